Context: an optimization exercise on an open-source flow, tuned for small area, a short achievable clock period and few clock cycles per item. The choices shown serve that exercise and are no tape-out recipe. Where RTL was checked, it was by simulation tests only, not by an equivalence proof against the original. Runs are listed by start time; runs that overlapped did not see each other's results, and the first one shown may already differ from the original design. Not every run is shown, and edits may drop behaviour that the tests do not exercise. For runs 3 to 6, 13 to 18, 31, 32, 39, 47, 59 and 60, only the layout was checked, not whether the RTL still works. Power is estimated from default activity; no workload was simulated.

$ cat design/flow/run.sh
#!/bin/bash
# synth_recipe.tcl (not shown) runs the flow's synth.tcl, then flattens the netlist and writes it again
# the make line also repeats each setting of config.mk as NAME=value (left out here)
make -C /OpenROAD-flow-scripts/flow DESIGN_CONFIG=/design/flow/config.mk WORK_HOME=/design/flow/orfs CLKGATE_MAP_FILE= SYNTH_SCRIPT=/design/flow/synth_recipe.tcl finish
$ cat design/flow/constraint.sdc
create_clock -name core_clock -period 12.0 [get_ports {clk}]
set_input_delay 2.4000 -clock core_clock [delete_from_list [all_inputs] [get_ports {clk}]]
set_output_delay 2.4000 -clock core_clock [all_outputs]
set_load 0.01 [all_outputs]
$ cat design/flow/design.v
module md5_kmsel (
  input  wire [5:0]  step,      
  output reg  [31:0] k_next,    
  output reg  [2:0]  msel,      
  output reg  [4:0]  shamt      
);
  always @(*) begin
    case (step)
      6'd0: begin k_next = 32'he8c7b756; msel = 3'd2; shamt = 5'd7; end
      6'd1: begin k_next = 32'h242070db; msel = 3'd4; shamt = 5'd12; end
      6'd2: begin k_next = 32'hc1bdceee; msel = 3'd1; shamt = 5'd17; end
      6'd3: begin k_next = 32'hf57c0faf; msel = 3'd0; shamt = 5'd22; end
      6'd4: begin k_next = 32'h4787c62a; msel = 3'd7; shamt = 5'd7; end
      6'd5: begin k_next = 32'ha8304613; msel = 3'd4; shamt = 5'd12; end
      6'd6: begin k_next = 32'hfd469501; msel = 3'd6; shamt = 5'd17; end
      6'd7: begin k_next = 32'h698098d8; msel = 3'd0; shamt = 5'd22; end
      6'd8: begin k_next = 32'h8b44f7af; msel = 3'd2; shamt = 5'd7; end
      6'd9: begin k_next = 32'hffff5bb1; msel = 3'd4; shamt = 5'd12; end
      6'd10: begin k_next = 32'h895cd7be; msel = 3'd1; shamt = 5'd17; end
      6'd11: begin k_next = 32'h6b901122; msel = 3'd0; shamt = 5'd22; end
      6'd12: begin k_next = 32'hfd987193; msel = 3'd7; shamt = 5'd7; end
      6'd13: begin k_next = 32'ha679438e; msel = 3'd4; shamt = 5'd12; end
      6'd14: begin k_next = 32'h49b40821; msel = 3'd6; shamt = 5'd17; end
      6'd15: begin k_next = 32'hf61e2562; msel = 3'd1; shamt = 5'd22; end
      6'd16: begin k_next = 32'hc040b340; msel = 3'd0; shamt = 5'd5; end
      6'd17: begin k_next = 32'h265e5a51; msel = 3'd5; shamt = 5'd9; end
      6'd18: begin k_next = 32'he9b6c7aa; msel = 3'd3; shamt = 5'd14; end
      6'd19: begin k_next = 32'hd62f105d; msel = 3'd6; shamt = 5'd20; end
      6'd20: begin k_next = 32'h02441453; msel = 3'd0; shamt = 5'd5; end
      6'd21: begin k_next = 32'hd8a1e681; msel = 3'd0; shamt = 5'd9; end
      6'd22: begin k_next = 32'he7d3fbc8; msel = 3'd3; shamt = 5'd14; end
      6'd23: begin k_next = 32'h21e1cde6; msel = 3'd1; shamt = 5'd20; end
      6'd24: begin k_next = 32'hc33707d6; msel = 3'd0; shamt = 5'd5; end
      6'd25: begin k_next = 32'hf4d50d87; msel = 3'd5; shamt = 5'd9; end
      6'd26: begin k_next = 32'h455a14ed; msel = 3'd3; shamt = 5'd14; end
      6'd27: begin k_next = 32'ha9e3e905; msel = 3'd6; shamt = 5'd20; end
      6'd28: begin k_next = 32'hfcefa3f8; msel = 3'd0; shamt = 5'd5; end
      6'd29: begin k_next = 32'h676f02d9; msel = 3'd0; shamt = 5'd9; end
      6'd30: begin k_next = 32'h8d2a4c8a; msel = 3'd3; shamt = 5'd14; end
      6'd31: begin k_next = 32'hfffa3942; msel = 3'd4; shamt = 5'd20; end
      6'd32: begin k_next = 32'h8771f681; msel = 3'd6; shamt = 5'd4; end
      6'd33: begin k_next = 32'h6d9d6122; msel = 3'd5; shamt = 5'd11; end
      6'd34: begin k_next = 32'hfde5380c; msel = 3'd7; shamt = 5'd16; end
      6'd35: begin k_next = 32'ha4beea44; msel = 3'd4; shamt = 5'd23; end
      6'd36: begin k_next = 32'h4bdecfa9; msel = 3'd1; shamt = 5'd4; end
      6'd37: begin k_next = 32'hf6bb4b60; msel = 3'd5; shamt = 5'd11; end
      6'd38: begin k_next = 32'hbebfbc70; msel = 3'd2; shamt = 5'd16; end
      6'd39: begin k_next = 32'h289b7ec6; msel = 3'd4; shamt = 5'd23; end
      6'd40: begin k_next = 32'heaa127fa; msel = 3'd6; shamt = 5'd4; end
      6'd41: begin k_next = 32'hd4ef3085; msel = 3'd5; shamt = 5'd11; end
      6'd42: begin k_next = 32'h04881d05; msel = 3'd7; shamt = 5'd16; end
      6'd43: begin k_next = 32'hd9d4d039; msel = 3'd4; shamt = 5'd23; end
      6'd44: begin k_next = 32'he6db99e5; msel = 3'd1; shamt = 5'd4; end
      6'd45: begin k_next = 32'h1fa27cf8; msel = 3'd5; shamt = 5'd11; end
      6'd46: begin k_next = 32'hc4ac5665; msel = 3'd2; shamt = 5'd16; end
      6'd47: begin k_next = 32'hf4292244; msel = 3'd0; shamt = 5'd23; end
      6'd48: begin k_next = 32'h432aff97; msel = 3'd3; shamt = 5'd6; end
      6'd49: begin k_next = 32'hab9423a7; msel = 3'd6; shamt = 5'd10; end
      6'd50: begin k_next = 32'hfc93a039; msel = 3'd5; shamt = 5'd15; end
      6'd51: begin k_next = 32'h655b59c3; msel = 3'd5; shamt = 5'd21; end
      6'd52: begin k_next = 32'h8f0ccc92; msel = 3'd3; shamt = 5'd6; end
      6'd53: begin k_next = 32'hffeff47d; msel = 3'd1; shamt = 5'd10; end
      6'd54: begin k_next = 32'h85845dd1; msel = 3'd5; shamt = 5'd15; end
      6'd55: begin k_next = 32'h6fa87e4f; msel = 3'd0; shamt = 5'd21; end
      6'd56: begin k_next = 32'hfe2ce6e0; msel = 3'd3; shamt = 5'd6; end
      6'd57: begin k_next = 32'ha3014314; msel = 3'd6; shamt = 5'd10; end
      6'd58: begin k_next = 32'h4e0811a1; msel = 3'd5; shamt = 5'd15; end
      6'd59: begin k_next = 32'hf7537e82; msel = 3'd5; shamt = 5'd21; end
      6'd60: begin k_next = 32'hbd3af235; msel = 3'd3; shamt = 5'd6; end
      6'd61: begin k_next = 32'h2ad7d2bb; msel = 3'd1; shamt = 5'd10; end
      6'd62: begin k_next = 32'heb86d391; msel = 3'd5; shamt = 5'd15; end
      6'd63: begin k_next = 32'hd76aa478; msel = 3'd0; shamt = 5'd21; end
      default: begin k_next = 32'h0; msel = 3'd0; shamt = 5'd0; end
    endcase
  end
endmodule
module MD5_custom_SIMD_instruction (clk, reset,
	in_v, rd, vrd1, vrd2,
		in_data, in_vdata1, in_vdata2,
	out_v, out_rd, out_vrd1, out_vrd2,
		out_data, out_vdata1, out_vdata2);
	input clk, reset;
	input in_v;
	input [4:0] rd;
	input [2:0] vrd1, vrd2;
	input [32-1:0] in_data;
	input [256-1:0] in_vdata1, in_vdata2;
	output out_v;
	output [4:0] out_rd;
	output [2:0] out_vrd1, out_vrd2;
	output [32-1:0] out_data;
	output [256-1:0] out_vdata1, out_vdata2;
	wire [511:0] min = {in_vdata2, in_vdata1};
	reg        busy, first, outv;
	reg [5:0]  cnt;
	reg [4:0]  t_rd;
	reg [2:0]  t_vrd1, t_vrd2;
	reg [31:0] a, b, c, d, t;
	reg [31:0] ring [0:15];
	wire [31:0] k_next;
	wire [2:0]  msel;
	wire [4:0]  shamt;
	md5_kmsel rom (.step(cnt), .k_next(k_next), .msel(msel), .shamt(shamt));
	reg [31:0] mword;
	always @(*) begin
		case (msel)
			3'd0: mword = ring[0];
			3'd1: mword = ring[1];
			3'd2: mword = ring[2];
			3'd3: mword = ring[3];
			3'd4: mword = ring[5];
			3'd5: mword = ring[8];
			3'd6: mword = ring[9];
			3'd7: mword = ring[10];
			default: mword = ring[0];
		endcase
	end
	reg [31:0] f;
	always @(*) begin
		if (first) f = 32'hd76aa477;
		else case (cnt[5:4])
			2'd0: f = (b & c) | (~b & d);
			2'd1: f = (d & b) | (~d & c);
			2'd2: f = b ^ c ^ d;
			default: f = c ^ (b | ~d);
		endcase
	end
	wire [31:0] x = f + t;
	wire [63:0] xx = {x, x} << shamt;
	wire [31:0] y = xx[63:32];
	wire [31:0] bn = b + y;
	integer j;
	always @(posedge clk) begin
		if (reset) begin
			busy <= 1'b0;
			outv <= 1'b0;
		end else begin
			busy <= busy ? (cnt != 6'd63) : in_v;
			outv <= busy & (cnt == 6'd63);
		end
		first <= ~busy;
		cnt <= busy ? cnt + 6'd1 : 6'd0;
		if (busy) begin
			a <= d; d <= c; c <= b; b <= bn;
			t <= d + k_next + mword;
			for (j = 0; j < 16; j = j + 1) ring[(j+1)%16] <= ring[j];
		end else begin
			a <= 32'h67452301; b <= 32'hefcdab89; c <= 32'h98badcfe; d <= 32'h10325476;
			t <= min[31:0];
			t_rd <= rd; t_vrd1 <= vrd1; t_vrd2 <= vrd2;
			ring[1] <= min[31:0];
			ring[2] <= min[63:32];
			ring[4] <= min[95:64];
			ring[15] <= min[127:96];
			ring[13] <= min[159:128];
			ring[6] <= min[191:160];
			ring[0] <= min[223:192];
			ring[3] <= min[255:224];
			ring[9] <= min[287:256];
			ring[10] <= min[319:288];
			ring[12] <= min[351:320];
			ring[7] <= min[383:352];
			ring[5] <= min[415:384];
			ring[14] <= min[447:416];
			ring[8] <= min[479:448];
			ring[11] <= min[511:480];
		end
	end
	assign out_v = outv;
	assign out_rd = t_rd;
	assign out_vrd1 = t_vrd1;
	assign out_vrd2 = t_vrd2;
	assign out_data = 32'd0;
	assign out_vdata2 = {256{1'b0}};
	assign out_vdata1 = {128'd0, d + 32'h10325476, c + 32'h98badcfe, b + 32'hefcdab89, a + 32'h67452301};
endmodule
$ cat design/flow/config.mk
export PLATFORM = sky130hd
export DESIGN_NAME = MD5_custom_SIMD_instruction
export DESIGN_NICKNAME = MD5_custom_SIMD_instruction
export VERILOG_FILES = /design/flow/design.v
export SDC_FILE = /design/flow/constraint.sdc
export NUM_CORES = 8
export LEC_CHECK = 0
export CAP_MARGIN = 20
export CORE_MARGIN = 2
export CORE_UTILIZATION = 30
export SLEW_MARGIN = 20
==> impl_metrics.yaml, run 1 <==
cells_and_area:
  multiInputGateArea_um2: 24600
  final_util_pct: 37.3
  final_nets: 5841
  area_delta_synth_final_pct: 23.3
  seq_area_um2: 14800
  drive_above_1_share_pct: 15.5
  design_area_um2: 52200
  fillCellCount: 14100
setup_path:
  critPathLaunchType: "register"
  end_kind: "register"
  r2r-end: "b[31]"
  critical_path_class: "register to register"
  crit_slowest_cell: "dfxtp_4"
  reg2reg_from: "cnt[4]"
  critPathMaxStageDelay_ps: 690
  r2r_cells: 29
  crit_arrival_ps: 9930
  worstPathRequired_ps: 12600
  r2r_setup_slack_ps: 2680
  cp_max_fo: 59
route:
  routed_wl_um: 184000
  wl_met3_um: 17900
  vias: 36300
  drc: 0
  dr.pass1.iters: 5
  wl_per_cell_um: 25.9
  first_iter_violations: 3546
  wl_met2_um: 83800
  topRoutingLayerUsed: "met5"
  vias_per_cell: 5.11
  wl_met1_um: 74800
  ant_nets: 0
yosys:
  ys_seq_elements: 732
  syn_area_per_cell_um2: 9.15
  async_reset_ff_share_pct: 0
  synth_cells: 4629
  synth_edf_count: 11
  ys_seq_area_share_pct: 34.9
  synth_flop_cell: "dfxtp_1"
  yosys_warnings: 3
  netlist_area_um2: 42400
  synth_cell_types: 89
min_path:
  min-delay-start: "ring[7][4]"
  whs_path_depth: 1
  min_path_type: "register to register"
  whs_endpoint: "ring[8][4]"
timing:
  worst_slew_pin_slew_ps: 1270
  whs_ps: 407
  fmax_ghz: 0.107
  maxSlewHeadroom_pct: 15.7
  fin_crit_ps: 9320
  hold_violations: 0
  fin_crit_sh_pct: 77.7
  maxSlewViolCount: 0
  setup_tns_ps: 0
  clock_skew_ps: 64.0
  finalSetupViolations: 0
  rsz0062_at_grt: "false"
placement:
  dp_hpwl_um: 147000
  placed_area_um2: 49100
  gp_congestion: 0.982
  io_buffer_count: 665
pwr:
  power-per-cell-area_nw_per_um2: 204
  ir_drop_mv: 0.114
  p_leak_uw: 0.0209
  finalPower_uw: 10600
grt:
  grt_usage_pct: 24.3
  grt_pass1_wl_um: 253000
  grt.overflow.total: 0
  grt_max_degree: 189
  antenna_found_initial: 83
  grt_pass1_vias: 33600
clock_network:
  numCtsBuffers: 86
  clk_pin_slew_worst_paths_ps: 70
  cts_tree: "built"
  cts_buffer_depth: 3
  clock-root-buffer: "clkbuf_16"
  cts-resized-gates: 0
  h-tree-depth: 3
  clkSinkCount: 732
  clk_latency_ps: 740
  cts_hold_buf: 0
  post_cts_buffers: 0
floorplan:
  rows: 137
  core_um2: 140000
  dieArea_um2: 144000
  pin_count: 1114
  floorplan.initialDensity_pct: 30.3
  die_x_um: 380
  die_y_um: 380
flow_run:
  cap_viol_max_count: 0
run_status:
  status: "complete, no violations"
registers in the layout, summed over array words and instances, names as in the netlist:
signal / flops
t: 32
b: 32
busy: 1
t_vrd1: 3
t_vrd2: 3
msel: 3
first: 1
a: 32
t_rd: 5
ring: 512
outv: 1
cnt: 6
k_next: 32
c: 32
shamt: 5
d: 32
per-stage QoR:
step	setup slack (ps)	std cells
6_report	2680	7105
5_1_grt	2100	7092
4_1_cts	2850	7076
3_5_place_dp	2920	6917
3_3_place_gp	3040	6917
2_1_floorplan	4570	5044
cell usage after synthesis (all sizes together) (17+ instances only):
master / count / area, um2
dfxtp: 721 / 14400
o22ai: 47 / 294
fa: 34 / 681
xnor2: 143 / 1250
a21oi: 259 / 1300
a221oi: 34 / 304
o21ai: 192 / 961
a21o: 46 / 345
a211oi: 31 / 243
clkbuf: 252 / 950
nand3: 82 / 410
a22o: 20 / 175
inv: 73 / 274
and2: 64 / 400
nor3: 76 / 380
nor2b: 17 / 106
mux2i: 68 / 681
o21a: 30 / 225
nor2: 298 / 1120
nand2: 387 / 1450
a31oi: 82 / 513
o211ai: 34 / 265
mux4: 28 / 631
buf: 473 / 3350
xor2: 106 / 928
and3: 24 / 155
o21bai: 33 / 248
nand2b: 71 / 444
mux2: 544 / 6130
o311ai: 19 / 166
ha: 120 / 1500
critical path: cells and delay by family, from the launching register on:
family                     cells  cell delay [ps]
and+or+nand+nor                8             1810
muxes                          3             1120
buffers and inverters          1              660
xor gates and xnor gates       1              160
AOI/OAI and AO/OA             13             3690
adders and majority gates      3             1030
DFF                            1              690
layout by cell type, fill, tap and decap left out, types with 18 or more instances in the layout:
| master | instances |
|---|---|
| nand2b_1 | 71 |
| and2_1 | 62 |
| xor2_1 | 106 |
| inv_1 | 67 |
| clkdlybuf4s50_1 | 665 |
| mux2_2 | 543 |
| fa_1 | 34 |
| o21a_1 | 30 |
| xnor2_1 | 143 |
| a22o_1 | 20 |
| nor3_1 | 76 |
| buf_4 | 56 |
| mux2i_1 | 68 |
| nor2_1 | 296 |
| o211ai_1 | 32 |
| nand3_1 | 82 |
| o21ai_0 | 180 |
| clkbuf_16 | 88 |
| and3_1 | 23 |
| a21oi_1 | 257 |
| o21bai_1 | 33 |
| a31oi_1 | 82 |
| conb_1 | 416 |
| clkbuf_8 | 20 |
| dfxtp_1 | 715 |
| o22ai_1 | 47 |
| a211oi_1 | 29 |
| ha_1 | 120 |
| diode_2 | 29 |
| mux4_2 | 28 |
| clkbuf_1 | 18 |
| a221oi_1 | 33 |
| nand2_1 | 386 |
| a21o_1 | 46 |
layout make-up:
cell class	instances	share of cell area (%)
flip-flops and latches	732	28.3
repair buffers	722	13.6
clock inverters	33	0.959
inverters	78	0.563
multi-input cells	3509	47.1
clock buffers	126	4.88
well taps	1876	4.50
diodes	29	0.139
kinds of logic (layout without fill, tap and decap cells):
| kind of cell | Yosys count | after routing | synth area share, % |
|---|---|---|---|
| simple gates | 1078 | 1078 | 11.5 |
| compound gates | 972 | 972 | 14.9 |
| buf+inv | 803 | 959 | 10.8 |
| flops | 732 | 732 | 34.9 |
| mux | 640 | 640 | 17.6 |
| xor+xnor | 249 | 249 | 5.15 |
| fa+ha+maj | 154 | 154 | 5.15 |
| other cells | 1 | 445 | 0.00885 |
report_power, final:
group | internal, uW | total, uW | switching [uW] | leakage (uW)
Combinational | 2090 | 4710 | 2610 | 0.0132
Sequential | 2760 | 3130 | 375 | 0.00617
Clock | 1620 | 2800 | 1180 | 0.00148
layer usage:
layer  up-vias  global-route usage, %
met4        42                   8.83
li1      16500                      -
met2      1801                   39.3
met1     17600                   30.5
met3       313                   7.22
met5         -                      0
worst max path at each step:
stage | startpoint | end | slack, ps
CTS | cnt[4] | b[31] | 2850
floorplan | cnt[4] | b[31] | 4570
finish | cnt[4] | b[31] | 2680
detailed placement | cnt[4] | b[31] | 2920
global route | cnt[4] | b[31] | 2100
global placement | cnt[4] | b[31] | 3040
Testbench counts, summed over its fixed seeds: cycles 104,000, hashes 1,600.
==> run 2, diff against run 1 <==
--- a/design/flow/config.mk
+++ b/design/flow/config.mk
@@ -6,6 +6,8 @@
 export NUM_CORES = 8
 export LEC_CHECK = 0
+export ABC_CLOCK_PERIOD_IN_PS = 2500
 export CAP_MARGIN = 20
 export CORE_MARGIN = 2
-export CORE_UTILIZATION = 30
+export CORE_UTILIZATION = 50
+export SETUP_SLACK_MARGIN = 5
 export SLEW_MARGIN = 20
==> impl_metrics.yaml, run 2 <==
run_status:
  status: "did not finish"
  haltStage: "I/O pin placement (3_2_place_iop)"
  firstError: "[ERROR PPL-0024] Number of IO pins (1114) exceeds maximum number of available positions (1064). Increase the die perimeter from 1180.18um to 1515.04um."
yosys:
  synth_edf_count: 11
  synth_flop_cell: "dfxtp_1"
  ys_seq_elements: 732
  synth_top_area_cell: "dfxtp_1"
  synth_common_cells: "dfxtp_1, mux2_2, buf_4, nand2_1, nor2_1"
  synth_cells: 4629
  yosys_warnings: 3
  yosysMostFrequentCell: "dfxtp_1"
  synthTopCellsByArea: "dfxtp_1, mux2_2, buf_4, ha_1, nand2_1"
  synth_top_area_share_pct: 34.1
  netlist_area_um2: 42400
  ys_seq_area_share_pct: 34.9
  synth_cell_types: 89
  syn_area_per_cell_um2: 9.15
  async_reset_ff_share_pct: 0
floorplan:
  die_x_um: 295
  rows: 106
  die_y_um: 295
  floorplan.initialDensity_pct: 50.5
run 2: cell counts after synthesis:
No cell type changed its count.
run 2: cells by family after synthesis:
group / share of synthesized area, %
compound gates: 14.9
mux: 17.6
other cells: 0.00885
xor+xnor: 5.15
simple gates: 11.5
buf+inv: 10.8
flops: 34.9
fa+ha+maj: 5.15
--- run 3: outline of the changes from run 2 ---
design/flow/design.v: 176 -> 197 lines; modules unchanged: 0
  md5_tables: new, 76 lines, shown in part
  MD5_custom_SIMD_instruction: edited, 100 -> 121 lines, not shown
  removed: md5_kmsel
==> module md5_tables as of run 3, first 10 of 76 lines <==
module md5_tables (
  input  wire [5:0]  step,
  output reg  [31:0] kadd,
  output reg  [7:0]  msel,
  output reg  [15:0] rsel
);
  always @(*) begin
    case (step)
      6'd0: begin kadd = 32'he8c7b756; msel = 8'b00000100; rsel = 16'b0000000000000001; end
      6'd1: begin kadd = 32'h242070db; msel = 8'b00010000; rsel = 16'b0000000000000010; end
--- a/design/flow/config.mk
+++ b/design/flow/config.mk
@@ -6,8 +6,8 @@
 export NUM_CORES = 8
 export LEC_CHECK = 0
-export ABC_CLOCK_PERIOD_IN_PS = 2500
+export ABC_CLOCK_PERIOD_IN_PS = 1000
 export CAP_MARGIN = 20
-export CORE_MARGIN = 2
-export CORE_UTILIZATION = 50
+export CORE_AREA = 5 5 385 385
+export DIE_AREA = 0 0 390 390
 export SETUP_SLACK_MARGIN = 5
 export SLEW_MARGIN = 20
==> impl_metrics.yaml, run 3 <==
grt:
  grt_max_degree: 195
  grt.overflow.total: 0
  grt_pass1_wl_um: 290000
  grt_usage_pct: 25.9
  antenna_found_initial: 56
  grt_pass1_vias: 39600
yosys:
  yosysMostFrequentCell: "nand2_1"
  ys_seq_elements: 749
  synth_top_area_cell: "dfxtp_1"
  synth_top_area_share_pct: 35.0
  synth_cell_types: 91
  netlist_area_um2: 42200
  syn_area_per_cell_um2: 7.51
  ys_seq_area_share_pct: 35.8
  async_reset_ff_share_pct: 0
  synth_cells: 5627
  synthTopCellsByArea: "dfxtp_1, nand2_1, buf_4, ha_1, a22oi_1"
  synth_flop_cell: "dfxtp_1"
  synth_edf_count: 11
  yosys_warnings: 3
  synth_common_cells: "nand2_1, dfxtp_1, buf_4, clkbuf_1, a21oi_1"
floorplan:
  core_um2: 143000
  pin_count: 1114
  floorplan.initialDensity_pct: 29.4
  dieArea_um2: 152000
  die_x_um: 390
  rows: 139
  die_y_um: 390
setup_path:
  worstPathRequired_ps: 12580
  crit_family: "compound AO/OA/AOI/OAI gates"
  worst-path-buf-inv: 4
  critPathLaunchType: "register"
  crit_arrival_ps: 7430
  cp_max_fo: 7
  critical_path_class: "register to register"
  critPathMaxStageDelay_ps: 450
  crit_slowest_cell: "ha_1"
  end_kind: "register"
route:
  vias: 42600
  ant_nets: 0
  drc: 0
  vias_per_cell: 5.21
  first_iter_violations: 4763
  dr.pass1.iters: 9
  routed_wl_um: 211000
  wl_per_cell_um: 25.8
timing:
  rsz0062_at_grt: "true"
  whs_ps: 367
  finalSetupViolations: 0
  maxSlewViolCount: 0
  worst_slew_pin_slew_ps: 1120
  fin_crit_sh_pct: 57.0
  setup_ws_ps: 5160
  fmax_ghz: 0.146
  setup_tns_ps: 0
  maxSlewHeadroom_pct: 24.9
  hold_violations: 0
  fin_crit_ps: 6840
  clock_skew_ps: 91.7
cells_and_area:
  largest_reg_flops: 512
  regMostFlops: "ring"
  drive_above_1_share_pct: 8.38
  multiInputGateArea_um2: 24800
  design_area_um2: 54200
  final_nets: 6900
  fillCellCount: 14900
  stdcell_count: 8187
  final_cell_mix: "nand2_1, dfxtp_1, clkdlybuf4s50_1"
  final_common_cell: "nand2_1"
  area_delta_synth_final_pct: 28.4
  seq_area_um2: 15100
  final_util_pct: 37.8
clock_network:
  clk_pin_slew_worst_paths_ps: 60
  clk_latency_ps: 750
  cts_tree: "built"
  cts_buffer_depth: 3
  h-tree-depth: 3
  clkSinkCount: 749
  numCtsBuffers: 85
  clock-root-buffer: "clkbuf_16"
placement:
  io_buffer_count: 665
  placed_cells: 7899
  placed_area_um2: 49200
  pre_cts_slack_ps: 3090
  dp_hpwl_um: 158000
  gp_congestion: 0.949
pwr:
  comb_cell_power_uw: 4910
  pg_seq_uw: 3210
  power-per-cell-area_nw_per_um2: 201
  switching_share_pct: 41.6
  combPwrFrac_pct: 45.0
  ir_drop_mv: 0.138
  finalPower_uw: 10900
  internal_power_uw: 6370
  power_clock_uw: 2790
  top_power_group: "combinational cells"
  p_leak_uw: 0.0241
  switching_power_uw: 4530
  pwr-share-clk_pct: 25.6
  pwr-share-seq_pct: 29.5
flow_run:
  cap_viol_max_count: 0
run_status:
  status: "complete, no violations"
min_path:
  min_path_type: "register to register"
-- run 3: cell count changes after synthesis, sizes merged, moves of 47 or more --
cell	previous run	this run
nor2	298	219
clkbuf	252	334
a221o	1	48
nand2	387	1844
xnor2	143	85
a22oi	16	187
mux2	544	2
mux2i	68	7
-- run 3: final cells by class --
| type | count | share of cell area, % |
|---|---|---|
| Tap cell | 1903 | 4.39 |
| Multi-Input combinational cell | 4385 | 45.7 |
| Sequential cell | 749 | 27.9 |
| Clock buffer | 123 | 4.67 |
| Timing Repair Buffer | 836 | 15.4 |
| Inverter | 118 | 0.847 |
| Clock inverter | 33 | 0.893 |
| Antenna cell | 40 | 0.185 |
-- run 3: cell families (layout without fill, tap and decap cells) --
kind of cell | Yosys count | count (layout) | share of synthesized area [%]
other | 1 | 456 | 0.00888
AO/OA/AOI/OAI | 1153 | 1153 | 19.0
XOR/XNOR | 148 | 148 | 3.07
AND/OR/NAND/NOR | 2482 | 2482 | 24.3
multiplexers | 9 | 9 | 0.219
flip-flops | 749 | 749 | 35.8
adder cells (fa/ha/maj) | 177 | 177 | 5.81
buffers and inverters | 908 | 1110 | 11.8
-- run 3: final timing paths --
check | start | end | slack, ps | cells after the start
hold / removal | ring[14][7] | ring[15][7] | 370 | 2
hold reg to reg | ring[14][7] | ring[15][7] | 370 | 2
setup reg to reg | cnt[4] | b[29] | 5160 | 31
setup / recovery | cnt[4] | b[29] | 5160 | 31
-- run 3: layer usage --
layer | global-route usage (%) | up-vias | wire length, um
li1 | - | 19500 | -
met1 | 34.3 | 20400 | 86700
met2 | 39.5 | 2317 | 92000
met3 | 7.40 | 424 | 22200
met4 | 10.4 | 44 | 9720
met5 | 0 | - | 293
-- run 3: timing repair --
item / 4_1_cts / 5_1_grt
setup endpoints to repair: 28 / 19
buffers inserted: 29 / 55
hold buffers: 0 / 0
cloned: 5 / 3
resized for setup: 102 / 104
pin swaps: 27 / 63
==> run 4, diff against run 3 <==
--- a/design/flow/config.mk
+++ b/design/flow/config.mk
@@ -6,5 +6,5 @@
 export NUM_CORES = 8
 export LEC_CHECK = 0
-export ABC_CLOCK_PERIOD_IN_PS = 1000
+export ABC_CLOCK_PERIOD_IN_PS = 2500
 export CAP_MARGIN = 20
 export CORE_AREA = 5 5 385 385
==> impl_metrics.yaml, run 4 <==
run_status:
  status: "complete, no violations"
grt:
  grt_pass1_wl_um: 290000
  grt_max_degree: 195
  antenna_found_initial: 56
  grt_pass1_vias: 39600
  grt.overflow.total: 0
  grt_usage_pct: 25.9
cells_and_area:
  design_area_um2: 54200
  area_delta_synth_final_pct: 28.4
  regMostFlops: "ring"
  final_nets: 6900
  fillCellCount: 14900
  drive_above_1_share_pct: 8.38
  final_cell_mix: "nand2_1, dfxtp_1, clkdlybuf4s50_1"
  final_common_cell: "nand2_1"
  largest_reg_flops: 512
timing:
  setup_tns_ps: 0
  fin_crit_sh_pct: 57.0
  finalSetupViolations: 0
  maxSlewHeadroom_pct: 24.9
  fmax_ghz: 0.146
  worst_slew_pin_slew_ps: 1120
  setup_ws_ps: 5160
  fin_crit_ps: 6840
  hold_violations: 0
  clock_skew_ps: 91.7
  maxSlewViolCount: 0
  rsz0062_at_grt: "true"
route:
  first_iter_violations: 4763
  ant_nets: 0
  routed_wl_um: 211000
  drc: 0
  wl_per_cell_um: 25.8
  vias_per_cell: 5.21
  vias: 42600
  dr.pass1.iters: 9
flow_run:
  cap_viol_max_count: 0
yosys:
  yosys_warnings: 3
  synth_cell_types: 91
  ys_seq_area_share_pct: 35.8
  synth_common_cells: "nand2_1, dfxtp_1, buf_4, clkbuf_1, a21oi_1"
  synth_top_area_cell: "dfxtp_1"
  synth_top_family_by_area: "simple AND/OR/NAND/NOR gates"
  synth_compound_area_share_pct: 19.0
  synth_top_area_share_pct: 35.0
  ys_seq_elements: 749
  synth_cells: 5627
  yosys.area_share.adder_pct: 5.81
  async_reset_ff_share_pct: 0
  netlist_area_um2: 42200
  synth_xor_area_share_pct: 3.07
  syn_area_per_cell_um2: 7.51
  synth.area.mux_share_pct: 0.219
  synthTopCellsByArea: "dfxtp_1, nand2_1, buf_4, ha_1, a22oi_1"
  synth_flop_cell: "dfxtp_1"
  synth_edf_count: 11
  yosys.area_share.simple_pct: 24.3
  yosysMostFrequentCell: "nand2_1"
floorplan:
  pin_count: 1114
  rows: 139
  floorplan.initialDensity_pct: 29.4
  core_um2: 143000
  die_y_um: 390
  die_x_um: 390
  dieArea_um2: 152000
clock_network:
  cts_hold_buf: 0
  numCtsBuffers: 85
  cts_tree: "built"
  clock-root-buffer: "clkbuf_16"
  clk_pin_slew_worst_paths_ps: 60
  clkSinkCount: 749
  clk_latency_ps: 750
  h-tree-depth: 3
  cts_buffer_depth: 3
placement:
  dp_hpwl_um: 158000
  gp_congestion: 0.949
  pre_cts_slack_ps: 3090
  io_buffer_count: 665
  placed_area_um2: 49200
pwr:
  p_leak_uw: 0.0241
  finalPower_uw: 10900
  power-per-cell-area_nw_per_um2: 201
  ir_drop_mv: 0.138
setup_path:
  critPathLaunchType: "register"
  crit_family: "compound AO/OA/AOI/OAI gates"
  crit_slowest_cell: "ha_1"
  crit_arrival_ps: 7430
  end_kind: "register"
  worst-path-buf-inv: 4
  critical_path_class: "register to register"
  cp_max_fo: 7
  critPathMaxStageDelay_ps: 450
  worstPathRequired_ps: 12580
min_path:
  min_path_type: "register to register"
-- run 4: where the power goes --
part / internal, uW / switching (uW) / total, uW
sequential: 2820 / 392 / 3210
combinational: 1950 / 2950 / 4910
clock: 1600 / 1190 / 2790
-- run 4: cells by family after synthesis --
family / Yosys count
and+or+nand+nor: 2482
adders and majority gates: 177
other: 1
xor gates and xnor gates: 148
buffers and inverters: 908
muxes: 9
AOI/OAI and AO/OA: 1153
DFF: 749
-- run 4: through the flow --
step                      util (%)  cells  hold WS [ps]
after CTS                     37.0   8089           366
after global routing          37.8   8170           407
after floorplan                  -   6042           397
after detailed placement      34.3   7899           406
final                         37.8   8187           367
after global placement        34.3   7899           404
-- run 4: final timing paths --
check | from | to | slack (ps) | depth (start not counted)
setup / recovery | cnt[4] | b[29] | 5160 | 31
hold / removal | ring[14][7] | ring[15][7] | 370 | 2
setup reg to reg | cnt[4] | b[29] | 5160 | 31
hold reg to reg | ring[14][7] | ring[15][7] | 370 | 2
-- run 4: layout make-up --
class / count / area [um2] / share of cell area [%]
Sequential cell: 749 / 15100 / 27.9
Antenna cell: 40 / 100 / 0.185
Inverter: 118 / 459 / 0.847
Multi-Input combinational cell: 4385 / 24800 / 45.7
Clock buffer: 123 / 2530 / 4.67
Timing Repair Buffer: 836 / 8360 / 15.4
Clock inverter: 33 / 484 / 0.893
Tap cell: 1903 / 2380 / 4.39
-- run 4: routing by layer --
layer | up-vias | global-route usage [%] | share of wire [%] | wire [um]
li1 | 19500 | - | - | -
met1 | 20400 | 34.3 | 41 | 86700
met2 | 2317 | 39.5 | 44 | 92000
met3 | 424 | 7.40 | 11 | 22200
met4 | 44 | 10.4 | 4.6 | 9720
met5 | - | 0 | 0.14 | 293
-- run 4: timing repair --
action	CTS	global route
gates cloned	5	3
endpoints found under the hold margin	0	0
buffers inserted	29	55
setup endpoints to repair	28	19
pin swaps	27	63
resized for setup	102	104
==> run 5: too many edits to list; what changed since run 4 <==
design/flow/design.v: 197 -> 266 lines; modules unchanged: 0
  md5_tables: edited, 76 -> 146 lines, not shown
  MD5_custom_SIMD_instruction: edited, 121 -> 120 lines, not shown
removed: design/flow/run.sh
==> design/flow/flow/run.sh (new file) <==
#!/bin/bash
# Standard ORFS layout with a tighter setup-repair target and minimum-size port buffers.
set -euo pipefail
bash standard.sh SETUP_SLACK_MARGIN=7.5 "BUFFER_PORTS_ARGS=-buffer_cell sky130_fd_sc_hd__buf_1" finish > standard.log 2>&1
==> design/flow/standard.sh (new file) <==
#!/bin/bash
# synth_recipe.tcl (not shown) runs the flow's synth.tcl, then flattens the netlist and writes it again
# the make line also repeats each setting of config.mk as NAME=value (left out here)
make -C /OpenROAD-flow-scripts/flow DESIGN_CONFIG=/design/flow/config.mk WORK_HOME=/design/flow/orfs CLKGATE_MAP_FILE= SYNTH_SCRIPT=/design/flow/synth_recipe.tcl "${@:-finish}"
--- a/design/flow/config.mk
+++ b/design/flow/config.mk
@@ -6,8 +6,6 @@
 export NUM_CORES = 8
 export LEC_CHECK = 0
-export ABC_CLOCK_PERIOD_IN_PS = 2500
 export CAP_MARGIN = 20
 export CORE_AREA = 5 5 385 385
 export DIE_AREA = 0 0 390 390
-export SETUP_SLACK_MARGIN = 5
 export SLEW_MARGIN = 20
==> impl_metrics.yaml, run 5 <==
grt:
  grt_max_degree: 220
  use_met1_pct: 33.6
  grt.overflow.total: 0
  grt.busiest_layer: "met2"
  gr-usage-met2_pct: 42.9
  grt_usage_pct: 26.6
  grt_pass1_vias: 40700
  met3_usage_pct: 7.57
  antenna_found_initial: 38
  grt_pass1_wl_um: 296000
timing:
  fin_crit_sh_pct: 57.2
  hold_violations: 0
  rsz0062_at_grt: "true"
  worst_slew_pin_slew_ps: 1120
  clock_skew_ps: 66.4
  fin_crit_ps: 6860
  finalSetupViolations: 0
  whs_ps: 415
  maxSlewHeadroom_pct: 25.0
  maxSlewViolCount: 0
  setup_tns_ps: 0
  fmax_ghz: 0.146
route:
  drc: 0
  wl_met2_um: 99300
  topRoutingLayerUsed: "met5"
  wl_met1_um: 85100
  vias: 43700
  wl_per_cell_um: 26.0
  wl_met3_um: 21900
  first_iter_violations: 4964
  routed_wl_um: 217000
  vias_per_cell: 5.24
  ant_nets: 0
  dr.pass1.iters: 9
placement:
  gp_congestion: 0.962
  dp_hpwl_um: 156000
  placed_cells: 7884
  io_buffer_count: 665
clock_network:
  clk_pin_slew_worst_paths_ps: 60
  cts_hold_buf: 0
  clock-root-buffer: "clkbuf_16"
  clkSinkCount: 775
  cts_buffer_depth: 3
  numCtsBuffers: 89
  cts_tree: "built"
  h-tree-depth: 3
  clk_latency_ps: 740
yosys:
  ys_seq_area_share_pct: 36.5
  yosys.area_share.adder_pct: 5.52
  synth_top_family_by_area: "simple AND/OR/NAND/NOR gates"
  yosys_warnings: 3
  syn_area_per_cell_um2: 7.62
  synth_cells: 5621
  yosysMostFrequentCell: "nand2_1"
  synth.area.mux_share_pct: 0.348
  synth_top_area_cell: "dfxtp_1"
  synth_common_cells: "nand2_1, dfxtp_1, buf_4, clkbuf_1, a22oi_1"
  synth_cell_types: 88
  synth_top_area_share_pct: 35.7
  synth_xor_area_share_pct: 3.25
  ys_seq_elements: 775
  async_reset_ff_share_pct: 0
  synth_compound_area_share_pct: 18.1
  synthTopCellsByArea: "dfxtp_1, nand2_1, buf_4, ha_1, a22oi_1"
  yosys.area_share.simple_pct: 24.5
  synth_edf_count: 11
  synth_flop_cell: "dfxtp_1"
  netlist_area_um2: 42800
floorplan:
  floorplan.initialDensity_pct: 29.9
  rows: 139
  die_x_um: 390
  dieArea_um2: 152000
  die_y_um: 390
  pin_count: 1114
  core_um2: 143000
cells_and_area:
  drive_above_1_share_pct: 12.9
  final_common_cell: "nand2_1"
  final_nets: 7060
  fillCellCount: 15000
  largest_reg_flops: 512
  stdcell_count: 8327
  area_delta_synth_final_pct: 24.3
  final_cell_mix: "nand2_1, dfxtp_1, buf_1"
  regMostFlops: "ring"
pwr:
  p_leak_uw: 0.0236
  finalPower_uw: 12000
  ir_drop_mv: 0.251
  power-per-cell-area_nw_per_um2: 226
min_path:
  min_path_type: "register to register"
setup_path:
  crit_arrival_ps: 7440
  critical_path_class: "register to register"
  critPathLaunchType: "register"
  crit_path_frequent_cell: "buf_4"
  crit_slowest_cell: "dfxtp_4"
  worstPathRequired_ps: 12580
  end_kind: "register"
  critPathMaxStageDelay_ps: 390
  cp_max_fo: 7
run_status:
  status: "complete, no violations"
flow_run:
  cap_viol_max_count: 0
-- run 5: power by group --
part           leakage [uW]  switching (uW)  internal [uW]
Clock               0.00150            1220           1660
Sequential          0.00652             458           2920
Combinational        0.0156            3340           2430
-- run 5: metrics by stage --
step,util [%],worst slack [ps],instance area (um2)
2_1_floorplan,-,5740,44700
5_1_grt,37.1,4980,53200
6_report,37.1,5140,53300
4_1_cts,36.4,5330,52300
3_3_place_gp,31.8,3690,45600
3_5_place_dp,31.8,3530,45600
-- run 5: worst paths after layout --
| check | startpoint | endpoint | slack, ps | cells after the start |
|---|---|---|---|---|
| worst max-delay path | fs[0] | b[31] | 5140 | 42 |
| worst min-delay path | ring[12][15] | ring[13][15] | 420 | 2 |
| worst max register to register | fs[0] | b[31] | 5140 | 42 |
| worst min register to register | ring[12][15] | ring[13][15] | 420 | 2 |
-- run 5: logic make-up after synthesis --
| logic type | after synthesis |
|---|---|
| xor gates and xnor gates | 159 |
| AOI/OAI and AO/OA | 1093 |
| muxes | 13 |
| other | 1 |
| and+or+nand+nor | 2497 |
| buffers and inverters | 915 |
| adders and majority gates | 168 |
| DFF | 775 |
-- run 5: critical path: cells and delay by family (launching register included) --
family | cells | cell delay (ps)
simple gates | 9 | 1670
flops | 1 | 390
compound gates | 5 | 1020
buf+inv | 27 | 3300
fa+ha+maj | 1 | 340
-- run 5: timing repair --
| item | 4_1_cts | 5_1_grt |
|---|---|---|
| hold endpoints to repair | 0 | 0 |
| gates cloned | 17 | 2 |
| setup endpoints to repair | 180 | 55 |
| pin swaps | 162 | 119 |
| gates resized for setup | 332 | 113 |
| setup buffers | 194 | 49 |
-- run 5: final cells by class --
type	instances	area (um2)	share of cell area, %
multi-input cells	4346	25600	48.0
flip-flops and latches	775	15700	29.5
repair buffers	1006	5960	11.2
clock buffers	127	2570	4.83
well taps	1903	2380	4.47
clock inverters	37	523	0.982
inverters	114	500	0.940
diodes	17	42.5	0.0799
repair inverters	2	32.5	0.0611
==> run 6, diff against run 5 <==
==> design/flow/flow/run.sh (replaced) <==
#!/bin/bash
# Standard ORFS layout with a tighter setup-repair target and minimum-size port buffers.
set -euo pipefail
bash standard.sh SETUP_SLACK_MARGIN=8.5 "BUFFER_PORTS_ARGS=-buffer_cell sky130_fd_sc_hd__buf_1" finish > standard.log 2>&1
==> impl_metrics.yaml, run 6 <==
run_status:
  status: "complete, no violations"
clock_network:
  numCtsBuffers: 91
  clock-root-buffer: "clkbuf_16"
  h-tree-depth: 3
  clk_latency_ps: 730
  cts_buffer_depth: 3
  cts_tree: "built"
  clk_pin_slew_worst_paths_ps: 80
  clkSinkCount: 775
  cts_hold_buf: 0
flow_run:
  cap_viol_max_count: 0
floorplan:
  dieArea_um2: 152000
  core_um2: 143000
  floorplan.initialDensity_pct: 29.9
  rows: 139
  die_x_um: 390
  die_y_um: 390
  pin_count: 1114
setup_path:
  cp_max_fo: 7
  critical_path_class: "register to register"
  crit_slowest_cell: "dfxtp_4"
  reg2reg_from: "fs[3]"
  worstPathRequired_ps: 12600
  end_kind: "register"
  critPathMaxStageDelay_ps: 380
  crit_start: "fs[3]"
  critPathLaunchType: "register"
  crit_arrival_ps: 7270
  worst-path-buf-inv: 4
  crit_family: "compound AO/OA/AOI/OAI gates"
timing:
  fmax_ghz: 0.150
  maxSlewViolCount: 0
  maxSlewHeadroom_pct: 41.4
  worst_slew_pin_slew_ps: 876
  fin_crit_sh_pct: 55.6
  setup_tns_ps: 0
  clock_skew_ps: 69.6
  finalSetupViolations: 0
  hold_violations: 0
  fin_crit_ps: 6670
  rsz0062_at_grt: "true"
yosys:
  synth_flop_cell: "dfxtp_1"
  yosys.area_share.simple_pct: 24.5
  synth_cell_types: 88
  synth_cells: 5621
  synth_top_family_by_area: "simple AND/OR/NAND/NOR gates"
  synth_common_cells: "nand2_1, dfxtp_1, buf_4, clkbuf_1, a22oi_1"
  yosys.area_share.adder_pct: 5.52
  synth_compound_area_share_pct: 18.1
  yosys_warnings: 3
  async_reset_ff_share_pct: 0
  synth.area.mux_share_pct: 0.348
  syn_area_per_cell_um2: 7.62
  synth_edf_count: 11
  synthTopCellsByArea: "dfxtp_1, nand2_1, buf_4, ha_1, a22oi_1"
  ys_seq_elements: 775
  netlist_area_um2: 42800
  ys_seq_area_share_pct: 36.5
  synth_top_area_share_pct: 35.7
  synth_top_area_cell: "dfxtp_1"
  synth_xor_area_share_pct: 3.25
  yosysMostFrequentCell: "nand2_1"
pwr:
  internal_power_uw: 7170
  switching_power_uw: 5040
  pwr-share-clk_pct: 23.8
  p_leak_uw: 0.0245
  finalPower_uw: 12200
  pwr-share-seq_pct: 27.7
  combPwrFrac_pct: 48.5
  ir_drop_mv: 0.244
  power-per-cell-area_nw_per_um2: 222
  switching_share_pct: 41.3
route:
  ant_nets: 0
  drc: 0
  first_iter_violations: 5192
  vias_per_cell: 5.23
  routed_wl_um: 217000
  vias: 43700
  dr.pass1.iters: 9
  wl_per_cell_um: 26.0
grt:
  grt_max_degree: 203
  antenna_found_initial: 31
  grt_pass1_wl_um: 297000
  grt_usage_pct: 26.7
  grt_pass1_vias: 40600
  grt.overflow.total: 0
cells_and_area:
  fillCellCount: 14700
  seq_area_um2: 16000
  final_cell_mix: "nand2_1, dfxtp_1, buf_1"
  area_delta_synth_final_pct: 28.5
  drive_above_1_share_pct: 17.3
  final_common_cell: "nand2_1"
  regMostFlops: "ring"
  largest_reg_flops: 512
  final_nets: 7088
  multiInputGateArea_um2: 25800
placement:
  dp_hpwl_um: 157000
  io_buffer_count: 665
  gp_congestion: 0.963
min_path:
  min-delay-start: "ring[4][12]"
  min_path_type: "register to register"
==> run 6: cell counts after synthesis <==
No cell type changed its count.
==> run 6: worst paths after layout <==
check	endpoint	depth (start not counted)	slack (ps)
worst max-delay path	b[31]	30	5330
worst min-delay path	ring[5][12]	2	380
worst max register to register	b[31]	30	5330
worst min register to register	ring[5][12]	2	380
==> run 6: timing repair <==
item	in CTS	in global routing
resized for setup	711	246
pin swaps	149	101
gates cloned	17	2
endpoints found under the setup margin	340	259
setup buffers	167	96
==> run 6: stage by stage <==
stage	util [%]	instances	instance area, um2	worst slack (ps)	hold WS [ps]
after floorplan	-	6036	45000	5740	386
after global placement	31.9	7890	45800	3700	404
after detailed placement	31.9	7890	45800	3620	408
after CTS	37.1	8242	53300	5450	386
after global routing	38.4	8345	55000	5080	417
final	38.4	8352	55100	5330	378
==> run 6: power groups by stage <==
stage                     clock network, uW  logic [uW]  registers, uW
after global placement                    0        4270           3400
after global routing                   3070        6320           3400
after CTS                              2960        5270           3390
final                                  2910        5920           3380
after detailed placement                  0        4300           3400
after floorplan                           0        3140           3180
==> run 6: layout make-up <==
class | count | area share, %
Multi-Input combinational cell | 4346 | 46.9
Sequential cell | 775 | 29.1
Timing Repair Buffer | 1033 | 12.9
Clock buffer | 125 | 4.68
Tap cell | 1903 | 4.33
Clock inverter | 43 | 1.05
Inverter | 114 | 0.932
Antenna cell | 12 | 0.0545
Timing Repair inverter | 1 | 0.0295
==> run 6: cells by family (layout without fill, tap and decap cells) <==
kind of cell	after synthesis	count (layout)
AOI/OAI and AO/OA	1093	1093
xor gates and xnor gates	159	159
adders and majority gates	168	168
buffers and inverters	915	1316
DFF	775	775
muxes	13	13
other	1	428
and+or+nand+nor	2497	2497
==> run 6: metal layers <==
metal / wire, um / vias up / global-route usage, %
li1: - / 19800 / -
met1: 86300 / 21100 / 34.9
met2: 99000 / 2369 / 42.9
met3: 22000 / 416 / 6.32
met4: 9470 / 22 / 9.63
met5: 154 / - / 0
--- run 7: outline of the changes from run 6 ---
design/flow/design.v: 266 -> 191 lines; modules unchanged: 0
  md5_tables: edited, 146 -> 70 lines, shown in part
  MD5_custom_SIMD_instruction: edited, 120 -> 121 lines, not shown
==> module md5_tables, changes in run 7, first 18 of 213 lines <==
@@ -1,146 +1,70 @@
 module md5_tables (
   input  wire [5:0]  step,
-  output reg  [31:0] kadd,
-  output reg  [7:0]  msel,
-  output reg  [3:0]  fnext,    
-  output reg  [16:0] rnext     
+  output wire [31:0] kadd,
+  output wire [7:0]  msel,
+  output wire [3:0]  fnext,
+  output wire [16:0] rnext
 );
-  always @(*) begin
-    case (step)
-      6'd0: kadd = 32'he8c7b756;
-      6'd1: kadd = 32'h242070db;
-      6'd2: kadd = 32'hc1bdceee;
-      6'd3: kadd = 32'hf57c0faf;
--- a/design/flow/config.mk
+++ b/design/flow/config.mk
@@ -6,6 +6,8 @@
 export NUM_CORES = 8
 export LEC_CHECK = 0
+export ABC_AREA = 1
 export CAP_MARGIN = 20
 export CORE_AREA = 5 5 385 385
+export CTS_BUF_LIST = sky130_fd_sc_hd__clkbuf_4 sky130_fd_sc_hd__clkbuf_8
 export DIE_AREA = 0 0 390 390
 export SLEW_MARGIN = 20
==> impl_metrics.yaml, run 7 <==
run_status:
  status: "complete, no violations"
clock_network:
  cts_tree: "built"
  numCtsBuffers: 131
  clock-root-buffer: "clkbuf_8"
  clkSinkCount: 714
  clk_pin_slew_worst_paths_ps: 60
  cts_buffer_depth: 3
  clk_latency_ps: 900
  h-tree-depth: 4
  cts_hold_buf: 0
setup_path:
  crit_path_frequent_cell: "nand2_4"
  crit_slowest_cell: "fa_2"
  crit_arrival_ps: 5760
  critPathLaunchType: "register"
  r2r_setup_slack_ps: 6950
  critPathMaxStageDelay_ps: 400
  worstPathRequired_ps: 12720
  r2r-end: "b[16]"
  cp_max_fo: 5
  r2r_cells: 34
  end_kind: "register"
  critical_path_class: "register to register"
  reg2reg_from: "fs[0]"
yosys:
  ys_seq_area_share_pct: 33.8
  syn_area_per_cell_um2: 7.42
  synth_xor_area_share_pct: 1.09
  synth.area.mux_share_pct: 9.97
  synthTopCellsByArea: "dfxtp_1, mux2i_1, nand2_1, buf_4, inv_1"
  synth_cell_types: 58
  netlist_area_um2: 42700
  yosys_warnings: 2
  synth_edf_count: 11
  ys_seq_elements: 714
  yosys.area_share.simple_pct: 23.0
  synth_compound_area_share_pct: 12.0
  synth_top_family_by_area: "simple AND/OR/NAND/NOR gates"
  yosys.area_share.adder_pct: 5.16
  async_reset_ff_share_pct: 0
  synth_cells: 5751
  synth_flop_cell: "dfxtp_1"
  synth_top_area_share_pct: 33.0
  synth_common_cells: "nand2_1, dfxtp_1, inv_1, nor2_1, mux2i_1"
  synth_top_area_cell: "dfxtp_1"
  yosysMostFrequentCell: "nand2_1"
grt:
  grt.overflow.total: 0
  antenna_found_initial: 54
  grt_max_degree: 133
  grt_pass1_vias: 44300
  grt_pass1_wl_um: 336000
  grt_usage_pct: 31.0
route:
  vias: 46700
  dr.pass1.iters: 9
  drc: 0
  routed_wl_um: 251000
  first_iter_violations: 4837
  vias_per_cell: 5.22
  wl_per_cell_um: 28.1
  ant_nets: 0
pwr:
  comb_cell_power_uw: 7160
  internal_power_uw: 7100
  pg_seq_uw: 3250
  power-per-cell-area_nw_per_um2: 215
  combPwrFrac_pct: 55.1
  p_leak_uw: 0.0287
  top_power_group: "combinational cells"
  pwr-share-seq_pct: 25.0
  power_clock_uw: 2580
  switching_share_pct: 45.3
  ir_drop_mv: 0.179
  pwr-share-clk_pct: 19.8
  switching_power_uw: 5880
timing:
  worst_slew_pin_slew_ps: 1150
  fmax_ghz: 0.198
  maxSlewHeadroom_pct: 21.3
  clock_skew_ps: 75.8
  rsz0062_at_grt: "true"
  setup_ws_ps: 6950
  finalSetupViolations: 0
  hold_violations: 0
  fin_crit_ps: 5050
  setup_tns_ps: 0
  fin_crit_sh_pct: 42.1
  maxSlewViolCount: 0
placement:
  io_buffer_count: 665
  gp_congestion: 1.01
  placed_cells: 8170
  dp_hpwl_um: 189000
  pre_cts_slack_ps: 4920
cells_and_area:
  fillCellCount: 14400
  final_common_cell: "nand2_1"
  final_cell_mix: "nand2_1, dfxtp_1, buf_1"
  area_delta_synth_final_pct: 41.6
  stdcell_count: 8936
  regMostFlops: "ring"
  largest_reg_flops: 512
  drive_above_1_share_pct: 29.1
  final_nets: 7620
min_path:
  min-delay-start: "ring[4][16]"
  whs_endpoint: "ring[5][16]"
  min_path_type: "register to register"
  whs_path_depth: 1
floorplan:
  die_x_um: 390
  dieArea_um2: 152000
  die_y_um: 390
  floorplan.initialDensity_pct: 29.7
  rows: 139
  pin_count: 1114
  core_um2: 143000
flow_run:
  cap_viol_max_count: 0
-- run 7: metal layers --
layer | wire length [um] | up-vias | share of wire, % | GRT usage, %
met4 | 18800 | 40 | 7.5 | 18.8
met3 | 24200 | 745 | 9.6 | 8.19
met5 | 275 | - | 0.11 | 0
met1 | 94500 | 22300 | 38 | 36.8
li1 | - | 20700 | - | -
met2 | 114000 | 2877 | 45 | 50.0
-- run 7: area by class of cell --
class / count / area [um2] / share of cell area (%)
multi-input combinational: 4194 / 29200 / 48.3
sequential: 714 / 14800 / 24.5
timing repair buffer: 1218 / 8330 / 13.8
inverter: 643 / 2780 / 4.60
clock buffer: 193 / 2420 / 4.01
tap: 1903 / 2380 / 3.94
clock inverter: 31 / 402 / 0.665
antenna: 35 / 87.6 / 0.145
timing repair inverter: 5 / 46.3 / 0.0766
-- run 7: timing repair --
item                                     CTS  global route
gates cloned                              14             0
resized for setup                       1305           510
pin swaps                                319           303
buffers inserted                         370           123
endpoints found under the setup margin   237           220
-- run 7: worst max path at each step --
| stage | start | cells after the start | end |
|---|---|---|---|
| floorplan | d[18] | 31 | b[23] |
| global placement | cnt[5] | 29 | t[27] |
| detailed placement | cnt[5] | 29 | t[27] |
| CTS | fs[0] | 32 | b[22] |
| global route | fs[0] | 33 | b[26] |
| finish | fs[0] | 34 | b[16] |
-- run 7: per-stage QoR --
step                      total power (uW)  utilization, %  hold WS, ps  instance area (um2)
after detailed placement              7570            32.3          392                46300
final                                13000            42.1          360                60400
after global routing                 13500            42.1          375                60400
after CTS                            11800            40.0          353                57400
after global placement                7550            32.3          388                46300
after floorplan                       5920               -          387                45000
-- run 7: worst max-delay path: cells and delay by family, from the launching register on --
family / cells / cell delay (ps)
AND/OR/NAND/NOR: 19 / 2290
adder cells (fa/ha/maj): 3 / 1010
buffers and inverters: 9 / 970
AO/OA/AOI/OAI: 3 / 280
flip-flops: 1 / 320
Testbench counts for the RTL of run 7, summed over its fixed seeds: cycles 105,600, hashes 1,600.
==> run 8, diff against run 7 <==
--- a/design/flow/config.mk
+++ b/design/flow/config.mk
@@ -9,5 +9,4 @@
 export CAP_MARGIN = 20
 export CORE_AREA = 5 5 385 385
-export CTS_BUF_LIST = sky130_fd_sc_hd__clkbuf_4 sky130_fd_sc_hd__clkbuf_8
 export DIE_AREA = 0 0 390 390
 export SLEW_MARGIN = 20
==> impl_metrics.yaml, run 8 <==
pwr:
  p_leak_uw: 0.0290
  power-per-cell-area_nw_per_um2: 218
  ir_drop_mv: 0.210
timing:
  hold_violations: 0
  worst_slew_pin_slew_ps: 1210
  maxSlewViolCount: 0
  finalSetupViolations: 0
  fin_crit_sh_pct: 42.1
  maxSlewHeadroom_pct: 19.2
  clock_skew_ps: 75.1
  fin_crit_ps: 5050
  fmax_ghz: 0.198
  setup_tns_ps: 0
  rsz0062_at_grt: "true"
yosys:
  synth_top_area_cell: "dfxtp_1"
  synth_common_cells: "nand2_1, dfxtp_1, inv_1, nor2_1, mux2i_1"
  synth_top_area_share_pct: 33.0
  yosysMostFrequentCell: "nand2_1"
  ys_seq_area_share_pct: 33.8
  synth_cells: 5751
  yosys_warnings: 2
  syn_area_per_cell_um2: 7.42
  synth_flop_cell: "dfxtp_1"
  synth_edf_count: 11
  netlist_area_um2: 42700
  synth_cell_types: 58
  ys_seq_elements: 714
  async_reset_ff_share_pct: 0
  synthTopCellsByArea: "dfxtp_1, mux2i_1, nand2_1, buf_4, inv_1"
grt:
  gr-usage-met2_pct: 50.2
  grt_usage_pct: 31.0
  grt_pass1_wl_um: 337000
  antenna_found_initial: 48
  grt.overflow.total: 0
  grt.busiest_layer: "met2"
  met3_usage_pct: 8.22
  grt_pass1_vias: 44200
  grt_max_degree: 133
  use_met1_pct: 36.5
route:
  wl_per_cell_um: 28.4
  routed_wl_um: 253000
  first_iter_violations: 4417
  vias_per_cell: 5.25
  vias: 46700
  ant_nets: 0
  dr.pass1.iters: 6
  drc: 0
cells_and_area:
  final_nets: 7604
  drive_above_1_share_pct: 29.4
  area_delta_synth_final_pct: 43.3
  final_cell_mix: "nand2_1, dfxtp_1, buf_1"
  final_common_cell: "nand2_1"
  largest_reg_flops: 512
  final_util_pct: 42.6
  regMostFlops: "ring"
min_path:
  whs_endpoint: "ring[5][19]"
  min_path_type: "register to register"
  whs_path_depth: 1
  min-delay-start: "ring[4][19]"
clock_network:
  cts_buffer_depth: 3
  h-tree-depth: 3
  cts_tree: "built"
  post_cts_buffers: 385
  cts-resized-gates: 1317
  cts_hold_buf: 0
  clk_pin_slew_worst_paths_ps: 60
  clock-root-buffer: "clkbuf_16"
  clkSinkCount: 714
  numCtsBuffers: 84
  clk_latency_ps: 760
setup_path:
  worst-path-buf-inv: 7
  worstPathRequired_ps: 12590
  critPathMaxStageDelay_ps: 370
  r2r_cells: 33
  critical_path_class: "register to register"
  r2r_setup_slack_ps: 6950
  cp_max_fo: 4
  crit_slowest_cell: "dfxtp_4"
  end_kind: "register"
  critPathLaunchType: "register"
  reg2reg_from: "d[8]"
  crit_family: "simple AND/OR/NAND/NOR gates"
  crit_arrival_ps: 5640
  r2r-end: "b[29]"
  crit_path_frequent_cell: "nand2_1"
floorplan:
  floorplan.initialDensity_pct: 29.7
  rows: 139
  dieArea_um2: 152000
  die_x_um: 390
  core_um2: 143000
  pin_count: 1114
  die_y_um: 390
run_status:
  status: "complete, no violations"
flow_run:
  cap_viol_max_count: 0
placement:
  dp_hpwl_um: 189000
  gp_congestion: 1.01
  io_buffer_count: 665
## run 8: cell counts after synthesis
Identical to the previous run, type by type.
## run 8: layer usage
metal / up-vias / routed length [um]
met5: - / 198
met3: 749 / 24700
li1: 20700 / -
met2: 2823 / 114000
met1: 22300 / 93900
met4: 32 / 20100
## run 8: cell type report
cell class / instances / area [um2]
clock buffer: 111 / 2320
timing repair inverter: 5 / 40.0
antenna: 31 / 77.6
multi-input combinational: 4194 / 29500
tap: 1903 / 2380
inverter: 643 / 2760
fill: 14300 / 82300
sequential: 714 / 14800
timing repair buffer: 1249 / 8710
clock inverter: 44 / 613
## run 8: how the worst max path moves through the flow
stage / depth (start not counted) / from / slack [ps] / to
2_1_floorplan: 31 / d[18] / 7760 / b[23]
3_3_place_gp: 29 / cnt[5] / 4850 / t[27]
3_5_place_dp: 29 / cnt[5] / 4920 / t[27]
4_1_cts: 27 / fs[1] / 7100 / b[26]
5_1_grt: 33 / d[9] / 6690 / b[29]
6_report: 33 / d[8] / 6950 / b[29]
## run 8: per-stage QoR
| stage | std cells | cell area (um2) | hold WS [ps] | total power [uW] | setup WS, ps |
|---|---|---|---|---|---|
| after global routing | 8881 | 61100 | 408 | 13900 | 6690 |
| after detailed placement | 8170 | 46300 | 392 | 7570 | 4920 |
| after floorplan | 6166 | 45000 | 387 | 5920 | 7760 |
| final | 8894 | 61200 | 391 | 13400 | 6950 |
| after global placement | 8170 | 46300 | 388 | 7550 | 4850 |
| after CTS | 8727 | 57800 | 394 | 12100 | 7100 |
## run 8: power breakdown
group	internal (uW)	leakage, uW	switching [uW]
Clock	1550	0.00142	1170
Combinational	3070	0.0215	4300
Sequential	2760	0.00605	498
## run 8: logic make-up after synthesis
family,synth area share [%]
other,0.00879
AO/OA/AOI/OAI,12.0
buffers and inverters,15.0
adder cells (fa/ha/maj),5.16
multiplexers,9.97
XOR/XNOR,1.09
flip-flops,33.8
AND/OR/NAND/NOR,23.0
==> run 9, diff against run 8 <==
==> design/flow/flow/run.sh (replaced) <==
#!/bin/bash
# Standard ORFS layout with a tighter setup-repair target, free resizing and minimum-size port buffers.
set -euo pipefail
bash standard.sh SETUP_SLACK_MARGIN=8.5 MATCH_CELL_FOOTPRINT=0 "BUFFER_PORTS_ARGS=-buffer_cell sky130_fd_sc_hd__buf_1" finish > standard.log 2>&1
--- a/design/flow/config.mk
+++ b/design/flow/config.mk
@@ -11,2 +11,3 @@
 export DIE_AREA = 0 0 390 390
 export SLEW_MARGIN = 20
+export TNS_END_PERCENT = 0
==> impl_metrics.yaml, run 9 <==
grt:
  grt.overflow.total: 0
  grt_pass1_wl_um: 321000
  grt_max_degree: 145
  antenna_found_initial: 62
  grt_usage_pct: 29.5
  grt_pass1_vias: 42600
yosys:
  syn_area_per_cell_um2: 7.42
  yosys_warnings: 2
  synth_flop_cell: "dfxtp_1"
  synth_top_area_cell: "dfxtp_1"
  yosys.area_share.adder_pct: 5.16
  synth_cell_types: 58
  synth_top_area_share_pct: 33.0
  synth_compound_area_share_pct: 12.0
  synth_cells: 5751
  synth_top_family_by_area: "simple AND/OR/NAND/NOR gates"
  synthTopCellsByArea: "dfxtp_1, mux2i_1, nand2_1, buf_4, inv_1"
  ys_seq_area_share_pct: 33.8
  yosys.area_share.simple_pct: 23.0
  ys_seq_elements: 714
  netlist_area_um2: 42700
  synth.area.mux_share_pct: 9.97
  yosysMostFrequentCell: "nand2_1"
  synth_xor_area_share_pct: 1.09
  async_reset_ff_share_pct: 0
  synth_edf_count: 11
  synth_common_cells: "nand2_1, dfxtp_1, inv_1, nor2_1, mux2i_1"
floorplan:
  pin_count: 1114
  rows: 139
  dieArea_um2: 152000
  core_um2: 143000
  die_x_um: 390
  floorplan.initialDensity_pct: 29.7
  die_y_um: 390
flow_run:
  cap_viol_max_count: 0
cells_and_area:
  final_nets: 7357
  design_area_um2: 55200
  drive_above_1_share_pct: 18.7
  final_util_pct: 38.5
  area_delta_synth_final_pct: 29.5
  largest_reg_flops: 512
  final_common_cell: "nand2_1"
  final_cell_mix: "nand2_1, buf_1, dfxtp_1"
  regMostFlops: "ring"
timing:
  finalSetupViolations: 0
  clock_skew_ps: 53.6
  fin_crit_ps: 5140
  maxSlewViolCount: 0
  fmax_ghz: 0.194
  rsz0062_at_grt: "true"
  setup_ws_ps: 6860
  whs_ps: 387
  hold_violations: 0
  worst_slew_pin_slew_ps: 1120
  setup_tns_ps: 0
  maxSlewHeadroom_pct: 25.5
  fin_crit_sh_pct: 42.9
pwr:
  power-per-cell-area_nw_per_um2: 211
  p_leak_uw: 0.0267
  ir_drop_mv: 0.187
setup_path:
  crit_arrival_ps: 5760
  worstPathRequired_ps: 12620
  critPathMaxStageDelay_ps: 440
  critical_path_class: "register to register"
  crit_path_frequent_cell: "nand2_1"
  cp_max_fo: 5
  critPathLaunchType: "register"
  crit_slowest_cell: "dfxtp_4"
  end_kind: "register"
  r2r_setup_slack_ps: 6860
placement:
  io_buffer_count: 665
  placed_area_um2: 45800
  gp_congestion: 1.05
  pre_cts_slack_ps: 5120
  dp_hpwl_um: 187000
run_status:
  status: "complete, no violations"
clock_network:
  clock-root-buffer: "clkbuf_16"
  clkSinkCount: 714
  clk_latency_ps: 730
  cts_tree: "built"
  clk_pin_slew_worst_paths_ps: 60
  h-tree-depth: 3
  numCtsBuffers: 82
  cts_hold_buf: 0
  cts_buffer_depth: 3
route:
  drc: 0
  vias_per_cell: 5.25
  dr.pass1.iters: 6
  first_iter_violations: 5021
  ant_nets: 0
  vias: 45300
  routed_wl_um: 240000
  wl_per_cell_um: 27.8
min_path:
  min_path_type: "register to register"
[run 9: final cells by class]
type                    count  area (um2)
multi-input cells        4193       27200
well taps                1903        2380
flip-flops and latches    714       14600
fillers                 15000       88200
repair inverters            2        17.5
clock buffers             108        2240
repair buffers           1008        5590
inverters                 643        2670
clock inverters            38         518
diodes                     27        67.6
[run 9: cells by family (layout without fill, tap and decap cells)]
logic type,Yosys count,in the layout
compound gates,854,854
flops,714,714
simple gates,2290,2290
mux,425,425
other cells,1,443
xor+xnor,53,53
fa+ha+maj,155,155
buf+inv,1259,1799
[run 9: path summary, 6_finish.rpt]
path | start | endpoint | cells past startpoint
max reg2reg | b[1] | b[29] | 30
max | b[1] | b[29] | 30
min | ring[4][11] | ring[5][11] | 1
min reg2reg | ring[4][11] | ring[5][11] | 1
[run 9: through the flow]
stage                     instances  total power [uW]
after CTS                      8520             10800
after floorplan                6166              5780
final                          8636             11600
after global routing           8622             12200
after detailed placement       8168              7350
after global placement         8168              7330
[run 9: power breakdown]
part | leakage, uW | switching [uW] | internal [uW]
combinational | 0.0193 | 3690 | 2150
clock | 0.00134 | 1150 | 1450
sequential | 0.00603 | 482 | 2730
[run 9: what timing repair did]
item | in CTS | in global routing
pin swaps | 138 | 225
setup endpoints to repair | 231 | 405
setup buffers | 203 | 84
gates cloned | 3 | 5
resized for setup | 589 | 424
[run 9: metal layers]
layer	track usage, %	routed length, um
met1	35.3	89400
met2	48.0	108000
met3	7.69	24500
met4	16.9	18200
met5	0	237
[run 9: critical path: cells and delay by family (launching register included)]
| kind | cells | cell delay [ps] |
|---|---|---|
| AOI/OAI and AO/OA | 6 | 700 |
| DFF | 1 | 440 |
| adders and majority gates | 2 | 790 |
| and+or+nand+nor | 18 | 2610 |
| buffers and inverters | 4 | 510 |
==> run 10, diff against run 9 <==
==> design/flow/flow/run.sh (replaced) <==
#!/bin/bash
# Standard ORFS layout with a tighter setup-repair target, free resizing and minimum-size port buffers.
set -euo pipefail
bash standard.sh SETUP_SLACK_MARGIN=7.5 MATCH_CELL_FOOTPRINT=0 "BUFFER_PORTS_ARGS=-buffer_cell sky130_fd_sc_hd__buf_1" finish > standard.log 2>&1
==> impl_metrics.yaml, run 10 <==
clock_network:
  clk_pin_slew_worst_paths_ps: 60
  cts_buffer_depth: 3
  clk_latency_ps: 760
  cts_tree: "built"
  numCtsBuffers: 86
  clock-root-buffer: "clkbuf_16"
  h-tree-depth: 3
  cts_hold_buf: 0
  clkSinkCount: 714
  cts-resized-gates: 674
  post_cts_buffers: 216
yosys:
  yosysMostFrequentCell: "nand2_1"
  synth_cell_types: 58
  syn_area_per_cell_um2: 7.42
  synth_top_area_share_pct: 33.0
  yosys_warnings: 2
  netlist_area_um2: 42700
  ys_seq_elements: 714
  synth_edf_count: 11
  synth_flop_cell: "dfxtp_1"
  ys_seq_area_share_pct: 33.8
  synth_top_area_cell: "dfxtp_1"
  async_reset_ff_share_pct: 0
  synth_cells: 5751
  synth_common_cells: "nand2_1, dfxtp_1, inv_1, nor2_1, mux2i_1"
  synthTopCellsByArea: "dfxtp_1, mux2i_1, nand2_1, buf_4, inv_1"
cells_and_area:
  inv_count: 645
  final_cell_mix: "nand2_1, buf_1, dfxtp_1"
  final_common_cell: "nand2_1"
  fillCellCount: 15000
  final-clk-cell-share_pct: 5.65
  final_nets: 7336
  seq_share_pct: 26.5
  seq_cells: 714
  multiInputGateArea_um2: 26800
  seq_area_um2: 14500
  stdcell_count: 8612
  n_antenna_cell: 16
  clkbuf_count: 117
  design_area_um2: 54800
  area_delta_synth_final_pct: 28.5
  final_util_pct: 38.2
  regMostFlops: "ring"
  drive_above_1_share_pct: 17.5
  nMultiInputCombCells: 4193
  largest_reg_flops: 512
  buf_share_pct: 9.69
  multi_input_area_share_pct: 48.8
  num-nonclk-buffers: 983
  largestClassByArea: "multi-input gates"
timing:
  maxSlewHeadroom_pct: 23.0
  fin_crit_ps: 5180
  setup_ws_ps: 6820
  hold_violations: 0
  clock_skew_ps: 78.7
  maxSlewViolCount: 0
  finalSetupViolations: 0
  whs_ps: 329
  rsz0062_at_grt: "true"
  fin_crit_sh_pct: 43.2
  worst_slew_pin_slew_ps: 1150
  setup_tns_ps: 0
  fmax_ghz: 0.193
placement:
  io_buffer_count: 665
  pre_cts_slack_ps: 4060
  placed_cells: 8165
  placed_area_um2: 45600
  dp_hpwl_um: 191000
  gp_congestion: 1.01
grt:
  grt_usage_pct: 30.1
  grt_max_degree: 124
  use_met1_pct: 35.7
  grt.overflow.total: 0
  grt_pass1_wl_um: 326000
  gr-usage-met2_pct: 48.7
  grt.busiest_layer: "met2"
  met3_usage_pct: 7.80
  antenna_found_initial: 48
  grt_pass1_vias: 42600
floorplan:
  dieArea_um2: 152000
  die_y_um: 390
  num_tap_cells: 1903
  pin_count: 1114
  die_x_um: 390
  core_um2: 143000
  rows: 139
  floorplan.initialDensity_pct: 29.7
route:
  first_iter_violations: 4714
  dr.pass1.iters: 7
  vias: 44700
  drc: 0
  vias_per_cell: 5.19
  routed_wl_um: 243000
  wl_per_cell_um: 28.2
  ant_nets: 0
pwr:
  p_leak_uw: 0.0265
  internal_power_uw: 6460
  ir_drop_mv: 0.175
  power-per-cell-area_nw_per_um2: 213
  combPwrFrac_pct: 48.4
  switching_share_pct: 44.8
  pwr-share-clk_pct: 24.2
  pwr-share-seq_pct: 27.4
  finalPower_uw: 11700
  switching_power_uw: 5240
setup_path:
  crit_arrival_ps: 5840
  end_kind: "register"
  critPathLaunchType: "register"
  cp_max_fo: 7
  critical_path_class: "register to register"
  worstPathRequired_ps: 12660
run_status:
  status: "complete, no violations"
flow_run:
  cap_viol_max_count: 0
min_path:
  min_path_type: "register to register"
==> run 10: changes by cell type in the layout (fill, tap and decap cells not counted), moves of 13 or more <==
cell,previous run,this run
dfxtp_1,633,646
inv_1,541,555
nand2_1,911,940
nand2_2,105,89
nor2_4,46,30
==> run 10: power by group through the flow <==
| stage | registers, uW | logic (uW) | clock network [uW] |
|---|---|---|---|
| global placement | 3210 | 4070 | 0 |
| floorplan | 2970 | 2750 | 0 |
| global route | 3240 | 6040 | 2970 |
| finish | 3210 | 5660 | 2840 |
| detailed placement | 3210 | 4090 | 0 |
| CTS | 3190 | 5120 | 2890 |
==> run 10: final timing paths <==
check | start | endpoint | slack (ps) | cells after the start
setup / recovery | cnt[0] | t[24] | 6820 | 24
hold / removal | ring[7][11] | ring[8][11] | 330 | 1
setup reg to reg | cnt[0] | t[24] | 6820 | 24
hold reg to reg | ring[7][11] | ring[8][11] | 330 | 1
==> run 10: worst max-delay path, stage by stage (launching register included) <==
cell and delay [ps]:
dfxtp_4 370, ha_4 180, ha_4 190, nand2_2 100
nor2_2 80, nand2_4 100, buf_4 190, nand2_1 180
nor3_1 770, nand4_1 230, o21ai_0 410, fa_1 490
inv_1 70, ha_2 300, a21oi_2 170, inv_1 70
a31oi_1 160, o21ai_0 150, a21oi_4 200, nor2_1 70
nand2_1 60, nand2_1 90, xor2_1 220, nor2_1 70
nor2_1 150
==> run 10: kinds of logic after synthesis <==
family | count (synthesis) | share of synthesized area (%)
flops | 714 | 33.8
simple gates | 2290 | 23.0
xor+xnor | 53 | 1.09
other cells | 1 | 0.00879
mux | 425 | 9.97
fa+ha+maj | 155 | 5.16
compound gates | 854 | 12.0
buf+inv | 1259 | 15.0
==> run 10: metal layers <==
layer  vias up  part of all wire, %
li1      20100                    -
met4        38                  7.7
met5         -                 0.10
met2      2624                   45
met3       646                  9.5
met1     21300                   38
--- run 11: outline of the changes from run 10 ---
design/flow/design.v: 191 -> 361 lines; modules unchanged: 0
  md5_tables: edited, 70 -> 63 lines, not shown
  md5_add: new, 169 lines, shown in part
  MD5_custom_SIMD_instruction: edited, 121 -> 129 lines, not shown
==> module md5_add as of run 11, first 26 of 169 lines <==
module md5_add (
  input  wire [31:0] a,
  input  wire [31:0] b,
  output wire [31:0] s
);
  wire [31:0] p = a ^ b;
  wire [31:0] gg = a & b;
  wire g1 = gg[1] | (p[1] & gg[0]);
  wire p1 = p[1] & p[0];
  wire g2 = gg[3] | (p[3] & gg[2]);
  wire p2 = p[3] & p[2];
  wire g3 = gg[5] | (p[5] & gg[4]);
  wire p3 = p[5] & p[4];
  wire g4 = gg[7] | (p[7] & gg[6]);
  wire p4 = p[7] & p[6];
  wire g5 = gg[9] | (p[9] & gg[8]);
  wire p5 = p[9] & p[8];
  wire g6 = gg[11] | (p[11] & gg[10]);
  wire p6 = p[11] & p[10];
  wire g7 = gg[13] | (p[13] & gg[12]);
  wire p7 = p[13] & p[12];
  wire g8 = gg[15] | (p[15] & gg[14]);
  wire p8 = p[15] & p[14];
  wire g9 = gg[17] | (p[17] & gg[16]);
  wire p9 = p[17] & p[16];
  wire g10 = gg[19] | (p[19] & gg[18]);
changed, not shown: design/flow/flow/run.sh
==> impl_metrics.yaml, run 11 <==
yosys:
  ys_seq_elements: 747
  yosysMostFrequentCell: "nand2_1"
  synth_flop_cell: "dfxtp_1"
  synth_cells: 5389
  synth_top_area_share_pct: 36.6
  ys_seq_area_share_pct: 37.4
  synth_cell_types: 58
  netlist_area_um2: 40300
  yosys_warnings: 2
  syn_area_per_cell_um2: 7.47
  synth_common_cells: "nand2_1, dfxtp_1, nor2_1, mux2i_1, inv_1"
  synth_edf_count: 11
  synth_top_area_cell: "dfxtp_1"
  async_reset_ff_share_pct: 0
  synthTopCellsByArea: "dfxtp_1, mux2i_1, nand2_1, buf_4, nand3_1"
min_path:
  min_path_type: "register to register"
  min-delay-start: "ring[4][12]"
timing:
  fin_crit_sh_pct: 35.8
  rsz0062_at_grt: "true"
  hold_violations: 0
  maxSlewViolCount: 0
  setup_tns_ps: 0
  worst_slew_pin_slew_ps: 1110
  maxSlewHeadroom_pct: 26.0
  clock_skew_ps: 78.0
  finalSetupViolations: 0
  fmax_ghz: 0.232
  fin_crit_ps: 4300
clock_network:
  cts_buffer_depth: 3
  numCtsBuffers: 86
  clkSinkCount: 747
  clock-root-buffer: "clkbuf_16"
  clk_pin_slew_worst_paths_ps: 60
  h-tree-depth: 3
  cts_tree: "built"
  clk_latency_ps: 730
floorplan:
  pin_count: 1114
  rows: 139
  die_y_um: 390
  dieArea_um2: 152000
  core_um2: 143000
  floorplan.initialDensity_pct: 28.1
  die_x_um: 390
setup_path:
  end_kind: "register"
  critPathLaunchType: "register"
  reg2reg_from: "fs[1]"
  worstPathRequired_ps: 12530
  critical_path_class: "register to register"
  critPathMaxStageDelay_ps: 430
  crit_path_frequent_cell: "nand2_1"
  worst-path-buf-inv: 2
  crit_start: "fs[1]"
  crit_arrival_ps: 4830
  cp_max_fo: 16
  crit_family: "simple AND/OR/NAND/NOR gates"
  crit_slowest_cell: "dfxtp_4"
grt:
  antenna_found_initial: 26
  grt_usage_pct: 24.3
  grt_pass1_wl_um: 268000
  grt_pass1_vias: 37300
  grt_max_degree: 131
  grt.overflow.total: 0
placement:
  placed_cells: 7854
  io_buffer_count: 665
  gp_congestion: 1.05
  dp_hpwl_um: 155000
cells_and_area:
  seq_area_um2: 15200
  fillCellCount: 15200
  stdcell_count: 8143
  final_nets: 6708
  regMostFlops: "ring"
  largest_reg_flops: 512
  drive_above_1_share_pct: 13.3
  area_delta_synth_final_pct: 22.1
  final_common_cell: "nand2_1"
  final_util_pct: 34.3
  final_cell_mix: "nand2_1, dfxtp_1, buf_1"
  multiInputGateArea_um2: 22700
route:
  wl_met3_um: 14400
  wl_met2_um: 91500
  routed_wl_um: 196000
  ant_nets: 0
  vias: 39500
  wl_per_cell_um: 24.1
  wl_met1_um: 81400
  topRoutingLayerUsed: "met5"
  first_iter_violations: 2975
  dr.pass1.iters: 6
  drc: 0
  vias_per_cell: 4.86
flow_run:
  cap_viol_max_count: 0
pwr:
  p_leak_uw: 0.0246
  ir_drop_mv: 0.135
  power-per-cell-area_nw_per_um2: 201
  finalPower_uw: 9900
run_status:
  status: "complete, no violations"
run 11: final timing paths:
check        slack [ps]  cells past startpoint     endpoint
min                 380                      1  ring[5][12]
max reg2reg        7700                     33        b[22]
max                7700                     33        b[22]
min reg2reg         380                      1  ring[5][12]
run 11: report_power, final:
group	switching, uW	internal, uW
sequential	392	2840
clock	1210	1630
combinational	2490	1340
run 11: layer usage:
layer / vias up / GRT usage (%)
met5: - / 0
met4: 10 / 10.0
met3: 371 / 5.29
met2: 1774 / 40.3
met1: 18900 / 30.6
li1: 18500 / -
run 11: cell families (layout without fill, tap and decap cells):
logic type	after synthesis	count (layout)	synth area share [%]
buffers and inverters	1067	1483	14.1
other	1	434	0.00931
flip-flops	747	747	37.4
AND/OR/NAND/NOR	2507	2509	27.1
AO/OA/AOI/OAI	483	483	7.17
XOR/XNOR	104	104	2.26
multiplexers	480	480	11.9
run 11: through the flow:
stage | hold WS (ps) | cell area [um2] | setup WS (ps)
6_report | 382 | 49200 | 7700
5_1_grt | 373 | 49200 | 7400
4_1_cts | 356 | 48700 | 7840
3_5_place_dp | 392 | 43400 | 6440
3_3_place_gp | 389 | 43400 | 6460
2_1_floorplan | 387 | 41900 | 8530
run 11: layout make-up:
cell class / count / area share (%)
Clock inverter: 47 / 1.26
Inverter: 489 / 3.80
Timing Repair inverter: 1 / 0.0102
Multi-Input combinational cell: 3992 / 46.1
Timing Repair Buffer: 833 / 8.04
Clock buffer: 113 / 4.97
Tap cell: 1903 / 4.84
Antenna cell: 18 / 0.0916
Sequential cell: 747 / 30.9
run 11: repair_timing:
item | CTS | global route
hold buffers | 0 | 0
buffers inserted | 92 | 16
gates cloned | 3 | 0
resized for setup | 337 | 105
endpoints found under the setup margin | 679 | 676
pin swaps | 107 | 56
Testbench counts for the RTL of run 11, summed over its fixed seeds: cycles 105,600, hashes 1,600.
==> run 12, diff against run 11 <==
==> design/flow/flow/run.sh (replaced) <==
#!/bin/bash
# ORFS layout (standard.sh) with: the full-adder and half-adder cells kept out of
# synthesis and layout (the platform's don't-use list plus fa/ha), a tighter setup-repair
# target, free resizing, and minimum-size port buffers.
set -euo pipefail
DU="sky130_fd_sc_hd__probe_p_8 sky130_fd_sc_hd__probec_p_8 sky130_fd_sc_hd__lpflow_bleeder_1 sky130_fd_sc_hd__lpflow_clkbufkapwr_1 sky130_fd_sc_hd__lpflow_clkbufkapwr_16 sky130_fd_sc_hd__lpflow_clkbufkapwr_2 sky130_fd_sc_hd__lpflow_clkbufkapwr_4 sky130_fd_sc_hd__lpflow_clkbufkapwr_8 sky130_fd_sc_hd__lpflow_clkinvkapwr_1 sky130_fd_sc_hd__lpflow_clkinvkapwr_16 sky130_fd_sc_hd__lpflow_clkinvkapwr_2 sky130_fd_sc_hd__lpflow_clkinvkapwr_4 sky130_fd_sc_hd__lpflow_clkinvkapwr_8 sky130_fd_sc_hd__lpflow_decapkapwr_12 sky130_fd_sc_hd__lpflow_decapkapwr_3 sky130_fd_sc_hd__lpflow_decapkapwr_4 sky130_fd_sc_hd__lpflow_decapkapwr_6 sky130_fd_sc_hd__lpflow_decapkapwr_8 sky130_fd_sc_hd__lpflow_inputiso0n_1 sky130_fd_sc_hd__lpflow_inputiso0p_1 sky130_fd_sc_hd__lpflow_inputiso1n_1 sky130_fd_sc_hd__lpflow_inputiso1p_1 sky130_fd_sc_hd__lpflow_inputisolatch_1 sky130_fd_sc_hd__lpflow_isobufsrc_1 sky130_fd_sc_hd__lpflow_isobufsrc_16 sky130_fd_sc_hd__lpflow_isobufsrc_2 sky130_fd_sc_hd__lpflow_isobufsrc_4 sky130_fd_sc_hd__lpflow_isobufsrc_8 sky130_fd_sc_hd__lpflow_isobufsrckapwr_16 sky130_fd_sc_hd__lpflow_lsbuf_lh_hl_isowell_tap_1 sky130_fd_sc_hd__lpflow_lsbuf_lh_hl_isowell_tap_2 sky130_fd_sc_hd__lpflow_lsbuf_lh_hl_isowell_tap_4 sky130_fd_sc_hd__lpflow_lsbuf_lh_isowell_4 sky130_fd_sc_hd__lpflow_lsbuf_lh_isowell_tap_1 sky130_fd_sc_hd__lpflow_lsbuf_lh_isowell_tap_2 sky130_fd_sc_hd__lpflow_lsbuf_lh_isowell_tap_4 sky130_fd_sc_hd__fa_1 sky130_fd_sc_hd__fa_2 sky130_fd_sc_hd__fa_4 sky130_fd_sc_hd__ha_1 sky130_fd_sc_hd__ha_2 sky130_fd_sc_hd__ha_4"
bash standard.sh "DONT_USE_CELLS=$DU" SETUP_SLACK_MARGIN=8.5 MATCH_CELL_FOOTPRINT=0 "BUFFER_PORTS_ARGS=-buffer_cell sky130_fd_sc_hd__buf_1" finish > standard.log 2>&1
==> impl_metrics.yaml, run 12 <==
run_status:
  status: "complete, no violations"
setup_path:
  r2r_setup_slack_ps: 7790
  crit_family: "simple AND/OR/NAND/NOR gates"
  crit_arrival_ps: 4760
  reg2reg_from: "cnt[2]"
  r2r-end: "rv[0]"
  crit_slowest_cell: "nor4_1"
  worst-path-buf-inv: 8
  critPathLaunchType: "register"
  critical_path_class: "register to register"
  end_kind: "register"
  crit_path_frequent_cell: "inv_1"
  cp_max_fo: 36
  r2r_cells: 19
  cp_cell_sequence: "inv_1 -> nor2_1 -> inv_1 -> nor2_1 -> nand2_1 -> inv_1 -> nand2_1 -> inv_1 -> nor2_4 -> o21ai_2 -> buf_6 -> inv_1 -> buf_4 -> nand2_1 -> inv_1 -> nor2_2 -> nand2_1 -> nor4_1 -> nand3_1"
  worstPathRequired_ps: 12550
  critPathMaxStageDelay_ps: 500
cells_and_area:
  final_common_cell: "nand2_1"
  drive_above_1_share_pct: 14.9
  final_cell_mix: "nand2_1, buf_1, dfxtp_1"
  final_util_pct: 34.5
  regMostFlops: "ring"
  largest_reg_flops: 512
  area_delta_synth_final_pct: 23.0
  final_nets: 6717
timing:
  maxSlewHeadroom_pct: 24.0
  worst_slew_pin_slew_ps: 1140
  fmax_ghz: 0.238
  maxSlewViolCount: 0
  clock_skew_ps: 81.2
  hold_violations: 0
  finalSetupViolations: 0
  whs_ps: 389
  rsz0062_at_grt: "true"
  setup_tns_ps: 0
  fin_crit_sh_pct: 35.0
  fin_crit_ps: 4210
floorplan:
  pin_count: 1114
  floorplan.initialDensity_pct: 28.1
  rows: 139
  dieArea_um2: 152000
  core_um2: 143000
  die_y_um: 390
  die_x_um: 390
min_path:
  min-delay-start: "ring[15][23]"
  min_path_type: "register to register"
  whs_endpoint: "ring[0][23]"
  whs_path_depth: 1
clock_network:
  cts_buffer_depth: 3
  clkSinkCount: 747
  clk_latency_ps: 740
  cts_tree: "built"
  numCtsBuffers: 85
  h-tree-depth: 3
  cts_hold_buf: 0
  clk_pin_slew_worst_paths_ps: 60
  clock-root-buffer: "clkbuf_16"
route:
  dr.pass1.iters: 5
  first_iter_violations: 3140
  ant_nets: 0
  vias: 39500
  vias_per_cell: 4.85
  wl_per_cell_um: 23.7
  routed_wl_um: 193000
  drc: 0
grt:
  grt_pass1_vias: 37000
  grt_max_degree: 134
  grt_usage_pct: 23.7
  grt.overflow.total: 0
  antenna_found_initial: 33
  grt_pass1_wl_um: 262000
flow_run:
  cap_viol_max_count: 0
yosys:
  syn_area_per_cell_um2: 7.47
  synth_edf_count: 11
  ys_seq_area_share_pct: 37.4
  yosys_warnings: 2
  synth_top_area_share_pct: 36.6
  synthTopCellsByArea: "dfxtp_1, mux2i_1, nand2_1, buf_4, nand3_1"
  synth_top_area_cell: "dfxtp_1"
  netlist_area_um2: 40300
  synth_flop_cell: "dfxtp_1"
  ys_seq_elements: 747
  synth_common_cells: "nand2_1, dfxtp_1, nor2_1, mux2i_1, inv_1"
  synth_cell_types: 58
  yosysMostFrequentCell: "nand2_1"
  synth_cells: 5389
  async_reset_ff_share_pct: 0
pwr:
  power-per-cell-area_nw_per_um2: 198
  ir_drop_mv: 0.128
  p_leak_uw: 0.0246
placement:
  io_buffer_count: 665
  dp_hpwl_um: 151000
  gp_congestion: 1.01
-- run 12: cell families after synthesis --
logic type	count (synthesis)	share of synthesized area, %
XOR/XNOR	104	2.26
multiplexers	480	11.9
flip-flops	747	37.4
AO/OA/AOI/OAI	483	7.17
AND/OR/NAND/NOR	2507	27.1
buffers and inverters	1067	14.1
other	1	0.00931
-- run 12: final cells by class --
cell class | instances | area (um2)
tap | 1903 | 2380
timing repair buffer | 844 | 4130
antenna | 17 | 42.5
clock inverter | 35 | 445
sequential | 747 | 15200
inverter | 489 | 1890
multi-input combinational | 3992 | 23000
fill | 15200 | 93900
clock buffer | 121 | 2420
-- run 12: worst max-delay path by stage --
| stage | startpoint | end | slack (ps) | depth (start not counted) |
|---|---|---|---|---|
| 4_1_cts | fs[1] | b[28] | 7900 | 35 |
| 5_1_grt | b[1] | b[20] | 7590 | 34 |
| 2_1_floorplan | b[2] | b[30] | 8500 | 36 |
| 3_5_place_dp | fin | t[24] | 6370 | 25 |
| 6_report | cnt[2] | rv[0] | 7790 | 19 |
| 3_3_place_gp | fin | t[24] | 6490 | 25 |
-- run 12: where the power goes --
part	switching (uW)	leakage, uW	internal, uW
clock network	1180	0.00137	1500
logic	2540	0.0169	1380
registers	389	0.00631	2850
-- run 12: routing by layer --
layer | global-route usage, % | share of wire, % | up-vias
li1 | - | - | 18500
met1 | 30.1 | 41 | 18700
met2 | 38.5 | 45 | 1877
met3 | 5.03 | 8.3 | 426
met4 | 11.0 | 5.3 | 10
met5 | 0 | 0.036 | -
-- run 12: stage by stage --
stage                     std cells  power [uW]  area (um2)  worst slack, ps
after floorplan                5804        5380       41900             8500
after global placement         7844        6300       43300             6490
after detailed placement       7844        6360       43300             6370
after CTS                      8087        9460       48100             7900
after global routing           8140       10400       49500             7590
final                          8148        9830       49600             7790
-- run 12: repair_timing --
item	4_1_cts	5_1_grt
setup buffers	82	44
cloned	5	0
gates resized for setup	291	340
pin swaps	72	120
endpoints found under the setup margin	514	502
==> run 13, diff against run 12 <==
--- a/design/flow/design.v
+++ b/design/flow/design.v
@@ -5,60 +5,62 @@
   output wire [3:0]  fsel,
   output wire [3:0]  rv,
-  output wire [4:0]  ru
+  output wire [4:0]  ru,
+  output wire        cl
 );
   wire [63:0] dec = 64'd1 << step;
-  assign kadd[0] = |(dec & 64'hf4ef5e112e3a536a);
-  assign kadd[1] = |(dec & 64'h289b0182c394bd3f);
-  assign kadd[2] = |(dec & 64'h12a3d68c0f88250d);
-  assign kadd[3] = |(dec & 64'h20a42914744c259e);
-  assign kadd[4] = |(dec & 64'h72752940311a16a3);
-  assign kadd[5] = |(dec & 64'h352679721484cf1c);
-  assign kadd[6] = |(dec & 64'h01e8f1e8b5db8087);
-  assign kadd[7] = |(dec & 64'h6d5b339177e4378e);
-  assign kadd[8] = |(dec & 64'hc64b15329bc5bf49);
-  assign kadd[9] = |(dec & 64'hfb83c1b93167273d);
-  assign kadd[10] = |(dec & 64'h09f165d147b4857d);
-  assign kadd[11] = |(dec & 64'h08d934fccac2428c);
-  assign kadd[12] = |(dec & 64'h7ce97ec5845b1fc3);
-  assign kadd[13] = |(dec & 64'h99a7a3cf98619103);
-  assign kadd[14] = |(dec & 64'h7bf968bb48e63736);
-  assign kadd[15] = |(dec & 64'h7135185918e505d5);
-  assign kadd[16] = |(dec & 64'haa2c93e73be82215);
-  assign kadd[17] = |(dec & 64'h782d32f8fd4e8251);
-  assign kadd[18] = |(dec & 64'he1724a5e331ec75d);
-  assign kadd[19] = |(dec & 64'h15b9d6faf40ab60c);
-  assign kadd[20] = |(dec & 64'h380e18fb8746fe2c);
-  assign kadd[21] = |(dec & 64'h11a1e36df9ac622e);
-  assign kadd[22] = |(dec & 64'ha8281a15bed32749);
-  assign kadd[23] = |(dec & 64'h60e67ffe9ae45a95);
-  assign kadd[24] = |(dec & 64'hdafb2817edc45fdc);
-  assign kadd[25] = |(dec & 64'hefb33171a15aab10);
-  assign kadd[26] = |(dec & 64'h9dfcf66ff64ab25a);
-  assign kadd[27] = |(dec & 64'h75b629d6d8245fe1);
-  assign kadd[28] = |(dec & 64'h1924aa6492289248);
-  assign kadd[29] = |(dec & 64'hfbae91eebac6baeb);
-  assign kadd[30] = |(dec & 64'hcdaddb36b76ddadd);
-  assign kadd[31] = |(dec & 64'h5b76db6ddb6db76d);
-  assign msel[0] = |(dec & 64'h0080800031310888);
-  assign msel[1] = |(dec & 64'h2020101000808404);
-  assign msel[2] = |(dec & 64'h0000404000000101);
-  assign msel[3] = |(dec & 64'h1111000044440000);
-  assign msel[4] = |(dec & 64'h0000088880002222);
-  assign msel[5] = |(dec & 64'h4c4c222202020000);
-  assign msel[6] = |(dec & 64'h0202010108084040);
-  assign msel[7] = |(dec & 64'h0000040400001010);
-  assign fsel[0] = |(dec & 64'h000000000000fffe);
-  assign fsel[1] = |(dec & 64'h00000000ffff0000);
-  assign fsel[2] = |(dec & 64'h0000ffff00000000);
-  assign fsel[3] = |(dec & 64'hffff000000000000);
-  assign rv[0] = |(dec & 64'h0000555588882222);
-  assign rv[1] = |(dec & 64'h8888000033334444);
-  assign rv[2] = |(dec & 64'h3333000044448888);
-  assign rv[3] = |(dec & 64'h4444aaaa00001111);
-  assign ru[0] = |(dec & 64'h1111111111111111);
-  assign ru[1] = |(dec & 64'h2222222222220000);
-  assign ru[2] = |(dec & 64'h4444000044442222);
-  assign ru[3] = |(dec & 64'h0000444400004444);
-  assign ru[4] = |(dec & 64'h8888888888888888);
+  assign kadd[0] = |(dec & 64'h7a77af08971d29b5);
+  assign kadd[1] = |(dec & 64'h944d80c161ca5e9f);
+  assign kadd[2] = |(dec & 64'h8951eb4607c41286);
+  assign kadd[3] = |(dec & 64'h1052148a3a2612cf);
+  assign kadd[4] = |(dec & 64'hb93a94a0188d0b51);
+  assign kadd[5] = |(dec & 64'h9a933cb90a42678e);
+  assign kadd[6] = |(dec & 64'h80f478f45aedc043);
+  assign kadd[7] = |(dec & 64'h36ad99c8bbf21bc7);
+  assign kadd[8] = |(dec & 64'h63258a994de2dfa4);
+  assign kadd[9] = |(dec & 64'h7dc1e0dc98b3939e);
+  assign kadd[10] = |(dec & 64'h84f8b2e8a3da42be);
+  assign kadd[11] = |(dec & 64'h046c9a7e65612146);
+  assign kadd[12] = |(dec & 64'hbe74bf62c22d8fe1);
+  assign kadd[13] = |(dec & 64'h4cd3d1e7cc30c881);
+  assign kadd[14] = |(dec & 64'hbdfcb45da4731b9b);
+  assign kadd[15] = |(dec & 64'h389a8c2c8c7282ea);
+  assign kadd[16] = |(dec & 64'h551649f39df4110a);
+  assign kadd[17] = |(dec & 64'hbc16997c7ea74128);
+  assign kadd[18] = |(dec & 64'h70b9252f198f63ae);
+  assign kadd[19] = |(dec & 64'h0adceb7d7a055b06);
+  assign kadd[20] = |(dec & 64'h9c070c7dc3a37f16);
+  assign kadd[21] = |(dec & 64'h88d0f1b6fcd63117);
+  assign kadd[22] = |(dec & 64'h54140d0adf6993a4);
+  assign kadd[23] = |(dec & 64'h30733fff4d722d4a);
+  assign kadd[24] = |(dec & 64'h6d7d940bf6e22fee);
+  assign kadd[25] = |(dec & 64'h77d998b8d0ad5588);
+  assign kadd[26] = |(dec & 64'h4efe7b37fb25592d);
+  assign kadd[27] = |(dec & 64'h3adb14eb6c122ff0);
+  assign kadd[28] = |(dec & 64'h8c92553249144924);
+  assign kadd[29] = |(dec & 64'h7dd748f75d635d75);
+  assign kadd[30] = |(dec & 64'h66d6ed9b5bb6ed6e);
+  assign kadd[31] = |(dec & 64'h2dbb6db6edb6dbb6);
+  assign msel[0] = |(dec & 64'h0040400018988444);
+  assign msel[1] = |(dec & 64'h1010080800404202);
+  assign msel[2] = |(dec & 64'h0000202000000080);
+  assign msel[3] = |(dec & 64'h0888800022220000);
+  assign msel[4] = |(dec & 64'h0000044440001111);
+  assign msel[5] = |(dec & 64'h2626111101010000);
+  assign msel[6] = |(dec & 64'h0101008084042020);
+  assign msel[7] = |(dec & 64'h0000020200000808);
+  assign fsel[0] = |(dec & 64'h0000000000007fff);
+  assign fsel[1] = |(dec & 64'h000000007fff8000);
+  assign fsel[2] = |(dec & 64'h00007fff80000000);
+  assign fsel[3] = |(dec & 64'h7fff800000000000);
+  assign rv[0] = |(dec & 64'h00002aaac4441111);
+  assign rv[1] = |(dec & 64'h444400001999a222);
+  assign rv[2] = |(dec & 64'h1999800022224444);
+  assign rv[3] = |(dec & 64'h2222555500000888);
+  assign ru[0] = |(dec & 64'h0888888888888888);
+  assign ru[1] = |(dec & 64'h1111111111110000);
+  assign ru[2] = |(dec & 64'h2222000022221111);
+  assign ru[3] = |(dec & 64'h0000222200002222);
+  assign ru[4] = |(dec & 64'h4444444444444444);
+  assign cl = |(dec & 64'h8000000000000000);
 endmodule
 module md5_add (
@@ -261,10 +263,10 @@
 	wire       run = busy | fin;
 	wire       last = busy & (cnt == 6'd63);
-	wire [5:0] cnt_n = busy ? cnt + 6'd1 : 6'd0;
 	wire [31:0] kadd;
 	wire [7:0]  msel;
 	wire [3:0]  fsel, rvn;
 	wire [4:0]  run_;
-	md5_tables tab (.step(cnt_n), .kadd(kadd), .msel(msel), .fsel(fsel), .rv(rvn), .ru(run_));
+	wire        cln;
+	md5_tables tab (.step(cnt), .kadd(kadd), .msel(msel), .fsel(fsel), .rv(rvn), .ru(run_), .cl(cln));
 	wire        pol = ~cnt[0] & ~fin;
 	wire [31:0] mword = {32{pol}} ^ (
@@ -316,11 +318,11 @@
 		end
 		first <= ~run;
-		cnt <= cnt_n;
-		kr <= last ? 32'h10325476 : kadd;
-		mr <= last ? 8'd0 : msel;
-		fs <= fsel;
-		rv <= last ? 4'd0 : rvn;
-		ru <= last ? 5'd0 : run_;
-		cl <= last;
+		cnt <= busy ? cnt + 6'd1 : 6'd0;
+		kr <= busy ? kadd : 32'he8c7b756;
+		mr <= busy ? msel : 8'd4;
+		fs <= busy ? fsel : 4'd0;
+		rv <= busy ? rvn : 4'd8;
+		ru <= busy ? run_ : 5'd1;
+		cl <= busy & cln;
 		a <= t;
 		if (run) begin
--- a/design/flow/config.mk
+++ b/design/flow/config.mk
@@ -11,3 +11,3 @@
 export DIE_AREA = 0 0 390 390
 export SLEW_MARGIN = 20
-export TNS_END_PERCENT = 0
+export TNS_END_PERCENT = 30
==> impl_metrics.yaml, run 13 <==
setup_path:
  cp_max_fo: 8
  crit_arrival_ps: 4790
  end_kind: "register"
  reg2reg_from: "fs[1]"
  r2r_cells: 31
  critical_path_class: "register to register"
  critPathMaxStageDelay_ps: 410
  crit_slowest_cell: "dfxtp_4"
  r2r-end: "b[30]"
  worstPathRequired_ps: 12530
  r2r_setup_slack_ps: 7740
  critPathLaunchType: "register"
min_path:
  min-delay-start: "ring[7][13]"
  min_path_type: "register to register"
  whs_path_depth: 1
  whs_endpoint: "ring[8][13]"
timing:
  worst_slew_pin_slew_ps: 1150
  fmax_ghz: 0.235
  rsz0062_at_grt: "true"
  whs_ps: 363
  setup_tns_ps: 0
  hold_violations: 0
  fin_crit_sh_pct: 35.5
  clock_skew_ps: 64.0
  fin_crit_ps: 4260
  finalSetupViolations: 0
  setup_ws_ps: 7740
  maxSlewHeadroom_pct: 23.5
  maxSlewViolCount: 0
cells_and_area:
  final_util_pct: 36.5
  final_cell_mix: "nand2_1, buf_1, dfxtp_1"
  regMostFlops: "ring"
  fillCellCount: 15000
  largest_reg_flops: 512
  area_delta_synth_final_pct: 29.6
  stdcell_count: 8249
  design_area_um2: 52400
  final_common_cell: "nand2_1"
  final_nets: 6826
  drive_above_1_share_pct: 19.8
pwr:
  p_leak_uw: 0.0256
  ir_drop_mv: 0.135
  finalPower_uw: 10400
  power-per-cell-area_nw_per_um2: 199
floorplan:
  die_x_um: 390
  rows: 139
  dieArea_um2: 152000
  floorplan.initialDensity_pct: 28.2
  core_um2: 143000
  die_y_um: 390
  pin_count: 1114
yosys:
  async_reset_ff_share_pct: 0
  synth_cell_types: 65
  synth_common_cells: "nand2_1, dfxtp_1, nor2_1, mux2i_1, inv_1"
  yosysMostFrequentCell: "nand2_1"
  yosys_warnings: 2
  synth_top_area_share_pct: 36.4
  netlist_area_um2: 40400
  synth_edf_count: 11
  ys_seq_elements: 747
  syn_area_per_cell_um2: 7.46
  ys_seq_area_share_pct: 37.3
  synth_flop_cell: "dfxtp_1"
  synth_top_area_cell: "dfxtp_1"
  synth_cells: 5419
  synthTopCellsByArea: "dfxtp_1, mux2i_1, nand2_1, buf_4, nand3_1"
placement:
  io_buffer_count: 665
  gp_congestion: 1.04
  dp_hpwl_um: 150000
  placed_cells: 7871
  pre_cts_slack_ps: 6680
  placed_area_um2: 43500
route:
  vias_per_cell: 4.87
  wl_per_cell_um: 24.0
  ant_nets: 0
  routed_wl_um: 198000
  dr.pass1.iters: 6
  drc: 0
  vias: 40200
  first_iter_violations: 3322
grt:
  grt_pass1_vias: 38100
  antenna_found_initial: 28
  grt_pass1_wl_um: 268000
  grt_usage_pct: 24.1
  grt_max_degree: 79
  grt.overflow.total: 0
clock_network:
  h-tree-depth: 3
  clock-root-buffer: "clkbuf_16"
  cts_hold_buf: 0
  numCtsBuffers: 88
  cts_tree: "built"
  clk_pin_slew_worst_paths_ps: 60
  cts_buffer_depth: 3
  clkSinkCount: 747
  clk_latency_ps: 740
flow_run:
  cap_viol_max_count: 0
run_status:
  status: "complete, no violations"
[run 13: layout make-up]
class / count / area (um2) / area share (%)
sequential: 747 / 15300 / 29.2
inverter: 501 / 1940 / 3.69
tap: 1903 / 2380 / 4.54
multi-input combinational: 4003 / 24400 / 46.6
timing repair buffer: 927 / 5290 / 10.1
clock buffer: 116 / 2470 / 4.71
antenna: 10 / 25.0 / 0.0477
clock inverter: 42 / 599 / 1.14
[run 13: where the power goes]
group	switching (uW)	leakage, uW	total [uW]	internal (uW)
logic	2740	0.0178	4370	1620
registers	388	0.00631	3230	2840
clock network	1200	0.00147	2830	1620
total	4340	0.0256	10400	6090
[run 13: repair_timing]
action | in CTS | in global routing
hold endpoints to repair | 0 | 0
gates cloned | 11 | 2
pin swaps | 120 | 234
setup endpoints to repair | 524 | 233
resized for setup | 483 | 616
buffers inserted | 120 | 77
[run 13: critical path: cells and delay by family (launching register included)]
kind | cells | cell delay, ps
and+or+nand+nor | 28 | 3160
buffers and inverters | 3 | 490
DFF | 1 | 410
[run 13: worst max-delay path by stage]
stage	from	end	cells past startpoint
after global routing	fs[1]	b[30]	30
after floorplan	d[15]	b[31]	35
final	fs[1]	b[30]	31
after global placement	mr[3]	t[25]	24
after detailed placement	mr[3]	t[16]	22
after CTS	fs[1]	b[28]	30
[run 13: metal layers]
layer	global-route usage, %	wire length, um
met1	29.8	79000
met2	40.3	92900
met3	5.29	16000
met4	10.6	10300
met5	0	106
[run 13: kinds of logic (layout without fill, tap and decap cells)]
logic type,count (synthesis),in the layout,share of synthesized area (%)
AOI/OAI and AO/OA,473,474,7.06
muxes,487,487,12.1
DFF,747,747,37.3
other,1,426,0.00927
xor gates and xnor gates,100,100,2.17
and+or+nand+nor,2522,2525,27.2
adders and majority gates,1,1,0.0248
buffers and inverters,1088,1586,14.2
==> run 14, diff against run 13 <==
--- a/design/flow/config.mk
+++ b/design/flow/config.mk
@@ -11,3 +11,3 @@
 export DIE_AREA = 0 0 390 390
 export SLEW_MARGIN = 20
-export TNS_END_PERCENT = 30
+export TNS_END_PERCENT = 10
==> impl_metrics.yaml, run 14 <==
grt:
  grt.overflow.total: 0
  antenna_found_initial: 26
  grt_pass1_wl_um: 267000
  grt_max_degree: 157
  grt_pass1_vias: 38000
  grt_usage_pct: 24.0
timing:
  fin_crit_sh_pct: 35.3
  maxSlewHeadroom_pct: 17.7
  whs_ps: 363
  hold_violations: 0
  rsz0062_at_grt: "true"
  fmax_ghz: 0.236
  finalSetupViolations: 0
  maxSlewViolCount: 0
  clock_skew_ps: 63.3
  worst_slew_pin_slew_ps: 1230
  setup_tns_ps: 0
  fin_crit_ps: 4240
pwr:
  pwr-share-seq_pct: 31.6
  switching_share_pct: 41.4
  switching_power_uw: 4240
  internal_power_uw: 6000
  pwr-share-clk_pct: 27.6
  top_power_group: "combinational cells"
  ir_drop_mv: 0.136
  pg_seq_uw: 3240
  combPwrFrac_pct: 40.8
  finalPower_uw: 10200
  p_leak_uw: 0.0253
  power_clock_uw: 2820
  comb_cell_power_uw: 4180
  power-per-cell-area_nw_per_um2: 198
floorplan:
  die_x_um: 390
  pin_count: 1114
  core_um2: 143000
  dieArea_um2: 152000
  floorplan.initialDensity_pct: 28.2
  die_y_um: 390
  rows: 139
route:
  routed_wl_um: 198000
  ant_nets: 0
  first_iter_violations: 3379
  wl_per_cell_um: 24.0
  dr.pass1.iters: 6
  vias: 40100
  drc: 0
  vias_per_cell: 4.87
clock_network:
  clkSinkCount: 747
  cts_hold_buf: 0
  h-tree-depth: 3
  numCtsBuffers: 88
  cts_tree: "built"
  clk_latency_ps: 740
  clock-root-buffer: "clkbuf_16"
  clk_pin_slew_worst_paths_ps: 60
  cts_buffer_depth: 3
yosys:
  yosys_warnings: 2
  syn_area_per_cell_um2: 7.46
  ys_seq_elements: 747
  synth_top_area_share_pct: 36.4
  synth_edf_count: 11
  async_reset_ff_share_pct: 0
  ys_seq_area_share_pct: 37.3
  synth_cells: 5419
  synth_top_area_cell: "dfxtp_1"
  synth_cell_types: 65
  synthTopCellsByArea: "dfxtp_1, mux2i_1, nand2_1, buf_4, nand3_1"
  netlist_area_um2: 40400
  synth_flop_cell: "dfxtp_1"
  synth_common_cells: "nand2_1, dfxtp_1, nor2_1, mux2i_1, inv_1"
  yosysMostFrequentCell: "nand2_1"
cells_and_area:
  final_nets: 6809
  multiInputGateArea_um2: 24200
  stdcell_count: 8234
  final_util_pct: 36.1
  final_common_cell: "nand2_1"
  area_delta_synth_final_pct: 28.2
  drive_above_1_share_pct: 18.7
  fillCellCount: 15100
  final_cell_mix: "nand2_1, buf_1, dfxtp_1"
  seq_area_um2: 15200
  largest_reg_flops: 512
  regMostFlops: "ring"
setup_path:
  end_kind: "register"
  crit_slowest_cell: "dfxtp_4"
  critPathLaunchType: "register"
  critPathMaxStageDelay_ps: 410
  critical_path_class: "register to register"
  crit_path_frequent_cell: "nand2_2"
  worstPathRequired_ps: 12570
  worst-path-buf-inv: 4
  crit_family: "simple AND/OR/NAND/NOR gates"
  crit_arrival_ps: 4810
  cp_max_fo: 8
placement:
  dp_hpwl_um: 150000
  gp_congestion: 1.04
  io_buffer_count: 665
  placed_cells: 7871
run_status:
  status: "complete, no violations"
min_path:
  min_path_type: "register to register"
flow_run:
  cap_viol_max_count: 0
-- run 14: metrics by stage --
stage / setup slack (ps) / instance area [um2]
2_1_floorplan: 8500 / 42000
3_3_place_gp: 6740 / 43500
3_5_place_dp: 6680 / 43500
4_1_cts: 7930 / 49300
5_1_grt: 7550 / 51800
6_report: 7760 / 51800
-- run 14: final timing paths --
check / startpoint / slack (ps) / depth (start not counted) / endpoint
worst max-delay path: fs[1] / 7760 / 31 / b[28]
worst min-delay path: ring[7][13] / 360 / 1 / ring[8][13]
worst max register to register: fs[1] / 7760 / 31 / b[28]
worst min register to register: ring[7][13] / 360 / 1 / ring[8][13]
-- run 14: layout make-up --
class / count / share of cell area [%]
Antenna cell: 12 / 0.0579
Clock buffer: 116 / 4.76
Clock inverter: 42 / 1.16
Inverter: 501 / 3.72
Multi-Input combinational cell: 4003 / 46.7
Sequential cell: 747 / 29.4
Tap cell: 1903 / 4.59
Timing Repair Buffer: 910 / 9.61
-- run 14: layer usage --
metal,vias up,part of all wire [%],wire length [um],global-route usage (%)
li1,18700,-,-,-
met1,19100,40,79100,29.7
met2,1894,47,92600,40.1
met3,453,7.8,15300,5.22
met4,14,5.3,10400,10.5
met5,-,0.044,86,0
-- run 14: cell families after synthesis --
logic type	count (synthesis)	synth area share (%)
simple gates	2522	27.2
buf+inv	1088	14.2
flops	747	37.3
mux	487	12.1
compound gates	473	7.06
xor+xnor	100	2.17
fa+ha+maj	1	0.0248
other cells	1	0.00927
-- run 14: worst reg2reg max path: cells and delay by family (launching register included) --
family | cells | cell delay (ps)
buffers and inverters | 4 | 510
AO/OA/AOI/OAI | 3 | 410
AND/OR/NAND/NOR | 23 | 2580
XOR/XNOR | 1 | 210
flip-flops | 1 | 410
-- run 14: what timing repair did --
action	CTS	global route
resized for setup	441	485
buffers inserted	112	68
pin swaps	120	177
cloned	10	3
setup endpoints to repair	524	517
==> run 15, diff against run 14 <==
--- a/design/flow/config.mk
+++ b/design/flow/config.mk
@@ -11,3 +11,3 @@
 export DIE_AREA = 0 0 390 390
 export SLEW_MARGIN = 20
-export TNS_END_PERCENT = 10
+export TNS_END_PERCENT = 0
==> impl_metrics.yaml, run 15 <==
run_status:
  status: "complete, no violations"
floorplan:
  dieArea_um2: 152000
  die_x_um: 390
  floorplan.initialDensity_pct: 28.2
  num_tap_cells: 1903
  core_um2: 143000
  rows: 139
  pin_count: 1114
  die_y_um: 390
yosys:
  synth_top_family_by_area: "simple AND/OR/NAND/NOR gates"
  synth_cell_types: 65
  yosysMostFrequentCell: "nand2_1"
  synth_flop_cell: "dfxtp_1"
  synth_common_cells: "nand2_1, dfxtp_1, nor2_1, mux2i_1, inv_1"
  yosys_warnings: 2
  ys_seq_area_share_pct: 37.3
  synth_top_area_share_pct: 36.4
  syn_area_per_cell_um2: 7.46
  async_reset_ff_share_pct: 0
  netlist_area_um2: 40400
  yosys.area_share.simple_pct: 27.2
  synth_edf_count: 11
  synth_compound_area_share_pct: 7.06
  yosys.area_share.adder_pct: 0.0248
  synth.area.mux_share_pct: 12.1
  synth_cells: 5419
  ys_seq_elements: 747
  synth_xor_area_share_pct: 2.17
  synth_top_area_cell: "dfxtp_1"
  synthTopCellsByArea: "dfxtp_1, mux2i_1, nand2_1, buf_4, nand3_1"
pwr:
  p_leak_uw: 0.0244
  switching_share_pct: 40.9
  pwr-share-seq_pct: 33.4
  ir_drop_mv: 0.134
  switching_power_uw: 3950
  pwr-share-clk_pct: 29.2
  finalPower_uw: 9660
  power-per-cell-area_nw_per_um2: 195
  internal_power_uw: 5710
  combPwrFrac_pct: 37.5
cells_and_area:
  final_nets: 6728
  area_delta_synth_final_pct: 22.2
  multi_input_area_share_pct: 46.1
  final_common_cell: "nand2_1"
  largest_reg_flops: 512
  seq_share_pct: 30.8
  fillCellCount: 15300
  num-nonclk-buffers: 829
  buf_share_pct: 8.19
  final_cell_mix: "nand2_1, buf_1, dfxtp_1"
  nMultiInputCombCells: 4003
  clkbuf_count: 116
  largestClassByArea: "multi-input gates"
  inv_count: 501
  drive_above_1_share_pct: 13.5
  design_area_um2: 49400
  multiInputGateArea_um2: 22800
  seq_cells: 747
  final-clk-cell-share_pct: 6.21
  seq_area_um2: 15200
  n_antenna_cell: 12
  regMostFlops: "ring"
grt:
  grt_pass1_vias: 37700
  grt_pass1_wl_um: 265000
  grt_usage_pct: 23.8
  grt.overflow.total: 0
  antenna_found_initial: 29
  grt_max_degree: 157
route:
  dr.pass1.iters: 6
  routed_wl_um: 192000
  vias: 39600
  first_iter_violations: 3233
  wl_per_cell_um: 23.6
  ant_nets: 0
  vias_per_cell: 4.86
  drc: 0
timing:
  finalSetupViolations: 0
  hold_violations: 0
  setup_tns_ps: 0
  fin_crit_sh_pct: 35.8
  worst_slew_pin_slew_ps: 1190
  maxSlewHeadroom_pct: 20.3
  fin_crit_ps: 4300
  fmax_ghz: 0.233
  clock_skew_ps: 61.2
  maxSlewViolCount: 0
  rsz0062_at_grt: "true"
placement:
  io_buffer_count: 665
  dp_hpwl_um: 150000
  gp_congestion: 1.04
  placed_area_um2: 43500
setup_path:
  cp_max_fo: 16
  r2r_setup_slack_ps: 7700
  r2r_cells: 31
  crit_slowest_cell: "dfxtp_4"
  critPathMaxStageDelay_ps: 380
  crit_start: "fs[1]"
  crit_path_frequent_cell: "nand2_2"
  critPathLaunchType: "register"
  crit_arrival_ps: 4860
  worstPathRequired_ps: 12560
  reg2reg_from: "fs[1]"
  critical_path_class: "register to register"
  r2r-end: "b[28]"
  end_kind: "register"
  critPathCapture: "b[28]"
clock_network:
  h-tree-depth: 3
  cts_hold_buf: 0
  numCtsBuffers: 88
  clkSinkCount: 747
  cts_tree: "built"
  cts_buffer_depth: 3
  clock-root-buffer: "clkbuf_16"
  clk_latency_ps: 730
  clk_pin_slew_worst_paths_ps: 60
flow_run:
  cap_viol_max_count: 0
min_path:
  min_path_type: "register to register"
## run 15: cell counts after synthesis
No cell type changed its count.
## run 15: layer usage
layer  vias up  GRT usage [%]  wire length, um  share of wire (%)
met5         -              0              118              0.061
met4        20           10.5             9660                5.0
met3       422           5.06            15100                7.9
met2      1839           39.7            89700                 47
met1     18800           29.6            77900                 40
li1      18600              -                -                  -
## run 15: worst max-delay path: cells and delay by family (launching register included)
kind | cells | cell delay, ps
compound gates | 1 | 140
flops | 1 | 380
simple gates | 27 | 3090
buf+inv | 3 | 460
## run 15: through the flow
step / setup slack, ps / cells / utilization [%] / hold WS [ps]
4_1_cts: 7930 / 8130 / 34.0 / 364
3_5_place_dp: 6680 / 7871 / 30.3 / 393
2_1_floorplan: 8500 / 5834 / - / 387
3_3_place_gp: 6740 / 7871 / 30.3 / 389
6_report: 7700 / 8153 / 34.5 / 363
5_1_grt: 7490 / 8143 / 34.4 / 373
## run 15: timing repair
action	CTS	global route
buffers inserted	93	11
pin swaps	104	66
gates cloned	8	0
resized for setup	376	137
endpoints found under the setup margin	524	517
## run 15: power by group through the flow
stage / logic (uW) / registers, uW / clock network [uW]
2_1_floorplan: 2140 / 3100 / 0
3_3_place_gp: 2870 / 3260 / 0
3_5_place_dp: 2920 / 3260 / 0
6_report: 3620 / 3220 / 2820
4_1_cts: 3400 / 3220 / 2910
5_1_grt: 3960 / 3260 / 3010
## run 15: how the worst min path moves through the flow
stage,startpoint,to,slack [ps],cells after the start
2_1_floorplan,ring[15][0],ring[0][0],390,1
3_3_place_gp,ring[11][31],ring[12][31],390,1
3_5_place_dp,ring[14][26],ring[15][26],390,1
4_1_cts,ring[7][13],ring[8][13],360,1
5_1_grt,ring[7][13],ring[8][13],370,1
6_report,ring[7][13],ring[8][13],360,1
==> run 16, diff against run 15 <==
--- a/design/flow/config.mk
+++ b/design/flow/config.mk
@@ -10,4 +10,5 @@
 export CORE_AREA = 5 5 385 385
 export DIE_AREA = 0 0 390 390
+export PLACE_DENSITY = 0.8
 export SLEW_MARGIN = 20
 export TNS_END_PERCENT = 0
==> impl_metrics.yaml, run 16 <==
floorplan:
  rows: 139
  floorplan.initialDensity_pct: 28.2
  pin_count: 1114
  dieArea_um2: 152000
  core_um2: 143000
  die_x_um: 390
  die_y_um: 390
placement:
  dp_hpwl_um: 150000
  placed_cells: 7863
  placed_area_um2: 43500
  gp_congestion: 1.07
  io_buffer_count: 665
timing:
  clock_skew_ps: 68.1
  fin_crit_ps: 4500
  fmax_ghz: 0.222
  hold_violations: 0
  maxSlewHeadroom_pct: 14.5
  worst_slew_pin_slew_ps: 1280
  fin_crit_sh_pct: 37.5
  maxSlewViolCount: 0
  setup_tns_ps: 0
  rsz0062_at_grt: "true"
  finalSetupViolations: 0
grt:
  grt_pass1_wl_um: 266000
  antenna_found_initial: 32
  grt_pass1_vias: 38900
  grt.overflow.total: 0
  grt_max_degree: 162
  grt_usage_pct: 23.9
clock_network:
  post_cts_buffers: 81
  cts_hold_buf: 0
  cts-resized-gates: 336
  cts_tree: "built"
  clkSinkCount: 747
  clock-root-buffer: "clkbuf_16"
  h-tree-depth: 3
  clk_latency_ps: 740
  cts_buffer_depth: 3
  numCtsBuffers: 88
  clk_pin_slew_worst_paths_ps: 60
yosys:
  synth_cells: 5419
  ys_seq_elements: 747
  synth_cell_types: 65
  netlist_area_um2: 40400
  yosys_warnings: 2
  synth_top_area_cell: "dfxtp_1"
  ys_seq_area_share_pct: 37.3
  synth_common_cells: "nand2_1, dfxtp_1, nor2_1, mux2i_1, inv_1"
  async_reset_ff_share_pct: 0
  synth_edf_count: 11
  synthTopCellsByArea: "dfxtp_1, mux2i_1, nand2_1, buf_4, nand3_1"
  yosysMostFrequentCell: "nand2_1"
  synth_top_area_share_pct: 36.4
  syn_area_per_cell_um2: 7.46
  synth_flop_cell: "dfxtp_1"
cells_and_area:
  stdcell_count: 8165
  regMostFlops: "ring"
  final_nets: 6737
  largest_reg_flops: 512
  final_util_pct: 34.8
  area_delta_synth_final_pct: 23.4
  fillCellCount: 14700
  design_area_um2: 49900
  final_cell_mix: "nand2_1, buf_1, dfxtp_1"
  final_common_cell: "nand2_1"
  drive_above_1_share_pct: 14.6
route:
  wl_per_cell_um: 24.0
  first_iter_violations: 3883
  dr.pass1.iters: 8
  vias_per_cell: 5.03
  routed_wl_um: 196000
  vias: 41100
  ant_nets: 0
  drc: 0
min_path:
  whs_endpoint: "ring[7][19]"
  min_path_type: "register to register"
  min-delay-start: "ring[6][19]"
  whs_path_depth: 1
setup_path:
  crit_slowest_cell: "a21boi_0"
  r2r-end: "b[22]"
  r2r_cells: 29
  worstPathRequired_ps: 12560
  reg2reg_from: "fs[1]"
  cp_max_fo: 8
  crit_path_frequent_cell: "nand2_1"
  end_kind: "register"
  critPathLaunchType: "register"
  critical_path_class: "register to register"
  r2r_setup_slack_ps: 7500
  crit_arrival_ps: 5070
  critPathMaxStageDelay_ps: 630
pwr:
  power-per-cell-area_nw_per_um2: 198
  ir_drop_mv: 0.132
  finalPower_uw: 9860
  p_leak_uw: 0.0245
run_status:
  status: "complete, no violations"
flow_run:
  cap_viol_max_count: 0
run 16: cell counts after synthesis:
Identical to the previous run, type by type.
run 16: layout make-up:
cell class / count / area [um2] / area share [%]
multi-input combinational: 4003 / 23000 / 46.2
sequential: 747 / 15200 / 30.5
timing repair buffer: 838 / 4140 / 8.30
clock buffer: 117 / 2450 / 4.91
tap: 1903 / 2380 / 4.77
inverter: 501 / 1940 / 3.88
clock inverter: 45 / 674 / 1.35
antenna: 11 / 27.5 / 0.0552
run 16: how the worst max path moves through the flow:
stage               startpoint    end
detailed placement       mr[2]  t[17]
finish                   fs[1]  b[22]
floorplan                d[15]  b[31]
global route             fs[1]  b[28]
CTS                      fs[1]  b[25]
global placement         mr[2]  t[30]
run 16: critical path: cells and delay by family, from the launching register on:
family | cells | cell delay [ps]
AND/OR/NAND/NOR | 22 | 2480
AO/OA/AOI/OAI | 2 | 770
buffers and inverters | 5 | 640
flip-flops | 1 | 430
run 16: logic make-up (layout without fill, tap and decap cells):
group	Yosys count	in the layout	synth area share (%)
AND/OR/NAND/NOR	2522	2525	27.2
AO/OA/AOI/OAI	473	474	7.06
buffers and inverters	1088	1501	14.2
adder cells (fa/ha/maj)	1	1	0.0248
flip-flops	747	747	37.3
multiplexers	487	487	12.1
XOR/XNOR	100	100	2.17
other	1	427	0.00927
run 16: report_power, final:
group | switching, uW | internal (uW)
clock network | 1210 | 1660
logic | 2450 | 1310
registers | 389 | 2840
total | 4050 | 5810
run 16: stage by stage:
| stage | worst slack [ps] | hold WS (ps) |
|---|---|---|
| global placement | 6920 | 390 |
| global route | 7320 | 405 |
| finish | 7500 | 380 |
| floorplan | 8500 | 387 |
| CTS | 7960 | 380 |
| detailed placement | 6850 | 392 |
run 16: layer usage:
layer  vias to the layer above  track usage (%)  routed length (um)
met5                         -                0                 172
met4                        24             14.0               13700
met3                       671             5.90               19200
met2                      2456             39.4               90200
met1                     19300             28.1               72800
li1                      18600                -                   -
## Run 17: large edit since run 16, in outline
design/flow/design.v: 363 -> 492 lines; modules unchanged: 1
  md5_tables: edited, 65 -> 32 lines, not shown
  md5_addbk: new, 123 lines, not shown
  md5_ktab: new, 38 lines, not shown
  MD5_custom_SIMD_instruction: edited, 129 -> 130 lines, not shown
changed, not shown: design/flow/flow/run.sh
--- a/design/flow/config.mk
+++ b/design/flow/config.mk
@@ -10,5 +10,4 @@
 export CORE_AREA = 5 5 385 385
 export DIE_AREA = 0 0 390 390
-export PLACE_DENSITY = 0.8
 export SLEW_MARGIN = 20
 export TNS_END_PERCENT = 0
==> impl_metrics.yaml, run 17 <==
route:
  drc: 0
  ant_nets: 0
  routed_wl_um: 186000
  first_iter_violations: 3032
  vias: 39100
  vias_per_cell: 4.88
  dr.pass1.iters: 6
  wl_per_cell_um: 23.3
yosys:
  synth_top_area_share_pct: 35.6
  synth_edf_count: 11
  synth_flop_cell: "dfxtp_1"
  synthTopCellsByArea: "dfxtp_1, mux2i_1, nand2_1, buf_4, nand3_1"
  syn_area_per_cell_um2: 7.44
  yosysMostFrequentCell: "nand2_1"
  synth_top_area_cell: "dfxtp_1"
  ys_seq_area_share_pct: 36.5
  async_reset_ff_share_pct: 0
  synth_common_cells: "nand2_1, dfxtp_1, mux2i_1, nand3_1, buf_4"
  netlist_area_um2: 39600
  synth_cell_types: 59
  yosys_warnings: 2
  synth_cells: 5316
  ys_seq_elements: 715
clock_network:
  post_cts_buffers: 60
  clkSinkCount: 715
  clk_pin_slew_worst_paths_ps: 70
  numCtsBuffers: 85
  h-tree-depth: 3
  cts_tree: "built"
  cts_buffer_depth: 3
  cts_hold_buf: 0
  cts-resized-gates: 249
  clk_latency_ps: 710
  clock-root-buffer: "clkbuf_16"
timing:
  worst_slew_pin_slew_ps: 1190
  clock_skew_ps: 55.3
  fmax_ghz: 0.223
  maxSlewHeadroom_pct: 20.8
  whs_ps: 387
  fin_crit_sh_pct: 37.4
  rsz0062_at_grt: "true"
  maxSlewViolCount: 0
  hold_violations: 0
  fin_crit_ps: 4480
  finalSetupViolations: 0
  setup_tns_ps: 0
placement:
  dp_hpwl_um: 146000
  placed_cells: 7753
  placed_area_um2: 42500
  io_buffer_count: 665
  gp_congestion: 1.10
cells_and_area:
  stdcell_count: 8000
  regMostFlops: "ring"
  multiInputGateArea_um2: 22200
  final_nets: 6581
  largest_reg_flops: 512
  drive_above_1_share_pct: 11.0
  area_delta_synth_final_pct: 19.8
  final_common_cell: "nand2_1"
  fillCellCount: 15200
  seq_area_um2: 14500
  design_area_um2: 47400
  final_cell_mix: "nand2_1, buf_1, dfxtp_1"
setup_path:
  crit_family: "simple AND/OR/NAND/NOR gates"
  critPathLaunchType: "register"
  r2r-end: "t[31]"
  critical_path_class: "register to register"
  end_kind: "register"
  crit_arrival_ps: 5050
  crit_slowest_cell: "or4_1"
  critPathMaxStageDelay_ps: 490
  cp_cell_sequence: "nand2_2 -> nor2_4 -> nand2_1 -> nor2_1 -> nand2_1 -> inv_1 -> nor2_2 -> nand3_1 -> or4_1 -> nor4_1 -> nand4_1 -> nor2_1 -> inv_1 -> nand2_1 -> xnor2_1 -> or2_2 -> nand2_1 -> nor2_1 -> nand2_1 -> nand2_1 -> nand2_1 -> nand3b_1 -> nand3_1 -> nand2_1"
  worst-path-buf-inv: 2
  worstPathRequired_ps: 12570
  crit_path_frequent_cell: "nand2_1"
  r2r_cells: 24
  r2r_setup_slack_ps: 7520
  reg2reg_from: "cnt[1]"
  cp_max_fo: 6
floorplan:
  core_um2: 143000
  die_y_um: 390
  dieArea_um2: 152000
  pin_count: 1114
  floorplan.initialDensity_pct: 27.6
  rows: 139
  die_x_um: 390
grt:
  antenna_found_initial: 24
  grt_max_degree: 134
  grt_pass1_vias: 36800
  grt.overflow.total: 0
  grt_pass1_wl_um: 256000
  grt_usage_pct: 23.0
pwr:
  p_leak_uw: 0.0239
  finalPower_uw: 9040
  power-per-cell-area_nw_per_um2: 191
  ir_drop_mv: 0.115
run_status:
  status: "complete, no violations"
min_path:
  whs_endpoint: "a[31]"
  min-delay-start: "t[31]"
  whs_path_depth: 0
  min_path_type: "register to register"
flow_run:
  cap_viol_max_count: 0
-- run 17: changes by cell type after synthesis, sizes merged, moves of 9 or more --
cell / before / now
a21boi: 23 / 36
nand2: 1270 / 1335
nand3: 397 / 445
buf: 503 / 493
nor2: 530 / 429
dfxtp: 736 / 704
xnor2: 26 / 15
o21ai: 154 / 144
nand4: 128 / 145
clkbuf: 84 / 94
inv: 497 / 434
o21bai: 16 / 25
-- run 17: where the power goes --
group	switching [uW]	total [uW]	internal [uW]
Clock	1150	2730	1580
Sequential	386	3110	2730
Combinational	2160	3200	1040
-- run 17: layout make-up --
cell class	count	share of cell area (%)
sequential	715	30.7
clock inverter	45	1.33
inverter	436	3.57
antenna	11	0.0581
timing repair inverter	2	0.0317
clock buffer	105	4.86
timing repair buffer	788	7.67
multi-input combinational	3995	46.8
tap	1903	5.02
-- run 17: routing by layer --
layer  vias up  track usage (%)  part of all wire, %
met3       469             4.81                  8.6
met2      2077             38.7                   47
li1      18300                -                    -
met1     18300             27.6                   39
met4         0             12.0                  5.9
met5         -                0                    0
-- run 17: kinds of logic after synthesis --
group,count (synthesis),synth area share (%)
and+or+nand+nor,2533,28.1
buffers and inverters,1023,13.9
DFF,715,36.5
muxes,482,12.2
AOI/OAI and AO/OA,469,7.27
xor gates and xnor gates,93,2.06
other,1,0.00948
-- run 17: how the worst max path moves through the flow --
| stage | cells past startpoint | startpoint | to |
|---|---|---|---|
| after floorplan | 37 | b[4] | b[22] |
| after global placement | 22 | cnt[3] | t[14] |
| after detailed placement | 29 | cnt[3] | t[31] |
| after CTS | 36 | b[10] | b[17] |
| after global routing | 31 | fs[0] | b[30] |
| final | 24 | cnt[1] | t[31] |
-- run 17: metrics by stage --
step / utilization [%] / setup WS, ps
2_1_floorplan: - / 8470
3_3_place_gp: 29.6 / 5940
3_5_place_dp: 29.6 / 6090
4_1_cts: 32.7 / 7650
5_1_grt: 33.0 / 7270
6_report: 33.0 / 7520
==> run 18, diff against run 17 <==
==> design/flow/flow/run.sh (replaced) <==
#!/bin/bash
# ORFS layout (standard.sh) with: the full-adder and half-adder cells kept out of
# synthesis and layout (the platform's don't-use list plus fa/ha), a tighter setup-repair
# target, free resizing, and minimum-size port buffers.
set -euo pipefail
DU="sky130_fd_sc_hd__probe_p_8 sky130_fd_sc_hd__probec_p_8 sky130_fd_sc_hd__lpflow_bleeder_1 sky130_fd_sc_hd__lpflow_clkbufkapwr_1 sky130_fd_sc_hd__lpflow_clkbufkapwr_16 sky130_fd_sc_hd__lpflow_clkbufkapwr_2 sky130_fd_sc_hd__lpflow_clkbufkapwr_4 sky130_fd_sc_hd__lpflow_clkbufkapwr_8 sky130_fd_sc_hd__lpflow_clkinvkapwr_1 sky130_fd_sc_hd__lpflow_clkinvkapwr_16 sky130_fd_sc_hd__lpflow_clkinvkapwr_2 sky130_fd_sc_hd__lpflow_clkinvkapwr_4 sky130_fd_sc_hd__lpflow_clkinvkapwr_8 sky130_fd_sc_hd__lpflow_decapkapwr_12 sky130_fd_sc_hd__lpflow_decapkapwr_3 sky130_fd_sc_hd__lpflow_decapkapwr_4 sky130_fd_sc_hd__lpflow_decapkapwr_6 sky130_fd_sc_hd__lpflow_decapkapwr_8 sky130_fd_sc_hd__lpflow_inputiso0n_1 sky130_fd_sc_hd__lpflow_inputiso0p_1 sky130_fd_sc_hd__lpflow_inputiso1n_1 sky130_fd_sc_hd__lpflow_inputiso1p_1 sky130_fd_sc_hd__lpflow_inputisolatch_1 sky130_fd_sc_hd__lpflow_isobufsrc_1 sky130_fd_sc_hd__lpflow_isobufsrc_16 sky130_fd_sc_hd__lpflow_isobufsrc_2 sky130_fd_sc_hd__lpflow_isobufsrc_4 sky130_fd_sc_hd__lpflow_isobufsrc_8 sky130_fd_sc_hd__lpflow_isobufsrckapwr_16 sky130_fd_sc_hd__lpflow_lsbuf_lh_hl_isowell_tap_1 sky130_fd_sc_hd__lpflow_lsbuf_lh_hl_isowell_tap_2 sky130_fd_sc_hd__lpflow_lsbuf_lh_hl_isowell_tap_4 sky130_fd_sc_hd__lpflow_lsbuf_lh_isowell_4 sky130_fd_sc_hd__lpflow_lsbuf_lh_isowell_tap_1 sky130_fd_sc_hd__lpflow_lsbuf_lh_isowell_tap_2 sky130_fd_sc_hd__lpflow_lsbuf_lh_isowell_tap_4 sky130_fd_sc_hd__fa_1 sky130_fd_sc_hd__fa_2 sky130_fd_sc_hd__fa_4 sky130_fd_sc_hd__ha_1 sky130_fd_sc_hd__ha_2 sky130_fd_sc_hd__ha_4"
bash standard.sh "DONT_USE_CELLS=$DU" SETUP_SLACK_MARGIN=8.5 MATCH_CELL_FOOTPRINT=0 "BUFFER_PORTS_ARGS=-buffer_cell sky130_fd_sc_hd__buf_1" finish > standard.log 2>&1
==> impl_metrics.yaml, run 18 <==
route:
  vias_per_cell: 4.89
  drc: 0
  wl_per_cell_um: 23.6
  first_iter_violations: 3041
  dr.pass1.iters: 6
  ant_nets: 0
  routed_wl_um: 193000
  vias: 39900
pwr:
  combPwrFrac_pct: 38.5
  comb_cell_power_uw: 3700
  power-per-cell-area_nw_per_um2: 189
  p_leak_uw: 0.0252
  pg_seq_uw: 3140
  pwr-share-seq_pct: 32.8
  power_clock_uw: 2750
  switching_power_uw: 3950
  internal_power_uw: 5640
  top_power_group: "combinational cells"
  pwr-share-clk_pct: 28.7
  ir_drop_mv: 0.144
  switching_share_pct: 41.2
timing:
  fmax_ghz: 0.237
  fin_crit_sh_pct: 35.2
  rsz0062_at_grt: "true"
  whs_ps: 387
  maxSlewHeadroom_pct: 22.6
  setup_ws_ps: 7770
  fin_crit_ps: 4230
  finalSetupViolations: 0
  setup_tns_ps: 0
  maxSlewViolCount: 0
  clock_skew_ps: 71.9
  hold_violations: 0
  worst_slew_pin_slew_ps: 1160
floorplan:
  pin_count: 1114
  rows: 139
  floorplan.initialDensity_pct: 27.6
  core_um2: 143000
  die_y_um: 390
  die_x_um: 390
  dieArea_um2: 152000
yosys:
  synthTopCellsByArea: "dfxtp_1, mux2i_1, nand2_1, buf_4, nand3_1"
  synth_top_area_share_pct: 35.6
  syn_area_per_cell_um2: 7.44
  yosysMostFrequentCell: "nand2_1"
  async_reset_ff_share_pct: 0
  synth_top_area_cell: "dfxtp_1"
  synth_common_cells: "nand2_1, dfxtp_1, mux2i_1, nand3_1, buf_4"
  synth_cells: 5316
  ys_seq_elements: 715
  synth_flop_cell: "dfxtp_1"
  synth_edf_count: 11
  yosys_warnings: 2
  synth_cell_types: 59
  ys_seq_area_share_pct: 36.5
  netlist_area_um2: 39600
setup_path:
  critPathLaunchType: "register"
  r2r_cells: 31
  cp_max_fo: 7
  crit_arrival_ps: 4820
  critPathMaxStageDelay_ps: 420
  worstPathRequired_ps: 12590
  crit_path_frequent_cell: "nand2_1"
  crit_slowest_cell: "dfxtp_4"
  end_kind: "register"
  critical_path_class: "register to register"
clock_network:
  numCtsBuffers: 83
  clock-root-buffer: "clkbuf_16"
  cts_buffer_depth: 3
  cts_tree: "built"
  h-tree-depth: 3
  clk_pin_slew_worst_paths_ps: 60
  clkSinkCount: 715
  clk_latency_ps: 720
cells_and_area:
  final_nets: 6739
  final_cell_mix: "nand2_1, buf_1, dfxtp_1"
  drive_above_1_share_pct: 19.8
  area_delta_synth_final_pct: 28.4
  final_util_pct: 35.4
  largest_reg_flops: 512
  fillCellCount: 15000
  final_common_cell: "nand2_1"
  regMostFlops: "ring"
grt:
  antenna_found_initial: 24
  grt_pass1_vias: 36800
  grt_usage_pct: 23.3
  grt.overflow.total: 0
  grt_max_degree: 148
  grt_pass1_wl_um: 259000
placement:
  io_buffer_count: 665
  pre_cts_slack_ps: 6150
  gp_congestion: 1.04
  dp_hpwl_um: 148000
run_status:
  status: "complete, no violations"
min_path:
  whs_path_depth: 0
  min_path_type: "register to register"
flow_run:
  cap_viol_max_count: 0
run 18: cell counts after synthesis:
Identical to the previous run, type by type.
run 18: cell families (layout without fill, tap and decap cells):
logic type / Yosys count / count (layout) / synth area share (%)
AO/OA/AOI/OAI: 469 / 469 / 7.27
other: 1 / 432 / 0.00948
multiplexers: 482 / 482 / 12.2
AND/OR/NAND/NOR: 2533 / 2536 / 28.1
XOR/XNOR: 93 / 93 / 2.06
buffers and inverters: 1023 / 1536 / 13.9
flip-flops: 715 / 715 / 36.5
run 18: what timing repair did:
item,CTS,global route
hold buffers,0,0
gates cloned,4,4
pin swaps,44,201
resized for setup,325,605
endpoints found under the setup margin,273,318
buffers inserted,87,146
run 18: area by class of cell:
type | count | area, um2 | area share, %
tap | 1903 | 2380 | 4.69
sequential | 715 | 14600 | 28.8
antenna | 16 | 40.0 | 0.0788
timing repair inverter | 4 | 35.0 | 0.0690
clock buffer | 113 | 2340 | 4.61
clock inverter | 38 | 618 | 1.22
timing repair buffer | 945 | 4980 | 9.81
multi-input combinational | 3996 | 24000 | 47.3
inverter | 436 | 1760 | 3.47
run 18: layer usage:
metal	wire length, um	track usage (%)	share of wire, %
met5	33	0	0.017
met4	12700	13.0	6.6
met3	16300	5.28	8.5
met2	89600	38.8	46
met1	74200	27.7	38
run 18: stage by stage:
step | instances | total power [uW] | cell area (um2)
floorplan | 5731 | 5170 | 41100
global placement | 7758 | 6110 | 42500
detailed placement | 7758 | 6160 | 42500
CTS | 8000 | 9080 | 47500
global route | 8157 | 10100 | 50800
finish | 8166 | 9590 | 50800
run 18: worst max-delay path: cells and delay by family (launching register included):
kind            cells  cell delay, ps
compound gates      1             180
xor+xnor            1             180
buf+inv             3             440
flops               1             420
simple gates       26            2870
run 18: worst paths after layout:
check | from | endpoint | slack (ps)
max | cnt[0] | t[23] | 7770
min | t[31] | a[31] | 390
max reg2reg | cnt[0] | t[23] | 7770
min reg2reg | t[31] | a[31] | 390
## Run 19: large edit since run 18, in outline
design/flow/design.v: 492 -> 563 lines; modules unchanged: 2
  md5_tables: edited, 32 -> 53 lines, not shown
  md5_ktab: edited, 38 -> 69 lines, shown in part
  MD5_custom_SIMD_instruction: edited, 130 -> 149 lines, not shown
==> module md5_ktab, changes in run 19, first 18 of 101 lines <==
@@ -3,36 +3,67 @@
   output wire [31:0] k
 );
-  wire [63:0] dec = 64'd1 << step;
-  assign k[0] = |(dec & 64'hf4ef5e112e3a536a);
-  assign k[1] = |(dec & 64'h289b0182c394bd3f);
-  assign k[2] = |(dec & 64'h12a3d68c0f88250d);
-  assign k[3] = |(dec & 64'h20a42914744c259e);
-  assign k[4] = |(dec & 64'h72752940311a16a3);
-  assign k[5] = |(dec & 64'h352679721484cf1c);
-  assign k[6] = |(dec & 64'h01e8f1e8b5db8087);
-  assign k[7] = |(dec & 64'h6d5b339177e4378e);
-  assign k[8] = |(dec & 64'hc64b15329bc5bf49);
-  assign k[9] = |(dec & 64'hfb83c1b93167273d);
-  assign k[10] = |(dec & 64'h09f165d147b4857d);
-  assign k[11] = |(dec & 64'h08d934fccac2428c);
-  assign k[12] = |(dec & 64'h7ce97ec5845b1fc3);
-  assign k[13] = |(dec & 64'h99a7a3cf98619103);
changed, not shown: design/flow/flow/run.sh
==> impl_metrics.yaml, run 19 <==
route:
  first_iter_violations: 2652
  wl_per_cell_um: 21.6
  ant_nets: 0
  drc: 0
  dr.pass1.iters: 6
  vias: 37500
  routed_wl_um: 170000
  vias_per_cell: 4.77
cells_and_area:
  final_cell_mix: "nand2_1, buf_1, dfxtp_1"
  fillCellCount: 15300
  largest_reg_flops: 512
  final_common_cell: "nand2_1"
  design_area_um2: 47300
  area_delta_synth_final_pct: 22.0
  seq_area_um2: 14400
  final_nets: 6430
  regMostFlops: "ring"
  drive_above_1_share_pct: 13.7
  final_util_pct: 33.0
  multiInputGateArea_um2: 22000
  stdcell_count: 7860
clock_network:
  cts_tree: "built"
  h-tree-depth: 3
  cts_buffer_depth: 3
  numCtsBuffers: 82
  clk_latency_ps: 700
  post_cts_buffers: 90
  cts_hold_buf: 0
  clkSinkCount: 705
  clock-root-buffer: "clkbuf_16"
  clk_pin_slew_worst_paths_ps: 70
  cts-resized-gates: 324
timing:
  whs_ps: 389
  fmax_ghz: 0.231
  worst_slew_pin_slew_ps: 1050
  maxSlewHeadroom_pct: 30.0
  finalSetupViolations: 0
  maxSlewViolCount: 0
  fin_crit_ps: 4330
  hold_violations: 0
  clock_skew_ps: 63.3
  rsz0062_at_grt: "true"
  fin_crit_sh_pct: 36.1
  setup_tns_ps: 0
  setup_ws_ps: 7670
placement:
  placed_area_um2: 41600
  dp_hpwl_um: 129000
  io_buffer_count: 665
  pre_cts_slack_ps: 5990
  gp_congestion: 0.965
  placed_cells: 7565
yosys:
  ys_seq_elements: 705
  yosys_warnings: 2
  yosysMostFrequentCell: "nand2_1"
  synth_edf_count: 11
  synth_cell_types: 68
  syn_area_per_cell_um2: 7.54
  synth_top_area_share_pct: 35.8
  ys_seq_area_share_pct: 36.7
  synth_flop_cell: "dfxtp_1"
  synth_common_cells: "nand2_1, dfxtp_1, mux2i_1, buf_4, nand3_1"
  synth_cells: 5139
  netlist_area_um2: 38800
  async_reset_ff_share_pct: 0
  synth_top_area_cell: "dfxtp_1"
  synthTopCellsByArea: "dfxtp_1, mux2i_1, nand2_1, buf_4, nand3_1"
min_path:
  min-delay-start: "ring[7][28]"
  min_path_type: "register to register"
floorplan:
  die_x_um: 390
  floorplan.initialDensity_pct: 27.0
  core_um2: 143000
  rows: 139
  dieArea_um2: 152000
  die_y_um: 390
  pin_count: 1114
setup_path:
  critical_path_class: "register to register"
  crit_slowest_cell: "nor2_1"
  crit_path_frequent_cell: "nand2_1"
  cp_max_fo: 5
  critPathLaunchType: "register"
  crit_start: "cnt[1]"
  end_kind: "register"
  reg2reg_from: "cnt[1]"
  worstPathRequired_ps: 12510
  critPathMaxStageDelay_ps: 410
  crit_arrival_ps: 4850
grt:
  antenna_found_initial: 35
  grt_pass1_vias: 35400
  grt.overflow.total: 0
  grt_max_degree: 144
  grt_usage_pct: 20.8
  grt_pass1_wl_um: 235000
pwr:
  power-per-cell-area_nw_per_um2: 197
  ir_drop_mv: 0.134
  finalPower_uw: 9320
  p_leak_uw: 0.0230
flow_run:
  cap_viol_max_count: 0
run_status:
  status: "complete, no violations"
-- run 19: cell count changes after synthesis, moves of 34 or more --
cell / delta
nor4_1: -48
a21oi_1: +60
nand3_1: -65
nor3_1: -34
o21ai_0: +41
inv_1: -48
nand2_1: -46
nand4_1: -71
-- run 19: power breakdown --
group | internal (uW) | switching (uW)
Combinational | 1250 | 2410
Clock | 1500 | 1100
Sequential | 2700 | 362
Total | 5450 | 3870
-- run 19: worst paths after layout --
check	depth (start not counted)	to	slack, ps
setup / recovery	27	t[13]	7670
setup reg to reg	27	t[13]	7670
hold reg to reg	1	ring[8][28]	390
hold / removal	1	ring[8][28]	390
-- run 19: cell type report --
type / instances / area share, %
well taps: 1903 / 5.04
repair inverters: 2 / 0.0291
inverters: 391 / 3.29
clock buffers: 113 / 4.82
clock inverters: 36 / 1.05
multi-input cells: 3863 / 46.6
repair buffers: 827 / 8.64
flip-flops and latches: 705 / 30.4
diodes: 20 / 0.106
-- run 19: critical path: cells and delay by family, from the launching register on --
| family | cells | cell delay [ps] |
|---|---|---|
| simple gates | 16 | 2270 |
| buf+inv | 6 | 780 |
| compound gates | 4 | 540 |
| flops | 1 | 370 |
| xor+xnor | 1 | 160 |
-- run 19: metal layers --
metal | vias to the layer above | global-route usage, % | wire (um)
li1 | 17700 | - | -
met1 | 17400 | 23.6 | 63600
met2 | 1923 | 34.8 | 80000
met3 | 429 | 5.51 | 15100
met4 | 20 | 13.0 | 11000
met5 | - | 0 | 137
-- run 19: cells by family (layout without fill, tap and decap cells) --
kind of cell / after synthesis / count (layout) / synth area share (%)
buf+inv: 988 / 1369 / 14.1
xor+xnor: 102 / 102 / 2.32
other cells: 1 / 436 / 0.00968
mux: 481 / 481 / 12.4
flops: 705 / 705 / 36.7
simple gates: 2244 / 2246 / 24.8
compound gates: 618 / 618 / 9.64
Testbench counts for the RTL of run 19, summed over its fixed seeds: cycles 105,600, hashes 1,600.
==> run 20, diff against run 19 <==
==> design/flow/flow/run.sh (replaced) <==
#!/bin/bash
# ORFS layout (standard.sh) with: the full-adder and half-adder cells kept out of
# synthesis and layout (the platform's don't-use list plus fa/ha), a tighter setup-repair
# target, free resizing, and minimum-size port buffers.
set -euo pipefail
DU="sky130_fd_sc_hd__probe_p_8 sky130_fd_sc_hd__probec_p_8 sky130_fd_sc_hd__lpflow_bleeder_1 sky130_fd_sc_hd__lpflow_clkbufkapwr_1 sky130_fd_sc_hd__lpflow_clkbufkapwr_16 sky130_fd_sc_hd__lpflow_clkbufkapwr_2 sky130_fd_sc_hd__lpflow_clkbufkapwr_4 sky130_fd_sc_hd__lpflow_clkbufkapwr_8 sky130_fd_sc_hd__lpflow_clkinvkapwr_1 sky130_fd_sc_hd__lpflow_clkinvkapwr_16 sky130_fd_sc_hd__lpflow_clkinvkapwr_2 sky130_fd_sc_hd__lpflow_clkinvkapwr_4 sky130_fd_sc_hd__lpflow_clkinvkapwr_8 sky130_fd_sc_hd__lpflow_decapkapwr_12 sky130_fd_sc_hd__lpflow_decapkapwr_3 sky130_fd_sc_hd__lpflow_decapkapwr_4 sky130_fd_sc_hd__lpflow_decapkapwr_6 sky130_fd_sc_hd__lpflow_decapkapwr_8 sky130_fd_sc_hd__lpflow_inputiso0n_1 sky130_fd_sc_hd__lpflow_inputiso0p_1 sky130_fd_sc_hd__lpflow_inputiso1n_1 sky130_fd_sc_hd__lpflow_inputiso1p_1 sky130_fd_sc_hd__lpflow_inputisolatch_1 sky130_fd_sc_hd__lpflow_isobufsrc_1 sky130_fd_sc_hd__lpflow_isobufsrc_16 sky130_fd_sc_hd__lpflow_isobufsrc_2 sky130_fd_sc_hd__lpflow_isobufsrc_4 sky130_fd_sc_hd__lpflow_isobufsrc_8 sky130_fd_sc_hd__lpflow_isobufsrckapwr_16 sky130_fd_sc_hd__lpflow_lsbuf_lh_hl_isowell_tap_1 sky130_fd_sc_hd__lpflow_lsbuf_lh_hl_isowell_tap_2 sky130_fd_sc_hd__lpflow_lsbuf_lh_hl_isowell_tap_4 sky130_fd_sc_hd__lpflow_lsbuf_lh_isowell_4 sky130_fd_sc_hd__lpflow_lsbuf_lh_isowell_tap_1 sky130_fd_sc_hd__lpflow_lsbuf_lh_isowell_tap_2 sky130_fd_sc_hd__lpflow_lsbuf_lh_isowell_tap_4 sky130_fd_sc_hd__fa_1 sky130_fd_sc_hd__fa_2 sky130_fd_sc_hd__fa_4 sky130_fd_sc_hd__ha_1 sky130_fd_sc_hd__ha_2 sky130_fd_sc_hd__ha_4"
bash standard.sh "DONT_USE_CELLS=$DU" SETUP_SLACK_MARGIN=8.5 MATCH_CELL_FOOTPRINT=0 "BUFFER_PORTS_ARGS=-buffer_cell sky130_fd_sc_hd__buf_1" finish > standard.log 2>&1
==> impl_metrics.yaml, run 20 <==
route:
  ant_nets: 0
  wl_per_cell_um: 21.8
  dr.pass1.iters: 9
  vias_per_cell: 4.80
  drc: 0
  routed_wl_um: 172000
  first_iter_violations: 2924
  vias: 38000
timing:
  clock_skew_ps: 41.6
  finalSetupViolations: 0
  worst_slew_pin_slew_ps: 1160
  fin_crit_ps: 4200
  maxSlewViolCount: 0
  fmax_ghz: 0.238
  setup_tns_ps: 0
  hold_violations: 0
  rsz0062_at_grt: "true"
  whs_ps: 386
  maxSlewHeadroom_pct: 22.8
  fin_crit_sh_pct: 35.0
placement:
  dp_hpwl_um: 129000
  placed_cells: 7564
  gp_congestion: 1.01
  io_buffer_count: 665
  placed_area_um2: 41600
setup_path:
  end_kind: "register"
  critPathLaunchType: "register"
  worstPathRequired_ps: 12530
  critPathMaxStageDelay_ps: 350
  crit_path_frequent_cell: "nand2_2"
  r2r_setup_slack_ps: 7800
  crit_arrival_ps: 4730
  critical_path_class: "register to register"
  r2r_cells: 35
  r2r-end: "b[22]"
  reg2reg_from: "fs[0]"
  cp_max_fo: 9
  crit_slowest_cell: "dfxtp_2"
clock_network:
  clkSinkCount: 705
  clk_latency_ps: 690
  clock-root-buffer: "clkbuf_16"
  numCtsBuffers: 79
  cts_tree: "built"
  h-tree-depth: 3
  clk_pin_slew_worst_paths_ps: 70
  cts-resized-gates: 470
  post_cts_buffers: 136
  cts_hold_buf: 0
  cts_buffer_depth: 3
cells_and_area:
  fillCellCount: 15100
  multiInputGateArea_um2: 22600
  largest_reg_flops: 512
  final_common_cell: "nand2_1"
  final_nets: 6501
  design_area_um2: 48600
  seq_area_um2: 14400
  final_cell_mix: "nand2_1, buf_1, dfxtp_1"
  area_delta_synth_final_pct: 25.3
  regMostFlops: "ring"
  stdcell_count: 7925
  drive_above_1_share_pct: 16.8
yosys:
  synth_flop_cell: "dfxtp_1"
  syn_area_per_cell_um2: 7.54
  yosys_warnings: 2
  synth_top_area_cell: "dfxtp_1"
  synth_top_area_share_pct: 35.8
  synth_cell_types: 68
  synthTopCellsByArea: "dfxtp_1, mux2i_1, nand2_1, buf_4, nand3_1"
  synth_edf_count: 11
  yosysMostFrequentCell: "nand2_1"
  synth_cells: 5139
  synth_common_cells: "nand2_1, dfxtp_1, mux2i_1, buf_4, nand3_1"
  ys_seq_area_share_pct: 36.7
  netlist_area_um2: 38800
  async_reset_ff_share_pct: 0
  ys_seq_elements: 705
floorplan:
  rows: 139
  floorplan.initialDensity_pct: 27.0
  dieArea_um2: 152000
  pin_count: 1114
  die_y_um: 390
  core_um2: 143000
  die_x_um: 390
grt:
  grt_pass1_wl_um: 238000
  grt_usage_pct: 21.1
  grt_pass1_vias: 35600
  grt_max_degree: 124
  grt.overflow.total: 0
  antenna_found_initial: 29
min_path:
  whs_path_depth: 1
  whs_endpoint: "ring[13][16]"
  min_path_type: "register to register"
  min-delay-start: "ring[12][16]"
run_status:
  status: "complete, no violations"
flow_run:
  cap_viol_max_count: 0
pwr:
  power-per-cell-area_nw_per_um2: 197
  p_leak_uw: 0.0235
  finalPower_uw: 9560
  ir_drop_mv: 0.129
==> run 20: cell counts after synthesis <==
Identical to the previous run, type by type.
==> run 20: worst max-delay path by stage <==
stage,cells past startpoint,slack [ps],endpoint,start
finish,35,7800,b[22],fs[0]
global route,37,7580,b[31],fs[0]
CTS,35,7890,b[22],fs[1]
detailed placement,29,5490,t[31],cnt[0]
global placement,30,5460,t[31],cnt[0]
floorplan,35,8500,b[22],b[0]
==> run 20: cells by family (layout without fill, tap and decap cells) <==
logic type	after synthesis	in the layout	share of synthesized area, %
flip-flops	705	705	36.7
other	1	433	0.00968
XOR/XNOR	102	102	2.32
buffers and inverters	988	1436	14.1
multiplexers	481	481	12.4
AO/OA/AOI/OAI	618	618	9.64
AND/OR/NAND/NOR	2244	2247	24.8
==> run 20: per-stage QoR <==
stage	setup WS, ps	utilization [%]
after floorplan	8500	-
after global placement	5460	29.0
after CTS	7890	33.0
after detailed placement	5490	29.0
final	7800	33.9
after global routing	7580	33.8
==> run 20: worst max-delay path, delay by kind of cell (launching register included) <==
family / cells / cell delay (ps)
compound gates: 3 / 350
simple gates: 29 / 2850
flops: 1 / 350
buf+inv: 3 / 420
==> run 20: metal layers <==
layer / vias to the layer above / routed length, um / track usage, %
li1: 17800 / - / -
met1: 17700 / 64400 / 24.0
met2: 1948 / 80900 / 35.8
met3: 494 / 15000 / 5.04
met4: 14 / 12100 / 12.6
met5: - / 103 / 0
==> run 20: report_power, final <==
| group | internal (uW) | switching (uW) |
|---|---|---|
| sequential | 2710 | 373 |
| combinational | 1350 | 2520 |
| clock | 1530 | 1080 |
| total | 5590 | 3970 |
==> run 20: final cells by class <==
cell class | count | share of cell area (%)
Clock buffer | 113 | 4.81
Clock inverter | 30 | 1.00
Antenna cell | 17 | 0.0876
Timing Repair Buffer | 899 | 9.64
Timing Repair inverter | 3 | 0.0567
Inverter | 391 | 3.31
Multi-Input combinational cell | 3864 | 46.5
Sequential cell | 705 | 29.7
Tap cell | 1903 | 4.90
==> run 21, diff against run 20 <==
--- a/design/flow/config.mk
+++ b/design/flow/config.mk
@@ -9,4 +9,6 @@
 export CAP_MARGIN = 20
 export CORE_AREA = 5 5 385 385
+export CTS_BUF_LIST = sky130_fd_sc_hd__clkbuf_2 sky130_fd_sc_hd__clkbuf_4 sky130_fd_sc_hd__clkbuf_8
+export CTS_CLUSTER_SIZE = 20
 export DIE_AREA = 0 0 390 390
 export SLEW_MARGIN = 20
==> impl_metrics.yaml, run 21 <==
clock_network:
  cts_hold_buf: 0
  numCtsBuffers: 120
  h-tree-depth: 3
  clock-root-buffer: "clkbuf_8"
  clkSinkCount: 705
  clk_pin_slew_worst_paths_ps: 60
  cts_buffer_depth: 3
  clk_latency_ps: 870
  cts_tree: "built"
setup_path:
  crit_arrival_ps: 4860
  cp_num_cells: 32
  critPathCapture: "b[22]"
  r2r_setup_slack_ps: 7790
  critical_path_class: "register to register"
  crit_start: "b[10]"
  r2r-end: "b[22]"
  worst-path-buf-inv: 5
  crit_family: "simple AND/OR/NAND/NOR gates"
  critPathMaxStageDelay_ps: 350
  critPathLaunchType: "register"
  reg2reg_from: "b[10]"
  crit_slowest_cell: "dfxtp_4"
  end_kind: "register"
  worstPathRequired_ps: 12650
  cp_max_fo: 8
  r2r_cells: 32
yosys:
  synth_common_cells: "nand2_1, dfxtp_1, mux2i_1, buf_4, nand3_1"
  synth_cells: 5139
  yosysMostFrequentCell: "nand2_1"
  async_reset_ff_share_pct: 0
  synth_top_area_share_pct: 35.8
  synth_flop_cell: "dfxtp_1"
  synth_cell_types: 68
  ys_seq_area_share_pct: 36.7
  yosys_warnings: 2
  synth_top_area_cell: "dfxtp_1"
  ys_seq_elements: 705
  netlist_area_um2: 38800
  synth_edf_count: 11
  synthTopCellsByArea: "dfxtp_1, mux2i_1, nand2_1, buf_4, nand3_1"
  syn_area_per_cell_um2: 7.54
flow_run:
  cap_viol_max_count: 0
grt:
  grt_max_degree: 124
  grt_usage_pct: 21.0
  grt.overflow.total: 0
  grt_pass1_vias: 35900
  grt_pass1_wl_um: 238000
  antenna_found_initial: 33
route:
  first_iter_violations: 2800
  vias: 38200
  vias_per_cell: 4.78
  routed_wl_um: 172000
  drc: 0
  wl_per_cell_um: 21.4
  dr.pass1.iters: 6
  ant_nets: 0
floorplan:
  die_y_um: 390
  die_x_um: 390
  dieArea_um2: 152000
  pin_count: 1114
  floorplan.initialDensity_pct: 27.0
  core_um2: 143000
  rows: 139
cells_and_area:
  multiInputGateArea_um2: 22500
  seq_area_um2: 14400
  largest_reg_flops: 512
  regMostFlops: "ring"
  final_util_pct: 33.8
  drive_above_1_share_pct: 17.9
  area_delta_synth_final_pct: 25.1
  fillCellCount: 15100
  final_nets: 6538
  final_common_cell: "nand2_1"
  final_cell_mix: "nand2_1, buf_1, dfxtp_1"
timing:
  maxSlewHeadroom_pct: 21.7
  maxSlewViolCount: 0
  setup_tns_ps: 0
  worst_slew_pin_slew_ps: 1170
  rsz0062_at_grt: "true"
  fin_crit_ps: 4210
  hold_violations: 0
  fin_crit_sh_pct: 35.1
  clock_skew_ps: 82.1
  finalSetupViolations: 0
  fmax_ghz: 0.238
placement:
  gp_congestion: 1.01
  dp_hpwl_um: 129000
  io_buffer_count: 665
pwr:
  ir_drop_mv: 0.111
  finalPower_uw: 9400
  p_leak_uw: 0.0236
  power-per-cell-area_nw_per_um2: 194
run_status:
  status: "complete, no violations"
min_path:
  min_path_type: "register to register"
run 21: cell counts after synthesis:
Identical to the previous run, type by type.
run 21: worst min-delay path by stage:
stage,from,end,cells past startpoint
final,ring[12][8],ring[13][8],1
after global placement,ring[6][1],ring[7][1],1
after CTS,ring[4][28],ring[5][28],1
after detailed placement,ring[13][24],ring[14][24],1
after global routing,ring[7][7],ring[8][7],1
after floorplan,ring[15][0],ring[0][0],1
run 21: what timing repair did:
action,4_1_cts,5_1_grt
cloned,7,1
endpoints found under the setup margin,334,329
pin swaps,73,121
gates resized for setup,400,294
setup buffers,124,65
run 21: kinds of logic after synthesis:
logic type	count (synthesis)	share of synthesized area, %
flip-flops	705	36.7
AO/OA/AOI/OAI	618	9.64
other	1	0.00968
XOR/XNOR	102	2.32
AND/OR/NAND/NOR	2244	24.8
buffers and inverters	988	14.1
multiplexers	481	12.4
run 21: cell type report:
class / instances / area share (%)
diodes: 20 / 0.103
clock buffers: 177 / 4.65
repair inverters: 3 / 0.0516
well taps: 1903 / 4.91
repair buffers: 896 / 9.72
clock inverters: 40 / 1.11
multi-input cells: 3863 / 46.4
inverters: 391 / 3.33
flip-flops and latches: 705 / 29.8
run 21: layer usage:
metal	share of wire [%]	up-vias	global-route usage, %
met5	0.054	-	0
met4	7.0	14	12.5
met3	8.7	489	5.17
met2	47	1994	35.6
met1	37	17800	23.7
li1	-	17900	-
run 21: stage by stage:
step	cells	area (um2)	hold slack, ps	worst slack (ps)
after global routing	7990	48500	371	7550
after detailed placement	7564	41600	392	5490
after floorplan	5554	40300	387	8500
after global placement	7564	41600	389	5460
final	7998	48500	349	7790
after CTS	7912	46900	352	7860
run 21: worst register-to-register path, delay by kind of cell, from the launching register on:
kind	cells	cell delay, ps
compound gates	3	320
buf+inv	5	760
flops	1	350
simple gates	24	2640
run 21: power breakdown:
part,leakage [uW],switching (uW),internal [uW]
clock network,0.00146,1100,1400
registers,0.00596,375,2710
logic,0.0162,2480,1340
==> run 22, diff against run 21 <==
==> design/flow/flow/run.sh (replaced) <==
#!/bin/bash
# ORFS layout (standard.sh) with: the full-adder and half-adder cells kept out of
# synthesis and layout (the platform's don't-use list plus fa/ha), a tighter setup-repair
# target, free resizing, and minimum-size port buffers.
set -euo pipefail
DU="sky130_fd_sc_hd__probe_p_8 sky130_fd_sc_hd__probec_p_8 sky130_fd_sc_hd__lpflow_bleeder_1 sky130_fd_sc_hd__lpflow_clkbufkapwr_1 sky130_fd_sc_hd__lpflow_clkbufkapwr_16 sky130_fd_sc_hd__lpflow_clkbufkapwr_2 sky130_fd_sc_hd__lpflow_clkbufkapwr_4 sky130_fd_sc_hd__lpflow_clkbufkapwr_8 sky130_fd_sc_hd__lpflow_clkinvkapwr_1 sky130_fd_sc_hd__lpflow_clkinvkapwr_16 sky130_fd_sc_hd__lpflow_clkinvkapwr_2 sky130_fd_sc_hd__lpflow_clkinvkapwr_4 sky130_fd_sc_hd__lpflow_clkinvkapwr_8 sky130_fd_sc_hd__lpflow_decapkapwr_12 sky130_fd_sc_hd__lpflow_decapkapwr_3 sky130_fd_sc_hd__lpflow_decapkapwr_4 sky130_fd_sc_hd__lpflow_decapkapwr_6 sky130_fd_sc_hd__lpflow_decapkapwr_8 sky130_fd_sc_hd__lpflow_inputiso0n_1 sky130_fd_sc_hd__lpflow_inputiso0p_1 sky130_fd_sc_hd__lpflow_inputiso1n_1 sky130_fd_sc_hd__lpflow_inputiso1p_1 sky130_fd_sc_hd__lpflow_inputisolatch_1 sky130_fd_sc_hd__lpflow_isobufsrc_1 sky130_fd_sc_hd__lpflow_isobufsrc_16 sky130_fd_sc_hd__lpflow_isobufsrc_2 sky130_fd_sc_hd__lpflow_isobufsrc_4 sky130_fd_sc_hd__lpflow_isobufsrc_8 sky130_fd_sc_hd__lpflow_isobufsrckapwr_16 sky130_fd_sc_hd__lpflow_lsbuf_lh_hl_isowell_tap_1 sky130_fd_sc_hd__lpflow_lsbuf_lh_hl_isowell_tap_2 sky130_fd_sc_hd__lpflow_lsbuf_lh_hl_isowell_tap_4 sky130_fd_sc_hd__lpflow_lsbuf_lh_isowell_4 sky130_fd_sc_hd__lpflow_lsbuf_lh_isowell_tap_1 sky130_fd_sc_hd__lpflow_lsbuf_lh_isowell_tap_2 sky130_fd_sc_hd__lpflow_lsbuf_lh_isowell_tap_4 sky130_fd_sc_hd__fa_1 sky130_fd_sc_hd__fa_2 sky130_fd_sc_hd__fa_4 sky130_fd_sc_hd__ha_1 sky130_fd_sc_hd__ha_2 sky130_fd_sc_hd__ha_4"
bash standard.sh "DONT_USE_CELLS=$DU" SETUP_SLACK_MARGIN=8.5 MATCH_CELL_FOOTPRINT=0 SKIP_REPAIR_TIE_FANOUT=1 "BUFFER_PORTS_ARGS=-buffer_cell sky130_fd_sc_hd__buf_1" finish > standard.log 2>&1
--- a/design/flow/config.mk
+++ b/design/flow/config.mk
@@ -9,6 +9,4 @@
 export CAP_MARGIN = 20
 export CORE_AREA = 5 5 385 385
-export CTS_BUF_LIST = sky130_fd_sc_hd__clkbuf_2 sky130_fd_sc_hd__clkbuf_4 sky130_fd_sc_hd__clkbuf_8
-export CTS_CLUSTER_SIZE = 20
 export DIE_AREA = 0 0 390 390
 export SLEW_MARGIN = 20
==> impl_metrics.yaml, run 22 <==
run_status:
  status: "complete, no violations"
timing:
  finalSetupViolations: 0
  fmax_ghz: 0.231
  setup_tns_ps: 0
  clock_skew_ps: 64.0
  rsz0062_at_grt: "true"
  maxSlewViolCount: 0
  maxSlewHeadroom_pct: 23.3
  hold_violations: 0
  worst_slew_pin_slew_ps: 1150
  fin_crit_sh_pct: 36.0
  fin_crit_ps: 4330
  setup_ws_ps: 7670
floorplan:
  die_y_um: 390
  dieArea_um2: 152000
  floorplan.initialDensity_pct: 27.0
  pin_count: 1114
  die_x_um: 390
  rows: 139
  core_um2: 143000
yosys:
  synthTopCellsByArea: "dfxtp_1, mux2i_1, nand2_1, buf_4, nand3_1"
  netlist_area_um2: 38800
  synth_top_area_share_pct: 35.8
  synth_cells: 5139
  async_reset_ff_share_pct: 0
  synth_flop_cell: "dfxtp_1"
  synth_top_area_cell: "dfxtp_1"
  yosys_warnings: 2
  ys_seq_area_share_pct: 36.7
  ys_seq_elements: 705
  synth_cell_types: 68
  synth_edf_count: 11
  syn_area_per_cell_um2: 7.54
  yosysMostFrequentCell: "nand2_1"
  synth_common_cells: "nand2_1, dfxtp_1, mux2i_1, buf_4, nand3_1"
pwr:
  internal_power_uw: 5630
  switching_share_pct: 41.6
  top_power_group: "combinational cells"
  switching_power_uw: 4010
  power_clock_uw: 2660
  power-per-cell-area_nw_per_um2: 204
  p_leak_uw: 0.0222
  comb_cell_power_uw: 3910
  pg_seq_uw: 3070
  combPwrFrac_pct: 40.6
  ir_drop_mv: 0.143
  pwr-share-seq_pct: 31.8
  pwr-share-clk_pct: 27.6
placement:
  io_buffer_count: 665
  dp_hpwl_um: 126000
  pre_cts_slack_ps: 5670
  gp_congestion: 0.987
  placed_cells: 7148
clock_network:
  numCtsBuffers: 80
  cts_tree: "built"
  clock-root-buffer: "clkbuf_16"
  cts_hold_buf: 0
  clkSinkCount: 705
  h-tree-depth: 3
  clk_pin_slew_worst_paths_ps: 90
  clk_latency_ps: 720
  cts_buffer_depth: 3
setup_path:
  end_kind: "register"
  crit_slowest_cell: "dfxtp_2"
  critPathMaxStageDelay_ps: 340
  crit_path_frequent_cell: "nand2_1"
  cp_max_fo: 14
  crit_arrival_ps: 4850
  worstPathRequired_ps: 12520
  worst-path-buf-inv: 7
  crit_family: "simple AND/OR/NAND/NOR gates"
  critical_path_class: "register to register"
  critPathLaunchType: "register"
grt:
  gr-usage-met2_pct: 35.5
  met3_usage_pct: 4.78
  antenna_found_initial: 28
  grt_usage_pct: 20.7
  grt_pass1_vias: 34700
  use_met1_pct: 23.7
  grt_max_degree: 417
  grt.busiest_layer: "met2"
  grt_pass1_wl_um: 234000
  grt.overflow.total: 0
cells_and_area:
  final_cell_mix: "nand2_1, buf_1, dfxtp_1"
  stdcell_count: 7499
  largest_reg_flops: 512
  drive_above_1_share_pct: 19.1
  fillCellCount: 15300
  final_common_cell: "nand2_1"
  area_delta_synth_final_pct: 21.9
  regMostFlops: "ring"
  final_nets: 6080
route:
  ant_nets: 0
  vias_per_cell: 4.89
  wl_met3_um: 13300
  drc: 0
  routed_wl_um: 169000
  first_iter_violations: 2627
  vias: 36700
  dr.pass1.iters: 6
  wl_met1_um: 63400
  topRoutingLayerUsed: "met5"
  wl_met2_um: 80400
  wl_per_cell_um: 22.6
flow_run:
  cap_viol_max_count: 0
min_path:
  min_path_type: "register to register"
-- run 22: repair_timing --
action / 4_1_cts / 5_1_grt
endpoints found under the setup margin: 454 / 247
pin swaps: 43 / 167
setup buffers: 76 / 110
resized for setup: 252 / 551
cloned: 5 / 4
-- run 22: cells by family after synthesis --
kind of cell | after synthesis | share of synthesized area (%)
simple gates | 2244 | 24.8
buf+inv | 988 | 14.1
flops | 705 | 36.7
compound gates | 618 | 9.64
mux | 481 | 12.4
xor+xnor | 102 | 2.32
other cells | 1 | 0.00968
-- run 22: through the flow --
stage / hold slack (ps) / power (uW) / utilization, % / instance area, um2
6_report: 397 / 9640 / 32.9 / 47200
4_1_cts: 377 / 9130 / 31.0 / 44500
5_1_grt: 403 / 10200 / 32.9 / 47200
3_5_place_dp: 392 / 6190 / 27.9 / 40000
3_3_place_gp: 389 / 6140 / 27.9 / 40000
2_1_floorplan: 387 / 5230 / - / 38800
-- run 22: area by class of cell --
| type | instances | area [um2] | share of cell area (%) |
|---|---|---|---|
| Antenna cell | 10 | 25.0 | 0.0530 |
| Clock buffer | 113 | 2320 | 4.91 |
| Clock inverter | 33 | 552 | 1.17 |
| Inverter | 391 | 1610 | 3.41 |
| Multi-Input combinational cell | 3449 | 21300 | 45.0 |
| Sequential cell | 705 | 14400 | 30.5 |
| Tap cell | 1903 | 2380 | 5.04 |
| Timing Repair Buffer | 892 | 4620 | 9.79 |
| Timing Repair inverter | 3 | 23.8 | 0.0503 |
-- run 22: final timing paths --
| path | from | depth (start not counted) | slack (ps) | end |
|---|---|---|---|---|
| worst min-delay path | ring[9][18] | 1 | 400 | ring[10][18] |
| worst max register to register | cnt[1] | 28 | 7670 | b[23] |
| worst min register to register | ring[9][18] | 1 | 400 | ring[10][18] |
| worst max-delay path | cnt[1] | 28 | 7670 | b[23] |
==> run 23, diff against run 22 <==
==> design/flow/flow/run.sh (replaced) <==
#!/bin/bash
# ORFS layout (standard.sh) with: the full-adder and half-adder cells kept out of
# synthesis and layout (the platform's don't-use list plus fa/ha), a tighter setup-repair
# target, free resizing, and minimum-size port buffers.
set -euo pipefail
DU="sky130_fd_sc_hd__probe_p_8 sky130_fd_sc_hd__probec_p_8 sky130_fd_sc_hd__lpflow_bleeder_1 sky130_fd_sc_hd__lpflow_clkbufkapwr_1 sky130_fd_sc_hd__lpflow_clkbufkapwr_16 sky130_fd_sc_hd__lpflow_clkbufkapwr_2 sky130_fd_sc_hd__lpflow_clkbufkapwr_4 sky130_fd_sc_hd__lpflow_clkbufkapwr_8 sky130_fd_sc_hd__lpflow_clkinvkapwr_1 sky130_fd_sc_hd__lpflow_clkinvkapwr_16 sky130_fd_sc_hd__lpflow_clkinvkapwr_2 sky130_fd_sc_hd__lpflow_clkinvkapwr_4 sky130_fd_sc_hd__lpflow_clkinvkapwr_8 sky130_fd_sc_hd__lpflow_decapkapwr_12 sky130_fd_sc_hd__lpflow_decapkapwr_3 sky130_fd_sc_hd__lpflow_decapkapwr_4 sky130_fd_sc_hd__lpflow_decapkapwr_6 sky130_fd_sc_hd__lpflow_decapkapwr_8 sky130_fd_sc_hd__lpflow_inputiso0n_1 sky130_fd_sc_hd__lpflow_inputiso0p_1 sky130_fd_sc_hd__lpflow_inputiso1n_1 sky130_fd_sc_hd__lpflow_inputiso1p_1 sky130_fd_sc_hd__lpflow_inputisolatch_1 sky130_fd_sc_hd__lpflow_isobufsrc_1 sky130_fd_sc_hd__lpflow_isobufsrc_16 sky130_fd_sc_hd__lpflow_isobufsrc_2 sky130_fd_sc_hd__lpflow_isobufsrc_4 sky130_fd_sc_hd__lpflow_isobufsrc_8 sky130_fd_sc_hd__lpflow_isobufsrckapwr_16 sky130_fd_sc_hd__lpflow_lsbuf_lh_hl_isowell_tap_1 sky130_fd_sc_hd__lpflow_lsbuf_lh_hl_isowell_tap_2 sky130_fd_sc_hd__lpflow_lsbuf_lh_hl_isowell_tap_4 sky130_fd_sc_hd__lpflow_lsbuf_lh_isowell_4 sky130_fd_sc_hd__lpflow_lsbuf_lh_isowell_tap_1 sky130_fd_sc_hd__lpflow_lsbuf_lh_isowell_tap_2 sky130_fd_sc_hd__lpflow_lsbuf_lh_isowell_tap_4 sky130_fd_sc_hd__fa_1 sky130_fd_sc_hd__fa_2 sky130_fd_sc_hd__fa_4 sky130_fd_sc_hd__ha_1 sky130_fd_sc_hd__ha_2 sky130_fd_sc_hd__ha_4"
bash standard.sh "DONT_USE_CELLS=$DU" SETUP_SLACK_MARGIN=7.5 MATCH_CELL_FOOTPRINT=0 SKIP_REPAIR_TIE_FANOUT=1 "BUFFER_PORTS_ARGS=-buffer_cell sky130_fd_sc_hd__buf_1" finish > standard.log 2>&1
==> impl_metrics.yaml, run 23 <==
run_status:
  status: "complete, no violations"
clock_network:
  h-tree-depth: 3
  cts_hold_buf: 0
  cts_tree: "built"
  cts_buffer_depth: 3
  clk_pin_slew_worst_paths_ps: 80
  clkSinkCount: 705
  clk_latency_ps: 710
  numCtsBuffers: 80
  clock-root-buffer: "clkbuf_16"
yosys:
  yosys_warnings: 2
  synth_cell_types: 68
  synth_top_area_cell: "dfxtp_1"
  netlist_area_um2: 38800
  yosysMostFrequentCell: "nand2_1"
  async_reset_ff_share_pct: 0
  synth_cells: 5139
  synthTopCellsByArea: "dfxtp_1, mux2i_1, nand2_1, buf_4, nand3_1"
  synth_common_cells: "nand2_1, dfxtp_1, mux2i_1, buf_4, nand3_1"
  ys_seq_elements: 705
  syn_area_per_cell_um2: 7.54
  ys_seq_area_share_pct: 36.7
  synth_flop_cell: "dfxtp_1"
  synth_top_area_share_pct: 35.8
  synth_edf_count: 11
cells_and_area:
  drive_above_1_share_pct: 14.9
  regMostFlops: "ring"
  final_nets: 6040
  area_delta_synth_final_pct: 18.8
  final_cell_mix: "nand2_1, buf_1, dfxtp_1"
  largest_reg_flops: 512
  fillCellCount: 15400
  final_common_cell: "nand2_1"
route:
  wl_per_cell_um: 22.5
  first_iter_violations: 2744
  wl_met1_um: 64200
  vias: 36500
  vias_per_cell: 4.89
  ant_nets: 0
  wl_met3_um: 12900
  wl_met2_um: 79400
  drc: 0
  dr.pass1.iters: 6
  routed_wl_um: 168000
  topRoutingLayerUsed: "met5"
setup_path:
  end_kind: "register"
  critPathLaunchType: "register"
  cp_max_fo: 8
  worstPathRequired_ps: 12550
  r2r_cells: 34
  critical_path_class: "register to register"
  crit_slowest_cell: "dfxtp_4"
  crit_path_frequent_cell: "nand2_1"
  r2r-end: "b[26]"
  reg2reg_from: "fs[1]"
  r2r_setup_slack_ps: 7610
  crit_arrival_ps: 4940
  critPathMaxStageDelay_ps: 470
pwr:
  switching_share_pct: 41.2
  combPwrFrac_pct: 38.9
  ir_drop_mv: 0.113
  p_leak_uw: 0.0218
  pwr-share-seq_pct: 32.5
  top_power_group: "combinational cells"
  comb_cell_power_uw: 3650
  internal_power_uw: 5520
  pg_seq_uw: 3050
  pwr-share-clk_pct: 28.6
  power_clock_uw: 2690
  power-per-cell-area_nw_per_um2: 204
  finalPower_uw: 9390
  switching_power_uw: 3870
grt:
  use_met1_pct: 24.0
  grt_pass1_vias: 34600
  grt.overflow.total: 0
  grt_max_degree: 417
  gr-usage-met2_pct: 35.0
  met3_usage_pct: 4.53
  grt_usage_pct: 20.5
  grt.busiest_layer: "met2"
  antenna_found_initial: 24
  grt_pass1_wl_um: 232000
timing:
  clock_skew_ps: 44.0
  hold_violations: 0
  rsz0062_at_grt: "true"
  setup_tns_ps: 0
  fin_crit_sh_pct: 36.6
  maxSlewViolCount: 0
  worst_slew_pin_slew_ps: 1210
  fmax_ghz: 0.228
  maxSlewHeadroom_pct: 19.3
  finalSetupViolations: 0
  fin_crit_ps: 4390
  whs_ps: 376
min_path:
  min-delay-start: "ring[13][29]"
  whs_endpoint: "ring[14][29]"
  whs_path_depth: 1
  min_path_type: "register to register"
placement:
  dp_hpwl_um: 126000
  io_buffer_count: 665
  gp_congestion: 0.964
floorplan:
  die_x_um: 390
  core_um2: 143000
  dieArea_um2: 152000
  rows: 139
  pin_count: 1114
  die_y_um: 390
  floorplan.initialDensity_pct: 27.0
flow_run:
  cap_viol_max_count: 0
run 23: cell counts after synthesis:
Identical to the previous run, type by type.
run 23: critical path: cells and delay by family, from the launching register on:
kind	cells	cell delay, ps
DFF	1	470
buffers and inverters	3	440
and+or+nand+nor	30	3240
AOI/OAI and AO/OA	1	80
run 23: logic make-up (layout without fill, tap and decap cells):
group | count (synthesis) | in the layout | share of synthesized area, %
compound gates | 618 | 618 | 9.64
buf+inv | 988 | 1391 | 14.1
other cells | 1 | 13 | 0.00968
flops | 705 | 705 | 36.7
mux | 481 | 481 | 12.4
xor+xnor | 102 | 102 | 2.32
simple gates | 2244 | 2246 | 24.8
run 23: worst max-delay path by stage:
stage / start / endpoint / slack [ps] / cells past startpoint
after floorplan: b[11] / b[22] / 8460 / 33
after detailed placement: cnt[0] / t[31] / 6050 / 30
after global placement: cnt[0] / t[31] / 6010 / 30
after CTS: cnt[1] / t[31] / 7430 / 33
final: fs[1] / b[26] / 7610 / 34
after global routing: fs[0] / b[17] / 7410 / 34
run 23: stage by stage:
| stage | utilization, % | setup slack (ps) | instance area [um2] | instances |
|---|---|---|---|---|
| floorplan | - | 8460 | 38800 | 5139 |
| global route | 32.1 | 7410 | 46000 | 7454 |
| CTS | 30.5 | 7430 | 43700 | 7333 |
| detailed placement | 27.9 | 6050 | 40000 | 7152 |
| finish | 32.1 | 7610 | 46100 | 7459 |
| global placement | 27.9 | 6010 | 40000 | 7152 |
run 23: final cells by class:
class,instances,area (um2),area share [%]
well taps,1903,2380,5.17
flip-flops and latches,705,14300,31.2
clock buffers,105,2210,4.79
diodes,12,30.0,0.0652
repair buffers,855,4380,9.52
repair inverters,1,7.51,0.0163
clock inverters,39,664,1.44
inverters,391,1570,3.40
multi-input cells,3448,20500,44.4
run 23: repair_timing:
item                       CTS  global route
gates resized for setup    133           372
pin swaps                    9            79
setup endpoints to repair   65            51
setup buffers               36           110
cloned                       1             3
==> run 24, diff against run 23 <==
==> design/flow/flow/run.sh (replaced) <==
#!/bin/bash
# ORFS layout (standard.sh) with: the full-adder and half-adder cells kept out of
# synthesis and layout (the platform's don't-use list plus fa/ha), a tighter setup-repair
# target, free resizing, and minimum-size port buffers.
set -euo pipefail
DU="sky130_fd_sc_hd__probe_p_8 sky130_fd_sc_hd__probec_p_8 sky130_fd_sc_hd__lpflow_bleeder_1 sky130_fd_sc_hd__lpflow_clkbufkapwr_1 sky130_fd_sc_hd__lpflow_clkbufkapwr_16 sky130_fd_sc_hd__lpflow_clkbufkapwr_2 sky130_fd_sc_hd__lpflow_clkbufkapwr_4 sky130_fd_sc_hd__lpflow_clkbufkapwr_8 sky130_fd_sc_hd__lpflow_clkinvkapwr_1 sky130_fd_sc_hd__lpflow_clkinvkapwr_16 sky130_fd_sc_hd__lpflow_clkinvkapwr_2 sky130_fd_sc_hd__lpflow_clkinvkapwr_4 sky130_fd_sc_hd__lpflow_clkinvkapwr_8 sky130_fd_sc_hd__lpflow_decapkapwr_12 sky130_fd_sc_hd__lpflow_decapkapwr_3 sky130_fd_sc_hd__lpflow_decapkapwr_4 sky130_fd_sc_hd__lpflow_decapkapwr_6 sky130_fd_sc_hd__lpflow_decapkapwr_8 sky130_fd_sc_hd__lpflow_inputiso0n_1 sky130_fd_sc_hd__lpflow_inputiso0p_1 sky130_fd_sc_hd__lpflow_inputiso1n_1 sky130_fd_sc_hd__lpflow_inputiso1p_1 sky130_fd_sc_hd__lpflow_inputisolatch_1 sky130_fd_sc_hd__lpflow_isobufsrc_1 sky130_fd_sc_hd__lpflow_isobufsrc_16 sky130_fd_sc_hd__lpflow_isobufsrc_2 sky130_fd_sc_hd__lpflow_isobufsrc_4 sky130_fd_sc_hd__lpflow_isobufsrc_8 sky130_fd_sc_hd__lpflow_isobufsrckapwr_16 sky130_fd_sc_hd__lpflow_lsbuf_lh_hl_isowell_tap_1 sky130_fd_sc_hd__lpflow_lsbuf_lh_hl_isowell_tap_2 sky130_fd_sc_hd__lpflow_lsbuf_lh_hl_isowell_tap_4 sky130_fd_sc_hd__lpflow_lsbuf_lh_isowell_4 sky130_fd_sc_hd__lpflow_lsbuf_lh_isowell_tap_1 sky130_fd_sc_hd__lpflow_lsbuf_lh_isowell_tap_2 sky130_fd_sc_hd__lpflow_lsbuf_lh_isowell_tap_4 sky130_fd_sc_hd__fa_1 sky130_fd_sc_hd__fa_2 sky130_fd_sc_hd__fa_4 sky130_fd_sc_hd__ha_1 sky130_fd_sc_hd__ha_2 sky130_fd_sc_hd__ha_4"
bash standard.sh "DONT_USE_CELLS=$DU" SETUP_SLACK_MARGIN=7 MATCH_CELL_FOOTPRINT=0 SKIP_REPAIR_TIE_FANOUT=1 "BUFFER_PORTS_ARGS=-buffer_cell sky130_fd_sc_hd__buf_1" finish > standard.log 2>&1
==> impl_metrics.yaml, run 24 <==
yosys:
  async_reset_ff_share_pct: 0
  synth_cell_types: 68
  synth_flop_cell: "dfxtp_1"
  synth_common_cells: "nand2_1, dfxtp_1, mux2i_1, buf_4, nand3_1"
  synth_compound_area_share_pct: 9.64
  yosys.area_share.simple_pct: 24.8
  synth_top_family_by_area: "simple AND/OR/NAND/NOR gates"
  synth_edf_count: 11
  synth_top_area_cell: "dfxtp_1"
  synth_top_area_share_pct: 35.8
  synth_xor_area_share_pct: 2.32
  yosys.area_share.adder_pct: 0
  syn_area_per_cell_um2: 7.54
  ys_seq_elements: 705
  synth.area.mux_share_pct: 12.4
  netlist_area_um2: 38800
  synth_cells: 5139
  yosys_warnings: 2
  synthTopCellsByArea: "dfxtp_1, mux2i_1, nand2_1, buf_4, nand3_1"
  ys_seq_area_share_pct: 36.7
  yosysMostFrequentCell: "nand2_1"
route:
  wl_met2_um: 78400
  vias: 35700
  dr.pass1.iters: 6
  drc: 0
  routed_wl_um: 165000
  wl_met3_um: 12800
  wl_met1_um: 63600
  vias_per_cell: 4.85
  topRoutingLayerUsed: "met5"
  wl_per_cell_um: 22.4
  ant_nets: 0
  first_iter_violations: 2717
placement:
  gp_congestion: 0.964
  placed_area_um2: 40000
  dp_hpwl_um: 126000
  io_buffer_count: 665
  placed_cells: 7152
  pre_cts_slack_ps: 6050
cells_and_area:
  regMostFlops: "ring"
  largest_reg_flops: 512
  final_nets: 5935
  final_cell_mix: "nand2_1, buf_1, dfxtp_1"
  area_delta_synth_final_pct: 13.0
  drive_above_1_share_pct: 8.81
  stdcell_count: 7354
  final_util_pct: 30.5
  design_area_um2: 43800
  final_common_cell: "nand2_1"
  fillCellCount: 15500
grt:
  grt_max_degree: 417
  grt_usage_pct: 20.4
  grt_pass1_vias: 34300
  grt.overflow.total: 0
  antenna_found_initial: 23
  grt_pass1_wl_um: 231000
clock_network:
  cts_hold_buf: 0
  clock-root-buffer: "clkbuf_16"
  h-tree-depth: 3
  clkSinkCount: 705
  cts_buffer_depth: 3
  numCtsBuffers: 80
  clk_pin_slew_worst_paths_ps: 70
  cts_tree: "built"
  clk_latency_ps: 710
timing:
  worst_slew_pin_slew_ps: 1150
  whs_ps: 373
  clock_skew_ps: 44.1
  fin_crit_ps: 4760
  setup_ws_ps: 7240
  maxSlewHeadroom_pct: 23.3
  setup_tns_ps: 0
  fmax_ghz: 0.210
  hold_violations: 0
  finalSetupViolations: 0
  maxSlewViolCount: 0
  rsz0062_at_grt: "true"
  fin_crit_sh_pct: 39.7
setup_path:
  crit_slowest_cell: "dfxtp_2"
  r2r_cells: 30
  cp_max_fo: 23
  r2r_setup_slack_ps: 7240
  critPathLaunchType: "register"
  reg2reg_from: "cnt[5]"
  end_kind: "register"
  critical_path_class: "register to register"
  critPathMaxStageDelay_ps: 520
  worstPathRequired_ps: 12550
  critPathCapture: "b[26]"
  crit_path_frequent_cell: "nand2_1"
  r2r-end: "b[26]"
  crit_arrival_ps: 5320
  crit_start: "cnt[5]"
floorplan:
  core_um2: 143000
  dieArea_um2: 152000
  floorplan.initialDensity_pct: 27.0
  pin_count: 1114
  die_x_um: 390
  rows: 139
  die_y_um: 390
pwr:
  power-per-cell-area_nw_per_um2: 204
  p_leak_uw: 0.0211
  finalPower_uw: 8940
  ir_drop_mv: 0.113
run_status:
  status: "complete, no violations"
min_path:
  min_path_type: "register to register"
flow_run:
  cap_viol_max_count: 0
[run 24: what timing repair did]
action / in CTS / in global routing
setup buffers: 7 / 35
cloned: 1 / 2
setup endpoints to repair: 56 / 49
pin swaps: 1 / 10
gates resized for setup: 29 / 103
[run 24: report_power, final]
group	leakage [uW]	switching [uW]	internal (uW)
clock network	0.00138	1100	1580
logic	0.0137	2200	1020
registers	0.00595	343	2690
[run 24: area by class of cell]
type	count	area, um2	area share [%]
clock inverters	39	664	1.52
repair buffers	750	3330	7.59
inverters	391	1510	3.45
diodes	12	30.0	0.0685
multi-input cells	3446	19400	44.3
flip-flops and latches	705	14300	32.6
repair inverters	3	20.0	0.0457
well taps	1903	2380	5.43
clock buffers	105	2210	5.03
[run 24: how the worst min path moves through the flow]
stage	startpoint	end	slack [ps]	cells past startpoint
2_1_floorplan	ring[15][0]	ring[0][0]	390	1
4_1_cts	ring[13][23]	ring[14][23]	360	1
3_3_place_gp	ring[13][27]	ring[14][27]	390	1
5_1_grt	ring[13][23]	ring[14][23]	370	1
6_report	ring[13][29]	ring[14][29]	370	1
3_5_place_dp	ring[14][21]	ring[15][21]	390	1
[run 24: critical path, delay by kind of cell, from the launching register on]
family / cells / cell delay [ps]
buffers and inverters: 10 / 1430
AOI/OAI and AO/OA: 4 / 700
and+or+nand+nor: 15 / 1750
DFF: 1 / 520
xor gates and xnor gates: 1 / 200
[run 24: logic make-up (layout without fill, tap and decap cells)]
kind of cell    after synthesis  after routing
compound gates              618            618
buf+inv                     988           1288
flops                       705            705
other cells                   1             13
simple gates               2244           2244
mux                         481            481
xor+xnor                    102            102
[run 24: per-layer routing]
layer	GRT usage [%]	up-vias
met5	0	-
li1	-	17100
met4	10.5	8
met3	4.50	378
met1	24.0	16600
met2	34.8	1537
==> run 25, diff against run 24 <==
==> design/flow/flow/run.sh (replaced) <==
#!/bin/bash
# ORFS layout (standard.sh) with: the full-adder and half-adder cells kept out of
# synthesis and layout (the platform's don't-use list plus fa/ha), a tighter setup-repair
# target, free resizing, and minimum-size port buffers.
set -euo pipefail
DU="sky130_fd_sc_hd__probe_p_8 sky130_fd_sc_hd__probec_p_8 sky130_fd_sc_hd__lpflow_bleeder_1 sky130_fd_sc_hd__lpflow_clkbufkapwr_1 sky130_fd_sc_hd__lpflow_clkbufkapwr_16 sky130_fd_sc_hd__lpflow_clkbufkapwr_2 sky130_fd_sc_hd__lpflow_clkbufkapwr_4 sky130_fd_sc_hd__lpflow_clkbufkapwr_8 sky130_fd_sc_hd__lpflow_clkinvkapwr_1 sky130_fd_sc_hd__lpflow_clkinvkapwr_16 sky130_fd_sc_hd__lpflow_clkinvkapwr_2 sky130_fd_sc_hd__lpflow_clkinvkapwr_4 sky130_fd_sc_hd__lpflow_clkinvkapwr_8 sky130_fd_sc_hd__lpflow_decapkapwr_12 sky130_fd_sc_hd__lpflow_decapkapwr_3 sky130_fd_sc_hd__lpflow_decapkapwr_4 sky130_fd_sc_hd__lpflow_decapkapwr_6 sky130_fd_sc_hd__lpflow_decapkapwr_8 sky130_fd_sc_hd__lpflow_inputiso0n_1 sky130_fd_sc_hd__lpflow_inputiso0p_1 sky130_fd_sc_hd__lpflow_inputiso1n_1 sky130_fd_sc_hd__lpflow_inputiso1p_1 sky130_fd_sc_hd__lpflow_inputisolatch_1 sky130_fd_sc_hd__lpflow_isobufsrc_1 sky130_fd_sc_hd__lpflow_isobufsrc_16 sky130_fd_sc_hd__lpflow_isobufsrc_2 sky130_fd_sc_hd__lpflow_isobufsrc_4 sky130_fd_sc_hd__lpflow_isobufsrc_8 sky130_fd_sc_hd__lpflow_isobufsrckapwr_16 sky130_fd_sc_hd__lpflow_lsbuf_lh_hl_isowell_tap_1 sky130_fd_sc_hd__lpflow_lsbuf_lh_hl_isowell_tap_2 sky130_fd_sc_hd__lpflow_lsbuf_lh_hl_isowell_tap_4 sky130_fd_sc_hd__lpflow_lsbuf_lh_isowell_4 sky130_fd_sc_hd__lpflow_lsbuf_lh_isowell_tap_1 sky130_fd_sc_hd__lpflow_lsbuf_lh_isowell_tap_2 sky130_fd_sc_hd__lpflow_lsbuf_lh_isowell_tap_4 sky130_fd_sc_hd__fa_1 sky130_fd_sc_hd__fa_2 sky130_fd_sc_hd__fa_4 sky130_fd_sc_hd__ha_1 sky130_fd_sc_hd__ha_2 sky130_fd_sc_hd__ha_4"
bash standard.sh "DONT_USE_CELLS=$DU" SETUP_SLACK_MARGIN=6.5 MATCH_CELL_FOOTPRINT=0 SKIP_REPAIR_TIE_FANOUT=1 "BUFFER_PORTS_ARGS=-buffer_cell sky130_fd_sc_hd__buf_1" finish > standard.log 2>&1
==> impl_metrics.yaml, run 25 <==
floorplan:
  dieArea_um2: 152000
  die_x_um: 390
  die_y_um: 390
  rows: 139
  floorplan.initialDensity_pct: 27.0
  core_um2: 143000
  pin_count: 1114
cells_and_area:
  area_delta_synth_final_pct: 11.4
  largest_reg_flops: 512
  final_common_cell: "nand2_1"
  multiInputGateArea_um2: 19200
  final_cell_mix: "nand2_1, dfxtp_1, buf_1"
  seq_area_um2: 14300
  final_nets: 5902
  final_util_pct: 30.1
  fillCellCount: 15600
  regMostFlops: "ring"
  drive_above_1_share_pct: 7.10
yosys:
  syn_area_per_cell_um2: 7.54
  synthTopCellsByArea: "dfxtp_1, mux2i_1, nand2_1, buf_4, nand3_1"
  synth_compound_area_share_pct: 9.64
  yosysMostFrequentCell: "nand2_1"
  netlist_area_um2: 38800
  synth_cell_types: 68
  async_reset_ff_share_pct: 0
  synth_cells: 5139
  ys_seq_elements: 705
  synth_top_family_by_area: "simple AND/OR/NAND/NOR gates"
  synth_edf_count: 11
  ys_seq_area_share_pct: 36.7
  synth.area.mux_share_pct: 12.4
  synth_xor_area_share_pct: 2.32
  synth_top_area_share_pct: 35.8
  synth_top_area_cell: "dfxtp_1"
  yosys.area_share.adder_pct: 0
  yosys_warnings: 2
  synth_common_cells: "nand2_1, dfxtp_1, mux2i_1, buf_4, nand3_1"
  synth_flop_cell: "dfxtp_1"
  yosys.area_share.simple_pct: 24.8
pwr:
  pwr-share-seq_pct: 34.1
  switching_share_pct: 40.8
  pwr-share-clk_pct: 30.3
  top_power_group: "combinational cells"
  switching_power_uw: 3620
  power-per-cell-area_nw_per_um2: 205
  pg_seq_uw: 3030
  comb_cell_power_uw: 3160
  internal_power_uw: 5250
  ir_drop_mv: 0.113
  power_clock_uw: 2680
  p_leak_uw: 0.0208
  combPwrFrac_pct: 35.6
clock_network:
  clk_latency_ps: 690
  cts_tree: "built"
  clock-root-buffer: "clkbuf_16"
  h-tree-depth: 3
  clk_pin_slew_worst_paths_ps: 70
  cts_hold_buf: 0
  numCtsBuffers: 80
  clkSinkCount: 705
  cts_buffer_depth: 3
placement:
  gp_congestion: 0.964
  dp_hpwl_um: 126000
  io_buffer_count: 665
grt:
  grt_usage_pct: 20.3
  grt.overflow.total: 0
  grt_pass1_wl_um: 230000
  grt_max_degree: 417
  antenna_found_initial: 24
  grt_pass1_vias: 34300
route:
  routed_wl_um: 163000
  vias: 35500
  ant_nets: 0
  drc: 0
  first_iter_violations: 2793
  vias_per_cell: 4.84
  wl_per_cell_um: 22.3
  dr.pass1.iters: 7
setup_path:
  worstPathRequired_ps: 12630
  crit_arrival_ps: 5780
  critPathMaxStageDelay_ps: 570
  crit_slowest_cell: "dfxtp_4"
  crit_path_frequent_cell: "nand2_1"
  critPathLaunchType: "register"
  worst-path-buf-inv: 3
  end_kind: "register"
  cp_max_fo: 28
  critical_path_class: "register to register"
  crit_family: "simple AND/OR/NAND/NOR gates"
timing:
  worst_slew_pin_slew_ps: 1210
  rsz0062_at_grt: "true"
  maxSlewHeadroom_pct: 19.2
  clock_skew_ps: 42.0
  fin_crit_sh_pct: 43.0
  maxSlewViolCount: 0
  setup_tns_ps: 0
  finalSetupViolations: 0
  hold_violations: 0
  fin_crit_ps: 5160
  fmax_ghz: 0.194
run_status:
  status: "complete, no violations"
flow_run:
  cap_viol_max_count: 0
min_path:
  min_path_type: "register to register"
-- run 25: cell count changes in the layout (fill, tap and decap cells not counted), sizes merged --
cell,delta
buf,-31
clkinvlp,-7
inv,+5
-- run 25: repair_timing --
item | CTS | global route
setup buffers | 0 | 11
gates resized for setup | 5 | 28
gates cloned | 0 | 1
endpoints found under the setup margin | 32 | 38
pin swaps | 0 | 2
-- run 25: kinds of logic after synthesis --
logic type	count (synthesis)
muxes	481
AOI/OAI and AO/OA	618
and+or+nand+nor	2244
other	1
buffers and inverters	988
DFF	705
xor gates and xnor gates	102
-- run 25: worst paths after layout --
check	start	end	slack, ps	cells past startpoint
hold / removal	ring[13][29]	ring[14][29]	380	1
hold reg to reg	ring[13][29]	ring[14][29]	380	1
setup reg to reg	cnt[3]	t[31]	6840	28
setup / recovery	cnt[3]	t[31]	6840	28
-- run 25: area by class of cell --
cell class / count / area share, %
antenna: 12 / 0.0695
clock buffer: 105 / 5.11
clock inverter: 39 / 1.54
inverter: 391 / 3.43
multi-input combinational: 3446 / 44.4
sequential: 705 / 33.0
tap: 1903 / 5.51
timing repair buffer: 719 / 6.91
timing repair inverter: 1 / 0.0174
-- run 25: metrics by stage --
stage | area (um2) | std cells | setup WS [ps] | power, uW | hold WS (ps)
5_1_grt | 43200 | 7316 | 6490 | 9420 | 371
4_1_cts | 42900 | 7296 | 6450 | 8900 | 358
2_1_floorplan | 38800 | 5139 | 8460 | 5220 | 387
6_report | 43200 | 7321 | 6840 | 8870 | 377
3_3_place_gp | 40000 | 7152 | 6010 | 6150 | 388
3_5_place_dp | 40000 | 7152 | 6050 | 6200 | 392
-- run 25: routing by layer --
| layer | GRT usage (%) | up-vias | wire, um |
|---|---|---|---|
| met5 | 0 | - | 61 |
| met4 | 10.4 | 10 | 9260 |
| met3 | 4.53 | 348 | 12700 |
| met2 | 34.7 | 1504 | 77500 |
| met1 | 23.8 | 16600 | 63300 |
| li1 | - | 17000 | - |
==> run 26, diff against run 25 <==
==> design/flow/flow/run.sh (replaced) <==
#!/bin/bash
# ORFS layout (standard.sh) with: the full-adder and half-adder cells kept out of
# synthesis and layout (the platform's don't-use list plus fa/ha), a tighter setup-repair
# target, free resizing, and minimum-size port buffers.
set -euo pipefail
DU="sky130_fd_sc_hd__probe_p_8 sky130_fd_sc_hd__probec_p_8 sky130_fd_sc_hd__lpflow_bleeder_1 sky130_fd_sc_hd__lpflow_clkbufkapwr_1 sky130_fd_sc_hd__lpflow_clkbufkapwr_16 sky130_fd_sc_hd__lpflow_clkbufkapwr_2 sky130_fd_sc_hd__lpflow_clkbufkapwr_4 sky130_fd_sc_hd__lpflow_clkbufkapwr_8 sky130_fd_sc_hd__lpflow_clkinvkapwr_1 sky130_fd_sc_hd__lpflow_clkinvkapwr_16 sky130_fd_sc_hd__lpflow_clkinvkapwr_2 sky130_fd_sc_hd__lpflow_clkinvkapwr_4 sky130_fd_sc_hd__lpflow_clkinvkapwr_8 sky130_fd_sc_hd__lpflow_decapkapwr_12 sky130_fd_sc_hd__lpflow_decapkapwr_3 sky130_fd_sc_hd__lpflow_decapkapwr_4 sky130_fd_sc_hd__lpflow_decapkapwr_6 sky130_fd_sc_hd__lpflow_decapkapwr_8 sky130_fd_sc_hd__lpflow_inputiso0n_1 sky130_fd_sc_hd__lpflow_inputiso0p_1 sky130_fd_sc_hd__lpflow_inputiso1n_1 sky130_fd_sc_hd__lpflow_inputiso1p_1 sky130_fd_sc_hd__lpflow_inputisolatch_1 sky130_fd_sc_hd__lpflow_isobufsrc_1 sky130_fd_sc_hd__lpflow_isobufsrc_16 sky130_fd_sc_hd__lpflow_isobufsrc_2 sky130_fd_sc_hd__lpflow_isobufsrc_4 sky130_fd_sc_hd__lpflow_isobufsrc_8 sky130_fd_sc_hd__lpflow_isobufsrckapwr_16 sky130_fd_sc_hd__lpflow_lsbuf_lh_hl_isowell_tap_1 sky130_fd_sc_hd__lpflow_lsbuf_lh_hl_isowell_tap_2 sky130_fd_sc_hd__lpflow_lsbuf_lh_hl_isowell_tap_4 sky130_fd_sc_hd__lpflow_lsbuf_lh_isowell_4 sky130_fd_sc_hd__lpflow_lsbuf_lh_isowell_tap_1 sky130_fd_sc_hd__lpflow_lsbuf_lh_isowell_tap_2 sky130_fd_sc_hd__lpflow_lsbuf_lh_isowell_tap_4 sky130_fd_sc_hd__fa_1 sky130_fd_sc_hd__fa_2 sky130_fd_sc_hd__fa_4 sky130_fd_sc_hd__ha_1 sky130_fd_sc_hd__ha_2 sky130_fd_sc_hd__ha_4"
bash standard.sh "DONT_USE_CELLS=$DU" SETUP_SLACK_MARGIN=9.5 MATCH_CELL_FOOTPRINT=0 SKIP_REPAIR_TIE_FANOUT=1 "BUFFER_PORTS_ARGS=-buffer_cell sky130_fd_sc_hd__buf_1" finish > standard.log 2>&1
==> impl_metrics.yaml, run 26 <==
floorplan:
  core_um2: 143000
  floorplan.initialDensity_pct: 27.0
  die_x_um: 390
  pin_count: 1114
  rows: 139
  die_y_um: 390
  dieArea_um2: 152000
timing:
  fin_crit_sh_pct: 35.1
  fin_crit_ps: 4210
  finalSetupViolations: 0
  fmax_ghz: 0.238
  maxSlewHeadroom_pct: 22.8
  whs_ps: 379
  rsz0062_at_grt: "true"
  setup_tns_ps: 0
  maxSlewViolCount: 0
  hold_violations: 0
  worst_slew_pin_slew_ps: 1160
  clock_skew_ps: 37.9
  setup_ws_ps: 7790
yosys:
  synthTopCellsByArea: "dfxtp_1, mux2i_1, nand2_1, buf_4, nand3_1"
  async_reset_ff_share_pct: 0
  synth_edf_count: 11
  synth_flop_cell: "dfxtp_1"
  syn_area_per_cell_um2: 7.54
  synth_cell_types: 68
  synth_top_area_cell: "dfxtp_1"
  ys_seq_area_share_pct: 36.7
  netlist_area_um2: 38800
  synth_top_area_share_pct: 35.8
  ys_seq_elements: 705
  yosys_warnings: 2
  synth_common_cells: "nand2_1, dfxtp_1, mux2i_1, buf_4, nand3_1"
  yosysMostFrequentCell: "nand2_1"
  synth_cells: 5139
pwr:
  power-per-cell-area_nw_per_um2: 204
  p_leak_uw: 0.0222
  ir_drop_mv: 0.146
grt:
  grt.overflow.total: 0
  grt_max_degree: 417
  grt_usage_pct: 20.8
  use_met1_pct: 23.9
  grt_pass1_vias: 35500
  gr-usage-met2_pct: 35.2
  grt.busiest_layer: "met2"
  antenna_found_initial: 18
  grt_pass1_wl_um: 235000
  met3_usage_pct: 4.60
cells_and_area:
  final_common_cell: "nand2_1"
  fillCellCount: 15200
  final_nets: 6075
  largest_reg_flops: 512
  area_delta_synth_final_pct: 21.3
  design_area_um2: 47000
  regMostFlops: "ring"
  drive_above_1_share_pct: 18.7
  stdcell_count: 7492
  final_cell_mix: "nand2_1, buf_1, dfxtp_1"
clock_network:
  clkSinkCount: 705
  numCtsBuffers: 78
  cts_tree: "built"
  clk_pin_slew_worst_paths_ps: 60
  h-tree-depth: 3
  cts_buffer_depth: 3
  cts_hold_buf: 0
  clock-root-buffer: "clkbuf_16"
  clk_latency_ps: 680
placement:
  io_buffer_count: 665
  pre_cts_slack_ps: 5960
  gp_congestion: 0.957
  placed_cells: 7152
  placed_area_um2: 40100
  dp_hpwl_um: 124000
route:
  routed_wl_um: 168000
  drc: 0
  wl_per_cell_um: 22.4
  vias: 36700
  first_iter_violations: 2640
  ant_nets: 0
  dr.pass1.iters: 6
  vias_per_cell: 4.89
setup_path:
  crit_family: "simple AND/OR/NAND/NOR gates"
  worst-path-buf-inv: 4
  end_kind: "register"
  critPathMaxStageDelay_ps: 420
  cp_max_fo: 8
  worstPathRequired_ps: 12590
  crit_path_frequent_cell: "nand2_2"
  critPathLaunchType: "register"
  crit_arrival_ps: 4800
  crit_slowest_cell: "dfxtp_4"
  critical_path_class: "register to register"
run_status:
  status: "complete, no violations"
min_path:
  min_path_type: "register to register"
flow_run:
  cap_viol_max_count: 0
-- run 26: cell families (layout without fill, tap and decap cells) --
kind of cell	after synthesis	in the layout	share of synthesized area [%]
XOR/XNOR	102	102	2.32
AND/OR/NAND/NOR	2244	2246	24.8
buffers and inverters	988	1424	14.1
other	1	13	0.00968
multiplexers	481	481	12.4
flip-flops	705	705	36.7
AO/OA/AOI/OAI	618	618	9.64
-- run 26: area by class of cell --
class                           instances  area, um2  area share (%)
Inverter                              391       1580            3.36
Timing Repair inverter                  4       25.0          0.0532
Timing Repair Buffer                  889       4640            9.87
Clock buffer                          106       2200            4.67
Tap cell                             1903       2380            5.06
Antenna cell                           12       30.0          0.0639
Clock inverter                         34        579            1.23
Sequential cell                       705      14400            30.6
Multi-Input combinational cell       3448      21200            45.1
-- run 26: per-layer routing --
metal,up-vias,part of all wire [%]
met5,-,0.0078
met2,1607,47
li1,17400,-
met1,17200,38
met3,466,7.7
met4,2,7.1
-- run 26: stage by stage --
step	util, %	power (uW)
floorplan	-	5250
global placement	28.0	6180
detailed placement	28.0	6220
CTS	31.9	9350
global route	32.8	10200
finish	32.8	9610
-- run 26: timing repair --
action | 4_1_cts | 5_1_grt
pin swaps | 137 | 117
resized for setup | 467 | 242
gates cloned | 8 | 1
buffers inserted | 140 | 39
endpoints found under the setup margin | 753 | 750
-- run 26: worst paths after layout --
path                    start           to  slack [ps]  cells past startpoint
setup / recovery        fs[1]        b[17]        7790                     37
hold / removal    ring[4][25]  ring[5][25]         380                      1
setup reg to reg        fs[1]        b[17]        7790                     37
hold reg to reg   ring[4][25]  ring[5][25]         380                      1
-- run 26: power by group --
group,internal (uW),switching (uW),leakage [uW]
Combinational,1380,2560,0.0149
Clock,1540,1070,0.00135
Sequential,2700,352,0.00596
-- run 26: worst reg2reg max path, delay by kind of cell (launching register included) --
kind	cells	cell delay, ps
AND/OR/NAND/NOR	31	3070
flip-flops	1	420
AO/OA/AOI/OAI	2	160
buffers and inverters	4	460
==> run 27, diff against run 26 <==
==> design/flow/flow/run.sh (replaced) <==
#!/bin/bash
# ORFS layout (standard.sh) with: the full-adder and half-adder cells kept out of
# synthesis and layout (the platform's don't-use list plus fa/ha), a tighter setup-repair
# target, free resizing, and minimum-size port buffers.
set -euo pipefail
DU="sky130_fd_sc_hd__probe_p_8 sky130_fd_sc_hd__probec_p_8 sky130_fd_sc_hd__lpflow_bleeder_1 sky130_fd_sc_hd__lpflow_clkbufkapwr_1 sky130_fd_sc_hd__lpflow_clkbufkapwr_16 sky130_fd_sc_hd__lpflow_clkbufkapwr_2 sky130_fd_sc_hd__lpflow_clkbufkapwr_4 sky130_fd_sc_hd__lpflow_clkbufkapwr_8 sky130_fd_sc_hd__lpflow_clkinvkapwr_1 sky130_fd_sc_hd__lpflow_clkinvkapwr_16 sky130_fd_sc_hd__lpflow_clkinvkapwr_2 sky130_fd_sc_hd__lpflow_clkinvkapwr_4 sky130_fd_sc_hd__lpflow_clkinvkapwr_8 sky130_fd_sc_hd__lpflow_decapkapwr_12 sky130_fd_sc_hd__lpflow_decapkapwr_3 sky130_fd_sc_hd__lpflow_decapkapwr_4 sky130_fd_sc_hd__lpflow_decapkapwr_6 sky130_fd_sc_hd__lpflow_decapkapwr_8 sky130_fd_sc_hd__lpflow_inputiso0n_1 sky130_fd_sc_hd__lpflow_inputiso0p_1 sky130_fd_sc_hd__lpflow_inputiso1n_1 sky130_fd_sc_hd__lpflow_inputiso1p_1 sky130_fd_sc_hd__lpflow_inputisolatch_1 sky130_fd_sc_hd__lpflow_isobufsrc_1 sky130_fd_sc_hd__lpflow_isobufsrc_16 sky130_fd_sc_hd__lpflow_isobufsrc_2 sky130_fd_sc_hd__lpflow_isobufsrc_4 sky130_fd_sc_hd__lpflow_isobufsrc_8 sky130_fd_sc_hd__lpflow_isobufsrckapwr_16 sky130_fd_sc_hd__lpflow_lsbuf_lh_hl_isowell_tap_1 sky130_fd_sc_hd__lpflow_lsbuf_lh_hl_isowell_tap_2 sky130_fd_sc_hd__lpflow_lsbuf_lh_hl_isowell_tap_4 sky130_fd_sc_hd__lpflow_lsbuf_lh_isowell_4 sky130_fd_sc_hd__lpflow_lsbuf_lh_isowell_tap_1 sky130_fd_sc_hd__lpflow_lsbuf_lh_isowell_tap_2 sky130_fd_sc_hd__lpflow_lsbuf_lh_isowell_tap_4 sky130_fd_sc_hd__fa_1 sky130_fd_sc_hd__fa_2 sky130_fd_sc_hd__fa_4 sky130_fd_sc_hd__ha_1 sky130_fd_sc_hd__ha_2 sky130_fd_sc_hd__ha_4"
bash standard.sh "DONT_USE_CELLS=$DU" SETUP_SLACK_MARGIN=10 MATCH_CELL_FOOTPRINT=0 SKIP_REPAIR_TIE_FANOUT=1 "BUFFER_PORTS_ARGS=-buffer_cell sky130_fd_sc_hd__buf_1" finish > standard.log 2>&1
==> impl_metrics.yaml, run 27 <==
route:
  vias_per_cell: 4.89
  first_iter_violations: 2640
  ant_nets: 0
  vias: 36700
  drc: 0
  wl_per_cell_um: 22.4
  routed_wl_um: 168000
  dr.pass1.iters: 6
pwr:
  pg_seq_uw: 3060
  ir_drop_mv: 0.146
  pwr-share-seq_pct: 31.8
  power-per-cell-area_nw_per_um2: 204
  p_leak_uw: 0.0222
  comb_cell_power_uw: 3940
  switching_power_uw: 3990
  power_clock_uw: 2610
  switching_share_pct: 41.5
  pwr-share-clk_pct: 27.1
  top_power_group: "combinational cells"
  combPwrFrac_pct: 41.1
  internal_power_uw: 5620
timing:
  maxSlewHeadroom_pct: 22.8
  clock_skew_ps: 37.9
  fin_crit_ps: 4210
  finalSetupViolations: 0
  hold_violations: 0
  fin_crit_sh_pct: 35.1
  maxSlewViolCount: 0
  setup_ws_ps: 7790
  rsz0062_at_grt: "true"
  fmax_ghz: 0.238
  setup_tns_ps: 0
  worst_slew_pin_slew_ps: 1160
setup_path:
  critPathLaunchType: "register"
  crit_arrival_ps: 4800
  crit_start: "fs[1]"
  crit_path_frequent_cell: "nand2_2"
  r2r_cells: 37
  end_kind: "register"
  r2r-end: "b[17]"
  crit_slowest_cell: "dfxtp_4"
  critPathMaxStageDelay_ps: 420
  worstPathRequired_ps: 12590
  critical_path_class: "register to register"
  crit_family: "simple AND/OR/NAND/NOR gates"
  reg2reg_from: "fs[1]"
  worst-path-buf-inv: 4
  cp_max_fo: 8
  r2r_setup_slack_ps: 7790
min_path:
  whs_path_depth: 1
  whs_endpoint: "ring[5][25]"
  min-delay-start: "ring[4][25]"
  min_path_type: "register to register"
cells_and_area:
  largest_reg_flops: 512
  drive_above_1_share_pct: 18.7
  final_common_cell: "nand2_1"
  final_cell_mix: "nand2_1, buf_1, dfxtp_1"
  final_nets: 6075
  fillCellCount: 15200
  regMostFlops: "ring"
  area_delta_synth_final_pct: 21.3
  design_area_um2: 47000
floorplan:
  die_x_um: 390
  floorplan.initialDensity_pct: 27.0
  dieArea_um2: 152000
  core_um2: 143000
  die_y_um: 390
  rows: 139
  pin_count: 1114
yosys:
  synth_top_family_by_area: "simple AND/OR/NAND/NOR gates"
  synth_compound_area_share_pct: 9.64
  yosys.area_share.adder_pct: 0
  synth_top_area_cell: "dfxtp_1"
  synth_flop_cell: "dfxtp_1"
  netlist_area_um2: 38800
  ys_seq_area_share_pct: 36.7
  synth.area.mux_share_pct: 12.4
  yosys.area_share.simple_pct: 24.8
  synth_edf_count: 11
  synth_cell_types: 68
  synth_top_area_share_pct: 35.8
  yosys_warnings: 2
  synth_cells: 5139
  synth_common_cells: "nand2_1, dfxtp_1, mux2i_1, buf_4, nand3_1"
  async_reset_ff_share_pct: 0
  ys_seq_elements: 705
  yosysMostFrequentCell: "nand2_1"
  syn_area_per_cell_um2: 7.54
  synth_xor_area_share_pct: 2.32
  synthTopCellsByArea: "dfxtp_1, mux2i_1, nand2_1, buf_4, nand3_1"
clock_network:
  h-tree-depth: 3
  cts_hold_buf: 0
  clk_latency_ps: 680
  clock-root-buffer: "clkbuf_16"
  cts_buffer_depth: 3
  clkSinkCount: 705
  cts_tree: "built"
  numCtsBuffers: 78
  clk_pin_slew_worst_paths_ps: 60
grt:
  grt_usage_pct: 20.8
  grt_pass1_vias: 35500
  grt.overflow.total: 0
  grt_pass1_wl_um: 235000
  antenna_found_initial: 18
  grt_max_degree: 417
placement:
  gp_congestion: 0.957
  io_buffer_count: 665
  pre_cts_slack_ps: 5960
  placed_area_um2: 40100
  dp_hpwl_um: 124000
run_status:
  status: "complete, no violations"
flow_run:
  cap_viol_max_count: 0
-- run 27: cell counts after synthesis --
No cell type changed its count.
-- run 27: per-stage QoR --
step | total power, uW | util (%) | hold slack (ps) | cells
6_report | 9610 | 32.8 | 379 | 7492
4_1_cts | 9350 | 31.9 | 378 | 7440
2_1_floorplan | 5250 | - | 387 | 5139
5_1_grt | 10200 | 32.8 | 403 | 7485
3_5_place_dp | 6220 | 28.0 | 392 | 7152
3_3_place_gp | 6180 | 28.0 | 389 | 7152
-- run 27: cells by family after synthesis --
family / after synthesis
AND/OR/NAND/NOR: 2244
other: 1
multiplexers: 481
buffers and inverters: 988
XOR/XNOR: 102
AO/OA/AOI/OAI: 618
flip-flops: 705
-- run 27: routing by layer --
layer	part of all wire [%]	vias to the layer above	global-route usage [%]
met3	7.7	466	4.60
li1	-	17400	-
met2	47	1607	35.2
met1	38	17200	23.9
met4	7.1	2	12.3
met5	0.0078	-	0
-- run 27: worst max-delay path by stage --
stage / to / slack (ps) / depth (start not counted)
floorplan: b[25] / 8550 / 38
global placement: t[31] / 5820 / 30
detailed placement: t[31] / 5960 / 30
CTS: b[27] / 7930 / 35
global route: b[28] / 7520 / 32
finish: b[17] / 7790 / 37
-- run 27: final cells by class --
type                    instances  area [um2]  area share [%]
diodes                         12        30.0          0.0639
clock buffers                 106        2200            4.67
clock inverters                34         579            1.23
inverters                     391        1580            3.36
multi-input cells            3448       21200            45.1
flip-flops and latches        705       14400            30.6
well taps                    1903        2380            5.06
repair buffers                889        4640            9.87
repair inverters                4        25.0          0.0532
-- run 27: timing repair --
action / 4_1_cts / 5_1_grt
gates resized for setup: 467 / 242
pin swaps: 137 / 117
gates cloned: 8 / 1
endpoints found under the setup margin: 798 / 767
buffers inserted: 140 / 39
==> run 28, diff against run 27 <==
==> design/flow/flow/run.sh (replaced) <==
#!/bin/bash
# ORFS layout (standard.sh) with: the full-adder and half-adder cells kept out of
# synthesis and layout (the platform's don't-use list plus fa/ha), a tighter setup-repair
# target, free resizing, and minimum-size port buffers.
set -euo pipefail
DU="sky130_fd_sc_hd__probe_p_8 sky130_fd_sc_hd__probec_p_8 sky130_fd_sc_hd__lpflow_bleeder_1 sky130_fd_sc_hd__lpflow_clkbufkapwr_1 sky130_fd_sc_hd__lpflow_clkbufkapwr_16 sky130_fd_sc_hd__lpflow_clkbufkapwr_2 sky130_fd_sc_hd__lpflow_clkbufkapwr_4 sky130_fd_sc_hd__lpflow_clkbufkapwr_8 sky130_fd_sc_hd__lpflow_clkinvkapwr_1 sky130_fd_sc_hd__lpflow_clkinvkapwr_16 sky130_fd_sc_hd__lpflow_clkinvkapwr_2 sky130_fd_sc_hd__lpflow_clkinvkapwr_4 sky130_fd_sc_hd__lpflow_clkinvkapwr_8 sky130_fd_sc_hd__lpflow_decapkapwr_12 sky130_fd_sc_hd__lpflow_decapkapwr_3 sky130_fd_sc_hd__lpflow_decapkapwr_4 sky130_fd_sc_hd__lpflow_decapkapwr_6 sky130_fd_sc_hd__lpflow_decapkapwr_8 sky130_fd_sc_hd__lpflow_inputiso0n_1 sky130_fd_sc_hd__lpflow_inputiso0p_1 sky130_fd_sc_hd__lpflow_inputiso1n_1 sky130_fd_sc_hd__lpflow_inputiso1p_1 sky130_fd_sc_hd__lpflow_inputisolatch_1 sky130_fd_sc_hd__lpflow_isobufsrc_1 sky130_fd_sc_hd__lpflow_isobufsrc_16 sky130_fd_sc_hd__lpflow_isobufsrc_2 sky130_fd_sc_hd__lpflow_isobufsrc_4 sky130_fd_sc_hd__lpflow_isobufsrc_8 sky130_fd_sc_hd__lpflow_isobufsrckapwr_16 sky130_fd_sc_hd__lpflow_lsbuf_lh_hl_isowell_tap_1 sky130_fd_sc_hd__lpflow_lsbuf_lh_hl_isowell_tap_2 sky130_fd_sc_hd__lpflow_lsbuf_lh_hl_isowell_tap_4 sky130_fd_sc_hd__lpflow_lsbuf_lh_isowell_4 sky130_fd_sc_hd__lpflow_lsbuf_lh_isowell_tap_1 sky130_fd_sc_hd__lpflow_lsbuf_lh_isowell_tap_2 sky130_fd_sc_hd__lpflow_lsbuf_lh_isowell_tap_4 sky130_fd_sc_hd__fa_1 sky130_fd_sc_hd__fa_2 sky130_fd_sc_hd__fa_4 sky130_fd_sc_hd__ha_1 sky130_fd_sc_hd__ha_2 sky130_fd_sc_hd__ha_4"
bash standard.sh "DONT_USE_CELLS=$DU" SETUP_SLACK_MARGIN=9 MATCH_CELL_FOOTPRINT=0 SKIP_REPAIR_TIE_FANOUT=1 "BUFFER_PORTS_ARGS=-buffer_cell sky130_fd_sc_hd__buf_1" finish > standard.log 2>&1
==> impl_metrics.yaml, run 28 <==
timing:
  maxSlewHeadroom_pct: 22.8
  maxSlewViolCount: 0
  finalSetupViolations: 0
  rsz0062_at_grt: "true"
  whs_ps: 379
  fin_crit_ps: 4210
  clock_skew_ps: 37.9
  worst_slew_pin_slew_ps: 1160
  fin_crit_sh_pct: 35.1
  hold_violations: 0
  fmax_ghz: 0.238
  setup_tns_ps: 0
cells_and_area:
  area_delta_synth_final_pct: 21.3
  final_nets: 6075
  final_cell_mix: "nand2_1, buf_1, dfxtp_1"
  regMostFlops: "ring"
  final_util_pct: 32.8
  drive_above_1_share_pct: 18.7
  final_common_cell: "nand2_1"
  largest_reg_flops: 512
setup_path:
  crit_family: "simple AND/OR/NAND/NOR gates"
  r2r-end: "b[17]"
  r2r_cells: 37
  worst-path-buf-inv: 4
  critPathLaunchType: "register"
  crit_arrival_ps: 4800
  end_kind: "register"
  crit_path_frequent_cell: "nand2_2"
  worstPathRequired_ps: 12590
  cp_max_fo: 8
  crit_slowest_cell: "dfxtp_4"
  critPathMaxStageDelay_ps: 420
  r2r_setup_slack_ps: 7790
  critical_path_class: "register to register"
  reg2reg_from: "fs[1]"
clock_network:
  clk_latency_ps: 680
  h-tree-depth: 3
  cts_buffer_depth: 3
  cts_tree: "built"
  clk_pin_slew_worst_paths_ps: 60
  clock-root-buffer: "clkbuf_16"
  numCtsBuffers: 78
  clkSinkCount: 705
pwr:
  power-per-cell-area_nw_per_um2: 204
  internal_power_uw: 5620
  pwr-share-seq_pct: 31.8
  ir_drop_mv: 0.146
  top_power_group: "combinational cells"
  combPwrFrac_pct: 41.1
  switching_share_pct: 41.5
  comb_cell_power_uw: 3940
  p_leak_uw: 0.0222
  power_clock_uw: 2610
  switching_power_uw: 3990
  pwr-share-clk_pct: 27.1
  pg_seq_uw: 3060
min_path:
  min-delay-start: "ring[4][25]"
  whs_path_depth: 1
  min_path_type: "register to register"
  whs_endpoint: "ring[5][25]"
placement:
  dp_hpwl_um: 124000
  io_buffer_count: 665
  gp_congestion: 0.957
route:
  wl_per_cell_um: 22.4
  routed_wl_um: 168000
  ant_nets: 0
  drc: 0
  vias_per_cell: 4.89
  vias: 36700
  dr.pass1.iters: 6
  first_iter_violations: 2640
yosys:
  synthTopCellsByArea: "dfxtp_1, mux2i_1, nand2_1, buf_4, nand3_1"
  netlist_area_um2: 38800
  synth_cells: 5139
  yosysMostFrequentCell: "nand2_1"
  synth_cell_types: 68
  synth_edf_count: 11
  ys_seq_elements: 705
  yosys_warnings: 2
  ys_seq_area_share_pct: 36.7
  syn_area_per_cell_um2: 7.54
  synth_flop_cell: "dfxtp_1"
  async_reset_ff_share_pct: 0
  synth_top_area_cell: "dfxtp_1"
  synth_top_area_share_pct: 35.8
  synth_common_cells: "nand2_1, dfxtp_1, mux2i_1, buf_4, nand3_1"
floorplan:
  pin_count: 1114
  floorplan.initialDensity_pct: 27.0
  dieArea_um2: 152000
  core_um2: 143000
  rows: 139
  die_y_um: 390
  die_x_um: 390
grt:
  grt_pass1_vias: 35500
  grt_max_degree: 417
  grt_usage_pct: 20.8
  grt_pass1_wl_um: 235000
  grt.overflow.total: 0
  antenna_found_initial: 18
flow_run:
  cap_viol_max_count: 0
run_status:
  status: "complete, no violations"
-- run 28: cell counts after synthesis --
No cell type changed its count.
-- run 28: kinds of logic after synthesis --
logic type	count (synthesis)	share of synthesized area, %
AND/OR/NAND/NOR	2244	24.8
buffers and inverters	988	14.1
flip-flops	705	36.7
AO/OA/AOI/OAI	618	9.64
multiplexers	481	12.4
XOR/XNOR	102	2.32
other	1	0.00968
-- run 28: metrics by stage --
stage | instance area [um2] | setup WS [ps] | power, uW | cells
after detailed placement | 40100 | 5960 | 6220 | 7152
after CTS | 45800 | 7930 | 9350 | 7440
final | 47000 | 7790 | 9610 | 7492
after floorplan | 38900 | 8550 | 5250 | 5139
after global placement | 40100 | 5820 | 6180 | 7152
after global routing | 47000 | 7520 | 10200 | 7485
-- run 28: worst max-delay path by stage --
stage / slack [ps] / startpoint / to / cells past startpoint
finish: 7790 / fs[1] / b[17] / 37
global route: 7520 / fs[1] / b[28] / 32
CTS: 7930 / fs[1] / b[27] / 35
detailed placement: 5960 / cnt[0] / t[31] / 30
global placement: 5820 / cnt[0] / t[31] / 30
floorplan: 8550 / b[3] / b[25] / 38
-- run 28: timing repair --
action                     4_1_cts  5_1_grt
setup endpoints to repair      639      578
cloned                           8        1
gates resized for setup        467      242
setup buffers                  140       39
pin swaps                      137      117
hold buffers                     0        0
-- run 28: metal layers --
metal,wire (um),track usage (%),vias to the layer above
met5,13,0,-
li1,-,-,17400
met2,78800,35.2,1607
met3,12900,4.60,466
met4,11900,12.3,2
met1,64200,23.9,17200
-- run 28: cell type report --
class / instances / area, um2
Antenna cell: 12 / 30.0
Clock buffer: 106 / 2200
Clock inverter: 34 / 579
Fill cell: 15200 / 96500
Inverter: 391 / 1580
Multi-Input combinational cell: 3448 / 21200
Sequential cell: 705 / 14400
Tap cell: 1903 / 2380
Timing Repair Buffer: 889 / 4640
Timing Repair inverter: 4 / 25.0
==> run 29, diff against run 28 <==
--- a/design/flow/config.mk
+++ b/design/flow/config.mk
@@ -8,6 +8,6 @@
 export ABC_AREA = 1
 export CAP_MARGIN = 20
-export CORE_AREA = 5 5 385 385
-export DIE_AREA = 0 0 390 390
+export CORE_AREA = 5 5 375 375
+export DIE_AREA = 0 0 380 380
 export SLEW_MARGIN = 20
 export TNS_END_PERCENT = 0
==> impl_metrics.yaml, run 29 <==
clock_network:
  clock-root-buffer: "clkbuf_16"
  cts_buffer_depth: 3
  h-tree-depth: 3
  clkSinkCount: 705
  numCtsBuffers: 80
  clk_latency_ps: 690
  cts_hold_buf: 0
  clk_pin_slew_worst_paths_ps: 60
  cts_tree: "built"
timing:
  maxSlewViolCount: 0
  setup_tns_ps: 0
  fmax_ghz: 0.239
  rsz0062_at_grt: "true"
  fin_crit_sh_pct: 34.9
  setup_ws_ps: 7820
  clock_skew_ps: 27.4
  hold_violations: 0
  finalSetupViolations: 0
  maxSlewHeadroom_pct: 21.2
  worst_slew_pin_slew_ps: 1180
  fin_crit_ps: 4180
cells_and_area:
  largest_reg_flops: 512
  final_common_cell: "nand2_1"
  fillCellCount: 14500
  final_cell_mix: "nand2_1, buf_1, dfxtp_1"
  buf_share_pct: 9.77
  inv_count: 394
  seq_area_um2: 14400
  largestClassByArea: "multi-input gates"
  nMultiInputCombCells: 3448
  final_nets: 6070
  final-clk-cell-share_pct: 5.77
  num-nonclk-buffers: 883
  seq_share_pct: 30.9
  drive_above_1_share_pct: 18.7
  seq_cells: 705
  regMostFlops: "ring"
  n_antenna_cell: 12
  clkbuf_count: 108
  multi_input_area_share_pct: 45.3
  multiInputGateArea_um2: 21200
  area_delta_synth_final_pct: 20.6
yosys:
  netlist_area_um2: 38800
  ys_seq_elements: 705
  yosysMostFrequentCell: "nand2_1"
  ys_seq_area_share_pct: 36.7
  synthTopCellsByArea: "dfxtp_1, mux2i_1, nand2_1, buf_4, nand3_1"
  syn_area_per_cell_um2: 7.54
  synth_cell_types: 68
  synth_edf_count: 11
  async_reset_ff_share_pct: 0
  synth_common_cells: "nand2_1, dfxtp_1, mux2i_1, buf_4, nand3_1"
  synth_top_area_share_pct: 35.8
  yosys_warnings: 2
  synth_flop_cell: "dfxtp_1"
  synth_cells: 5139
  synth_top_area_cell: "dfxtp_1"
placement:
  pre_cts_slack_ps: 5910
  dp_hpwl_um: 123000
  gp_congestion: 0.982
  io_buffer_count: 665
pwr:
  power-per-cell-area_nw_per_um2: 203
  p_leak_uw: 0.0221
  ir_drop_mv: 0.144
grt:
  grt_pass1_wl_um: 235000
  grt_max_degree: 417
  met3_usage_pct: 4.81
  antenna_found_initial: 21
  grt.overflow.total: 0
  grt_pass1_vias: 35700
  grt.busiest_layer: "met2"
  grt_usage_pct: 21.6
  gr-usage-met2_pct: 37.2
  use_met1_pct: 24.5
route:
  drc: 0
  vias_per_cell: 5.00
  vias: 36800
  dr.pass1.iters: 6
  routed_wl_um: 165000
  ant_nets: 0
  first_iter_violations: 3117
  wl_per_cell_um: 22.4
setup_path:
  critPathLaunchType: "register"
  crit_arrival_ps: 4740
  cp_max_fo: 5
  crit_path_frequent_cell: "nand2_1"
  critical_path_class: "register to register"
  end_kind: "register"
  worstPathRequired_ps: 12550
  crit_slowest_cell: "dfxtp_4"
  critPathMaxStageDelay_ps: 420
floorplan:
  pin_count: 1114
  core_um2: 136000
  floorplan.initialDensity_pct: 28.5
  rows: 135
  dieArea_um2: 144000
  die_y_um: 380
  num_tap_cells: 1781
  die_x_um: 380
min_path:
  min_path_type: "register to register"
run_status:
  status: "complete, no violations"
flow_run:
  cap_viol_max_count: 0
[run 29: report_power, final]
group / switching (uW) / total (uW) / internal (uW)
Combinational: 2520 / 3910 / 1390
Sequential: 363 / 3070 / 2710
Clock: 1090 / 2510 / 1420
Total: 3970 / 9480 / 5510
[run 29: logic make-up after synthesis]
| group | count (synthesis) | synth area share [%] |
|---|---|---|
| AO/OA/AOI/OAI | 618 | 9.64 |
| multiplexers | 481 | 12.4 |
| AND/OR/NAND/NOR | 2244 | 24.8 |
| flip-flops | 705 | 36.7 |
| buffers and inverters | 988 | 14.1 |
| other | 1 | 0.00968 |
| XOR/XNOR | 102 | 2.32 |
[run 29: per-layer routing]
metal	part of all wire [%]	vias to the layer above
met4	6.9	18
met1	37	17300
met2	48	1685
met3	8.1	461
li1	-	17400
met5	0.065	-
[run 29: stage by stage]
stage                     utilization, %  power (uW)  hold WS, ps  cell area [um2]  instances
after CTS                           33.3        9150          395            45200       7298
final                               34.4        9480          399            46700       7369
after floorplan                        -        5250          387            38900       5139
after global placement              29.4        6150          389            40000       7026
after global routing                34.4       10000          408            46700       7365
after detailed placement            29.4        6190          392            40000       7027
[run 29: final timing paths]
| check | start | to | slack (ps) | cells past startpoint |
|---|---|---|---|---|
| setup reg to reg | b[24] | b[15] | 7820 | 29 |
| hold reg to reg | ring[7][5] | ring[8][5] | 400 | 1 |
| hold / removal | ring[7][5] | ring[8][5] | 400 | 1 |
| setup / recovery | b[24] | b[15] | 7820 | 29 |
[run 29: critical path: cells and delay by family, from the launching register on]
family | cells | cell delay [ps]
compound gates | 6 | 630
buf+inv | 5 | 630
flops | 1 | 420
simple gates | 18 | 2330
[run 29: repair_timing]
action / in CTS / in global routing
cloned: 6 / 2
resized for setup: 402 / 314
pin swaps: 94 / 137
setup buffers: 119 / 57
setup endpoints to repair: 520 / 642
==> run 30, diff against run 29 <==
--- a/design/flow/config.mk
+++ b/design/flow/config.mk
@@ -10,4 +10,5 @@
 export CORE_AREA = 5 5 375 375
 export DIE_AREA = 0 0 380 380
+export PLACE_DENSITY = 0.5
 export SLEW_MARGIN = 20
 export TNS_END_PERCENT = 0
==> impl_metrics.yaml, run 30 <==
run_status:
  status: "complete, no violations"
cells_and_area:
  final_cell_mix: "nand2_1, buf_1, dfxtp_1"
  final_common_cell: "nand2_1"
  multiInputGateArea_um2: 21200
  fillCellCount: 14500
  area_delta_synth_final_pct: 21.0
  largest_reg_flops: 512
  final_nets: 6070
  seq_area_um2: 14400
  regMostFlops: "ring"
  drive_above_1_share_pct: 18.3
setup_path:
  crit_path_frequent_cell: "nand2_1"
  critical_path_class: "register to register"
  cp_max_fo: 8
  cp_num_cells: 35
  r2r-end: "b[19]"
  r2r_cells: 35
  crit_arrival_ps: 4800
  reg2reg_from: "d[15]"
  critPathLaunchType: "register"
  critPathCapture: "b[19]"
  end_kind: "register"
  crit_slowest_cell: "dfxtp_4"
  crit_family: "simple AND/OR/NAND/NOR gates"
  crit_start: "d[15]"
  r2r_setup_slack_ps: 7730
  worstPathRequired_ps: 12520
  worst-path-buf-inv: 4
  critPathMaxStageDelay_ps: 450
route:
  routed_wl_um: 171000
  ant_nets: 0
  wl_per_cell_um: 23.1
  dr.pass1.iters: 6
  first_iter_violations: 2793
  vias: 36200
  vias_per_cell: 4.91
  drc: 0
clock_network:
  cts_tree: "built"
  clk_pin_slew_worst_paths_ps: 60
  clkSinkCount: 705
  h-tree-depth: 3
  cts_buffer_depth: 3
  clock-root-buffer: "clkbuf_16"
  numCtsBuffers: 84
  cts_hold_buf: 0
  clk_latency_ps: 750
yosys:
  synth_edf_count: 11
  synth_common_cells: "nand2_1, dfxtp_1, mux2i_1, buf_4, nand3_1"
  synth_cell_types: 68
  yosys_warnings: 2
  synth_flop_cell: "dfxtp_1"
  ys_seq_area_share_pct: 36.7
  netlist_area_um2: 38800
  synth_cells: 5139
  ys_seq_elements: 705
  synthTopCellsByArea: "dfxtp_1, mux2i_1, nand2_1, buf_4, nand3_1"
  yosysMostFrequentCell: "nand2_1"
  synth_top_area_cell: "dfxtp_1"
  synth_top_area_share_pct: 35.8
  async_reset_ff_share_pct: 0
  syn_area_per_cell_um2: 7.54
pwr:
  p_leak_uw: 0.0222
  pwr-share-seq_pct: 31.8
  power-per-cell-area_nw_per_um2: 205
  switching_power_uw: 4040
  combPwrFrac_pct: 40.6
  ir_drop_mv: 0.128
  switching_share_pct: 42.1
  internal_power_uw: 5560
  pwr-share-clk_pct: 27.6
grt:
  antenna_found_initial: 42
  grt_max_degree: 417
  grt_usage_pct: 22.2
  grt_pass1_wl_um: 240000
  grt.overflow.total: 0
  grt_pass1_vias: 35000
timing:
  setup_tns_ps: 0
  clock_skew_ps: 79.9
  maxSlewHeadroom_pct: 19.8
  fin_crit_sh_pct: 35.6
  finalSetupViolations: 0
  worst_slew_pin_slew_ps: 1200
  fin_crit_ps: 4270
  maxSlewViolCount: 0
  hold_violations: 0
  rsz0062_at_grt: "true"
  fmax_ghz: 0.234
  whs_ps: 356
floorplan:
  rows: 135
  core_um2: 136000
  pin_count: 1114
  floorplan.initialDensity_pct: 28.5
  dieArea_um2: 144000
  die_y_um: 380
  die_x_um: 380
placement:
  io_buffer_count: 665
  dp_hpwl_um: 126000
  gp_congestion: 0.950
flow_run:
  cap_viol_max_count: 0
min_path:
  min_path_type: "register to register"
==> run 30: what timing repair did <==
action	4_1_cts	5_1_grt
setup buffers	102	66
gates resized for setup	373	311
setup endpoints to repair	662	645
pin swaps	99	144
cloned	8	3
==> run 30: layout make-up <==
class                   count  share of cell area (%)
diodes                     19                   0.101
clock buffers             120                    5.18
clock inverters            32                   0.984
inverters                 391                    3.38
multi-input cells        3448                    45.2
flip-flops and latches    705                    30.7
well taps                1781                    4.75
repair buffers            878                    9.66
repair inverters            4                  0.0907
==> run 30: cells by family after synthesis <==
family | Yosys count | synth area share (%)
simple gates | 2244 | 24.8
compound gates | 618 | 9.64
buf+inv | 988 | 14.1
xor+xnor | 102 | 2.32
other cells | 1 | 0.00968
flops | 705 | 36.7
mux | 481 | 12.4
==> run 30: per-stage QoR <==
step	instance area (um2)	setup slack [ps]	util [%]	total power (uW)	std cells
6_report	46900	7730	34.5	9600	7378
5_1_grt	46900	7520	34.5	10200	7371
4_1_cts	45200	7800	33.3	9300	7290
3_5_place_dp	40000	5620	29.4	6200	7028
3_3_place_gp	40000	5420	29.4	6180	7028
2_1_floorplan	38900	8550	-	5250	5139
==> run 30: per-layer routing <==
metal	GRT usage [%]	part of all wire, %	vias up
met5	0	0.10	-
met4	11.1	5.7	26
met3	5.25	7.4	404
met2	38.0	47	1439
met1	26.1	39	17000
li1	-	-	17400
==> run 30: worst min path at each step <==
stage,start,to,slack (ps),depth (start not counted)
detailed placement,ring[13][14],ring[14][14],390,1
finish,ring[11][14],ring[12][14],360,1
global route,ring[11][14],ring[12][14],360,1
CTS,ring[7][16],ring[8][16],350,1
global placement,ring[14][19],ring[15][19],390,1
floorplan,ring[15][0],ring[0][0],390,1
==> run 30: power by group through the flow <==
stage | combinational (uW) | sequential (uW) | clock, uW
floorplan | 2290 | 2960 | 0
global placement | 3100 | 3080 | 0
detailed placement | 3120 | 3080 | 0
CTS | 3540 | 3040 | 2720
global route | 4250 | 3080 | 2820
finish | 3900 | 3050 | 2650
==> run 31: too many edits to list; what changed since run 30 <==
design/flow/design.v: 563 -> 661 lines; modules unchanged: 4
  md5_add: edited, 169 -> 267 lines, not shown
--- a/design/flow/config.mk
+++ b/design/flow/config.mk
@@ -10,5 +10,4 @@
 export CORE_AREA = 5 5 375 375
 export DIE_AREA = 0 0 380 380
-export PLACE_DENSITY = 0.5
 export SLEW_MARGIN = 20
 export TNS_END_PERCENT = 0
==> impl_metrics.yaml, run 31 <==
pwr:
  power_clock_uw: 2590
  combPwrFrac_pct: 46.5
  pwr-share-seq_pct: 29.3
  p_leak_uw: 0.0237
  top_power_group: "combinational cells"
  power-per-cell-area_nw_per_um2: 212
  pg_seq_uw: 3140
  internal_power_uw: 5850
  comb_cell_power_uw: 4970
  switching_share_pct: 45.3
  pwr-share-clk_pct: 24.2
  finalPower_uw: 10700
  ir_drop_mv: 0.201
  switching_power_uw: 4850
yosys:
  netlist_area_um2: 41100
  ys_seq_elements: 705
  synth_top_area_share_pct: 33.8
  synthTopCellsByArea: "dfxtp_1, nand2_1, mux2i_1, buf_4, nand3_1"
  synth_top_family_by_area: "simple AND/OR/NAND/NOR gates"
  yosys.area_share.simple_pct: 29.5
  synth_cells: 5651
  yosys_warnings: 2
  synth.area.mux_share_pct: 11.7
  synth_top_area_cell: "dfxtp_1"
  synth_cell_types: 68
  yosys.area_share.adder_pct: 0
  synth_compound_area_share_pct: 8.11
  synth_flop_cell: "dfxtp_1"
  synth_common_cells: "nand2_1, dfxtp_1, mux2i_1, nand3_1, buf_4"
  async_reset_ff_share_pct: 0
  synth_xor_area_share_pct: 2.20
  yosysMostFrequentCell: "nand2_1"
  syn_area_per_cell_um2: 7.27
  synth_edf_count: 11
  ys_seq_area_share_pct: 34.6
clock_network:
  cts_buffer_depth: 3
  numCtsBuffers: 80
  clock-root-buffer: "clkbuf_16"
  h-tree-depth: 3
  clkSinkCount: 705
  clk_latency_ps: 710
  clk_pin_slew_worst_paths_ps: 60
  cts_tree: "built"
route:
  routed_wl_um: 188000
  ant_nets: 0
  vias_per_cell: 5.09
  vias: 40300
  dr.pass1.iters: 6
  first_iter_violations: 3341
  drc: 0
  wl_per_cell_um: 23.7
setup_path:
  cp_max_fo: 5
  end_kind: "register"
  crit_slowest_cell: "dfxtp_4"
  critPathMaxStageDelay_ps: 450
  critical_path_class: "register to register"
  crit_path_frequent_cell: "nand2_4"
  worstPathRequired_ps: 12540
  crit_arrival_ps: 4680
  critPathLaunchType: "register"
cells_and_area:
  fillCellCount: 14200
  multiInputGateArea_um2: 24100
  design_area_um2: 50400
  stdcell_count: 7923
  seq_area_um2: 14400
  final_cell_mix: "nand2_1, buf_1, dfxtp_1"
  regMostFlops: "ring"
  final_nets: 6608
  drive_above_1_share_pct: 22.4
  largest_reg_flops: 512
  area_delta_synth_final_pct: 22.7
  final_common_cell: "nand2_1"
  final_util_pct: 37.1
placement:
  gp_congestion: 1.00
  placed_cells: 7537
  placed_area_um2: 42300
  io_buffer_count: 665
  dp_hpwl_um: 143000
  pre_cts_slack_ps: 6450
grt:
  antenna_found_initial: 34
  grt_usage_pct: 24.4
  grt_pass1_vias: 38700
  grt.overflow.total: 0
  grt_pass1_wl_um: 262000
  grt_max_degree: 417
floorplan:
  rows: 135
  die_y_um: 380
  dieArea_um2: 144000
  die_x_um: 380
  core_um2: 136000
  pin_count: 1114
  floorplan.initialDensity_pct: 30.2
timing:
  finalSetupViolations: 0
  fin_crit_ps: 4140
  maxSlewViolCount: 0
  hold_violations: 0
  whs_ps: 380
  clock_skew_ps: 68.5
  fin_crit_sh_pct: 34.5
  worst_slew_pin_slew_ps: 1070
  fmax_ghz: 0.241
  setup_ws_ps: 7860
  maxSlewHeadroom_pct: 29.0
  rsz0062_at_grt: "true"
  setup_tns_ps: 0
min_path:
  min_path_type: "register to register"
flow_run:
  cap_viol_max_count: 0
run_status:
  status: "complete, no violations"
run 31: changes by cell type in the layout (fill, tap and decap cells not counted), sizes merged, moves of 9 or more:
cell	before	now
clkinv	18	28
o21ai	192	182
a21boi	29	17
nor2	404	453
o211ai	25	10
nand4	75	114
inv	387	444
nand3b	23	10
nand2	1285	1630
buf	870	889
a21oi	214	205
nand3	386	477
xor2	81	90
run 31: logic make-up (layout without fill, tap and decap cells):
group | Yosys count | count (layout)
AND/OR/NAND/NOR | 2758 | 2759
buffers and inverters | 1049 | 1514
flip-flops | 705 | 705
AO/OA/AOI/OAI | 554 | 554
multiplexers | 481 | 481
XOR/XNOR | 103 | 103
other | 1 | 26
run 31: worst max-delay path: cells and delay by family (launching register included):
family	cells	cell delay (ps)
AO/OA/AOI/OAI	2	250
buffers and inverters	5	880
flip-flops	1	450
AND/OR/NAND/NOR	25	2410
run 31: metal layers:
layer | GRT usage, % | wire length (um)
met5 | 0 | 74
met4 | 15.1 | 13300
met3 | 6.26 | 16400
met2 | 40.9 | 87200
met1 | 27.7 | 70700
run 31: path summary, 6_finish.rpt:
path | startpoint | to | slack [ps] | cells after the start
max | d[13] | b[25] | 7860 | 32
max reg2reg | d[13] | b[25] | 7860 | 32
min reg2reg | ring[7][10] | ring[8][10] | 380 | 1
min | ring[7][10] | ring[8][10] | 380 | 1
run 31: area by class of cell:
type | count | share of cell area, %
antenna | 25 | 0.124
clock buffer | 104 | 4.43
clock inverter | 45 | 1.08
inverter | 456 | 3.85
multi-input combinational | 3898 | 47.9
sequential | 705 | 28.7
tap | 1781 | 4.42
timing repair buffer | 905 | 9.50
timing repair inverter | 4 | 0.0596
run 31: what timing repair did:
item                                    4_1_cts  5_1_grt
endpoints found under the setup margin      591      397
buffers inserted                            110       94
resized for setup                           480      484
hold buffers                                  0        0
gates cloned                                  7        1
pin swaps                                    98      238
==> run 32, diff against run 31 <==
--- a/design/flow/design.v
+++ b/design/flow/design.v
@@ -584,5 +584,5 @@
 	wire [31:0] tc = (d & kr) | (d & mword) | (kr & mword);
 	wire [31:0] tsum;
-	md5_addbk addt (.a(ts), .b({tc[30:0], 1'b0}), .s(tsum));
+	md5_add addt (.a(ts), .b({tc[30:0], 1'b0}), .s(tsum));
 	wire [31:0] f = ({32{first}} & 32'hd76aa477) |
 		({32{fs[0]}} & ((b & c) | (~b & d))) |
==> impl_metrics.yaml, run 32 <==
run_status:
  status: "complete, no violations"
cells_and_area:
  final_nets: 6841
  seq_area_um2: 14400
  stdcell_count: 8145
  fillCellCount: 14300
  drive_above_1_share_pct: 25.0
  multiInputGateArea_um2: 25300
  final_util_pct: 38.6
  final_common_cell: "nand2_1"
  largest_reg_flops: 512
  design_area_um2: 52400
  regMostFlops: "ring"
  area_delta_synth_final_pct: 25.5
  final_cell_mix: "nand2_1, buf_1, dfxtp_1"
clock_network:
  cts_buffer_depth: 3
  clk_latency_ps: 710
  cts_tree: "built"
  clock-root-buffer: "clkbuf_16"
  clk_pin_slew_worst_paths_ps: 60
  clkSinkCount: 705
  cts_hold_buf: 0
  numCtsBuffers: 81
  h-tree-depth: 3
placement:
  placed_area_um2: 43000
  pre_cts_slack_ps: 6220
  io_buffer_count: 665
  dp_hpwl_um: 150000
  gp_congestion: 0.994
  placed_cells: 7695
yosys:
  async_reset_ff_share_pct: 0
  yosysMostFrequentCell: "nand2_1"
  ys_seq_elements: 705
  ys_seq_area_share_pct: 34.0
  synth_flop_cell: "dfxtp_1"
  synth_edf_count: 11
  synth_compound_area_share_pct: 8.44
  synth_top_area_cell: "dfxtp_1"
  netlist_area_um2: 41800
  synth.area.mux_share_pct: 11.6
  synth_cell_types: 68
  yosys.area_share.simple_pct: 30.1
  synth_top_area_share_pct: 33.3
  yosys.area_share.adder_pct: 0
  synthTopCellsByArea: "dfxtp_1, nand2_1, mux2i_1, buf_4, nand3_1"
  syn_area_per_cell_um2: 7.19
  synth_top_family_by_area: "simple AND/OR/NAND/NOR gates"
  synth_cells: 5809
  synth_common_cells: "nand2_1, dfxtp_1, mux2i_1, nand3_1, buf_4"
  synth_xor_area_share_pct: 1.94
  yosys_warnings: 2
grt:
  antenna_found_initial: 42
  grt_pass1_wl_um: 279000
  grt_usage_pct: 26.1
  grt.overflow.total: 0
  grt_pass1_vias: 40400
  grt_max_degree: 417
timing:
  fmax_ghz: 0.246
  whs_ps: 379
  rsz0062_at_grt: "true"
  setup_tns_ps: 0
  maxSlewHeadroom_pct: 33.5
  setup_ws_ps: 7940
  fin_crit_sh_pct: 33.8
  worst_slew_pin_slew_ps: 998
  clock_skew_ps: 47.9
  hold_violations: 0
  fin_crit_ps: 4060
  finalSetupViolations: 0
  maxSlewViolCount: 0
floorplan:
  die_x_um: 380
  die_y_um: 380
  rows: 135
  floorplan.initialDensity_pct: 30.8
  core_um2: 136000
  dieArea_um2: 144000
  pin_count: 1114
pwr:
  ir_drop_mv: 0.189
  p_leak_uw: 0.0247
  power-per-cell-area_nw_per_um2: 214
  pwr-share-seq_pct: 28.3
  finalPower_uw: 11200
  switching_share_pct: 45.9
  internal_power_uw: 6070
  switching_power_uw: 5140
  combPwrFrac_pct: 48.7
  pwr-share-clk_pct: 23.0
setup_path:
  critPathLaunchType: "register"
  critical_path_class: "register to register"
  critPathMaxStageDelay_ps: 320
  crit_family: "simple AND/OR/NAND/NOR gates"
  worstPathRequired_ps: 12620
  crit_arrival_ps: 4680
  worst-path-buf-inv: 4
  r2r_setup_slack_ps: 7940
  crit_slowest_cell: "dfxtp_2"
  end_kind: "register"
  cp_max_fo: 7
  crit_path_frequent_cell: "nand2_1"
route:
  wl_per_cell_um: 24.5
  first_iter_violations: 3447
  dr.pass1.iters: 8
  vias: 42200
  ant_nets: 0
  routed_wl_um: 199000
  vias_per_cell: 5.18
  drc: 0
min_path:
  min_path_type: "register to register"
flow_run:
  cap_viol_max_count: 0
run 32: cell types whose count changed in the layout (fill, tap and decap cells not counted), sizes merged, moves of 9 or more:
cell and change:
a21oi +34, buf +67, clkbuf +12, inv +28, nand2 +20, nand3 -10, nor2 +55, nor3 +9
o21ai +11, xor2 -20
run 32: kinds of logic (layout without fill, tap and decap cells):
group                  after synthesis  in the layout
AO/OA/AOI/OAI                      599            599
XOR/XNOR                            91             91
buffers and inverters             1091           1624
flip-flops                         705            705
multiplexers                       483            483
other                                1             21
AND/OR/NAND/NOR                   2839           2841
run 32: final timing paths:
| path | start | end | cells after the start |
|---|---|---|---|
| max reg2reg | cnt[0] | t[26] | 25 |
| max | cnt[0] | t[26] | 25 |
| min reg2reg | ring[6][22] | ring[7][22] | 1 |
| min | ring[6][22] | ring[7][22] | 1 |
run 32: timing repair:
| action | in CTS | in global routing |
|---|---|---|
| resized for setup | 778 | 451 |
| endpoints found under the setup margin | 739 | 562 |
| gates cloned | 11 | 2 |
| setup buffers | 205 | 68 |
| pin swaps | 224 | 254 |
run 32: layout make-up:
type / count / share of cell area [%]
Timing Repair Buffer: 980 / 10.4
Clock buffer: 108 / 4.31
Tap cell: 1781 / 4.25
Clock inverter: 36 / 0.902
Inverter: 496 / 4.08
Antenna cell: 20 / 0.0955
Multi-Input combinational cell: 4015 / 48.3
Timing Repair inverter: 4 / 0.0692
Sequential cell: 705 / 27.6
run 32: power groups by stage:
stage	clock network [uW]	registers [uW]	logic [uW]
final	2580	3180	5460
after global routing	2720	3210	5920
after CTS	2640	3170	4790
after detailed placement	0	3180	4050
after global placement	0	3170	4030
after floorplan	0	2980	2880
run 32: layer usage:
metal | up-vias | share of wire, % | track usage (%)
met5 | - | 0.061 | 0
met4 | 18 | 7.3 | 16.0
met3 | 545 | 8.8 | 7.08
met2 | 2054 | 46 | 42.9
met1 | 19900 | 38 | 30.3
li1 | 19700 | - | -
==> run 33, diff against run 32 <==
==> design/flow/design.v: back to that of run 19 <==
--- a/design/flow/config.mk
+++ b/design/flow/config.mk
@@ -10,4 +10,5 @@
 export CORE_AREA = 5 5 375 375
 export DIE_AREA = 0 0 380 380
+export PLACE_DENSITY = 0.7
 export SLEW_MARGIN = 20
 export TNS_END_PERCENT = 0
==> impl_metrics.yaml, run 33 <==
setup_path:
  reg2reg_from: "fs[1]"
  crit_start: "fs[1]"
  critical_path_class: "register to register"
  crit_path_frequent_cell: "nand2_1"
  worst-path-buf-inv: 4
  crit_slowest_cell: "dfxtp_4"
  r2r-end: "b[15]"
  critPathLaunchType: "register"
  cp_max_fo: 8
  crit_arrival_ps: 4920
  worstPathRequired_ps: 12550
  r2r_cells: 31
  crit_family: "simple AND/OR/NAND/NOR gates"
  cp_num_cells: 31
  critPathMaxStageDelay_ps: 420
  end_kind: "register"
  r2r_setup_slack_ps: 7630
yosys:
  synth_flop_cell: "dfxtp_1"
  syn_area_per_cell_um2: 7.54
  synth_top_area_share_pct: 35.8
  synth_common_cells: "nand2_1, dfxtp_1, mux2i_1, buf_4, nand3_1"
  synth_cell_types: 68
  synth_top_area_cell: "dfxtp_1"
  synthTopCellsByArea: "dfxtp_1, mux2i_1, nand2_1, buf_4, nand3_1"
  yosys_warnings: 2
  synth_edf_count: 11
  yosysMostFrequentCell: "nand2_1"
  synth_cells: 5139
  ys_seq_area_share_pct: 36.7
  ys_seq_elements: 705
  netlist_area_um2: 38800
  async_reset_ff_share_pct: 0
pwr:
  ir_drop_mv: 0.144
  power-per-cell-area_nw_per_um2: 203
  finalPower_uw: 9390
  p_leak_uw: 0.0218
grt:
  grt_max_degree: 417
  grt.overflow.total: 0
  grt_usage_pct: 21.7
  antenna_found_initial: 22
  grt_pass1_wl_um: 235000
  grt_pass1_vias: 35800
timing:
  maxSlewHeadroom_pct: 21.5
  rsz0062_at_grt: "true"
  hold_violations: 0
  setup_tns_ps: 0
  maxSlewViolCount: 0
  whs_ps: 383
  fin_crit_ps: 4370
  worst_slew_pin_slew_ps: 1180
  clock_skew_ps: 35.9
  fmax_ghz: 0.229
  finalSetupViolations: 0
  fin_crit_sh_pct: 36.4
  setup_ws_ps: 7630
placement:
  placed_area_um2: 40000
  placed_cells: 7025
  io_buffer_count: 665
  pre_cts_slack_ps: 5960
  gp_congestion: 0.993
  dp_hpwl_um: 126000
cells_and_area:
  final_nets: 6038
  final_common_cell: "nand2_1"
  stdcell_count: 7334
  final_util_pct: 34.0
  fillCellCount: 14300
  design_area_um2: 46200
  drive_above_1_share_pct: 16.9
  largest_reg_flops: 512
  area_delta_synth_final_pct: 19.1
  regMostFlops: "ring"
  final_cell_mix: "nand2_1, buf_1, dfxtp_1"
clock_network:
  clock-root-buffer: "clkbuf_16"
  numCtsBuffers: 78
  clk_pin_slew_worst_paths_ps: 60
  clk_latency_ps: 690
  h-tree-depth: 3
  cts_tree: "built"
  clkSinkCount: 705
  cts_buffer_depth: 3
floorplan:
  floorplan.initialDensity_pct: 28.5
  pin_count: 1114
  die_y_um: 380
  dieArea_um2: 144000
  core_um2: 136000
  rows: 135
  die_x_um: 380
min_path:
  min_path_type: "register to register"
  whs_path_depth: 1
  min-delay-start: "ring[4][25]"
  whs_endpoint: "ring[5][25]"
flow_run:
  cap_viol_max_count: 0
route:
  first_iter_violations: 3066
  vias_per_cell: 5.06
  dr.pass1.iters: 6
  ant_nets: 0
  drc: 0
  vias: 37100
  wl_per_cell_um: 22.9
  routed_wl_um: 168000
run_status:
  status: "complete, no violations"
[run 33: cell types whose count changed after synthesis, sizes merged, moves of 45 or more]
cell and delta:
nand2 -367, nor2 -102, inv -100, nand3 -81, clkbuf +47, buf -45
nand4 -45
[run 33: routing by layer]
layer | track usage (%) | routed length, um | part of all wire [%]
met1 | 24.5 | 62800 | 37
met2 | 37.3 | 79200 | 47
met4 | 12.4 | 11600 | 6.9
met3 | 5.17 | 14100 | 8.4
met5 | 0 | 94 | 0.056
[run 33: repair_timing]
item | in CTS | in global routing
cloned | 4 | 3
setup buffers | 87 | 62
gates resized for setup | 323 | 290
hold buffers | 0 | 0
pin swaps | 71 | 124
endpoints found under the setup margin | 592 | 590
hold endpoints to repair | 0 | 0
[run 33: final cells by class]
class | count | area, um2 | area share (%)
Clock inverter | 29 | 377 | 0.816
Multi-Input combinational cell | 3448 | 21000 | 45.4
Sequential cell | 705 | 14400 | 31.1
Tap cell | 1781 | 2230 | 4.83
Clock buffer | 111 | 2260 | 4.89
Timing Repair Buffer | 854 | 4350 | 9.43
Inverter | 391 | 1580 | 3.41
Timing Repair inverter | 2 | 12.5 | 0.0271
Antenna cell | 13 | 32.5 | 0.0705
[run 33: power by group]
group | internal [uW] | total [uW] | switching (uW)
clock | 1410 | 2470 | 1060
sequential | 2700 | 3070 | 363
combinational | 1330 | 3860 | 2530
[run 33: kinds of logic after synthesis]
logic type      Yosys count  share of synthesized area, %
xor+xnor                102                          2.32
simple gates           2244                          24.8
compound gates          618                          9.64
buf+inv                 988                          14.1
mux                     481                          12.4
other cells               1                       0.00968
flops                   705                          36.7
[run 33: how the worst max path moves through the flow]
| stage | endpoint | slack, ps |
|---|---|---|
| 6_report | b[15] | 7630 |
| 3_5_place_dp | b[31] | 5960 |
| 5_1_grt | b[15] | 7510 |
| 4_1_cts | b[15] | 7860 |
| 2_1_floorplan | b[25] | 8550 |
| 3_3_place_gp | t[31] | 5800 |
Testbench counts for the RTL of run 33, summed over its fixed seeds: cycles 105,600, hashes 1,600.
==> run 34, diff against run 33 <==
--- a/design/flow/design.v
+++ b/design/flow/design.v
@@ -462,5 +462,5 @@
 		endcase
 	end
-	wire       run = busy | fin;
+	reg        run;    
 	wire       last = busy & (cnt == 6'd63);
 	wire [31:0] kadd;
@@ -513,8 +513,10 @@
 	always @(posedge clk) begin
 		if (reset) begin
+			run <= 1'b0;
 			busy <= 1'b0;
 			fin <= 1'b0;
 			outv <= 1'b0;
 		end else begin
+			run <= busy | in_v;
 			busy <= busy ? ~last : in_v;
 			fin <= last;
--- a/design/flow/config.mk
+++ b/design/flow/config.mk
@@ -10,5 +10,4 @@
 export CORE_AREA = 5 5 375 375
 export DIE_AREA = 0 0 380 380
-export PLACE_DENSITY = 0.7
 export SLEW_MARGIN = 20
 export TNS_END_PERCENT = 0
==> impl_metrics.yaml, run 34 <==
pwr:
  ir_drop_mv: 0.138
  power-per-cell-area_nw_per_um2: 207
  p_leak_uw: 0.0205
setup_path:
  crit_start: "fs[1]"
  cp_num_cells: 28
  reg2reg_from: "fs[1]"
  r2r_setup_slack_ps: 7810
  end_kind: "register"
  worstPathRequired_ps: 12590
  critical_path_class: "register to register"
  crit_slowest_cell: "xnor2_1"
  crit_path_frequent_cell: "nand2_1"
  r2r-end: "b[28]"
  critPathMaxStageDelay_ps: 460
  crit_arrival_ps: 4780
  r2r_cells: 28
  critPathLaunchType: "register"
  critPathCapture: "b[28]"
  cp_max_fo: 8
  worst-path-buf-inv: 2
  crit_family: "simple AND/OR/NAND/NOR gates"
clock_network:
  numCtsBuffers: 82
  post_cts_buffers: 133
  cts_buffer_depth: 3
  clkSinkCount: 706
  cts_hold_buf: 0
  cts_tree: "built"
  h-tree-depth: 3
  clock-root-buffer: "clkbuf_16"
  clk_latency_ps: 700
  clk_pin_slew_worst_paths_ps: 60
  cts-resized-gates: 415
cells_and_area:
  final_util_pct: 34.0
  largest_reg_flops: 512
  regMostFlops: "ring"
  stdcell_count: 7445
  final_common_cell: "nand2_1"
  area_delta_synth_final_pct: 18.7
  final_cell_mix: "nand2_1, buf_1, dfxtp_1"
  final_nets: 6139
  drive_above_1_share_pct: 15.5
timing:
  worst_slew_pin_slew_ps: 1120
  setup_ws_ps: 7810
  rsz0062_at_grt: "true"
  finalSetupViolations: 0
  setup_tns_ps: 0
  whs_ps: 385
  fin_crit_sh_pct: 34.9
  hold_violations: 0
  fmax_ghz: 0.239
  maxSlewViolCount: 0
  maxSlewHeadroom_pct: 25.1
  fin_crit_ps: 4190
  clock_skew_ps: 49.0
route:
  vias_per_cell: 4.96
  dr.pass1.iters: 6
  routed_wl_um: 171000
  first_iter_violations: 2698
  ant_nets: 0
  drc: 0
  vias: 36900
  wl_per_cell_um: 23.0
grt:
  grt_pass1_wl_um: 242000
  grt_usage_pct: 22.4
  grt_pass1_vias: 35900
  antenna_found_initial: 33
  grt.overflow.total: 0
  grt_max_degree: 417
yosys:
  netlist_area_um2: 38900
  ys_seq_area_share_pct: 36.6
  synthTopCellsByArea: "dfxtp_1, nand2_1, mux2i_1, buf_4, nand3_1"
  yosysMostFrequentCell: "nand2_1"
  synth_common_cells: "nand2_1, dfxtp_1, inv_1, buf_4, mux2i_1"
  synth_flop_cell: "dfxtp_1"
  async_reset_ff_share_pct: 0
  synth_top_area_share_pct: 35.8
  synth_top_area_cell: "dfxtp_1"
  synth_cells: 5243
  synth_edf_count: 11
  synth_cell_types: 67
  ys_seq_elements: 706
  yosys_warnings: 2
  syn_area_per_cell_um2: 7.42
floorplan:
  die_y_um: 380
  pin_count: 1114
  floorplan.initialDensity_pct: 28.7
  rows: 135
  die_x_um: 380
  core_um2: 136000
  dieArea_um2: 144000
placement:
  placed_cells: 7124
  dp_hpwl_um: 130000
  io_buffer_count: 665
  gp_congestion: 0.969
  pre_cts_slack_ps: 6320
min_path:
  min_path_type: "register to register"
  whs_path_depth: 1
  whs_endpoint: "ring[7][28]"
  min-delay-start: "ring[6][28]"
run_status:
  status: "complete, no violations"
flow_run:
  cap_viol_max_count: 0
==> run 34: cell count changes after synthesis, moves of 11 or more <==
cell / previous run / this run
o21ai_0: 150 / 238
inv_1: 349 / 430
mux2i_1: 481 / 401
nor2_1: 374 / 326
nand2_1: 1233 / 1276
nand3_1: 379 / 355
o2111ai_1: 6 / 30
o22ai_1: 12 / 29
nand4_1: 70 / 54
a21oi_1: 208 / 196
o21ai_1: 41 / 29
nand2_2: 45 / 56
==> run 34: logic make-up (layout without fill, tap and decap cells) <==
group           after synthesis  count (layout)  share of synthesized area [%]
compound gates              732             732                           11.4
flops                       706             706                           36.6
buf+inv                    1072            1473                           14.7
other cells                   1              19                        0.00964
simple gates               2217            2219                           24.4
xor+xnor                    113             113                           2.54
mux                         401             401                           10.3
fa+ha+maj                     1               1                         0.0257
==> run 34: through the flow <==
stage | area [um2] | total power [uW]
floorplan | 38900 | 5320
global placement | 40100 | 6310
detailed placement | 40100 | 6360
CTS | 45800 | 9490
global route | 46200 | 10100
finish | 46200 | 9560
==> run 34: final cells by class <==
| cell class | count | area (um2) |
|---|---|---|
| clock buffers | 106 | 2280 |
| well taps | 1781 | 2230 |
| multi-input cells | 3467 | 20500 |
| repair inverters | 2 | 15.0 |
| inverters | 467 | 1850 |
| repair buffers | 855 | 4330 |
| clock inverters | 43 | 609 |
| flip-flops and latches | 706 | 14400 |
| fillers | 14600 | 89600 |
| diodes | 18 | 45.0 |
==> run 34: metal layers <==
metal	track usage [%]	routed length, um	up-vias
li1	-	-	17600
met5	0	122	-
met3	4.70	12600	424
met4	12.1	10200	18
met2	38.5	81600	1620
met1	26.3	66700	17200
==> run 34: power breakdown <==
| part | internal (uW) | switching, uW | total, uW |
|---|---|---|---|
| clock | 1560 | 1110 | 2680 |
| combinational | 1290 | 2510 | 3800 |
| sequential | 2710 | 374 | 3090 |
| total | 5560 | 4000 | 9560 |
Testbench counts for the RTL of run 34, summed over its fixed seeds: cycles 105,600, hashes 1,600.
==> run 35, diff against run 34 <==
--- a/design/flow/config.mk
+++ b/design/flow/config.mk
@@ -11,3 +11,3 @@
 export DIE_AREA = 0 0 380 380
 export SLEW_MARGIN = 20
-export TNS_END_PERCENT = 0
+export TNS_END_PERCENT = 2
==> impl_metrics.yaml, run 35 <==
route:
  drc: 0
  wl_met1_um: 67200
  wl_per_cell_um: 23.1
  first_iter_violations: 2778
  ant_nets: 0
  vias: 37400
  topRoutingLayerUsed: "met5"
  vias_per_cell: 4.98
  routed_wl_um: 173000
  dr.pass1.iters: 8
  wl_met2_um: 82400
  wl_met3_um: 12900
yosys:
  synth_top_area_cell: "dfxtp_1"
  netlist_area_um2: 38900
  synth_top_area_share_pct: 35.8
  syn_area_per_cell_um2: 7.42
  async_reset_ff_share_pct: 0
  yosysMostFrequentCell: "nand2_1"
  synth_cells: 5243
  ys_seq_elements: 706
  synth_flop_cell: "dfxtp_1"
  synth_edf_count: 11
  synth_common_cells: "nand2_1, dfxtp_1, inv_1, buf_4, mux2i_1"
  ys_seq_area_share_pct: 36.6
  synth_cell_types: 67
  yosys_warnings: 2
  synthTopCellsByArea: "dfxtp_1, nand2_1, mux2i_1, buf_4, nand3_1"
pwr:
  internal_power_uw: 5710
  ir_drop_mv: 0.138
  p_leak_uw: 0.0210
  switching_share_pct: 42.0
  power_clock_uw: 2680
  switching_power_uw: 4140
  top_power_group: "combinational cells"
  pwr-share-seq_pct: 31.4
  combPwrFrac_pct: 41.4
  power-per-cell-area_nw_per_um2: 207
  pg_seq_uw: 3100
  pwr-share-clk_pct: 27.2
  comb_cell_power_uw: 4080
placement:
  gp_congestion: 0.969
  dp_hpwl_um: 130000
  pre_cts_slack_ps: 6320
  io_buffer_count: 665
setup_path:
  r2r_setup_slack_ps: 7800
  crit_arrival_ps: 4740
  worstPathRequired_ps: 12530
  end_kind: "register"
  worst-path-buf-inv: 1
  critical_path_class: "register to register"
  r2r_cells: 34
  crit_path_frequent_cell: "nand2_2"
  cp_max_fo: 8
  crit_start: "fs[1]"
  critPathLaunchType: "register"
  crit_family: "simple AND/OR/NAND/NOR gates"
  critPathCapture: "b[29]"
  cp_num_cells: 34
  reg2reg_from: "fs[1]"
  crit_slowest_cell: "dfxtp_4"
  critPathMaxStageDelay_ps: 410
  r2r-end: "b[29]"
clock_network:
  cts_tree: "built"
  numCtsBuffers: 82
  clkSinkCount: 706
  clk_latency_ps: 700
  clock-root-buffer: "clkbuf_16"
  h-tree-depth: 3
  clk_pin_slew_worst_paths_ps: 60
  cts_buffer_depth: 3
min_path:
  min_path_type: "register to register"
  min-delay-start: "ring[6][28]"
timing:
  finalSetupViolations: 0
  fin_crit_ps: 4200
  worst_slew_pin_slew_ps: 1200
  clock_skew_ps: 46.5
  maxSlewHeadroom_pct: 20.1
  rsz0062_at_grt: "true"
  fin_crit_sh_pct: 35.0
  hold_violations: 0
  maxSlewViolCount: 0
  setup_tns_ps: 0
  fmax_ghz: 0.238
  setup_ws_ps: 7800
grt:
  grt.busiest_layer: "met2"
  grt_usage_pct: 22.6
  grt_max_degree: 417
  use_met1_pct: 26.3
  grt_pass1_vias: 36200
  gr-usage-met2_pct: 38.7
  met3_usage_pct: 4.77
  antenna_found_initial: 33
  grt.overflow.total: 0
  grt_pass1_wl_um: 243000
cells_and_area:
  regMostFlops: "ring"
  final_nets: 6198
  area_delta_synth_final_pct: 22.2
  final_common_cell: "nand2_1"
  drive_above_1_share_pct: 19.0
  final_cell_mix: "nand2_1, buf_1, dfxtp_1"
  largest_reg_flops: 512
run_status:
  status: "complete, no violations"
floorplan:
  die_y_um: 380
  pin_count: 1114
  rows: 135
  dieArea_um2: 144000
  core_um2: 136000
  floorplan.initialDensity_pct: 28.7
  die_x_um: 380
flow_run:
  cap_viol_max_count: 0
run 35: changes by cell type in the layout (fill, tap and decap cells not counted), sizes merged:
cell and change:
clkinvlp +1, buf +57, inv -1, clkbuf +2
run 35: cell type report:
class                           count  area, um2
Antenna cell                       18       45.0
Clock buffer                      106       2280
Clock inverter                     43        609
Fill cell                       14400      88200
Inverter                          467       1880
Multi-Input combinational cell   3467      21200
Sequential cell                   706      14400
Tap cell                         1781       2230
Timing Repair Buffer              914       4890
Timing Repair inverter              2       15.0
run 35: logic make-up (layout without fill, tap and decap cells):
kind of cell / count (synthesis) / after routing / synth area share (%)
AO/OA/AOI/OAI: 732 / 732 / 11.4
other: 1 / 19 / 0.00964
XOR/XNOR: 113 / 113 / 2.54
AND/OR/NAND/NOR: 2217 / 2219 / 24.4
flip-flops: 706 / 706 / 36.6
adder cells (fa/ha/maj): 1 / 1 / 0.0257
buffers and inverters: 1072 / 1532 / 14.7
multiplexers: 401 / 401 / 10.3
run 35: worst min path at each step:
stage | endpoint | slack, ps | depth (start not counted)
2_1_floorplan | ring[0][0] | 390 | 1
6_report | ring[7][28] | 390 | 1
4_1_cts | ring[7][28] | 390 | 1
5_1_grt | ring[7][28] | 400 | 1
3_3_place_gp | ring[7][31] | 390 | 1
3_5_place_dp | ring[8][2] | 400 | 1
run 35: metrics by stage:
stage	utilization, %	hold slack, ps	power [uW]	std cells	cell area (um2)
2_1_floorplan	-	391	5320	5243	38900
3_3_place_gp	29.5	392	6310	7124	40100
3_5_place_dp	29.5	398	6360	7124	40100
4_1_cts	34.1	385	9550	7448	46300
5_1_grt	35.0	401	10400	7496	47500
6_report	35.0	389	9850	7504	47600
run 35: repair_timing:
| action | CTS | global route |
|---|---|---|
| setup endpoints to repair | 358 | 419 |
| pin swaps | 113 | 69 |
| hold buffers | 0 | 0 |
| setup buffers | 168 | 37 |
| cloned | 7 | 1 |
| gates resized for setup | 493 | 243 |
==> run 36, diff against run 35 <==
--- a/design/flow/config.mk
+++ b/design/flow/config.mk
@@ -9,5 +9,7 @@
 export CAP_MARGIN = 20
 export CORE_AREA = 5 5 375 375
+export CTS_CLUSTER_DIAMETER = 80
+export CTS_CLUSTER_SIZE = 22
 export DIE_AREA = 0 0 380 380
 export SLEW_MARGIN = 20
-export TNS_END_PERCENT = 2
+export TNS_END_PERCENT = 0
==> impl_metrics.yaml, run 36 <==
run_status:
  status: "complete, no violations"
cells_and_area:
  final_nets: 6153
  regMostFlops: "ring"
  clkbuf_count: 61
  drive_above_1_share_pct: 17.8
  num-nonclk-buffers: 893
  largest_reg_flops: 512
  n_antenna_cell: 16
  final-clk-cell-share_pct: 4.17
  nMultiInputCombCells: 3467
  multi_input_area_share_pct: 45.6
  buf_share_pct: 9.93
  seq_area_um2: 14400
  multiInputGateArea_um2: 21100
  design_area_um2: 46200
  area_delta_synth_final_pct: 18.7
  fillCellCount: 14500
  seq_cells: 706
  final_common_cell: "nand2_1"
  final_cell_mix: "nand2_1, buf_1, dfxtp_1"
  seq_share_pct: 31.2
  inv_count: 471
  largestClassByArea: "multi-input gates"
clock_network:
  clk_pin_slew_worst_paths_ps: 90
  cts_buffer_depth: 3
  clock-root-buffer: "clkbuf_16"
  clkSinkCount: 706
  numCtsBuffers: 56
  cts_tree: "built"
  clk_latency_ps: 730
  h-tree-depth: 2
yosys:
  synth.area.mux_share_pct: 10.3
  yosys_warnings: 2
  synth_common_cells: "nand2_1, dfxtp_1, inv_1, buf_4, mux2i_1"
  synth_top_area_share_pct: 35.8
  synth_edf_count: 11
  synthTopCellsByArea: "dfxtp_1, nand2_1, mux2i_1, buf_4, nand3_1"
  synth_top_family_by_area: "simple AND/OR/NAND/NOR gates"
  netlist_area_um2: 38900
  yosys.area_share.adder_pct: 0.0257
  ys_seq_elements: 706
  yosysMostFrequentCell: "nand2_1"
  ys_seq_area_share_pct: 36.6
  synth_cells: 5243
  yosys.area_share.simple_pct: 24.4
  async_reset_ff_share_pct: 0
  syn_area_per_cell_um2: 7.42
  synth_xor_area_share_pct: 2.54
  synth_flop_cell: "dfxtp_1"
  synth_compound_area_share_pct: 11.4
  synth_top_area_cell: "dfxtp_1"
  synth_cell_types: 67
setup_path:
  critPathMaxStageDelay_ps: 380
  r2r_cells: 32
  r2r_setup_slack_ps: 7740
  crit_path_frequent_cell: "buf_4"
  cp_max_fo: 8
  r2r-end: "b[7]"
  end_kind: "register"
  worstPathRequired_ps: 12620
  critical_path_class: "register to register"
  reg2reg_from: "first"
  crit_arrival_ps: 4880
  crit_slowest_cell: "dfxtp_4"
  critPathLaunchType: "register"
floorplan:
  floorplan.initialDensity_pct: 28.7
  rows: 135
  pin_count: 1114
  dieArea_um2: 144000
  die_y_um: 380
  core_um2: 136000
  num_tap_cells: 1781
  die_x_um: 380
timing:
  fin_crit_sh_pct: 35.5
  fmax_ghz: 0.235
  maxSlewViolCount: 0
  finalSetupViolations: 0
  maxSlewHeadroom_pct: 20.5
  rsz0062_at_grt: "true"
  clock_skew_ps: 115
  setup_tns_ps: 0
  setup_ws_ps: 7740
  fin_crit_ps: 4260
  hold_violations: 0
  worst_slew_pin_slew_ps: 1190
placement:
  pre_cts_slack_ps: 6320
  dp_hpwl_um: 130000
  gp_congestion: 0.969
  io_buffer_count: 665
  placed_area_um2: 40100
grt:
  grt_usage_pct: 22.3
  grt_max_degree: 417
  antenna_found_initial: 35
  grt_pass1_wl_um: 240000
  grt.overflow.total: 0
  grt_pass1_vias: 35600
pwr:
  p_leak_uw: 0.0203
  finalPower_uw: 9200
  ir_drop_mv: 0.138
  power-per-cell-area_nw_per_um2: 199
route:
  ant_nets: 0
  wl_per_cell_um: 23.1
  vias: 37000
  dr.pass1.iters: 6
  first_iter_violations: 2813
  vias_per_cell: 4.98
  drc: 0
  routed_wl_um: 172000
flow_run:
  cap_viol_max_count: 0
min_path:
  whs_path_depth: 1
  min_path_type: "register to register"
  min-delay-start: "ring[12][18]"
  whs_endpoint: "ring[13][18]"
-- run 36: cell counts after synthesis --
Identical to the previous run, type by type.
-- run 36: cell families after synthesis --
family,Yosys count
compound gates,732
xor+xnor,113
fa+ha+maj,1
buf+inv,1072
flops,706
mux,401
other cells,1
simple gates,2217
-- run 36: worst max path at each step --
stage               slack [ps]   start  endpoint  cells past startpoint
floorplan                 8530    b[9]     b[29]                     35
global placement          6130  cnt[0]     t[31]                     28
detailed placement        6320  cnt[0]     t[31]                     29
CTS                       7820   fs[0]     b[29]                     35
global route              7500   c[14]     b[28]                     35
finish                    7740   first      b[7]                     32
-- run 36: stage by stage --
stage / util (%) / cells / hold slack (ps)
finish: 34.0 / 7425 / 408
global route: 34.0 / 7417 / 417
CTS: 33.0 / 7368 / 410
detailed placement: 29.5 / 7124 / 398
global placement: 29.5 / 7124 / 392
floorplan: - / 5243 / 391
-- run 36: where the power goes --
group	total (uW)	internal, uW	switching (uW)
logic	4080	1430	2650
clock network	2030	1010	1020
registers	3090	2710	383
-- run 36: critical path, delay by kind of cell (launching register included) --
kind	cells	cell delay [ps]
buffers and inverters	10	1260
DFF	1	380
and+or+nand+nor	20	2250
AOI/OAI and AO/OA	2	250
-- run 36: repair_timing --
action / in CTS / in global routing
hold endpoints to repair: 0 / 0
resized for setup: 416 / 292
gates cloned: 7 / 1
setup endpoints to repair: 354 / 417
buffers inserted: 146 / 40
pin swaps: 91 / 121
hold buffers: 0 / 0
-- run 36: layer usage --
| layer | global-route usage, % | vias up | routed length [um] |
|---|---|---|---|
| met5 | 0 | - | 143 |
| met4 | 12.1 | 20 | 11000 |
| met3 | 4.40 | 431 | 12200 |
| met2 | 38.6 | 1611 | 81800 |
| met1 | 25.9 | 17300 | 66600 |
| li1 | - | 17600 | - |
==> run 37, diff against run 36 <==
--- a/design/flow/config.mk
+++ b/design/flow/config.mk
@@ -10,5 +10,5 @@
 export CORE_AREA = 5 5 375 375
 export CTS_CLUSTER_DIAMETER = 80
-export CTS_CLUSTER_SIZE = 22
+export CTS_CLUSTER_SIZE = 28
 export DIE_AREA = 0 0 380 380
 export SLEW_MARGIN = 20
==> impl_metrics.yaml, run 37 <==
timing:
  maxSlewViolCount: 0
  hold_violations: 0
  fin_crit_sh_pct: 35.7
  fmax_ghz: 0.233
  rsz0062_at_grt: "true"
  setup_tns_ps: 0
  worst_slew_pin_slew_ps: 1110
  whs_ps: 409
  setup_ws_ps: 7710
  maxSlewHeadroom_pct: 25.9
  finalSetupViolations: 0
  clock_skew_ps: 84.4
  fin_crit_ps: 4290
route:
  wl_met1_um: 66600
  vias_per_cell: 4.96
  topRoutingLayerUsed: "met5"
  first_iter_violations: 2661
  dr.pass1.iters: 7
  vias: 36700
  wl_per_cell_um: 23.1
  wl_met3_um: 11700
  drc: 0
  ant_nets: 0
  routed_wl_um: 170000
  wl_met2_um: 81300
grt:
  grt_pass1_wl_um: 240000
  grt.overflow.total: 0
  antenna_found_initial: 33
  gr-usage-met2_pct: 38.5
  grt_pass1_vias: 35500
  grt.busiest_layer: "met2"
  use_met1_pct: 26.0
  met3_usage_pct: 4.19
  grt_max_degree: 417
  grt_usage_pct: 22.2
cells_and_area:
  final_util_pct: 33.4
  area_delta_synth_final_pct: 16.5
  final_nets: 6115
  design_area_um2: 45300
  stdcell_count: 7389
  drive_above_1_share_pct: 15.6
  largest_reg_flops: 512
  final_common_cell: "nand2_1"
  final_cell_mix: "nand2_1, buf_1, dfxtp_1"
  regMostFlops: "ring"
setup_path:
  critPathLaunchType: "register"
  crit_slowest_cell: "dfxtp_2"
  critical_path_class: "register to register"
  worstPathRequired_ps: 12610
  end_kind: "register"
  crit_path_frequent_cell: "buf_4"
  cp_max_fo: 8
  reg2reg_from: "fs[0]"
  crit_start: "fs[0]"
  critPathMaxStageDelay_ps: 340
  r2r_setup_slack_ps: 7710
  crit_arrival_ps: 4890
yosys:
  synth_edf_count: 11
  synth_common_cells: "nand2_1, dfxtp_1, inv_1, buf_4, mux2i_1"
  ys_seq_elements: 706
  synth_flop_cell: "dfxtp_1"
  synth_top_area_share_pct: 35.8
  async_reset_ff_share_pct: 0
  synthTopCellsByArea: "dfxtp_1, nand2_1, mux2i_1, buf_4, nand3_1"
  synth_top_area_cell: "dfxtp_1"
  synth_cells: 5243
  yosysMostFrequentCell: "nand2_1"
  synth_cell_types: 67
  yosys_warnings: 2
  netlist_area_um2: 38900
  ys_seq_area_share_pct: 36.6
  syn_area_per_cell_um2: 7.42
clock_network:
  clkSinkCount: 706
  numCtsBuffers: 53
  clk_latency_ps: 700
  clk_pin_slew_worst_paths_ps: 100
  cts_hold_buf: 0
  h-tree-depth: 2
  cts_buffer_depth: 3
  cts_tree: "built"
  clock-root-buffer: "clkbuf_16"
floorplan:
  dieArea_um2: 144000
  rows: 135
  core_um2: 136000
  die_y_um: 380
  pin_count: 1114
  floorplan.initialDensity_pct: 28.7
  die_x_um: 380
placement:
  io_buffer_count: 665
  pre_cts_slack_ps: 6320
  dp_hpwl_um: 130000
  placed_area_um2: 40100
  placed_cells: 7124
  gp_congestion: 0.969
min_path:
  min_path_type: "register to register"
  min-delay-start: "ring[13][14]"
run_status:
  status: "complete, no violations"
pwr:
  finalPower_uw: 8940
  switching_share_pct: 44.4
  ir_drop_mv: 0.138
  pwr-share-seq_pct: 34.6
  pwr-share-clk_pct: 22.2
  p_leak_uw: 0.0200
  combPwrFrac_pct: 43.3
  internal_power_uw: 4970
  switching_power_uw: 3970
  power-per-cell-area_nw_per_um2: 197
flow_run:
  cap_viol_max_count: 0
run 37: changes by cell type in the layout (fill, tap and decap cells not counted), moves of 7 or more:
cell,before,now
buf_4,192,160
dfxtp_1,615,625
inv_4,16,8
nand2_1,1130,1176
nand2_2,159,132
nand2_4,43,24
nand3_1,282,292
nand3_2,65,57
nor2_1,256,267
nor2_4,38,25
o21ai_2,16,9
run 37: cell families after synthesis:
group                    synth area share (%)
multiplexers                             10.3
XOR/XNOR                                 2.54
flip-flops                               36.6
buffers and inverters                    14.7
other                                 0.00964
AND/OR/NAND/NOR                          24.4
AO/OA/AOI/OAI                            11.4
adder cells (fa/ha/maj)                0.0257
run 37: layout make-up:
| cell class | instances | area [um2] |
|---|---|---|
| well taps | 1781 | 2230 |
| flip-flops and latches | 706 | 14400 |
| diodes | 16 | 40.0 |
| clock buffers | 56 | 1370 |
| repair buffers | 858 | 4320 |
| repair inverters | 4 | 47.5 |
| clock inverters | 34 | 542 |
| multi-input cells | 3467 | 20600 |
| fillers | 14600 | 90500 |
| inverters | 467 | 1860 |
run 37: timing repair:
item / in CTS / in global routing
buffers inserted: 139 / 13
pin swaps: 90 / 47
cloned: 7 / 0
endpoints found under the hold margin: 0 / 0
setup endpoints to repair: 353 / 416
resized for setup: 418 / 127
run 37: worst max-delay path: cells and delay by family (launching register included):
family | cells | cell delay (ps)
AND/OR/NAND/NOR | 18 | 2140
buffers and inverters | 10 | 1310
AO/OA/AOI/OAI | 3 | 420
flip-flops | 1 | 340
run 37: power groups by stage:
stage / clock network [uW] / logic [uW] / registers [uW]
after floorplan: 0 / 2340 / 2980
after global placement: 0 / 3190 / 3120
after detailed placement: 0 / 3230 / 3130
after CTS: 2030 / 3700 / 3090
after global routing: 2120 / 4230 / 3130
final: 1980 / 3870 / 3090
run 37: worst paths after layout:
path | depth (start not counted) | end
hold / removal | 1 | ring[14][14]
setup reg to reg | 31 | b[7]
setup / recovery | 31 | b[7]
hold reg to reg | 1 | ring[14][14]
==> run 38, diff against run 37 <==
--- a/design/flow/config.mk
+++ b/design/flow/config.mk
@@ -7,9 +7,9 @@
 export LEC_CHECK = 0
 export ABC_AREA = 1
-export CAP_MARGIN = 20
+export CAP_MARGIN = 5
 export CORE_AREA = 5 5 375 375
 export CTS_CLUSTER_DIAMETER = 80
 export CTS_CLUSTER_SIZE = 28
 export DIE_AREA = 0 0 380 380
-export SLEW_MARGIN = 20
+export SLEW_MARGIN = 5
 export TNS_END_PERCENT = 0
==> impl_metrics.yaml, run 38 <==
run_status:
  status: "complete, no violations"
clock_network:
  clock-root-buffer: "clkbuf_16"
  cts_tree: "built"
  clk_latency_ps: 700
  numCtsBuffers: 53
  cts_buffer_depth: 3
  clk_pin_slew_worst_paths_ps: 100
  h-tree-depth: 2
  clkSinkCount: 706
  cts_hold_buf: 0
cells_and_area:
  fillCellCount: 14600
  design_area_um2: 45300
  regMostFlops: "ring"
  final_util_pct: 33.4
  stdcell_count: 7389
  largest_reg_flops: 512
  final_nets: 6115
  drive_above_1_share_pct: 15.6
  area_delta_synth_final_pct: 16.5
  final_common_cell: "nand2_1"
  final_cell_mix: "nand2_1, buf_1, dfxtp_1"
setup_path:
  critical_path_class: "register to register"
  critPathMaxStageDelay_ps: 340
  worstPathRequired_ps: 12610
  cp_max_fo: 8
  crit_path_frequent_cell: "buf_4"
  crit_arrival_ps: 4890
  end_kind: "register"
  crit_slowest_cell: "dfxtp_2"
  critPathLaunchType: "register"
flow_run:
  cap_viol_max_count: 0
timing:
  fin_crit_ps: 4290
  setup_ws_ps: 7710
  hold_violations: 0
  setup_tns_ps: 0
  maxSlewHeadroom_pct: 25.9
  clock_skew_ps: 84.4
  worst_slew_pin_slew_ps: 1110
  fin_crit_sh_pct: 35.7
  finalSetupViolations: 0
  maxSlewViolCount: 0
  rsz0062_at_grt: "true"
  fmax_ghz: 0.233
  whs_ps: 409
pwr:
  finalPower_uw: 8940
  ir_drop_mv: 0.138
  p_leak_uw: 0.0200
  power-per-cell-area_nw_per_um2: 197
floorplan:
  pin_count: 1114
  die_y_um: 380
  die_x_um: 380
  dieArea_um2: 144000
  core_um2: 136000
  rows: 135
  floorplan.initialDensity_pct: 28.7
yosys:
  netlist_area_um2: 38900
  synth_edf_count: 11
  ys_seq_area_share_pct: 36.6
  synth_top_area_share_pct: 35.8
  synthTopCellsByArea: "dfxtp_1, nand2_1, mux2i_1, buf_4, nand3_1"
  async_reset_ff_share_pct: 0
  ys_seq_elements: 706
  synth_cells: 5243
  synth_common_cells: "nand2_1, dfxtp_1, inv_1, buf_4, mux2i_1"
  yosys_warnings: 2
  synth_flop_cell: "dfxtp_1"
  yosysMostFrequentCell: "nand2_1"
  synth_cell_types: 67
  synth_top_area_cell: "dfxtp_1"
  syn_area_per_cell_um2: 7.42
grt:
  grt.overflow.total: 0
  grt_pass1_wl_um: 240000
  grt_pass1_vias: 35500
  grt_usage_pct: 22.2
  grt_max_degree: 417
  antenna_found_initial: 33
placement:
  placed_area_um2: 40100
  pre_cts_slack_ps: 6320
  dp_hpwl_um: 130000
  placed_cells: 7124
  io_buffer_count: 665
  gp_congestion: 0.969
route:
  vias_per_cell: 4.96
  drc: 0
  wl_per_cell_um: 23.1
  ant_nets: 0
  routed_wl_um: 170000
  vias: 36700
  first_iter_violations: 2661
  dr.pass1.iters: 7
min_path:
  min_path_type: "register to register"
==> run 38: final cells by class <==
| cell class | count | area (um2) | area share [%] |
|---|---|---|---|
| multi-input combinational | 3467 | 20600 | 45.3 |
| sequential | 706 | 14400 | 31.7 |
| timing repair buffer | 858 | 4320 | 9.52 |
| tap | 1781 | 2230 | 4.91 |
| inverter | 467 | 1860 | 4.10 |
| clock buffer | 56 | 1370 | 3.02 |
| clock inverter | 34 | 542 | 1.19 |
| timing repair inverter | 4 | 47.5 | 0.105 |
| antenna | 16 | 40.0 | 0.0883 |
==> run 38: worst paths after layout <==
kind                            slack (ps)      endpoint          from  cells after the start
worst min-delay path                   410  ring[14][14]  ring[13][14]                      1
worst max-delay path                  7710          b[7]         fs[0]                     31
worst min register to register         410  ring[14][14]  ring[13][14]                      1
worst max register to register        7710          b[7]         fs[0]                     31
==> run 38: cells by family after synthesis <==
kind of cell / share of synthesized area [%]
simple gates: 24.4
buf+inv: 14.7
compound gates: 11.4
flops: 36.6
mux: 10.3
xor+xnor: 2.54
fa+ha+maj: 0.0257
other cells: 0.00964
==> run 38: per-layer routing <==
layer	global-route usage [%]	part of all wire (%)	vias up
met5	0	0.079	-
met3	4.19	6.9	424
met2	38.5	48	1537
met1	26.0	39	17200
li1	-	-	17500
met4	11.9	6.2	18
==> run 38: repair_timing <==
item / 4_1_cts / 5_1_grt
pin swaps: 90 / 47
setup endpoints to repair: 353 / 416
gates resized for setup: 418 / 127
endpoints found under the hold margin: 0 / 0
setup buffers: 139 / 13
cloned: 7 / 0
==> run 38: where the power goes <==
part	internal [uW]	leakage, uW	total, uW	switching (uW)
combinational	1320	0.0131	3870	2550
sequential	2710	0.00597	3090	380
clock	938	0.000919	1980	1040
total	4970	0.0200	8940	3970
==> run 38: worst max-delay path, delay by kind of cell (launching register included) <==
family,cells,cell delay (ps)
flops,1,340
buf+inv,10,1310
compound gates,3,420
simple gates,18,2140
==> run 39, diff against run 38 <==
--- a/design/flow/design.v
+++ b/design/flow/design.v
@@ -348,67 +348,67 @@
   output wire [31:0] k
 );
-  wire [63:0] t0 = 64'hf4ef5e112e3a536a;
+  wire [63:0] t0 = 64'h7a77af08971d29b5;
   assign k[0] = t0[step];
-  wire [63:0] t1 = 64'h289b0182c394bd3f;
+  wire [63:0] t1 = 64'h944d80c161ca5e9f;
   assign k[1] = t1[step];
-  wire [63:0] t2 = 64'h12a3d68c0f88250d;
+  wire [63:0] t2 = 64'h8951eb4607c41286;
   assign k[2] = t2[step];
-  wire [63:0] t3 = 64'h20a42914744c259e;
+  wire [63:0] t3 = 64'h1052148a3a2612cf;
   assign k[3] = t3[step];
-  wire [63:0] t4 = 64'h72752940311a16a3;
+  wire [63:0] t4 = 64'hb93a94a0188d0b51;
   assign k[4] = t4[step];
-  wire [63:0] t5 = 64'h352679721484cf1c;
+  wire [63:0] t5 = 64'h9a933cb90a42678e;
   assign k[5] = t5[step];
-  wire [63:0] t6 = 64'h01e8f1e8b5db8087;
+  wire [63:0] t6 = 64'h80f478f45aedc043;
   assign k[6] = t6[step];
-  wire [63:0] t7 = 64'h6d5b339177e4378e;
+  wire [63:0] t7 = 64'h36ad99c8bbf21bc7;
   assign k[7] = t7[step];
-  wire [63:0] t8 = 64'hc64b15329bc5bf49;
+  wire [63:0] t8 = 64'h63258a994de2dfa4;
   assign k[8] = t8[step];
-  wire [63:0] t9 = 64'hfb83c1b93167273d;
+  wire [63:0] t9 = 64'h7dc1e0dc98b3939e;
   assign k[9] = t9[step];
-  wire [63:0] t10 = 64'h09f165d147b4857d;
+  wire [63:0] t10 = 64'h84f8b2e8a3da42be;
   assign k[10] = t10[step];
-  wire [63:0] t11 = 64'h08d934fccac2428c;
+  wire [63:0] t11 = 64'h046c9a7e65612146;
   assign k[11] = t11[step];
-  wire [63:0] t12 = 64'h7ce97ec5845b1fc3;
+  wire [63:0] t12 = 64'hbe74bf62c22d8fe1;
   assign k[12] = t12[step];
-  wire [63:0] t13 = 64'h99a7a3cf98619103;
+  wire [63:0] t13 = 64'h4cd3d1e7cc30c881;
   assign k[13] = t13[step];
-  wire [63:0] t14 = 64'h7bf968bb48e63736;
+  wire [63:0] t14 = 64'hbdfcb45da4731b9b;
   assign k[14] = t14[step];
-  wire [63:0] t15 = 64'h7135185918e505d5;
+  wire [63:0] t15 = 64'h389a8c2c8c7282ea;
   assign k[15] = t15[step];
-  wire [63:0] t16 = 64'haa2c93e73be82215;
+  wire [63:0] t16 = 64'h551649f39df4110a;
   assign k[16] = t16[step];
-  wire [63:0] t17 = 64'h782d32f8fd4e8251;
+  wire [63:0] t17 = 64'hbc16997c7ea74128;
   assign k[17] = t17[step];
-  wire [63:0] t18 = 64'he1724a5e331ec75d;
+  wire [63:0] t18 = 64'h70b9252f198f63ae;
   assign k[18] = t18[step];
-  wire [63:0] t19 = 64'h15b9d6faf40ab60c;
+  wire [63:0] t19 = 64'h0adceb7d7a055b06;
   assign k[19] = t19[step];
-  wire [63:0] t20 = 64'h380e18fb8746fe2c;
+  wire [63:0] t20 = 64'h9c070c7dc3a37f16;
   assign k[20] = t20[step];
-  wire [63:0] t21 = 64'h11a1e36df9ac622e;
+  wire [63:0] t21 = 64'h88d0f1b6fcd63117;
   assign k[21] = t21[step];
-  wire [63:0] t22 = 64'ha8281a15bed32749;
+  wire [63:0] t22 = 64'h54140d0adf6993a4;
   assign k[22] = t22[step];
-  wire [63:0] t23 = 64'h60e67ffe9ae45a95;
+  wire [63:0] t23 = 64'h30733fff4d722d4a;
   assign k[23] = t23[step];
-  wire [63:0] t24 = 64'hdafb2817edc45fdc;
+  wire [63:0] t24 = 64'h6d7d940bf6e22fee;
   assign k[24] = t24[step];
-  wire [63:0] t25 = 64'hefb33171a15aab10;
+  wire [63:0] t25 = 64'h77d998b8d0ad5588;
   assign k[25] = t25[step];
-  wire [63:0] t26 = 64'h9dfcf66ff64ab25a;
+  wire [63:0] t26 = 64'h4efe7b37fb25592d;
   assign k[26] = t26[step];
-  wire [63:0] t27 = 64'h75b629d6d8245fe1;
+  wire [63:0] t27 = 64'h3adb14eb6c122ff0;
   assign k[27] = t27[step];
-  wire [63:0] t28 = 64'h1924aa6492289248;
+  wire [63:0] t28 = 64'h8c92553249144924;
   assign k[28] = t28[step];
-  wire [63:0] t29 = 64'hfbae91eebac6baeb;
+  wire [63:0] t29 = 64'h7dd748f75d635d75;
   assign k[29] = t29[step];
-  wire [63:0] t30 = 64'hcdaddb36b76ddadd;
+  wire [63:0] t30 = 64'h66d6ed9b5bb6ed6e;
   assign k[30] = t30[step];
-  wire [63:0] t31 = 64'h5b76db6ddb6db76d;
+  wire [63:0] t31 = 64'h2dbb6db6edb6dbb6;
   assign k[31] = t31[step];
 endmodule
@@ -437,5 +437,7 @@
 	reg [31:0] ring [0:15];
 	reg [7:0]  mr;
-	reg [3:0]  fs;
+	reg [3:0]  fs;     
+	reg [3:0]  fs2;    
+	reg [31:0] kr;     
 	wire       cl = fin;
 	reg [3:0]  rv;
@@ -480,7 +482,8 @@
 		({32{mr[6]}} & ring[9]) |
 		({32{mr[7]}} & ring[10]));
+	wire [5:0]  nstep = cnt + 6'd1;
+	wire [1:0]  nround = nstep[5:4];
 	wire [31:0] kt;
 	md5_ktab ktab (.step(cnt), .k(kt));
-	wire [31:0] kr = fin ? 32'h10325476 : kt;
 	wire [31:0] ts = d ^ kr ^ mword;
 	wire [31:0] tc = (d & kr) | (d & mword) | (kr & mword);
@@ -488,8 +491,8 @@
 	md5_addbk addt (.a(ts), .b({tc[30:0], 1'b0}), .s(tsum));
 	wire [31:0] f = ({32{first}} & 32'hd76aa477) |
-		({32{fs[0]}} & ((b & c) | (~b & d))) |
-		({32{fs[1]}} & ((d & b) | (~d & c))) |
-		({32{fs[2]}} & (b ^ c ^ d)) |
-		({32{fs[3]}} & (c ^ (b | ~d)));
+		({fs2[0], fs2[0], fs2[0], fs2[0], fs2[0], fs2[0], fs2[0], fs2[0], fs2[0], fs2[0], fs2[0], fs2[0], fs2[0], fs2[0], fs2[0], fs2[0], {16{fs[0]}}} & ((b & c) | (~b & d))) |
+		({fs2[1], fs2[1], fs2[1], fs2[1], fs2[1], fs2[1], fs2[1], fs2[1], fs2[1], fs2[1], fs2[1], fs2[1], fs2[1], fs2[1], fs2[1], fs2[1], {16{fs[1]}}} & ((d & b) | (~d & c))) |
+		({fs2[2], fs2[2], fs2[2], fs2[2], fs2[2], fs2[2], fs2[2], fs2[2], fs2[2], fs2[2], fs2[2], fs2[2], fs2[2], fs2[2], fs2[2], fs2[2], {16{fs[2]}}} & (b ^ c ^ d)) |
+		({fs2[3], fs2[3], fs2[3], fs2[3], fs2[3], fs2[3], fs2[3], fs2[3], fs2[3], fs2[3], fs2[3], fs2[3], fs2[3], fs2[3], fs2[3], fs2[3], {16{fs[3]}}} & (c ^ (b | ~d)));
 	wire [31:0] x;
 	md5_add addx (.a(f), .b(t), .s(x));
@@ -527,4 +530,6 @@
 		mr <= busy ? msel : 8'd4;
 		fs <= busy ? fsel : 4'd0;
+		fs2 <= (busy & (cnt != 6'd63)) ? (4'd1 << nround) : 4'd0;
+		kr <= busy ? kt : 32'he8c7b756;
 		a <= t;
 		if (run) begin
--- a/design/flow/config.mk
+++ b/design/flow/config.mk
@@ -7,9 +7,9 @@
 export LEC_CHECK = 0
 export ABC_AREA = 1
-export CAP_MARGIN = 5
+export CAP_MARGIN = 20
 export CORE_AREA = 5 5 375 375
 export CTS_CLUSTER_DIAMETER = 80
 export CTS_CLUSTER_SIZE = 28
 export DIE_AREA = 0 0 380 380
-export SLEW_MARGIN = 5
+export SLEW_MARGIN = 20
 export TNS_END_PERCENT = 0
==> impl_metrics.yaml, run 39 <==
run_status:
  status: "complete, no violations"
cells_and_area:
  seq_cells: 742
  buf_share_pct: 9.04
  design_area_um2: 46900
  num-nonclk-buffers: 861
  largest_reg_flops: 512
  final_nets: 6181
  clkbuf_count: 61
  n_antenna_cell: 42
  seq_share_pct: 32.5
  inv_count: 492
  nMultiInputCombCells: 3469
  fillCellCount: 14400
  area_delta_synth_final_pct: 18.1
  final_cell_mix: "nand2_1, buf_1, dfxtp_1"
  largestClassByArea: "multi-input gates"
  stdcell_count: 7487
  regMostFlops: "ring"
  final-clk-cell-share_pct: 4.40
  multi_input_area_share_pct: 44.9
  multiInputGateArea_um2: 21100
  final_common_cell: "nand2_1"
  seq_area_um2: 15200
  drive_above_1_share_pct: 17.4
yosys:
  yosysMostFrequentCell: "nand2_1"
  synth_flop_cell: "dfxtp_1"
  async_reset_ff_share_pct: 0
  synth_edf_count: 11
  netlist_area_um2: 39700
  synth_top_area_cell: "dfxtp_1"
  synth_cells: 5299
  synth_common_cells: "nand2_1, dfxtp_1, inv_1, buf_4, mux2i_1"
  synth_top_area_share_pct: 36.9
  ys_seq_elements: 742
  ys_seq_area_share_pct: 37.7
  synth_cell_types: 70
  yosys_warnings: 2
  syn_area_per_cell_um2: 7.49
  synthTopCellsByArea: "dfxtp_1, nand2_1, mux2i_1, buf_4, nand3_1"
timing:
  fin_crit_ps: 4130
  maxSlewViolCount: 0
  hold_violations: 0
  worst_slew_pin_slew_ps: 1060
  maxSlewHeadroom_pct: 29.6
  clock_skew_ps: 88.3
  rsz0062_at_grt: "true"
  setup_tns_ps: 0
  fin_crit_sh_pct: 34.4
  setup_ws_ps: 7870
  finalSetupViolations: 0
  fmax_ghz: 0.242
grt:
  gr-usage-met2_pct: 40.1
  grt_pass1_wl_um: 252000
  grt_usage_pct: 23.8
  grt_pass1_vias: 35300
  grt.busiest_layer: "met2"
  met3_usage_pct: 5.23
  grt.overflow.total: 0
  antenna_found_initial: 63
  use_met1_pct: 28.1
  grt_max_degree: 417
min_path:
  min_path_type: "register to register"
route:
  wl_met3_um: 15800
  wl_met2_um: 86200
  dr.pass1.iters: 8
  topRoutingLayerUsed: "met5"
  vias_per_cell: 5.05
  wl_met1_um: 69500
  routed_wl_um: 184000
  drc: 0
  ant_nets: 0
  vias: 37800
  first_iter_violations: 3657
  wl_per_cell_um: 24.5
floorplan:
  num_tap_cells: 1781
  floorplan.initialDensity_pct: 29.2
  dieArea_um2: 144000
  pin_count: 1114
  rows: 135
  die_x_um: 380
  die_y_um: 380
  core_um2: 136000
pwr:
  p_leak_uw: 0.0205
  ir_drop_mv: 0.138
  power-per-cell-area_nw_per_um2: 195
placement:
  pre_cts_slack_ps: 6460
  placed_area_um2: 41000
  gp_congestion: 0.976
  io_buffer_count: 665
  placed_cells: 7183
  dp_hpwl_um: 141000
clock_network:
  cts_hold_buf: 0
  clk_latency_ps: 730
  h-tree-depth: 2
  clk_pin_slew_worst_paths_ps: 100
  cts_tree: "built"
  cts_buffer_depth: 3
  clock-root-buffer: "clkbuf_16"
  clkSinkCount: 742
  numCtsBuffers: 57
setup_path:
  critPathLaunchType: "register"
  worst-path-buf-inv: 7
  crit_arrival_ps: 4680
  cp_max_fo: 20
  worstPathRequired_ps: 12540
  critPathMaxStageDelay_ps: 340
  crit_family: "simple AND/OR/NAND/NOR gates"
  crit_slowest_cell: "dfxtp_1"
  end_kind: "register"
  critical_path_class: "register to register"
flow_run:
  cap_viol_max_count: 0
[run 39: cell count changes after synthesis, moves of 9 or more]
| cell | before | now |
|---|---|---|
| nor3_1 | 39 | 30 |
| a21oi_1 | 196 | 217 |
| o21ai_1 | 29 | 40 |
| o21ai_0 | 238 | 254 |
| inv_1 | 430 | 446 |
| nand2_1 | 1276 | 1230 |
| dfxtp_1 | 695 | 731 |
| xor2_1 | 86 | 77 |
| a211oi_1 | 16 | 4 |
| nor2_1 | 326 | 352 |
| o2111ai_1 | 30 | 21 |
[run 39: report_power, final]
group	switching, uW	leakage [uW]	total (uW)	internal, uW
registers	376	0.00627	3200	2820
clock network	1140	0.000989	2150	1010
logic	2430	0.0132	3790	1350
[run 39: through the flow]
stage | util (%) | hold WS, ps | total power, uW
floorplan | - | 391 | 5240
global placement | 30.2 | 393 | 6090
detailed placement | 30.2 | 398 | 6140
CTS | 33.3 | 388 | 8740
global route | 34.5 | 416 | 9620
finish | 34.5 | 387 | 9130
[run 39: repair_timing]
action / 4_1_cts / 5_1_grt
buffers inserted: 112 / 40
gates cloned: 8 / 2
pin swaps: 89 / 141
gates resized for setup: 385 / 329
setup endpoints to repair: 310 / 298
[run 39: logic make-up (layout without fill, tap and decap cells)]
kind of cell,after synthesis,in the layout,synth area share [%]
AND/OR/NAND/NOR,2195,2197,23.9
buffers and inverters,1090,1453,14.5
AO/OA/AOI/OAI,759,759,11.3
flip-flops,742,742,37.7
multiplexers,405,405,10.2
XOR/XNOR,106,106,2.36
adder cells (fa/ha/maj),1,1,0.0252
other,1,43,0.00945
[run 39: worst paths after layout]
path / start / to / slack (ps) / cells after the start
worst max-delay path: cnt[4] / b[17] / 7870 / 26
worst max register to register: cnt[4] / b[17] / 7870 / 26
worst min register to register: ring[12][2] / ring[13][2] / 390 / 1
worst min-delay path: ring[12][2] / ring[13][2] / 390 / 1
==> run 40, diff against run 39 <==
--- a/design/flow/design.v
+++ b/design/flow/design.v
@@ -440,28 +440,7 @@
 	reg [3:0]  fs2;    
 	reg [31:0] kr;     
-	wire       cl = fin;
 	reg [3:0]  rv;
 	reg [4:0]  ru;
-	always @(*) begin
-		case ({cnt[5:4], cnt[1:0]})
-			4'd0: begin rv = fin ? 4'd0 : 4'd8; ru = fin ? 5'd0 : 5'd1; end
-			4'd1: begin rv = fin ? 4'd0 : 4'd1; ru = fin ? 5'd0 : 5'd4; end
-			4'd2: begin rv = fin ? 4'd0 : 4'd2; ru = fin ? 5'd0 : 5'd8; end
-			4'd3: begin rv = fin ? 4'd0 : 4'd4; ru = fin ? 5'd0 : 5'd16; end
-			4'd4: begin rv = fin ? 4'd0 : 4'd2; ru = fin ? 5'd0 : 5'd1; end
-			4'd5: begin rv = fin ? 4'd0 : 4'd2; ru = fin ? 5'd0 : 5'd2; end
-			4'd6: begin rv = fin ? 4'd0 : 4'd4; ru = fin ? 5'd0 : 5'd4; end
-			4'd7: begin rv = fin ? 4'd0 : 4'd1; ru = fin ? 5'd0 : 5'd16; end
-			4'd8: begin rv = fin ? 4'd0 : 4'd1; ru = fin ? 5'd0 : 5'd1; end
-			4'd9: begin rv = fin ? 4'd0 : 4'd8; ru = fin ? 5'd0 : 5'd2; end
-			4'd10: begin rv = fin ? 4'd0 : 4'd1; ru = fin ? 5'd0 : 5'd8; end
-			4'd11: begin rv = fin ? 4'd0 : 4'd8; ru = fin ? 5'd0 : 5'd16; end
-			4'd12: begin rv = fin ? 4'd0 : 4'd4; ru = fin ? 5'd0 : 5'd1; end
-			4'd13: begin rv = fin ? 4'd0 : 4'd4; ru = fin ? 5'd0 : 5'd2; end
-			4'd14: begin rv = fin ? 4'd0 : 4'd8; ru = fin ? 5'd0 : 5'd4; end
-			4'd15: begin rv = fin ? 4'd0 : 4'd2; ru = fin ? 5'd0 : 5'd16; end
-			default: begin rv = 4'd0; ru = 5'd0; end
-		endcase
-	end
+	reg        cl;
 	reg        run;    
 	wire       last = busy & (cnt == 6'd63);
@@ -530,4 +509,7 @@
 		mr <= busy ? msel : 8'd4;
 		fs <= busy ? fsel : 4'd0;
+		rv <= busy ? rvn : 4'd8;
+		ru <= busy ? run_ : 5'd1;
+		cl <= busy & cln;
 		fs2 <= (busy & (cnt != 6'd63)) ? (4'd1 << nround) : 4'd0;
 		kr <= busy ? kt : 32'he8c7b756;
==> impl_metrics.yaml, run 40 <==
yosys:
  synth_top_area_cell: "dfxtp_1"
  yosysMostFrequentCell: "nand2_1"
  synth_flop_cell: "dfxtp_1"
  ys_seq_area_share_pct: 38.0
  synth_cell_types: 66
  netlist_area_um2: 39900
  yosys_warnings: 2
  ys_seq_elements: 752
  synth_top_area_share_pct: 37.1
  synth_edf_count: 11
  synth_common_cells: "nand2_1, dfxtp_1, inv_1, buf_4, mux2i_1"
  synth_cells: 5351
  syn_area_per_cell_um2: 7.47
  async_reset_ff_share_pct: 0
  synthTopCellsByArea: "dfxtp_1, nand2_1, mux2i_1, buf_4, inv_1"
grt:
  grt_max_degree: 417
  grt.busiest_layer: "met2"
  gr-usage-met2_pct: 39.8
  met3_usage_pct: 4.35
  grt_pass1_vias: 35100
  antenna_found_initial: 47
  use_met1_pct: 28.5
  grt.overflow.total: 0
  grt_pass1_wl_um: 249000
  grt_usage_pct: 23.4
timing:
  fmax_ghz: 0.239
  fin_crit_sh_pct: 34.8
  rsz0062_at_grt: "true"
  fin_crit_ps: 4180
  clock_skew_ps: 75.7
  maxSlewViolCount: 0
  maxSlewHeadroom_pct: 21.7
  setup_tns_ps: 0
  setup_ws_ps: 7820
  worst_slew_pin_slew_ps: 1170
  finalSetupViolations: 0
  hold_violations: 0
placement:
  io_buffer_count: 665
  pre_cts_slack_ps: 6820
  dp_hpwl_um: 141000
  gp_congestion: 0.970
clock_network:
  clkSinkCount: 752
  h-tree-depth: 2
  clk_pin_slew_worst_paths_ps: 110
  cts_buffer_depth: 3
  numCtsBuffers: 54
  clk_latency_ps: 720
  cts_tree: "built"
  clock-root-buffer: "clkbuf_16"
cells_and_area:
  final_nets: 6155
  drive_above_1_share_pct: 14.5
  final_cell_mix: "nand2_1, buf_1, dfxtp_1"
  largest_reg_flops: 512
  regMostFlops: "ring"
  final_common_cell: "nand2_1"
  area_delta_synth_final_pct: 14.9
floorplan:
  rows: 135
  core_um2: 136000
  die_x_um: 380
  die_y_um: 380
  floorplan.initialDensity_pct: 29.4
  dieArea_um2: 144000
  pin_count: 1114
route:
  topRoutingLayerUsed: "met5"
  wl_met3_um: 13700
  ant_nets: 0
  dr.pass1.iters: 5
  wl_met2_um: 84600
  drc: 0
  wl_per_cell_um: 24.2
  first_iter_violations: 3605
  wl_met1_um: 70900
  routed_wl_um: 180000
  vias: 37500
  vias_per_cell: 5.04
setup_path:
  cp_num_cells: 35
  worst-path-buf-inv: 1
  end_kind: "register"
  crit_family: "simple AND/OR/NAND/NOR gates"
  cp_max_fo: 8
  crit_slowest_cell: "dfxtp_4"
  critPathLaunchType: "register"
  crit_path_frequent_cell: "nand2_2"
  worstPathRequired_ps: 12590
  critical_path_class: "register to register"
  r2r_cells: 35
  crit_arrival_ps: 4770
  critPathMaxStageDelay_ps: 390
min_path:
  whs_path_depth: 1
  min_path_type: "register to register"
pwr:
  power-per-cell-area_nw_per_um2: 194
  ir_drop_mv: 0.127
  p_leak_uw: 0.0200
run_status:
  status: "complete, no violations"
flow_run:
  cap_viol_max_count: 0
==> run 40: cell types whose count changed after synthesis, moves of 8 or more <==
cell and change:
nand3_1 -12, xnor2_1 +10, nand2_1 -27, mux2i_1 -15, inv_1 +24, dfxtp_1 +10
nor2_1 +36, buf_2 -10, nor3_1 +8, a221oi_1 -9, clkbuf_1 +26, o21ai_0 +16
==> run 40: through the flow <==
stage	hold WS [ps]	total power [uW]	cells	utilization [%]	cell area [um2]
final	383	8930	7443	33.8	45900
after global routing	392	9420	7434	33.8	45900
after CTS	378	8660	7374	32.9	44600
after detailed placement	397	6210	7224	30.3	41200
after global placement	392	6170	7224	30.3	41200
after floorplan	391	5270	5351	-	40000
==> run 40: cells by family (layout without fill, tap and decap cells) <==
group	Yosys count	after routing	share of synthesized area (%)
XOR/XNOR	116	116	2.54
flip-flops	752	752	38.0
multiplexers	390	390	9.77
AND/OR/NAND/NOR	2181	2183	23.4
AO/OA/AOI/OAI	786	786	11.7
buffers and inverters	1125	1408	14.7
other	1	27	0.00939
==> run 40: where the power goes <==
part	total (uW)	internal (uW)	switching (uW)	leakage, uW
Clock	2130	990	1140	0.000974
Sequential	3240	2860	389	0.00635
Combinational	3550	1210	2340	0.0127
==> run 40: layout make-up <==
class | instances | area [um2]
Timing Repair Buffer | 800 | 3700
Multi-Input combinational cell | 3476 | 20500
Sequential cell | 752 | 15400
Clock buffer | 57 | 1380
Antenna cell | 26 | 65.1
Clock inverter | 38 | 651
Fill cell | 14500 | 89900
Tap cell | 1781 | 2230
Inverter | 513 | 1980
==> run 40: final timing paths <==
check,from,endpoint,slack [ps]
hold / removal,ring[4][23],ring[5][23],380
setup / recovery,b[2],b[17],7820
setup reg to reg,b[2],b[17],7820
hold reg to reg,ring[4][23],ring[5][23],380
==> run 40: repair_timing <==
item / CTS / global route
gates resized for setup: 282 / 260
setup endpoints to repair: 293 / 303
hold buffers: 0 / 0
setup buffers: 52 / 43
cloned: 3 / 0
pin swaps: 45 / 99
Testbench counts for the RTL of run 40, summed over its fixed seeds: cycles 105,600, hashes 1,600.
==> run 41, diff against run 40 <==
--- a/design/flow/design.v
+++ b/design/flow/design.v
@@ -489,5 +489,5 @@
 		({32{cl}} & 32'hefcdab89);
 	wire [31:0] bn;
-	md5_add addb (.a(b), .b(y), .s(bn));
+	md5_add addb (.a(b & {32{run}}), .b(y), .s(bn));
 	wire [31:0] dn;
 	md5_addbk addd (.a(c), .b({32{fin}} & 32'h98badcfe), .s(dn));
@@ -509,12 +509,12 @@
 		mr <= busy ? msel : 8'd4;
 		fs <= busy ? fsel : 4'd0;
-		rv <= busy ? rvn : 4'd8;
-		ru <= busy ? run_ : 5'd1;
-		cl <= busy & cln;
+		rv <= reset ? 4'd0 : busy ? rvn : in_v ? 4'd8 : 4'd0;
+		ru <= reset ? 5'd0 : busy ? run_ : in_v ? 5'd1 : 5'd0;
+		cl <= reset | (busy ? cln : ~in_v);
 		fs2 <= (busy & (cnt != 6'd63)) ? (4'd1 << nround) : 4'd0;
 		kr <= busy ? kt : 32'he8c7b756;
 		a <= t;
+		b <= bn;
 		if (run) begin
-			b <= bn;
 			c <= b;
 			d <= dn;
@@ -522,5 +522,5 @@
 			for (j = 0; j < 16; j = j + 1) ring[(j+1)%16] <= ~ring[j];
 		end else begin
-			b <= 32'hefcdab89; c <= 32'h98badcfe; d <= 32'h10325476;
+			c <= 32'h98badcfe; d <= 32'h10325476;
 			t <= min[31:0];
 			t_rd <= rd; t_vrd1 <= vrd1; t_vrd2 <= vrd2;
==> impl_metrics.yaml, run 41 <==
setup_path:
  crit_path_frequent_cell: "nand2_1"
  worstPathRequired_ps: 12600
  end_kind: "register"
  crit_slowest_cell: "dfxtp_2"
  crit_arrival_ps: 4710
  cp_max_fo: 8
  critical_path_class: "register to register"
  critPathLaunchType: "register"
  critPathMaxStageDelay_ps: 360
yosys:
  synth_cells: 5333
  synth_cell_types: 68
  yosys.area_share.simple_pct: 23.2
  synth_common_cells: "nand2_1, dfxtp_1, inv_1, buf_4, nor2_1"
  synth_top_area_cell: "dfxtp_1"
  synth_top_area_share_pct: 37.1
  synth.area.mux_share_pct: 9.95
  ys_seq_elements: 752
  syn_area_per_cell_um2: 7.51
  async_reset_ff_share_pct: 0
  ys_seq_area_share_pct: 37.9
  yosys_warnings: 2
  synthTopCellsByArea: "dfxtp_1, nand2_1, mux2i_1, buf_4, inv_1"
  synth_flop_cell: "dfxtp_1"
  synth_edf_count: 11
  yosys.area_share.adder_pct: 0.0750
  yosysMostFrequentCell: "nand2_1"
  synth_xor_area_share_pct: 2.97
  netlist_area_um2: 40000
  synth_top_family_by_area: "simple AND/OR/NAND/NOR gates"
  synth_compound_area_share_pct: 11.3
route:
  ant_nets: 0
  drc: 0
  vias: 37400
  first_iter_violations: 3701
  routed_wl_um: 178000
  wl_per_cell_um: 23.9
  vias_per_cell: 5.02
  dr.pass1.iters: 6
timing:
  clock_skew_ps: 55.4
  setup_tns_ps: 0
  maxSlewHeadroom_pct: 20.3
  fmax_ghz: 0.243
  whs_ps: 401
  fin_crit_ps: 4110
  setup_ws_ps: 7890
  hold_violations: 0
  maxSlewViolCount: 0
  fin_crit_sh_pct: 34.3
  rsz0062_at_grt: "true"
  worst_slew_pin_slew_ps: 1190
  finalSetupViolations: 0
floorplan:
  core_um2: 136000
  die_x_um: 380
  die_y_um: 380
  floorplan.initialDensity_pct: 29.5
  dieArea_um2: 144000
  rows: 135
  pin_count: 1114
grt:
  gr-usage-met2_pct: 37.4
  grt_pass1_vias: 34700
  grt_pass1_wl_um: 247000
  grt.overflow.total: 0
  use_met1_pct: 30.6
  grt_usage_pct: 23.2
  antenna_found_initial: 42
  met3_usage_pct: 5.29
  grt.busiest_layer: "met2"
  grt_max_degree: 417
run_status:
  status: "complete, no violations"
cells_and_area:
  final_cell_mix: "nand2_1, buf_1, dfxtp_1"
  drive_above_1_share_pct: 14.4
  area_delta_synth_final_pct: 14.5
  stdcell_count: 7447
  final_common_cell: "nand2_1"
  design_area_um2: 45800
  largest_reg_flops: 512
  fillCellCount: 14600
  regMostFlops: "ring"
  final_nets: 6162
pwr:
  p_leak_uw: 0.0202
  internal_power_uw: 4660
  pwr-share-clk_pct: 26.2
  ir_drop_mv: 0.187
  pwr-share-seq_pct: 41.2
  switching_power_uw: 3150
  power-per-cell-area_nw_per_um2: 170
  switching_share_pct: 40.3
  combPwrFrac_pct: 32.6
clock_network:
  clk_latency_ps: 690
  cts_buffer_depth: 3
  h-tree-depth: 2
  cts_tree: "built"
  clk_pin_slew_worst_paths_ps: 110
  clkSinkCount: 752
  numCtsBuffers: 53
  clock-root-buffer: "clkbuf_16"
placement:
  pre_cts_slack_ps: 6990
  gp_congestion: 0.966
  dp_hpwl_um: 139000
  io_buffer_count: 665
  placed_cells: 7222
  placed_area_um2: 41200
flow_run:
  cap_viol_max_count: 0
min_path:
  min_path_type: "register to register"
-- run 41: per-layer routing --
metal	share of wire, %	wire (um)
met3	9.0	16000
met1	42	74700
met2	45	80000
met4	4.0	7130
met5	0.039	69
-- run 41: metrics by stage --
step	power, uW	utilization, %
3_5_place_dp	5450	30.3
5_1_grt	8230	33.7
6_report	7810	33.8
3_3_place_gp	5410	30.3
4_1_cts	7680	32.8
2_1_floorplan	4680	-
-- run 41: worst paths after layout --
path | startpoint | endpoint | slack [ps] | depth (start not counted)
worst max register to register | first | b[28] | 7890 | 31
worst min register to register | ring[4][28] | ring[5][28] | 400 | 1
worst max-delay path | first | b[28] | 7890 | 31
worst min-delay path | ring[4][28] | ring[5][28] | 400 | 1
-- run 41: cells by family (layout without fill, tap and decap cells) --
logic type	after synthesis	in the layout
buf+inv	1116	1421
mux	398	398
fa+ha+maj	3	3
compound gates	757	757
simple gates	2171	2173
flops	752	752
xor+xnor	135	135
other cells	1	27
-- run 41: area by class of cell --
cell class	count	area, um2	area share [%]
multi-input cells	3467	20300	44.4
diodes	26	65.1	0.142
well taps	1781	2230	4.86
repair buffers	817	3890	8.50
clock inverters	35	546	1.19
inverters	513	1980	4.31
flip-flops and latches	752	15400	33.6
clock buffers	56	1370	2.98
-- run 41: critical path, delay by kind of cell (launching register included) --
family                 cells  cell delay [ps]
and+or+nand+nor           21             2470
buffers and inverters      7              830
DFF                        1              360
AOI/OAI and AO/OA          3              390
-- run 41: power by group through the flow --
stage | registers (uW) | clock network, uW | logic (uW)
global placement | 3260 | 0 | 2150
detailed placement | 3260 | 0 | 2180
CTS | 3220 | 2100 | 2360
finish | 3220 | 2050 | 2550
global route | 3250 | 2180 | 2800
floorplan | 3090 | 0 | 1590
-- run 41: repair_timing --
action	CTS	global route
gates resized for setup	313	262
cloned	3	0
buffers inserted	66	39
hold buffers	0	0
endpoints found under the setup margin	295	307
pin swaps	57	107
Testbench counts for the RTL of run 41, summed over its fixed seeds: cycles 105,600, hashes 1,600.
==> run 42, diff against run 41 <==
--- a/design/flow/design.v
+++ b/design/flow/design.v
@@ -469,9 +469,12 @@
 	wire [31:0] tsum;
 	md5_addbk addt (.a(ts), .b({tc[30:0], 1'b0}), .s(tsum));
-	wire [31:0] f = ({32{first}} & 32'hd76aa477) |
-		({fs2[0], fs2[0], fs2[0], fs2[0], fs2[0], fs2[0], fs2[0], fs2[0], fs2[0], fs2[0], fs2[0], fs2[0], fs2[0], fs2[0], fs2[0], fs2[0], {16{fs[0]}}} & ((b & c) | (~b & d))) |
-		({fs2[1], fs2[1], fs2[1], fs2[1], fs2[1], fs2[1], fs2[1], fs2[1], fs2[1], fs2[1], fs2[1], fs2[1], fs2[1], fs2[1], fs2[1], fs2[1], {16{fs[1]}}} & ((d & b) | (~d & c))) |
-		({fs2[2], fs2[2], fs2[2], fs2[2], fs2[2], fs2[2], fs2[2], fs2[2], fs2[2], fs2[2], fs2[2], fs2[2], fs2[2], fs2[2], fs2[2], fs2[2], {16{fs[2]}}} & (b ^ c ^ d)) |
-		({fs2[3], fs2[3], fs2[3], fs2[3], fs2[3], fs2[3], fs2[3], fs2[3], fs2[3], fs2[3], fs2[3], fs2[3], fs2[3], fs2[3], fs2[3], fs2[3], {16{fs[3]}}} & (c ^ (b | ~d)));
+	wire [31:0] cxd = c ^ d;
+	wire [31:0] fs32a = {{16{fs2[0]}}, {16{fs[0]}}};
+	wire [31:0] fs32b = {{16{fs2[1]}}, {16{fs[1]}}};
+	wire [31:0] fs32c = {{16{fs2[2]}}, {16{fs[2]}}};
+	wire [31:0] fs32d = {{16{fs2[3]}}, {16{fs[3]}}};
+	wire [31:0] f1 = ({32{first}} & 32'hd76aa477) | (fs32a & c) | (fs32b & (c | d)) | (fs32c & ~cxd) | (fs32d & ~c);
+	wire [31:0] f0 = ({32{first}} & 32'hd76aa477) | (fs32a & d) | (fs32b & (c & ~d)) | (fs32c & cxd) | (fs32d & ~cxd);
+	wire [31:0] f = (b & f1) | (~b & f0);
 	wire [31:0] x;
 	md5_add addx (.a(f), .b(t), .s(x));
==> impl_metrics.yaml, run 42 <==
min_path:
  min_path_type: "register to register"
route:
  vias_per_cell: 4.97
  wl_met1_um: 73400
  topRoutingLayerUsed: "met5"
  drc: 0
  dr.pass1.iters: 6
  vias: 36600
  routed_wl_um: 172000
  wl_met3_um: 15800
  wl_per_cell_um: 23.3
  ant_nets: 0
  wl_met2_um: 78100
  first_iter_violations: 3747
clock_network:
  clk_latency_ps: 720
  numCtsBuffers: 55
  h-tree-depth: 2
  clock-root-buffer: "clkbuf_16"
  clkSinkCount: 752
  cts_tree: "built"
  clk_pin_slew_worst_paths_ps: 110
  cts_buffer_depth: 3
grt:
  grt_pass1_vias: 34000
  grt_pass1_wl_um: 240000
  met3_usage_pct: 5.57
  gr-usage-met2_pct: 36.3
  grt.overflow.total: 0
  grt_max_degree: 417
  grt_usage_pct: 22.4
  antenna_found_initial: 24
  grt.busiest_layer: "met2"
  use_met1_pct: 29.8
pwr:
  ir_drop_mv: 0.288
  power-per-cell-area_nw_per_um2: 177
  p_leak_uw: 0.0194
run_status:
  status: "complete, no violations"
yosys:
  ys_seq_elements: 752
  synth_common_cells: "nand2_1, dfxtp_1, inv_1, buf_4, mux2i_1"
  synth_top_area_cell: "dfxtp_1"
  synth_cell_types: 67
  synthTopCellsByArea: "dfxtp_1, nand2_1, mux2i_1, buf_4, inv_1"
  synth_cells: 5354
  synth_flop_cell: "dfxtp_1"
  ys_seq_area_share_pct: 37.8
  yosysMostFrequentCell: "nand2_1"
  synth_top_area_share_pct: 37.0
  yosys_warnings: 2
  netlist_area_um2: 40100
  syn_area_per_cell_um2: 7.49
  async_reset_ff_share_pct: 0
  synth_edf_count: 11
timing:
  worst_slew_pin_slew_ps: 1130
  maxSlewHeadroom_pct: 24.3
  maxSlewViolCount: 0
  fin_crit_ps: 4170
  fin_crit_sh_pct: 34.8
  hold_violations: 0
  clock_skew_ps: 77.4
  setup_tns_ps: 0
  rsz0062_at_grt: "true"
  finalSetupViolations: 0
  fmax_ghz: 0.240
setup_path:
  crit_path_frequent_cell: "nand2_1"
  crit_arrival_ps: 4720
  end_kind: "register"
  critPathLaunchType: "register"
  critical_path_class: "register to register"
  crit_slowest_cell: "dfxtp_2"
  cp_max_fo: 8
  critPathMaxStageDelay_ps: 330
  worstPathRequired_ps: 12550
flow_run:
  cap_viol_max_count: 0
placement:
  io_buffer_count: 665
  dp_hpwl_um: 134000
  gp_congestion: 0.946
floorplan:
  die_x_um: 380
  die_y_um: 380
  core_um2: 136000
  floorplan.initialDensity_pct: 29.5
  pin_count: 1114
  rows: 135
  dieArea_um2: 144000
cells_and_area:
  final_common_cell: "nand2_1"
  largest_reg_flops: 512
  fillCellCount: 14600
  final_util_pct: 32.8
  area_delta_synth_final_pct: 11.1
  regMostFlops: "ring"
  final_cell_mix: "nand2_1, dfxtp_1, buf_1"
  final_nets: 6107
  drive_above_1_share_pct: 9.38
==> run 42: cell families after synthesis <==
family / after synthesis / share of synthesized area, %
AOI/OAI and AO/OA: 775 / 11.5
xor gates and xnor gates: 135 / 2.99
adders and majority gates: 1 / 0.0250
buffers and inverters: 1139 / 14.9
DFF: 752 / 37.8
muxes: 396 / 9.89
other: 1 / 0.00935
and+or+nand+nor: 2155 / 22.9
==> run 42: repair_timing <==
item	4_1_cts	5_1_grt
setup endpoints to repair	383	398
setup buffers	28	17
hold buffers	0	0
hold endpoints to repair	0	0
cloned	1	3
gates resized for setup	116	125
pin swaps	16	29
==> run 42: cell type report <==
class	count	area, um2	area share (%)
clock inverters	31	505	1.13
multi-input cells	3465	19700	44.1
repair buffers	759	3450	7.73
flip-flops and latches	752	15200	34.2
diodes	15	37.5	0.0843
clock buffers	61	1460	3.28
well taps	1781	2230	5.00
inverters	516	1990	4.47
==> run 42: path summary, 6_finish.rpt <==
kind,depth (start not counted),end,startpoint,slack [ps]
setup / recovery,34,b[31],first,7830
hold / removal,1,ring[13][0],ring[12][0],400
setup reg to reg,34,b[31],first,7830
hold reg to reg,1,ring[13][0],ring[12][0],400
==> run 42: critical path, delay by kind of cell (launching register included) <==
family | cells | cell delay, ps
compound gates | 3 | 260
simple gates | 28 | 3070
flops | 1 | 330
buf+inv | 3 | 370
==> run 42: power breakdown <==
| part | leakage, uW | switching, uW | internal (uW) |
|---|---|---|---|
| Clock | 0.000946 | 1110 | 965 |
| Sequential | 0.00634 | 400 | 2830 |
| Combinational | 0.0122 | 1720 | 848 |
==> run 42: stage by stage <==
step	total power (uW)	hold slack, ps	setup slack, ps	area (um2)	cells
2_1_floorplan	4840	391	8500	40100	5354
3_3_place_gp	5630	392	6930	41200	7224
3_5_place_dp	5660	398	6840	41200	7224
4_1_cts	7820	406	7830	43900	7345
5_1_grt	8320	416	7500	44500	7376
6_report	7880	402	7830	44600	7380
Testbench counts for the RTL of run 42, summed over its fixed seeds: cycles 105,600, hashes 1,600.
==> run 43, diff against run 42 <==
--- a/design/flow/config.mk
+++ b/design/flow/config.mk
@@ -9,6 +9,6 @@
 export CAP_MARGIN = 20
 export CORE_AREA = 5 5 375 375
-export CTS_CLUSTER_DIAMETER = 80
-export CTS_CLUSTER_SIZE = 28
+export CTS_CLUSTER_DIAMETER = 60
+export CTS_CLUSTER_SIZE = 24
 export DIE_AREA = 0 0 380 380
 export SLEW_MARGIN = 20
==> impl_metrics.yaml, run 43 <==
yosys:
  netlist_area_um2: 40100
  synth_common_cells: "nand2_1, dfxtp_1, inv_1, buf_4, mux2i_1"
  synth.area.mux_share_pct: 9.89
  synth_edf_count: 11
  async_reset_ff_share_pct: 0
  synthTopCellsByArea: "dfxtp_1, nand2_1, mux2i_1, buf_4, inv_1"
  syn_area_per_cell_um2: 7.49
  synth_top_area_cell: "dfxtp_1"
  synth_top_area_share_pct: 37.0
  synth_compound_area_share_pct: 11.5
  ys_seq_area_share_pct: 37.8
  yosys.area_share.simple_pct: 22.9
  synth_top_family_by_area: "simple AND/OR/NAND/NOR gates"
  yosys.area_share.adder_pct: 0.0250
  yosysMostFrequentCell: "nand2_1"
  synth_cells: 5354
  synth_cell_types: 67
  ys_seq_elements: 752
  synth_xor_area_share_pct: 2.99
  synth_flop_cell: "dfxtp_1"
  yosys_warnings: 2
cells_and_area:
  fillCellCount: 14500
  final_nets: 6134
  stdcell_count: 7432
  largest_reg_flops: 512
  regMostFlops: "ring"
  final_common_cell: "nand2_1"
  design_area_um2: 45400
  final_util_pct: 33.4
  area_delta_synth_final_pct: 13.1
  final_cell_mix: "nand2_1, dfxtp_1, buf_1"
  drive_above_1_share_pct: 10.1
route:
  routed_wl_um: 172000
  dr.pass1.iters: 6
  wl_per_cell_um: 23.2
  vias: 36700
  drc: 0
  first_iter_violations: 3824
  ant_nets: 0
  vias_per_cell: 4.94
placement:
  placed_area_um2: 41200
  placed_cells: 7224
  gp_congestion: 0.946
  io_buffer_count: 665
  dp_hpwl_um: 134000
pwr:
  top_power_group: "registers"
  internal_power_uw: 5090
  pwr-share-clk_pct: 31.2
  switching_power_uw: 3330
  comb_cell_power_uw: 2560
  ir_drop_mv: 0.291
  combPwrFrac_pct: 30.4
  p_leak_uw: 0.0198
  switching_share_pct: 39.6
  power-per-cell-area_nw_per_um2: 186
  pwr-share-seq_pct: 38.4
  pg_seq_uw: 3240
  power_clock_uw: 2630
timing:
  finalSetupViolations: 0
  maxSlewHeadroom_pct: 21.9
  fmax_ghz: 0.239
  clock_skew_ps: 84.4
  setup_tns_ps: 0
  whs_ps: 391
  fin_crit_sh_pct: 34.8
  maxSlewViolCount: 0
  hold_violations: 0
  rsz0062_at_grt: "true"
  worst_slew_pin_slew_ps: 1170
  fin_crit_ps: 4180
setup_path:
  crit_path_frequent_cell: "nand2_1"
  critPathMaxStageDelay_ps: 330
  crit_arrival_ps: 4720
  critical_path_class: "register to register"
  end_kind: "register"
  r2r_setup_slack_ps: 7820
  crit_slowest_cell: "dfxtp_2"
  critPathLaunchType: "register"
  worstPathRequired_ps: 12540
  cp_max_fo: 11
floorplan:
  rows: 135
  core_um2: 136000
  die_y_um: 380
  floorplan.initialDensity_pct: 29.5
  die_x_um: 380
  pin_count: 1114
  dieArea_um2: 144000
run_status:
  status: "complete, no violations"
grt:
  grt_pass1_wl_um: 241000
  grt_max_degree: 417
  grt.overflow.total: 0
  grt_pass1_vias: 34400
  grt_usage_pct: 22.6
  antenna_found_initial: 28
min_path:
  min_path_type: "register to register"
clock_network:
  clkSinkCount: 752
  h-tree-depth: 3
  cts_hold_buf: 0
  cts_tree: "built"
  clk_pin_slew_worst_paths_ps: 80
  clk_latency_ps: 740
  clock-root-buffer: "clkbuf_16"
  numCtsBuffers: 77
  cts_buffer_depth: 3
flow_run:
  cap_viol_max_count: 0
## run 43: cell count changes in the layout (fill, tap and decap cells not counted), moves of 4 or more
cell       delta
buf_4         +5
clkbuf_1      +6
clkbuf_16    +21
inv_16        -4
nor2_1        +5
clkinv_2      +6
a21oi_2       -6
bufinv_16     +6
dfxtp_2       +5
inv_12        +4
a21oi_1       +6
dfxtp_1       -8
## run 43: per-layer routing
layer | wire, um | vias to the layer above | global-route usage (%)
met3 | 16600 | 240 | 6.27
met4 | 5370 | 12 | 7.34
met2 | 77300 | 1616 | 35.9
li1 | - | 17600 | -
met5 | 74 | - | 0
met1 | 73100 | 17300 | 29.6
## run 43: timing repair
| item | in CTS | in global routing |
|---|---|---|
| setup endpoints to repair | 349 | 396 |
| setup buffers | 33 | 16 |
| gates cloned | 2 | 3 |
| resized for setup | 147 | 92 |
| pin swaps | 19 | 27 |
## run 43: final cells by class
type | instances | area (um2) | area share, %
clock buffers | 85 | 1970 | 4.34
multi-input cells | 3465 | 19600 | 43.2
repair inverters | 1 | 11.3 | 0.0248
clock inverters | 53 | 813 | 1.79
flip-flops and latches | 752 | 15200 | 33.6
well taps | 1781 | 2230 | 4.91
repair buffers | 763 | 3470 | 7.65
diodes | 16 | 40.0 | 0.0883
inverters | 516 | 1990 | 4.39
## run 43: worst paths after layout
| kind | cells after the start | from | to |
|---|---|---|---|
| max reg2reg | 31 | first | b[31] |
| max | 31 | first | b[31] |
| min reg2reg | 1 | ring[13][1] | ring[14][1] |
| min | 1 | ring[13][1] | ring[14][1] |
## run 43: metrics by stage
step | setup WS (ps) | total power [uW]
finish | 7820 | 8430
global route | 7500 | 8890
global placement | 6930 | 5630
CTS | 7870 | 8390
floorplan | 8500 | 4840
detailed placement | 6840 | 5660
## run 43: critical path: cells and delay by family, from the launching register on
kind | cells | cell delay (ps)
compound gates | 3 | 610
flops | 1 | 330
buf+inv | 2 | 300
simple gates | 26 | 2770
==> run 44, diff against run 43 <==
--- a/design/flow/config.mk
+++ b/design/flow/config.mk
@@ -9,7 +9,8 @@
 export CAP_MARGIN = 20
 export CORE_AREA = 5 5 375 375
-export CTS_CLUSTER_DIAMETER = 60
-export CTS_CLUSTER_SIZE = 24
+export CTS_CLUSTER_DIAMETER = 80
+export CTS_CLUSTER_SIZE = 28
 export DIE_AREA = 0 0 380 380
+export PLACE_DENSITY = 0.55
 export SLEW_MARGIN = 20
 export TNS_END_PERCENT = 0
==> impl_metrics.yaml, run 44 <==
run_status:
  status: "complete, no violations"
route:
  wl_per_cell_um: 23.3
  first_iter_violations: 3662
  vias: 36800
  ant_nets: 0
  vias_per_cell: 4.97
  dr.pass1.iters: 5
  drc: 0
  routed_wl_um: 172000
yosys:
  synth_edf_count: 11
  ys_seq_elements: 752
  yosys.area_share.adder_pct: 0.0250
  ys_seq_area_share_pct: 37.8
  yosys.area_share.simple_pct: 22.9
  synthTopCellsByArea: "dfxtp_1, nand2_1, mux2i_1, buf_4, inv_1"
  synth_cell_types: 67
  synth_cells: 5354
  syn_area_per_cell_um2: 7.49
  yosys_warnings: 2
  synth_top_area_cell: "dfxtp_1"
  synth_xor_area_share_pct: 2.99
  netlist_area_um2: 40100
  synth_top_area_share_pct: 37.0
  synth_common_cells: "nand2_1, dfxtp_1, inv_1, buf_4, mux2i_1"
  synth_top_family_by_area: "simple AND/OR/NAND/NOR gates"
  synth_flop_cell: "dfxtp_1"
  synth_compound_area_share_pct: 11.5
  async_reset_ff_share_pct: 0
  yosysMostFrequentCell: "nand2_1"
  synth.area.mux_share_pct: 9.89
grt:
  grt_pass1_vias: 34100
  gr-usage-met2_pct: 36.6
  met3_usage_pct: 5.29
  grt_pass1_wl_um: 239000
  grt_usage_pct: 22.3
  use_met1_pct: 29.4
  grt.overflow.total: 0
  grt.busiest_layer: "met2"
  antenna_found_initial: 22
  grt_max_degree: 417
clock_network:
  numCtsBuffers: 55
  clkSinkCount: 752
  h-tree-depth: 2
  cts_hold_buf: 0
  clock-root-buffer: "clkbuf_16"
  cts_tree: "built"
  clk_pin_slew_worst_paths_ps: 110
  post_cts_buffers: 33
  clk_latency_ps: 730
  cts_buffer_depth: 3
  cts-resized-gates: 171
setup_path:
  crit_path_frequent_cell: "nand2_2"
  critical_path_class: "register to register"
  critPathMaxStageDelay_ps: 390
  crit_slowest_cell: "dfxtp_4"
  r2r_cells: 33
  critPathLaunchType: "register"
  crit_arrival_ps: 4680
  end_kind: "register"
  worstPathRequired_ps: 12550
  cp_max_fo: 8
  crit_start: "fs[3]"
  critPathCapture: "b[29]"
  r2r_setup_slack_ps: 7870
  reg2reg_from: "fs[3]"
  r2r-end: "b[29]"
floorplan:
  pin_count: 1114
  dieArea_um2: 144000
  die_y_um: 380
  core_um2: 136000
  rows: 135
  die_x_um: 380
  floorplan.initialDensity_pct: 29.5
flow_run:
  cap_viol_max_count: 0
cells_and_area:
  drive_above_1_share_pct: 12.4
  area_delta_synth_final_pct: 14.0
  regMostFlops: "ring"
  fillCellCount: 14500
  final_common_cell: "nand2_1"
  largest_reg_flops: 512
  multiInputGateArea_um2: 20300
  final_cell_mix: "nand2_1, dfxtp_1, buf_1"
  final_util_pct: 33.7
  design_area_um2: 45700
  final_nets: 6144
  stdcell_count: 7411
  seq_area_um2: 15300
timing:
  hold_violations: 0
  whs_ps: 392
  fin_crit_sh_pct: 34.4
  rsz0062_at_grt: "true"
  setup_tns_ps: 0
  maxSlewHeadroom_pct: 15.4
  setup_ws_ps: 7870
  worst_slew_pin_slew_ps: 1270
  clock_skew_ps: 83.6
  fmax_ghz: 0.242
  fin_crit_ps: 4130
  finalSetupViolations: 0
  maxSlewViolCount: 0
pwr:
  power_clock_uw: 2110
  switching_share_pct: 41.7
  ir_drop_mv: 0.149
  power-per-cell-area_nw_per_um2: 177
  combPwrFrac_pct: 34.0
  internal_power_uw: 4720
  comb_cell_power_uw: 2750
  pwr-share-clk_pct: 26.1
  switching_power_uw: 3370
  p_leak_uw: 0.0199
  pwr-share-seq_pct: 39.8
  finalPower_uw: 8090
  pg_seq_uw: 3220
  top_power_group: "registers"
placement:
  io_buffer_count: 665
  pre_cts_slack_ps: 7030
  dp_hpwl_um: 132000
  placed_cells: 7227
  placed_area_um2: 41200
  gp_congestion: 0.936
min_path:
  min_path_type: "register to register"
-- run 44: cell types whose count changed in the layout (fill, tap and decap cells not counted), moves of 9 or more --
| cell | delta |
|---|---|
| nand2_1 | -54 |
| a21oi_1 | -11 |
| nand3_2 | +22 |
| nand2_2 | +40 |
| nand2_4 | +12 |
| nor2_1 | -17 |
| buf_4 | +26 |
| nor2_4 | +11 |
| o21ai_0 | -9 |
| nand3_1 | -27 |
| clkbuf_16 | -16 |
-- run 44: how the worst min path moves through the flow --
stage | startpoint | end | slack [ps] | cells after the start
6_report | ring[11][15] | ring[12][15] | 390 | 1
5_1_grt | ring[7][30] | ring[8][30] | 420 | 1
4_1_cts | ring[7][30] | ring[8][30] | 390 | 1
3_5_place_dp | ring[6][14] | ring[7][14] | 400 | 1
3_3_place_gp | ring[4][11] | ring[5][11] | 390 | 1
2_1_floorplan | ring[15][0] | ring[0][0] | 390 | 1
-- run 44: final cells by class --
| cell class | count | area share [%] |
|---|---|---|
| inverters | 516 | 4.42 |
| multi-input cells | 3466 | 44.3 |
| repair buffers | 795 | 8.47 |
| clock buffers | 55 | 3.01 |
| clock inverters | 38 | 1.42 |
| flip-flops and latches | 752 | 33.4 |
| diodes | 8 | 0.0438 |
| well taps | 1781 | 4.87 |
-- run 44: critical path, delay by kind of cell, from the launching register on --
| kind | cells | cell delay (ps) |
|---|---|---|
| AOI/OAI and AO/OA | 2 | 380 |
| buffers and inverters | 4 | 480 |
| DFF | 1 | 390 |
| and+or+nand+nor | 27 | 2710 |
-- run 44: metal layers --
layer | vias to the layer above | share of wire (%) | wire length [um]
met5 | - | 0.053 | 91
met4 | 16 | 2.8 | 4900
met3 | 242 | 9.0 | 15500
met2 | 1542 | 46 | 79100
met1 | 17500 | 42 | 72800
li1 | 17500 | - | -
==> run 45, diff against run 44 <==
==> design/flow/flow/run.sh (replaced) <==
#!/bin/bash
# ORFS layout (standard.sh) with: the full-adder and half-adder cells kept out of
# synthesis and layout (the platform's don't-use list plus fa/ha), a tighter setup-repair
# target, free resizing, and minimum-size port buffers.
set -euo pipefail
DU="sky130_fd_sc_hd__probe_p_8 sky130_fd_sc_hd__probec_p_8 sky130_fd_sc_hd__lpflow_bleeder_1 sky130_fd_sc_hd__lpflow_clkbufkapwr_1 sky130_fd_sc_hd__lpflow_clkbufkapwr_16 sky130_fd_sc_hd__lpflow_clkbufkapwr_2 sky130_fd_sc_hd__lpflow_clkbufkapwr_4 sky130_fd_sc_hd__lpflow_clkbufkapwr_8 sky130_fd_sc_hd__lpflow_clkinvkapwr_1 sky130_fd_sc_hd__lpflow_clkinvkapwr_16 sky130_fd_sc_hd__lpflow_clkinvkapwr_2 sky130_fd_sc_hd__lpflow_clkinvkapwr_4 sky130_fd_sc_hd__lpflow_clkinvkapwr_8 sky130_fd_sc_hd__lpflow_decapkapwr_12 sky130_fd_sc_hd__lpflow_decapkapwr_3 sky130_fd_sc_hd__lpflow_decapkapwr_4 sky130_fd_sc_hd__lpflow_decapkapwr_6 sky130_fd_sc_hd__lpflow_decapkapwr_8 sky130_fd_sc_hd__lpflow_inputiso0n_1 sky130_fd_sc_hd__lpflow_inputiso0p_1 sky130_fd_sc_hd__lpflow_inputiso1n_1 sky130_fd_sc_hd__lpflow_inputiso1p_1 sky130_fd_sc_hd__lpflow_inputisolatch_1 sky130_fd_sc_hd__lpflow_isobufsrc_1 sky130_fd_sc_hd__lpflow_isobufsrc_16 sky130_fd_sc_hd__lpflow_isobufsrc_2 sky130_fd_sc_hd__lpflow_isobufsrc_4 sky130_fd_sc_hd__lpflow_isobufsrc_8 sky130_fd_sc_hd__lpflow_isobufsrckapwr_16 sky130_fd_sc_hd__lpflow_lsbuf_lh_hl_isowell_tap_1 sky130_fd_sc_hd__lpflow_lsbuf_lh_hl_isowell_tap_2 sky130_fd_sc_hd__lpflow_lsbuf_lh_hl_isowell_tap_4 sky130_fd_sc_hd__lpflow_lsbuf_lh_isowell_4 sky130_fd_sc_hd__lpflow_lsbuf_lh_isowell_tap_1 sky130_fd_sc_hd__lpflow_lsbuf_lh_isowell_tap_2 sky130_fd_sc_hd__lpflow_lsbuf_lh_isowell_tap_4 sky130_fd_sc_hd__fa_1 sky130_fd_sc_hd__fa_2 sky130_fd_sc_hd__fa_4 sky130_fd_sc_hd__ha_1 sky130_fd_sc_hd__ha_2 sky130_fd_sc_hd__ha_4"
bash standard.sh "DONT_USE_CELLS=$DU" SETUP_SLACK_MARGIN=8.3 MATCH_CELL_FOOTPRINT=0 SKIP_REPAIR_TIE_FANOUT=1 "BUFFER_PORTS_ARGS=-buffer_cell sky130_fd_sc_hd__buf_1" finish > standard.log 2>&1
--- a/design/flow/config.mk
+++ b/design/flow/config.mk
@@ -12,5 +12,4 @@
 export CTS_CLUSTER_SIZE = 28
 export DIE_AREA = 0 0 380 380
-export PLACE_DENSITY = 0.55
 export SLEW_MARGIN = 20
 export TNS_END_PERCENT = 0
==> impl_metrics.yaml, run 45 <==
run_status:
  status: "complete, no violations"
floorplan:
  rows: 135
  core_um2: 136000
  die_y_um: 380
  dieArea_um2: 144000
  floorplan.initialDensity_pct: 29.5
  die_x_um: 380
  pin_count: 1114
timing:
  clock_skew_ps: 56.0
  setup_ws_ps: 7850
  hold_violations: 0
  finalSetupViolations: 0
  maxSlewHeadroom_pct: 30.8
  rsz0062_at_grt: "true"
  setup_tns_ps: 0
  fin_crit_sh_pct: 34.6
  fmax_ghz: 0.241
  maxSlewViolCount: 0
  worst_slew_pin_slew_ps: 1040
  fin_crit_ps: 4150
grt:
  gr-usage-met2_pct: 36.9
  antenna_found_initial: 28
  grt_max_degree: 417
  use_met1_pct: 30.0
  grt.busiest_layer: "met2"
  grt_pass1_wl_um: 243000
  grt_pass1_vias: 34100
  met3_usage_pct: 5.90
  grt_usage_pct: 22.7
  grt.overflow.total: 0
setup_path:
  crit_slowest_cell: "dfxtp_2"
  reg2reg_from: "first"
  r2r-end: "b[30]"
  critPathLaunchType: "register"
  crit_start: "first"
  crit_arrival_ps: 4690
  end_kind: "register"
  critical_path_class: "register to register"
  r2r_setup_slack_ps: 7850
  critPathCapture: "b[30]"
  cp_max_fo: 8
  r2r_cells: 34
  worstPathRequired_ps: 12530
  critPathMaxStageDelay_ps: 340
yosys:
  ys_seq_elements: 752
  synth_flop_cell: "dfxtp_1"
  synth_common_cells: "nand2_1, dfxtp_1, inv_1, buf_4, mux2i_1"
  synth_cells: 5354
  synth_top_area_cell: "dfxtp_1"
  yosys.area_share.adder_pct: 0.0250
  yosys_warnings: 2
  synth_cell_types: 67
  syn_area_per_cell_um2: 7.49
  synth.area.mux_share_pct: 9.89
  synth_top_family_by_area: "simple AND/OR/NAND/NOR gates"
  synth_top_area_share_pct: 37.0
  ys_seq_area_share_pct: 37.8
  synth_xor_area_share_pct: 2.99
  yosysMostFrequentCell: "nand2_1"
  async_reset_ff_share_pct: 0
  netlist_area_um2: 40100
  yosys.area_share.simple_pct: 22.9
  synth_compound_area_share_pct: 11.5
  synthTopCellsByArea: "dfxtp_1, nand2_1, mux2i_1, buf_4, inv_1"
  synth_edf_count: 11
cells_and_area:
  final_common_cell: "nand2_1"
  final_cell_mix: "nand2_1, dfxtp_1, buf_1"
  final_nets: 6161
  area_delta_synth_final_pct: 14.0
  drive_above_1_share_pct: 12.4
  fillCellCount: 14500
  largest_reg_flops: 512
  regMostFlops: "ring"
min_path:
  min-delay-start: "ring[15][6]"
  whs_path_depth: 1
  whs_endpoint: "ring[0][6]"
  min_path_type: "register to register"
clock_network:
  numCtsBuffers: 55
  clk_latency_ps: 700
  cts_buffer_depth: 3
  cts_tree: "built"
  clkSinkCount: 752
  clock-root-buffer: "clkbuf_16"
  clk_pin_slew_worst_paths_ps: 100
  h-tree-depth: 2
  cts_hold_buf: 0
placement:
  pre_cts_slack_ps: 7000
  gp_congestion: 0.960
  dp_hpwl_um: 134000
  io_buffer_count: 665
pwr:
  switching_share_pct: 41.5
  pg_seq_uw: 3230
  comb_cell_power_uw: 2790
  p_leak_uw: 0.0199
  combPwrFrac_pct: 34.5
  internal_power_uw: 4730
  ir_drop_mv: 0.281
  switching_power_uw: 3350
  pwr-share-seq_pct: 39.9
  power-per-cell-area_nw_per_um2: 177
  pwr-share-clk_pct: 25.6
  power_clock_uw: 2070
  top_power_group: "registers"
route:
  dr.pass1.iters: 6
  first_iter_violations: 3801
  wl_per_cell_um: 23.6
  routed_wl_um: 175000
  drc: 0
  vias: 37000
  vias_per_cell: 4.98
  ant_nets: 0
flow_run:
  cap_viol_max_count: 0
-- run 45: cell counts after synthesis --
Identical to the previous run, type by type.
-- run 45: per-stage QoR --
| stage | util [%] | power (uW) | hold WS (ps) | cell area [um2] | cells |
|---|---|---|---|---|---|
| after floorplan | - | 4830 | 391 | 40100 | 5354 |
| after global placement | 30.4 | 5610 | 393 | 41200 | 7229 |
| after detailed placement | 30.4 | 5640 | 397 | 41200 | 7229 |
| after CTS | 32.8 | 7900 | 403 | 44600 | 7390 |
| after global routing | 33.7 | 8540 | 419 | 45700 | 7427 |
| final | 33.7 | 8090 | 399 | 45700 | 7431 |
-- run 45: repair_timing --
item / 4_1_cts / 5_1_grt
pin swaps: 57 / 89
resized for setup: 244 / 192
endpoints found under the setup margin: 298 / 241
setup buffers: 62 / 26
gates cloned: 4 / 6
-- run 45: final cells by class --
cell class                 count  area [um2]  area share, %
clock buffer                  57        1400           3.07
clock inverter                38         524           1.15
sequential                   752       15300           33.4
inverter                     516        2000           4.37
timing repair buffer         810        3960           8.67
multi-input combinational   3466       20300           44.4
antenna                        9        22.5         0.0493
tap                         1781        2230           4.88
timing repair inverter         2        22.5         0.0493
-- run 45: worst max-delay path: cells and delay by family, from the launching register on --
| family | cells | cell delay, ps |
|---|---|---|
| buffers and inverters | 6 | 770 |
| and+or+nand+nor | 25 | 2490 |
| DFF | 1 | 340 |
| AOI/OAI and AO/OA | 3 | 380 |
-- run 45: logic make-up (layout without fill, tap and decap cells) --
kind of cell               count (synthesis)  in the layout
muxes                                    396            396
adders and majority gates                  1              1
DFF                                      752            752
buffers and inverters                   1139           1423
and+or+nand+nor                         2155           2158
other                                      1             10
AOI/OAI and AO/OA                        775            775
xor gates and xnor gates                 135            135
-- run 45: routing by layer --
metal	up-vias	share of wire [%]
met5	-	0.080
met4	20	3.0
met3	276	9.6
met2	1537	45
met1	17600	42
li1	17600	-
==> run 46, diff against run 45 <==
==> design/flow/flow/run.sh (replaced) <==
#!/bin/bash
# ORFS layout (standard.sh) with: the full-adder and half-adder cells kept out of
# synthesis and layout (the platform's don't-use list plus fa/ha), a tighter setup-repair
# target, free resizing, and minimum-size port buffers.
set -euo pipefail
DU="sky130_fd_sc_hd__probe_p_8 sky130_fd_sc_hd__probec_p_8 sky130_fd_sc_hd__lpflow_bleeder_1 sky130_fd_sc_hd__lpflow_clkbufkapwr_1 sky130_fd_sc_hd__lpflow_clkbufkapwr_16 sky130_fd_sc_hd__lpflow_clkbufkapwr_2 sky130_fd_sc_hd__lpflow_clkbufkapwr_4 sky130_fd_sc_hd__lpflow_clkbufkapwr_8 sky130_fd_sc_hd__lpflow_clkinvkapwr_1 sky130_fd_sc_hd__lpflow_clkinvkapwr_16 sky130_fd_sc_hd__lpflow_clkinvkapwr_2 sky130_fd_sc_hd__lpflow_clkinvkapwr_4 sky130_fd_sc_hd__lpflow_clkinvkapwr_8 sky130_fd_sc_hd__lpflow_decapkapwr_12 sky130_fd_sc_hd__lpflow_decapkapwr_3 sky130_fd_sc_hd__lpflow_decapkapwr_4 sky130_fd_sc_hd__lpflow_decapkapwr_6 sky130_fd_sc_hd__lpflow_decapkapwr_8 sky130_fd_sc_hd__lpflow_inputiso0n_1 sky130_fd_sc_hd__lpflow_inputiso0p_1 sky130_fd_sc_hd__lpflow_inputiso1n_1 sky130_fd_sc_hd__lpflow_inputiso1p_1 sky130_fd_sc_hd__lpflow_inputisolatch_1 sky130_fd_sc_hd__lpflow_isobufsrc_1 sky130_fd_sc_hd__lpflow_isobufsrc_16 sky130_fd_sc_hd__lpflow_isobufsrc_2 sky130_fd_sc_hd__lpflow_isobufsrc_4 sky130_fd_sc_hd__lpflow_isobufsrc_8 sky130_fd_sc_hd__lpflow_isobufsrckapwr_16 sky130_fd_sc_hd__lpflow_lsbuf_lh_hl_isowell_tap_1 sky130_fd_sc_hd__lpflow_lsbuf_lh_hl_isowell_tap_2 sky130_fd_sc_hd__lpflow_lsbuf_lh_hl_isowell_tap_4 sky130_fd_sc_hd__lpflow_lsbuf_lh_isowell_4 sky130_fd_sc_hd__lpflow_lsbuf_lh_isowell_tap_1 sky130_fd_sc_hd__lpflow_lsbuf_lh_isowell_tap_2 sky130_fd_sc_hd__lpflow_lsbuf_lh_isowell_tap_4 sky130_fd_sc_hd__fa_1 sky130_fd_sc_hd__fa_2 sky130_fd_sc_hd__fa_4 sky130_fd_sc_hd__ha_1 sky130_fd_sc_hd__ha_2 sky130_fd_sc_hd__ha_4"
bash standard.sh "DONT_USE_CELLS=$DU" SETUP_SLACK_MARGIN=8.7 MATCH_CELL_FOOTPRINT=0 SKIP_REPAIR_TIE_FANOUT=1 "BUFFER_PORTS_ARGS=-buffer_cell sky130_fd_sc_hd__buf_1" finish > standard.log 2>&1
==> impl_metrics.yaml, run 46 <==
route:
  drc: 0
  ant_nets: 0
  wl_per_cell_um: 23.3
  vias: 36600
  dr.pass1.iters: 6
  vias_per_cell: 4.97
  first_iter_violations: 3747
  routed_wl_um: 172000
pwr:
  power-per-cell-area_nw_per_um2: 177
  ir_drop_mv: 0.288
  p_leak_uw: 0.0194
floorplan:
  die_y_um: 380
  floorplan.initialDensity_pct: 29.5
  core_um2: 136000
  pin_count: 1114
  die_x_um: 380
  dieArea_um2: 144000
  rows: 135
yosys:
  yosys_warnings: 2
  ys_seq_elements: 752
  synth.area.mux_share_pct: 9.89
  synth_cell_types: 67
  synth_cells: 5354
  synth_edf_count: 11
  syn_area_per_cell_um2: 7.49
  synth_xor_area_share_pct: 2.99
  async_reset_ff_share_pct: 0
  synth_top_area_share_pct: 37.0
  synthTopCellsByArea: "dfxtp_1, nand2_1, mux2i_1, buf_4, inv_1"
  synth_top_area_cell: "dfxtp_1"
  yosysMostFrequentCell: "nand2_1"
  netlist_area_um2: 40100
  yosys.area_share.simple_pct: 22.9
  ys_seq_area_share_pct: 37.8
  synth_flop_cell: "dfxtp_1"
  synth_top_family_by_area: "simple AND/OR/NAND/NOR gates"
  synth_compound_area_share_pct: 11.5
  yosys.area_share.adder_pct: 0.0250
  synth_common_cells: "nand2_1, dfxtp_1, inv_1, buf_4, mux2i_1"
timing:
  maxSlewViolCount: 0
  hold_violations: 0
  rsz0062_at_grt: "true"
  fmax_ghz: 0.240
  fin_crit_ps: 4170
  clock_skew_ps: 77.4
  maxSlewHeadroom_pct: 24.3
  fin_crit_sh_pct: 34.8
  setup_ws_ps: 7830
  setup_tns_ps: 0
  worst_slew_pin_slew_ps: 1130
  finalSetupViolations: 0
grt:
  grt_pass1_vias: 34000
  grt_usage_pct: 22.4
  grt_pass1_wl_um: 240000
  use_met1_pct: 29.8
  antenna_found_initial: 24
  grt_max_degree: 417
  grt.overflow.total: 0
  met3_usage_pct: 5.57
  grt.busiest_layer: "met2"
  gr-usage-met2_pct: 36.3
min_path:
  min_path_type: "register to register"
setup_path:
  critPathMaxStageDelay_ps: 330
  end_kind: "register"
  crit_arrival_ps: 4720
  critPathLaunchType: "register"
  worst-path-buf-inv: 3
  worstPathRequired_ps: 12550
  critical_path_class: "register to register"
  crit_slowest_cell: "dfxtp_2"
  cp_max_fo: 8
  crit_family: "simple AND/OR/NAND/NOR gates"
  crit_path_frequent_cell: "nand2_1"
cells_and_area:
  final_nets: 6107
  largest_reg_flops: 512
  final_cell_mix: "nand2_1, dfxtp_1, buf_1"
  regMostFlops: "ring"
  drive_above_1_share_pct: 9.38
  final_common_cell: "nand2_1"
  area_delta_synth_final_pct: 11.1
clock_network:
  clk_latency_ps: 720
  numCtsBuffers: 55
  cts_buffer_depth: 3
  clock-root-buffer: "clkbuf_16"
  clkSinkCount: 752
  clk_pin_slew_worst_paths_ps: 110
  h-tree-depth: 2
  cts_tree: "built"
placement:
  gp_congestion: 0.946
  pre_cts_slack_ps: 6840
  dp_hpwl_um: 134000
  io_buffer_count: 665
run_status:
  status: "complete, no violations"
flow_run:
  cap_viol_max_count: 0
run 46: cell types whose count changed in the layout (fill, tap and decap cells not counted), moves of 6 or more:
cell | before | now
a21oi_4 | 9 | 2
buf_12 | 18 | 11
buf_4 | 109 | 65
dfxtp_1 | 684 | 703
dfxtp_2 | 49 | 31
diode_2 | 9 | 15
nand2_1 | 1156 | 1199
nand2_2 | 91 | 62
nand2_4 | 20 | 8
nand3_1 | 264 | 290
nand3_2 | 46 | 30
nand3_4 | 10 | 0
nor2_1 | 353 | 359
nor2_4 | 24 | 17
run 46: worst paths after layout:
check         startpoint          end  slack (ps)  depth (start not counted)
min          ring[12][0]  ring[13][0]         400                          1
max                first        b[31]        7830                         34
max reg2reg        first        b[31]        7830                         34
min reg2reg  ring[12][0]  ring[13][0]         400                          1
run 46: repair_timing:
item                                    4_1_cts  5_1_grt
pin swaps                                    16       29
buffers inserted                             28       17
gates cloned                                  1        3
endpoints found under the setup margin      319      320
resized for setup                           116      125
hold buffers                                  0        0
run 46: layout make-up:
type	instances	area [um2]
fillers	14600	91300
multi-input cells	3465	19700
flip-flops and latches	752	15200
repair buffers	759	3450
well taps	1781	2230
inverters	516	1990
clock buffers	61	1460
clock inverters	31	505
diodes	15	37.5
run 46: routing by layer:
layer | share of wire [%] | up-vias | wire, um
met1 | 43 | 17400 | 73400
met4 | 2.7 | 10 | 4670
li1 | - | 17500 | -
met5 | 0.037 | - | 64
met3 | 9.2 | 224 | 15800
met2 | 45 | 1579 | 78100
run 46: per-stage QoR:
stage               cell area [um2]  util [%]  instances  power (uW)  hold slack [ps]
floorplan                     40100         -       5354        4840              391
global placement              41200      30.3       7224        5630              392
detailed placement            41200      30.3       7224        5660              398
CTS                           43900      32.3       7345        7820              406
global route                  44500      32.8       7376        8320              416
finish                        44600      32.8       7380        7880              402
run 46: report_power, final:
group	internal, uW	switching [uW]
clock	965	1110
combinational	848	1720
sequential	2830	400
==> run 47, diff against run 46 <==
--- a/design/flow/design.v
+++ b/design/flow/design.v
@@ -434,5 +434,5 @@
 	reg [4:0]  t_rd;
 	reg [2:0]  t_vrd1, t_vrd2;
-	reg [31:0] a, b, c, d, t;
+	reg [31:0] b, c, d, t;
 	reg [31:0] ring [0:15];
 	reg [7:0]  mr;
@@ -517,8 +517,7 @@
 		fs2 <= (busy & (cnt != 6'd63)) ? (4'd1 << nround) : 4'd0;
 		kr <= busy ? kt : 32'he8c7b756;
-		a <= t;
 		b <= bn;
 		if (run) begin
-			c <= b;
+			c <= fin ? t : b;    
 			d <= dn;
 			t <= tsum;
@@ -552,4 +551,4 @@
 	assign out_data = 32'd0;
 	assign out_vdata2 = {256{1'b0}};
-	assign out_vdata1 = {128'd0, t, d, b, a};
+	assign out_vdata1 = {128'd0, t, d, b, c};
 endmodule
==> design/flow/flow/run.sh (replaced) <==
#!/bin/bash
# ORFS layout (standard.sh) with: the full-adder and half-adder cells kept out of
# synthesis and layout (the platform's don't-use list plus fa/ha), a tighter setup-repair
# target, free resizing, and minimum-size port buffers.
set -euo pipefail
DU="sky130_fd_sc_hd__probe_p_8 sky130_fd_sc_hd__probec_p_8 sky130_fd_sc_hd__lpflow_bleeder_1 sky130_fd_sc_hd__lpflow_clkbufkapwr_1 sky130_fd_sc_hd__lpflow_clkbufkapwr_16 sky130_fd_sc_hd__lpflow_clkbufkapwr_2 sky130_fd_sc_hd__lpflow_clkbufkapwr_4 sky130_fd_sc_hd__lpflow_clkbufkapwr_8 sky130_fd_sc_hd__lpflow_clkinvkapwr_1 sky130_fd_sc_hd__lpflow_clkinvkapwr_16 sky130_fd_sc_hd__lpflow_clkinvkapwr_2 sky130_fd_sc_hd__lpflow_clkinvkapwr_4 sky130_fd_sc_hd__lpflow_clkinvkapwr_8 sky130_fd_sc_hd__lpflow_decapkapwr_12 sky130_fd_sc_hd__lpflow_decapkapwr_3 sky130_fd_sc_hd__lpflow_decapkapwr_4 sky130_fd_sc_hd__lpflow_decapkapwr_6 sky130_fd_sc_hd__lpflow_decapkapwr_8 sky130_fd_sc_hd__lpflow_inputiso0n_1 sky130_fd_sc_hd__lpflow_inputiso0p_1 sky130_fd_sc_hd__lpflow_inputiso1n_1 sky130_fd_sc_hd__lpflow_inputiso1p_1 sky130_fd_sc_hd__lpflow_inputisolatch_1 sky130_fd_sc_hd__lpflow_isobufsrc_1 sky130_fd_sc_hd__lpflow_isobufsrc_16 sky130_fd_sc_hd__lpflow_isobufsrc_2 sky130_fd_sc_hd__lpflow_isobufsrc_4 sky130_fd_sc_hd__lpflow_isobufsrc_8 sky130_fd_sc_hd__lpflow_isobufsrckapwr_16 sky130_fd_sc_hd__lpflow_lsbuf_lh_hl_isowell_tap_1 sky130_fd_sc_hd__lpflow_lsbuf_lh_hl_isowell_tap_2 sky130_fd_sc_hd__lpflow_lsbuf_lh_hl_isowell_tap_4 sky130_fd_sc_hd__lpflow_lsbuf_lh_isowell_4 sky130_fd_sc_hd__lpflow_lsbuf_lh_isowell_tap_1 sky130_fd_sc_hd__lpflow_lsbuf_lh_isowell_tap_2 sky130_fd_sc_hd__lpflow_lsbuf_lh_isowell_tap_4 sky130_fd_sc_hd__fa_1 sky130_fd_sc_hd__fa_2 sky130_fd_sc_hd__fa_4 sky130_fd_sc_hd__ha_1 sky130_fd_sc_hd__ha_2 sky130_fd_sc_hd__ha_4"
bash standard.sh "DONT_USE_CELLS=$DU" SETUP_SLACK_MARGIN=9 MATCH_CELL_FOOTPRINT=0 SKIP_REPAIR_TIE_FANOUT=1 "BUFFER_PORTS_ARGS=-buffer_cell sky130_fd_sc_hd__buf_1" finish > standard.log 2>&1
==> impl_metrics.yaml, run 47 <==
run_status:
  status: "complete, no violations"
pwr:
  power-per-cell-area_nw_per_um2: 175
  power_clock_uw: 2030
  internal_power_uw: 4550
  switching_share_pct: 42.9
  top_power_group: "registers"
  switching_power_uw: 3420
  combPwrFrac_pct: 35.7
  comb_cell_power_uw: 2840
  pwr-share-clk_pct: 25.5
  pwr-share-seq_pct: 38.9
  finalPower_uw: 7960
  p_leak_uw: 0.0198
  ir_drop_mv: 0.167
  pg_seq_uw: 3090
yosys:
  synth_cells: 5400
  synth_top_area_cell: "dfxtp_1"
  async_reset_ff_share_pct: 0
  netlist_area_um2: 39800
  synth_flop_cell: "dfxtp_1"
  ys_seq_area_share_pct: 36.5
  yosys_warnings: 2
  ys_seq_elements: 720
  yosysMostFrequentCell: "nand2_1"
  synth_common_cells: "nand2_1, dfxtp_1, inv_1, buf_4, nor2_1"
  synth_edf_count: 11
  synth_top_area_share_pct: 35.6
  synthTopCellsByArea: "dfxtp_1, nand2_1, mux2i_1, buf_4, inv_1"
  synth_cell_types: 74
  syn_area_per_cell_um2: 7.37
setup_path:
  worstPathRequired_ps: 12590
  r2r_cells: 32
  crit_slowest_cell: "dfxtp_4"
  critPathMaxStageDelay_ps: 410
  critical_path_class: "register to register"
  r2r_setup_slack_ps: 7740
  cp_max_fo: 8
  reg2reg_from: "fs[0]"
  end_kind: "register"
  critPathLaunchType: "register"
  crit_path_frequent_cell: "nand2_1"
  r2r-end: "b[26]"
  crit_arrival_ps: 4850
flow_run:
  cap_viol_max_count: 0
timing:
  fmax_ghz: 0.235
  hold_violations: 0
  clock_skew_ps: 70.3
  worst_slew_pin_slew_ps: 1210
  fin_crit_sh_pct: 35.5
  rsz0062_at_grt: "true"
  setup_tns_ps: 0
  finalSetupViolations: 0
  fin_crit_ps: 4260
  maxSlewHeadroom_pct: 18.9
  maxSlewViolCount: 0
route:
  wl_per_cell_um: 26.2
  vias: 38500
  first_iter_violations: 4093
  wl_met1_um: 74100
  wl_met3_um: 18700
  drc: 0
  wl_met2_um: 87800
  ant_nets: 0
  routed_wl_um: 195000
  vias_per_cell: 5.16
  topRoutingLayerUsed: "met5"
  dr.pass1.iters: 8
floorplan:
  floorplan.initialDensity_pct: 29.3
  pin_count: 1114
  rows: 135
  die_y_um: 380
  core_um2: 136000
  dieArea_um2: 144000
  die_x_um: 380
clock_network:
  cts-resized-gates: 288
  numCtsBuffers: 50
  clock-root-buffer: "clkbuf_16"
  h-tree-depth: 2
  cts_hold_buf: 0
  clk_latency_ps: 740
  clkSinkCount: 720
  cts_buffer_depth: 3
  cts_tree: "built"
  post_cts_buffers: 58
  clk_pin_slew_worst_paths_ps: 110
cells_and_area:
  design_area_um2: 45500
  final_nets: 6175
  fillCellCount: 14600
  regMostFlops: "ring"
  final_util_pct: 33.5
  final_cell_mix: "nand2_1, buf_1, dfxtp_1"
  drive_above_1_share_pct: 12.8
  area_delta_synth_final_pct: 14.3
  final_common_cell: "nand2_1"
  largest_reg_flops: 512
placement:
  placed_area_um2: 40800
  dp_hpwl_um: 154000
  io_buffer_count: 665
  gp_congestion: 0.984
min_path:
  whs_path_depth: 1
  whs_endpoint: "ring[2][2]"
  min_path_type: "register to register"
  min-delay-start: "ring[1][2]"
grt:
  grt.busiest_layer: "met2"
  grt_usage_pct: 25.3
  gr-usage-met2_pct: 41.1
  use_met1_pct: 29.9
  grt_pass1_wl_um: 265000
  grt.overflow.total: 0
  antenna_found_initial: 52
  met3_usage_pct: 6.88
  grt_pass1_vias: 36200
  grt_max_degree: 417
## run 47: changes by cell type after synthesis, moves of 9 or more
cell	delta
a21oi_2	-10
nor2_1	+31
o21ai_0	+21
nand2_2	-10
o22ai_1	-9
buf_4	+9
dfxtp_1	-32
nand3_1	+16
buf_1	-11
nand2_1	+22
o211ai_1	+11
clkbuf_1	+19
## run 47: cell type report
| type | count | area (um2) | area share, % |
|---|---|---|---|
| Antenna cell | 24 | 60.1 | 0.132 |
| Clock buffer | 51 | 1260 | 2.78 |
| Clock inverter | 38 | 663 | 1.46 |
| Inverter | 505 | 1950 | 4.29 |
| Multi-Input combinational cell | 3538 | 20700 | 45.5 |
| Sequential cell | 720 | 14700 | 32.3 |
| Tap cell | 1781 | 2230 | 4.90 |
| Timing Repair Buffer | 802 | 3930 | 8.64 |
## run 47: worst max-delay path by stage
stage / startpoint / end / slack [ps] / cells past startpoint
global route: fs[0] / b[26] / 7530 / 32
detailed placement: fin / t[31] / 6410 / 28
global placement: fin / t[31] / 6440 / 28
floorplan: first / b[30] / 8520 / 35
finish: fs[0] / b[26] / 7740 / 32
CTS: first / b[18] / 7920 / 31
## run 47: worst max-delay path: cells and delay by family, from the launching register on
family / cells / cell delay (ps)
AOI/OAI and AO/OA: 1 / 180
and+or+nand+nor: 27 / 3040
buffers and inverters: 4 / 500
DFF: 1 / 410
## run 47: stage by stage
| stage | cells | hold slack, ps | setup WS (ps) |
|---|---|---|---|
| CTS | 7401 | 387 | 7920 |
| finish | 7459 | 382 | 7740 |
| detailed placement | 7248 | 398 | 6410 |
| global placement | 7248 | 393 | 6440 |
| global route | 7452 | 396 | 7530 |
| floorplan | 5400 | 391 | 8520 |
## run 47: kinds of logic after synthesis
family	count (synthesis)	synth area share [%]
AND/OR/NAND/NOR	2193	23.2
XOR/XNOR	131	2.94
multiplexers	402	10.1
other	1	0.00942
adder cells (fa/ha/maj)	1	0.0251
buffers and inverters	1144	15.2
AO/OA/AOI/OAI	808	12.1
flip-flops	720	36.5
==> run 48, diff against run 47 <==
--- a/design/flow/design.v
+++ b/design/flow/design.v
@@ -4,5 +4,5 @@
   output wire [3:0]  fsel,
   output wire [3:0]  rv,
-  output wire [4:0]  ru,
+  output wire [3:0]  ru,
   output wire        cl
 );
@@ -31,22 +31,20 @@
   wire [63:0] fsel_t3 = 64'h7fff800000000000;
   assign fsel[3] = fsel_t3[step];
-  wire [63:0] rv_t0 = 64'h00002aaac4441111;
+  wire [63:0] rv_t0 = 64'h00000888f7770000;
   assign rv[0] = rv_t0[step];
-  wire [63:0] rv_t1 = 64'h444400001999a222;
+  wire [63:0] rv_t1 = 64'h7777000008888000;
   assign rv[1] = rv_t1[step];
-  wire [63:0] rv_t2 = 64'h1999800022224444;
+  wire [63:0] rv_t2 = 64'h0888b33300004444;
   assign rv[2] = rv_t2[step];
-  wire [63:0] rv_t3 = 64'h2222555500000888;
+  wire [63:0] rv_t3 = 64'h0000444400003bbb;
   assign rv[3] = rv_t3[step];
   wire [63:0] ru_t0 = 64'h0888888888888888;
   assign ru[0] = ru_t0[step];
-  wire [63:0] ru_t1 = 64'h1111111111110000;
+  wire [63:0] ru_t1 = 64'h1111111111111111;
   assign ru[1] = ru_t1[step];
-  wire [63:0] ru_t2 = 64'h2222000022221111;
+  wire [63:0] ru_t2 = 64'h2222222222222222;
   assign ru[2] = ru_t2[step];
-  wire [63:0] ru_t3 = 64'h0000222200002222;
+  wire [63:0] ru_t3 = 64'h4444444444444444;
   assign ru[3] = ru_t3[step];
-  wire [63:0] ru_t4 = 64'h4444444444444444;
-  assign ru[4] = ru_t4[step];
   wire [63:0] cl_t0 = 64'h8000000000000000;
   assign cl = cl_t0[step];
@@ -441,5 +439,5 @@
 	reg [31:0] kr;     
 	reg [3:0]  rv;
-	reg [4:0]  ru;
+	reg [3:0]  ru;
 	reg        cl;
 	reg        run;    
@@ -448,5 +446,5 @@
 	wire [7:0]  msel;
 	wire [3:0]  fsel, rvn;
-	wire [4:0]  run_;
+	wire [3:0]  run_;
 	wire        cln;
 	md5_tables tab (.step(cnt), .msel(msel), .fsel(fsel), .rv(rvn), .ru(run_), .cl(cln));
@@ -486,8 +484,7 @@
 	wire [31:0] y =
 		({32{ru[0]}} & {z[27:0], z[31:28]}) |
-		({32{ru[1]}} & {z[23:0], z[31:24]}) |
-		({32{ru[2]}} & {z[19:0], z[31:20]}) |
-		({32{ru[3]}} & {z[15:0], z[31:16]}) |
-		({32{ru[4]}} & {z[11:0], z[31:12]}) |
+		({32{ru[1]}} & {z[22:0], z[31:23]}) |
+		({32{ru[2]}} & {z[17:0], z[31:18]}) |
+		({32{ru[3]}} & {z[11:0], z[31:12]}) |
 		({32{cl}} & 32'hefcdab89);
 	wire [31:0] bn;
@@ -513,5 +510,5 @@
 		fs <= busy ? fsel : 4'd0;
 		rv <= reset ? 4'd0 : busy ? rvn : in_v ? 4'd8 : 4'd0;
-		ru <= reset ? 5'd0 : busy ? run_ : in_v ? 5'd1 : 5'd0;
+		ru <= reset ? 4'd0 : busy ? run_ : in_v ? 4'd1 : 4'd0;
 		cl <= reset | (busy ? cln : ~in_v);
 		fs2 <= (busy & (cnt != 6'd63)) ? (4'd1 << nround) : 4'd0;
==> impl_metrics.yaml, run 48 <==
run_status:
  status: "complete, no violations"
cells_and_area:
  final_common_cell: "nand2_1"
  final_nets: 6069
  final_cell_mix: "nand2_1, buf_1, dfxtp_1"
  stdcell_count: 7338
  regMostFlops: "ring"
  largest_reg_flops: 512
  area_delta_synth_final_pct: 13.2
  drive_above_1_share_pct: 12.1
  design_area_um2: 44600
  final_util_pct: 32.8
  fillCellCount: 14600
clock_network:
  cts_buffer_depth: 3
  h-tree-depth: 2
  clk_pin_slew_worst_paths_ps: 100
  clk_latency_ps: 680
  cts_tree: "built"
  clock-root-buffer: "clkbuf_16"
  clkSinkCount: 719
  numCtsBuffers: 46
timing:
  worst_slew_pin_slew_ps: 1040
  fmax_ghz: 0.243
  finalSetupViolations: 0
  clock_skew_ps: 54.6
  setup_tns_ps: 0
  maxSlewViolCount: 0
  rsz0062_at_grt: "true"
  fin_crit_sh_pct: 34.3
  maxSlewHeadroom_pct: 30.5
  fin_crit_ps: 4120
  hold_violations: 0
  whs_ps: 385
  setup_ws_ps: 7880
floorplan:
  die_x_um: 380
  rows: 135
  floorplan.initialDensity_pct: 29.0
  dieArea_um2: 144000
  die_y_um: 380
  pin_count: 1114
  core_um2: 136000
route:
  first_iter_violations: 3270
  vias: 36600
  routed_wl_um: 177000
  wl_per_cell_um: 24.1
  dr.pass1.iters: 6
  ant_nets: 0
  topRoutingLayerUsed: "met5"
  wl_met2_um: 82300
  drc: 0
  wl_met3_um: 13200
  wl_met1_um: 75400
  vias_per_cell: 4.98
setup_path:
  critPathLaunchType: "register"
  end_kind: "register"
  crit_path_frequent_cell: "nand2_2"
  crit_arrival_ps: 4720
  cp_max_fo: 11
  critical_path_class: "register to register"
  worstPathRequired_ps: 12610
  critPathMaxStageDelay_ps: 410
  r2r_setup_slack_ps: 7880
  crit_slowest_cell: "dfxtp_4"
yosys:
  synth_edf_count: 11
  synth_top_area_share_pct: 36.0
  syn_area_per_cell_um2: 7.45
  synth_common_cells: "nand2_1, dfxtp_1, inv_1, buf_4, mux2i_1"
  synthTopCellsByArea: "dfxtp_1, nand2_1, mux2i_1, buf_4, nand3_1"
  async_reset_ff_share_pct: 0
  yosysMostFrequentCell: "nand2_1"
  ys_seq_elements: 719
  synth_cell_types: 69
  yosys_warnings: 2
  netlist_area_um2: 39400
  synth_top_area_cell: "dfxtp_1"
  synth_flop_cell: "dfxtp_1"
  ys_seq_area_share_pct: 36.8
  synth_cells: 5290
grt:
  grt.overflow.total: 0
  grt_pass1_wl_um: 247000
  grt_pass1_vias: 34700
  antenna_found_initial: 26
  grt_usage_pct: 23.1
  grt_max_degree: 417
placement:
  placed_cells: 7149
  dp_hpwl_um: 138000
  gp_congestion: 0.957
  placed_area_um2: 40400
  io_buffer_count: 665
  pre_cts_slack_ps: 6650
pwr:
  ir_drop_mv: 0.112
  power-per-cell-area_nw_per_um2: 171
  finalPower_uw: 7620
  p_leak_uw: 0.0195
flow_run:
  cap_viol_max_count: 0
min_path:
  min_path_type: "register to register"
==> run 48: cell count changes after synthesis, moves of 8 or more <==
cell	delta
nand3_1	+23
nor2_1	-29
o21ai_0	-10
o22ai_1	-10
clkbuf_1	-11
o21ai_1	-14
inv_2	-10
nand2_1	-55
nand4_1	+8
a21oi_1	-11
mux2i_1	+18
==> run 48: critical path: cells and delay by family (launching register included) <==
family	cells	cell delay, ps
simple gates	27	2580
buf+inv	5	790
flops	1	410
compound gates	3	240
==> run 48: final cells by class <==
cell class              instances  area [um2]  area share [%]
inverters                     493        1900            4.26
well taps                    1781        2230            5.00
multi-input cells            3445       20200            45.2
diodes                         14        35.0          0.0785
flip-flops and latches        719       14700            32.9
clock inverters                28         523            1.17
repair buffers                806        3900            8.75
clock buffers                  52        1190            2.68
==> run 48: path summary, 6_finish.rpt <==
path | startpoint | endpoint | depth (start not counted)
setup reg to reg | first | b[20] | 35
hold / removal | ring[14][5] | ring[15][5] | 1
setup / recovery | first | b[20] | 35
hold reg to reg | ring[14][5] | ring[15][5] | 1
==> run 48: metal layers <==
layer  GRT usage [%]  up-vias
met4            7.90        8
li1                -    17400
met1            29.9    17400
met3            4.54      242
met5               0        -
met2            38.6     1493
==> run 48: cells by family after synthesis <==
kind of cell | synth area share (%)
compound gates | 11.5
xor+xnor | 2.97
buf+inv | 15.1
flops | 36.8
mux | 10.7
other cells | 0.00951
simple gates | 22.9
==> run 48: power by group <==
group / internal (uW) / leakage, uW / switching (uW)
Clock: 838 / 0.000811 / 1050
Combinational: 900 / 0.0126 / 1750
Sequential: 2690 / 0.00607 / 381
Total: 4430 / 0.0195 / 3190
==> run 48: what timing repair did <==
| item | in CTS | in global routing |
|---|---|---|
| gates resized for setup | 351 | 104 |
| setup buffers | 76 | 12 |
| hold buffers | 0 | 0 |
| endpoints found under the setup margin | 257 | 274 |
| endpoints found under the hold margin | 0 | 0 |
| cloned | 7 | 0 |
| pin swaps | 102 | 49 |
Testbench counts for the RTL of run 48, summed over its fixed seeds: cycles 105,600, hashes 1,600.
==> run 49, diff against run 48 <==
--- a/design/flow/config.mk
+++ b/design/flow/config.mk
@@ -9,6 +9,7 @@
 export CAP_MARGIN = 20
 export CORE_AREA = 5 5 375 375
-export CTS_CLUSTER_DIAMETER = 80
-export CTS_CLUSTER_SIZE = 28
+export CTS_BUF_LIST = sky130_fd_sc_hd__clkbuf_4 sky130_fd_sc_hd__clkbuf_8
+export CTS_CLUSTER_DIAMETER = 60
+export CTS_CLUSTER_SIZE = 14
 export DIE_AREA = 0 0 380 380
 export SLEW_MARGIN = 20
==> impl_metrics.yaml, run 49 <==
placement:
  placed_area_um2: 40400
  dp_hpwl_um: 138000
  gp_congestion: 0.957
  io_buffer_count: 665
yosys:
  syn_area_per_cell_um2: 7.45
  synth_edf_count: 11
  ys_seq_elements: 719
  synth_flop_cell: "dfxtp_1"
  synthTopCellsByArea: "dfxtp_1, nand2_1, mux2i_1, buf_4, nand3_1"
  netlist_area_um2: 39400
  synth_cell_types: 69
  synth_cells: 5290
  yosys_warnings: 2
  async_reset_ff_share_pct: 0
  yosysMostFrequentCell: "nand2_1"
  synth_common_cells: "nand2_1, dfxtp_1, inv_1, buf_4, mux2i_1"
  synth_top_area_cell: "dfxtp_1"
  synth_top_area_share_pct: 36.0
  ys_seq_area_share_pct: 36.8
clock_network:
  cts_hold_buf: 0
  clock-root-buffer: "clkbuf_8"
  clk_latency_ps: 780
  h-tree-depth: 3
  clkSinkCount: 719
  cts_tree: "built"
  cts_buffer_depth: 3
  numCtsBuffers: 79
  clk_pin_slew_worst_paths_ps: 100
floorplan:
  floorplan.initialDensity_pct: 29.0
  pin_count: 1114
  die_x_um: 380
  dieArea_um2: 144000
  rows: 135
  die_y_um: 380
  core_um2: 136000
  num_tap_cells: 1781
cells_and_area:
  drive_above_1_share_pct: 14.1
  buf_share_pct: 9.00
  nMultiInputCombCells: 3446
  inv_count: 494
  num-nonclk-buffers: 815
  largest_reg_flops: 512
  seq_area_um2: 14700
  area_delta_synth_final_pct: 14.1
  multiInputGateArea_um2: 20300
  clkbuf_count: 89
  fillCellCount: 14600
  final_cell_mix: "nand2_1, buf_1, dfxtp_1"
  n_antenna_cell: 20
  seq_cells: 719
  seq_share_pct: 32.7
  largestClassByArea: "multi-input gates"
  multi_input_area_share_pct: 45.2
  final-clk-cell-share_pct: 3.82
  final_common_cell: "nand2_1"
  design_area_um2: 45000
  regMostFlops: "ring"
  final_nets: 6113
timing:
  fin_crit_ps: 4110
  rsz0062_at_grt: "true"
  maxSlewHeadroom_pct: 24.6
  fin_crit_sh_pct: 34.3
  clock_skew_ps: 65.9
  finalSetupViolations: 0
  worst_slew_pin_slew_ps: 1130
  fmax_ghz: 0.243
  whs_ps: 383
  setup_tns_ps: 0
  hold_violations: 0
  maxSlewViolCount: 0
setup_path:
  cp_num_cells: 33
  worstPathRequired_ps: 12620
  crit_path_frequent_cell: "nand2_2"
  critical_path_class: "register to register"
  end_kind: "register"
  crit_family: "simple AND/OR/NAND/NOR gates"
  r2r_cells: 33
  critPathMaxStageDelay_ps: 550
  worst-path-buf-inv: 6
  critPathLaunchType: "register"
  r2r-end: "b[20]"
  reg2reg_from: "first"
  critPathCapture: "b[20]"
  cp_max_fo: 8
  crit_start: "first"
  r2r_setup_slack_ps: 7890
  crit_arrival_ps: 4740
  crit_slowest_cell: "dfxtp_4"
min_path:
  min_path_type: "register to register"
route:
  routed_wl_um: 179000
  first_iter_violations: 3263
  vias: 37000
  vias_per_cell: 5.00
  dr.pass1.iters: 5
  wl_per_cell_um: 24.2
  drc: 0
  ant_nets: 0
grt:
  grt_pass1_vias: 34800
  antenna_found_initial: 24
  grt_pass1_wl_um: 247000
  grt_usage_pct: 23.2
  grt.overflow.total: 0
  grt_max_degree: 417
run_status:
  status: "complete, no violations"
pwr:
  p_leak_uw: 0.0197
  ir_drop_mv: 0.125
  power-per-cell-area_nw_per_um2: 170
flow_run:
  cap_viol_max_count: 0
run 49: per-stage QoR:
stage	utilization [%]	instances	total power [uW]	worst slack, ps
2_1_floorplan	-	5290	4620	8590
3_3_place_gp	29.8	7149	5380	6670
3_5_place_dp	29.8	7149	5410	6650
4_1_cts	32.1	7335	7450	7970
5_1_grt	33.1	7391	8080	7610
6_report	33.1	7400	7670	7890
run 49: cell families (layout without fill, tap and decap cells):
kind of cell | Yosys count | in the layout | synth area share [%]
AND/OR/NAND/NOR | 2133 | 2135 | 22.9
buffers and inverters | 1127 | 1434 | 15.1
AO/OA/AOI/OAI | 758 | 758 | 11.5
flip-flops | 719 | 719 | 36.8
multiplexers | 420 | 420 | 10.7
XOR/XNOR | 132 | 132 | 2.97
other | 1 | 21 | 0.00951
run 49: repair_timing:
action | in CTS | in global routing
gates cloned | 8 | 4
setup endpoints to repair | 258 | 274
pin swaps | 58 | 112
resized for setup | 281 | 254
setup buffers | 53 | 41
run 49: power breakdown:
part	internal [uW]	leakage [uW]	total [uW]	switching, uW
Sequential	2690	0.00607	3080	383
Combinational	928	0.0128	2710	1780
Clock	863	0.000880	1880	1020
Total	4480	0.0197	7670	3180
run 49: how the worst min path moves through the flow:
| stage | from | endpoint | cells past startpoint |
|---|---|---|---|
| finish | ring[4][27] | ring[5][27] | 1 |
| global route | ring[4][14] | ring[5][14] | 1 |
| CTS | ring[4][14] | ring[5][14] | 1 |
| detailed placement | ring[4][27] | ring[5][27] | 1 |
| global placement | ring[4][19] | ring[5][19] | 1 |
| floorplan | ring[15][0] | ring[0][0] | 1 |
run 49: worst register-to-register path, delay by kind of cell (launching register included):
kind,cells,cell delay (ps)
flops,1,550
buf+inv,6,910
compound gates,3,300
simple gates,24,2260
run 49: per-layer routing:
metal / share of wire [%] / track usage [%] / vias to the layer above
met4: 3.4 / 7.41 / 8
met2: 47 / 38.9 / 1583
met3: 7.9 / 4.70 / 253
met1: 42 / 29.9 / 17700
li1: - / - / 17500
met5: 0.030 / 0 / -
==> run 50, diff against run 49 <==
--- a/design/flow/config.mk
+++ b/design/flow/config.mk
@@ -9,7 +9,7 @@
 export CAP_MARGIN = 20
 export CORE_AREA = 5 5 375 375
-export CTS_BUF_LIST = sky130_fd_sc_hd__clkbuf_4 sky130_fd_sc_hd__clkbuf_8
+export CTS_BUF_LIST = sky130_fd_sc_hd__clkbuf_8
 export CTS_CLUSTER_DIAMETER = 60
-export CTS_CLUSTER_SIZE = 14
+export CTS_CLUSTER_SIZE = 16
 export DIE_AREA = 0 0 380 380
 export SLEW_MARGIN = 20
==> impl_metrics.yaml, run 50 <==
route:
  routed_wl_um: 178000
  drc: 0
  first_iter_violations: 3263
  wl_per_cell_um: 24.1
  ant_nets: 0
  vias_per_cell: 5.01
  vias: 37100
  wl_met2_um: 82900
  dr.pass1.iters: 6
  topRoutingLayerUsed: "met5"
  wl_met3_um: 13900
  wl_met1_um: 75000
cells_and_area:
  regMostFlops: "ring"
  final_nets: 6102
  fillCellCount: 14700
  final_common_cell: "nand2_1"
  final_cell_mix: "nand2_1, buf_1, dfxtp_1"
  drive_above_1_share_pct: 12.8
  largest_reg_flops: 512
  final_util_pct: 32.8
  seq_area_um2: 14700
  area_delta_synth_final_pct: 13.1
  multiInputGateArea_um2: 20100
yosys:
  synth_top_area_share_pct: 36.0
  synth_cells: 5290
  synth_edf_count: 11
  synth_common_cells: "nand2_1, dfxtp_1, inv_1, buf_4, mux2i_1"
  synth_flop_cell: "dfxtp_1"
  syn_area_per_cell_um2: 7.45
  netlist_area_um2: 39400
  ys_seq_area_share_pct: 36.8
  synth_cell_types: 69
  synth_top_area_cell: "dfxtp_1"
  yosysMostFrequentCell: "nand2_1"
  async_reset_ff_share_pct: 0
  ys_seq_elements: 719
  yosys_warnings: 2
  synthTopCellsByArea: "dfxtp_1, nand2_1, mux2i_1, buf_4, nand3_1"
min_path:
  min_path_type: "register to register"
placement:
  gp_congestion: 0.957
  io_buffer_count: 665
  dp_hpwl_um: 138000
clock_network:
  numCtsBuffers: 75
  cts_tree: "built"
  h-tree-depth: 3
  clock-root-buffer: "clkbuf_8"
  cts_hold_buf: 0
  cts_buffer_depth: 3
  clk_pin_slew_worst_paths_ps: 100
  clk_latency_ps: 770
  clkSinkCount: 719
pwr:
  pwr-share-clk_pct: 24.2
  pwr-share-seq_pct: 40.7
  combPwrFrac_pct: 35.1
  switching_power_uw: 3150
  ir_drop_mv: 0.109
  internal_power_uw: 4400
  p_leak_uw: 0.0196
  power-per-cell-area_nw_per_um2: 169
  switching_share_pct: 41.7
grt:
  grt.overflow.total: 0
  grt_pass1_wl_um: 247000
  grt_max_degree: 417
  grt_usage_pct: 23.2
  grt_pass1_vias: 34900
  grt.busiest_layer: "met2"
  use_met1_pct: 29.9
  antenna_found_initial: 26
  met3_usage_pct: 4.80
  gr-usage-met2_pct: 38.7
setup_path:
  crit_slowest_cell: "dfxtp_4"
  critPathLaunchType: "register"
  cp_max_fo: 8
  critical_path_class: "register to register"
  critPathMaxStageDelay_ps: 390
  end_kind: "register"
  crit_arrival_ps: 4790
  worstPathRequired_ps: 12610
floorplan:
  die_x_um: 380
  floorplan.initialDensity_pct: 29.0
  pin_count: 1114
  dieArea_um2: 144000
  die_y_um: 380
  core_um2: 136000
  rows: 135
timing:
  fmax_ghz: 0.239
  rsz0062_at_grt: "true"
  setup_tns_ps: 0
  maxSlewHeadroom_pct: 27.0
  worst_slew_pin_slew_ps: 1090
  clock_skew_ps: 58.6
  maxSlewViolCount: 0
  hold_violations: 0
  fin_crit_sh_pct: 34.8
  finalSetupViolations: 0
  fin_crit_ps: 4180
flow_run:
  cap_viol_max_count: 0
run_status:
  status: "complete, no violations"
[run 50: power by group through the flow]
stage	Sequential, uW	Combinational (uW)	Clock (uW)
3_3_place_gp	3110	2270	0
5_1_grt	3100	2910	1960
3_5_place_dp	3110	2300	0
2_1_floorplan	2930	1690	0
4_1_cts	3060	2470	1870
6_report	3070	2650	1830
[run 50: cells by family (layout without fill, tap and decap cells)]
group	after synthesis	after routing	share of synthesized area [%]
multiplexers	420	420	10.7
flip-flops	719	719	36.8
AO/OA/AOI/OAI	758	758	11.5
other	1	24	0.00951
buffers and inverters	1127	1430	15.1
AND/OR/NAND/NOR	2133	2135	22.9
XOR/XNOR	132	132	2.97
[run 50: cell type report]
class	instances	share of cell area, %
repair buffers	809	8.86
diodes	23	0.129
flip-flops and latches	719	33.0
multi-input cells	3446	45.0
clock inverters	46	1.26
clock buffers	82	2.53
inverters	493	4.27
well taps	1781	5.00
[run 50: path summary, 6_finish.rpt]
path,start,end,slack [ps],depth (start not counted)
hold / removal,ring[13][10],ring[14][10],400,1
setup reg to reg,fs[3],b[20],7820,32
setup / recovery,fs[3],b[20],7820,32
hold reg to reg,ring[13][10],ring[14][10],400,1
[run 50: metrics by stage]
step	power [uW]	area, um2	hold slack [ps]	worst slack, ps	instances
final	7550	44600	399	7820	7399
after global placement	5380	40400	393	6670	7149
after CTS	7400	43500	398	7910	7340
after floorplan	4620	39400	391	8590	5290
after global routing	7970	44600	410	7550	7390
after detailed placement	5410	40400	398	6650	7149
[run 50: critical path: cells and delay by family, from the launching register on]
| kind | cells | cell delay (ps) |
|---|---|---|
| buffers and inverters | 8 | 1180 |
| AND/OR/NAND/NOR | 20 | 1940 |
| AO/OA/AOI/OAI | 4 | 500 |
| flip-flops | 1 | 390 |
[run 50: timing repair]
item                       CTS  global route
buffers inserted            56            34
cloned                       7             2
gates resized for setup    242           209
pin swaps                   53            93
setup endpoints to repair  258           270
==> run 51, diff against run 50 <==
==> design/flow/flow/run.sh (replaced) <==
#!/bin/bash
# ORFS layout (standard.sh) with: the full-adder and half-adder cells kept out of
# synthesis and layout (the platform's don't-use list plus fa/ha), a tighter setup-repair
# target, free resizing, and minimum-size port buffers.
set -euo pipefail
DU="sky130_fd_sc_hd__probe_p_8 sky130_fd_sc_hd__probec_p_8 sky130_fd_sc_hd__lpflow_bleeder_1 sky130_fd_sc_hd__lpflow_clkbufkapwr_1 sky130_fd_sc_hd__lpflow_clkbufkapwr_16 sky130_fd_sc_hd__lpflow_clkbufkapwr_2 sky130_fd_sc_hd__lpflow_clkbufkapwr_4 sky130_fd_sc_hd__lpflow_clkbufkapwr_8 sky130_fd_sc_hd__lpflow_clkinvkapwr_1 sky130_fd_sc_hd__lpflow_clkinvkapwr_16 sky130_fd_sc_hd__lpflow_clkinvkapwr_2 sky130_fd_sc_hd__lpflow_clkinvkapwr_4 sky130_fd_sc_hd__lpflow_clkinvkapwr_8 sky130_fd_sc_hd__lpflow_decapkapwr_12 sky130_fd_sc_hd__lpflow_decapkapwr_3 sky130_fd_sc_hd__lpflow_decapkapwr_4 sky130_fd_sc_hd__lpflow_decapkapwr_6 sky130_fd_sc_hd__lpflow_decapkapwr_8 sky130_fd_sc_hd__lpflow_inputiso0n_1 sky130_fd_sc_hd__lpflow_inputiso0p_1 sky130_fd_sc_hd__lpflow_inputiso1n_1 sky130_fd_sc_hd__lpflow_inputiso1p_1 sky130_fd_sc_hd__lpflow_inputisolatch_1 sky130_fd_sc_hd__lpflow_isobufsrc_1 sky130_fd_sc_hd__lpflow_isobufsrc_16 sky130_fd_sc_hd__lpflow_isobufsrc_2 sky130_fd_sc_hd__lpflow_isobufsrc_4 sky130_fd_sc_hd__lpflow_isobufsrc_8 sky130_fd_sc_hd__lpflow_isobufsrckapwr_16 sky130_fd_sc_hd__lpflow_lsbuf_lh_hl_isowell_tap_1 sky130_fd_sc_hd__lpflow_lsbuf_lh_hl_isowell_tap_2 sky130_fd_sc_hd__lpflow_lsbuf_lh_hl_isowell_tap_4 sky130_fd_sc_hd__lpflow_lsbuf_lh_isowell_4 sky130_fd_sc_hd__lpflow_lsbuf_lh_isowell_tap_1 sky130_fd_sc_hd__lpflow_lsbuf_lh_isowell_tap_2 sky130_fd_sc_hd__lpflow_lsbuf_lh_isowell_tap_4 sky130_fd_sc_hd__fa_1 sky130_fd_sc_hd__fa_2 sky130_fd_sc_hd__fa_4 sky130_fd_sc_hd__ha_1 sky130_fd_sc_hd__ha_2 sky130_fd_sc_hd__ha_4"
bash standard.sh "DONT_USE_CELLS=$DU" SETUP_SLACK_MARGIN=9 MATCH_CELL_FOOTPRINT=0 SKIP_LAST_GASP=1 SKIP_REPAIR_TIE_FANOUT=1 "BUFFER_PORTS_ARGS=-buffer_cell sky130_fd_sc_hd__buf_1" finish > standard.log 2>&1
--- a/design/flow/config.mk
+++ b/design/flow/config.mk
@@ -9,7 +9,6 @@
 export CAP_MARGIN = 20
 export CORE_AREA = 5 5 375 375
-export CTS_BUF_LIST = sky130_fd_sc_hd__clkbuf_8
-export CTS_CLUSTER_DIAMETER = 60
-export CTS_CLUSTER_SIZE = 16
+export CTS_CLUSTER_DIAMETER = 80
+export CTS_CLUSTER_SIZE = 28
 export DIE_AREA = 0 0 380 380
 export SLEW_MARGIN = 20
==> impl_metrics.yaml, run 51 <==
floorplan:
  pin_count: 1114
  dieArea_um2: 144000
  die_y_um: 380
  core_um2: 136000
  floorplan.initialDensity_pct: 29.0
  rows: 135
  die_x_um: 380
setup_path:
  worstPathRequired_ps: 12610
  critPathMaxStageDelay_ps: 410
  critPathLaunchType: "register"
  crit_slowest_cell: "dfxtp_4"
  crit_path_frequent_cell: "nand2_2"
  reg2reg_from: "first"
  critPathCapture: "b[20]"
  critical_path_class: "register to register"
  end_kind: "register"
  r2r_cells: 35
  r2r-end: "b[20]"
  r2r_setup_slack_ps: 7880
  crit_start: "first"
  cp_max_fo: 11
  crit_arrival_ps: 4720
timing:
  setup_ws_ps: 7880
  whs_ps: 385
  worst_slew_pin_slew_ps: 1040
  clock_skew_ps: 54.6
  fin_crit_sh_pct: 34.3
  fin_crit_ps: 4120
  maxSlewHeadroom_pct: 30.5
  maxSlewViolCount: 0
  fmax_ghz: 0.243
  hold_violations: 0
  setup_tns_ps: 0
  rsz0062_at_grt: "true"
  finalSetupViolations: 0
pwr:
  finalPower_uw: 7620
  p_leak_uw: 0.0195
  switching_share_pct: 41.8
  pwr-share-clk_pct: 24.8
  ir_drop_mv: 0.112
  internal_power_uw: 4430
  pwr-share-seq_pct: 40.3
  power-per-cell-area_nw_per_um2: 171
  switching_power_uw: 3190
  combPwrFrac_pct: 34.8
cells_and_area:
  final_cell_mix: "nand2_1, buf_1, dfxtp_1"
  drive_above_1_share_pct: 12.1
  design_area_um2: 44600
  final_util_pct: 32.8
  multiInputGateArea_um2: 20200
  fillCellCount: 14600
  regMostFlops: "ring"
  seq_area_um2: 14700
  final_common_cell: "nand2_1"
  stdcell_count: 7338
  area_delta_synth_final_pct: 13.2
  largest_reg_flops: 512
  final_nets: 6069
clock_network:
  clk_pin_slew_worst_paths_ps: 100
  clk_latency_ps: 680
  clock-root-buffer: "clkbuf_16"
  numCtsBuffers: 46
  clkSinkCount: 719
  cts_buffer_depth: 3
  cts_tree: "built"
  h-tree-depth: 2
grt:
  grt.overflow.total: 0
  grt_usage_pct: 23.1
  use_met1_pct: 29.9
  grt_pass1_vias: 34700
  grt_max_degree: 417
  gr-usage-met2_pct: 38.6
  grt.busiest_layer: "met2"
  antenna_found_initial: 26
  grt_pass1_wl_um: 247000
  met3_usage_pct: 4.54
min_path:
  min_path_type: "register to register"
  min-delay-start: "ring[14][5]"
  whs_path_depth: 1
  whs_endpoint: "ring[15][5]"
yosys:
  ys_seq_area_share_pct: 36.8
  async_reset_ff_share_pct: 0
  netlist_area_um2: 39400
  synth_top_area_cell: "dfxtp_1"
  synth_common_cells: "nand2_1, dfxtp_1, inv_1, buf_4, mux2i_1"
  synthTopCellsByArea: "dfxtp_1, nand2_1, mux2i_1, buf_4, nand3_1"
  syn_area_per_cell_um2: 7.45
  synth_flop_cell: "dfxtp_1"
  synth_cell_types: 69
  yosys_warnings: 2
  synth_top_area_share_pct: 36.0
  ys_seq_elements: 719
  yosysMostFrequentCell: "nand2_1"
  synth_cells: 5290
  synth_edf_count: 11
route:
  first_iter_violations: 3270
  routed_wl_um: 177000
  vias: 36600
  dr.pass1.iters: 6
  ant_nets: 0
  vias_per_cell: 4.98
  drc: 0
  wl_per_cell_um: 24.1
placement:
  gp_congestion: 0.957
  placed_area_um2: 40400
  pre_cts_slack_ps: 6650
  dp_hpwl_um: 138000
  placed_cells: 7149
  io_buffer_count: 665
run_status:
  status: "complete, no violations"
flow_run:
  cap_viol_max_count: 0
[run 51: changes by cell type in the layout (fill, tap and decap cells not counted), moves of 5 or more]
cell       before  now
nand3_1       309  301
clkinv_2       10    2
nand3_2        43   48
clkbuf_8       84    4
dfxtp_4        35   27
diode_2        23   14
dfxtp_1       623  630
inv_16          0    5
clkbuf_16       7   52
clkinv_16       0    6
inv_8           8    3
[run 51: cell families (layout without fill, tap and decap cells)]
| logic type | count (synthesis) | after routing | synth area share (%) |
|---|---|---|---|
| other | 1 | 15 | 0.00951 |
| muxes | 420 | 420 | 10.7 |
| AOI/OAI and AO/OA | 758 | 758 | 11.5 |
| buffers and inverters | 1127 | 1379 | 15.1 |
| xor gates and xnor gates | 132 | 132 | 2.97 |
| and+or+nand+nor | 2133 | 2134 | 22.9 |
| DFF | 719 | 719 | 36.8 |
[run 51: critical path, delay by kind of cell, from the launching register on]
family,cells,cell delay (ps)
compound gates,3,240
buf+inv,5,790
flops,1,410
simple gates,27,2580
[run 51: repair_timing]
| item | CTS | global route |
|---|---|---|
| endpoints found under the setup margin | 257 | 274 |
| resized for setup | 351 | 104 |
| gates cloned | 7 | 0 |
| hold buffers | 0 | 0 |
| buffers inserted | 76 | 12 |
| pin swaps | 102 | 49 |
[run 51: layer usage]
layer	part of all wire [%]	wire length, um	vias up
met5	0.029	51	-
met4	3.5	6280	8
met3	7.4	13200	242
met2	46	82300	1493
met1	43	75400	17400
li1	-	-	17400
[run 51: final cells by class]
type                       instances  area share [%]
antenna                           14          0.0785
clock buffer                      52            2.68
clock inverter                    28            1.17
inverter                         493            4.26
multi-input combinational       3445            45.2
sequential                       719            32.9
tap                             1781            5.00
timing repair buffer             806            8.75
[run 51: power by group through the flow]
stage / clock, uW / combinational [uW] / sequential [uW]
global route: 2010 / 2920 / 3100
finish: 1890 / 2650 / 3070
detailed placement: 0 / 2300 / 3110
CTS: 1930 / 2550 / 3060
global placement: 0 / 2270 / 3110
floorplan: 0 / 1690 / 2930
==> run 52, diff against run 51 <==
==> design/flow/flow/run.sh (replaced) <==
#!/bin/bash
# ORFS layout (standard.sh) with: the full-adder and half-adder cells kept out of
# synthesis and layout (the platform's don't-use list plus fa/ha), a tighter setup-repair
# target, free resizing, and minimum-size port buffers.
set -euo pipefail
DU="sky130_fd_sc_hd__probe_p_8 sky130_fd_sc_hd__probec_p_8 sky130_fd_sc_hd__lpflow_bleeder_1 sky130_fd_sc_hd__lpflow_clkbufkapwr_1 sky130_fd_sc_hd__lpflow_clkbufkapwr_16 sky130_fd_sc_hd__lpflow_clkbufkapwr_2 sky130_fd_sc_hd__lpflow_clkbufkapwr_4 sky130_fd_sc_hd__lpflow_clkbufkapwr_8 sky130_fd_sc_hd__lpflow_clkinvkapwr_1 sky130_fd_sc_hd__lpflow_clkinvkapwr_16 sky130_fd_sc_hd__lpflow_clkinvkapwr_2 sky130_fd_sc_hd__lpflow_clkinvkapwr_4 sky130_fd_sc_hd__lpflow_clkinvkapwr_8 sky130_fd_sc_hd__lpflow_decapkapwr_12 sky130_fd_sc_hd__lpflow_decapkapwr_3 sky130_fd_sc_hd__lpflow_decapkapwr_4 sky130_fd_sc_hd__lpflow_decapkapwr_6 sky130_fd_sc_hd__lpflow_decapkapwr_8 sky130_fd_sc_hd__lpflow_inputiso0n_1 sky130_fd_sc_hd__lpflow_inputiso0p_1 sky130_fd_sc_hd__lpflow_inputiso1n_1 sky130_fd_sc_hd__lpflow_inputiso1p_1 sky130_fd_sc_hd__lpflow_inputisolatch_1 sky130_fd_sc_hd__lpflow_isobufsrc_1 sky130_fd_sc_hd__lpflow_isobufsrc_16 sky130_fd_sc_hd__lpflow_isobufsrc_2 sky130_fd_sc_hd__lpflow_isobufsrc_4 sky130_fd_sc_hd__lpflow_isobufsrc_8 sky130_fd_sc_hd__lpflow_isobufsrckapwr_16 sky130_fd_sc_hd__lpflow_lsbuf_lh_hl_isowell_tap_1 sky130_fd_sc_hd__lpflow_lsbuf_lh_hl_isowell_tap_2 sky130_fd_sc_hd__lpflow_lsbuf_lh_hl_isowell_tap_4 sky130_fd_sc_hd__lpflow_lsbuf_lh_isowell_4 sky130_fd_sc_hd__lpflow_lsbuf_lh_isowell_tap_1 sky130_fd_sc_hd__lpflow_lsbuf_lh_isowell_tap_2 sky130_fd_sc_hd__lpflow_lsbuf_lh_isowell_tap_4 sky130_fd_sc_hd__fa_1 sky130_fd_sc_hd__fa_2 sky130_fd_sc_hd__fa_4 sky130_fd_sc_hd__ha_1 sky130_fd_sc_hd__ha_2 sky130_fd_sc_hd__ha_4"
bash standard.sh "DONT_USE_CELLS=$DU" SETUP_SLACK_MARGIN=9 MATCH_CELL_FOOTPRINT=0 SKIP_GATE_CLONING=1 SKIP_REPAIR_TIE_FANOUT=1 "BUFFER_PORTS_ARGS=-buffer_cell sky130_fd_sc_hd__buf_1" finish > standard.log 2>&1
==> impl_metrics.yaml, run 52 <==
run_status:
  status: "complete, no violations"
setup_path:
  r2r_cells: 27
  crit_slowest_cell: "dfxtp_1"
  reg2reg_from: "mr[2]"
  crit_start: "mr[2]"
  crit_path_frequent_cell: "nand2_1"
  r2r_setup_slack_ps: 7800
  r2r-end: "t[30]"
  worst-path-buf-inv: 3
  critPathLaunchType: "register"
  end_kind: "register"
  cp_max_fo: 22
  worstPathRequired_ps: 12510
  critPathCapture: "t[30]"
  critical_path_class: "register to register"
  cp_num_cells: 27
  crit_family: "simple AND/OR/NAND/NOR gates"
  crit_arrival_ps: 4700
  critPathMaxStageDelay_ps: 340
pwr:
  p_leak_uw: 0.0188
  power-per-cell-area_nw_per_um2: 171
  finalPower_uw: 7360
  ir_drop_mv: 0.113
timing:
  fin_crit_ps: 4200
  whs_ps: 384
  finalSetupViolations: 0
  hold_violations: 0
  clock_skew_ps: 57.0
  setup_tns_ps: 0
  worst_slew_pin_slew_ps: 1110
  maxSlewHeadroom_pct: 25.8
  maxSlewViolCount: 0
  fin_crit_sh_pct: 35.0
  fmax_ghz: 0.238
  rsz0062_at_grt: "true"
  setup_ws_ps: 7800
yosys:
  ys_seq_area_share_pct: 36.8
  yosysMostFrequentCell: "nand2_1"
  synth_top_area_cell: "dfxtp_1"
  netlist_area_um2: 39400
  synth_cell_types: 69
  ys_seq_elements: 719
  synthTopCellsByArea: "dfxtp_1, nand2_1, mux2i_1, buf_4, nand3_1"
  yosys_warnings: 2
  syn_area_per_cell_um2: 7.45
  synth_edf_count: 11
  synth_top_area_share_pct: 36.0
  synth_cells: 5290
  synth_flop_cell: "dfxtp_1"
  async_reset_ff_share_pct: 0
  synth_common_cells: "nand2_1, dfxtp_1, inv_1, buf_4, mux2i_1"
cells_and_area:
  drive_above_1_share_pct: 7.66
  design_area_um2: 43100
  final_util_pct: 31.7
  stdcell_count: 7280
  final_nets: 6010
  final_common_cell: "nand2_1"
  area_delta_synth_final_pct: 9.30
  regMostFlops: "ring"
  largest_reg_flops: 512
  final_cell_mix: "nand2_1, buf_1, dfxtp_1"
floorplan:
  core_um2: 136000
  die_y_um: 380
  pin_count: 1114
  dieArea_um2: 144000
  floorplan.initialDensity_pct: 29.0
  rows: 135
  die_x_um: 380
clock_network:
  cts_hold_buf: 0
  clkSinkCount: 719
  numCtsBuffers: 46
  clock-root-buffer: "clkbuf_16"
  clk_latency_ps: 690
  cts_tree: "built"
  cts_buffer_depth: 3
  h-tree-depth: 2
  clk_pin_slew_worst_paths_ps: 110
grt:
  grt_pass1_wl_um: 244000
  grt.overflow.total: 0
  grt_usage_pct: 22.8
  grt_max_degree: 417
  antenna_found_initial: 25
  grt_pass1_vias: 34100
route:
  topRoutingLayerUsed: "met5"
  dr.pass1.iters: 5
  ant_nets: 0
  wl_met3_um: 13500
  drc: 0
  wl_met2_um: 80900
  wl_met1_um: 73900
  routed_wl_um: 174000
  vias_per_cell: 4.98
  vias: 36200
  wl_per_cell_um: 24.0
  first_iter_violations: 3159
placement:
  placed_cells: 7149
  gp_congestion: 0.957
  dp_hpwl_um: 138000
  pre_cts_slack_ps: 6650
  io_buffer_count: 665
  placed_area_um2: 40400
flow_run:
  cap_viol_max_count: 0
min_path:
  min_path_type: "register to register"
-- run 52: cell counts after synthesis --
Identical to the previous run, type by type.
-- run 52: final cells by class --
class,count,area [um2]
Fill cell,14700,92700
Multi-Input combinational cell,3444,19300
Tap cell,1781,2230
Antenna cell,15,37.5
Sequential cell,719,14600
Timing Repair Buffer,748,3310
Clock buffer,52,1190
Inverter,493,1880
Clock inverter,28,523
-- run 52: how the worst min path moves through the flow --
stage	startpoint	endpoint	cells past startpoint
2_1_floorplan	ring[15][0]	ring[0][0]	1
3_3_place_gp	ring[4][19]	ring[5][19]	1
3_5_place_dp	ring[4][27]	ring[5][27]	1
4_1_cts	ring[14][5]	ring[15][5]	1
5_1_grt	ring[13][26]	ring[14][26]	1
6_report	ring[14][5]	ring[15][5]	1
-- run 52: cell families (layout without fill, tap and decap cells) --
group / after synthesis / after routing / share of synthesized area [%]
muxes: 420 / 420 / 10.7
AOI/OAI and AO/OA: 758 / 758 / 11.5
buffers and inverters: 1127 / 1321 / 15.1
DFF: 719 / 719 / 36.8
other: 1 / 16 / 0.00951
and+or+nand+nor: 2133 / 2133 / 22.9
xor gates and xnor gates: 132 / 132 / 2.97
-- run 52: routing by layer --
layer,vias up,track usage [%]
met5,-,0
met4,10,7.46
met3,241,4.46
li1,17300,-
met1,17200,29.6
met2,1502,38.1
-- run 52: power breakdown --
group / switching, uW / internal [uW] / total (uW)
clock network: 1050 / 837 / 1890
logic: 1620 / 783 / 2400
registers: 373 / 2690 / 3060
-- run 52: repair_timing --
action | in CTS | in global routing
resized for setup | 124 | 59
pin swaps | 15 | 11
setup buffers | 28 | 8
endpoints found under the setup margin | 257 | 269
==> run 53, diff against run 52 <==
==> design/flow/flow/run.sh (replaced) <==
#!/bin/bash
# ORFS layout (standard.sh) with: the full-adder and half-adder cells kept out of
# synthesis and layout (the platform's don't-use list plus fa/ha), a tighter setup-repair
# target, free resizing, and minimum-size port buffers.
set -euo pipefail
DU="sky130_fd_sc_hd__probe_p_8 sky130_fd_sc_hd__probec_p_8 sky130_fd_sc_hd__lpflow_bleeder_1 sky130_fd_sc_hd__lpflow_clkbufkapwr_1 sky130_fd_sc_hd__lpflow_clkbufkapwr_16 sky130_fd_sc_hd__lpflow_clkbufkapwr_2 sky130_fd_sc_hd__lpflow_clkbufkapwr_4 sky130_fd_sc_hd__lpflow_clkbufkapwr_8 sky130_fd_sc_hd__lpflow_clkinvkapwr_1 sky130_fd_sc_hd__lpflow_clkinvkapwr_16 sky130_fd_sc_hd__lpflow_clkinvkapwr_2 sky130_fd_sc_hd__lpflow_clkinvkapwr_4 sky130_fd_sc_hd__lpflow_clkinvkapwr_8 sky130_fd_sc_hd__lpflow_decapkapwr_12 sky130_fd_sc_hd__lpflow_decapkapwr_3 sky130_fd_sc_hd__lpflow_decapkapwr_4 sky130_fd_sc_hd__lpflow_decapkapwr_6 sky130_fd_sc_hd__lpflow_decapkapwr_8 sky130_fd_sc_hd__lpflow_inputiso0n_1 sky130_fd_sc_hd__lpflow_inputiso0p_1 sky130_fd_sc_hd__lpflow_inputiso1n_1 sky130_fd_sc_hd__lpflow_inputiso1p_1 sky130_fd_sc_hd__lpflow_inputisolatch_1 sky130_fd_sc_hd__lpflow_isobufsrc_1 sky130_fd_sc_hd__lpflow_isobufsrc_16 sky130_fd_sc_hd__lpflow_isobufsrc_2 sky130_fd_sc_hd__lpflow_isobufsrc_4 sky130_fd_sc_hd__lpflow_isobufsrc_8 sky130_fd_sc_hd__lpflow_isobufsrckapwr_16 sky130_fd_sc_hd__lpflow_lsbuf_lh_hl_isowell_tap_1 sky130_fd_sc_hd__lpflow_lsbuf_lh_hl_isowell_tap_2 sky130_fd_sc_hd__lpflow_lsbuf_lh_hl_isowell_tap_4 sky130_fd_sc_hd__lpflow_lsbuf_lh_isowell_4 sky130_fd_sc_hd__lpflow_lsbuf_lh_isowell_tap_1 sky130_fd_sc_hd__lpflow_lsbuf_lh_isowell_tap_2 sky130_fd_sc_hd__lpflow_lsbuf_lh_isowell_tap_4 sky130_fd_sc_hd__fa_1 sky130_fd_sc_hd__fa_2 sky130_fd_sc_hd__fa_4 sky130_fd_sc_hd__ha_1 sky130_fd_sc_hd__ha_2 sky130_fd_sc_hd__ha_4"
bash standard.sh "DONT_USE_CELLS=$DU" SETUP_SLACK_MARGIN=9 MATCH_CELL_FOOTPRINT=0 SKIP_GATE_CLONING=1 SKIP_PIN_SWAP=1 SKIP_REPAIR_TIE_FANOUT=1 "BUFFER_PORTS_ARGS=-buffer_cell sky130_fd_sc_hd__buf_1" finish > standard.log 2>&1
==> impl_metrics.yaml, run 53 <==
run_status:
  status: "complete, no violations"
route:
  ant_nets: 0
  first_iter_violations: 3374
  routed_wl_um: 172000
  dr.pass1.iters: 6
  drc: 0
  vias_per_cell: 5.00
  wl_per_cell_um: 23.6
  vias: 36300
yosys:
  synth_top_area_share_pct: 36.0
  synth_common_cells: "nand2_1, dfxtp_1, inv_1, buf_4, mux2i_1"
  synth_top_area_cell: "dfxtp_1"
  synth_cells: 5290
  yosysMostFrequentCell: "nand2_1"
  synthTopCellsByArea: "dfxtp_1, nand2_1, mux2i_1, buf_4, nand3_1"
  synth_cell_types: 69
  netlist_area_um2: 39400
  async_reset_ff_share_pct: 0
  yosys_warnings: 2
  syn_area_per_cell_um2: 7.45
  ys_seq_area_share_pct: 36.8
  synth_flop_cell: "dfxtp_1"
  synth_edf_count: 11
  ys_seq_elements: 719
setup_path:
  crit_arrival_ps: 4730
  critPathLaunchType: "register"
  critical_path_class: "register to register"
  reg2reg_from: "first"
  worstPathRequired_ps: 12530
  r2r_cells: 35
  r2r-end: "b[19]"
  critPathMaxStageDelay_ps: 360
  cp_max_fo: 16
  crit_path_frequent_cell: "nand2_1"
  crit_slowest_cell: "dfxtp_4"
  crit_family: "simple AND/OR/NAND/NOR gates"
  r2r_setup_slack_ps: 7800
  end_kind: "register"
  worst-path-buf-inv: 5
timing:
  clock_skew_ps: 47.8
  worst_slew_pin_slew_ps: 1140
  fin_crit_ps: 4200
  rsz0062_at_grt: "true"
  setup_tns_ps: 0
  fin_crit_sh_pct: 35.0
  hold_violations: 0
  setup_ws_ps: 7800
  fmax_ghz: 0.238
  finalSetupViolations: 0
  maxSlewViolCount: 0
  maxSlewHeadroom_pct: 23.9
placement:
  pre_cts_slack_ps: 6560
  io_buffer_count: 665
  dp_hpwl_um: 136000
  gp_congestion: 0.981
pwr:
  finalPower_uw: 7250
  top_power_group: "registers"
  pwr-share-clk_pct: 24.5
  switching_share_pct: 41.4
  internal_power_uw: 4250
  p_leak_uw: 0.0188
  pwr-share-seq_pct: 42.2
  ir_drop_mv: 0.137
  pg_seq_uw: 3060
  comb_cell_power_uw: 2410
  power_clock_uw: 1780
  combPwrFrac_pct: 33.2
  switching_power_uw: 3000
  power-per-cell-area_nw_per_um2: 169
floorplan:
  dieArea_um2: 144000
  die_y_um: 380
  floorplan.initialDensity_pct: 29.0
  rows: 135
  pin_count: 1114
  die_x_um: 380
  core_um2: 136000
cells_and_area:
  drive_above_1_share_pct: 7.13
  final_cell_mix: "nand2_1, dfxtp_1, buf_1"
  fillCellCount: 14800
  largest_reg_flops: 512
  final_common_cell: "nand2_1"
  area_delta_synth_final_pct: 8.61
  regMostFlops: "ring"
  final_nets: 6004
clock_network:
  clk_latency_ps: 660
  cts_buffer_depth: 3
  numCtsBuffers: 43
  clock-root-buffer: "clkbuf_16"
  h-tree-depth: 2
  clkSinkCount: 719
  clk_pin_slew_worst_paths_ps: 100
  cts_tree: "built"
grt:
  grt_pass1_wl_um: 242000
  grt_usage_pct: 22.5
  antenna_found_initial: 23
  grt_max_degree: 417
  grt.overflow.total: 0
  grt_pass1_vias: 34400
min_path:
  min_path_type: "register to register"
  min-delay-start: "ring[13][15]"
  whs_path_depth: 1
  whs_endpoint: "ring[14][15]"
flow_run:
  cap_viol_max_count: 0
-- run 53: per-layer routing --
| layer | track usage (%) | vias up | wire length (um) |
|---|---|---|---|
| li1 | - | 17200 | - |
| met1 | 28.8 | 17200 | 71000 |
| met2 | 37.1 | 1644 | 78700 |
| met3 | 5.30 | 277 | 15100 |
| met4 | 8.04 | 2 | 6720 |
| met5 | 0 | - | 13 |
-- run 53: cell families (layout without fill, tap and decap cells) --
group | Yosys count | after routing | share of synthesized area [%]
buffers and inverters | 1127 | 1309 | 15.1
XOR/XNOR | 132 | 132 | 2.97
multiplexers | 420 | 420 | 10.7
AND/OR/NAND/NOR | 2133 | 2133 | 22.9
AO/OA/AOI/OAI | 758 | 758 | 11.5
flip-flops | 719 | 719 | 36.8
other | 1 | 16 | 0.00951
-- run 53: worst max path at each step --
stage	slack (ps)	cells after the start	startpoint	end
after global placement	6570	30	mr[5]	t[31]
after CTS	7860	33	first	b[19]
after floorplan	8620	35	fs[0]	b[29]
final	7800	35	first	b[19]
after detailed placement	6560	27	mr[5]	t[27]
after global routing	7400	29	fs2[2]	b[20]
-- run 53: per-stage QoR --
step                hold slack [ps]  instances  utilization [%]  instance area (um2)
finish                          402       7268             31.5                42800
global placement                393       7149             29.8                40500
floorplan                       391       5290                -                39500
CTS                             403       7251             31.4                42700
global route                    406       7264             31.5                42800
detailed placement              398       7149             29.8                40500
-- run 53: area by class of cell --
cell class	count	area, um2	area share, %
inverter	493	1880	4.40
clock inverter	25	424	0.991
clock buffer	46	1110	2.59
tap	1781	2230	5.21
timing repair buffer	745	3320	7.75
sequential	719	14600	34.0
multi-input combinational	3444	19200	44.9
antenna	15	37.5	0.0877
-- run 53: what timing repair did --
action	CTS	global route
endpoints found under the setup margin	378	471
buffers inserted	31	2
resized for setup	114	15
hold endpoints to repair	0	0
hold buffers	0	0
cloned	0	0
==> run 54, diff against run 53 <==
==> design/flow/flow/run.sh (replaced) <==
#!/bin/bash
# ORFS layout (standard.sh) with: the full-adder and half-adder cells kept out of
# synthesis and layout (the platform's don't-use list plus fa/ha), a tighter setup-repair
# target, free resizing, and minimum-size port buffers.
set -euo pipefail
DU="sky130_fd_sc_hd__probe_p_8 sky130_fd_sc_hd__probec_p_8 sky130_fd_sc_hd__lpflow_bleeder_1 sky130_fd_sc_hd__lpflow_clkbufkapwr_1 sky130_fd_sc_hd__lpflow_clkbufkapwr_16 sky130_fd_sc_hd__lpflow_clkbufkapwr_2 sky130_fd_sc_hd__lpflow_clkbufkapwr_4 sky130_fd_sc_hd__lpflow_clkbufkapwr_8 sky130_fd_sc_hd__lpflow_clkinvkapwr_1 sky130_fd_sc_hd__lpflow_clkinvkapwr_16 sky130_fd_sc_hd__lpflow_clkinvkapwr_2 sky130_fd_sc_hd__lpflow_clkinvkapwr_4 sky130_fd_sc_hd__lpflow_clkinvkapwr_8 sky130_fd_sc_hd__lpflow_decapkapwr_12 sky130_fd_sc_hd__lpflow_decapkapwr_3 sky130_fd_sc_hd__lpflow_decapkapwr_4 sky130_fd_sc_hd__lpflow_decapkapwr_6 sky130_fd_sc_hd__lpflow_decapkapwr_8 sky130_fd_sc_hd__lpflow_inputiso0n_1 sky130_fd_sc_hd__lpflow_inputiso0p_1 sky130_fd_sc_hd__lpflow_inputiso1n_1 sky130_fd_sc_hd__lpflow_inputiso1p_1 sky130_fd_sc_hd__lpflow_inputisolatch_1 sky130_fd_sc_hd__lpflow_isobufsrc_1 sky130_fd_sc_hd__lpflow_isobufsrc_16 sky130_fd_sc_hd__lpflow_isobufsrc_2 sky130_fd_sc_hd__lpflow_isobufsrc_4 sky130_fd_sc_hd__lpflow_isobufsrc_8 sky130_fd_sc_hd__lpflow_isobufsrckapwr_16 sky130_fd_sc_hd__lpflow_lsbuf_lh_hl_isowell_tap_1 sky130_fd_sc_hd__lpflow_lsbuf_lh_hl_isowell_tap_2 sky130_fd_sc_hd__lpflow_lsbuf_lh_hl_isowell_tap_4 sky130_fd_sc_hd__lpflow_lsbuf_lh_isowell_4 sky130_fd_sc_hd__lpflow_lsbuf_lh_isowell_tap_1 sky130_fd_sc_hd__lpflow_lsbuf_lh_isowell_tap_2 sky130_fd_sc_hd__lpflow_lsbuf_lh_isowell_tap_4 sky130_fd_sc_hd__fa_1 sky130_fd_sc_hd__fa_2 sky130_fd_sc_hd__fa_4 sky130_fd_sc_hd__ha_1 sky130_fd_sc_hd__ha_2 sky130_fd_sc_hd__ha_4"
bash standard.sh "DONT_USE_CELLS=$DU" SETUP_SLACK_MARGIN=9 MATCH_CELL_FOOTPRINT=0 SKIP_GATE_CLONING=1 SKIP_REPAIR_TIE_FANOUT=1 "BUFFER_PORTS_ARGS=-buffer_cell sky130_fd_sc_hd__buf_1" finish > standard.log 2>&1
--- a/design/flow/config.mk
+++ b/design/flow/config.mk
@@ -9,6 +9,7 @@
 export CAP_MARGIN = 20
 export CORE_AREA = 5 5 375 375
-export CTS_CLUSTER_DIAMETER = 80
-export CTS_CLUSTER_SIZE = 28
+export CTS_BUF_LIST = sky130_fd_sc_hd__clkbuf_4 sky130_fd_sc_hd__clkbuf_8
+export CTS_CLUSTER_DIAMETER = 60
+export CTS_CLUSTER_SIZE = 14
 export DIE_AREA = 0 0 380 380
 export SLEW_MARGIN = 20
==> impl_metrics.yaml, run 54 <==
run_status:
  status: "complete, no violations"
cells_and_area:
  design_area_um2: 44900
  area_delta_synth_final_pct: 13.9
  final_nets: 6135
  drive_above_1_share_pct: 14.1
  final_util_pct: 33.1
  fillCellCount: 14600
  regMostFlops: "ring"
  stdcell_count: 7421
  largest_reg_flops: 512
  final_common_cell: "nand2_1"
  final_cell_mix: "nand2_1, buf_1, dfxtp_1"
route:
  vias: 37100
  ant_nets: 0
  dr.pass1.iters: 8
  routed_wl_um: 178000
  drc: 0
  wl_per_cell_um: 24.0
  vias_per_cell: 4.99
  first_iter_violations: 3030
clock_network:
  cts_buffer_depth: 3
  cts_tree: "built"
  h-tree-depth: 3
  numCtsBuffers: 79
  clock-root-buffer: "clkbuf_8"
  clk_pin_slew_worst_paths_ps: 100
  clkSinkCount: 719
  cts_hold_buf: 0
  clk_latency_ps: 790
timing:
  maxSlewHeadroom_pct: 29.7
  setup_tns_ps: 0
  whs_ps: 384
  worst_slew_pin_slew_ps: 1050
  fin_crit_ps: 4100
  hold_violations: 0
  setup_ws_ps: 7900
  fin_crit_sh_pct: 34.2
  rsz0062_at_grt: "true"
  fmax_ghz: 0.244
  maxSlewViolCount: 0
  finalSetupViolations: 0
  clock_skew_ps: 68.9
yosys:
  yosysMostFrequentCell: "nand2_1"
  synth_cells: 5290
  synthTopCellsByArea: "dfxtp_1, nand2_1, mux2i_1, buf_4, nand3_1"
  synth_common_cells: "nand2_1, dfxtp_1, inv_1, buf_4, mux2i_1"
  ys_seq_area_share_pct: 36.8
  synth_cell_types: 69
  synth_flop_cell: "dfxtp_1"
  yosys_warnings: 2
  syn_area_per_cell_um2: 7.45
  synth_edf_count: 11
  synth_top_area_share_pct: 36.0
  netlist_area_um2: 39400
  synth_top_area_cell: "dfxtp_1"
  async_reset_ff_share_pct: 0
  ys_seq_elements: 719
placement:
  gp_congestion: 0.957
  placed_cells: 7149
  io_buffer_count: 665
  dp_hpwl_um: 138000
  placed_area_um2: 40400
  pre_cts_slack_ps: 6650
min_path:
  min_path_type: "register to register"
setup_path:
  end_kind: "register"
  crit_path_frequent_cell: "nand2_1"
  crit_family: "simple AND/OR/NAND/NOR gates"
  critPathLaunchType: "register"
  worst-path-buf-inv: 5
  cp_max_fo: 10
  crit_slowest_cell: "dfxtp_2"
  critical_path_class: "register to register"
  worstPathRequired_ps: 12630
  critPathMaxStageDelay_ps: 320
  crit_arrival_ps: 4730
flow_run:
  cap_viol_max_count: 0
floorplan:
  floorplan.initialDensity_pct: 29.0
  die_x_um: 380
  core_um2: 136000
  rows: 135
  dieArea_um2: 144000
  die_y_um: 380
  pin_count: 1114
grt:
  grt.overflow.total: 0
  grt_pass1_vias: 35100
  antenna_found_initial: 24
  grt_pass1_wl_um: 248000
  grt_max_degree: 417
  grt_usage_pct: 23.2
pwr:
  power-per-cell-area_nw_per_um2: 171
  finalPower_uw: 7680
  p_leak_uw: 0.0197
  ir_drop_mv: 0.125
[run 54: final cells by class]
| cell class | count | area (um2) | share of cell area [%] |
|---|---|---|---|
| Timing Repair Buffer | 840 | 4140 | 9.23 |
| Clock inverter | 36 | 548 | 1.22 |
| Tap cell | 1781 | 2230 | 4.96 |
| Sequential cell | 719 | 14700 | 32.7 |
| Multi-Input combinational cell | 3444 | 20200 | 44.9 |
| Inverter | 493 | 1900 | 4.23 |
| Antenna cell | 19 | 47.5 | 0.106 |
| Clock buffer | 89 | 1170 | 2.60 |
[run 54: cell families (layout without fill, tap and decap cells)]
group / count (synthesis) / after routing / synth area share, %
other: 1 / 20 / 0.00951
buffers and inverters: 1127 / 1458 / 15.1
DFF: 719 / 719 / 36.8
AOI/OAI and AO/OA: 758 / 758 / 11.5
muxes: 420 / 420 / 10.7
xor gates and xnor gates: 132 / 132 / 2.97
and+or+nand+nor: 2133 / 2133 / 22.9
[run 54: worst paths after layout]
kind / startpoint / slack (ps) / to / cells after the start
worst min-delay path: ring[4][14] / 380 / ring[5][14] / 1
worst max register to register: fs[0] / 7900 / b[20] / 33
worst max-delay path: fs[0] / 7900 / b[20] / 33
worst min register to register: ring[4][14] / 380 / ring[5][14] / 1
[run 54: report_power, final]
part	switching [uW]	internal [uW]
clock network	1020	863
logic	1790	947
registers	376	2690
total	3180	4500
[run 54: layer usage]
metal	GRT usage [%]	wire, um
met1	29.8	73600
met2	38.9	83100
met3	4.83	14900
met4	7.75	6260
met5	0	50
[run 54: timing repair]
action,4_1_cts,5_1_grt
pin swaps,70,114
setup buffers,85,43
hold endpoints to repair,0,0
setup endpoints to repair,258,274
resized for setup,307,203
==> run 55, diff against run 54 <==
==> design/flow/flow/run.sh (replaced) <==
#!/bin/bash
# ORFS layout (standard.sh) with: the full-adder and half-adder cells kept out of
# synthesis and layout (the platform's don't-use list plus fa/ha), a tighter setup-repair
# target, free resizing, and minimum-size port buffers.
set -euo pipefail
DU="sky130_fd_sc_hd__probe_p_8 sky130_fd_sc_hd__probec_p_8 sky130_fd_sc_hd__lpflow_bleeder_1 sky130_fd_sc_hd__lpflow_clkbufkapwr_1 sky130_fd_sc_hd__lpflow_clkbufkapwr_16 sky130_fd_sc_hd__lpflow_clkbufkapwr_2 sky130_fd_sc_hd__lpflow_clkbufkapwr_4 sky130_fd_sc_hd__lpflow_clkbufkapwr_8 sky130_fd_sc_hd__lpflow_clkinvkapwr_1 sky130_fd_sc_hd__lpflow_clkinvkapwr_16 sky130_fd_sc_hd__lpflow_clkinvkapwr_2 sky130_fd_sc_hd__lpflow_clkinvkapwr_4 sky130_fd_sc_hd__lpflow_clkinvkapwr_8 sky130_fd_sc_hd__lpflow_decapkapwr_12 sky130_fd_sc_hd__lpflow_decapkapwr_3 sky130_fd_sc_hd__lpflow_decapkapwr_4 sky130_fd_sc_hd__lpflow_decapkapwr_6 sky130_fd_sc_hd__lpflow_decapkapwr_8 sky130_fd_sc_hd__lpflow_inputiso0n_1 sky130_fd_sc_hd__lpflow_inputiso0p_1 sky130_fd_sc_hd__lpflow_inputiso1n_1 sky130_fd_sc_hd__lpflow_inputiso1p_1 sky130_fd_sc_hd__lpflow_inputisolatch_1 sky130_fd_sc_hd__lpflow_isobufsrc_1 sky130_fd_sc_hd__lpflow_isobufsrc_16 sky130_fd_sc_hd__lpflow_isobufsrc_2 sky130_fd_sc_hd__lpflow_isobufsrc_4 sky130_fd_sc_hd__lpflow_isobufsrc_8 sky130_fd_sc_hd__lpflow_isobufsrckapwr_16 sky130_fd_sc_hd__lpflow_lsbuf_lh_hl_isowell_tap_1 sky130_fd_sc_hd__lpflow_lsbuf_lh_hl_isowell_tap_2 sky130_fd_sc_hd__lpflow_lsbuf_lh_hl_isowell_tap_4 sky130_fd_sc_hd__lpflow_lsbuf_lh_isowell_4 sky130_fd_sc_hd__lpflow_lsbuf_lh_isowell_tap_1 sky130_fd_sc_hd__lpflow_lsbuf_lh_isowell_tap_2 sky130_fd_sc_hd__lpflow_lsbuf_lh_isowell_tap_4 sky130_fd_sc_hd__fa_1 sky130_fd_sc_hd__fa_2 sky130_fd_sc_hd__fa_4 sky130_fd_sc_hd__ha_1 sky130_fd_sc_hd__ha_2 sky130_fd_sc_hd__ha_4"
bash standard.sh "DONT_USE_CELLS=$DU" SETUP_SLACK_MARGIN=8.6 MATCH_CELL_FOOTPRINT=0 SKIP_GATE_CLONING=1 SKIP_REPAIR_TIE_FANOUT=1 "BUFFER_PORTS_ARGS=-buffer_cell sky130_fd_sc_hd__buf_1" finish > standard.log 2>&1
--- a/design/flow/config.mk
+++ b/design/flow/config.mk
@@ -9,7 +9,6 @@
 export CAP_MARGIN = 20
 export CORE_AREA = 5 5 375 375
-export CTS_BUF_LIST = sky130_fd_sc_hd__clkbuf_4 sky130_fd_sc_hd__clkbuf_8
-export CTS_CLUSTER_DIAMETER = 60
-export CTS_CLUSTER_SIZE = 14
+export CTS_CLUSTER_DIAMETER = 80
+export CTS_CLUSTER_SIZE = 28
 export DIE_AREA = 0 0 380 380
 export SLEW_MARGIN = 20
==> impl_metrics.yaml, run 55 <==
yosys:
  synth_top_family_by_area: "simple AND/OR/NAND/NOR gates"
  yosysMostFrequentCell: "nand2_1"
  synth_cells: 5290
  async_reset_ff_share_pct: 0
  synthTopCellsByArea: "dfxtp_1, nand2_1, mux2i_1, buf_4, nand3_1"
  ys_seq_area_share_pct: 36.8
  syn_area_per_cell_um2: 7.45
  netlist_area_um2: 39400
  synth_edf_count: 11
  synth_xor_area_share_pct: 2.97
  synth_cell_types: 69
  yosys.area_share.adder_pct: 0
  synth.area.mux_share_pct: 10.7
  synth_top_area_cell: "dfxtp_1"
  synth_compound_area_share_pct: 11.5
  synth_flop_cell: "dfxtp_1"
  yosys.area_share.simple_pct: 22.9
  ys_seq_elements: 719
  yosys_warnings: 2
  synth_top_area_share_pct: 36.0
  synth_common_cells: "nand2_1, dfxtp_1, inv_1, buf_4, mux2i_1"
timing:
  maxSlewHeadroom_pct: 25.8
  setup_tns_ps: 0
  hold_violations: 0
  fin_crit_sh_pct: 35.0
  fin_crit_ps: 4200
  maxSlewViolCount: 0
  fmax_ghz: 0.238
  finalSetupViolations: 0
  worst_slew_pin_slew_ps: 1110
  rsz0062_at_grt: "true"
  clock_skew_ps: 57.0
pwr:
  power-per-cell-area_nw_per_um2: 171
  finalPower_uw: 7360
  ir_drop_mv: 0.113
  p_leak_uw: 0.0188
floorplan:
  dieArea_um2: 144000
  die_x_um: 380
  floorplan.initialDensity_pct: 29.0
  pin_count: 1114
  core_um2: 136000
  rows: 135
  die_y_um: 380
grt:
  antenna_found_initial: 25
  grt.overflow.total: 0
  grt_max_degree: 417
  grt_pass1_wl_um: 244000
  grt_pass1_vias: 34100
  grt_usage_pct: 22.8
cells_and_area:
  stdcell_count: 7280
  final_common_cell: "nand2_1"
  final_cell_mix: "nand2_1, buf_1, dfxtp_1"
  largest_reg_flops: 512
  area_delta_synth_final_pct: 9.30
  final_nets: 6010
  seq_area_um2: 14600
  regMostFlops: "ring"
  drive_above_1_share_pct: 7.66
  final_util_pct: 31.7
  multiInputGateArea_um2: 19300
  fillCellCount: 14700
  design_area_um2: 43100
run_status:
  status: "complete, no violations"
placement:
  gp_congestion: 0.957
  placed_cells: 7149
  dp_hpwl_um: 138000
  placed_area_um2: 40400
  io_buffer_count: 665
setup_path:
  cp_num_cells: 27
  crit_slowest_cell: "dfxtp_1"
  critPathLaunchType: "register"
  r2r_cells: 27
  critPathMaxStageDelay_ps: 340
  cp_max_fo: 22
  worst-path-buf-inv: 3
  crit_family: "simple AND/OR/NAND/NOR gates"
  crit_arrival_ps: 4700
  critical_path_class: "register to register"
  r2r-end: "t[30]"
  crit_path_frequent_cell: "nand2_1"
  r2r_setup_slack_ps: 7800
  worstPathRequired_ps: 12510
  end_kind: "register"
  reg2reg_from: "mr[2]"
clock_network:
  clock-root-buffer: "clkbuf_16"
  clk_latency_ps: 690
  cts_tree: "built"
  numCtsBuffers: 46
  clk_pin_slew_worst_paths_ps: 110
  clkSinkCount: 719
  h-tree-depth: 2
  cts_buffer_depth: 3
min_path:
  whs_path_depth: 1
  whs_endpoint: "ring[15][5]"
  min_path_type: "register to register"
  min-delay-start: "ring[14][5]"
route:
  routed_wl_um: 174000
  first_iter_violations: 3159
  vias_per_cell: 4.98
  drc: 0
  dr.pass1.iters: 5
  ant_nets: 0
  wl_per_cell_um: 24.0
  vias: 36200
flow_run:
  cap_viol_max_count: 0
[run 55: per-stage QoR]
stage	worst slack (ps)	hold WS, ps
CTS	7860	395
global placement	6670	393
finish	7800	384
floorplan	8590	391
global route	7450	416
detailed placement	6650	398
[run 55: final cells by class]
| class | instances | area share (%) |
|---|---|---|
| Antenna cell | 15 | 0.0871 |
| Clock buffer | 52 | 2.77 |
| Tap cell | 1781 | 5.17 |
| Inverter | 493 | 4.36 |
| Timing Repair Buffer | 748 | 7.69 |
| Sequential cell | 719 | 33.9 |
| Clock inverter | 28 | 1.21 |
| Multi-Input combinational cell | 3444 | 44.8 |
[run 55: kinds of logic (layout without fill, tap and decap cells)]
kind of cell | count (synthesis) | count (layout)
muxes | 420 | 420
other | 1 | 16
AOI/OAI and AO/OA | 758 | 758
and+or+nand+nor | 2133 | 2133
xor gates and xnor gates | 132 | 132
buffers and inverters | 1127 | 1321
DFF | 719 | 719
[run 55: what timing repair did]
action	CTS	global route
resized for setup	124	59
hold buffers	0	0
setup endpoints to repair	228	232
pin swaps	15	11
endpoints found under the hold margin	0	0
setup buffers	28	8
[run 55: power by group]
group	switching, uW	internal (uW)	leakage [uW]
Combinational	1620	783	0.0120
Clock	1050	837	0.000811
Sequential	373	2690	0.00607
[run 55: worst max-delay path by stage]
stage | start | to | slack, ps
detailed placement | mr[5] | t[31] | 6650
CTS | fs[0] | b[20] | 7860
finish | mr[2] | t[30] | 7800
floorplan | c[10] | b[28] | 8590
global route | first | b[19] | 7450
global placement | mr[5] | t[31] | 6670
[run 55: routing by layer]
metal / GRT usage, % / share of wire (%)
met3: 4.46 / 7.8
met5: 0 / 0.033
met4: 7.46 / 3.5
met2: 38.1 / 46
met1: 29.6 / 42
==> run 56, diff against run 55 <==
==> design/flow/flow/run.sh (replaced) <==
#!/bin/bash
# ORFS layout (standard.sh) with: the full-adder and half-adder cells kept out of
# synthesis and layout (the platform's don't-use list plus fa/ha), a tighter setup-repair
# target, free resizing, and minimum-size port buffers.
set -euo pipefail
DU="sky130_fd_sc_hd__probe_p_8 sky130_fd_sc_hd__probec_p_8 sky130_fd_sc_hd__lpflow_bleeder_1 sky130_fd_sc_hd__lpflow_clkbufkapwr_1 sky130_fd_sc_hd__lpflow_clkbufkapwr_16 sky130_fd_sc_hd__lpflow_clkbufkapwr_2 sky130_fd_sc_hd__lpflow_clkbufkapwr_4 sky130_fd_sc_hd__lpflow_clkbufkapwr_8 sky130_fd_sc_hd__lpflow_clkinvkapwr_1 sky130_fd_sc_hd__lpflow_clkinvkapwr_16 sky130_fd_sc_hd__lpflow_clkinvkapwr_2 sky130_fd_sc_hd__lpflow_clkinvkapwr_4 sky130_fd_sc_hd__lpflow_clkinvkapwr_8 sky130_fd_sc_hd__lpflow_decapkapwr_12 sky130_fd_sc_hd__lpflow_decapkapwr_3 sky130_fd_sc_hd__lpflow_decapkapwr_4 sky130_fd_sc_hd__lpflow_decapkapwr_6 sky130_fd_sc_hd__lpflow_decapkapwr_8 sky130_fd_sc_hd__lpflow_inputiso0n_1 sky130_fd_sc_hd__lpflow_inputiso0p_1 sky130_fd_sc_hd__lpflow_inputiso1n_1 sky130_fd_sc_hd__lpflow_inputiso1p_1 sky130_fd_sc_hd__lpflow_inputisolatch_1 sky130_fd_sc_hd__lpflow_isobufsrc_1 sky130_fd_sc_hd__lpflow_isobufsrc_16 sky130_fd_sc_hd__lpflow_isobufsrc_2 sky130_fd_sc_hd__lpflow_isobufsrc_4 sky130_fd_sc_hd__lpflow_isobufsrc_8 sky130_fd_sc_hd__lpflow_isobufsrckapwr_16 sky130_fd_sc_hd__lpflow_lsbuf_lh_hl_isowell_tap_1 sky130_fd_sc_hd__lpflow_lsbuf_lh_hl_isowell_tap_2 sky130_fd_sc_hd__lpflow_lsbuf_lh_hl_isowell_tap_4 sky130_fd_sc_hd__lpflow_lsbuf_lh_isowell_4 sky130_fd_sc_hd__lpflow_lsbuf_lh_isowell_tap_1 sky130_fd_sc_hd__lpflow_lsbuf_lh_isowell_tap_2 sky130_fd_sc_hd__lpflow_lsbuf_lh_isowell_tap_4 sky130_fd_sc_hd__fa_1 sky130_fd_sc_hd__fa_2 sky130_fd_sc_hd__fa_4 sky130_fd_sc_hd__ha_1 sky130_fd_sc_hd__ha_2 sky130_fd_sc_hd__ha_4"
bash standard.sh "DONT_USE_CELLS=$DU" SETUP_SLACK_MARGIN=9 MATCH_CELL_FOOTPRINT=0 SKIP_GATE_CLONING=1 SKIP_REPAIR_TIE_FANOUT=1 "BUFFER_PORTS_ARGS=-buffer_cell sky130_fd_sc_hd__buf_1" finish > standard.log 2>&1
--- a/design/flow/config.mk
+++ b/design/flow/config.mk
@@ -8,8 +8,8 @@
 export ABC_AREA = 1
 export CAP_MARGIN = 20
-export CORE_AREA = 5 5 375 375
+export CORE_AREA = 4 4 375 375
 export CTS_CLUSTER_DIAMETER = 80
 export CTS_CLUSTER_SIZE = 28
-export DIE_AREA = 0 0 380 380
+export DIE_AREA = 0 0 379 379
 export SLEW_MARGIN = 20
 export TNS_END_PERCENT = 0
==> impl_metrics.yaml, run 56 <==
cells_and_area:
  final_cell_mix: "nand2_1, buf_1, dfxtp_1"
  final_common_cell: "nand2_1"
  final_nets: 6091
  multiInputGateArea_um2: 20000
  largest_reg_flops: 512
  regMostFlops: "ring"
  design_area_um2: 44500
  area_delta_synth_final_pct: 12.9
  seq_area_um2: 14700
  fillCellCount: 14600
  drive_above_1_share_pct: 11.6
clock_network:
  numCtsBuffers: 46
  cts_buffer_depth: 3
  cts_tree: "built"
  clk_pin_slew_worst_paths_ps: 100
  clk_latency_ps: 690
  h-tree-depth: 2
  clock-root-buffer: "clkbuf_16"
  cts-resized-gates: 171
  cts_hold_buf: 0
  clkSinkCount: 719
  post_cts_buffers: 61
placement:
  pre_cts_slack_ps: 6560
  placed_area_um2: 40500
  dp_hpwl_um: 137000
  gp_congestion: 0.975
  io_buffer_count: 665
pwr:
  internal_power_uw: 4410
  p_leak_uw: 0.0194
  power-per-cell-area_nw_per_um2: 171
  switching_power_uw: 3210
  combPwrFrac_pct: 35.4
  finalPower_uw: 7620
  ir_drop_mv: 0.130
  switching_share_pct: 42.2
  pwr-share-clk_pct: 24.4
  pwr-share-seq_pct: 40.1
grt:
  grt.overflow.total: 0
  grt_pass1_wl_um: 246000
  grt_max_degree: 417
  grt_usage_pct: 23.4
  antenna_found_initial: 29
  grt_pass1_vias: 34700
yosys:
  syn_area_per_cell_um2: 7.45
  synth_top_area_share_pct: 36.0
  synth_cell_types: 69
  ys_seq_elements: 719
  async_reset_ff_share_pct: 0
  synth_edf_count: 11
  synth_common_cells: "nand2_1, dfxtp_1, inv_1, buf_4, mux2i_1"
  synth_flop_cell: "dfxtp_1"
  netlist_area_um2: 39400
  synth_top_area_cell: "dfxtp_1"
  yosysMostFrequentCell: "nand2_1"
  ys_seq_area_share_pct: 36.8
  yosys_warnings: 2
  synth_cells: 5290
  synthTopCellsByArea: "dfxtp_1, nand2_1, mux2i_1, buf_4, nand3_1"
flow_run:
  cap_viol_max_count: 0
route:
  vias: 37000
  wl_per_cell_um: 24.1
  ant_nets: 0
  routed_wl_um: 177000
  vias_per_cell: 5.03
  dr.pass1.iters: 6
  drc: 0
  first_iter_violations: 3442
timing:
  maxSlewViolCount: 0
  worst_slew_pin_slew_ps: 1150
  maxSlewHeadroom_pct: 23.1
  rsz0062_at_grt: "true"
  fin_crit_sh_pct: 35.4
  clock_skew_ps: 53.3
  fin_crit_ps: 4240
  setup_ws_ps: 7760
  fmax_ghz: 0.236
  hold_violations: 0
  finalSetupViolations: 0
  setup_tns_ps: 0
setup_path:
  crit_path_frequent_cell: "nand2_1"
  worstPathRequired_ps: 12540
  cp_max_fo: 11
  r2r-end: "b[30]"
  critPathCapture: "b[30]"
  r2r_setup_slack_ps: 7760
  crit_slowest_cell: "dfxtp_4"
  r2r_cells: 33
  worst-path-buf-inv: 4
  crit_arrival_ps: 4780
  critical_path_class: "register to register"
  cp_num_cells: 33
  crit_family: "simple AND/OR/NAND/NOR gates"
  crit_start: "first"
  critPathLaunchType: "register"
  end_kind: "register"
  reg2reg_from: "first"
  critPathMaxStageDelay_ps: 370
run_status:
  status: "complete, no violations"
floorplan:
  core_um2: 136000
  die_y_um: 379
  dieArea_um2: 144000
  die_x_um: 379
  rows: 135
  pin_count: 1114
  floorplan.initialDensity_pct: 29.0
min_path:
  min_path_type: "register to register"
==> run 56: worst min path at each step <==
stage            startpoint           end  slack (ps)  cells after the start
2_1_floorplan   ring[15][0]    ring[0][0]         390                      1
3_3_place_gp   ring[13][29]  ring[14][29]         390                      1
3_5_place_dp    ring[4][27]   ring[5][27]         400                      1
4_1_cts         ring[13][5]   ring[14][5]         380                      1
5_1_grt         ring[11][6]   ring[12][6]         400                      1
6_report        ring[13][5]   ring[14][5]         380                      1
==> run 56: power by group through the flow <==
stage	clock network [uW]	logic (uW)	registers [uW]
after global placement	0	2280	3100
after global routing	1980	2970	3090
after CTS	1900	2440	3050
after detailed placement	0	2310	3110
after floorplan	0	1690	2930
final	1860	2700	3060
==> run 56: area by class of cell <==
class / count / area share, %
repair buffers: 829 / 8.96
clock buffers: 49 / 2.66
well taps: 1781 / 5.01
inverters: 493 / 4.24
clock inverters: 27 / 1.16
diodes: 10 / 0.0562
multi-input cells: 3444 / 45.0
flip-flops and latches: 719 / 32.9
==> run 56: per-stage QoR <==
| stage | cells | hold WS [ps] | util [%] |
|---|---|---|---|
| after global routing | 7352 | 396 | 32.7 |
| after global placement | 7160 | 393 | 29.8 |
| after detailed placement | 7160 | 397 | 29.8 |
| after CTS | 7297 | 382 | 31.8 |
| final | 7352 | 381 | 32.7 |
| after floorplan | 5290 | 391 | - |
==> run 56: kinds of logic (layout without fill, tap and decap cells) <==
group,Yosys count,count (layout),synth area share (%)
buffers and inverters,1127,1398,15.1
AOI/OAI and AO/OA,758,758,11.5
other,1,11,0.00951
xor gates and xnor gates,132,132,2.97
and+or+nand+nor,2133,2133,22.9
DFF,719,719,36.8
muxes,420,420,10.7
==> run 56: metal layers <==
metal  GRT usage (%)  routed length, um
met3            5.15              15500
met2            38.5              81500
met4            8.20               6570
met1            30.1              73500
met5               0                 73
==> run 57, diff against run 56 <==
--- a/design/flow/config.mk
+++ b/design/flow/config.mk
@@ -8,8 +8,9 @@
 export ABC_AREA = 1
 export CAP_MARGIN = 20
-export CORE_AREA = 4 4 375 375
+export CORE_AREA = 5 5 375 375
 export CTS_CLUSTER_DIAMETER = 80
 export CTS_CLUSTER_SIZE = 28
-export DIE_AREA = 0 0 379 379
+export DIE_AREA = 0 0 380 380
+export GPL_TIMING_DRIVEN = 0
 export SLEW_MARGIN = 20
 export TNS_END_PERCENT = 0
==> impl_metrics.yaml, run 57 <==
yosys:
  yosys_warnings: 2
  synth_edf_count: 11
  netlist_area_um2: 39400
  yosys.area_share.adder_pct: 0
  syn_area_per_cell_um2: 7.45
  synth_cells: 5290
  synth_top_area_cell: "dfxtp_1"
  synth_top_family_by_area: "simple AND/OR/NAND/NOR gates"
  synthTopCellsByArea: "dfxtp_1, nand2_1, mux2i_1, buf_4, nand3_1"
  synth_xor_area_share_pct: 2.97
  yosys.area_share.simple_pct: 22.9
  synth_cell_types: 69
  yosysMostFrequentCell: "nand2_1"
  synth_top_area_share_pct: 36.0
  async_reset_ff_share_pct: 0
  ys_seq_area_share_pct: 36.8
  synth_flop_cell: "dfxtp_1"
  synth_common_cells: "nand2_1, dfxtp_1, inv_1, buf_4, mux2i_1"
  synth_compound_area_share_pct: 11.5
  synth.area.mux_share_pct: 10.7
  ys_seq_elements: 719
route:
  drc: 0
  vias_per_cell: 5.11
  wl_per_cell_um: 26.2
  ant_nets: 0
  routed_wl_um: 206000
  dr.pass1.iters: 8
  vias: 40200
  first_iter_violations: 4136
floorplan:
  rows: 135
  pin_count: 1114
  die_y_um: 380
  die_x_um: 380
  floorplan.initialDensity_pct: 29.0
  core_um2: 136000
  dieArea_um2: 144000
setup_path:
  critical_path_class: "register to register"
  reg2reg_from: "run"
  worst-path-buf-inv: 6
  critPathMaxStageDelay_ps: 700
  crit_family: "buffers and inverters"
  crit_arrival_ps: 4750
  cp_max_fo: 10
  crit_path_frequent_cell: "clkbuf_1"
  crit_slowest_cell: "mux2i_1"
  critPathLaunchType: "register"
  end_kind: "register"
  cp_cell_sequence: "clkbuf_1 -> clkbuf_1 -> clkbuf_1 -> clkbuf_2 -> clkbuf_1 -> clkbuf_4 -> mux2i_1"
  crit_start: "run"
  r2r_cells: 7
  r2r_setup_slack_ps: 7760
  r2r-end: "ring[12][30]"
  worstPathRequired_ps: 12510
clock_network:
  numCtsBuffers: 44
  cts_tree: "built"
  h-tree-depth: 2
  clk_pin_slew_worst_paths_ps: 110
  clock-root-buffer: "clkbuf_16"
  clk_latency_ps: 680
  clkSinkCount: 719
  cts_buffer_depth: 3
timing:
  setup_tns_ps: 0
  maxSlewViolCount: 0
  hold_violations: 0
  maxSlewHeadroom_pct: 19.4
  finalSetupViolations: 0
  worst_slew_pin_slew_ps: 1210
  clock_skew_ps: 51.2
  fmax_ghz: 0.236
  fin_crit_sh_pct: 35.4
  fin_crit_ps: 4240
  rsz0062_at_grt: "true"
grt:
  grt_pass1_wl_um: 281000
  grt.overflow.total: 0
  grt_pass1_vias: 37300
  grt_usage_pct: 26.8
  grt_max_degree: 417
  antenna_found_initial: 36
min_path:
  whs_path_depth: 1
  min_path_type: "register to register"
  min-delay-start: "ring[7][1]"
  whs_endpoint: "ring[8][1]"
pwr:
  p_leak_uw: 0.0214
  ir_drop_mv: 0.125
  power-per-cell-area_nw_per_um2: 161
cells_and_area:
  final_nets: 6599
  largest_reg_flops: 512
  drive_above_1_share_pct: 15.0
  final_common_cell: "nand2_1"
  final_cell_mix: "nand2_1, buf_1, dfxtp_1"
  design_area_um2: 46800
  area_delta_synth_final_pct: 18.7
  regMostFlops: "ring"
  final_util_pct: 34.4
flow_run:
  cap_viol_max_count: 0
placement:
  dp_hpwl_um: 170000
  placed_area_um2: 44200
  gp_congestion: 1.03
  io_buffer_count: 665
run_status:
  status: "complete, no violations"
-- run 57: timing repair --
action                                  in CTS  in global routing
pin swaps                                   22                 23
gates resized for setup                    235                 63
endpoints found under the hold margin        0                  0
endpoints found under the setup margin     809                813
setup buffers                               28                 10
hold buffers                                 0                  0
-- run 57: through the flow --
stage / hold slack (ps) / std cells / setup WS [ps] / total power [uW]
finish: 397 / 7872 / 7760 / 7540
global route: 414 / 7866 / 7480 / 7920
CTS: 399 / 7838 / 7870 / 7460
detailed placement: 398 / 7738 / 6680 / 5630
global placement: 393 / 7736 / 6790 / 5600
floorplan: 391 / 5290 / 8590 / 4620
-- run 57: where the power goes --
group | internal, uW | switching [uW] | leakage (uW) | total [uW]
combinational | 911 | 1780 | 0.0146 | 2690
sequential | 2690 | 381 | 0.00606 | 3070
clock | 766 | 1010 | 0.000739 | 1780
-- run 57: metal layers --
metal	wire [um]	GRT usage, %	up-vias
met5	97	0	-
met4	10300	11.8	14
met3	20400	6.92	416
met2	92500	43.3	2308
met1	83000	33.6	19000
li1	-	-	18400
-- run 57: cells by family after synthesis --
family	after synthesis
xor gates and xnor gates	132
DFF	719
and+or+nand+nor	2133
AOI/OAI and AO/OA	758
other	1
muxes	420
buffers and inverters	1127
-- run 57: worst max path at each step --
stage / end / depth (start not counted)
6_report: ring[12][30] / 7
2_1_floorplan: b[28] / 36
4_1_cts: b[26] / 35
3_5_place_dp: t[23] / 8
5_1_grt: b[29] / 33
3_3_place_gp: t[24] / 8
-- run 57: layout make-up --
| type | count | area [um2] |
|---|---|---|
| sequential | 719 | 14600 |
| timing repair buffer | 705 | 2830 |
| clock inverter | 24 | 373 |
| tap | 1781 | 2230 |
| buffer | 634 | 4260 |
| fill | 14500 | 89000 |
| multi-input combinational | 3444 | 19400 |
| clock buffer | 48 | 1170 |
| inverter | 493 | 1870 |
| antenna | 24 | 60.1 |
==> run 58, diff against run 57 <==
==> design/flow/flow/run.sh (replaced) <==
#!/bin/bash
# ORFS layout (standard.sh) with: the full-adder and half-adder cells kept out of
# synthesis and layout (the platform's don't-use list plus fa/ha), a tighter setup-repair
# target, free resizing, and minimum-size port buffers.
set -euo pipefail
DU="sky130_fd_sc_hd__probe_p_8 sky130_fd_sc_hd__probec_p_8 sky130_fd_sc_hd__lpflow_bleeder_1 sky130_fd_sc_hd__lpflow_clkbufkapwr_1 sky130_fd_sc_hd__lpflow_clkbufkapwr_16 sky130_fd_sc_hd__lpflow_clkbufkapwr_2 sky130_fd_sc_hd__lpflow_clkbufkapwr_4 sky130_fd_sc_hd__lpflow_clkbufkapwr_8 sky130_fd_sc_hd__lpflow_clkinvkapwr_1 sky130_fd_sc_hd__lpflow_clkinvkapwr_16 sky130_fd_sc_hd__lpflow_clkinvkapwr_2 sky130_fd_sc_hd__lpflow_clkinvkapwr_4 sky130_fd_sc_hd__lpflow_clkinvkapwr_8 sky130_fd_sc_hd__lpflow_decapkapwr_12 sky130_fd_sc_hd__lpflow_decapkapwr_3 sky130_fd_sc_hd__lpflow_decapkapwr_4 sky130_fd_sc_hd__lpflow_decapkapwr_6 sky130_fd_sc_hd__lpflow_decapkapwr_8 sky130_fd_sc_hd__lpflow_inputiso0n_1 sky130_fd_sc_hd__lpflow_inputiso0p_1 sky130_fd_sc_hd__lpflow_inputiso1n_1 sky130_fd_sc_hd__lpflow_inputiso1p_1 sky130_fd_sc_hd__lpflow_inputisolatch_1 sky130_fd_sc_hd__lpflow_isobufsrc_1 sky130_fd_sc_hd__lpflow_isobufsrc_16 sky130_fd_sc_hd__lpflow_isobufsrc_2 sky130_fd_sc_hd__lpflow_isobufsrc_4 sky130_fd_sc_hd__lpflow_isobufsrc_8 sky130_fd_sc_hd__lpflow_isobufsrckapwr_16 sky130_fd_sc_hd__lpflow_lsbuf_lh_hl_isowell_tap_1 sky130_fd_sc_hd__lpflow_lsbuf_lh_hl_isowell_tap_2 sky130_fd_sc_hd__lpflow_lsbuf_lh_hl_isowell_tap_4 sky130_fd_sc_hd__lpflow_lsbuf_lh_isowell_4 sky130_fd_sc_hd__lpflow_lsbuf_lh_isowell_tap_1 sky130_fd_sc_hd__lpflow_lsbuf_lh_isowell_tap_2 sky130_fd_sc_hd__lpflow_lsbuf_lh_isowell_tap_4 sky130_fd_sc_hd__fa_1 sky130_fd_sc_hd__fa_2 sky130_fd_sc_hd__fa_4 sky130_fd_sc_hd__ha_1 sky130_fd_sc_hd__ha_2 sky130_fd_sc_hd__ha_4"
bash standard.sh "DONT_USE_CELLS=$DU" SETUP_SLACK_MARGIN=9 MATCH_CELL_FOOTPRINT=0 SKIP_GATE_CLONING=1 "BUFFER_PORTS_ARGS=-buffer_cell sky130_fd_sc_hd__buf_1" finish > standard.log 2>&1
--- a/design/flow/config.mk
+++ b/design/flow/config.mk
@@ -12,5 +12,4 @@
 export CTS_CLUSTER_SIZE = 28
 export DIE_AREA = 0 0 380 380
-export GPL_TIMING_DRIVEN = 0
 export SLEW_MARGIN = 20
 export TNS_END_PERCENT = 0
==> impl_metrics.yaml, run 58 <==
yosys:
  synth_edf_count: 11
  async_reset_ff_share_pct: 0
  synthTopCellsByArea: "dfxtp_1, nand2_1, mux2i_1, buf_4, nand3_1"
  syn_area_per_cell_um2: 7.45
  yosysMostFrequentCell: "nand2_1"
  synth_top_area_cell: "dfxtp_1"
  yosys_warnings: 2
  synth_cell_types: 69
  synth_common_cells: "nand2_1, dfxtp_1, inv_1, buf_4, mux2i_1"
  ys_seq_elements: 719
  synth_top_area_share_pct: 36.0
  synth_cells: 5290
  netlist_area_um2: 39400
  synth_flop_cell: "dfxtp_1"
  ys_seq_area_share_pct: 36.8
timing:
  fmax_ghz: 0.234
  fin_crit_ps: 4280
  setup_tns_ps: 0
  maxSlewHeadroom_pct: 21.5
  worst_slew_pin_slew_ps: 1180
  clock_skew_ps: 44.6
  hold_violations: 0
  rsz0062_at_grt: "true"
  whs_ps: 393
  fin_crit_sh_pct: 35.7
  finalSetupViolations: 0
  maxSlewViolCount: 0
grt:
  grt.overflow.total: 0
  gr-usage-met2_pct: 38.1
  met3_usage_pct: 4.76
  use_met1_pct: 28.8
  grt_pass1_vias: 34800
  grt.busiest_layer: "met2"
  antenna_found_initial: 39
  grt_usage_pct: 22.7
  grt_max_degree: 171
  grt_pass1_wl_um: 243000
route:
  wl_per_cell_um: 22.7
  dr.pass1.iters: 8
  drc: 0
  vias: 37400
  wl_met2_um: 81100
  wl_met1_um: 72500
  wl_met3_um: 14700
  first_iter_violations: 3066
  topRoutingLayerUsed: "met5"
  vias_per_cell: 4.83
  ant_nets: 0
  routed_wl_um: 176000
floorplan:
  die_x_um: 380
  core_um2: 136000
  dieArea_um2: 144000
  floorplan.initialDensity_pct: 29.0
  die_y_um: 380
  pin_count: 1114
  rows: 135
setup_path:
  r2r_setup_slack_ps: 7720
  crit_arrival_ps: 4850
  critPathMaxStageDelay_ps: 610
  crit_path_frequent_cell: "nand2_1"
  crit_slowest_cell: "dfxtp_1"
  worst-path-buf-inv: 4
  worstPathRequired_ps: 12570
  critPathLaunchType: "register"
  crit_family: "simple AND/OR/NAND/NOR gates"
  end_kind: "register"
  critical_path_class: "register to register"
  cp_max_fo: 8
clock_network:
  cts_hold_buf: 0
  h-tree-depth: 2
  cts_tree: "built"
  numCtsBuffers: 51
  clkSinkCount: 719
  cts_buffer_depth: 3
  clk_latency_ps: 700
  clock-root-buffer: "clkbuf_16"
  clk_pin_slew_worst_paths_ps: 100
pwr:
  ir_drop_mv: 0.125
  power-per-cell-area_nw_per_um2: 165
  p_leak_uw: 0.0206
cells_and_area:
  final_common_cell: "nand2_1"
  largest_reg_flops: 512
  area_delta_synth_final_pct: 15.7
  final_nets: 6470
  drive_above_1_share_pct: 8.64
  regMostFlops: "ring"
  design_area_um2: 45600
  fillCellCount: 14500
  final_cell_mix: "nand2_1, buf_1, dfxtp_1"
placement:
  placed_area_um2: 42100
  gp_congestion: 0.977
  io_buffer_count: 665
  dp_hpwl_um: 137000
flow_run:
  cap_viol_max_count: 0
run_status:
  status: "complete, no violations"
min_path:
  min_path_type: "register to register"
-- run 58: cell counts after synthesis --
No cell type changed its count.
-- run 58: metrics by stage --
step	util [%]	total power [uW]	setup slack (ps)	instances
floorplan	-	4620	8590	5705
global placement	31.0	5310	6400	7570
detailed placement	31.0	5350	6390	7570
CTS	33.0	7450	7840	7701
global route	33.6	7990	7440	7737
finish	33.6	7550	7720	7747
-- run 58: timing repair --
item,4_1_cts,5_1_grt
gates resized for setup,120,136
setup buffers,42,28
setup endpoints to repair,297,308
pin swaps,24,38
-- run 58: worst register-to-register path, delay by kind of cell, from the launching register on --
kind / cells / cell delay [ps]
buffers and inverters: 4 / 460
flip-flops: 1 / 610
AND/OR/NAND/NOR: 33 / 3080
-- run 58: logic make-up (layout without fill, tap and decap cells) --
kind of cell           count (synthesis)  after routing  synth area share (%)
flip-flops                           719            719                  36.8
AND/OR/NAND/NOR                     2133           2133                  22.9
other                                  1            434               0.00951
AO/OA/AOI/OAI                        758            758                  11.5
multiplexers                         420            420                  10.7
XOR/XNOR                             132            132                  2.97
buffers and inverters               1127           1370                  15.1
-- run 58: worst paths after layout --
kind	start	to	depth (start not counted)
setup / recovery	c[15]	b[26]	37
hold / removal	ring[15][3]	ring[0][3]	1
setup reg to reg	c[15]	b[26]	37
hold reg to reg	ring[15][3]	ring[0][3]	1
-- run 58: power breakdown --
part | leakage, uW | total, uW | switching (uW) | internal (uW)
Sequential | 0.00606 | 3030 | 337 | 2690
Clock | 0.000916 | 2020 | 1130 | 894
Combinational | 0.0136 | 2500 | 1650 | 847
-- run 58: cell type report --
cell class	count	area, um2	area share (%)
inverters	493	1900	4.17
repair buffers	788	3800	8.34
multi-input cells	3859	21100	46.2
flip-flops and latches	719	14600	32.0
well taps	1781	2230	4.88
diodes	18	45.0	0.0987
clock inverters	36	667	1.46
clock buffers	53	1290	2.84
==> run 59, diff against run 58 <==
--- a/design/flow/design.v
+++ b/design/flow/design.v
@@ -432,5 +432,5 @@
 	reg [4:0]  t_rd;
 	reg [2:0]  t_vrd1, t_vrd2;
-	reg [31:0] b, c, d, t;
+	reg [31:0] a, b, c, d, t;
 	reg [31:0] ring [0:15];
 	reg [7:0]  mr;
@@ -514,7 +514,8 @@
 		fs2 <= (busy & (cnt != 6'd63)) ? (4'd1 << nround) : 4'd0;
 		kr <= busy ? kt : 32'he8c7b756;
+		a <= t;
 		b <= bn;
 		if (run) begin
-			c <= fin ? t : b;    
+			c <= b;
 			d <= dn;
 			t <= tsum;
@@ -548,4 +549,4 @@
 	assign out_data = 32'd0;
 	assign out_vdata2 = {256{1'b0}};
-	assign out_vdata1 = {128'd0, t, d, b, c};
+	assign out_vdata1 = {128'd0, t, d, b, a};
 endmodule
==> design/flow/flow/run.sh (replaced) <==
#!/bin/bash
# ORFS layout (standard.sh) with: the full-adder and half-adder cells kept out of
# synthesis and layout (the platform's don't-use list plus fa/ha), a tighter setup-repair
# target, free resizing, and minimum-size port buffers.
set -euo pipefail
DU="sky130_fd_sc_hd__probe_p_8 sky130_fd_sc_hd__probec_p_8 sky130_fd_sc_hd__lpflow_bleeder_1 sky130_fd_sc_hd__lpflow_clkbufkapwr_1 sky130_fd_sc_hd__lpflow_clkbufkapwr_16 sky130_fd_sc_hd__lpflow_clkbufkapwr_2 sky130_fd_sc_hd__lpflow_clkbufkapwr_4 sky130_fd_sc_hd__lpflow_clkbufkapwr_8 sky130_fd_sc_hd__lpflow_clkinvkapwr_1 sky130_fd_sc_hd__lpflow_clkinvkapwr_16 sky130_fd_sc_hd__lpflow_clkinvkapwr_2 sky130_fd_sc_hd__lpflow_clkinvkapwr_4 sky130_fd_sc_hd__lpflow_clkinvkapwr_8 sky130_fd_sc_hd__lpflow_decapkapwr_12 sky130_fd_sc_hd__lpflow_decapkapwr_3 sky130_fd_sc_hd__lpflow_decapkapwr_4 sky130_fd_sc_hd__lpflow_decapkapwr_6 sky130_fd_sc_hd__lpflow_decapkapwr_8 sky130_fd_sc_hd__lpflow_inputiso0n_1 sky130_fd_sc_hd__lpflow_inputiso0p_1 sky130_fd_sc_hd__lpflow_inputiso1n_1 sky130_fd_sc_hd__lpflow_inputiso1p_1 sky130_fd_sc_hd__lpflow_inputisolatch_1 sky130_fd_sc_hd__lpflow_isobufsrc_1 sky130_fd_sc_hd__lpflow_isobufsrc_16 sky130_fd_sc_hd__lpflow_isobufsrc_2 sky130_fd_sc_hd__lpflow_isobufsrc_4 sky130_fd_sc_hd__lpflow_isobufsrc_8 sky130_fd_sc_hd__lpflow_isobufsrckapwr_16 sky130_fd_sc_hd__lpflow_lsbuf_lh_hl_isowell_tap_1 sky130_fd_sc_hd__lpflow_lsbuf_lh_hl_isowell_tap_2 sky130_fd_sc_hd__lpflow_lsbuf_lh_hl_isowell_tap_4 sky130_fd_sc_hd__lpflow_lsbuf_lh_isowell_4 sky130_fd_sc_hd__lpflow_lsbuf_lh_isowell_tap_1 sky130_fd_sc_hd__lpflow_lsbuf_lh_isowell_tap_2 sky130_fd_sc_hd__lpflow_lsbuf_lh_isowell_tap_4 sky130_fd_sc_hd__fa_1 sky130_fd_sc_hd__fa_2 sky130_fd_sc_hd__fa_4 sky130_fd_sc_hd__ha_1 sky130_fd_sc_hd__ha_2 sky130_fd_sc_hd__ha_4"
bash standard.sh "DONT_USE_CELLS=$DU" SETUP_SLACK_MARGIN=9 MATCH_CELL_FOOTPRINT=0 SKIP_GATE_CLONING=1 SKIP_REPAIR_TIE_FANOUT=1 "BUFFER_PORTS_ARGS=-buffer_cell sky130_fd_sc_hd__buf_1" finish > standard.log 2>&1
==> impl_metrics.yaml, run 59 <==
run_status:
  status: "complete, no violations"
pwr:
  internal_power_uw: 4480
  ir_drop_mv: 0.120
  power_clock_uw: 1950
  switching_power_uw: 3120
  pwr-share-clk_pct: 25.7
  comb_cell_power_uw: 2420
  p_leak_uw: 0.0192
  pwr-share-seq_pct: 42.5
  power-per-cell-area_nw_per_um2: 175
  switching_share_pct: 41.1
  combPwrFrac_pct: 31.8
  pg_seq_uw: 3230
  top_power_group: "registers"
timing:
  maxSlewViolCount: 0
  maxSlewHeadroom_pct: 19.7
  setup_tns_ps: 0
  fmax_ghz: 0.230
  rsz0062_at_grt: "true"
  fin_crit_sh_pct: 36.3
  worst_slew_pin_slew_ps: 1170
  hold_violations: 0
  fin_crit_ps: 4350
  whs_ps: 340
  clock_skew_ps: 101
  finalSetupViolations: 0
grt:
  antenna_found_initial: 40
  grt_max_degree: 417
  grt_pass1_vias: 34000
  grt_usage_pct: 23.3
  met3_usage_pct: 5.33
  grt_pass1_wl_um: 247000
  grt.overflow.total: 0
  grt.busiest_layer: "met2"
  use_met1_pct: 31.4
  gr-usage-met2_pct: 37.2
cells_and_area:
  multiInputGateArea_um2: 18900
  largest_reg_flops: 512
  seq_area_um2: 15200
  final_common_cell: "nand2_1"
  final_nets: 6032
  area_delta_synth_final_pct: 9.40
  regMostFlops: "ring"
  drive_above_1_share_pct: 7.48
  final_cell_mix: "nand2_1, dfxtp_1, buf_1"
  fillCellCount: 14700
clock_network:
  clk_latency_ps: 730
  cts-resized-gates: 125
  numCtsBuffers: 50
  clkSinkCount: 751
  h-tree-depth: 2
  cts_tree: "built"
  cts_hold_buf: 0
  clock-root-buffer: "clkbuf_16"
  post_cts_buffers: 27
  clk_pin_slew_worst_paths_ps: 80
  cts_buffer_depth: 3
yosys:
  netlist_area_um2: 39700
  synth_flop_cell: "dfxtp_1"
  synth_xor_area_share_pct: 2.89
  yosys.area_share.simple_pct: 23.2
  yosys_warnings: 2
  synthTopCellsByArea: "dfxtp_1, nand2_1, mux2i_1, buf_4, inv_1"
  synth_common_cells: "nand2_1, dfxtp_1, inv_1, buf_4, mux2i_1"
  synth_cell_types: 68
  synth_top_area_cell: "dfxtp_1"
  synth_top_family_by_area: "simple AND/OR/NAND/NOR gates"
  yosysMostFrequentCell: "nand2_1"
  syn_area_per_cell_um2: 7.50
  synth_cells: 5293
  ys_seq_area_share_pct: 38.1
  ys_seq_elements: 751
  synth_edf_count: 11
  synth_top_area_share_pct: 37.3
  async_reset_ff_share_pct: 0
  yosys.area_share.adder_pct: 0.0252
  synth_compound_area_share_pct: 10.6
  synth.area.mux_share_pct: 10.2
floorplan:
  die_y_um: 380
  floorplan.initialDensity_pct: 29.2
  rows: 135
  dieArea_um2: 144000
  pin_count: 1114
  die_x_um: 380
  core_um2: 136000
flow_run:
  cap_viol_max_count: 0
route:
  dr.pass1.iters: 6
  vias_per_cell: 5.00
  routed_wl_um: 178000
  drc: 0
  ant_nets: 0
  wl_per_cell_um: 24.3
  vias: 36500
  first_iter_violations: 4045
placement:
  dp_hpwl_um: 141000
  gp_congestion: 0.973
  io_buffer_count: 665
setup_path:
  crit_arrival_ps: 4860
  critical_path_class: "register to register"
  critPathLaunchType: "register"
  cp_max_fo: 32
  r2r_cells: 27
  end_kind: "register"
  worstPathRequired_ps: 12510
min_path:
  min_path_type: "register to register"
  whs_path_depth: 1
run 59: cell types whose count changed in the layout (fill, tap and decap cells not counted), moves of 15 or more:
cell      change
dfxtp_1      +44
inv_2        +20
buf_4        -30
o21ai_0      -24
nand2_1      +54
o211ai_1     -18
o22ai_1      +15
conb_1      -415
run 59: critical path, cell delays in order, from the launching register on:
cell and delay (ps):
dfxtp_1 300, buf_4 280, nand2_1 130, nand2_1 70, a21oi_2 190, nand4_1 260
xor2_1 260, xnor2_1 270, xor2_1 220, nand2_1 80, nand2_1 110, nand2_1 70
nand2_1 160, nand3_1 90, nand2_1 150, nand2_2 130, o21ai_4 340, nand3_1 140
nand2_2 140, nand3_1 130, nand2_1 100, nand3_1 70, nand2_1 90, nand2_1 80
nand2_1 70, nand2_1 50, nand3_1 90, nand2_1 90
run 59: cell type report:
cell class | instances | share of cell area (%)
multi-input cells | 3418 | 43.6
clock inverters | 31 | 1.13
flip-flops and latches | 751 | 35.0
well taps | 1781 | 5.13
inverters | 508 | 4.51
diodes | 11 | 0.0634
clock buffers | 55 | 2.97
repair buffers | 745 | 7.63
run 59: metrics by stage:
stage	power, uW	utilization, %	cells	area [um2]	setup WS (ps)
after floorplan	4770	-	5293	39700	8580
after global placement	5560	30.1	7174	40800	6660
after detailed placement	5590	30.1	7174	40800	6530
after CTS	7610	31.9	7287	43400	7840
after global routing	8010	32.0	7295	43400	7370
final	7600	32.0	7300	43400	7650
run 59: routing by layer:
metal	vias to the layer above	share of wire [%]
li1	17200	-
met1	17300	43
met2	1699	45
met3	275	8.8
met4	32	3.1
met5	-	0.12
run 59: worst paths after layout:
| kind | startpoint | endpoint | slack (ps) |
|---|---|---|---|
| worst max-delay path | mr[0] | t[31] | 7650 |
| worst min register to register | ring[14][31] | ring[15][31] | 340 |
| worst max register to register | mr[0] | t[31] | 7650 |
| worst min-delay path | ring[14][31] | ring[15][31] | 340 |
==> run 60, diff against run 59 <==
--- a/design/flow/design.v
+++ b/design/flow/design.v
@@ -432,9 +432,8 @@
 	reg [4:0]  t_rd;
 	reg [2:0]  t_vrd1, t_vrd2;
-	reg [31:0] a, b, c, d, t;
+	reg [31:0] b, c, d, t;
 	reg [31:0] ring [0:15];
 	reg [7:0]  mr;
 	reg [3:0]  fs;     
-	reg [3:0]  fs2;    
 	reg [31:0] kr;     
 	reg [3:0]  rv;
@@ -468,8 +467,8 @@
 	md5_addbk addt (.a(ts), .b({tc[30:0], 1'b0}), .s(tsum));
 	wire [31:0] cxd = c ^ d;
-	wire [31:0] fs32a = {{16{fs2[0]}}, {16{fs[0]}}};
-	wire [31:0] fs32b = {{16{fs2[1]}}, {16{fs[1]}}};
-	wire [31:0] fs32c = {{16{fs2[2]}}, {16{fs[2]}}};
-	wire [31:0] fs32d = {{16{fs2[3]}}, {16{fs[3]}}};
+	wire [31:0] fs32a = {32{fs[0]}};
+	wire [31:0] fs32b = {32{fs[1]}};
+	wire [31:0] fs32c = {32{fs[2]}};
+	wire [31:0] fs32d = {32{fs[3]}};
 	wire [31:0] f1 = ({32{first}} & 32'hd76aa477) | (fs32a & c) | (fs32b & (c | d)) | (fs32c & ~cxd) | (fs32d & ~c);
 	wire [31:0] f0 = ({32{first}} & 32'hd76aa477) | (fs32a & d) | (fs32b & (c & ~d)) | (fs32c & cxd) | (fs32d & ~cxd);
@@ -491,5 +490,5 @@
 	md5_add addb (.a(b & {32{run}}), .b(y), .s(bn));
 	wire [31:0] dn;
-	md5_addbk addd (.a(c), .b({32{fin}} & 32'h98badcfe), .s(dn));
+	md5_addbk addd (.a(c & {32{run}}), .b(({32{fin}} & 32'h98badcfe) | ({32{~run}} & 32'h10325476)), .s(dn));
 	integer j;
 	always @(posedge clk) begin
@@ -512,15 +511,13 @@
 		ru <= reset ? 4'd0 : busy ? run_ : in_v ? 4'd1 : 4'd0;
 		cl <= reset | (busy ? cln : ~in_v);
-		fs2 <= (busy & (cnt != 6'd63)) ? (4'd1 << nround) : 4'd0;
 		kr <= busy ? kt : 32'he8c7b756;
-		a <= t;
 		b <= bn;
+		d <= dn;
 		if (run) begin
-			c <= b;
-			d <= dn;
+			c <= fin ? t : b;    
 			t <= tsum;
 			for (j = 0; j < 16; j = j + 1) ring[(j+1)%16] <= ~ring[j];
 		end else begin
-			c <= 32'h98badcfe; d <= 32'h10325476;
+			c <= 32'h98badcfe;
 			t <= min[31:0];
 			t_rd <= rd; t_vrd1 <= vrd1; t_vrd2 <= vrd2;
@@ -549,4 +546,4 @@
 	assign out_data = 32'd0;
 	assign out_vdata2 = {256{1'b0}};
-	assign out_vdata1 = {128'd0, t, d, b, a};
+	assign out_vdata1 = {128'd0, t, d, b, c};
 endmodule
==> impl_metrics.yaml, run 60 <==
run_status:
  status: "complete, no violations"
min_path:
  min_path_type: "register to register"
  min-delay-start: "ring[4][6]"
yosys:
  synth.area.mux_share_pct: 10.3
  yosys.area_share.adder_pct: 0.0509
  yosys.area_share.simple_pct: 23.4
  synth_cell_types: 66
  synth_top_family_by_area: "simple AND/OR/NAND/NOR gates"
  async_reset_ff_share_pct: 0
  yosys_warnings: 2
  ys_seq_elements: 715
  synth_xor_area_share_pct: 3.38
  yosysMostFrequentCell: "nand2_1"
  synth_top_area_share_pct: 35.8
  netlist_area_um2: 39400
  synth_flop_cell: "dfxtp_1"
  synth_edf_count: 11
  synth_compound_area_share_pct: 11.1
  synth_top_area_cell: "dfxtp_1"
  syn_area_per_cell_um2: 7.43
  synth_common_cells: "nand2_1, dfxtp_1, inv_1, buf_4, mux2i_1"
  ys_seq_area_share_pct: 36.6
  synth_cells: 5296
  synthTopCellsByArea: "dfxtp_1, nand2_1, mux2i_1, buf_4, nand3_1"
cells_and_area:
  final_cell_mix: "nand2_1, dfxtp_1, buf_1"
  regMostFlops: "ring"
  fillCellCount: 14700
  design_area_um2: 43800
  final_common_cell: "nand2_1"
  final_nets: 6067
  area_delta_synth_final_pct: 11.2
  drive_above_1_share_pct: 9.25
  largest_reg_flops: 512
grt:
  grt_usage_pct: 23.8
  grt_max_degree: 417
  grt_pass1_wl_um: 252000
  grt_pass1_vias: 34800
  grt.overflow.total: 0
  antenna_found_initial: 46
setup_path:
  crit_start: "fs[1]"
  crit_arrival_ps: 4880
  critPathLaunchType: "register"
  reg2reg_from: "fs[1]"
  crit_family: "simple AND/OR/NAND/NOR gates"
  cp_max_fo: 11
  end_kind: "register"
  critical_path_class: "register to register"
  worst-path-buf-inv: 5
  worstPathRequired_ps: 12560
  crit_slowest_cell: "dfxtp_4"
  crit_path_frequent_cell: "nand2_1"
  critPathMaxStageDelay_ps: 420
clock_network:
  cts_buffer_depth: 3
  clk_pin_slew_worst_paths_ps: 100
  clk_latency_ps: 670
  clock-root-buffer: "clkbuf_16"
  cts_tree: "built"
  numCtsBuffers: 44
  h-tree-depth: 2
  clkSinkCount: 715
placement:
  gp_congestion: 0.964
  dp_hpwl_um: 143000
  io_buffer_count: 665
  placed_area_um2: 40500
timing:
  rsz0062_at_grt: "true"
  finalSetupViolations: 0
  fin_crit_sh_pct: 36.0
  maxSlewViolCount: 0
  setup_tns_ps: 0
  fin_crit_ps: 4320
  clock_skew_ps: 55.5
  hold_violations: 0
  worst_slew_pin_slew_ps: 1140
  fmax_ghz: 0.231
  maxSlewHeadroom_pct: 23.7
flow_run:
  cap_viol_max_count: 0
pwr:
  internal_power_uw: 4280
  switching_share_pct: 41.8
  switching_power_uw: 3080
  pwr-share-seq_pct: 40.8
  p_leak_uw: 0.0192
  power-per-cell-area_nw_per_um2: 168
  pwr-share-clk_pct: 24.0
  combPwrFrac_pct: 35.1
  ir_drop_mv: 0.129
floorplan:
  pin_count: 1114
  floorplan.initialDensity_pct: 29.0
  core_um2: 136000
  die_x_um: 380
  rows: 135
  dieArea_um2: 144000
  die_y_um: 380
route:
  vias_per_cell: 5.06
  dr.pass1.iters: 6
  routed_wl_um: 184000
  vias: 37200
  ant_nets: 0
  first_iter_violations: 3687
  wl_per_cell_um: 25.1
  drc: 0
[run 60: changes by cell type in the layout (fill, tap and decap cells not counted), sizes merged, moves of 7 or more]
cell and delta:
inv -11, nor2 -54, clkbuf -7, nand3 +41, buf +55, diode +13
o22ai +13, dfxtp -36, a21o -7, xor2 +20, a22oi +19
[run 60: power by group through the flow]
stage / Sequential, uW / Combinational (uW) / Clock, uW
CTS: 2990 / 2450 / 1810
global route: 3030 / 2840 / 1890
finish: 3000 / 2590 / 1770
global placement: 3040 / 2340 / 0
floorplan: 2910 / 1700 / 0
detailed placement: 3050 / 2370 / 0
[run 60: stage by stage]
step           std cells  utilization (%)  hold slack [ps]  worst slack (ps)  total power, uW
2_1_floorplan       5296                -              391              8530             4610
3_3_place_gp        7165             29.8              392              6600             5380
3_5_place_dp        7165             29.8              399              6590             5420
4_1_cts             7280             31.6              391              7770             7250
5_1_grt             7328             32.2              407              7410             7760
6_report            7341             32.2              391              7680             7360
[run 60: area by class of cell]
class / instances / area (um2) / area share (%)
tap: 1781 / 2230 / 5.09
timing repair buffer: 800 / 3950 / 9.02
clock buffer: 48 / 1120 / 2.55
inverter: 499 / 1930 / 4.42
multi-input combinational: 3449 / 19600 / 44.7
sequential: 715 / 14500 / 33.1
clock inverter: 25 / 448 / 1.02
antenna: 24 / 60.1 / 0.137
[run 60: repair_timing]
item,4_1_cts,5_1_grt
resized for setup,109,124
hold buffers,0,0
buffers inserted,42,37
setup endpoints to repair,340,348
pin swaps,18,41
[run 60: worst paths after layout]
| path | end | slack, ps | cells past startpoint |
|---|---|---|---|
| worst max-delay path | b[30] | 7680 | 28 |
| worst min-delay path | ring[5][6] | 390 | 1 |
| worst max register to register | b[30] | 7680 | 28 |
| worst min register to register | ring[5][6] | 390 | 1 |
[run 60: layer usage]
metal,vias to the layer above,GRT usage (%),wire (um)
met4,18,10.7,10100
met2,1753,40.7,86400
met3,370,5.55,15600
li1,17400,-,-
met1,17600,28.3,71800
met5,-,0,116
==> run 61, diff against run 60 <==
--- a/design/flow/design.v
+++ b/design/flow/design.v
@@ -436,4 +436,5 @@
 	reg [7:0]  mr;
 	reg [3:0]  fs;     
+	reg [3:0]  fs2;    
 	reg [31:0] kr;     
 	reg [3:0]  rv;
@@ -467,8 +468,8 @@
 	md5_addbk addt (.a(ts), .b({tc[30:0], 1'b0}), .s(tsum));
 	wire [31:0] cxd = c ^ d;
-	wire [31:0] fs32a = {32{fs[0]}};
-	wire [31:0] fs32b = {32{fs[1]}};
-	wire [31:0] fs32c = {32{fs[2]}};
-	wire [31:0] fs32d = {32{fs[3]}};
+	wire [31:0] fs32a = {{16{fs2[0]}}, {16{fs[0]}}};
+	wire [31:0] fs32b = {{16{fs2[1]}}, {16{fs[1]}}};
+	wire [31:0] fs32c = {{16{fs2[2]}}, {16{fs[2]}}};
+	wire [31:0] fs32d = {{16{fs2[3]}}, {16{fs[3]}}};
 	wire [31:0] f1 = ({32{first}} & 32'hd76aa477) | (fs32a & c) | (fs32b & (c | d)) | (fs32c & ~cxd) | (fs32d & ~c);
 	wire [31:0] f0 = ({32{first}} & 32'hd76aa477) | (fs32a & d) | (fs32b & (c & ~d)) | (fs32c & cxd) | (fs32d & ~cxd);
@@ -490,5 +491,5 @@
 	md5_add addb (.a(b & {32{run}}), .b(y), .s(bn));
 	wire [31:0] dn;
-	md5_addbk addd (.a(c & {32{run}}), .b(({32{fin}} & 32'h98badcfe) | ({32{~run}} & 32'h10325476)), .s(dn));
+	md5_addbk addd (.a(c), .b({32{fin}} & 32'h98badcfe), .s(dn));
 	integer j;
 	always @(posedge clk) begin
@@ -511,13 +512,14 @@
 		ru <= reset ? 4'd0 : busy ? run_ : in_v ? 4'd1 : 4'd0;
 		cl <= reset | (busy ? cln : ~in_v);
+		fs2 <= (busy & (cnt != 6'd63)) ? (4'd1 << nround) : 4'd0;
 		kr <= busy ? kt : 32'he8c7b756;
 		b <= bn;
-		d <= dn;
 		if (run) begin
 			c <= fin ? t : b;    
+			d <= dn;
 			t <= tsum;
 			for (j = 0; j < 16; j = j + 1) ring[(j+1)%16] <= ~ring[j];
 		end else begin
-			c <= 32'h98badcfe;
+			c <= 32'h98badcfe; d <= 32'h10325476;
 			t <= min[31:0];
 			t_rd <= rd; t_vrd1 <= vrd1; t_vrd2 <= vrd2;
--- a/design/flow/config.mk
+++ b/design/flow/config.mk
@@ -12,4 +12,5 @@
 export CTS_CLUSTER_SIZE = 28
 export DIE_AREA = 0 0 380 380
+export PLACE_DENSITY = 0.64
 export SLEW_MARGIN = 20
 export TNS_END_PERCENT = 0
==> impl_metrics.yaml, run 61 <==
run_status:
  status: "complete, no violations"
timing:
  worst_slew_pin_slew_ps: 1070
  clock_skew_ps: 60.6
  whs_ps: 396
  setup_tns_ps: 0
  fin_crit_ps: 4300
  fmax_ghz: 0.233
  maxSlewViolCount: 0
  maxSlewHeadroom_pct: 28.7
  rsz0062_at_grt: "true"
  setup_ws_ps: 7700
  finalSetupViolations: 0
  fin_crit_sh_pct: 35.8
  hold_violations: 0
setup_path:
  end_kind: "register"
  r2r_setup_slack_ps: 7700
  crit_slowest_cell: "dfxtp_4"
  cp_max_fo: 12
  critical_path_class: "register to register"
  r2r-end: "b[18]"
  critPathCapture: "b[18]"
  critPathLaunchType: "register"
  worstPathRequired_ps: 12530
  crit_arrival_ps: 4830
  crit_start: "first"
  r2r_cells: 30
  critPathMaxStageDelay_ps: 390
  crit_path_frequent_cell: "nand2_1"
  reg2reg_from: "first"
floorplan:
  dieArea_um2: 144000
  floorplan.initialDensity_pct: 29.0
  die_x_um: 380
  die_y_um: 380
  pin_count: 1114
  rows: 135
  core_um2: 136000
route:
  dr.pass1.iters: 8
  vias: 36700
  wl_per_cell_um: 23.6
  routed_wl_um: 173000
  first_iter_violations: 3587
  vias_per_cell: 5.02
  ant_nets: 0
  drc: 0
yosys:
  async_reset_ff_share_pct: 0
  ys_seq_area_share_pct: 36.8
  syn_area_per_cell_um2: 7.45
  synth_top_area_cell: "dfxtp_1"
  synth_cell_types: 69
  yosys_warnings: 2
  netlist_area_um2: 39400
  synth_edf_count: 11
  synth_top_area_share_pct: 36.0
  synth_common_cells: "nand2_1, dfxtp_1, inv_1, buf_4, mux2i_1"
  synth_flop_cell: "dfxtp_1"
  synth_cells: 5290
  ys_seq_elements: 719
  synthTopCellsByArea: "dfxtp_1, nand2_1, mux2i_1, buf_4, nand3_1"
  yosysMostFrequentCell: "nand2_1"
clock_network:
  cts_hold_buf: 0
  clock-root-buffer: "clkbuf_16"
  cts_buffer_depth: 3
  clk_latency_ps: 700
  numCtsBuffers: 45
  h-tree-depth: 2
  clk_pin_slew_worst_paths_ps: 120
  clkSinkCount: 719
  post_cts_buffers: 30
  cts-resized-gates: 123
  cts_tree: "built"
grt:
  grt_max_degree: 417
  grt_pass1_vias: 34400
  grt.overflow.total: 0
  grt_pass1_wl_um: 241000
  antenna_found_initial: 30
  grt_usage_pct: 22.4
placement:
  placed_area_um2: 40500
  dp_hpwl_um: 135000
  io_buffer_count: 665
  pre_cts_slack_ps: 6570
  placed_cells: 7156
  gp_congestion: 0.991
cells_and_area:
  final_util_pct: 32.3
  design_area_um2: 43800
  fillCellCount: 14600
  area_delta_synth_final_pct: 11.2
  regMostFlops: "ring"
  stdcell_count: 7318
  drive_above_1_share_pct: 9.76
  final_cell_mix: "nand2_1, buf_1, dfxtp_1"
  final_nets: 6051
  seq_area_um2: 14600
  multiInputGateArea_um2: 19700
  largest_reg_flops: 512
  final_common_cell: "nand2_1"
pwr:
  ir_drop_mv: 0.133
  finalPower_uw: 7460
  p_leak_uw: 0.0192
  power-per-cell-area_nw_per_um2: 170
flow_run:
  cap_viol_max_count: 0
min_path:
  min-delay-start: "ring[6][1]"
  min_path_type: "register to register"
==> run 61: cell types whose count changed after synthesis, sizes merged, moves of 10 or more <==
cell and change:
or2 -10, o211ai +14, nor2 +61, xor2 -19, o22ai -27, nand3 -24
mux2i +15, a21oi +15, a22oi -20, nand4 -12, o21ai +22, nand2 -39
==> run 61: layer usage <==
metal	global-route usage, %	vias up	routed length, um
li1	-	17300	-
met1	28.5	17400	71600
met2	36.7	1657	78900
met3	5.68	294	15400
met4	8.20	12	6910
met5	0	-	74
==> run 61: kinds of logic after synthesis <==
family / after synthesis / synth area share, %
AOI/OAI and AO/OA: 758 / 11.5
other: 1 / 0.00951
xor gates and xnor gates: 132 / 2.97
muxes: 420 / 10.7
and+or+nand+nor: 2133 / 22.9
buffers and inverters: 1127 / 15.1
DFF: 719 / 36.8
==> run 61: power by group <==
part / switching, uW / internal, uW / leakage (uW) / total (uW)
logic: 1710 / 856 / 0.0123 / 2560
clock network: 1040 / 793 / 0.000783 / 1830
registers: 370 / 2690 / 0.00607 / 3060
==> run 61: final cells by class <==
| cell class | count | share of cell area, % |
|---|---|---|
| inverters | 493 | 4.32 |
| clock buffers | 48 | 2.59 |
| flip-flops and latches | 719 | 33.3 |
| diodes | 16 | 0.0913 |
| repair buffers | 790 | 8.47 |
| multi-input cells | 3444 | 45.0 |
| clock inverters | 27 | 1.13 |
| well taps | 1781 | 5.08 |
==> run 61: worst min-delay path by stage <==
stage / end / slack [ps] / cells after the start
final: ring[7][1] / 400 / 1
after global routing: ring[7][1] / 400 / 1
after CTS: ring[7][1] / 400 / 1
after detailed placement: ring[13][22] / 400 / 1
after global placement: ring[14][24] / 390 / 1
after floorplan: ring[0][0] / 390 / 1
==> run 61: critical path: cells and delay by family (launching register included) <==
kind,cells,cell delay [ps]
AO/OA/AOI/OAI,1,110
XOR/XNOR,1,230
buffers and inverters,7,1060
flip-flops,1,390
AND/OR/NAND/NOR,21,2390
Testbench counts for the RTL of run 61, summed over its fixed seeds: cycles 105,600, hashes 1,600.
==> run 62, diff against run 61 <==
--- a/design/flow/config.mk
+++ b/design/flow/config.mk
@@ -9,8 +9,5 @@
 export CAP_MARGIN = 20
 export CORE_AREA = 5 5 375 375
-export CTS_CLUSTER_DIAMETER = 80
-export CTS_CLUSTER_SIZE = 28
 export DIE_AREA = 0 0 380 380
-export PLACE_DENSITY = 0.64
 export SLEW_MARGIN = 20
 export TNS_END_PERCENT = 0
==> impl_metrics.yaml, run 62 <==
floorplan:
  die_y_um: 380
  die_x_um: 380
  dieArea_um2: 144000
  floorplan.initialDensity_pct: 29.0
  core_um2: 136000
  rows: 135
  pin_count: 1114
timing:
  rsz0062_at_grt: "true"
  fin_crit_ps: 4180
  fmax_ghz: 0.239
  clock_skew_ps: 63.6
  fin_crit_sh_pct: 34.9
  worst_slew_pin_slew_ps: 1040
  setup_tns_ps: 0
  maxSlewHeadroom_pct: 30.2
  maxSlewViolCount: 0
  finalSetupViolations: 0
  hold_violations: 0
  whs_ps: 405
route:
  drc: 0
  routed_wl_um: 175000
  dr.pass1.iters: 6
  first_iter_violations: 3371
  vias: 36600
  vias_per_cell: 4.97
  ant_nets: 0
  wl_per_cell_um: 23.9
min_path:
  min-delay-start: "ring[7][21]"
  min_path_type: "register to register"
yosys:
  synth_top_area_share_pct: 36.0
  yosys_warnings: 2
  netlist_area_um2: 39400
  synth_flop_cell: "dfxtp_1"
  synth_top_area_cell: "dfxtp_1"
  syn_area_per_cell_um2: 7.45
  yosysMostFrequentCell: "nand2_1"
  synth_cell_types: 69
  synth_common_cells: "nand2_1, dfxtp_1, inv_1, buf_4, mux2i_1"
  async_reset_ff_share_pct: 0
  ys_seq_elements: 719
  synth_cells: 5290
  synth_edf_count: 11
  synthTopCellsByArea: "dfxtp_1, nand2_1, mux2i_1, buf_4, nand3_1"
  ys_seq_area_share_pct: 36.8
pwr:
  comb_cell_power_uw: 2410
  pwr-share-seq_pct: 37.8
  p_leak_uw: 0.0194
  pwr-share-clk_pct: 32.5
  finalPower_uw: 8120
  switching_power_uw: 3130
  power_clock_uw: 2640
  internal_power_uw: 4990
  power-per-cell-area_nw_per_um2: 184
  pg_seq_uw: 3070
  switching_share_pct: 38.6
  top_power_group: "registers"
  ir_drop_mv: 0.121
  combPwrFrac_pct: 29.7
cells_and_area:
  regMostFlops: "ring"
  area_delta_synth_final_pct: 12.1
  final_cell_mix: "nand2_1, buf_1, dfxtp_1"
  drive_above_1_share_pct: 8.52
  final_common_cell: "nand2_1"
  fillCellCount: 14600
  design_area_um2: 44200
  final_nets: 6041
  largest_reg_flops: 512
placement:
  gp_congestion: 0.957
  dp_hpwl_um: 138000
  placed_area_um2: 40400
  io_buffer_count: 665
setup_path:
  r2r_cells: 26
  worstPathRequired_ps: 12530
  r2r-end: "t[30]"
  crit_start: "mr[7]"
  crit_family: "simple AND/OR/NAND/NOR gates"
  worst-path-buf-inv: 3
  critPathCapture: "t[30]"
  end_kind: "register"
  r2r_setup_slack_ps: 7820
  critPathLaunchType: "register"
  crit_arrival_ps: 4710
  cp_max_fo: 15
  crit_path_frequent_cell: "nand2_1"
  critPathMaxStageDelay_ps: 540
  reg2reg_from: "mr[7]"
  cp_num_cells: 26
  critical_path_class: "register to register"
  crit_slowest_cell: "dfxtp_4"
grt:
  grt_pass1_vias: 34500
  grt_max_degree: 417
  grt_usage_pct: 23.0
  antenna_found_initial: 25
  grt_pass1_wl_um: 245000
  grt.overflow.total: 0
clock_network:
  cts_tree: "built"
  cts_buffer_depth: 3
  clk_pin_slew_worst_paths_ps: 60
  clk_latency_ps: 700
  clock-root-buffer: "clkbuf_16"
  numCtsBuffers: 81
  clkSinkCount: 719
  h-tree-depth: 3
run_status:
  status: "complete, no violations"
flow_run:
  cap_viol_max_count: 0
run 62: cell counts after synthesis:
No cell type changed its count.
run 62: how the worst min path moves through the flow:
stage / endpoint / slack [ps] / depth (start not counted)
2_1_floorplan: ring[0][0] / 390 / 1
3_3_place_gp: ring[5][19] / 390 / 1
3_5_place_dp: ring[5][27] / 400 / 1
4_1_cts: ring[5][27] / 400 / 1
5_1_grt: ring[14][26] / 410 / 1
6_report: ring[8][21] / 400 / 1
run 62: logic make-up after synthesis:
| kind of cell | count (synthesis) | synth area share [%] |
|---|---|---|
| compound gates | 758 | 11.5 |
| xor+xnor | 132 | 2.97 |
| buf+inv | 1127 | 15.1 |
| flops | 719 | 36.8 |
| mux | 420 | 10.7 |
| other cells | 1 | 0.00951 |
| simple gates | 2133 | 22.9 |
run 62: metal layers:
layer | global-route usage, % | up-vias | share of wire [%]
met3 | 4.79 | 237 | 7.9
met1 | 29.8 | 17300 | 42
met2 | 38.2 | 1662 | 46
met5 | 0 | - | 0.025
li1 | - | 17400 | -
met4 | 7.59 | 6 | 3.5
run 62: cell type report:
| class | instances | area [um2] | area share, % |
|---|---|---|---|
| Antenna cell | 18 | 45.0 | 0.102 |
| Clock buffer | 117 | 2400 | 5.44 |
| Clock inverter | 33 | 465 | 1.05 |
| Inverter | 493 | 1880 | 4.25 |
| Multi-Input combinational cell | 3444 | 19300 | 43.7 |
| Sequential cell | 719 | 14600 | 33.0 |
| Tap cell | 1781 | 2230 | 5.04 |
| Timing Repair Buffer | 744 | 3280 | 7.42 |
run 62: stage by stage:
stage	cells	worst slack [ps]	utilization, %
floorplan	5290	8590	-
global placement	7149	6670	29.8
detailed placement	7149	6650	29.8
CTS	7325	7880	32.4
global route	7340	7440	32.5
finish	7349	7820	32.5
run 62: timing repair:
| action | 4_1_cts | 5_1_grt |
|---|---|---|
| setup buffers | 26 | 6 |
| hold buffers | 0 | 0 |
| pin swaps | 21 | 8 |
| gates resized for setup | 133 | 39 |
| endpoints found under the setup margin | 254 | 273 |

==> afterwards: timing with drivers on the ports <==
The flow's constraints put no driver on any port. The routed layouts listed below were extracted and timed again, unchanged, in two steps.
Step 1 (the two cells are an assumption about what drives the block):
set clk [get_ports {clk}]
set_driving_cell -lib_cell sky130_fd_sc_hd__clkbuf_16 $clk
set_driving_cell -lib_cell sky130_fd_sc_hd__buf_2 [delete_from_list [all_inputs] $clk]
Step 2 also shifts input and output timing later by t, the mid clock arrival at the registers, as if the neighbouring blocks saw the same clock.
a / b / c = ideal / step 1 / step 2; a / b = the first two.
| run | shift t [ns] | setup slack, ns | worst setup path after step 2 |
|---|---|---|---|
| run 1 | 0.781 | 2.677 / 2.677 / 2.677 | register to register |
| run 3 | 0.774 | 5.157 / 5.157 / 5.157 | register to register |
| run 4 | 0.774 | 5.157 / 5.157 / 5.157 | register to register |
| run 5 | 0.780 | 5.141 / 5.141 / 5.141 | register to register |
| run 6 | 0.772 | 5.326 / 5.326 / 5.326 | register to register |
| run 7 | 0.954 | 6.952 / 6.952 / 6.952 | register to register |
| run 8 | 0.796 | 6.949 / 6.949 / 6.949 | register to register |
| run 9 | 0.786 | 6.856 / 6.856 / 6.856 | register to register |
| run 10 | 0.804 | 6.817 / 6.817 / 6.817 | register to register |
| run 11 | 0.779 | 7.699 / 7.699 / 7.699 | register to register |
| run 12 | 0.776 | 7.795 / 7.795 / 7.795 | register to register |
| run 13 | 0.796 | 7.740 / 7.740 / 7.740 | register to register |
| run 14 | 0.795 | 7.761 / 7.761 / 7.761 | register to register |
| run 15 | 0.789 | 7.699 / 7.699 / 7.699 | register to register |
| run 16 | 0.786 | 7.498 / 7.498 / 7.498 | register to register |
| run 17 | 0.756 | 7.515 / 7.515 / 7.515 | register to register |
| run 18 | 0.751 | 7.775 / 7.718 / 7.775 | register to register |
| run 19 | 0.754 | 7.669 / 7.669 / 7.669 | register to register |
| run 20 | 0.760 | 7.804 / 7.804 / 7.804 | register to register |
| run 21 | 0.912 | 7.793 / 7.793 / 7.793 | register to register |
| run 22 | 0.766 | 7.675 / 7.675 / 7.675 | register to register |
| run 23 | 0.762 | 7.607 / 7.607 / 7.607 | register to register |
| run 24 | 0.762 | 7.236 / 7.236 / 7.236 | register to register |
| run 25 | 0.760 | 6.844 / 6.844 / 6.844 | register to register |
| run 26 | 0.752 | 7.793 / 7.793 / 7.793 | register to register |
| run 27 | 0.752 | 7.793 / 7.793 / 7.793 | register to register |
| run 28 | 0.752 | 7.793 / 7.793 / 7.793 | register to register |
| run 29 | 0.757 | 7.817 / 7.817 / 7.817 | register to register |
| run 30 | 0.768 | 7.725 / 7.725 / 7.725 | register to register |
| run 31 | 0.764 | 7.856 / 7.856 / 7.856 | register to register |
| run 32 | 0.758 | 7.940 / 7.940 / 7.940 | register to register |
| run 33 | 0.752 | 7.627 / 7.627 / 7.627 | register to register |
| run 34 | 0.766 | 7.811 / 7.811 / 7.811 | register to register |
| run 35 | 0.766 | 7.796 / 7.796 / 7.796 | register to register |
| run 36 | 0.758 | 7.740 / 7.740 / 7.740 | register to register |
| run 37 | 0.744 | 7.711 / 7.711 / 7.711 | register to register |
| run 38 | 0.744 | 7.711 / 7.711 / 7.711 | register to register |
| run 39 | 0.757 | 7.866 / 7.866 / 7.866 | register to register |
| run 40 | 0.752 | 7.823 / 7.823 / 7.823 | register to register |
| run 41 | 0.742 | 7.889 / 7.889 / 7.889 | register to register |
| run 42 | 0.754 | 7.827 / 7.796 / 7.827 | register to register |
| run 43 | 0.768 | 7.819 / 7.819 / 7.819 | register to register |
| run 44 | 0.769 | 7.870 / 7.870 / 7.870 | register to register |
| run 45 | 0.743 | 7.846 / 7.846 / 7.846 | register to register |
| run 46 | 0.754 | 7.827 / 7.796 / 7.827 | register to register |
| run 47 | 0.768 | 7.739 / 7.739 / 7.739 | register to register |
| run 48 | 0.726 | 7.882 / 7.882 / 7.882 | register to register |
| run 49 | 0.834 | 7.887 / 7.887 / 7.887 | register to register |
| run 50 | 0.822 | 7.825 / 7.825 / 7.825 | register to register |
| run 51 | 0.726 | 7.882 / 7.882 / 7.882 | register to register |
| run 52 | 0.728 | 7.803 / 7.803 / 7.803 | register to register |
| run 53 | 0.711 | 7.796 / 7.796 / 7.796 | register to register |
| run 54 | 0.842 | 7.901 / 7.901 / 7.901 | register to register |
| run 55 | 0.728 | 7.803 / 7.803 / 7.803 | register to register |
| run 56 | 0.726 | 7.756 / 7.756 / 7.756 | register to register |
| run 57 | 0.732 | 7.757 / 7.757 / 7.757 | register to register |
| run 58 | 0.752 | 7.718 / 7.718 / 7.718 | register to register |
| run 59 | 0.747 | 7.648 / 7.648 / 7.648 | register to register |
| run 60 | 0.717 | 7.677 / 7.677 / 7.677 | register to register |
| run 61 | 0.726 | 7.702 / 7.702 / 7.702 | register to register |
| run 62 | 0.736 | 7.815 / 7.806 / 7.815 | register to register |
After both steps setup and hold are still met in every run listed.
